Source: an optimization exercise on an open RTL-to-GDS flow (aim: small area, a short achievable clock period and few clock cycles). Production flows keep margins and buffers that such runs may drop.
At most, simulation tests tie the RTL to the original design; equivalence was not proved.
Order is by start time. A run may have started before the one above it ended, and the first run may already hold edits.
Some runs may be left out. An edit can pass the tests and still lose a function that they never use.
For runs 2 to 5, 12, 14, 15 and 20, only the layout was checked, not whether the RTL still works.
Power and IR drop assume default switching activity. The flow treats the clock pin as an ideal source, which a real chip does not have.

==> design/flow/design.v <==
`timescale 1ns / 1ps
module EditDistance(
output reg [(32-1):0]addr_rom_0,
input wire [(2-1):0]data_o_0,
output reg [(32-1):0]addr_rom_1,
input wire [(2-1):0]data_o_1,
input wire clk,
input wire rst,
output reg result_en,
output reg [(32-1):0]result_addr,
output reg [(32-1):0]result
);
function [5:0]distance;
input [5:0] a;
input [5:0] b;
input [5:0] c;
input [(2-1):0] x;
input [(2-1):0] y;
reg [5:0] a1;
reg [5:0] b1;
reg [5:0] c1;
begin
    a1=a+1;
    b1=(x==y)?b:(b+2);
    c1=c+1;
    distance=
    (((a1<=b1)&&(a1<=c1))?(a1):(6'd0))|
    (((b1<=c1)&&(b1<=a1))?(b1):(6'd0))|
    (((c1<=a1)&&(c1<=b1))?(c1):(6'd0));
end
endfunction
genvar d,e;
reg [(32-1):0] state;
reg [(32-1):0] delay_addr_0,addr_rom_o_0; 
reg read_en_0,delay_en_0,read_en_o_0; 
always@(posedge clk)begin
    delay_en_0<=read_en_0;   delay_addr_0<=addr_rom_0;
    read_en_o_0<=delay_en_0; addr_rom_o_0<=delay_addr_0;
end
reg [(32-1):0] delay_addr_1,addr_rom_o_1; 
reg read_en_1,delay_en_1,read_en_o_1; 
always@(posedge clk)begin
    delay_en_1<=read_en_1;   delay_addr_1<=addr_rom_1;
    read_en_o_1<=delay_en_1; addr_rom_o_1<=delay_addr_1;
end
localparam [(32-1):0] size_0=32'h668,size_1=32'h3a8; 
reg delay2_en_0[0:(2*16+1)]; 
always@(posedge clk)begin : en_delay
integer a;
if ( rst ) begin
    delay2_en_0[0]<=0;
    for ( a=0 ; a<(2*16+1); a=a+1) delay2_en_0[a+1]<=0;
    result_en<=0;
end else begin
    delay2_en_0[0]<=read_en_0;
    for ( a=0 ; a<(2*16+1); a=a+1) delay2_en_0[a+1]<=delay2_en_0[a];
    result_en<=delay2_en_0[2*16+1]&&(delay2_addr_0[2*16+1]<=(size_0-16));
end
end
reg [(32-1):0] delay2_addr_0[0:(2*16+1)]; 
always@(posedge clk)begin : addr_delay
integer a;
if ( rst ) begin
    delay2_addr_0[0]<=0;
    for ( a=0 ; a<(2*16+1); a=a+1) delay2_addr_0[a+1]<=0;
    result_addr<=0;
end else begin
    delay2_addr_0[0]<=addr_rom_0;
    for ( a=0 ; a<(2*16+1); a=a+1) delay2_addr_0[a+1]<=delay2_addr_0[a];
    result_addr<=delay2_addr_0[2*16+1];
end
end
reg [(2-1):0] fixed_data[0:(16-1)];
always @(posedge clk) begin
if ( read_en_o_1 ) begin 
    fixed_data[addr_rom_o_1[3:0]]<=data_o_1;
end
end
reg [(2-1):0] pipe_data[1:16];
always @(posedge clk) begin : pipe
integer a;
    pipe_data[1]<=data_o_0;
    for ( a=1 ; a<16; a=a+1) begin
        pipe_data[a+1]<=pipe_data[a];
    end
end
wire [5:0] compute_matrix[0:16][0:16];
wire [5:0] diag_matrix[0:16][0:16]; 
assign compute_matrix[0][0]=0; 
assign diag_matrix[0][0]=0;
for ( d=0 ; d<(16); d=d+1) begin : boundary
    assign compute_matrix[d+1][0]=d+1;
    assign compute_matrix[0][d+1]=d+1;
    assign diag_matrix[d+1][0]=d+1;
    assign diag_matrix[0][d+1]=d+1;
end
for ( e=1 ; e<(16+1); e=e+1) begin : row
    for ( d=1 ; d<(16+1); d=d+1) begin : col
        reg [5:0] mcell;
        reg [5:0] dcell;
        always@(posedge clk)begin
            mcell<=distance(
                compute_matrix[e][d-1],diag_matrix[e-1][d-1],compute_matrix[e-1][d],
                pipe_data[d],fixed_data[d-1]
                );
            dcell<=mcell;
        end
        assign compute_matrix[e][d]=mcell;
        assign diag_matrix[e][d]=dcell;
    end
end
always@(posedge clk)begin
    result<=compute_matrix[16][16];
end
always @(posedge clk)begin
if (rst) begin
    state<=0;
    read_en_0<=0;
    addr_rom_0<=0;
    read_en_1<=0;
    addr_rom_1<=0;
end
else if (state==0) begin
	state<=state+1; 
    read_en_0<=0;
    addr_rom_0<=0;
    read_en_1<=0;
    addr_rom_1<=0;
end
else if (state==1) begin 
    state<=state+1; 
    read_en_0<=0;
    addr_rom_0<=0;
    read_en_1<=1; 
    addr_rom_1<=0;
end
else if (state==2) begin 
	if ( addr_rom_1<(16-1) ) begin
        state<=state;
        read_en_0<=0;
        addr_rom_0<=0;
        read_en_1<=1; 
        addr_rom_1<=addr_rom_1+1; 
    end else
    begin
    state<=state+1; 
    read_en_0<=0;
    addr_rom_0<=0;
    read_en_1<=0;
    addr_rom_1<=0;
    end
end
else if (state==3) begin 
    state<=state+1; 
    read_en_0<=1; 
    addr_rom_0<=0;
    read_en_1<=0;
    addr_rom_1<=0;
end
else if (state==4) begin 
	if ( addr_rom_0<(size_0-1) ) begin
        state<=state;
        read_en_0<=1;
        addr_rom_0<=addr_rom_0+1;
        read_en_1<=0; 
        addr_rom_1<=0; 
    end else
    begin
    state<=state+1; 
    read_en_0<=0;
    addr_rom_0<=0;
    read_en_1<=0;
    addr_rom_1<=0;
    end
end
end
endmodule
==> design/flow/run.sh <==
#!/bin/bash
# synth_recipe.tcl (not shown) runs the flow's synth.tcl, then flattens the netlist and writes it again
# the make line also repeats each setting of config.mk as NAME=value (left out here)
make -C /OpenROAD-flow-scripts/flow DESIGN_CONFIG=/design/flow/config.mk WORK_HOME=/design/flow/orfs CLKGATE_MAP_FILE= SYNTH_SCRIPT=/design/flow/synth_recipe.tcl finish
==> design/flow/config.mk <==
export PLATFORM = sky130hd
export DESIGN_NAME = EditDistance
export DESIGN_NICKNAME = EditDistance
export VERILOG_FILES = /design/flow/design.v
export SDC_FILE = /design/flow/constraint.sdc
export NUM_CORES = 4
export LEC_CHECK = 0
export CAP_MARGIN = 20
export CORE_MARGIN = 2
export CORE_UTILIZATION = 40
export SLEW_MARGIN = 20
==> design/flow/constraint.sdc <==
create_clock -name core_clock -period 5.0 [get_ports {clk}]
set_input_delay 1.0000 -clock core_clock [delete_from_list [all_inputs] [get_ports {clk}]]
set_output_delay 1.0000 -clock core_clock [all_outputs]
set_load 0.01 [all_outputs]
==> results of run 1 <==
## kinds of logic after synthesis
kind of cell / count (synthesis) / share of synthesized area [%]
multiplexers: 41 / 0.1654
other: 2 / 0.002894
buffers and inverters: 3429 / 5.020
adder cells (fa/ha/maj): 3535 / 16.89
AO/OA/AOI/OAI: 6567 / 17.73
AND/OR/NAND/NOR: 8612 / 16.48
XOR/XNOR: 3228 / 11.59
flip-flops: 4149 / 32.13
## how the worst min path moves through the flow
stage	from	endpoint	slack (ns)	cells after the start
2_1_floorplan	delay_addr_1[0]	addr_rom_o_1[0]	0.31	0
6_report	row[12].col[15].mcell[5]	row[12].col[15].dcell[5]	0.32	0
5_1_grt	row[12].col[15].mcell[5]	row[12].col[15].dcell[5]	0.32	0
3_3_place_gp	row[16].col[16].mcell[3]	result[3]	0.31	0
3_5_place_dp	row[16].col[16].mcell[1]	result[1]	0.31	0
4_1_cts	row[2].col[14].mcell[4]	row[2].col[14].dcell[4]	0.31	0
## worst max-delay path, cell delays in order, from the launching register on
cell and delay (ns):
edfxtp_1 0.45, xnor2_2 0.18, nand2_2 0.67, nand4_1 0.21, xnor2_1 0.31, ha_1 0.30
nand2_1 0.09, a21oi_1 0.05, o21a_1 0.18, o31ai_1 0.25, a21boi_0 0.20, o32ai_1 0.75
nor2_1 0.13, a221o_1 0.28
## final cells by class
type | count | share of cell area (%)
Inverter | 3036 | 3.950
Clock inverter | 231 | 1.197
Antenna cell | 9 | 0.007806
Clock buffer | 598 | 4.379
Timing Repair Buffer | 325 | 1.000
Tap cell | 8613 | 3.735
Multi-Input combinational cell | 22070 | 56.83
Sequential cell | 4149 | 28.90
## metal layers
metal	global-route usage (%)	wire (µm)
met1	27.38	323600
met2	37.61	352100
met3	2.320	36850
met4	9.618	36950
met5	0	13
## registers in the layout, summed over array words and instances (netlist names), 6 cells and up
signal,count
delay2_en_0,34
fixed_data,32
pipe_data,32
state,32
addr_rom_1,32
delay2_addr_0,1088
result_addr,32
row.col.mcell,1501
addr_rom_0,32
row.col.dcell,1315
result,6
## cells in the final DEF (no fill, tap or decap), drive strengths merged, types with 106 or more instances in the layout
master / netlist / layout
a2111oi: 224 / 224
a21boi: 148 / 148
a21o: 219 / 219
a21oi: 1388 / 1388
a221o: 189 / 189
a31o: 123 / 123
a31oi: 262 / 262
a32oi: 118 / 118
a41oi: 154 / 154
and2: 184 / 184
and3: 179 / 179
buf: 94 / 219
clkbuf: 299 / 598
clkdlybuf4s50: 0 / 106
clkinv: 11 / 123
dfxtp: 4117 / 4117
ha: 3369 / 3369
inv: 3025 / 3051
maj3: 165 / 165
nand2: 2841 / 2841
nand2b: 304 / 304
nand3: 1212 / 1212
nand4: 379 / 379
nor2: 965 / 965
nor2b: 1357 / 1357
nor3: 361 / 361
nor4: 447 / 447
o2111ai: 113 / 113
o21a: 280 / 280
o21ai: 1267 / 1267
o221ai: 1097 / 1097
o22ai: 179 / 179
o32ai: 137 / 137
or3: 156 / 156
xnor2: 2005 / 2005
xor2: 1153 / 1153
## stage by stage
stage	utilization [%]	instance area (µm²)
floorplan	-	259800
CTS	44.65	288400
finish	44.67	288500
global route	44.67	288500
global placement	42.16	272300
detailed placement	42.16	272300
==> run_results.csv, run 1 <==
group,metric,value,unit
placed_design,preCtsSetupSlack,1.019,ns
yosys,ys_ff_latch,4149,
yosys,async_flop_share,0,%
worst_setup_path,r2r-start,"fixed_data[1][0]",
route,dr.pass1.iters,7,
worst_setup_path,required,5.90,ns
route,drtAntennaViolNets,0,
clocking,ctsResizeCount,0,
yosys,yosys-top-cells-count,"dfxtp_1 (4117), ha_1 (3369), inv_1 (3018)",
timing,setup_ws,0.7639,ns
placed_design,portBuffers,108,
route,wl,749.4,mm
timing,hold_viol,0,
worst_setup_path,cp.arrival,5.13,ns
placed_design,dp_cells,38190,
clocking,clock-sinks,4149,
global_route,grt_max_degree,234,
global_route,grt_usage,21.77,%
layout,syn_to_final_growth,11.18,%
clocking,clk_pin_slew,0.06,ns
clocking,cts_root_buf,"clkbuf_16",
clocking,clockBufferDepth,4,
yosys,syn_inst,29560,
placed_design,gp_congestion,0.9265,
worst_setup_path,reg2reg_to,"row[10].col[2].mcell[5]",
worst_setup_path,crit_path_end,"row[10].col[2].mcell[5]",
floorplan,start_util,40.18,%
run_status,status,"no timing/DRC/antenna violations",
worst_setup_path,rr_worst_depth,13,
clocking,cts_max_level,5,
layout,drive_above_1_share,4.525,%
worst_setup_path,critPathMaxFanout,23,
layout,instances_no_fill,39030,
clocking,cts_setup_buffers,0,
timing,finalCritPeriodShare,84.72,%
clocking,cts_buffers,448,
yosys,netlist_area,259500,µm²
job,cap_violations,0,
clocking,insertion_delay,1.10,ns
timing,holdWs,0.3246,ns
placed_design,dp_hpwl,592.6,mm
layout,seq_area,83380,µm²
clocking,tritoncts,"built",
layout,fin_nets,33400,
clocking,holdBufCountCts,0,
route,drt-vias-per-instance,5.631,
timing,fmax,0.2361,GHz
global_route,grt_overflow,0,
yosys,synth_seq_area_share,32.13,%
worst_setup_path,startpoint,"fixed_data[1][0]",
yosys,yosys.area.top_type_share,31.76,%
worst_hold_path,hp-class,"flop to flop",
yosys,ys_types,107,
floorplan,ios,135,
route,route.detailed.drc,0,
floorplan,row_count,295,
yosys,synth_area_per_cell,8.778,µm²
worst_setup_path,path_class,"flop to flop",
worst_setup_path,critPathCaptureType,"flop",
timing,max_slew_margin,22.62,%
timing,worst_pin_slew,1.160,ns
yosys,synth_flop_cell,"dfxtp_1",
timing,finalSetupTns,0,ns
yosys,ys_warn_count,4,
yosys,yosysTopAreaCell,"dfxtp_1",
layout,fillers,62500,
global_route,grt_pass1_vias,214000,
route,dr.first_iter.drc_count,15970,
timing,rsz0062_at_grt,"false",
yosys,synth_edf_count,32,
worst_setup_path,reg2reg_slack,0.76,ns
yosys,yosys-top-cells-area,"dfxtp_1 (32%), ha_1 (16%), xnor2_1 (6.4%)",
floorplan,die_x,809.5,µm
floorplan,fp.dieArea,655200,µm²
timing,fin_crit,4.236,ns
global_route,grt_first_pass_wirelength,1180,mm
timing,drv_slew,0,
timing,finalSetupViolations,0,
global_route,antenna_found_initial,11,
worst_setup_path,crit_path_start_kind,"flop",
route,vias,219800,
route,wl_per_cell,19.20,µm
timing,skew,0.09513,ns
layout,multi_input_area,164000,µm²
yosys,synth.most_common_cell,"dfxtp_1",
floorplan,core_area,645900,µm²
floorplan,die_h,809.5,µm
Testbench counts, summed over its fixed seeds: cycles 53,760.
Power of run 1 is not shown: the default activity estimate is doubtful for this run.
==> run 2: changes to the inputs <==
==> design/flow/design.v (replaced) <==
`timescale 1ns / 1ps
module EditDistance(
output wire [31:0] addr_rom_0,
input  wire [1:0]  data_o_0,
output wire [31:0] addr_rom_1,
input  wire [1:0]  data_o_1,
input  wire clk,
input  wire rst,
output reg         result_en,
output wire [31:0] result_addr,
output wire [31:0] result
);
localparam P    = 16;         
localparam N    = 1640;       
localparam W    = N - P + 1;  
localparam NB   = 1;          
localparam CW   = P / NB;     
reg        ph;
reg [10:0] cnt;
reg        done;
reg [10:0] raddr;
reg        ld1, ld2;          
always @(posedge clk) begin
    if (rst) begin
        ph    <= 1'b0;
        cnt   <= 11'd0;
        done  <= 1'b0;
        result_en <= 1'b0;
        raddr <= 11'd0;
    end else begin
        if (!ph && cnt[3:0] == 4'd15) begin
            ph  <= 1'b1;
            cnt <= 11'd0;
        end else begin
            cnt <= cnt + 11'd1;
        end
        if (ph && cnt == (11'd19 + NB - 1) && !done)
            result_en <= 1'b1;
        if (result_en) begin
            raddr <= raddr + 11'd1;
            if (raddr == W - 1) begin
                result_en <= 1'b0;
                done <= 1'b1;
            end
        end
    end
end
always @(posedge clk) begin
    ld1 <= !ph;
    ld2 <= ld1;
end
assign addr_rom_0  = {21'd0, cnt};
assign addr_rom_1  = {28'd0, cnt[3:0]};
assign result_addr = {21'd0, raddr};
reg [1:0] pat [0:P-1];
always @(posedge clk) begin : pat_shift
    integer j;
    if (ld2) begin
        pat[P-1] <= data_o_1;
        for (j = 0; j < P-1; j = j + 1) pat[j] <= pat[j+1];
    end
end
wire [1:0] tsel [0:NB-1];
assign tsel[0] = data_o_0;
genvar g;
for (g = 1; g < NB; g = g + 1) begin : tdel
    reg [1:0] q;
    if (g == 1) begin : d1
        always @(posedge clk) q <= data_o_0;
    end else begin : dn
        always @(posedge clk) q <= tdel[g-1].q;
    end
    assign tsel[g] = q;
end
reg [P-1:0] m;
always @(posedge clk) begin : match
    integer j;
    for (j = 0; j < P; j = j + 1) m[j] <= (tsel[j / CW] == pat[j]);
end
wire [P-1:0] nbr [0:P];
assign nbr[0] = {P{1'b1}};
genvar r, k, c;
for (r = 1; r <= P; r = r + 1) begin : row
    reg [P-1:0] nbq;
    wire [NB:0] aout;              
    reg  [NB:0] aq;
    assign aout[0] = 1'b0;
    always @(posedge clk) aq <= aout;
    for (k = 0; k < NB; k = k + 1) begin : blk
        wire [CW:0] a;
        assign a[0] = (k == 0) ? 1'b0 : aq[k];
        for (c = 0; c < CW; c = c + 1) begin : cl
            assign a[c+1] = nbr[r-1][k*CW+c] & (m[k*CW+c] | a[c]);
            always @(posedge clk)
                nbq[k*CW+c] <= a[c] | (~m[k*CW+c] & nbr[r-1][k*CW+c]);
        end
        assign aout[k+1] = a[CW];
    end
    assign nbr[r] = nbq;
end
function [4:0] pop;
input [P-1:0] v;
integer j;
begin
    pop = 5'd0;
    for (j = 0; j < P; j = j + 1) pop = pop + v[j];
end
endfunction
reg [4:0] acc [0:NB-1];
for (k = 0; k < NB; k = k + 1) begin : sum
    wire [P-1:0] part = nbr[P] & ({{(P-CW){1'b0}}, {CW{1'b1}}} << (k*CW));
    always @(posedge clk)
        acc[k] <= (k == 0 ? 5'd0 : acc[k == 0 ? 0 : k-1]) + pop(part);
end
assign result = {26'd0, acc[NB-1], 1'b0};
endmodule
==> run 2 against run 1 <==
Utilization decreased by 0.12 points. Die area decreased by 94%. Critical path depth fell by 2. Routed wire length decreased by 96%. Global-route usage down 7.0 points. Hold slack gained 0.0015 ns. Still clean. Clock-buffer cell count down 539. First-iteration DRC count fell by 97%. Sequential share of layout area increased by 15 points.
==> run_results.csv, run 2 <==
group,metric,value,unit
run_status,status,"no timing/DRC/antenna violations",
worst_setup_path,path_class,"flop to flop",
timing,max_slew_margin,34.54,%
floorplan,start_util,40.43,%
pwr,power_density,603.4,nW/µm²
layout,fillers,3514,
yosys,ys_types,50,
layout,final_common_cell,"dfxtp_1",
yosys,yosys.area.top_type_share,41.31,%
floorplan,fp.dieArea,38380,µm²
yosys,synthMuxAreaShare,0.06795,%
clocking,cts_setup_buffers,0,
worst_setup_path,critPathMaxFanout,2,
layout,seq_area,7052,µm²
pwr,power,9.794,mW
global_route,grt_usage,14.81,%
yosys,netlist_area,14730,µm²
worst_hold_path,min_to,"ld2",
yosys,synthAdderAreaFrac,2.038,%
layout,fin_nets,1643,
route,wl,28.89,mm
layout,final_cell_mix,"dfxtp_1 (302), inv_1 (166), o21ai_0 (155), a21oi_1 (123), conb_1 (97)",
global_route,grt_first_pass_wirelength,47.83,mm
worst_setup_path,critPathCaptureType,"flop",
yosys,synth_compound_area_share,25.29,%
layout,largest_reg_flops,256,
timing,holdWs,0.3261,ns
timing,hold_viol,0,
global_route,antenna_found_initial,0,
timing,finalSetupTns,0,ns
pwr,power.leakage,7.052,nW
yosys,synth_seq_area_share,47.83,%
yosys,yosys-top-cells-area,"dfxtp_1 (41%), edfxtp_1 (6.5%), o21ai_0 (5.3%)",
yosys,synth_edf_count,32,
timing,worst_pin_slew,0.9572,ns
clocking,cts_buffers,37,
placed_design,dp_hpwl,20.52,mm
clocking,holdBufCountCts,0,
yosys,syn_inst,1617,
yosys,synth_xor_area_share,2.854,%
clocking,insertion_delay,0.53,ns
global_route,grt_overflow,0,
yosys,ys_warn_count,3,
timing,fin_crit,3.281,ns
layout,drive_above_1_share,6.011,%
clocking,cts_max_level,2,
worst_setup_path,reg2reg_slack,1.72,ns
timing,rsz0062_at_grt,"false",
route,dr.first_iter.drc_count,428,
worst_hold_path,hp-class,"flop to flop",
clocking,cts_root_buf,"clkbuf_16",
worst_setup_path,required,5.47,ns
route,wl_per_cell,13.66,µm
yosys,synth_top_family_by_area,"compound AO/OA/AOI/OAI gates",
layout,syn_to_final_growth,10.18,%
floorplan,row_count,70,
floorplan,core_area,36430,µm²
yosys,synth_flop_cell,"dfxtp_1",
worst_setup_path,r2r-start,"row[16].nbq[0]",
route,dr.pass1.iters,5,
route,drt-vias-per-instance,5.096,
worst_setup_path,rr_worst_depth,11,
global_route,grt_pass1_vias,10310,
layout,top_regs,"row.nbq: 256 flops, pat: 32 flops, m: 16 flops",
timing,skew,0.01186,ns
placed_design,gp_congestion,0.8304,
yosys,yosysTopAreaCell,"dfxtp_1",
floorplan,die_x,195.9,µm
clocking,clockBufferDepth,3,
clocking,clk_pin_slew,0.06,ns
worst_setup_path,cp.arrival,3.75,ns
clocking,clock-sinks,336,
worst_setup_path,reg2reg_to,"acc[0][4]",
worst_hold_path,hp-start,"ld1",
timing,drv_slew,0,
yosys,yosys-top-cells-count,"dfxtp_1 (304), inv_1 (166), o21ai_0 (155)",
pwr,vdd_drop_max,302.1,µV
layout,instances_no_fill,2115,
route,route.detailed.drc,0,
floorplan,ios,135,
global_route,grt_max_degree,64,
timing,finalCritPeriodShare,65.61,%
yosys,synth.most_common_cell,"dfxtp_1",
timing,fmax,0.3048,GHz
floorplan,die_h,195.9,µm
yosys,ys_ff_latch,336,
layout,num_antenna_cells,0,
timing,finalSetupViolations,0,
placed_design,portBuffers,37,
layout,largest-register,"row.nbq",
placed_design,dp_cells,2048,
job,cap_violations,0,
clocking,tritoncts,"built",
worst_hold_path,min_path_cells,0,
worst_setup_path,crit_path_start_kind,"flop",
yosys,async_flop_share,0,%
route,vias,10780,
yosys,synth-simple-area-share,10.12,%
route,drtAntennaViolNets,0,
layout,multi_input_area,6312,µm²
yosys,synth_area_per_cell,9.110,µm²
clocking,ctsResizeCount,0,
## run 2: changes by cell type in the layout (fill, tap and decap cells not counted), moves of 1033 or more
| cell | change |
|---|---|
| nand3_1 | -1174 |
| ha_1 | -3361 |
| inv_1 | -2849 |
| nand2_1 | -2751 |
| nor2b_1 | -1341 |
| o21ai_0 | -1033 |
| xor2_1 | -1061 |
| o221ai_1 | -1058 |
| xnor2_1 | -1877 |
| dfxtp_1 | -3815 |
| a21oi_1 | -1258 |
## run 2: area by class of cell
cell class              instances  share of cell area, %
inverters                     168                  3.885
well taps                     468                  3.607
clock buffers                  59                  6.907
flip-flops and latches        336                  43.44
clock inverters                 8                 0.4317
repair buffers                 49                  2.837
multi-input cells            1027                  38.89
## run 2: cell families after synthesis
kind of cell,count (synthesis)
xor+xnor,48
mux,1
fa+ha+maj,18
flops,336
simple gates,300
buf+inv,350
compound gates,563
other cells,1
## run 2: how the worst max path moves through the flow
stage	start	end	slack (ns)
CTS	row[16].nbq[0]	acc[0][4]	1.70
floorplan	row[16].nbq[0]	acc[0][4]	1.84
global placement	row[16].nbq[0]	acc[0][4]	1.74
global route	row[16].nbq[0]	acc[0][4]	1.57
finish	row[16].nbq[0]	acc[0][4]	1.72
detailed placement	row[16].nbq[0]	acc[0][4]	1.72
## run 2: routing by layer
layer  vias up  GRT usage (%)  wire length, µm
met1      5149          17.11            12690
met3        50          2.699             1028
met4         0          5.584              673
met5         -              0                0
li1       5433              -                -
met2       147          27.16            14500
## run 2: critical path, stage by stage (launching register included)
cell and delay (ns):
dfxtp_1 0.31, fa_1 0.53, inv_1 0.06, fa_1 0.48
fa_1 0.53, fa_1 0.41, inv_1 0.07, ha_1 0.16
inv_1 0.06, fa_1 0.40, nor2b_1 0.13, o21a_1 0.11
## run 2: report_power, final
group | internal, mW | switching, mW | leakage (nW) | total [mW]
registers | 3.56 | 0.506 | 2.87 | 4.06
clock network | 1.59 | 1.08 | 0.584 | 2.67
logic | 1.35 | 1.71 | 3.60 | 3.07
## run 2: stage by stage
stage	setup WS [ns]	util [%]	cell area (µm²)
finish	1.719	44.55	16230
global route	1.567	44.55	16230
CTS	1.700	44.54	16230
detailed placement	1.719	41.27	15040
global placement	1.736	41.27	15040
floorplan	1.838	-	15090
==> run 3: changes to the inputs <==
--- a/design/flow/design.v
+++ b/design/flow/design.v
@@ -14,5 +14,5 @@
 localparam N    = 1640;       
 localparam W    = N - P + 1;  
-localparam NB   = 1;          
+localparam NB   = 2;          
 localparam CW   = P / NB;     
 reg        ph;
@@ -35,5 +35,5 @@
             cnt <= cnt + 11'd1;
         end
-        if (ph && cnt == (11'd19 + NB - 1) && !done)
+        if (ph && cnt == (11'd19 + NB) && !done)
             result_en <= 1'b1;
         if (result_en) begin
@@ -99,18 +99,24 @@
     assign nbr[r] = nbq;
 end
-function [4:0] pop;
-input [P-1:0] v;
+function [3:0] pop8;
+input [7:0] v;
 integer j;
 begin
-    pop = 5'd0;
-    for (j = 0; j < P; j = j + 1) pop = pop + v[j];
+    pop8 = 4'd0;
+    for (j = 0; j < 8; j = j + 1) pop8 = pop8 + v[j];
 end
 endfunction
-reg [4:0] acc [0:NB-1];
-for (k = 0; k < NB; k = k + 1) begin : sum
-    wire [P-1:0] part = nbr[P] & ({{(P-CW){1'b0}}, {CW{1'b1}}} << (k*CW));
-    always @(posedge clk)
-        acc[k] <= (k == 0 ? 5'd0 : acc[k == 0 ? 0 : k-1]) + pop(part);
+wire [3:0] pal [0:1];
+for (k = 0; k < 2; k = k + 1) begin : half
+    localparam DL = NB - 1 - (k * 8) / CW;    
+    reg [3:0] pc [0:DL];
+    always @(posedge clk) pc[0] <= pop8(nbr[P][k*8 +: 8]);
+    for (c = 1; c <= DL; c = c + 1) begin : dly
+        always @(posedge clk) pc[c] <= pc[c-1];
+    end
+    assign pal[k] = pc[DL];
 end
-assign result = {26'd0, acc[NB-1], 1'b0};
+reg [4:0] zeros;
+always @(posedge clk) zeros <= pal[0] + pal[1];
+assign result = {26'd0, zeros, 1'b0};
 endmodule
==> run 3 against run 2 <==
Critical path type unchanged. Routed wire length is 8.9% lower. Register-to-register slack improved by 0.59 ns. Highest routed layer unchanged. Clock-buffer cell count decreased by 4.
==> run_results.csv, run 3 <==
group,metric,value,unit
pwr,seqPwrFrac,46.7,%
floorplan,start_util,40.35,%
route,wl,26.31,mm
route,route.detailed.drc,0,
pwr,internal_power,6.488,mW
layout,multi_input_area,5688,µm²
global_route,grt_max_degree,49,
floorplan,die_x,195.7,µm
yosys,synth.most_common_cell,"dfxtp_1",
pwr,power.leakage,7.052,nW
worst_hold_path,hp-class,"flop to flop",
layout,largest-register,"row.nbq",
worst_setup_path,critPathMaxFanout,2,
layout,top_regs,"row.nbq: 256 flops, pat: 32 flops",
worst_setup_path,required,5.39,ns
timing,drv_slew,0,
clocking,tritoncts,"built",
placed_design,dp_hpwl,17.71,mm
route,drt-vias-per-instance,4.778,
floorplan,fp.dieArea,38310,µm²
global_route,grt_usage,13.70,%
pwr,switching_share,30.80,%
yosys,ys_ff_latch,366,
clocking,cts_root_buf,"clkbuf_16",
timing,rsz0062_at_grt,"false",
yosys,yosysTopAreaCell,"dfxtp_1",
pwr,pwr-share-clk,27.7,%
timing,hold_viol,0,
floorplan,core_area,36430,µm²
job,cap_violations,0,
clocking,clk_pin_slew,0.06,ns
yosys,synth_area_per_cell,9.686,µm²
timing,worst_pin_slew,1.052,ns
timing,max_slew_margin,29.76,%
layout,fin_nets,1564,
pwr,power,9.376,mW
yosys,synth_flop_cell,"dfxtp_1",
layout,utilization,44.39,%
clocking,holdBufCountCts,0,
worst_hold_path,min_to,"ld2",
yosys,netlist_area,14700,µm²
floorplan,die_h,195.7,µm
layout,drive_above_1_share,6.992,%
timing,fmax,0.3710,GHz
placed_design,placed_area,15030,µm²
clocking,cts_buffers,37,
layout,num_antenna_cells,0,
yosys,synth_edf_count,32,
layout,final_common_cell,"dfxtp_1",
worst_setup_path,critPathCaptureType,"flop",
clocking,clock-sinks,366,
clocking,clockBufferDepth,3,
clocking,cts_max_level,2,
worst_hold_path,hp-start,"ld1",
pwr,total_switching_power,2.887,mW
worst_setup_path,reg2reg_to,"half[1].pc[0][2]",
global_route,antenna_found_initial,0,
timing,finalSetupViolations,0,
yosys,ys_types,52,
clocking,cts_setup_buffers,0,
yosys,yosys-top-cells-count,"dfxtp_1 (334), inv_1 (174), o21ai_0 (163)",
timing,skew,0.01627,ns
pwr,power_density,579.7,nW/µm²
route,drtAntennaViolNets,0,
pwr,combPwrFrac,25.6,%
timing,finalSetupTns,0,ns
timing,holdWs,0.3265,ns
yosys,yosys.area.top_type_share,45.48,%
run_status,status,"no timing/DRC/antenna violations",
layout,final_area,16170,µm²
clocking,ctsResizeCount,0,
yosys,yosys-top-cells-area,"dfxtp_1 (45%), edfxtp_1 (6.5%), o21ai_0 (5.5%)",
route,wl_per_cell,12.98,µm
worst_hold_path,min_path_cells,0,
placed_design,portBuffers,37,
worst_setup_path,startpoint,"row[16].nbq[8]",
route,vias,9686,
clocking,insertion_delay,0.51,ns
layout,largest_reg_flops,256,
pwr,vdd_drop_max,217.3,µV
yosys,synth_seq_area_share,52.01,%
worst_setup_path,rr_worst_depth,9,
worst_setup_path,cp.arrival,3.08,ns
route,dr.first_iter.drc_count,455,
layout,seq_area,7649,µm²
floorplan,row_count,70,
yosys,ys_warn_count,4,
global_route,grt_first_pass_wirelength,44.58,mm
worst_setup_path,reg2reg_slack,2.30,ns
global_route,grt_pass1_vias,9083,
timing,finalCritPeriodShare,53.91,%
worst_setup_path,crit_path_start_kind,"flop",
worst_setup_path,r2r-start,"row[16].nbq[8]",
layout,syn_to_final_growth,9.999,%
layout,final_cell_mix,"dfxtp_1 (333), inv_1 (174), o21ai_0 (163), conb_1 (97), a21o_1 (76)",
worst_setup_path,path_class,"flop to flop",
yosys,async_flop_share,0,%
yosys,syn_inst,1518,
placed_design,gp_congestion,0.7455,
global_route,grt_overflow,0,
timing,fin_crit,2.696,ns
floorplan,ios,135,
layout,fillers,3512,
route,dr.pass1.iters,5,
run 3: power groups by stage:
| stage | registers (mW) | logic (mW) | clock network, mW |
|---|---|---|---|
| after global placement | 4.42 | 2.37 | 0 |
| after global routing | 4.49 | 2.79 | 2.81 |
| after floorplan | 4.27 | 2.04 | 0 |
| after detailed placement | 4.43 | 2.41 | 0 |
| final | 4.38 | 2.40 | 2.60 |
| after CTS | 4.38 | 2.43 | 2.68 |
run 3: layer usage:
metal | GRT usage [%] | wire length [µm] | vias to the layer above
met1 | 19.75 | 13470 | 4541
met5 | 0 | 0 | -
met4 | 3.816 | 518 | 0
li1 | - | - | 4992
met3 | 2.286 | 845 | 41
met2 | 21.23 | 11480 | 112
run 3: through the flow:
stage / setup WS [ns] / instances
after floorplan: 2.404 / 1614
after global placement: 2.350 / 1964
after detailed placement: 2.291 / 1964
after CTS: 2.294 / 2027
after global routing: 2.147 / 2027
final: 2.304 / 2027
run 3: worst max-delay path by stage:
stage,to,slack (ns)
floorplan,half[0].pc[0][2],2.40
global placement,half[1].pc[0][1],2.35
detailed placement,half[0].pc[0][2],2.29
CTS,half[1].pc[0][2],2.29
global route,half[1].pc[0][2],2.15
finish,half[1].pc[0][2],2.30
run 3: cells by family after synthesis:
group                      after synthesis  share of synthesized area [%]
and+or+nand+nor                        239                          8.510
other                                    1                        0.02551
AOI/OAI and AO/OA                      494                          22.04
adders and majority gates               23                          2.417
xor gates and xnor gates                53                          3.157
buffers and inverters                  341                          11.77
muxes                                    1                        0.06808
DFF                                    366                          52.01
run 3: area by class of cell:
class                   instances  share of cell area (%)
clock buffers                  55                   6.638
clock inverters                 8                  0.4178
inverters                     175                   4.062
multi-input cells             907                   35.17
flip-flops and latches        366                   47.29
well taps                     468                   3.621
repair buffers                 48                   2.801
run 3: critical path, stage by stage (launching register included):
cell and delay (ns):
dfxtp_1 0.31, fa_1 0.53, inv_1 0.05, fa_1 0.49, fa_1 0.41, inv_1 0.07
ha_1 0.15, inv_1 0.06, fa_1 0.37, xnor2_1 0.14
==> run 4: changes to the inputs <==
--- a/design/flow/design.v
+++ b/design/flow/design.v
@@ -78,24 +78,37 @@
     for (j = 0; j < P; j = j + 1) m[j] <= (tsel[j / CW] == pat[j]);
 end
-wire [P-1:0] nbr [0:P];
-assign nbr[0] = {P{1'b1}};
+wire [P-1:0] vr [0:P];
 genvar r, k, c;
+for (k = 0; k < P; k = k + 1) begin : top
+    assign vr[0][k] = (k % 2 == 1);           
+end
 for (r = 1; r <= P; r = r + 1) begin : row
-    reg [P-1:0] nbq;
+    reg [P-1:0] vq;
     wire [NB:0] aout;              
     reg  [NB:0] aq;
+    always @(posedge clk) aq <= aout;
     assign aout[0] = 1'b0;
-    always @(posedge clk) aq <= aout;
     for (k = 0; k < NB; k = k + 1) begin : blk
-        wire [CW:0] a;
-        assign a[0] = (k == 0) ? 1'b0 : aq[k];
+        wire [CW:0] a;                 
+        assign a[0] = (k == 0) ? ((r % 2) == 1) : aq[k];
         for (c = 0; c < CW; c = c + 1) begin : cl
-            assign a[c+1] = nbr[r-1][k*CW+c] & (m[k*CW+c] | a[c]);
-            always @(posedge clk)
-                nbq[k*CW+c] <= a[c] | (~m[k*CW+c] & nbr[r-1][k*CW+c]);
+            localparam J = k*CW + c;
+            wire mm = m[J];
+            wire v  = vr[r-1][J];
+            if ((r + J) % 2 == 0) begin : ev
+                assign a[c+1] = ~((mm | a[c]) & v);
+                always @(posedge clk) vq[J] <= ~((~mm & v) | a[c]);
+            end else begin : od
+                assign a[c+1] = ~((a[c] & ~mm) | v);
+                always @(posedge clk) vq[J] <= ~((mm | v) & a[c]);
+            end
         end
         assign aout[k+1] = a[CW];
     end
-    assign nbr[r] = nbq;
+    assign vr[r] = vq;
+end
+wire [P-1:0] nbr16;
+for (k = 0; k < P; k = k + 1) begin : fix
+    assign nbr16[k] = (k % 2 == 0) ? ~vr[P][k] : vr[P][k];
 end
 function [3:0] pop8;
@@ -111,5 +124,5 @@
     localparam DL = NB - 1 - (k * 8) / CW;    
     reg [3:0] pc [0:DL];
-    always @(posedge clk) pc[0] <= pop8(nbr[P][k*8 +: 8]);
+    always @(posedge clk) pc[0] <= pop8(nbr16[k*8 +: 8]);
     for (c = 1; c <= DL; c = c + 1) begin : dly
         always @(posedge clk) pc[c] <= pc[c-1];
--- a/design/flow/config.mk
+++ b/design/flow/config.mk
@@ -9,3 +9,4 @@
 export CORE_MARGIN = 2
 export CORE_UTILIZATION = 40
+export SETUP_SLACK_MARGIN = 2.8
 export SLEW_MARGIN = 20
==> run 4 against run 3 <==
Still clean on timing, DRC and antenna. Die area is 2.8% lower. Sequential cell count stayed put. First-iteration DRC count fell by 2.0%. Clock power increased by 9.2%. Synthesized area decreased by 2.9%. Cell area fell by 1.2%. Non-clock buffer count is 4 higher. Clock-buffer cell count increased by 1. Clock skew is 0.0072 ns lower. Largest power group unchanged.
==> run_results.csv, run 4 <==
group,metric,value,unit
run_status,status,"no timing/DRC/antenna violations",
yosys,synth.most_common_cell,"dfxtp_1",
route,dr.pass1.iters,5,
placed_design,dp_hpwl,17.37,mm
clocking,cts_buffers,38,
layout,num_antenna_cells,0,
floorplan,ios,135,
global_route,grt_first_pass_wirelength,44.00,mm
layout,utilization,45.16,%
route,dr.first_iter.drc_count,446,
layout,top_regs,"row.vq: 256 flops, pat: 32 flops",
yosys,async_flop_share,0,%
timing,rsz0062_at_grt,"true",
timing,fin_crit,2.737,ns
global_route,grt_pass1_vias,9570,
layout,largest-register,"row.vq",
layout,instances_no_fill,1955,
clocking,clockBufferDepth,3,
clocking,clock-sinks,366,
timing,fmax,0.3654,GHz
floorplan,die_h,192.9,µm
global_route,antenna_found_initial,0,
layout,syn_to_final_growth,11.96,%
timing,finalSetupTns,0,ns
timing,finalSetupViolations,0,
placed_design,portBuffers,37,
global_route,grt_max_degree,35,
route,vias,9696,
floorplan,core_area,35400,µm²
yosys,synth_seq_area_share,53.56,%
floorplan,start_util,40.34,%
pwr,power_density,597.1,nW/µm²
clocking,clk_pin_slew,0.06,ns
timing,drv_slew,0,
yosys,yosys-top-cells-area,"dfxtp_1 (47%), edfxtp_1 (6.7%), buf_4 (5.5%)",
route,wl_per_cell,13.03,µm
route,wl,25.47,mm
yosys,yosys-top-cells-count,"dfxtp_1 (334), o21ai_0 (141), a21oi_1 (136)",
timing,max_slew_margin,35.20,%
timing,worst_pin_slew,0.9688,ns
global_route,grt_overflow,0,
yosys,synth_flop_cell,"dfxtp_1",
clocking,tritoncts,"built",
yosys,synthMuxAreaShare,0.07010,%
route,drt-vias-per-instance,4.960,
yosys,ys_types,60,
worst_setup_path,critPathCaptureType,"flop",
placed_design,gp_congestion,0.7560,
yosys,synth_compound_area_share,21.33,%
floorplan,row_count,69,
yosys,yosys.area.top_type_share,46.83,%
job,cap_violations,0,
timing,hold_viol,0,
clocking,insertion_delay,0.51,ns
route,route.detailed.drc,0,
yosys,synth-simple-area-share,9.157,%
layout,drive_above_1_share,10.84,%
layout,final_cell_mix,"dfxtp_1 (309), o21ai_0 (141), a21oi_1 (134), conb_1 (97), inv_1 (94)",
yosys,synth_xor_area_share,3.251,%
yosys,synth_edf_count,32,
yosys,synth_area_per_cell,9.909,µm²
yosys,ys_warn_count,4,
clocking,cts_root_buf,"clkbuf_16",
clocking,holdBufCountCts,0,
worst_hold_path,hp-class,"flop to flop",
layout,fin_nets,1494,
pwr,vdd_drop_max,452.3,µV
layout,largest_reg_flops,256,
pwr,power,9.545,mW
placed_design,dp_cells,1883,
pwr,power.leakage,6.633,nW
worst_setup_path,path_class,"flop to flop",
worst_setup_path,critPathMaxFanout,2,
yosys,netlist_area,14280,µm²
global_route,grt_usage,14.01,%
clocking,cts_max_level,2,
floorplan,fp.dieArea,37220,µm²
worst_setup_path,required,5.41,ns
yosys,synth_top_family_by_area,"compound AO/OA/AOI/OAI gates",
timing,holdWs,0.3269,ns
yosys,yosysTopAreaCell,"dfxtp_1",
timing,finalCritPeriodShare,54.73,%
yosys,synthAdderAreaFrac,2.489,%
layout,final_common_cell,"dfxtp_1",
route,drtAntennaViolNets,0,
worst_setup_path,crit_path_start_kind,"flop",
timing,skew,0.009097,ns
floorplan,die_x,192.9,µm
worst_setup_path,cp.arrival,3.15,ns
yosys,syn_inst,1441,
yosys,ys_ff_latch,366,
[run 4: changes by cell type in the layout (fill, tap and decap cells not counted), sizes merged, moves of 22 or more]
cell / before / now
a221oi: 0 / 22
inv: 175 / 103
clkdlybuf4s50: 37 / 5
nor2: 58 / 86
nand2: 29 / 64
a21oi: 66 / 136
a21o: 76 / 30
o21ai: 228 / 145
[run 4: path summary, 6_finish.rpt]
kind,slack [ns],start,cells past startpoint,to
worst min register to register,0.33,half[0].pc[0][0],0,half[0].pc[1][0]
worst min-delay path,0.33,half[0].pc[0][0],0,half[0].pc[1][0]
worst max register to register,2.26,row[16].vq[8],10,half[1].pc[0][1]
worst max-delay path,2.26,row[16].vq[8],10,half[1].pc[0][1]
[run 4: cell type report]
cell class / instances / area, µm²
clock buffer: 56 / 1140
clock inverter: 13 / 140.1
fill: 3366 / 19410
inverter: 104 / 390.4
multi-input combinational: 903 / 5590
sequential: 366 / 7694
tap: 461 / 576.8
timing repair buffer: 52 / 455.4
[run 4: critical path, cell delays in order, from the launching register on]
cell and delay, ns:
dfxtp_2 0.32, inv_2 0.03, fa_1 0.52, inv_1 0.05
fa_1 0.50, fa_1 0.43, inv_2 0.08, ha_4 0.13
inv_2 0.04, fa_2 0.51, inv_1 0.03
[run 4: per-stage QoR]
step                setup slack, ns  instance area (µm²)
global placement              2.307                14630
finish                        2.263                15990
CTS                           2.266                15980
detailed placement            2.237                14630
floorplan                     2.370                14640
global route                  2.202                15990
[run 4: what timing repair did]
| action | in CTS | in global routing |
|---|---|---|
| buffers inserted | 2 | 1 |
| setup endpoints to repair | 43 | 40 |
| resized for setup | 87 | 21 |
| pin swaps | 2 | 1 |
[run 4: logic make-up after synthesis]
group	count (synthesis)
buffers and inverters	268
xor gates and xnor gates	53
other	1
muxes	1
adders and majority gates	23
AOI/OAI and AO/OA	469
DFF	366
and+or+nand+nor	260
[run 4: report_power, final]
part / internal [mW] / switching (mW)
registers: 3.87 / 0.536
clock network: 1.73 / 1.11
logic: 1.10 / 1.20
[run 4: per-layer routing]
layer	GRT usage, %	vias to the layer above	share of wire (%)
met2	24.70	131	48
met1	17.54	4663	47
met5	0	-	0
met4	4.516	0	2.3
li1	-	4851	-
met3	2.208	51	3.0
==> run 5: changes to the inputs <==
--- a/design/flow/config.mk
+++ b/design/flow/config.mk
@@ -9,4 +9,3 @@
 export CORE_MARGIN = 2
 export CORE_UTILIZATION = 40
-export SETUP_SLACK_MARGIN = 2.8
 export SLEW_MARGIN = 20
==> run 5 against run 4 <==
Hold slack worse by 0.0017 ns. Synthesized cell count stayed put. Non-clock buffer count is 4 lower. Die area stayed put. Via count is 0.55% lower. Register-to-register slack hardly changed. Cell area is 0.77% lower. Largest cell class unchanged.
==> run_results.csv, run 5 <==
group,metric,value,unit
run_status,status,"no timing/DRC/antenna violations",
yosys,synth.most_common_cell,"dfxtp_1",
clocking,cts_buffers,37,
timing,skew,0.02097,ns
timing,finalSetupViolations,0,
timing,max_slew_margin,35.63,%
global_route,grt_overflow,0,
clocking,cts_root_buf,"clkbuf_16",
worst_setup_path,path_class,"flop to flop",
timing,fmax,0.3655,GHz
floorplan,fp.dieArea,37220,µm²
yosys,yosys-top-cells-area,"dfxtp_1 (47%), edfxtp_1 (6.7%), buf_4 (5.5%)",
global_route,grt_max_degree,35,
yosys,ys_types,60,
timing,fin_crit,2.736,ns
yosys,synth_edf_count,32,
worst_hold_path,hp-class,"flop to flop",
layout,final_common_cell,"dfxtp_1",
global_route,grt_pass1_vias,9521,
yosys,yosys-top-cells-count,"dfxtp_1 (334), o21ai_0 (141), a21oi_1 (136)",
route,wl,26.07,mm
worst_setup_path,cp_slowest_cell,"fa_1",
global_route,grt_first_pass_wirelength,44.83,mm
route,dr.first_iter.drc_count,425,
layout,drive_above_1_share,8.003,%
pwr,vdd_drop_max,319.3,µV
yosys,synth_flop_cell,"dfxtp_1",
floorplan,die_h,192.9,µm
global_route,antenna_found_initial,0,
clocking,cts_setup_buffers,0,
floorplan,core_area,35400,µm²
global_route,grt_usage,14.39,%
clocking,clock-sinks,366,
yosys,synth_seq_area_share,53.56,%
route,vias,9643,
timing,finalCritPeriodShare,54.72,%
layout,final_cell_mix,"dfxtp_1 (334), o21ai_0 (141), a21oi_1 (136), inv_1 (100), conb_1 (97)",
placed_design,portBuffers,37,
pwr,power_density,587.0,nW/µm²
clocking,cts_max_level,2,
clocking,clk_pin_slew,0.06,ns
route,drt-vias-per-instance,4.950,
yosys,async_flop_share,0,%
worst_setup_path,critPathCaptureType,"flop",
floorplan,die_x,192.9,µm
worst_setup_path,critical_path.max_stage_delay,0.53,ns
placed_design,dp_hpwl,17.76,mm
layout,syn_to_final_growth,11.10,%
timing,finalSetupTns,0,ns
layout,fillers,3386,
floorplan,row_count,69,
route,wl_per_cell,13.38,µm
layout,largest-register,"row.vq",
pwr,power.leakage,6.536,nW
worst_setup_path,cp_num_buf_inv,4,
layout,largest_reg_flops,256,
placed_design,placed_area,14620,µm²
timing,drv_slew,0,
route,drtAntennaViolNets,0,
worst_setup_path,reg2reg_slack,2.26,ns
yosys,syn_inst,1441,
placed_design,gp_congestion,0.7491,
job,cap_violations,0,
worst_setup_path,path_cells,"inv_1 > fa_1 > inv_1 > fa_1 > fa_1 > inv_1 > ha_1 > inv_1 > fa_1 > xnor2_1",
layout,final_area,15860,µm²
yosys,ys_ff_latch,366,
route,route.detailed.drc,0,
worst_setup_path,required,5.41,ns
yosys,yosysTopAreaCell,"dfxtp_1",
clocking,holdBufCountCts,0,
floorplan,ios,135,
floorplan,start_util,40.34,%
timing,holdWs,0.3252,ns
worst_setup_path,crit_path_start_kind,"flop",
yosys,ys_warn_count,4,
clocking,tritoncts,"built",
clocking,insertion_delay,0.52,ns
layout,fin_nets,1489,
worst_setup_path,critPathMaxFanout,2,
clocking,clockBufferDepth,3,
route,dr.pass1.iters,4,
yosys,netlist_area,14280,µm²
clocking,ctsResizeCount,0,
worst_setup_path,cp.arrival,3.15,ns
timing,hold_viol,0,
timing,worst_pin_slew,0.9567,ns
yosys,yosys.area.top_type_share,46.83,%
worst_setup_path,crit_family,"adder cells",
timing,rsz0062_at_grt,"false",
yosys,synth_area_per_cell,9.909,µm²
layout,top_regs,"row.vq: 256 flops, pat: 32 flops",
layout,num_antenna_cells,0,
[run 5: cell counts after synthesis]
No cell type changed its count.
[run 5: through the flow]
step	utilization [%]	worst slack [ns]	total power [mW]	std cells
2_1_floorplan	-	2.370	6.132	1537
3_3_place_gp	41.30	2.309	6.534	1882
3_5_place_dp	41.30	2.247	6.630	1882
4_1_cts	44.82	2.251	9.419	1948
5_1_grt	44.82	2.122	10.03	1948
6_report	44.82	2.264	9.313	1948
[run 5: final timing paths]
| check | startpoint | end | depth (start not counted) |
|---|---|---|---|
| max | row[16].vq[8] | half[1].pc[0][2] | 10 |
| min | half[0].pc[0][1] | half[0].pc[1][1] | 0 |
| max reg2reg | row[16].vq[8] | half[1].pc[0][2] | 10 |
| min reg2reg | half[0].pc[0][1] | half[0].pc[1][1] | 0 |
[run 5: layout make-up]
class	instances	area [µm²]	share of cell area [%]
sequential	366	7647	48.21
multi-input combinational	903	5553	35.00
clock buffer	54	1142	7.201
tap	461	576.8	3.636
timing repair buffer	48	452.9	2.855
inverter	104	390.4	2.461
clock inverter	12	101.3	0.6388
[run 5: power by group]
part	switching (mW)	internal [mW]	leakage [nW]	total [mW]
logic	1.13	1.00	2.81	2.13
clock network	1.12	1.64	0.617	2.76
registers	0.552	3.87	3.11	4.42
total	2.80	6.51	6.54	9.31
[run 5: logic make-up (layout without fill, tap and decap cells)]
family          count (synthesis)  after routing  share of synthesized area (%)
compound gates                469            469                          21.33
flops                         366            366                          53.56
buf+inv                       268            218                          10.12
simple gates                  260            260                          9.157
xor+xnor                       53             53                          3.251
fa+ha+maj                      23             23                          2.489
other cells                     1             97                        0.02626
mux                             1              1                        0.07010
[run 5: layer usage]
layer  GRT usage [%]  wire (µm)  up-vias  part of all wire (%)
li1                -          -     4834                     -
met1           18.32      12270     4622                    47
met2           24.51      12380      145                    47
met3           2.896        911       42                   3.5
met4           4.662        514        0                   2.0
met5               0          0        -                     0
==> run 6: changes to the inputs <==
--- a/design/flow/design.v
+++ b/design/flow/design.v
@@ -112,17 +112,42 @@
     assign nbr16[k] = (k % 2 == 0) ? ~vr[P][k] : vr[P][k];
 end
-function [3:0] pop8;
+localparam HALF = 8;
+localparam G    = P / HALF;
+function [3:0] popg;
 input [7:0] v;
-integer j;
+reg [7:0] s;
+reg x;
 begin
-    pop8 = 4'd0;
-    for (j = 0; j < 8; j = j + 1) pop8 = pop8 + v[j];
+    s = v;
+    x = s[0] & s[1]; s[1] = s[0] | s[1]; s[0] = x;
+    x = s[2] & s[3]; s[3] = s[2] | s[3]; s[2] = x;
+    x = s[0] & s[2]; s[2] = s[0] | s[2]; s[0] = x;
+    x = s[1] & s[3]; s[3] = s[1] | s[3]; s[1] = x;
+    x = s[1] & s[2]; s[2] = s[1] | s[2]; s[1] = x;
+    x = s[4] & s[5]; s[5] = s[4] | s[5]; s[4] = x;
+    x = s[6] & s[7]; s[7] = s[6] | s[7]; s[6] = x;
+    x = s[4] & s[6]; s[6] = s[4] | s[6]; s[4] = x;
+    x = s[5] & s[7]; s[7] = s[5] | s[7]; s[5] = x;
+    x = s[5] & s[6]; s[6] = s[5] | s[6]; s[5] = x;
+    x = s[0] & s[4]; s[4] = s[0] | s[4]; s[0] = x;
+    x = s[2] & s[6]; s[6] = s[2] | s[6]; s[2] = x;
+    x = s[2] & s[4]; s[4] = s[2] | s[4]; s[2] = x;
+    x = s[1] & s[5]; s[5] = s[1] | s[5]; s[1] = x;
+    x = s[3] & s[7]; s[7] = s[3] | s[7]; s[3] = x;
+    x = s[3] & s[5]; s[5] = s[3] | s[5]; s[3] = x;
+    x = s[1] & s[2]; s[2] = s[1] | s[2]; s[1] = x;
+    x = s[3] & s[4]; s[4] = s[3] | s[4]; s[3] = x;
+    x = s[5] & s[6]; s[6] = s[5] | s[6]; s[5] = x;
+    popg[0] = (s[7] & ~s[6]) | (s[5] & ~s[4]) | (s[3] & ~s[2]) | (s[1] & ~s[0]);
+    popg[1] = (s[6] & ~s[5]) | (s[5] & ~s[4]) | (s[2] & ~s[1]) | (s[1] & ~s[0]);
+    popg[2] = (s[4] & ~s[3]) | (s[3] & ~s[2]) | (s[2] & ~s[1]) | (s[1] & ~s[0]);
+    popg[3] = (s[0]);
 end
 endfunction
-wire [3:0] pal [0:1];
-for (k = 0; k < 2; k = k + 1) begin : half
-    localparam DL = NB - 1 - (k * 8) / CW;    
-    reg [3:0] pc [0:DL];
-    always @(posedge clk) pc[0] <= pop8(nbr16[k*8 +: 8]);
+wire [4-1:0] pal [0:G-1];
+for (k = 0; k < G; k = k + 1) begin : grp
+    localparam DL = NB - 1 - (k * HALF) / CW;    
+    reg [4-1:0] pc [0:DL];
+    always @(posedge clk) pc[0] <= popg(nbr16[k*HALF +: HALF]);
     for (c = 1; c <= DL; c = c + 1) begin : dly
         always @(posedge clk) pc[c] <= pc[c-1];
@@ -131,5 +156,11 @@
 end
 reg [4:0] zeros;
-always @(posedge clk) zeros <= pal[0] + pal[1];
+always @(posedge clk) begin : tot
+    integer j;
+    reg [4:0] z;
+    z = 5'd0;
+    for (j = 0; j < G; j = j + 1) z = z + pal[j];
+    zeros <= z;
+end
 assign result = {26'd0, zeros, 1'b0};
 endmodule
--- a/design/flow/config.mk
+++ b/design/flow/config.mk
@@ -9,3 +9,5 @@
 export CORE_MARGIN = 2
 export CORE_UTILIZATION = 40
+export CTS_BUF_LIST = sky130_fd_sc_hd__clkbuf_8
+export CTS_CLUSTER_SIZE = 30
 export SLEW_MARGIN = 20
==> run 6 against run 5 <==
Still clean on timing, DRC and antenna. Clock skew increased by 0.020 ns. Synthesized cell count increased by 0.49%. Sequential share of layout area increased by 1.5 points. First-iteration DRC count increased by 9.9%. Synthesized area decreased by 3.1%. Combinational power decreased by 8%.
==> run_results.csv, run 6 <==
group,metric,value,unit
worst_setup_path,crit_path_start_kind,"flop",
clocking,clk_pin_slew,0.06,ns
clocking,clockBufferDepth,3,
floorplan,core_area,34290,µm²
yosys,synth_seq_area_share,55.28,%
worst_setup_path,critPathCaptureType,"output pin",
pwr,vdd_drop_max,214.2,µV
worst_setup_path,path_cells,"clkdlybuf4s50_1",
layout,drive_above_1_share,6.649,%
timing,skew,0.04123,ns
global_route,grt_overflow,0,
route,wl,25.22,mm
layout,final_area,15380,µm²
layout,utilization,44.86,%
layout,largest_reg_flops,256,
global_route,antenna_found_initial,0,
yosys,syn_inst,1448,
clocking,clock-sinks,366,
route,vias,9661,
floorplan,ios,135,
worst_setup_path,critPathMaxFanout,8,
layout,fin_nets,1510,
floorplan,fp.dieArea,36090,µm²
layout,num_antenna_cells,0,
clocking,cts_buffers,57,
worst_setup_path,crit_family,"buffers and inverters",
timing,worst_pin_slew,0.8068,ns
placed_design,preCtsSetupSlack,2.440,ns
route,dr.first_iter.drc_count,467,
floorplan,die_h,190.0,µm
timing,setup_ws,2.292,ns
yosys,synth_flop_cell,"dfxtp_1",
layout,final_cell_mix,"dfxtp_1 (334), a21oi_1 (181), o21ai_0 (153), nor2_1 (116), conb_1 (97)",
timing,finalCritPeriodShare,54.16,%
timing,fin_crit,2.708,ns
route,route.detailed.drc,0,
yosys,synth.most_common_cell,"dfxtp_1",
yosys,yosysTopAreaCell,"dfxtp_1",
worst_hold_path,hp-class,"flop to flop",
global_route,grt_usage,13.86,%
timing,max_slew_margin,46.14,%
yosys,synth_area_per_cell,9.553,µm²
layout,largest-register,"row.vq",
route,drtAntennaViolNets,0,
placed_design,gp_congestion,0.7670,
route,drt-vias-per-instance,4.857,
global_route,grt_pass1_vias,8853,
run_status,status,"no timing/DRC/antenna violations",
worst_setup_path,critical_path.max_stage_delay,0.61,ns
timing,finalSetupViolations,0,
route,wl_per_cell,12.68,µm
layout,top_regs,"row.vq: 256 flops, pat: 32 flops",
clocking,cts_max_level,2,
clocking,insertion_delay,0.60,ns
clocking,cts_root_buf,"clkbuf_8",
yosys,yosys-top-cells-area,"dfxtp_1 (48%), edfxtp_1 (6.9%), a21oi_1 (6.5%)",
timing,hold_viol,0,
worst_setup_path,cp_num_buf_inv,1,
floorplan,row_count,68,
pwr,power_density,577.1,nW/µm²
global_route,grt_first_pass_wirelength,42.66,mm
timing,holdWs,0.3263,ns
worst_setup_path,required,4.00,ns
clocking,ctsResizeCount,0,
yosys,netlist_area,13830,µm²
yosys,yosys-top-cells-count,"dfxtp_1 (334), a21oi_1 (181), o21ai_0 (153)",
route,dr.pass1.iters,5,
yosys,ys_ff_latch,366,
timing,fmax,0.3693,GHz
placed_design,placed_area,14210,µm²
yosys,ys_warn_count,4,
placed_design,dp_hpwl,17.42,mm
clocking,cts_setup_buffers,0,
worst_setup_path,cp.arrival,1.71,ns
yosys,yosys.area.top_type_share,48.34,%
job,cap_violations,0,
clocking,tritoncts,"built",
floorplan,start_util,40.34,%
timing,finalSetupTns,0,ns
clocking,holdBufCountCts,0,
pwr,power.leakage,6.313,nW
floorplan,die_x,190.0,µm
worst_setup_path,path_class,"flop to output pin",
yosys,async_flop_share,0,%
timing,rsz0062_at_grt,"false",
placed_design,portBuffers,37,
layout,final_common_cell,"dfxtp_1",
yosys,ys_types,59,
global_route,grt_max_degree,33,
worst_setup_path,cp_slowest_cell,"clkdlybuf4s50_1",
timing,drv_slew,0,
layout,syn_to_final_growth,11.20,%
yosys,synth_edf_count,32,
==> run 6: cell count changes after synthesis, moves of 9 or more <==
cell / delta
inv_1: -47
a21oi_1: +45
nor2_1: +31
nand2_1: +24
a21o_1: -23
o21ba_2: -13
o21ai_0: +12
a2bb2oi_1: +9
buf_2: -9
==> run 6: report_power, final <==
part / internal (mW) / switching (mW) / leakage, nW / total, mW
sequential: 3.85 / 0.574 / 3.11 / 4.42
combinational: 0.909 / 1.05 / 2.52 / 1.96
clock: 1.37 / 1.13 / 0.681 / 2.50
total: 6.13 / 2.75 / 6.31 / 8.88
==> run 6: cell families after synthesis <==
kind of cell             count (synthesis)  synth area share [%]
AO/OA/AOI/OAI                          477                 20.40
flip-flops                             366                 55.28
AND/OR/NAND/NOR                        324                 11.11
buffers and inverters                  214                 8.575
XOR/XNOR                                50                 3.166
adder cells (fa/ha/maj)                 14                 1.302
multiplexers                             2                0.1447
other                                    1               0.02711
==> run 6: worst paths after layout <==
path / slack (ns) / end / depth (start not counted) / start
worst min register to register: 0.33 / ld2 / 0 / ld1
worst min-delay path: 0.33 / ld2 / 0 / ld1
worst max register to register: 2.48 / row[4].vq[14] / 6 / m[9]
worst max-delay path: 2.29 / result_en / 1 / result_en
==> run 6: layout make-up <==
cell class	count	area (µm²)
clock buffer	70	963.4
sequential	366	7647
timing repair buffer	42	407.9
fill	3323	18910
inverter	60	225.2
clock inverter	32	209.0
tap	455	569.3
multi-input combinational	964	5360
==> run 6: per-stage QoR <==
step | total power [mW] | cells
6_report | 8.877 | 1989
5_1_grt | 9.530 | 1989
4_1_cts | 8.980 | 1989
3_5_place_dp | 6.434 | 1887
3_3_place_gp | 6.391 | 1887
2_1_floorplan | 5.967 | 1544
==> run 6: routing by layer <==
metal / vias up / global-route usage (%) / part of all wire, %
li1: 4946 / - / -
met1: 4484 / 18.79 / 49
met2: 193 / 22.38 / 45
met3: 38 / 2.583 / 4.2
met4: 0 / 4.413 / 1.7
met5: - / 0 / 0
Testbench counts for the RTL of run 6, summed over its fixed seeds: cycles 53,248.
==> run 7: changes to the inputs <==
--- a/design/flow/config.mk
+++ b/design/flow/config.mk
@@ -6,8 +6,11 @@
 export NUM_CORES = 4
 export LEC_CHECK = 0
+export ABC_CLOCK_PERIOD_IN_PS = 1500
 export CAP_MARGIN = 20
 export CORE_MARGIN = 2
 export CORE_UTILIZATION = 40
-export CTS_BUF_LIST = sky130_fd_sc_hd__clkbuf_8
+export CTS_BUF_LIST = sky130_fd_sc_hd__clkbuf_16
+export CTS_CLUSTER_DIAMETER = 100
 export CTS_CLUSTER_SIZE = 30
+export SETUP_SLACK_MARGIN = 2.9
 export SLEW_MARGIN = 20
==> run 7 against run 6 <==
Clock-buffer cell count shrank 54. Sequential power is essentially flat. Synthesized cell count is the same. Die area is the same. Combinational power grew 5%. First-iteration DRC count shrank 1.9%. Clock skew shrank 0.015 ns. Register-to-register slack gained 0.43 ns. Non-clock buffer count grew 32. Cell count shrank 2.3%. Largest power group unchanged. Cell area shrank 2.4%. Largest cell class unchanged.
==> run_results.csv, run 7 <==
group,metric,value,unit
route,drtAntennaViolNets,0,
layout,final_common_cell,"dfxtp_1",
floorplan,row_count,68,
job,cap_violations,0,
global_route,met1_usage,18.92,%
timing,worst_pin_slew,0.7353,ns
yosys,ys_ff_latch,366,
route,wl,25.10,mm
global_route,grt_first_pass_wirelength,42.58,mm
pwr,power_density,532.3,nW/µm²
floorplan,die_h,190.0,µm
global_route,grt_max_degree,33,
layout,top_regs,"row.vq: 256 flops, pat: 32 flops",
clocking,cts_buffers,16,
layout,final_area,15020,µm²
global_route,gr-usage-met2,23.12,%
placed_design,placed_area,14220,µm²
yosys,synth_edf_count,32,
worst_setup_path,critPathCaptureType,"flop",
layout,drive_above_1_share,12.09,%
timing,fmax,0.4793,GHz
timing,fin_crit,2.086,ns
worst_setup_path,cp.arrival,2.49,ns
yosys,yosysTopAreaCell,"dfxtp_1",
yosys,synth_xor_area_share,3.166,%
worst_setup_path,crit_path_start_kind,"flop",
yosys,async_flop_share,0,%
yosys,ys_warn_count,4,
timing,drv_slew,0,
floorplan,start_util,40.34,%
timing,rsz0062_at_grt,"true",
layout,instances_no_fill,1944,
layout,syn_to_final_growth,8.548,%
clocking,cts_max_level,1,
worst_setup_path,path_cells,"nor3b_4 > nand2_2 > a21oi_2 > o21ai_1 > o21ai_1 > nand2_1 > ha_2 > nor3b_1 > or4_1",
route,vias,9478,
yosys,synth-simple-area-share,11.11,%
placed_design,gp_congestion,0.7692,
yosys,ys_types,59,
layout,num_antenna_cells,0,
route,dr.first_iter.drc_count,458,
layout,fillers,3316,
worst_setup_path,critical_path.max_stage_delay,0.48,ns
layout,final_cell_mix,"dfxtp_1 (288), a21oi_1 (179), o21ai_0 (150), nor2_1 (114), conb_1 (97)",
worst_setup_path,rr_worst_depth,9,
yosys,yosys-top-cells-count,"dfxtp_1 (334), a21oi_1 (181), o21ai_0 (153)",
run_status,status,"no timing/DRC/antenna violations",
worst_hold_path,min_path_cells,0,
clocking,tritoncts,"built",
layout,fin_nets,1502,
pwr,vdd_drop_max,226.6,µV
layout,largest_reg_flops,256,
route,dr.pass1.iters,5,
worst_setup_path,crit_top_cell,"o21ai_1",
global_route,grt_pass1_vias,8778,
timing,finalCritPeriodShare,41.73,%
yosys,synthMuxAreaShare,0.1447,%
clocking,clockBufferDepth,3,
yosys,synth.most_common_cell,"dfxtp_1",
pwr,power.leakage,6.161,nW
timing,finalSetupViolations,0,
timing,max_slew_margin,50.93,%
timing,skew,0.02603,ns
yosys,synth_area_per_cell,9.553,µm²
worst_setup_path,cp_slowest_cell,"or4_1",
clocking,cts_root_buf,"clkbuf_16",
yosys,yosys.area.top_type_share,48.34,%
layout,largest-register,"row.vq",
yosys,yosys-top-cells-area,"dfxtp_1 (48%), edfxtp_1 (6.9%), a21oi_1 (6.5%)",
yosys,synthAdderAreaFrac,1.302,%
worst_setup_path,required,5.41,ns
yosys,synth_top_family_by_area,"compound AO/OA/AOI/OAI gates",
floorplan,ios,135,
global_route,grt_usage,13.67,%
yosys,netlist_area,13830,µm²
placed_design,portBuffers,37,
placed_design,dp_hpwl,17.39,mm
yosys,synth_compound_area_share,20.40,%
clocking,holdBufCountCts,0,
floorplan,core_area,34290,µm²
worst_setup_path,critPathMaxFanout,5,
clocking,clk_pin_slew,0.11,ns
worst_setup_path,path_class,"flop to flop",
clocking,insertion_delay,0.52,ns
route,drt-vias-per-instance,4.876,
yosys,synth_seq_area_share,55.28,%
placed_design,dp_cells,1887,
worst_hold_path,hp-class,"flop to flop",
timing,holdWs,0.3383,ns
floorplan,die_x,190.0,µm
global_route,antenna_found_initial,0,
global_route,grt.busiest_layer,"met2",
floorplan,fp.dieArea,36090,µm²
yosys,synth_flop_cell,"dfxtp_1",
timing,hold_viol,0,
timing,finalSetupTns,0,ns
global_route,grt_overflow,0,
global_route,met3_usage,1.660,%
clocking,clock-sinks,366,
yosys,syn_inst,1448,
route,route.detailed.drc,0,
route,wl_per_cell,12.91,µm
## run 7: cell count changes in the layout (fill, tap and decap cells not counted), moves of 6 or more
| cell | delta |
|---|---|
| dfxtp_2 | +27 |
| a221oi_2 | +6 |
| clkdlybuf4s50_1 | -32 |
| inv_1 | -18 |
| clkbuf_16 | +16 |
| buf_2 | +26 |
| dfxtp_1 | -46 |
| clkbuf_8 | -70 |
| a221oi_1 | -6 |
| dfxtp_4 | +19 |
| buf_4 | +32 |
## run 7: metrics by stage
| stage | util [%] | power, mW | setup WS (ns) |
|---|---|---|---|
| 2_1_floorplan | - | 5.974 | 2.905 |
| 3_3_place_gp | 41.46 | 6.398 | 2.492 |
| 3_5_place_dp | 41.46 | 6.441 | 2.466 |
| 4_1_cts | 43.57 | 8.009 | 2.756 |
| 5_1_grt | 43.79 | 8.598 | 2.790 |
| 6_report | 43.79 | 7.993 | 2.914 |
## run 7: where the power goes
group          total, mW  internal (mW)  switching [mW]
combinational       2.05          0.961            1.09
clock               1.49          0.606           0.889
sequential          4.45           3.85           0.599
## run 7: timing repair
action,4_1_cts,5_1_grt
setup endpoints to repair,163,99
pin swaps,2,10
setup buffers,24,8
cloned,0,1
gates resized for setup,167,57
## run 7: worst max-delay path, delay by kind of cell (launching register included)
kind,cells,cell delay (ns)
simple gates,5,1.06
compound gates,3,0.35
flops,1,0.38
fa+ha+maj,1,0.19
## run 7: layer usage
metal / vias to the layer above / share of wire [%]
li1: 4894 / -
met1: 4409 / 50
met2: 145 / 45
met3: 30 / 3.1
met4: 0 / 1.3
met5: - / 0
## run 7: final cells by class
cell class | instances | area [µm²] | share of cell area (%)
clock inverters | 8 | 60.06 | 0.4000
repair buffers | 74 | 500.5 | 3.333
multi-input cells | 964 | 5485 | 36.53
well taps | 455 | 569.3 | 3.791
repair inverters | 1 | 5.005 | 0.03333
clock buffers | 16 | 400.4 | 2.666
flip-flops and latches | 366 | 7752 | 51.63
inverters | 60 | 242.7 | 1.617
## run 7: worst paths after layout
check	start	to	slack [ns]
setup / recovery	row[16].vq[8]	grp[1].pc[0][0]	2.91
hold / removal	grp[0].pc[0][1]	grp[0].pc[1][1]	0.34
setup reg to reg	row[16].vq[8]	grp[1].pc[0][0]	2.91
hold reg to reg	grp[0].pc[0][1]	grp[0].pc[1][1]	0.34
## run 7: kinds of logic (layout without fill, tap and decap cells)
| kind of cell | count (synthesis) | after routing |
|---|---|---|
| other | 1 | 97 |
| AND/OR/NAND/NOR | 324 | 324 |
| buffers and inverters | 214 | 159 |
| adder cells (fa/ha/maj) | 14 | 14 |
| AO/OA/AOI/OAI | 477 | 477 |
| XOR/XNOR | 50 | 50 |
| flip-flops | 366 | 366 |
| multiplexers | 2 | 2 |
==> run 8: changes to the inputs <==
--- a/design/flow/config.mk
+++ b/design/flow/config.mk
@@ -6,5 +6,4 @@
 export NUM_CORES = 4
 export LEC_CHECK = 0
-export ABC_CLOCK_PERIOD_IN_PS = 1500
 export CAP_MARGIN = 20
 export CORE_MARGIN = 2
==> run 8 against run 7 <==
Still clean on timing, DRC and antenna. Critical path depth unchanged. Sequential share of layout area unchanged. Synthesized area unchanged. Critical endpoint unchanged. Highest routed layer unchanged. Clock-buffer cell count unchanged.
==> run_results.csv, run 8 <==
group,metric,value,unit
clocking,clock-sinks,366,
yosys,synth_edf_count,32,
worst_hold_path,hp-class,"flop to flop",
global_route,grt_usage,13.67,%
worst_setup_path,required,5.41,ns
clocking,clockBufferDepth,3,
layout,largest-register,"row.vq",
route,vias,9478,
yosys,yosysTopAreaCell,"dfxtp_1",
worst_setup_path,path_class,"flop to flop",
pwr,power,7.993,mW
run_status,status,"no timing/DRC/antenna violations",
route,route.detailed.drc,0,
floorplan,start_util,40.34,%
global_route,grt_max_degree,33,
placed_design,gp_congestion,0.7692,
timing,finalSetupViolations,0,
yosys,syn_inst,1448,
layout,final_common_cell,"dfxtp_1",
worst_setup_path,critPathMaxFanout,5,
floorplan,ios,135,
layout,syn_to_final_growth,8.548,%
route,wl,25.10,mm
layout,largest_reg_flops,256,
global_route,antenna_found_initial,0,
layout,num_antenna_cells,0,
pwr,vdd_drop_max,226.6,µV
worst_setup_path,cp_slowest_cell,"or4_1",
layout,top_regs,"row.vq: 256 flops, pat: 32 flops",
yosys,async_flop_share,0,%
timing,fmax,0.4793,GHz
yosys,yosys-top-cells-count,"dfxtp_1 (334), a21oi_1 (181), o21ai_0 (153)",
clocking,cts_buffers,16,
global_route,grt_overflow,0,
route,wl_per_cell,12.91,µm
floorplan,row_count,68,
yosys,ys_ff_latch,366,
timing,skew,0.02603,ns
yosys,synth.most_common_cell,"dfxtp_1",
clocking,insertion_delay,0.52,ns
clocking,tritoncts,"built",
worst_setup_path,critPathCaptureType,"flop",
timing,hold_viol,0,
worst_setup_path,path_cells,"nor3b_4 > nand2_2 > a21oi_2 > o21ai_1 > o21ai_1 > nand2_1 > ha_2 > nor3b_1 > or4_1",
clocking,cts_max_level,1,
layout,fillers,3316,
route,drtAntennaViolNets,0,
timing,rsz0062_at_grt,"true",
worst_setup_path,crit_family,"simple AND/OR/NAND/NOR gates",
timing,finalSetupTns,0,ns
yosys,synth_area_per_cell,9.553,µm²
pwr,power.leakage,6.161,nW
global_route,grt_pass1_vias,8778,
worst_setup_path,cp.arrival,2.49,ns
yosys,yosys.area.top_type_share,48.34,%
global_route,grt_first_pass_wirelength,42.58,mm
layout,fin_nets,1502,
yosys,yosys-top-cells-area,"dfxtp_1 (48%), edfxtp_1 (6.9%), a21oi_1 (6.5%)",
timing,max_slew_margin,50.93,%
clocking,clk_pin_slew,0.11,ns
floorplan,die_x,190.0,µm
job,cap_violations,0,
clocking,cts_root_buf,"clkbuf_16",
route,dr.pass1.iters,5,
floorplan,die_h,190.0,µm
floorplan,core_area,34290,µm²
pwr,power_density,532.3,nW/µm²
worst_setup_path,crit_path_start_kind,"flop",
yosys,ys_warn_count,4,
route,dr.first_iter.drc_count,458,
layout,drive_above_1_share,12.09,%
yosys,synth_seq_area_share,55.28,%
timing,drv_slew,0,
floorplan,fp.dieArea,36090,µm²
worst_setup_path,crit_top_cell,"o21ai_1",
layout,final_cell_mix,"dfxtp_1 (288), a21oi_1 (179), o21ai_0 (150), nor2_1 (114), conb_1 (97)",
worst_setup_path,cp_num_buf_inv,0,
yosys,synth_flop_cell,"dfxtp_1",
yosys,ys_types,59,
placed_design,dp_hpwl,17.39,mm
timing,worst_pin_slew,0.7353,ns
route,drt-vias-per-instance,4.876,
clocking,holdBufCountCts,0,
placed_design,portBuffers,37,
worst_setup_path,critical_path.max_stage_delay,0.48,ns
yosys,netlist_area,13830,µm²
timing,finalCritPeriodShare,41.73,%
timing,fin_crit,2.086,ns
[run 8: worst register-to-register path, delay by kind of cell (launching register included)]
family / cells / cell delay [ns]
AOI/OAI and AO/OA: 3 / 0.35
and+or+nand+nor: 5 / 1.06
adders and majority gates: 1 / 0.19
DFF: 1 / 0.38
[run 8: metrics by stage]
| stage | hold slack (ns) | setup slack, ns | util [%] | area, µm² | instances |
|---|---|---|---|---|---|
| after floorplan | 0.3096 | 2.905 | - | 14200 | 1544 |
| after global placement | 0.3114 | 2.492 | 41.46 | 14220 | 1887 |
| after detailed placement | 0.3121 | 2.466 | 41.46 | 14220 | 1887 |
| after CTS | 0.3382 | 2.756 | 43.57 | 14940 | 1935 |
| after global routing | 0.3467 | 2.790 | 43.79 | 15020 | 1944 |
| final | 0.3383 | 2.914 | 43.79 | 15020 | 1944 |
[run 8: worst paths after layout]
| kind | startpoint | endpoint | slack, ns | cells past startpoint |
|---|---|---|---|---|
| worst max-delay path | row[16].vq[8] | grp[1].pc[0][0] | 2.91 | 9 |
| worst min-delay path | grp[0].pc[0][1] | grp[0].pc[1][1] | 0.34 | 0 |
| worst max register to register | row[16].vq[8] | grp[1].pc[0][0] | 2.91 | 9 |
| worst min register to register | grp[0].pc[0][1] | grp[0].pc[1][1] | 0.34 | 0 |
[run 8: layout make-up]
| type | instances | area (µm²) | area share (%) |
|---|---|---|---|
| Sequential cell | 366 | 7752 | 51.63 |
| Timing Repair Buffer | 74 | 500.5 | 3.333 |
| Clock inverter | 8 | 60.06 | 0.4000 |
| Timing Repair inverter | 1 | 5.005 | 0.03333 |
| Tap cell | 455 | 569.3 | 3.791 |
| Multi-Input combinational cell | 964 | 5485 | 36.53 |
| Clock buffer | 16 | 400.4 | 2.666 |
| Inverter | 60 | 242.7 | 1.617 |
[run 8: repair_timing]
item / CTS / global route
endpoints found under the setup margin: 163 / 99
buffers inserted: 24 / 8
pin swaps: 2 / 10
gates cloned: 0 / 1
gates resized for setup: 167 / 57
[run 8: power breakdown]
group	switching, mW	internal, mW	leakage [nW]	total (mW)
Sequential	0.599	3.85	3.13	4.45
Combinational	1.09	0.961	2.79	2.05
Clock	0.889	0.606	0.241	1.49
[run 8: routing by layer]
metal  up-vias  wire length [µm]  global-route usage [%]
li1       4894                 -                       -
met1      4409             12580                   18.92
met2       145             11420                   23.12
met3        30               769                   1.660
met4         0               334                   2.534
met5         -                 0                       0
[run 8: logic make-up after synthesis]
| group | count (synthesis) | share of synthesized area (%) |
|---|---|---|
| buffers and inverters | 214 | 8.575 |
| xor gates and xnor gates | 50 | 3.166 |
| and+or+nand+nor | 324 | 11.11 |
| muxes | 2 | 0.1447 |
| other | 1 | 0.02711 |
| DFF | 366 | 55.28 |
| AOI/OAI and AO/OA | 477 | 20.40 |
| adders and majority gates | 14 | 1.302 |
==> run 9: changes to the inputs <==
--- a/design/flow/config.mk
+++ b/design/flow/config.mk
@@ -12,4 +12,4 @@
 export CTS_CLUSTER_DIAMETER = 100
 export CTS_CLUSTER_SIZE = 30
-export SETUP_SLACK_MARGIN = 2.9
+export SETUP_SLACK_MARGIN = 3.1
 export SLEW_MARGIN = 20
==> run 9 against run 8 <==
Global-route usage is 0.30 points higher. Hold slack worse by 0.0018 ns. Sequential power hardly changed. Die area unchanged. Register-to-register slack improved by 0.03 ns. Worst setup slack improved by 0.028 ns. Power is 3.7% higher. Utilization up 1.5 points. Clock power is 4% higher. First-iteration DRC count grew 15%. Sequential share of layout area shrank 1.6 points. Largest cell class unchanged.
==> run_results.csv, run 9 <==
group,metric,value,unit
run_status,status,"no timing/DRC/antenna violations",
floorplan,ios,135,
pwr,power,8.288,mW
timing,fmax,0.4858,GHz
floorplan,fp.dieArea,36090,µm²
placed_design,preCtsSetupSlack,2.464,ns
route,drt-vias-per-instance,4.883,
timing,finalSetupViolations,0,
route,wl,25.72,mm
yosys,netlist_area,13830,µm²
timing,holdWs,0.3364,ns
yosys,ys_ff_latch,366,
worst_setup_path,critPathMaxFanout,4,
yosys,yosys-top-cells-count,"dfxtp_1 (334), a21oi_1 (181), o21ai_0 (153)",
placed_design,dp_hpwl,17.35,mm
layout,largest-register,"row.vq",
yosys,async_flop_share,0,%
timing,setup_ws,2.941,ns
layout,drive_above_1_share,14.67,%
timing,hold_viol,0,
yosys,syn_inst,1448,
placed_design,portBuffers,37,
global_route,antenna_found_initial,0,
layout,fin_nets,1519,
clocking,cts_max_level,1,
timing,drv_slew,0,
timing,finalCritPeriodShare,41.17,%
timing,skew,0.01376,ns
layout,num_antenna_cells,0,
layout,utilization,45.31,%
pwr,vdd_drop_max,279.9,µV
floorplan,die_x,190.0,µm
yosys,synth_area_per_cell,9.553,µm²
global_route,grt_first_pass_wirelength,43.20,mm
clocking,insertion_delay,0.51,ns
timing,max_slew_margin,52.95,%
placed_design,gp_congestion,0.7700,
layout,final_common_cell,"dfxtp_1",
pwr,power_density,533.4,nW/µm²
global_route,grt_overflow,0,
yosys,synth_flop_cell,"dfxtp_1",
route,dr.first_iter.drc_count,526,
clocking,tritoncts,"built",
worst_setup_path,critPathCaptureType,"flop",
job,cap_violations,0,
global_route,grt_pass1_vias,8919,
yosys,yosysTopAreaCell,"dfxtp_1",
layout,final_area,15540,µm²
layout,syn_to_final_growth,12.31,%
yosys,synth_seq_area_share,55.28,%
worst_setup_path,crit_path_start_kind,"flop",
clocking,clockBufferDepth,3,
pwr,power.leakage,6.300,nW
floorplan,row_count,68,
clocking,clk_pin_slew,0.11,ns
yosys,synth.most_common_cell,"dfxtp_1",
placed_design,placed_area,14270,µm²
worst_setup_path,required,5.39,ns
global_route,grt_usage,13.97,%
yosys,yosys.area.top_type_share,48.34,%
yosys,ys_warn_count,4,
clocking,cts_buffers,16,
timing,finalSetupTns,0,ns
worst_setup_path,cp.arrival,2.44,ns
layout,instances_no_fill,1961,
yosys,ys_types,59,
worst_hold_path,hp-class,"flop to flop",
yosys,yosys-top-cells-area,"dfxtp_1 (48%), edfxtp_1 (6.9%), a21oi_1 (6.5%)",
floorplan,core_area,34290,µm²
layout,final_cell_mix,"dfxtp_1 (286), a21oi_1 (175), o21ai_0 (146), nor2_1 (114), conb_1 (97)",
layout,largest_reg_flops,256,
floorplan,die_h,190.0,µm
worst_setup_path,path_class,"flop to flop",
clocking,cts_root_buf,"clkbuf_16",
route,route.detailed.drc,0,
route,drtAntennaViolNets,0,
route,dr.pass1.iters,4,
placed_design,dp_cells,1887,
clocking,clock-sinks,366,
yosys,synth_edf_count,32,
timing,worst_pin_slew,0.7043,ns
layout,top_regs,"row.vq: 256 flops, pat: 32 flops",
route,vias,9576,
timing,fin_crit,2.059,ns
route,wl_per_cell,13.12,µm
floorplan,start_util,40.34,%
timing,rsz0062_at_grt,"true",
global_route,grt_max_degree,33,
## run 9: cell types whose count changed in the layout (fill, tap and decap cells not counted), moves of 4 or more
| cell | before | now |
|---|---|---|
| a21oi_2 | 2 | 6 |
| nor2b_1 | 24 | 20 |
| buf_6 | 0 | 30 |
| dfxtp_2 | 27 | 22 |
| buf_2 | 26 | 5 |
| clkbuf_2 | 4 | 0 |
| o21ai_1 | 3 | 7 |
| inv_1 | 56 | 52 |
| o21ai_0 | 150 | 146 |
| buf_4 | 37 | 48 |
| dfxtp_4 | 19 | 26 |
| a21oi_1 | 179 | 175 |
## run 9: worst paths after layout
path,cells after the start,slack (ns),end,from
worst max register to register,7,2.94,grp[1].pc[0][0],row[16].vq[14]
worst min register to register,0,0.34,grp[0].pc[1][1],grp[0].pc[0][1]
worst max-delay path,7,2.94,grp[1].pc[0][0],row[16].vq[14]
worst min-delay path,0,0.34,grp[0].pc[1][1],grp[0].pc[0][1]
## run 9: report_power, final
group,switching [mW],internal (mW)
combinational,1.16,1.13
sequential,0.599,3.86
clock,0.886,0.661
total,2.64,5.65
## run 9: cell families (layout without fill, tap and decap cells)
kind of cell	after synthesis	after routing	share of synthesized area (%)
other cells	1	97	0.02711
flops	366	366	55.28
fa+ha+maj	14	14	1.302
xor+xnor	50	50	3.166
mux	2	2	0.1447
compound gates	477	477	20.40
buf+inv	214	176	8.575
simple gates	324	324	11.11
## run 9: cell type report
cell class	count	area, µm²
Multi-Input combinational cell	964	5632
Clock inverter	6	37.54
Fill cell	3253	18750
Sequential cell	366	7772
Timing Repair inverter	2	12.51
Timing Repair Buffer	90	805.8
Inverter	60	256.5
Clock buffer	18	450.4
Tap cell	455	569.3
## run 9: worst max-delay path: stages, from the launching register on
cell	delay, ns
dfxtp_2	0.35
nand2b_4	0.16
a21o_1	0.17
o22a_1	0.22
or2_4	0.28
ha_4	0.16
nor3b_1	0.13
or4_4	0.47
## run 9: per-layer routing
layer | up-vias | part of all wire (%) | wire length (µm) | global-route usage [%]
met5 | - | 0 | 0 | 0
met3 | 28 | 3.2 | 835 | 1.734
met1 | 4473 | 49 | 12630 | 19.57
li1 | 4933 | - | - | -
met2 | 142 | 46 | 11850 | 22.99
met4 | 0 | 1.6 | 401 | 3.280
## run 9: timing repair
action / in CTS / in global routing
cloned: 1 / 1
gates resized for setup: 252 / 44
pin swaps: 17 / 16
hold buffers: 0 / 0
endpoints found under the setup margin: 195 / 110
buffers inserted: 40 / 8
==> run 10: changes to the inputs <==
--- a/design/flow/config.mk
+++ b/design/flow/config.mk
@@ -8,8 +8,9 @@
 export CAP_MARGIN = 20
 export CORE_MARGIN = 2
-export CORE_UTILIZATION = 40
+export CORE_UTILIZATION = 70
 export CTS_BUF_LIST = sky130_fd_sc_hd__clkbuf_16
 export CTS_CLUSTER_DIAMETER = 100
 export CTS_CLUSTER_SIZE = 30
-export SETUP_SLACK_MARGIN = 3.1
+export PLACE_DENSITY = 0.8
+export SETUP_SLACK_MARGIN = 2.9
 export SLEW_MARGIN = 20
==> run 10 against run 9 <==
Cell area down 5.3%. Largest cell class unchanged. Sequential cell count did not move. Sequential share of layout area grew 2.6 points. Routed wire length increased by 1.9%. Worst setup slack better by 0.022 ns. Combinational power decreased by about 10%.
==> run_results.csv, run 10 <==
group,metric,value,unit
layout,largest_reg_flops,256,
yosys,synth_flop_cell,"dfxtp_1",
worst_setup_path,crit_path_start_kind,"flop",
placed_design,portBuffers,37,
floorplan,fp.dieArea,20900,µm²
layout,final_area,14720,µm²
floorplan,ios,135,
clocking,cts_root_buf,"clkbuf_16",
clocking,clk_pin_slew,0.11,ns
yosys,yosys-top-cells-area,"dfxtp_1 (48%), edfxtp_1 (6.9%), a21oi_1 (6.5%)",
yosys,ys_ff_latch,366,
global_route,grt_overflow,0,
clocking,insertion_delay,0.52,ns
layout,syn_to_final_growth,6.413,%
route,wl,26.21,mm
yosys,yosys-top-cells-count,"dfxtp_1 (334), a21oi_1 (181), o21ai_0 (153)",
global_route,antenna_found_initial,0,
timing,fmax,0.4909,GHz
route,drtAntennaViolNets,0,
clocking,tritoncts,"built",
placed_design,placed_area,13970,µm²
route,route.detailed.drc,0,
layout,final_common_cell,"dfxtp_1",
pwr,power,8.032,mW
route,vias,9857,
yosys,async_flop_share,0,%
route,drt-vias-per-instance,5.636,
placed_design,gp_congestion,0.8261,
layout,top_regs,"row.vq: 256 flops, pat: 32 flops",
worst_setup_path,cp_slowest_cell,"or3b_2",
yosys,ys_types,59,
global_route,grt_usage,24.45,%
clocking,cts_buffers,16,
layout,fin_nets,1499,
yosys,synth_edf_count,32,
yosys,synth_area_per_cell,9.553,µm²
job,cap_violations,0,
route,dr.pass1.iters,5,
timing,worst_pin_slew,0.7546,ns
route,wl_per_cell,14.98,µm
clocking,holdBufCountCts,0,
floorplan,start_util,71.31,%
timing,finalSetupViolations,0,
timing,max_slew_margin,49.64,%
worst_setup_path,crit_family,"simple AND/OR/NAND/NOR gates",
worst_setup_path,required,5.41,ns
pwr,vdd_drop_max,410.6,µV
floorplan,core_area,19400,µm²
yosys,netlist_area,13830,µm²
worst_setup_path,path_class,"flop to flop",
yosys,yosysTopAreaCell,"dfxtp_1",
clocking,clockBufferDepth,3,
timing,hold_viol,0,
route,dr.first_iter.drc_count,516,
pwr,power_density,545.6,nW/µm²
timing,fin_crit,2.037,ns
layout,final_cell_mix,"dfxtp_1 (287), a21oi_1 (179), o21ai_0 (151), nor2_1 (115), conb_1 (97)",
worst_setup_path,critPathMaxFanout,7,
global_route,grt_pass1_vias,9011,
worst_hold_path,hp-class,"flop to flop",
clocking,clock-sinks,366,
worst_setup_path,path_cells,"or3b_2 > o311a_1 > and2_1 > ha_1 > nor2b_1 > a2111o_1",
pwr,power.leakage,6.158,nW
worst_setup_path,cp.arrival,2.45,ns
timing,finalCritPeriodShare,40.74,%
yosys,syn_inst,1448,
layout,drive_above_1_share,11.59,%
floorplan,die_h,144.6,µm
floorplan,die_x,144.6,µm
global_route,grt_first_pass_wirelength,42.06,mm
yosys,yosys.area.top_type_share,48.34,%
layout,num_antenna_cells,0,
worst_setup_path,cp_num_buf_inv,0,
floorplan,row_count,51,
run_status,status,"no timing/DRC/antenna violations",
placed_design,dp_hpwl,17.52,mm
timing,finalSetupTns,0,ns
clocking,cts_max_level,1,
timing,rsz0062_at_grt,"false",
timing,drv_slew,0,
global_route,grt_max_degree,33,
layout,fillers,1398,
yosys,synth.most_common_cell,"dfxtp_1",
timing,skew,0.02850,ns
layout,largest-register,"row.vq",
worst_setup_path,critPathCaptureType,"flop",
yosys,synth_seq_area_share,55.28,%
timing,holdWs,0.3367,ns
yosys,ys_warn_count,4,
worst_setup_path,critical_path.max_stage_delay,0.50,ns
==> run 10: cell counts after synthesis <==
No cell type changed its count.
==> run 10: final timing paths <==
path                                         to  slack (ns)  cells after the start     startpoint
worst min-delay path                        ld2        0.34                      0            ld1
worst max-delay path            grp[0].pc[0][0]        2.96                      6  row[16].vq[1]
worst max register to register  grp[0].pc[0][0]        2.96                      6  row[16].vq[1]
worst min register to register              ld2        0.34                      0            ld1
==> run 10: cell type report <==
class                   count  area, µm²  share of cell area [%]
clock buffers              17      425.4                   2.890
clock inverters             5      45.04                  0.3060
inverters                  60      240.2                   1.632
multi-input cells         964       5459                   37.08
flip-flops and latches    366       7746                   52.62
well taps                 265      331.6                   2.252
repair buffers             71      467.9                   3.179
repair inverters            1      5.005                 0.03400
==> run 10: through the flow <==
| step | utilization, % | std cells | setup slack (ns) |
|---|---|---|---|
| floorplan | - | 1544 | 2.905 |
| detailed placement | 72.02 | 1696 | 2.443 |
| global placement | 72.02 | 1696 | 2.508 |
| CTS | 76.08 | 1742 | 2.901 |
| finish | 75.88 | 1749 | 2.963 |
| global route | 75.88 | 1749 | 2.878 |
==> run 10: power by group <==
group	internal, mW	switching (mW)
clock network	0.631	0.881
logic	0.951	1.09
registers	3.85	0.622
total	5.43	2.60
==> run 10: kinds of logic (layout without fill, tap and decap cells) <==
family	after synthesis	count (layout)	share of synthesized area, %
compound gates	477	477	20.40
fa+ha+maj	14	14	1.302
simple gates	324	324	11.11
flops	366	366	55.28
buf+inv	214	154	8.575
other cells	1	97	0.02711
mux	2	2	0.1447
xor+xnor	50	50	3.166
==> run 10: routing by layer <==
metal	share of wire [%]	global-route usage, %	up-vias
met2	50	43.20	172
met3	3.5	2.682	32
met5	0	0	-
met4	1.3	5.621	0
met1	45	32.45	4758
li1	-	-	4895
==> run 10: repair_timing <==
item / in CTS / in global routing
endpoints found under the setup margin: 141 / 103
pin swaps: 1 / 7
setup buffers: 24 / 6
resized for setup: 153 / 66
cloned: 0 / 1
==> run 10: worst reg2reg max path: cells and delay by family (launching register included) <==
kind | cells | cell delay, ns
AO/OA/AOI/OAI | 2 | 0.54
AND/OR/NAND/NOR | 3 | 0.82
flip-flops | 1 | 0.40
adder cells (fa/ha/maj) | 1 | 0.17
==> run 11: changes to the inputs <==
--- a/design/flow/config.mk
+++ b/design/flow/config.mk
@@ -8,9 +8,8 @@
 export CAP_MARGIN = 20
 export CORE_MARGIN = 2
-export CORE_UTILIZATION = 70
+export CORE_UTILIZATION = 60
 export CTS_BUF_LIST = sky130_fd_sc_hd__clkbuf_16
 export CTS_CLUSTER_DIAMETER = 100
 export CTS_CLUSTER_SIZE = 30
-export PLACE_DENSITY = 0.8
 export SETUP_SLACK_MARGIN = 2.9
 export SLEW_MARGIN = 20
==> run 11 against run 10 <==
Critical path depth down 5. Still clean on timing, DRC and antenna. Utilization shrank 11 points. Power fell by 0.15%. First-iteration DRC count down 7.4%. Sequential share of layout area is 0.19 points lower. Non-clock buffer count up 1.
==> run_results.csv, run 11 <==
group,metric,value,unit
job,cap_violations,0,
worst_setup_path,critPathCaptureType,"output pin",
route,dr.pass1.iters,5,
yosys,synth.most_common_cell,"dfxtp_1",
worst_setup_path,critPathMaxFanout,1,
layout,final_common_cell,"dfxtp_1",
clocking,tritoncts,"built",
timing,finalSetupViolations,0,
clocking,cts_buffers,16,
yosys,async_flop_share,0,%
worst_setup_path,critical_path.max_stage_delay,0.31,ns
worst_setup_path,cp_num_buf_inv,1,
yosys,yosys.area.top_type_share,48.34,%
worst_setup_path,r2r-start,"row[16].vq[8]",
pwr,vdd_drop_max,312.3,µV
route,wl_per_cell,14.74,µm
yosys,netlist_area,13830,µm²
placed_design,portBuffers,37,
worst_setup_path,crit_family,"flip-flops",
global_route,grt_overflow,0,
yosys,ys_types,59,
layout,fin_nets,1499,
placed_design,gp_congestion,0.7761,
pwr,total_switching_power,2.576,mW
route,route.detailed.drc,0,
yosys,yosys-top-cells-area,"dfxtp_1 (48%), edfxtp_1 (6.9%), a21oi_1 (6.5%)",
global_route,grt_first_pass_wirelength,43.00,mm
worst_setup_path,path_class,"flop to output pin",
timing,fin_crit,2.063,ns
yosys,ys_ff_latch,366,
yosys,ys_warn_count,4,
route,vias,9745,
worst_setup_path,cp_slowest_cell,"dfxtp_1",
layout,drive_above_1_share,11.25,%
timing,hold_viol,0,
layout,seq_area,7741,µm²
layout,final_cell_mix,"dfxtp_1 (291), a21oi_1 (178), o21ai_0 (151), nor2_1 (115), conb_1 (97)",
layout,top_regs,"row.vq: 256 flops, pat: 32 flops",
placed_design,preCtsSetupSlack,2.389,ns
yosys,syn_inst,1448,
timing,max_slew_margin,46.07,%
clocking,cts_max_level,1,
global_route,grt_usage,21.18,%
timing,worst_pin_slew,0.8073,ns
pwr,pwr-share-clk,18.9,%
yosys,yosysTopAreaCell,"dfxtp_1",
clocking,clockBufferDepth,3,
floorplan,row_count,55,
worst_setup_path,rr_worst_depth,8,
route,dr.first_iter.drc_count,478,
route,wl,26.09,mm
pwr,seqPwrFrac,55.5,%
clocking,insertion_delay,0.51,ns
route,drtAntennaViolNets,0,
floorplan,start_util,61.10,%
worst_hold_path,hp-class,"flop to flop",
clocking,clk_pin_slew,0.10,ns
timing,setup_ws,2.937,ns
global_route,antenna_found_initial,0,
yosys,synth_edf_count,32,
timing,holdWs,0.3362,ns
floorplan,die_x,155.8,µm
timing,fmax,0.4848,GHz
clocking,holdBufCountCts,0,
yosys,yosys-top-cells-count,"dfxtp_1 (334), a21oi_1 (181), o21ai_0 (153)",
floorplan,fp.dieArea,24290,µm²
layout,fillers,1928,
clocking,clock-sinks,366,
layout,largest-register,"row.vq",
floorplan,core_area,22640,µm²
layout,syn_to_final_growth,6.720,%
worst_setup_path,path_cells,"dlygate4sd2_1",
pwr,switching_share,32.11,%
timing,finalCritPeriodShare,41.25,%
layout,multi_input_area,5465,µm²
pwr,internal_power,5.445,mW
layout,largest_reg_flops,256,
route,drt-vias-per-instance,5.506,
layout,utilization,65.21,%
pwr,power.leakage,6.167,nW
worst_setup_path,startpoint,"zeros[0]",
worst_setup_path,crit_path_start_kind,"flop",
global_route,grt_max_degree,33,
global_route,grt_pass1_vias,9143,
yosys,synth_flop_cell,"dfxtp_1",
worst_hold_path,min_path_cells,0,
clocking,cts_root_buf,"clkbuf_16",
timing,rsz0062_at_grt,"true",
pwr,power_density,543.3,nW/µm²
yosys,synth_seq_area_share,55.28,%
timing,drv_slew,0,
worst_hold_path,hp-start,"grp[0].pc[0][0]",
worst_setup_path,required,4.00,ns
floorplan,die_h,155.8,µm
worst_setup_path,path_depth,1,
yosys,synth_area_per_cell,9.553,µm²
timing,skew,0.02425,ns
timing,finalSetupTns,0,ns
placed_design,dp_hpwl,17.71,mm
pwr,combPwrFrac,25.5,%
worst_setup_path,cp.arrival,1.06,ns
run_status,status,"no timing/DRC/antenna violations",
layout,num_antenna_cells,0,
floorplan,ios,135,
pwr,power,8.020,mW
[run 11: cell count changes in the layout (fill, tap and decap cells not counted), moves of 2 or more]
cell	previous run	this run
clkdlybuf4s15_1	0	2
dfxtp_1	287	291
dfxtp_2	31	27
buf_2	28	25
[run 11: repair_timing]
item | 4_1_cts | 5_1_grt
setup endpoints to repair | 152 | 105
buffers inserted | 25 | 4
resized for setup | 154 | 55
pin swaps | 1 | 5
[run 11: power by group through the flow]
stage | clock (mW) | combinational [mW] | sequential (mW)
finish | 1.52 | 2.05 | 4.45
global route | 1.66 | 2.33 | 4.56
CTS | 1.56 | 2.02 | 4.42
detailed placement | 0 | 1.98 | 4.49
global placement | 0 | 1.93 | 4.48
floorplan | 0 | 1.68 | 4.29
[run 11: final cells by class]
type / instances / share of cell area, %
repair buffers: 72 / 3.356
well taps: 285 / 2.415
flip-flops and latches: 366 / 52.44
clock inverters: 6 / 0.2882
clock buffers: 17 / 2.882
inverters: 60 / 1.602
multi-input cells: 964 / 37.02
[run 11: cell families (layout without fill, tap and decap cells)]
kind of cell / count (synthesis) / count (layout) / share of synthesized area, %
buffers and inverters: 214 / 155 / 8.575
adder cells (fa/ha/maj): 14 / 14 / 1.302
AND/OR/NAND/NOR: 324 / 324 / 11.11
XOR/XNOR: 50 / 50 / 3.166
multiplexers: 2 / 2 / 0.1447
AO/OA/AOI/OAI: 477 / 477 / 20.40
other: 1 / 97 / 0.02711
flip-flops: 366 / 366 / 55.28
[run 11: per-layer routing]
layer | share of wire (%) | GRT usage (%) | wire [µm] | vias to the layer above
met5 | 0 | 0 | 0 | -
met4 | 1.3 | 4.543 | 346 | 0
met3 | 2.7 | 2.056 | 714 | 28
met2 | 48 | 36.58 | 12510 | 145
met1 | 48 | 29.10 | 12520 | 4674
li1 | - | - | - | 4898
[run 11: path summary, 6_finish.rpt]
| check | to | slack (ns) |
|---|---|---|
| max reg2reg | grp[1].pc[0][0] | 2.97 |
| min reg2reg | grp[0].pc[1][0] | 0.34 |
| max | result[1] | 2.94 |
| min | grp[0].pc[1][0] | 0.34 |
[run 11: metrics by stage]
step	cells	cell area (µm²)
4_1_cts	1766	14740
5_1_grt	1770	14760
3_3_place_gp	1718	14010
6_report	1770	14760
3_5_place_dp	1718	14010
2_1_floorplan	1544	14200
==> run 12: changes to the inputs <==
--- a/design/flow/design.v
+++ b/design/flow/design.v
@@ -20,5 +20,6 @@
 reg        done;
 reg [10:0] raddr;
-reg        ld1, ld2;          
+localparam [10:0] FIRST = 11'd19 + NB;
+localparam [10:0] LAST  = W - 1;
 always @(posedge clk) begin
     if (rst) begin
@@ -35,9 +36,9 @@
             cnt <= cnt + 11'd1;
         end
-        if (ph && cnt == (11'd19 + NB) && !done)
+        if (ph && (cnt & FIRST) == FIRST && !done)
             result_en <= 1'b1;
         if (result_en) begin
             raddr <= raddr + 11'd1;
-            if (raddr == W - 1) begin
+            if ((raddr & LAST) == LAST) begin
                 result_en <= 1'b0;
                 done <= 1'b1;
@@ -46,8 +47,5 @@
     end
 end
-always @(posedge clk) begin
-    ld1 <= !ph;
-    ld2 <= ld1;
-end
+wire ld = !ph || cnt[10:1] == 10'd0;
 assign addr_rom_0  = {21'd0, cnt};
 assign addr_rom_1  = {28'd0, cnt[3:0]};
@@ -56,5 +54,5 @@
 always @(posedge clk) begin : pat_shift
     integer j;
-    if (ld2) begin
+    if (ld) begin
         pat[P-1] <= data_o_1;
         for (j = 0; j < P-1; j = j + 1) pat[j] <= pat[j+1];
--- a/design/flow/config.mk
+++ b/design/flow/config.mk
@@ -8,8 +8,9 @@
 export CAP_MARGIN = 20
 export CORE_MARGIN = 2
-export CORE_UTILIZATION = 60
+export CORE_UTILIZATION = 70
 export CTS_BUF_LIST = sky130_fd_sc_hd__clkbuf_16
 export CTS_CLUSTER_DIAMETER = 100
 export CTS_CLUSTER_SIZE = 30
+export PLACE_DENSITY = 0.8
 export SETUP_SLACK_MARGIN = 2.9
 export SLEW_MARGIN = 20
==> run 12 against run 11 <==
Still clean on timing, DRC and antenna. Maximum frequency fell by 0.67%. Utilization rose by 11 points. Non-clock buffer count rose by 2. Routed wire length fell by 2.3%. Cell area rose by 1.4%. Power rose by 1.3%. First-iteration DRC count rose by 31%. Synthesized cell count rose by 1.2%. Clock skew fell by 0.0074 ns. Critical endpoint is now result_addr[4]. Largest cell class unchanged. Largest power group unchanged.
==> run_results.csv, run 12 <==
group,metric,value,unit
run_status,status,"no timing/DRC/antenna violations",
yosys,netlist_area,14040,µm²
placed_design,dp_hpwl,17.41,mm
clocking,holdBufCountCts,0,
placed_design,portBuffers,37,
floorplan,row_count,51,
global_route,grt_pass1_vias,9041,
worst_setup_path,critical_path.max_stage_delay,0.35,ns
clocking,cts_max_level,1,
yosys,synth_flop_cell,"dfxtp_1",
clocking,tritoncts,"built",
pwr,power_density,542.6,nW/µm²
layout,fillers,1366,
clocking,cts_buffers,16,
timing,max_slew_margin,34.50,%
worst_setup_path,path_cells,"clkdlybuf4s15_2",
worst_setup_path,cp_slowest_cell,"dfxtp_2",
clocking,clk_pin_slew,0.11,ns
worst_setup_path,critPathCaptureType,"output pin",
layout,largest-register,"row.vq",
yosys,yosys-top-cells-area,"dfxtp_1 (47%), edfxtp_1 (6.8%), a21oi_1 (6.3%)",
global_route,grt_max_degree,33,
yosys,ys_types,71,
timing,setup_ws,2.924,ns
worst_setup_path,critPathMaxFanout,2,
clocking,clock-sinks,364,
yosys,synth_seq_area_share,54.19,%
yosys,synth_area_per_cell,9.576,µm²
worst_setup_path,cp.arrival,1.08,ns
yosys,yosys.area.top_type_share,47.34,%
route,route.detailed.drc,0,
worst_setup_path,crit_path_start_kind,"flop",
route,wl_per_cell,14.44,µm
placed_design,dp_cells,1718,
floorplan,fp.dieArea,21200,µm²
floorplan,core_area,19590,µm²
floorplan,ios,135,
placed_design,preCtsSetupSlack,2.466,ns
worst_setup_path,crit_family,"flip-flops",
timing,rsz0062_at_grt,"false",
timing,drv_slew,0,
route,dr.first_iter.drc_count,625,
worst_hold_path,hp-class,"flop to flop",
route,drtAntennaViolNets,0,
yosys,yosys-top-cells-count,"dfxtp_1 (332), a21oi_1 (177), nor2_1 (161)",
timing,hold_viol,0,
timing,fin_crit,2.076,ns
route,drt-vias-per-instance,5.630,
yosys,async_flop_share,0,%
layout,fin_nets,1515,
clocking,cts_root_buf,"clkbuf_16",
pwr,vdd_drop_max,347.2,µV
clocking,clockBufferDepth,3,
pwr,power.leakage,6.153,nW
timing,finalSetupTns,0,ns
layout,syn_to_final_growth,6.675,%
global_route,grt_first_pass_wirelength,42.41,mm
floorplan,die_h,145.6,µm
layout,largest_reg_flops,256,
job,cap_violations,0,
floorplan,die_x,145.6,µm
layout,final_common_cell,"dfxtp_1",
yosys,synth.most_common_cell,"dfxtp_1",
floorplan,start_util,71.66,%
layout,final_cell_mix,"dfxtp_1 (292), a21oi_1 (175), nor2_1 (160), o21ai_0 (142), conb_1 (97)",
yosys,syn_inst,1466,
global_route,antenna_found_initial,0,
clocking,insertion_delay,0.51,ns
timing,worst_pin_slew,0.9812,ns
layout,num_antenna_cells,0,
yosys,yosysTopAreaCell,"dfxtp_1",
timing,fmax,0.4816,GHz
placed_design,gp_congestion,0.8279,
worst_setup_path,cp_num_buf_inv,1,
yosys,ys_warn_count,4,
route,vias,9942,
global_route,grt_overflow,0,
yosys,synth_edf_count,32,
worst_setup_path,path_class,"flop to output pin",
yosys,ys_ff_latch,364,
route,wl,25.50,mm
layout,instances_no_fill,1766,
timing,finalCritPeriodShare,41.53,%
layout,utilization,76.45,%
layout,drive_above_1_share,11.53,%
global_route,grt_usage,23.28,%
layout,top_regs,"row.vq: 256 flops, pat: 32 flops",
worst_setup_path,required,4.00,ns
timing,skew,0.01682,ns
timing,finalSetupViolations,0,
route,dr.pass1.iters,5,
-- run 12: through the flow --
stage / area [µm²] / hold slack (ns) / total power, mW
finish: 14980 / 0.3357 / 8.125
global route: 14980 / 0.3432 / 8.659
CTS: 14900 / 0.3363 / 8.048
detailed placement: 14200 / 0.3121 / 6.552
global placement: 14200 / 0.3108 / 6.446
floorplan: 14420 / 0.3096 / 6.078
-- run 12: cell type report --
cell class                 instances  area, µm²  area share (%)
timing repair buffer              74      589.3           3.935
multi-input combinational        988       5685           37.96
tap                              265      331.6           2.214
clock inverter                     4      45.04          0.3008
inverter                          54      206.4           1.379
clock buffer                      17      425.4           2.841
sequential                       364       7692           51.37
-- run 12: repair_timing --
item                       in CTS  in global routing
gates cloned                    0                  0
pin swaps                       0                  2
buffers inserted               21                  6
resized for setup             138                 44
setup endpoints to repair     100                130
-- run 12: where the power goes --
group	leakage [nW]	total (mW)	internal, mW	switching [mW]
Sequential	3.11	4.44	3.83	0.603
Combinational	2.81	2.19	0.994	1.19
Clock	0.232	1.50	0.631	0.867
Total	6.15	8.13	5.46	2.67
-- run 12: path summary, 6_finish.rpt --
kind / from / to / slack (ns) / cells after the start
worst max register to register: cnt[1] / pat[11][1] / 2.95 / 4
worst max-delay path: raddr[4] / result_addr[4] / 2.92 / 1
worst min register to register: grp[0].pc[0][1] / grp[0].pc[1][1] / 0.34 / 0
worst min-delay path: grp[0].pc[0][1] / grp[0].pc[1][1] / 0.34 / 0
-- run 12: layer usage --
layer | global-route usage (%) | part of all wire, % | up-vias
met5 | 0 | 0 | -
met4 | 4.706 | 1.0 | 0
met3 | 2.382 | 3.6 | 23
met2 | 39.95 | 48 | 199
met1 | 32.39 | 47 | 4749
li1 | - | - | 4971
-- run 12: kinds of logic after synthesis --
kind of cell,share of synthesized area [%]
other cells,0.02671
compound gates,21.95
buf+inv,8.574
mux,0.07130
xor+xnor,3.057
flops,54.19
simple gates,11.10
fa+ha+maj,1.034
==> run 13: changes to the inputs <==
--- a/design/flow/design.v
+++ b/design/flow/design.v
@@ -20,6 +20,5 @@
 reg        done;
 reg [10:0] raddr;
-localparam [10:0] FIRST = 11'd19 + NB;
-localparam [10:0] LAST  = W - 1;
+reg        ld1, ld2;          
 always @(posedge clk) begin
     if (rst) begin
@@ -36,9 +35,9 @@
             cnt <= cnt + 11'd1;
         end
-        if (ph && (cnt & FIRST) == FIRST && !done)
+        if (ph && cnt == (11'd19 + NB) && !done)
             result_en <= 1'b1;
         if (result_en) begin
             raddr <= raddr + 11'd1;
-            if ((raddr & LAST) == LAST) begin
+            if (raddr == W - 1) begin
                 result_en <= 1'b0;
                 done <= 1'b1;
@@ -47,5 +46,8 @@
     end
 end
-wire ld = !ph || cnt[10:1] == 10'd0;
+always @(posedge clk) begin
+    ld1 <= !ph;
+    ld2 <= ld1;
+end
 assign addr_rom_0  = {21'd0, cnt};
 assign addr_rom_1  = {28'd0, cnt[3:0]};
@@ -54,5 +56,5 @@
 always @(posedge clk) begin : pat_shift
     integer j;
-    if (ld) begin
+    if (ld2) begin
         pat[P-1] <= data_o_1;
         for (j = 0; j < P-1; j = j + 1) pat[j] <= pat[j+1];
--- a/design/flow/config.mk
+++ b/design/flow/config.mk
@@ -8,9 +8,9 @@
 export CAP_MARGIN = 20
 export CORE_MARGIN = 2
-export CORE_UTILIZATION = 70
+export CORE_UTILIZATION = 80
 export CTS_BUF_LIST = sky130_fd_sc_hd__clkbuf_16
 export CTS_CLUSTER_DIAMETER = 100
 export CTS_CLUSTER_SIZE = 30
-export PLACE_DENSITY = 0.8
+export PLACE_DENSITY = 0.85
 export SETUP_SLACK_MARGIN = 2.9
 export SLEW_MARGIN = 20
==> run 13 against run 12 <==
Register-to-register slack lost 0.12 ns. Sequential cell count grew 2. Combinational power is essentially flat. Synthesized cell count shrank 1.2%. Maximum frequency shrank 4.3%. Highest routed layer unchanged.
==> run_results.csv, run 13 <==
group,metric,value,unit
worst_setup_path,crit_path_start_kind,"flop",
pwr,power_density,551.1,nW/µm²
timing,skew,0.02505,ns
layout,seq_area,7750,µm²
global_route,antenna_found_initial,0,
route,vias,10450,
clocking,insertion_delay,0.50,ns
worst_setup_path,critPathCaptureType,"flop",
floorplan,die_x,135.5,µm
worst_setup_path,cp_slowest_cell,"or4_1",
layout,top_regs,"row.vq: 256 flops, pat: 32 flops",
layout,num_antenna_cells,0,
clocking,cts_max_level,1,
layout,largest-register,"row.vq",
layout,final_cell_mix,"dfxtp_1 (290), a21oi_1 (179), o21ai_0 (151), nor2_1 (115), conb_1 (97)",
timing,finalCritPeriodShare,43.38,%
layout,fillers,938,
timing,fin_crit,2.169,ns
run_status,status,"no timing/DRC/antenna violations",
timing,worst_pin_slew,0.8606,ns
route,dr.first_iter.drc_count,798,
layout,largest_reg_flops,256,
yosys,synth_seq_area_share,55.28,%
yosys,yosys.area.top_type_share,48.34,%
worst_setup_path,crit_top_cell,"inv_1",
worst_setup_path,critical_path.max_stage_delay,0.43,ns
yosys,yosysTopAreaCell,"dfxtp_1",
route,wl,29.32,mm
worst_setup_path,cp.arrival,2.55,ns
clocking,holdBufCountCts,0,
timing,fmax,0.4610,GHz
layout,multi_input_area,5463,µm²
job,cap_violations,0,
pwr,vdd_drop_max,507.6,µV
global_route,grt_max_degree,33,
layout,final_common_cell,"dfxtp_1",
global_route,grt_first_pass_wirelength,45.28,mm
clocking,clockBufferDepth,3,
yosys,synth.most_common_cell,"dfxtp_1",
placed_design,preCtsSetupSlack,2.448,ns
worst_setup_path,required,5.38,ns
placed_design,gp_congestion,0.8636,
global_route,grt_usage,29.96,%
timing,hold_viol,0,
floorplan,die_h,135.5,µm
yosys,synth_edf_count,32,
global_route,grt_overflow,0,
yosys,ys_types,59,
floorplan,start_util,80.82,%
yosys,synth_area_per_cell,9.553,µm²
placed_design,dp_hpwl,18.01,mm
yosys,yosys-top-cells-count,"dfxtp_1 (334), a21oi_1 (181), o21ai_0 (153)",
route,route.detailed.drc,0,
yosys,ys_warn_count,4,
timing,finalSetupViolations,0,
worst_setup_path,path_class,"flop to flop",
layout,drive_above_1_share,11.97,%
route,wl_per_cell,17.03,µm
floorplan,core_area,17120,µm²
yosys,netlist_area,13830,µm²
placed_design,portBuffers,37,
floorplan,ios,135,
layout,syn_to_final_growth,7.001,%
route,drtAntennaViolNets,0,
clocking,cts_root_buf,"clkbuf_16",
worst_hold_path,hp-class,"flop to flop",
timing,setup_ws,2.831,ns
route,drt-vias-per-instance,6.070,
route,dr.pass1.iters,5,
worst_setup_path,path_cells,"inv_1 > maj3_1 > a21oi_2 > or2_4 > inv_1 > ha_1 > nor2b_1 > or4_1",
floorplan,row_count,48,
timing,max_slew_margin,42.42,%
floorplan,fp.dieArea,18360,µm²
yosys,syn_inst,1448,
layout,fin_nets,1511,
timing,finalSetupTns,0,ns
clocking,tritoncts,"built",
clocking,clk_pin_slew,0.11,ns
timing,drv_slew,0,
yosys,synth_flop_cell,"dfxtp_1",
yosys,async_flop_share,0,%
clocking,cts_buffers,16,
timing,rsz0062_at_grt,"true",
worst_setup_path,critPathMaxFanout,4,
clocking,clock-sinks,366,
pwr,power.leakage,6.217,nW
yosys,yosys-top-cells-area,"dfxtp_1 (48%), edfxtp_1 (6.9%), a21oi_1 (6.5%)",
global_route,grt_pass1_vias,9658,
yosys,ys_ff_latch,366,
run 13: changes by cell type after synthesis, moves of 10 or more:
cell / change
inv_1: +10
nor2_1: -45
o22ai_1: +14
o21ai_1: -15
nand2_1: +20
run 13: stage by stage:
| stage | hold slack [ns] | cell area (µm²) | total power, mW | utilization (%) | instances |
|---|---|---|---|---|---|
| after floorplan | 0.3096 | 14200 | 5.974 | - | 1544 |
| after global placement | 0.3106 | 13940 | 6.336 | 81.42 | 1658 |
| after detailed placement | 0.3128 | 13940 | 6.486 | 81.42 | 1658 |
| after CTS | 0.3466 | 14740 | 8.018 | 86.11 | 1709 |
| after global routing | 0.3481 | 14800 | 8.643 | 86.48 | 1721 |
| final | 0.3326 | 14800 | 8.157 | 86.48 | 1721 |
run 13: cell type report:
type	instances	area share, %
clock buffers	17	2.874
clock inverters	5	0.3043
inverters	60	1.623
multi-input cells	964	36.91
flip-flops and latches	366	52.36
well taps	225	1.902
repair buffers	83	3.998
repair inverters	1	0.03381
run 13: cell families (layout without fill, tap and decap cells):
kind of cell | after synthesis | in the layout | synth area share [%]
AO/OA/AOI/OAI | 477 | 477 | 20.40
flip-flops | 366 | 366 | 55.28
AND/OR/NAND/NOR | 324 | 324 | 11.11
buffers and inverters | 214 | 166 | 8.575
XOR/XNOR | 50 | 50 | 3.166
adder cells (fa/ha/maj) | 14 | 14 | 1.302
multiplexers | 2 | 2 | 0.1447
other | 1 | 97 | 0.02711
run 13: worst paths after layout:
| kind | endpoint | cells after the start | from | slack, ns |
|---|---|---|---|---|
| max | grp[1].pc[0][0] | 8 | row[16].vq[8] | 2.83 |
| min | grp[0].pc[1][3] | 0 | grp[0].pc[0][3] | 0.33 |
| min reg2reg | grp[0].pc[1][3] | 0 | grp[0].pc[0][3] | 0.33 |
| max reg2reg | grp[1].pc[0][0] | 8 | row[16].vq[8] | 2.83 |
run 13: critical path, delay by kind of cell, from the launching register on:
family	cells	cell delay (ns)
compound gates	1	0.21
fa+ha+maj	2	0.57
buf+inv	2	0.12
flops	1	0.40
simple gates	3	0.75
run 13: report_power, final:
group	switching (mW)	internal, mW
clock network	0.867	0.631
logic	1.20	0.970
registers	0.640	3.85
run 13: timing repair:
item	CTS	global route
pin swaps	1	9
gates resized for setup	145	67
buffers inserted	29	11
gates cloned	0	1
endpoints found under the setup margin	158	98
run 13: metal layers:
metal / share of wire (%) / vias to the layer above / global-route usage [%]
met5: 0 / - / 0
met4: 2.1 / 0 / 7.350
met3: 5.1 / 56 / 3.330
met2: 52 / 364 / 54.94
met1: 41 / 5098 / 38.04
li1: - / 4929 / -
Testbench counts for the RTL of run 13, summed over its fixed seeds: cycles 53,248.
==> run 14: changes to the inputs <==
--- a/design/flow/design.v
+++ b/design/flow/design.v
@@ -20,5 +20,6 @@
 reg        done;
 reg [10:0] raddr;
-reg        ld1, ld2;          
+localparam [10:0] FIRST = 11'd19 + NB;
+localparam [10:0] LAST  = W - 1;
 always @(posedge clk) begin
     if (rst) begin
@@ -35,9 +36,9 @@
             cnt <= cnt + 11'd1;
         end
-        if (ph && cnt == (11'd19 + NB) && !done)
+        if (ph && (cnt & FIRST) == FIRST && !done)
             result_en <= 1'b1;
         if (result_en) begin
             raddr <= raddr + 11'd1;
-            if (raddr == W - 1) begin
+            if ((raddr & LAST) == LAST) begin
                 result_en <= 1'b0;
                 done <= 1'b1;
@@ -46,8 +47,5 @@
     end
 end
-always @(posedge clk) begin
-    ld1 <= !ph;
-    ld2 <= ld1;
-end
+wire ld = !ph || cnt[10:1] == 10'd0;
 assign addr_rom_0  = {21'd0, cnt};
 assign addr_rom_1  = {28'd0, cnt[3:0]};
@@ -56,5 +54,5 @@
 always @(posedge clk) begin : pat_shift
     integer j;
-    if (ld2) begin
+    if (ld) begin
         pat[P-1] <= data_o_1;
         for (j = 0; j < P-1; j = j + 1) pat[j] <= pat[j+1];
@@ -74,4 +72,5 @@
 end
 reg [P-1:0] m;
+wire [P-1:0] mn = ~m;
 always @(posedge clk) begin : match
     integer j;
@@ -96,10 +95,20 @@
             wire mm = m[J];
             wire v  = vr[r-1][J];
-            if ((r + J) % 2 == 0) begin : ev
-                assign a[c+1] = ~((mm | a[c]) & v);
-                always @(posedge clk) vq[J] <= ~((~mm & v) | a[c]);
-            end else begin : od
-                assign a[c+1] = ~((a[c] & ~mm) | v);
-                always @(posedge clk) vq[J] <= ~((mm | v) & a[c]);
+            if (r == 1 || J == 0) begin : edge_cell
+                if ((r + J) % 2 == 0) begin : ev
+                    assign a[c+1] = ~((mm | a[c]) & v);
+                    always @(posedge clk) vq[J] <= ~((~mm & v) | a[c]);
+                end else begin : od
+                    assign a[c+1] = ~((a[c] & ~mm) | v);
+                    always @(posedge clk) vq[J] <= ~((mm | v) & a[c]);
+                end
+            end else begin : inner
+                wire vo;
+                if ((r + J) % 2 == 0) begin : ev
+                    EdCellE u (.a(a[c]), .v(v), .m(mm), .mn(mn[J]), .ao(a[c+1]), .vo(vo));
+                end else begin : od
+                    EdCellO u (.a(a[c]), .v(v), .m(mm), .mn(mn[J]), .ao(a[c+1]), .vo(vo));
+                end
+                always @(posedge clk) vq[J] <= vo;
             end
         end
@@ -165,2 +174,12 @@
 assign result = {26'd0, zeros, 1'b0};
 endmodule
+module EdCellE(input wire a, input wire v, input wire m, input wire mn,
+               output wire ao, output wire vo);
+    assign ao = ~((m | a) & v);
+    assign vo = ~((mn & v) | a);
+endmodule
+module EdCellO(input wire a, input wire v, input wire m, input wire mn,
+               output wire ao, output wire vo);
+    assign ao = ~((a & mn) | v);
+    assign vo = ~((m | v) & a);
+endmodule
--- a/design/flow/config.mk
+++ b/design/flow/config.mk
@@ -8,9 +8,10 @@
 export CAP_MARGIN = 20
 export CORE_MARGIN = 2
-export CORE_UTILIZATION = 80
+export CORE_UTILIZATION = 70
 export CTS_BUF_LIST = sky130_fd_sc_hd__clkbuf_16
 export CTS_CLUSTER_DIAMETER = 100
 export CTS_CLUSTER_SIZE = 30
-export PLACE_DENSITY = 0.85
+export PLACE_DENSITY = 0.8
 export SETUP_SLACK_MARGIN = 2.9
 export SLEW_MARGIN = 20
+export SYNTH_HIERARCHICAL = 1
==> run 14 against run 13 <==
Critical path type unchanged. Clock-buffer cell count did not move. Sequential power fell by 2%. Largest power group unchanged. Global-route usage fell by 9.3 points. Routed wire length fell by 27%. Clock power barely moved. Cell count fell by 8.0%.
==> run_results.csv, run 14 <==
group,metric,value,unit
yosys,synth_area_per_cell,10.45,µm²
clocking,cts_max_level,1,
run_status,status,"no timing/DRC/antenna violations",
floorplan,ios,135,
global_route,grt_pass1_vias,7768,
route,detailroute.wirelength.met2,10.60,mm
worst_setup_path,cp.arrival,2.49,ns
route,dr.first_iter.drc_count,488,
clocking,cts_root_buf,"clkbuf_16",
worst_setup_path,cp_num_buf_inv,2,
yosys,syn_inst,1246,
worst_setup_path,crit_family,"simple AND/OR/NAND/NOR gates",
timing,setup_ws,2.918,ns
yosys,ys_warn_count,10,
layout,final_cell_mix,"dfxtp_1 (296), o21ai_1 (218), a21oi_1 (127), a21oi_2 (106), conb_1 (97)",
route,routed.top_layer,"met4",
global_route,grt_max_degree,33,
route,wl_per_cell,13.55,µm
worst_setup_path,path_cells,"nor3b_4 > buf_4 > buf_6 > a221oi_2 > and2_4 > or2_4 > or3_1 > a211o_1",
worst_setup_path,critical_path.max_stage_delay,0.39,ns
clocking,insertion_delay,0.51,ns
route,drt-vias-per-instance,5.356,
layout,drive_above_1_share,20.90,%
floorplan,die_h,140.4,µm
timing,finalSetupTns,0,ns
global_route,grt_first_pass_wirelength,35.21,mm
layout,final_area,14220,µm²
job,cap_violations,0,
worst_setup_path,cp_slowest_cell,"or3_1",
floorplan,die_x,140.4,µm
layout,top_regs,"row.vq: 256 flops, pat: 32 flops",
timing,finalSetupViolations,0,
placed_design,dp_hpwl,14.26,mm
clocking,tritoncts,"built",
pwr,vdd_drop_max,358.7,µV
layout,num_antenna_cells,0,
placed_design,dp_cells,1503,
placed_design,placed_area,13310,µm²
worst_setup_path,crit_path_start_kind,"flop",
route,dr.pass1.iters,5,
route,routed-wl-met3,672,µm
clocking,clockBufferDepth,3,
pwr,power_density,545.0,nW/µm²
timing,hold_viol,0,
layout,largest-register,"row.vq",
yosys,netlist_area,13020,µm²
timing,skew,0.03597,ns
timing,finalCritPeriodShare,41.63,%
route,vias,8479,
layout,final_common_cell,"dfxtp_1",
layout,fin_nets,1365,
layout,syn_to_final_growth,9.145,%
layout,instances_no_fill,1583,
clocking,holdBufCountCts,0,
route,drtAntennaViolNets,0,
floorplan,start_util,72.02,%
layout,utilization,78.60,%
worst_hold_path,hp-class,"flop to flop",
layout,largest_reg_flops,256,
route,drt-met1-wl,9.848,mm
timing,holdWs,0.3367,ns
clocking,cts_buffers,16,
floorplan,fp.dieArea,19710,µm²
timing,fmax,0.4804,GHz
route,route.detailed.drc,0,
pwr,power.leakage,5.678,nW
worst_setup_path,required,5.41,ns
global_route,grt_overflow,0,
timing,drv_slew,0,
global_route,grt_usage,20.71,%
placed_design,preCtsSetupSlack,2.509,ns
floorplan,row_count,49,
floorplan,core_area,18090,µm²
worst_setup_path,path_class,"flop to flop",
global_route,antenna_found_initial,0,
timing,fin_crit,2.082,ns
placed_design,gp_congestion,0.7762,
clocking,clock-sinks,364,
timing,rsz0062_at_grt,"true",
timing,worst_pin_slew,0.6771,ns
pwr,power,7.748,mW
timing,max_slew_margin,54.77,%
worst_setup_path,critPathMaxFanout,5,
worst_setup_path,critPathCaptureType,"flop",
placed_design,portBuffers,37,
route,wl,21.44,mm
clocking,clk_pin_slew,0.11,ns
-- run 14: where the power goes --
group	internal, mW	switching (mW)
combinational	0.872	1.01
sequential	3.83	0.560
clock	0.632	0.849
-- run 14: metal layers --
metal / GRT usage, % / vias to the layer above
met5: 0 / -
met3: 3.009 / 26
met2: 36.38 / 135
met1: 27.47 / 3931
li1: - / 4387
met4: 4.306 / 0
-- run 14: cell type report --
cell class	count	area, µm²
Clock buffer	17	425.4
Sequential cell	364	7687
Multi-Input combinational cell	835	4912
Fill cell	1210	3870
Inverter	31	136.4
Tap cell	229	286.5
Clock inverter	7	52.55
Timing Repair Buffer	100	715.7
-- run 14: worst reg2reg max path, stage by stage, from the launching register on --
cell	delay [ns]
dfxtp_4	0.37
nor3b_4	0.24
buf_4	0.16
buf_6	0.11
a221oi_2	0.04
and2_4	0.17
or2_4	0.25
or3_1	0.39
a211o_1	0.26
-- run 14: worst paths after layout --
| kind | start | to | slack, ns | depth (start not counted) |
|---|---|---|---|---|
| max | row[16].vq[2] | grp[0].pc[0][2] | 2.92 | 8 |
| max reg2reg | row[16].vq[2] | grp[0].pc[0][2] | 2.92 | 8 |
| min | grp[0].pc[0][1] | grp[0].pc[1][1] | 0.34 | 0 |
| min reg2reg | grp[0].pc[0][1] | grp[0].pc[1][1] | 0.34 | 0 |
-- run 14: what timing repair did --
action                                  CTS  global route
resized for setup                       148            36
endpoints found under the setup margin  126            97
pin swaps                                 1             8
buffers inserted                         37            19
==> run 15: changes to the inputs <==
--- a/design/flow/config.mk
+++ b/design/flow/config.mk
@@ -6,4 +6,5 @@
 export NUM_CORES = 4
 export LEC_CHECK = 0
+export ABC_AREA = 1
 export CAP_MARGIN = 20
 export CORE_MARGIN = 2
==> run 15 against run 14 <==
Largest power group unchanged. Critical path type is now flop to output pin. Clock-buffer cell count unchanged. Register-to-register slack improved by 0.05 ns. Synthesized area decreased by 0.81%. Clock power about the same. Clock skew decreased by 0.0020 ns.
==> run_results.csv, run 15 <==
group,metric,value,unit
run_status,status,"no timing/DRC/antenna violations",
pwr,vdd_drop_max,408.2,µV
layout,largest_reg_flops,256,
timing,finalCritPeriodShare,41.73,%
clocking,clk_pin_slew,0.11,ns
worst_setup_path,rr_worst_depth,11,
layout,fillers,1222,
layout,syn_to_final_growth,9.026,%
clocking,clockBufferDepth,3,
pwr,power.leakage,5.795,nW
timing,fin_crit,2.086,ns
route,drtAntennaViolNets,0,
floorplan,core_area,18020,µm²
floorplan,die_x,139.9,µm
layout,fin_nets,1423,
timing,hold_viol,0,
route,wl_per_cell,12.76,µm
timing,rsz0062_at_grt,"true",
pwr,pwr-share-clk,19.5,%
placed_design,gp_congestion,0.8076,
clocking,cts_root_buf,"clkbuf_16",
global_route,grt_first_pass_wirelength,35.29,mm
global_route,grt_overflow,0,
pwr,internal_power,5.221,mW
layout,num_antenna_cells,0,
placed_design,portBuffers,37,
worst_setup_path,required,4.00,ns
yosys,syn_inst,1305,
yosys,synth_area_per_cell,9.900,µm²
route,route.detailed.drc,0,
layout,final_common_cell,"dfxtp_1",
global_route,grt_usage,20.69,%
floorplan,row_count,49,
timing,fmax,0.4793,GHz
worst_hold_path,min_path_cells,0,
layout,drive_above_1_share,18.50,%
clocking,clock-sinks,364,
global_route,grt_max_degree,33,
pwr,power_density,537.9,nW/µm²
worst_setup_path,crit_path_start_kind,"flop",
timing,finalSetupViolations,0,
timing,finalSetupTns,0,ns
route,dr.pass1.iters,5,
floorplan,ios,135,
placed_design,preCtsSetupSlack,2.463,ns
worst_setup_path,cp.arrival,1.09,ns
layout,final_cell_mix,"dfxtp_1 (305), o21ai_1 (215), a21oi_1 (126), a21oi_2 (106), conb_1 (97)",
placed_design,dp_hpwl,13.77,mm
timing,drv_slew,0,
timing,skew,0.03401,ns
floorplan,fp.dieArea,19560,µm²
route,drt-vias-per-instance,5.354,
clocking,insertion_delay,0.51,ns
pwr,total_switching_power,2.355,mW
worst_setup_path,path_class,"flop to output pin",
floorplan,start_util,71.68,%
clocking,holdBufCountCts,0,
timing,max_slew_margin,45.81,%
yosys,netlist_area,12920,µm²
route,wl,20.93,mm
layout,top_regs,"row.vq: 256 flops, pat: 32 flops",
layout,largest-register,"row.vq",
global_route,antenna_found_initial,0,
job,cap_violations,0,
worst_setup_path,critPathCaptureType,"output pin",
worst_hold_path,hp-class,"flop to flop",
pwr,combPwrFrac,23.8,%
timing,setup_ws,2.914,ns
clocking,cts_max_level,1,
clocking,cts_buffers,16,
route,dr.first_iter.drc_count,438,
timing,worst_pin_slew,0.8128,ns
route,vias,8781,
worst_setup_path,critPathMaxFanout,4,
global_route,grt_pass1_vias,8220,
pwr,seqPwrFrac,56.7,%
floorplan,die_h,139.9,µm
yosys,ys_warn_count,10,
pwr,switching_share,31.08,%
clocking,tritoncts,"built",
==> run 15: critical path, cell delays in order (launching register included) <==
cell,delay [ns]
dfxtp_2,0.36
buf_6,0.12
buf_6,0.11
==> run 15: path summary, 6_finish.rpt <==
path / slack (ns) / start / end
setup reg to reg: 2.97 / m[8] / row[7].vq[15]
setup / recovery: 2.91 / cnt[1] / addr_rom_1[1]
hold / removal: 0.33 / grp[0].pc[0][1] / grp[0].pc[1][1]
hold reg to reg: 0.33 / grp[0].pc[0][1] / grp[0].pc[1][1]
==> run 15: final cells by class <==
class                           instances  area (µm²)  area share (%)
Inverter                               80       334.1           2.372
Sequential cell                       364        7676           54.49
Multi-Input combinational cell        847        4587           32.56
Clock inverter                          6       48.80          0.3464
Clock buffer                           17       425.4           3.020
Timing Repair Buffer                   97       728.2           5.170
Tap cell                              229       286.5           2.034
==> run 15: power by group through the flow <==
| stage | registers (mW) | logic (mW) | clock network (mW) |
|---|---|---|---|
| 6_report | 4.29 | 1.81 | 1.48 |
| 3_5_place_dp | 4.37 | 1.74 | 0 |
| 4_1_cts | 4.30 | 1.77 | 1.52 |
| 3_3_place_gp | 4.32 | 1.67 | 0 |
| 5_1_grt | 4.41 | 2.08 | 1.62 |
| 2_1_floorplan | 4.29 | 1.46 | 0 |
==> run 15: repair_timing <==
item                                    4_1_cts  5_1_grt
buffers inserted                             34       18
endpoints found under the setup margin      107       81
cloned                                        0        0
gates resized for setup                     141       35
pin swaps                                     0        8
==> run 15: per-layer routing <==
layer	GRT usage, %	vias up	routed length, µm
met5	0	-	0
met4	4.579	0	291
met3	2.615	22	680
met2	38.41	153	10520
met1	25.78	4149	9434
li1	-	4457	-
==> run 15: metrics by stage <==
step / total power [mW] / cell area, µm² / std cells / utilization, % / hold slack, ns
finish: 7.576 / 14090 / 1640 / 78.15 / 0.3271
global route: 8.099 / 14090 / 1640 / 78.15 / 0.3355
CTS: 7.586 / 13980 / 1622 / 77.55 / 0.3262
detailed placement: 6.111 / 13200 / 1565 / 73.22 / 0.3138
global placement: 5.988 / 13200 / 1565 / 73.22 / 0.3122
floorplan: 5.751 / 13280 / 1401 / - / 0.3096
==> run 16: changes to the inputs <==
--- a/design/flow/design.v
+++ b/design/flow/design.v
@@ -181,5 +181,5 @@
 module EdCellO(input wire a, input wire v, input wire m, input wire mn,
                output wire ao, output wire vo);
-    assign ao = ~((a & mn) | v);
+    assign ao = ~((mn & a) | v);
     assign vo = ~((m | v) & a);
 endmodule
--- a/design/flow/config.mk
+++ b/design/flow/config.mk
@@ -6,5 +6,4 @@
 export NUM_CORES = 4
 export LEC_CHECK = 0
-export ABC_AREA = 1
 export CAP_MARGIN = 20
 export CORE_MARGIN = 2
==> run 16 against run 15 <==
Via count grew 1.2%. Clock power about the same. Utilization up 0.69 points. Synthesized cell count is 4.5% lower. Largest power group unchanged. Highest routed layer unchanged.
==> run_results.csv, run 16 <==
group,metric,value,unit
floorplan,die_x,138.3,µm
layout,largest_reg_flops,256,
worst_setup_path,cp.arrival,1.10,ns
floorplan,row_count,49,
clocking,cts_buffers,16,
global_route,grt_overflow,0,
route,drtAntennaViolNets,0,
clocking,clk_pin_slew,0.11,ns
timing,fmax,0.4757,GHz
timing,drv_slew,0,
pwr,vdd_drop_max,388.8,µV
route,wl,22.25,mm
layout,num_antenna_cells,0,
route,drt-vias-per-instance,5.562,
clocking,cts_max_level,1,
layout,largest-register,"row.vq",
global_route,grt_pass1_vias,8011,
layout,utilization,78.84,%
worst_hold_path,hp-class,"flop to flop",
clocking,holdBufCountCts,0,
timing,finalSetupTns,0,ns
yosys,syn_inst,1246,
timing,setup_ws,2.898,ns
layout,top_regs,"row.vq: 256 flops, pat: 32 flops",
clocking,tritoncts,"built",
floorplan,core_area,17840,µm²
layout,fin_nets,1381,
floorplan,die_h,138.3,µm
global_route,grt_usage,20.83,%
worst_setup_path,critPathCaptureType,"output pin",
yosys,ys_warn_count,10,
global_route,grt_first_pass_wirelength,34.74,mm
layout,final_cell_mix,"dfxtp_1 (297), o21ai_1 (216), a21oi_1 (215), conb_1 (97), buf_4 (70)",
timing,worst_pin_slew,0.6146,ns
route,dr.first_iter.drc_count,520,
run_status,status,"no timing/DRC/antenna violations",
timing,rsz0062_at_grt,"true",
pwr,power.leakage,5.736,nW
layout,drive_above_1_share,15.86,%
route,vias,8883,
pwr,power_density,541.7,nW/µm²
worst_setup_path,required,4.00,ns
timing,finalCritPeriodShare,42.05,%
yosys,netlist_area,12630,µm²
global_route,antenna_found_initial,0,
timing,max_slew_margin,58.97,%
timing,skew,0.03416,ns
placed_design,preCtsSetupSlack,2.455,ns
job,cap_violations,0,
route,route.detailed.drc,0,
timing,finalSetupViolations,0,
layout,syn_to_final_growth,11.36,%
placed_design,portBuffers,37,
placed_design,gp_congestion,0.7793,
worst_setup_path,crit_path_start_kind,"flop",
timing,hold_viol,0,
layout,fillers,1180,
floorplan,fp.dieArea,19140,µm²
worst_setup_path,path_class,"flop to output pin",
clocking,cts_root_buf,"clkbuf_16",
yosys,synth_area_per_cell,10.14,µm²
floorplan,ios,135,
worst_setup_path,critPathMaxFanout,2,
clocking,insertion_delay,0.51,ns
global_route,grt_max_degree,32,
placed_design,dp_hpwl,13.65,mm
floorplan,start_util,70.80,%
route,dr.pass1.iters,4,
timing,fin_crit,2.102,ns
clocking,clock-sinks,364,
clocking,clockBufferDepth,3,
route,wl_per_cell,13.93,µm
layout,final_common_cell,"dfxtp_1",
==> run 16: cell count changes in the layout (fill, tap and decap cells not counted), moves of 7 or more <==
| cell | before | now |
|---|---|---|
| a21oi_1 | 126 | 215 |
| a21oi_2 | 106 | 18 |
| buf_4 | 54 | 70 |
| dfxtp_1 | 305 | 297 |
| inv_1 | 76 | 29 |
| nand2_1 | 94 | 38 |
| nand3_1 | 27 | 15 |
| nor2_1 | 88 | 62 |
| xnor2_1 | 2 | 9 |
| xor2_1 | 35 | 42 |
==> run 16: critical path, cell delays in order (launching register included) <==
cell	delay, ns
dfxtp_4	0.37
buf_6	0.12
buf_6	0.11
==> run 16: repair_timing <==
action                     in CTS  in global routing
buffers inserted               35                 32
setup endpoints to repair     126                 91
gates resized for setup       153                 67
pin swaps                       6                 15
gates cloned                    1                  2
==> run 16: layout make-up <==
cell class | instances | area [µm²] | area share, %
timing repair buffer | 114 | 850.8 | 6.049
tap | 229 | 286.5 | 2.037
sequential | 364 | 7691 | 54.68
clock inverter | 5 | 45.04 | 0.3202
inverter | 31 | 140.1 | 0.9963
multi-input combinational | 835 | 4617 | 32.82
clock buffer | 17 | 425.4 | 3.024
timing repair inverter | 2 | 10.01 | 0.07116
==> run 16: path summary, 6_finish.rpt <==
kind                   startpoint         endpoint  slack, ns  cells after the start
setup reg to reg           cnt[7]       pat[13][1]       2.92                      4
setup / recovery           cnt[0]    addr_rom_1[0]       2.90                      2
hold reg to reg   grp[0].pc[0][0]  grp[0].pc[1][0]       0.33                      0
hold / removal    grp[0].pc[0][0]  grp[0].pc[1][0]       0.33                      0
==> run 16: routing by layer <==
metal / track usage, % / vias to the layer above / share of wire, %
li1: - / 4445 / -
met1: 25.24 / 4193 / 43
met2: 38.95 / 216 / 52
met3: 3.048 / 29 / 4.1
met4: 5.209 / 0 / 1.3
met5: 0 / - / 0
==> run 16: metrics by stage <==
stage	instances	power (mW)	hold slack [ns]	cell area [µm²]
6_report	1597	7.620	0.3303	14070
5_1_grt	1597	8.113	0.3436	14070
4_1_cts	1563	7.509	0.3342	13730
3_5_place_dp	1505	6.029	0.3132	12930
3_3_place_gp	1505	5.900	0.3133	12930
2_1_floorplan	1342	5.666	0.3096	13020
==> run 16: where the power goes <==
| group | leakage, nW | switching (mW) | internal (mW) |
|---|---|---|---|
| logic | 2.38 | 0.986 | 0.835 |
| registers | 3.11 | 0.498 | 3.82 |
| clock network | 0.242 | 0.849 | 0.630 |
Testbench counts for the RTL of run 16, summed over its fixed seeds: cycles 53,248.
==> run 17: changes to the inputs <==
--- a/design/flow/config.mk
+++ b/design/flow/config.mk
@@ -6,4 +6,5 @@
 export NUM_CORES = 4
 export LEC_CHECK = 0
+export ABC_AREA = 1
 export CAP_MARGIN = 20
 export CORE_MARGIN = 2
==> run 17 against run 16 <==
Non-clock buffer count fell by 13. Die area is 0.81% lower. Routed wire length shrank 1.1%. Largest power group unchanged. Highest routed layer unchanged.
==> run_results.csv, run 17 <==
group,metric,value,unit
placed_design,gp_congestion,0.7802,
clocking,cts_max_level,1,
pwr,pwr-share-clk,19.8,%
pwr,combPwrFrac,22.9,%
layout,fillers,1156,
floorplan,core_area,17420,µm²
layout,syn_to_final_growth,10.38,%
clocking,cts_root_buf,"clkbuf_16",
worst_setup_path,crit_path_start_kind,"flop",
worst_setup_path,required,4.00,ns
timing,hold_viol,0,
pwr,power.leakage,5.791,nW
run_status,status,"no timing/DRC/antenna violations",
worst_setup_path,critical_path.max_stage_delay,0.35,ns
job,cap_violations,0,
global_route,grt_pass1_vias,8030,
placed_design,dp_hpwl,14.01,mm
timing,max_slew_margin,47.67,%
layout,drive_above_1_share,13.47,%
floorplan,start_util,71.92,%
route,dr.first_iter.drc_count,588,
pwr,power_density,541.6,nW/µm²
route,wl,22.01,mm
timing,finalCritPeriodShare,41.27,%
clocking,insertion_delay,0.51,ns
floorplan,fp.dieArea,18980,µm²
timing,fmax,0.4846,GHz
clocking,clk_pin_slew,0.11,ns
route,dr.pass1.iters,5,
global_route,grt_usage,21.78,%
layout,final_cell_mix,"dfxtp_1 (302), o21ai_1 (213), a21oi_1 (208), conb_1 (97), nand2_1 (94)",
placed_design,placed_area,12780,µm²
route,drt-vias-per-instance,5.495,
timing,finalSetupViolations,0,
layout,top_regs,"row.vq: 256 flops, pat: 32 flops",
worst_setup_path,path_class,"flop to output pin",
layout,largest-register,"row.vq",
layout,final_area,13830,µm²
floorplan,row_count,48,
worst_setup_path,startpoint,"cnt[9]",
route,drtAntennaViolNets,0,
clocking,cts_buffers,16,
yosys,syn_inst,1305,
worst_setup_path,cp.arrival,1.06,ns
timing,fin_crit,2.063,ns
floorplan,die_x,137.8,µm
layout,seq_area,7682,µm²
clocking,clock-sinks,364,
pwr,switching_share,30.91,%
global_route,grt_max_degree,33,
worst_hold_path,hp-class,"flop to flop",
layout,largest_reg_flops,256,
yosys,ys_warn_count,10,
timing,drv_slew,0,
layout,multi_input_area,4299,µm²
yosys,synth_area_per_cell,9.598,µm²
route,route.detailed.drc,0,
timing,worst_pin_slew,0.7850,ns
worst_setup_path,cp_num_buf_inv,1,
layout,utilization,79.38,%
timing,rsz0062_at_grt,"false",
pwr,seqPwrFrac,57.2,%
clocking,holdBufCountCts,0,
worst_setup_path,r2r-start,"m[8]",
worst_setup_path,path_cells,"clkdlybuf4s15_2",
layout,final_common_cell,"dfxtp_1",
route,vias,9028,
pwr,vdd_drop_max,356.0,µV
clocking,tritoncts,"built",
worst_setup_path,cp_slowest_cell,"dfxtp_2",
floorplan,ios,135,
global_route,grt_first_pass_wirelength,34.27,mm
floorplan,die_h,137.8,µm
placed_design,portBuffers,37,
layout,num_antenna_cells,0,
worst_hold_path,hp-start,"grp[0].pc[0][0]",
timing,finalSetupTns,0,ns
layout,fin_nets,1430,
pwr,internal_power,5.173,mW
worst_setup_path,critPathCaptureType,"output pin",
yosys,netlist_area,12530,µm²
clocking,clockBufferDepth,3,
global_route,grt_overflow,0,
global_route,antenna_found_initial,0,
route,wl_per_cell,13.40,µm
pwr,total_switching_power,2.314,mW
timing,skew,0.03655,ns
worst_setup_path,critPathMaxFanout,2,
worst_setup_path,crit_family,"flip-flops",
## run 17: timing repair
| item | CTS | global route |
|---|---|---|
| endpoints found under the setup margin | 99 | 82 |
| gates resized for setup | 140 | 65 |
| setup buffers | 27 | 30 |
| cloned | 1 | 3 |
| pin swaps | 0 | 13 |
## run 17: layer usage
layer	up-vias	part of all wire (%)	GRT usage [%]
li1	4480	-	-
met1	4304	44	26.77
met2	213	50	40.91
met4	0	1.3	4.535
met5	-	0	0
met3	31	4.1	2.796
## run 17: layout make-up
class / count / share of cell area (%)
timing repair buffer: 101 / 5.376
inverter: 80 / 2.389
timing repair inverter: 3 / 0.1086
sequential: 364 / 55.57
clock buffer: 17 / 3.077
multi-input combinational: 847 / 31.09
clock inverter: 6 / 0.3529
tap: 225 / 2.036
## run 17: final timing paths
| path | endpoint | slack [ns] | cells past startpoint |
|---|---|---|---|
| worst max-delay path | addr_rom_0[9] | 2.94 | 1 |
| worst min-delay path | grp[0].pc[1][0] | 0.34 | 0 |
| worst max register to register | row[7].vq[15] | 2.98 | 11 |
| worst min register to register | grp[0].pc[1][0] | 0.34 | 0 |
## run 17: power groups by stage
stage | clock [mW] | sequential [mW] | combinational [mW]
CTS | 1.51 | 4.25 | 1.59
global placement | 0 | 4.26 | 1.49
floorplan | 0 | 4.23 | 1.30
finish | 1.48 | 4.29 | 1.72
global route | 1.61 | 4.39 | 1.98
detailed placement | 0 | 4.32 | 1.57
## run 17: per-stage QoR
step                      instances  total power [mW]  setup slack (ns)  hold slack (ns)
after floorplan                1401             5.529             3.017           0.3096
after global placement         1559             5.759             2.535           0.3112
after detailed placement       1559             5.897             2.487           0.3150
after CTS                      1610             7.356             2.780           0.3397
after global routing           1643             7.982             2.860           0.3495
final                          1643             7.488             2.937           0.3383
==> run 18: changes to the inputs <==
--- a/design/flow/config.mk
+++ b/design/flow/config.mk
@@ -14,5 +14,5 @@
 export CTS_CLUSTER_SIZE = 30
 export PLACE_DENSITY = 0.8
-export SETUP_SLACK_MARGIN = 2.9
+export SETUP_SLACK_MARGIN = 2.75
 export SLEW_MARGIN = 20
 export SYNTH_HIERARCHICAL = 1
==> run 18 against run 17 <==
Hold slack barely moved. Utilization shrank 2.1 points. Cell count is 2.6% lower. Synthesized area is the same. Power shrank 1.9%. Clock-buffer cell count stayed put. Critical path depth is the same. Critical path type unchanged. Largest cell class unchanged.
==> run_results.csv, run 18 <==
group,metric,value,unit
route,drtAntennaViolNets,0,
timing,fin_crit,2.206,ns
yosys,synth_area_per_cell,9.598,µm²
placed_design,placed_area,12780,µm²
worst_setup_path,cp_num_buf_inv,1,
floorplan,core_area,17420,µm²
global_route,grt_usage,20.94,%
layout,largest_reg_flops,256,
run_status,status,"no timing/DRC/antenna violations",
layout,final_area,13460,µm²
timing,finalCritPeriodShare,44.13,%
clocking,insertion_delay,0.50,ns
worst_setup_path,path_class,"flop to output pin",
layout,final_cell_mix,"dfxtp_1 (309), a21oi_1 (224), o21ai_1 (218), conb_1 (97), nand2_1 (94)",
floorplan,die_h,137.8,µm
placed_design,gp_congestion,0.7802,
global_route,grt_first_pass_wirelength,33.17,mm
route,dr.first_iter.drc_count,541,
worst_setup_path,critical_path.max_stage_delay,0.41,ns
route,route.detailed.drc,0,
route,drt-vias-per-instance,5.419,
route,wl_per_cell,12.87,µm
worst_setup_path,critPathMaxFanout,6,
yosys,netlist_area,12530,µm²
timing,rsz0062_at_grt,"true",
worst_setup_path,crit_family,"flip-flops",
clocking,tritoncts,"built",
timing,skew,0.02958,ns
floorplan,die_x,137.8,µm
route,wl,20.60,mm
clocking,clk_pin_slew,0.11,ns
clocking,clock-sinks,364,
global_route,grt_overflow,0,
clocking,cts_max_level,1,
placed_design,preCtsSetupSlack,2.487,ns
worst_setup_path,required,4.00,ns
layout,fillers,1236,
layout,seq_area,7651,µm²
timing,drv_slew,0,
worst_setup_path,path_cells,"dlygate4sd2_1",
pwr,power_density,545.9,nW/µm²
timing,finalSetupViolations,0,
global_route,antenna_found_initial,0,
floorplan,start_util,71.92,%
worst_setup_path,cp_slowest_cell,"dfxtp_2",
layout,utilization,77.26,%
layout,multi_input_area,4205,µm²
global_route,grt_max_degree,33,
placed_design,dp_hpwl,14.01,mm
worst_hold_path,hp-class,"flop to flop",
clocking,cts_buffers,16,
layout,largest-register,"row.vq",
global_route,met3_usage,2.686,%
layout,num_antenna_cells,0,
floorplan,row_count,48,
clocking,clockBufferDepth,3,
placed_design,portBuffers,37,
floorplan,ios,135,
worst_setup_path,critPathCaptureType,"output pin",
pwr,vdd_drop_max,355.6,µV
route,dr.pass1.iters,5,
floorplan,fp.dieArea,18980,µm²
global_route,grt_pass1_vias,7905,
layout,syn_to_final_growth,7.422,%
timing,setup_ws,2.794,ns
route,vias,8670,
layout,final_common_cell,"dfxtp_1",
layout,drive_above_1_share,6.182,%
timing,hold_viol,0,
timing,worst_pin_slew,0.7860,ns
global_route,grt.busiest_layer,"met2",
worst_setup_path,crit_path_start_kind,"flop",
pwr,power.leakage,5.657,nW
global_route,met1_usage,25.02,%
layout,fin_nets,1387,
clocking,cts_root_buf,"clkbuf_16",
yosys,ys_warn_count,10,
global_route,gr-usage-met2,40.22,%
timing,finalSetupTns,0,ns
worst_setup_path,cp.arrival,1.21,ns
job,cap_violations,0,
layout,top_regs,"row.vq: 256 flops, pat: 32 flops",
yosys,syn_inst,1305,
timing,fmax,0.4532,GHz
timing,max_slew_margin,47.60,%
clocking,holdBufCountCts,0,
-- run 18: layer usage --
layer,vias up,share of wire (%)
li1,4390,-
met1,4079,44
met2,171,51
met3,30,3.8
met4,0,1.2
met5,-,0
-- run 18: repair_timing --
item                       in CTS  in global routing
cloned                          0                  1
buffers inserted                4                 13
setup endpoints to repair      71                 50
hold endpoints to repair        0                  0
resized for setup              56                 17
-- run 18: worst paths after layout --
| path | start | to | slack, ns | depth (start not counted) |
|---|---|---|---|---|
| setup / recovery | raddr[7] | result_addr[7] | 2.79 | 1 |
| hold / removal | grp[0].pc[0][3] | grp[0].pc[1][3] | 0.34 | 0 |
| setup reg to reg | m[8] | row[3].vq[15] | 2.92 | 10 |
| hold reg to reg | grp[0].pc[0][3] | grp[0].pc[1][3] | 0.34 | 0 |
-- run 18: final cells by class --
| type | count | area share, % |
|---|---|---|
| repair inverters | 1 | 0.03720 |
| clock inverters | 6 | 0.3627 |
| repair buffers | 60 | 3.887 |
| multi-input cells | 847 | 31.25 |
| inverters | 80 | 2.343 |
| flip-flops and latches | 364 | 56.86 |
| well taps | 225 | 2.092 |
| clock buffers | 17 | 3.162 |
-- run 18: power breakdown --
group | leakage (nW) | switching (mW) | total [mW] | internal, mW
Clock | 0.248 | 0.846 | 1.48 | 0.631
Combinational | 2.30 | 0.942 | 1.60 | 0.663
Sequential | 3.11 | 0.444 | 4.26 | 3.82
-- run 18: metrics by stage --
step                hold WS, ns  std cells  power (mW)
floorplan                0.3096       1401       5.529
global placement         0.3112       1559       5.759
detailed placement       0.3150       1559       5.897
CTS                      0.3397       1586       7.345
global route             0.3502       1600       7.840
finish                   0.3383       1600       7.345
==> run 19: changes to the inputs <==
--- a/design/flow/config.mk
+++ b/design/flow/config.mk
@@ -14,5 +14,5 @@
 export CTS_CLUSTER_SIZE = 30
 export PLACE_DENSITY = 0.8
-export SETUP_SLACK_MARGIN = 2.75
+export SETUP_SLACK_MARGIN = 3.0
 export SLEW_MARGIN = 20
 export SYNTH_HIERARCHICAL = 1
==> run 19 against run 18 <==
Register-to-register slack improved by 0.06 ns. Hold slack got worse by 0.00058 ns. Cell count is 3.2% higher. Via count grew 4.8%. Die area stayed put. Synthesized area is the same. Utilization increased by 4.0 points.
==> run_results.csv, run 19 <==
group,metric,value,unit
run_status,status,"no timing/DRC/antenna violations",
worst_setup_path,critical_path.max_stage_delay,0.41,ns
clocking,holdBufCountCts,0,
layout,largest_reg_flops,256,
floorplan,ios,135,
yosys,synth_area_per_cell,9.598,µm²
job,cap_violations,0,
route,dr.first_iter.drc_count,644,
global_route,grt.busiest_layer,"met2",
placed_design,portBuffers,37,
route,wl,23.14,mm
pwr,power_density,537.8,nW/µm²
route,drtAntennaViolNets,0,
pwr,internal_power,5.227,mW
worst_setup_path,path_class,"flop to output pin",
worst_hold_path,hp-start,"grp[0].pc[0][0]",
route,vias,9085,
timing,worst_pin_slew,0.6134,ns
layout,final_area,14160,µm²
global_route,grt_pass1_vias,8126,
timing,finalSetupTns,0,ns
pwr,power.leakage,5.875,nW
worst_setup_path,crit_family,"flip-flops",
worst_setup_path,reg2reg_to,"row[7].vq[15]",
worst_setup_path,critPathCaptureType,"output pin",
layout,num_antenna_cells,0,
worst_setup_path,cp.arrival,1.04,ns
clocking,clk_pin_slew,0.12,ns
pwr,total_switching_power,2.387,mW
layout,largest-register,"row.vq",
worst_setup_path,cp_num_buf_inv,1,
global_route,antenna_found_initial,0,
worst_setup_path,required,4.00,ns
route,route.detailed.drc,0,
floorplan,die_x,137.8,µm
global_route,grt_overflow,0,
pwr,vdd_drop_max,359.1,µV
pwr,pwr-share-clk,19.7,%
clocking,clock-sinks,364,
timing,skew,0.03783,ns
floorplan,die_h,137.8,µm
layout,top_regs,"row.vq: 256 flops, pat: 32 flops",
clocking,tritoncts,"built",
clocking,cts_max_level,1,
clocking,cts_root_buf,"clkbuf_16",
global_route,grt_first_pass_wirelength,35.52,mm
placed_design,dp_hpwl,14.01,mm
global_route,met1_usage,28.32,%
clocking,insertion_delay,0.51,ns
timing,finalCritPeriodShare,40.73,%
worst_setup_path,cp_slowest_cell,"dfxtp_4",
layout,fin_nets,1438,
global_route,gr-usage-met2,42.21,%
floorplan,core_area,17420,µm²
timing,hold_viol,0,
layout,final_cell_mix,"dfxtp_1 (300), o21ai_1 (208), a21oi_1 (194), conb_1 (97), nand2_1 (94)",
floorplan,fp.dieArea,18980,µm²
worst_hold_path,hp-class,"flop to flop",
worst_setup_path,crit_path_start_kind,"flop",
worst_hold_path,min_to,"grp[0].pc[1][0]",
yosys,ys_warn_count,10,
layout,syn_to_final_growth,13.04,%
worst_setup_path,reg2reg_slack,2.98,ns
worst_setup_path,r2r-start,"m[8]",
layout,drive_above_1_share,15.50,%
route,drt-vias-per-instance,5.503,
placed_design,placed_area,12780,µm²
pwr,switching_share,31.35,%
route,dr.pass1.iters,7,
global_route,grt_max_degree,33,
timing,fmax,0.4910,GHz
worst_setup_path,rr_worst_depth,11,
worst_hold_path,min_path_cells,0,
clocking,clockBufferDepth,3,
floorplan,row_count,48,
yosys,syn_inst,1305,
timing,finalSetupViolations,0,
global_route,met3_usage,2.796,%
timing,max_slew_margin,59.05,%
pwr,seqPwrFrac,56.5,%
yosys,netlist_area,12530,µm²
clocking,cts_buffers,16,
timing,fin_crit,2.037,ns
worst_setup_path,path_cells,"buf_6",
floorplan,start_util,71.92,%
layout,utilization,81.29,%
placed_design,gp_congestion,0.7802,
timing,rsz0062_at_grt,"true",
timing,drv_slew,0,
worst_setup_path,critPathMaxFanout,6,
global_route,grt_usage,22.66,%
route,wl_per_cell,14.02,µm
layout,final_common_cell,"dfxtp_1",
layout,fillers,1073,
pwr,combPwrFrac,23.8,%
-- run 19: stage by stage --
step | total power [mW] | worst slack [ns] | hold WS, ns | instances
after CTS | 7.425 | 2.907 | 0.3397 | 1624
after floorplan | 5.529 | 3.017 | 0.3096 | 1401
after global routing | 8.091 | 2.871 | 0.3495 | 1651
after global placement | 5.759 | 2.535 | 0.3112 | 1559
after detailed placement | 5.897 | 2.487 | 0.3150 | 1559
final | 7.614 | 2.963 | 0.3377 | 1651
-- run 19: per-layer routing --
metal | share of wire (%) | up-vias | routed length [µm]
met2 | 51 | 226 | 11910
met3 | 4.3 | 29 | 998
li1 | - | 4498 | -
met1 | 43 | 4332 | 9955
met4 | 1.2 | 0 | 277
met5 | 0 | - | 0
-- run 19: power by group through the flow --
stage          Clock [mW]  Sequential (mW)  Combinational [mW]
2_1_floorplan           0             4.23                1.30
3_3_place_gp            0             4.26                1.49
3_5_place_dp            0             4.32                1.57
4_1_cts              1.51             4.26                1.65
5_1_grt              1.62             4.40                2.07
6_report             1.50             4.30                1.81
-- run 19: worst reg2reg max path: stages (launching register included) --
cell and delay [ns]:
dfxtp_4 0.39, buf_8 0.14, clkinvlp_4 0.10, buf_6 0.16, a21oi_4 0.15, o21ai_2 0.09, a21oi_2 0.20, o21ai_2 0.09
a21oi_2 0.20, o21ai_1 0.12, a21oi_1 0.18, a21oi_1 0.07
-- run 19: worst max-delay path by stage --
| stage | start | endpoint | slack (ns) | cells after the start |
|---|---|---|---|---|
| floorplan | m[8] | row[11].vq[15] | 3.02 | 9 |
| CTS | result_en | result_en | 2.91 | 1 |
| global placement | rst | cnt[7] | 2.54 | 5 |
| finish | cnt[3] | addr_rom_0[3] | 2.96 | 1 |
| detailed placement | rst | cnt[7] | 2.49 | 5 |
| global route | m[8] | row[15].vq[15] | 2.87 | 11 |
-- run 19: cell type report --
cell class | instances | area, µm² | area share [%]
repair inverters | 2 | 12.51 | 0.08837
well taps | 225 | 281.5 | 1.988
clock buffers | 17 | 425.4 | 3.005
clock inverters | 6 | 48.80 | 0.3446
flip-flops and latches | 364 | 7687 | 54.29
inverters | 80 | 330.3 | 2.333
multi-input cells | 847 | 4394 | 31.04
repair buffers | 110 | 978.4 | 6.911
-- run 19: repair_timing --
item,4_1_cts,5_1_grt
hold endpoints to repair,0,0
pin swaps,4,16
gates cloned,2,1
gates resized for setup,209,61
setup buffers,40,26
endpoints found under the setup margin,115,128
==> run 20: changes to the inputs <==
--- a/design/flow/design.v
+++ b/design/flow/design.v
@@ -22,10 +22,11 @@
 localparam [10:0] FIRST = 11'd19 + NB;
 localparam [10:0] LAST  = W - 1;
+reg rq;
+always @(posedge clk) rq <= rst;
 always @(posedge clk) begin
-    if (rst) begin
+    if (rq) begin
         ph    <= 1'b0;
         cnt   <= 11'd0;
         done  <= 1'b0;
-        result_en <= 1'b0;
         raddr <= 11'd0;
     end else begin
@@ -36,14 +37,18 @@
             cnt <= cnt + 11'd1;
         end
-        if (ph && (cnt & FIRST) == FIRST && !done)
-            result_en <= 1'b1;
         if (result_en) begin
             raddr <= raddr + 11'd1;
-            if ((raddr & LAST) == LAST) begin
-                result_en <= 1'b0;
+            if ((raddr & LAST) == LAST)
                 done <= 1'b1;
-            end
         end
     end
+end
+always @(posedge clk) begin
+    if (rst || rq)
+        result_en <= 1'b0;
+    else if (result_en && (raddr & LAST) == LAST)
+        result_en <= 1'b0;
+    else if (ph && (cnt & FIRST) == FIRST && !done)
+        result_en <= 1'b1;
 end
 wire ld = !ph || cnt[10:1] == 10'd0;
--- a/design/flow/config.mk
+++ b/design/flow/config.mk
@@ -14,5 +14,5 @@
 export CTS_CLUSTER_SIZE = 30
 export PLACE_DENSITY = 0.8
-export SETUP_SLACK_MARGIN = 3.0
+export SETUP_SLACK_MARGIN = 2.9
 export SLEW_MARGIN = 20
 export SYNTH_HIERARCHICAL = 1
==> run 20 against run 19 <==
Via count is 2.9% lower. Worst setup slack worse by 0.015 ns. Hold slack worse by 0.00071 ns. Utilization is 3.2 points lower. First-iteration DRC count is 27% lower. Largest power group unchanged. Maximum frequency is 0.75% lower. Synthesized area is 0.42% higher. Sequential share of layout area is 1.1 points higher. Critical path depth stayed put. Synthesized cell count is 0.15% lower. Global-route usage is 2.5 points lower.
==> run_results.csv, run 20 <==
group,metric,value,unit
yosys,netlist_area,12580,µm²
worst_setup_path,rr_worst_depth,11,
floorplan,fp.dieArea,19060,µm²
global_route,antenna_found_initial,0,
timing,worst_pin_slew,0.6192,ns
worst_hold_path,min_path_cells,0,
placed_design,dp_hpwl,13.91,mm
global_route,grt_pass1_vias,7739,
placed_design,portBuffers,37,
timing,max_slew_margin,58.66,%
worst_setup_path,r2r-start,"m[8]",
layout,fin_nets,1427,
clocking,clock-sinks,365,
layout,largest-register,"row.vq",
timing,fmax,0.4874,GHz
layout,largest_reg_flops,256,
route,route.detailed.drc,0,
placed_design,placed_area,12840,µm²
global_route,grt_overflow,0,
timing,rsz0062_at_grt,"true",
worst_setup_path,path_cells,"clkbuf_2",
layout,final_area,13880,µm²
placed_design,gp_congestion,0.7597,
clocking,cts_buffers,16,
run_status,status,"no timing/DRC/antenna violations",
pwr,power.leakage,5.839,nW
layout,syn_to_final_growth,10.35,%
floorplan,core_area,17780,µm²
worst_setup_path,path_depth,1,
worst_setup_path,cp.arrival,1.05,ns
timing,setup_ws,2.948,ns
floorplan,ios,135,
timing,drv_slew,0,
clocking,cts_root_buf,"clkbuf_16",
worst_setup_path,cp_num_buf_inv,1,
yosys,ys_warn_count,10,
worst_setup_path,crit_path_start_kind,"flop",
worst_setup_path,critical_path.max_stage_delay,0.41,ns
timing,skew,0.03023,ns
route,dr.first_iter.drc_count,473,
clocking,holdBufCountCts,0,
global_route,grt_usage,20.18,%
worst_setup_path,cp_slowest_cell,"dfxtp_4",
job,cap_violations,0,
timing,finalSetupViolations,0,
worst_setup_path,path_class,"flop to output pin",
global_route,grt_first_pass_wirelength,33.55,mm
route,dr.pass1.iters,5,
worst_hold_path,hp-class,"flop to flop",
floorplan,die_x,138.1,µm
timing,finalCritPeriodShare,41.04,%
timing,fin_crit,2.052,ns
worst_setup_path,critPathMaxFanout,6,
global_route,grt_max_degree,33,
route,vias,8821,
route,drt-vias-per-instance,5.366,
layout,final_cell_mix,"dfxtp_1 (303), a21oi_1 (216), o21ai_1 (206), conb_1 (97), nand2_1 (90)",
timing,hold_viol,0,
timing,holdWs,0.3370,ns
pwr,vdd_drop_max,515.9,µV
floorplan,start_util,70.75,%
clocking,insertion_delay,0.51,ns
clocking,cts_max_level,1,
yosys,synth_area_per_cell,9.653,µm²
pwr,power_density,540.3,nW/µm²
floorplan,row_count,49,
worst_setup_path,required,4.00,ns
clocking,clockBufferDepth,3,
worst_setup_path,crit_family,"flip-flops",
worst_hold_path,hp-start,"grp[0].pc[0][2]",
worst_setup_path,startpoint,"result_en",
clocking,tritoncts,"built",
layout,num_antenna_cells,0,
layout,top_regs,"row.vq: 256 flops, pat: 32 flops",
placed_design,preCtsSetupSlack,2.502,ns
layout,utilization,78.06,%
route,drtAntennaViolNets,0,
layout,drive_above_1_share,14.06,%
yosys,syn_inst,1303,
worst_setup_path,critPathCaptureType,"output pin",
timing,finalSetupTns,0,ns
floorplan,die_h,138.1,µm
route,wl_per_cell,13.01,µm
clocking,clk_pin_slew,0.11,ns
route,wl,21.38,mm
layout,final_common_cell,"dfxtp_1",
[run 20: layout make-up]
cell class	count	area (µm²)
clock buffers	17	425.4
repair inverters	2	12.51
flip-flops and latches	365	7695
inverters	83	339.1
fillers	1182	3900
clock inverters	6	48.80
multi-input cells	841	4342
well taps	229	286.5
repair buffers	101	730.7
[run 20: power breakdown]
part / total (mW) / switching (mW) / leakage (nW) / internal (mW)
Sequential: 4.28 / 0.456 / 3.12 / 3.83
Clock: 1.48 / 0.853 / 0.248 / 0.631
Combinational: 1.73 / 0.997 / 2.47 / 0.736
Total: 7.50 / 2.31 / 5.84 / 5.19
[run 20: worst paths after layout]
check                         end  slack [ns]
hold reg to reg   grp[0].pc[1][2]        0.34
setup reg to reg    row[9].vq[15]        2.95
hold / removal    grp[0].pc[1][2]        0.34
setup / recovery        result_en        2.95
[run 20: timing repair]
item,in CTS,in global routing
pin swaps,0,16
buffers inserted,23,34
resized for setup,134,68
setup endpoints to repair,114,88
cloned,1,1
[run 20: per-stage QoR]
stage	instances	total power, mW
after floorplan	1399	5.556
after global placement	1562	5.789
after detailed placement	1562	5.914
after CTS	1609	7.392
after global routing	1644	7.982
final	1644	7.499
[run 20: metal layers]
layer | global-route usage (%) | routed length [µm] | share of wire, %
met4 | 5.156 | 276 | 1.3
met2 | 36.61 | 10780 | 50
met3 | 2.702 | 741 | 3.5
met1 | 25.61 | 9584 | 45
met5 | 0 | 0 | 0
==> run 21: changes to the inputs <==
--- a/design/flow/design.v
+++ b/design/flow/design.v
@@ -22,11 +22,10 @@
 localparam [10:0] FIRST = 11'd19 + NB;
 localparam [10:0] LAST  = W - 1;
-reg rq;
-always @(posedge clk) rq <= rst;
 always @(posedge clk) begin
-    if (rq) begin
+    if (rst) begin
         ph    <= 1'b0;
         cnt   <= 11'd0;
         done  <= 1'b0;
+        result_en <= 1'b0;
         raddr <= 11'd0;
     end else begin
@@ -37,18 +36,14 @@
             cnt <= cnt + 11'd1;
         end
+        if (ph && (cnt & FIRST) == FIRST && !done)
+            result_en <= 1'b1;
         if (result_en) begin
             raddr <= raddr + 11'd1;
-            if ((raddr & LAST) == LAST)
+            if ((raddr & LAST) == LAST) begin
+                result_en <= 1'b0;
                 done <= 1'b1;
+            end
         end
     end
-end
-always @(posedge clk) begin
-    if (rst || rq)
-        result_en <= 1'b0;
-    else if (result_en && (raddr & LAST) == LAST)
-        result_en <= 1'b0;
-    else if (ph && (cnt & FIRST) == FIRST && !done)
-        result_en <= 1'b1;
 end
 wire ld = !ph || cnt[10:1] == 10'd0;
--- a/design/flow/config.mk
+++ b/design/flow/config.mk
@@ -11,6 +11,6 @@
 export CORE_UTILIZATION = 70
 export CTS_BUF_LIST = sky130_fd_sc_hd__clkbuf_16
-export CTS_CLUSTER_DIAMETER = 100
-export CTS_CLUSTER_SIZE = 30
+export CTS_CLUSTER_DIAMETER = 80
+export CTS_CLUSTER_SIZE = 24
 export PLACE_DENSITY = 0.8
 export SETUP_SLACK_MARGIN = 2.9
==> run 21 against run 20 <==
Global-route usage is 2.0 points higher. Via count is 1.9% higher. Sequential power hardly changed. Sequential cell count is 1 lower. Largest cell class unchanged. Non-clock buffer count is 4 lower.
==> run_results.csv, run 21 <==
group,metric,value,unit
run_status,status,"no timing/DRC/antenna violations",
timing,hold_viol,0,
global_route,grt_pass1_vias,8063,
worst_setup_path,r2r-start,"m[9]",
route,wl,22.26,mm
worst_setup_path,critical_path.max_stage_delay,0.35,ns
floorplan,row_count,48,
pwr,power.leakage,5.788,nW
pwr,power_density,546.1,nW/µm²
worst_setup_path,critPathCaptureType,"flop",
layout,top_regs,"row.vq: 256 flops, pat: 32 flops",
placed_design,dp_hpwl,14.01,mm
pwr,internal_power,5.234,mW
timing,setup_ws,2.875,ns
clocking,holdBufCountCts,0,
global_route,grt_first_pass_wirelength,34.70,mm
placed_design,preCtsSetupSlack,2.487,ns
route,vias,8987,
placed_design,dp_cells,1559,
clocking,clockBufferDepth,3,
pwr,vdd_drop_max,430.0,µV
timing,finalSetupViolations,0,
layout,fin_nets,1428,
yosys,synth_area_per_cell,9.598,µm²
floorplan,core_area,17420,µm²
clocking,cts_root_buf,"clkbuf_16",
worst_setup_path,cp.arrival,2.55,ns
floorplan,fp.dieArea,18980,µm²
placed_design,gp_congestion,0.7802,
clocking,insertion_delay,0.50,ns
clocking,tritoncts,"built",
worst_hold_path,hp-start,"grp[0].pc[0][0]",
route,drtAntennaViolNets,0,
pwr,combPwrFrac,22.6,%
timing,fmax,0.4705,GHz
timing,drv_slew,0,
floorplan,die_h,137.8,µm
route,wl_per_cell,13.56,µm
worst_setup_path,crit_family,"compound AO/OA/AOI/OAI gates",
floorplan,die_x,137.8,µm
timing,finalSetupTns,0,ns
timing,fin_crit,2.126,ns
layout,utilization,79.53,%
yosys,netlist_area,12530,µm²
worst_setup_path,rr_worst_depth,10,
layout,syn_to_final_growth,10.59,%
placed_design,placed_area,12780,µm²
timing,rsz0062_at_grt,"true",
timing,max_slew_margin,46.53,%
floorplan,ios,135,
clocking,cts_max_level,1,
worst_setup_path,path_class,"flop to flop",
yosys,syn_inst,1305,
worst_setup_path,crit_path_start_kind,"flop",
layout,final_cell_mix,"dfxtp_1 (302), o21ai_1 (216), a21oi_1 (205), conb_1 (97), nand2_1 (94)",
job,cap_violations,0,
layout,final_area,13850,µm²
global_route,grt_overflow,0,
layout,instances_no_fill,1642,
layout,num_antenna_cells,0,
worst_setup_path,reg2reg_to,"row[12].vq[15]",
pwr,seqPwrFrac,56.7,%
yosys,ys_warn_count,10,
worst_hold_path,hp-class,"flop to flop",
layout,drive_above_1_share,13.13,%
global_route,grt_max_degree,33,
layout,final_common_cell,"dfxtp_1",
pwr,power,7.565,mW
clocking,clk_pin_slew,0.09,ns
placed_design,portBuffers,37,
timing,worst_pin_slew,0.8020,ns
layout,largest-register,"row.vq",
clocking,clock-sinks,364,
route,drt-vias-per-instance,5.473,
floorplan,start_util,71.92,%
worst_setup_path,critPathMaxFanout,17,
worst_setup_path,path_cells,"buf_6 > clkinvlp_4 > buf_4 > a21oi_1 > o21ai_1 > a21oi_1 > o21ai_1 > a21oi_2 > o21ai_1 > o21ai_1",
pwr,switching_share,30.81,%
route,dr.pass1.iters,5,
timing,finalCritPeriodShare,42.51,%
worst_setup_path,cp_slowest_cell,"dfxtp_1",
route,route.detailed.drc,0,
timing,holdWs,0.3342,ns
worst_hold_path,min_path_cells,0,
clocking,cts_buffers,19,
pwr,total_switching_power,2.331,mW
worst_setup_path,reg2reg_slack,2.87,ns
global_route,grt_usage,22.18,%
timing,skew,0.02263,ns
worst_setup_path,crit_top_cell,"o21ai_1",
layout,largest_reg_flops,256,
worst_setup_path,cp_num_buf_inv,3,
pwr,pwr-share-clk,20.7,%
worst_setup_path,required,5.43,ns
global_route,antenna_found_initial,0,
route,dr.first_iter.drc_count,555,
layout,fillers,1143,
worst_hold_path,min_to,"grp[0].pc[1][0]",
[run 21: layout make-up]
class	count	area, µm²	area share [%]
Timing Repair Buffer	97	729.5	5.266
Multi-Input combinational cell	847	4299	31.04
Clock inverter	8	46.29	0.3342
Inverter	80	330.3	2.385
Clock buffer	19	475.5	3.432
Sequential cell	364	7680	55.44
Timing Repair inverter	2	10.01	0.07226
Tap cell	225	281.5	2.032
[run 21: worst max path at each step]
stage                    from              to  slack, ns  cells after the start
floorplan                m[8]  row[11].vq[15]       3.02                      9
detailed placement        rst          cnt[7]       2.49                      5
finish                   m[9]  row[12].vq[15]       2.87                     10
CTS                 result_en       result_en       2.79                      1
global placement          rst          cnt[7]       2.54                      5
global route             m[9]  row[12].vq[15]       2.75                     10
[run 21: repair_timing]
action / CTS / global route
gates cloned: 1 / 1
setup endpoints to repair: 100 / 85
pin swaps: 0 / 14
gates resized for setup: 135 / 63
setup buffers: 27 / 27
[run 21: routing by layer]
metal / GRT usage (%) / up-vias / part of all wire, %
li1: - / 4493 / -
met1: 27.05 / 4234 / 42
met2: 41.18 / 227 / 52
met3: 2.943 / 33 / 4.3
met4: 5.896 / 0 / 1.7
met5: 0 / - / 0
[run 21: power by group through the flow]
stage / Clock [mW] / Sequential (mW) / Combinational (mW)
finish: 1.57 / 4.29 / 1.71
global route: 1.70 / 4.39 / 1.97
CTS: 1.60 / 4.26 / 1.59
detailed placement: 0 / 4.32 / 1.57
global placement: 0 / 4.26 / 1.49
floorplan: 0 / 4.23 / 1.30
Testbench counts for the RTL of run 21, summed over its fixed seeds: cycles 53,248.
==> run 22: changes to the inputs <==
--- a/design/flow/config.mk
+++ b/design/flow/config.mk
@@ -10,7 +10,7 @@
 export CORE_MARGIN = 2
 export CORE_UTILIZATION = 70
-export CTS_BUF_LIST = sky130_fd_sc_hd__clkbuf_16
-export CTS_CLUSTER_DIAMETER = 80
-export CTS_CLUSTER_SIZE = 24
+export CTS_BUF_LIST = sky130_fd_sc_hd__clkbuf_8
+export CTS_CLUSTER_DIAMETER = 60
+export CTS_CLUSTER_SIZE = 20
 export PLACE_DENSITY = 0.8
 export SETUP_SLACK_MARGIN = 2.9
==> run 22 against run 21 <==
Still clean on timing, DRC and antenna. Register-to-register slack improved by 0.09 ns. Utilization decreased by 1.6 points. Clock power decreased by 19%. Largest cell class unchanged.
==> run_results.csv, run 22 <==
group,metric,value,unit
clocking,insertion_delay,0.55,ns
route,dr.first_iter.drc_count,552,
timing,max_slew_margin,47.05,%
route,route.detailed.drc,0,
clocking,clockBufferDepth,3,
global_route,grt_usage,21.55,%
pwr,power.leakage,5.700,nW
floorplan,die_x,137.8,µm
timing,finalSetupViolations,0,
route,wl,21.27,mm
timing,holdWs,0.3392,ns
global_route,met3_usage,2.796,%
worst_setup_path,cp.arrival,1.06,ns
layout,largest_reg_flops,256,
global_route,grt_pass1_vias,8026,
layout,final_common_cell,"dfxtp_1",
worst_setup_path,critPathCaptureType,"output pin",
clocking,cts_root_buf,"clkbuf_8",
clocking,cts_buffers,22,
pwr,vdd_drop_max,356.7,µV
pwr,combPwrFrac,23.1,%
placed_design,portBuffers,37,
floorplan,row_count,48,
worst_setup_path,required,4.00,ns
timing,finalCritPeriodShare,41.18,%
global_route,grt_max_degree,33,
pwr,switching_share,31.28,%
yosys,ys_warn_count,10,
pwr,internal_power,4.950,mW
global_route,grt.busiest_layer,"met2",
layout,drive_above_1_share,12.73,%
global_route,met1_usage,26.25,%
layout,largest-register,"row.vq",
timing,worst_pin_slew,0.7942,ns
floorplan,fp.dieArea,18980,µm²
worst_setup_path,cp_slowest_cell,"dfxtp_4",
route,drtAntennaViolNets,0,
timing,fin_crit,2.059,ns
pwr,total_switching_power,2.253,mW
timing,skew,0.02163,ns
timing,finalSetupTns,0,ns
timing,rsz0062_at_grt,"true",
layout,num_antenna_cells,0,
worst_setup_path,critPathMaxFanout,3,
timing,hold_viol,0,
worst_setup_path,path_class,"flop to output pin",
clocking,clk_pin_slew,0.12,ns
worst_setup_path,path_cells,"buf_2",
worst_setup_path,crit_path_start_kind,"flop",
route,drt-vias-per-instance,5.411,
layout,final_cell_mix,"dfxtp_1 (302), o21ai_1 (216), a21oi_1 (209), conb_1 (97), nand2_1 (94)",
placed_design,dp_hpwl,14.01,mm
job,cap_violations,0,
clocking,tritoncts,"built",
pwr,pwr-share-clk,17.6,%
layout,syn_to_final_growth,8.371,%
route,dr.pass1.iters,4,
pwr,seqPwrFrac,59.2,%
route,wl_per_cell,12.98,µm
clocking,clock-sinks,364,
floorplan,ios,135,
floorplan,core_area,17420,µm²
layout,fin_nets,1423,
placed_design,gp_congestion,0.7802,
route,vias,8868,
run_status,status,"no timing/DRC/antenna violations",
timing,drv_slew,0,
worst_hold_path,hp-class,"flop to flop",
yosys,netlist_area,12530,µm²
yosys,syn_inst,1305,
global_route,grt_overflow,0,
floorplan,start_util,71.92,%
worst_setup_path,crit_family,"flip-flops",
global_route,antenna_found_initial,0,
worst_setup_path,cp_num_buf_inv,1,
timing,fmax,0.4856,GHz
worst_setup_path,critical_path.max_stage_delay,0.37,ns
global_route,grt_first_pass_wirelength,34.07,mm
clocking,cts_max_level,1,
yosys,synth_area_per_cell,9.598,µm²
pwr,power_density,530.6,nW/µm²
global_route,gr-usage-met2,40.24,%
layout,top_regs,"row.vq: 256 flops, pat: 32 flops",
floorplan,die_h,137.8,µm
==> run 22: per-layer routing <==
layer / up-vias / wire [µm]
li1: 4464 / -
met3: 31 / 985
met4: 0 / 371
met2: 218 / 10660
met5: - / 0
met1: 4155 / 9251
==> run 22: final timing paths <==
check / endpoint / slack, ns / depth (start not counted) / from
worst max register to register: row[7].vq[15] / 2.96 / 10 / m[8]
worst max-delay path: addr_rom_1[0] / 2.94 / 1 / cnt[0]
worst min register to register: grp[0].pc[1][0] / 0.34 / 0 / grp[0].pc[0][0]
worst min-delay path: grp[0].pc[1][0] / 0.34 / 0 / grp[0].pc[0][0]
==> run 22: stage by stage <==
stage | area, µm² | utilization, % | power [mW] | setup slack [ns] | instances
after global routing | 13570 | 77.94 | 7.710 | 2.813 | 1639
after CTS | 13300 | 76.36 | 7.134 | 2.830 | 1620
after detailed placement | 12780 | 73.40 | 5.897 | 2.487 | 1559
after global placement | 12780 | 73.40 | 5.759 | 2.535 | 1559
after floorplan | 12890 | - | 5.529 | 3.017 | 1401
final | 13570 | 77.94 | 7.203 | 2.941 | 1639
==> run 22: timing repair <==
action,4_1_cts,5_1_grt
endpoints found under the setup margin,98,67
gates resized for setup,171,36
setup buffers,28,19
pin swaps,0,11
hold buffers,0,0
gates cloned,1,0
==> run 22: power groups by stage <==
stage	Combinational, mW	Sequential, mW	Clock, mW
3_3_place_gp	1.49	4.26	0
3_5_place_dp	1.57	4.32	0
5_1_grt	1.93	4.37	1.41
4_1_cts	1.58	4.25	1.31
6_report	1.67	4.27	1.27
2_1_floorplan	1.30	4.23	0
==> run 22: area by class of cell <==
type                            instances  area (µm²)
Clock inverter                          9       47.55
Inverter                               80       322.8
Sequential cell                       364        7680
Tap cell                              225       281.5
Timing Repair inverter                  1       5.005
Timing Repair Buffer                   90       644.4
Clock buffer                           23       316.6
Fill cell                            1215        3842
Multi-Input combinational cell        847        4277
==> run 23: changes to the inputs <==
==> design/flow/flow/run.sh (new file) <==
#!/bin/bash
set -euo pipefail
bash standard.sh \
  "CTS_ARGS=-sink_clustering_enable -repair_clock_nets -sink_clustering_size 30 -sink_clustering_max_diameter 100 -buf_list sky130_fd_sc_hd__clkbuf_16 -dont_use_dummy_load" \
  finish > flow.log 2>&1
==> design/flow/standard.sh (new file) <==
#!/bin/bash
# synth_recipe.tcl (not shown) runs the flow's synth.tcl, then flattens the netlist and writes it again
# the make line also repeats each setting of config.mk as NAME=value (left out here)
make -C /OpenROAD-flow-scripts/flow DESIGN_CONFIG=/design/flow/config.mk WORK_HOME=/design/flow/orfs CLKGATE_MAP_FILE= SYNTH_SCRIPT=/design/flow/synth_recipe.tcl "${@:-finish}"
--- a/design/flow/config.mk
+++ b/design/flow/config.mk
@@ -10,7 +10,7 @@
 export CORE_MARGIN = 2
 export CORE_UTILIZATION = 70
-export CTS_BUF_LIST = sky130_fd_sc_hd__clkbuf_8
-export CTS_CLUSTER_DIAMETER = 60
-export CTS_CLUSTER_SIZE = 20
+export CTS_BUF_LIST = sky130_fd_sc_hd__clkbuf_16
+export CTS_CLUSTER_DIAMETER = 100
+export CTS_CLUSTER_SIZE = 30
 export PLACE_DENSITY = 0.8
 export SETUP_SLACK_MARGIN = 2.9
removed: design/flow/run.sh
==> run 23 against run 22 <==
Still clean. Cell count fell by 0.49%. First-iteration DRC count rose by 6.0%. Hold slack got worse by 0.0042 ns. Clock-buffer cell count fell by 7. Critical path type unchanged. Largest cell class unchanged. Highest routed layer unchanged.
==> run_results.csv, run 23 <==
group,metric,value,unit
timing,finalSetupTns,0,ns
worst_setup_path,critical_path.max_stage_delay,0.35,ns
route,wl,21.58,mm
layout,drive_above_1_share,12.80,%
timing,fmax,0.4836,GHz
timing,max_slew_margin,47.87,%
clocking,clk_pin_slew,0.11,ns
layout,final_cell_mix,"dfxtp_1 (302), o21ai_1 (216), a21oi_1 (208), conb_1 (97), nand2_1 (94)",
layout,final_common_cell,"dfxtp_1",
global_route,grt_max_degree,33,
timing,finalSetupViolations,0,
layout,fin_nets,1425,
floorplan,row_count,48,
layout,top_regs,"row.vq: 256 flops, pat: 32 flops",
run_status,status,"no timing/DRC/antenna violations",
timing,worst_pin_slew,0.7819,ns
floorplan,core_area,17420,µm²
job,cap_violations,0,
floorplan,ios,135,
pwr,power.leakage,5.700,nW
pwr,power_density,536.4,nW/µm²
route,route.detailed.drc,0,
timing,fin_crit,2.068,ns
placed_design,gp_congestion,0.7802,
route,vias,8948,
global_route,grt_usage,21.78,%
clocking,clockBufferDepth,3,
route,drt-vias-per-instance,5.486,
global_route,grt_first_pass_wirelength,34.20,mm
floorplan,die_h,137.8,µm
worst_setup_path,required,4.00,ns
floorplan,start_util,71.92,%
worst_setup_path,critPathMaxFanout,2,
layout,syn_to_final_growth,9.230,%
worst_setup_path,path_cells,"clkdlybuf4s15_2",
yosys,syn_inst,1305,
layout,num_antenna_cells,0,
floorplan,die_x,137.8,µm
clocking,cts_root_buf,"clkbuf_16",
worst_setup_path,crit_path_start_kind,"flop",
global_route,antenna_found_initial,0,
timing,skew,0.06153,ns
timing,finalCritPeriodShare,41.36,%
route,wl_per_cell,13.23,µm
timing,hold_viol,0,
worst_setup_path,critPathCaptureType,"output pin",
floorplan,fp.dieArea,18980,µm²
worst_setup_path,cp_slowest_cell,"dfxtp_2",
clocking,holdBufCountCts,0,
worst_setup_path,cp_num_buf_inv,1,
clocking,tritoncts,"built",
global_route,grt_overflow,0,
global_route,grt_pass1_vias,8036,
worst_setup_path,cp.arrival,1.07,ns
route,dr.first_iter.drc_count,585,
route,dr.pass1.iters,9,
placed_design,portBuffers,37,
layout,utilization,78.56,%
clocking,clock-sinks,364,
layout,largest-register,"row.vq",
timing,drv_slew,0,
clocking,insertion_delay,0.51,ns
yosys,ys_warn_count,10,
layout,largest_reg_flops,256,
route,drtAntennaViolNets,0,
yosys,netlist_area,12530,µm²
worst_hold_path,hp-class,"flop to flop",
clocking,cts_max_level,1,
placed_design,dp_hpwl,14.01,mm
worst_setup_path,path_class,"flop to output pin",
yosys,synth_area_per_cell,9.598,µm²
worst_setup_path,crit_family,"flip-flops",
timing,rsz0062_at_grt,"true",
pwr,vdd_drop_max,355.7,µV
clocking,cts_buffers,16,
==> run 23: metrics by stage <==
stage / cells / setup slack [ns] / cell area [µm²] / power (mW) / hold slack, ns
6_report: 1631 / 2.932 / 13680 / 7.338 / 0.3350
4_1_cts: 1603 / 2.792 / 13460 / 7.261 / 0.3354
3_3_place_gp: 1559 / 2.535 / 12780 / 5.759 / 0.3112
3_5_place_dp: 1559 / 2.487 / 12780 / 5.897 / 0.3150
2_1_floorplan: 1401 / 3.017 / 12890 / 5.529 / 0.3096
5_1_grt: 1631 / 2.796 / 13680 / 7.828 / 0.3495
==> run 23: what timing repair did <==
item	in CTS	in global routing
pin swaps	0	12
setup endpoints to repair	98	90
gates resized for setup	132	63
cloned	1	1
setup buffers	27	27
==> run 23: worst register-to-register path, delay by kind of cell, from the launching register on <==
family | cells | cell delay (ns)
flops | 1 | 0.35
compound gates | 8 | 1.15
buf+inv | 2 | 0.39
==> run 23: report_power, final <==
group	switching (mW)	internal, mW
clock network	0.816	0.579
logic	0.970	0.703
registers	0.454	3.82
==> run 23: worst paths after layout <==
| kind | start | slack, ns | endpoint | cells after the start |
|---|---|---|---|---|
| worst max register to register | m[8] | 3.00 | row[15].vq[15] | 10 |
| worst min register to register | grp[0].pc[0][2] | 0.33 | grp[0].pc[1][2] | 0 |
| worst max-delay path | cnt[9] | 2.93 | addr_rom_0[9] | 1 |
| worst min-delay path | grp[0].pc[0][2] | 0.33 | grp[0].pc[1][2] | 0 |
==> run 23: metal layers <==
| metal | share of wire (%) | GRT usage, % |
|---|---|---|
| met5 | 0 | 0 |
| met4 | 1.4 | 4.819 |
| met3 | 4.1 | 2.723 |
| met2 | 51 | 40.85 |
| met1 | 44 | 26.75 |
==> run 23: area by class of cell <==
type,count,area [µm²]
clock buffer,16,400.4
fill,1182,3735
inverter,80,330.3
multi-input combinational,847,4273
sequential,364,7680
tap,225,281.5
timing repair buffer,97,706.9
timing repair inverter,2,10.01
==> run 24: changes to the inputs <==
--- a/design/flow/config.mk
+++ b/design/flow/config.mk
@@ -13,4 +13,5 @@
 export CTS_CLUSTER_DIAMETER = 100
 export CTS_CLUSTER_SIZE = 30
+export GPL_TIMING_DRIVEN = 0
 export PLACE_DENSITY = 0.8
 export SETUP_SLACK_MARGIN = 2.9
==> run 24 against run 23 <==
First-iteration DRC count increased by 9.7%. Clock power about the same. Cell area grew 6.0%. Via count increased by 2.8%. Critical path depth is 1 higher. Sequential power barely moved. Largest cell class unchanged. Largest power group unchanged. Highest routed layer unchanged.
==> run_results.csv, run 24 <==
group,metric,value,unit
run_status,status,"no timing/DRC/antenna violations",
layout,largest-register,"row.vq",
route,dr.pass1.iters,7,
placed_design,portBuffers,36,
layout,final_common_cell,"dfxtp_1",
worst_setup_path,path_cells,"buf_6 > buf_6",
worst_setup_path,crit_top_cell,"buf_6",
worst_hold_path,hp-class,"flop to flop",
layout,fin_nets,1526,
route,wl,22.92,mm
floorplan,ios,135,
clocking,cts_root_buf,"clkbuf_16",
timing,max_slew_margin,57.95,%
route,dr.first_iter.drc_count,642,
floorplan,die_x,137.8,µm
timing,holdWs,0.3377,ns
timing,rsz0062_at_grt,"true",
clocking,clk_pin_slew,0.10,ns
clocking,tritoncts,"built",
timing,worst_pin_slew,0.6299,ns
clocking,insertion_delay,0.50,ns
global_route,grt_first_pass_wirelength,35.27,mm
floorplan,core_area,17420,µm²
yosys,netlist_area,12530,µm²
global_route,grt_usage,22.43,%
route,drtAntennaViolNets,0,
clocking,clock-sinks,364,
timing,finalCritPeriodShare,41.71,%
global_route,antenna_found_initial,0,
route,vias,9203,
yosys,syn_inst,1305,
pwr,power.leakage,6.260,nW
floorplan,start_util,71.92,%
route,route.detailed.drc,0,
layout,top_regs,"row.vq: 256 flops, pat: 32 flops",
layout,final_cell_mix,"dfxtp_1 (301), o21ai_1 (214), a21oi_1 (204), buf_4 (150), conb_1 (97)",
placed_design,dp_hpwl,14.50,mm
timing,fmax,0.4794,GHz
layout,utilization,83.23,%
layout,num_antenna_cells,0,
pwr,power,7.406,mW
timing,finalSetupViolations,0,
pwr,vdd_drop_max,346.2,µV
yosys,synth_area_per_cell,9.598,µm²
layout,syn_to_final_growth,15.73,%
global_route,grt_overflow,0,
timing,drv_slew,0,
worst_setup_path,cp_slowest_cell,"dfxtp_4",
worst_setup_path,critPathMaxFanout,4,
job,cap_violations,0,
placed_design,gp_congestion,0.7147,
floorplan,fp.dieArea,18980,µm²
clocking,cts_max_level,1,
pwr,power_density,510.9,nW/µm²
timing,fin_crit,2.086,ns
timing,hold_viol,0,
clocking,cts_buffers,16,
worst_setup_path,critical_path.max_stage_delay,0.37,ns
layout,largest_reg_flops,256,
worst_setup_path,required,4.00,ns
route,drt-vias-per-instance,5.314,
timing,skew,0.06430,ns
yosys,ys_warn_count,10,
floorplan,die_h,137.8,µm
floorplan,row_count,48,
worst_setup_path,critPathCaptureType,"output pin",
worst_setup_path,cp.arrival,1.09,ns
global_route,grt_max_degree,33,
clocking,clockBufferDepth,3,
worst_setup_path,crit_path_start_kind,"flop",
global_route,grt_pass1_vias,8185,
layout,drive_above_1_share,19.11,%
route,wl_per_cell,13.23,µm
worst_setup_path,path_class,"flop to output pin",
clocking,holdBufCountCts,0,
timing,finalSetupTns,0,ns
-- run 24: path summary, 6_finish.rpt --
| check | cells past startpoint | slack [ns] | endpoint | from |
|---|---|---|---|---|
| hold / removal | 0 | 0.34 | grp[0].pc[1][2] | grp[0].pc[0][2] |
| setup reg to reg | 10 | 2.96 | row[13].vq[15] | m[8] |
| hold reg to reg | 0 | 0.34 | grp[0].pc[1][2] | grp[0].pc[0][2] |
| setup / recovery | 2 | 2.91 | addr_rom_1[1] | cnt[1] |
-- run 24: what timing repair did --
item                                    4_1_cts  5_1_grt
gates resized for setup                     151       65
gates cloned                                  0        0
endpoints found under the setup margin      124       94
pin swaps                                     1        8
setup buffers                                30       24
-- run 24: report_power, final --
group / internal [mW] / total (mW) / switching, mW
combinational: 0.749 / 1.73 / 0.979
sequential: 3.82 / 4.30 / 0.477
clock: 0.579 / 1.38 / 0.804
-- run 24: critical path: cells and delay by family (launching register included) --
kind,cells,cell delay [ns]
buffers and inverters,2,0.22
flip-flops,1,0.37
-- run 24: per-layer routing --
layer	up-vias	GRT usage, %	routed length, µm
met5	-	0	0
li1	4657	-	-
met2	241	42.10	11650
met1	4271	27.69	9695
met4	0	4.762	428
met3	34	2.723	1148
-- run 24: layout make-up --
cell class	instances	area (µm²)
inverter	80	330.3
multi-input combinational	847	4309
sequential	364	7681
timing repair buffer	90	661.9
fill	1073	2920
buffer	110	832.0
tap	225	281.5
clock buffer	16	400.4
-- run 24: stage by stage --
step | setup WS, ns | instances | area, µm²
finish | 2.914 | 1732 | 14500
global route | 2.823 | 1732 | 14500
CTS | 2.893 | 1708 | 14240
detailed placement | 2.421 | 1662 | 13530
global placement | 2.615 | 1662 | 13530
floorplan | 3.017 | 1401 | 12890
==> run 25: changes to the inputs <==
--- a/design/flow/config.mk
+++ b/design/flow/config.mk
@@ -9,10 +9,9 @@
 export CAP_MARGIN = 20
 export CORE_MARGIN = 2
-export CORE_UTILIZATION = 70
+export CORE_UTILIZATION = 65
 export CTS_BUF_LIST = sky130_fd_sc_hd__clkbuf_16
 export CTS_CLUSTER_DIAMETER = 100
 export CTS_CLUSTER_SIZE = 30
-export GPL_TIMING_DRIVEN = 0
-export PLACE_DENSITY = 0.8
+export PLACE_DENSITY = 0.75
 export SETUP_SLACK_MARGIN = 2.9
 export SLEW_MARGIN = 20
==> run 25 against run 24 <==
Still clean. Hold slack worse by 0.0020 ns. Register-to-register slack worse by 0.02 ns. Synthesized cell count unchanged. Cell count down 3.6%. Maximum frequency up 1.3%. Worst setup slack better by 0.028 ns. Via count down 4.7%. Non-clock buffer count down 100. Critical path type is now flop to flop.
==> run_results.csv, run 25 <==
group,metric,value,unit
route,route.detailed.drc,0,
clocking,cts_max_level,1,
route,vias,8769,
route,routed-wl-met3,684,µm
timing,finalSetupTns,0,ns
route,drt-met1-wl,9.415,mm
route,routed.top_layer,"met4",
run_status,status,"no timing/DRC/antenna violations",
worst_setup_path,required,5.38,ns
worst_setup_path,critPathMaxFanout,8,
timing,drv_slew,0,
global_route,grt_pass1_vias,8074,
worst_setup_path,cp.arrival,2.44,ns
pwr,seqPwrFrac,57.9,%
floorplan,ios,135,
yosys,ys_warn_count,10,
layout,top_regs,"row.vq: 256 flops, pat: 32 flops",
floorplan,die_x,142.8,µm
worst_setup_path,crit_top_cell,"o21ai_2",
global_route,grt_max_degree,33,
placed_design,dp_hpwl,13.81,mm
timing,fmax,0.4859,GHz
global_route,antenna_found_initial,0,
floorplan,die_h,142.8,µm
layout,syn_to_final_growth,10.08,%
global_route,grt_first_pass_wirelength,34.36,mm
route,wl_per_cell,12.42,µm
timing,setup_ws,2.942,ns
clocking,clockBufferDepth,3,
yosys,syn_inst,1305,
layout,fin_nets,1428,
global_route,grt_overflow,0,
worst_hold_path,hp-class,"flop to flop",
pwr,internal_power,5.133,mW
yosys,netlist_area,12530,µm²
floorplan,row_count,50,
layout,final_cell_mix,"dfxtp_1 (302), a21oi_1 (209), o21ai_1 (209), conb_1 (97), nand2_1 (94)",
clocking,clock-sinks,364,
pwr,power.leakage,5.741,nW
worst_setup_path,critPathCaptureType,"flop",
clocking,clk_pin_slew,0.10,ns
clocking,cts_root_buf,"clkbuf_16",
pwr,vdd_drop_max,329.7,µV
worst_setup_path,critical_path.max_stage_delay,0.36,ns
timing,max_slew_margin,56.38,%
layout,largest-register,"row.vq",
worst_setup_path,cp_slowest_cell,"dfxtp_2",
placed_design,preCtsSetupSlack,2.458,ns
clocking,tritoncts,"built",
layout,num_antenna_cells,0,
placed_design,portBuffers,37,
route,detailroute.wirelength.met2,10.37,mm
layout,final_common_cell,"dfxtp_1",
pwr,combPwrFrac,23.3,%
route,dr.pass1.iters,5,
worst_setup_path,path_cells,"buf_12 > clkinvlp_4 > buf_4 > buf_6 > a21oi_4 > o21ai_2 > a21oi_2 > o21ai_2 > a21oi_2 > o21ai_2 > a21oi_1 > a21oi_1",
floorplan,core_area,18830,µm²
timing,finalSetupViolations,0,
worst_setup_path,path_class,"flop to flop",
global_route,grt_usage,19.78,%
route,drtAntennaViolNets,0,
route,wl,20.72,mm
clocking,insertion_delay,0.51,ns
route,drt-vias-per-instance,5.254,
timing,rsz0062_at_grt,"true",
pwr,pwr-share-clk,18.7,%
job,cap_violations,0,
timing,worst_pin_slew,0.6535,ns
yosys,synth_area_per_cell,9.598,µm²
timing,finalCritPeriodShare,41.16,%
worst_setup_path,crit_path_start_kind,"flop",
route,dr.first_iter.drc_count,517,
placed_design,gp_congestion,0.7965,
clocking,cts_buffers,16,
floorplan,start_util,66.52,%
pwr,switching_share,30.42,%
pwr,total_switching_power,2.245,mW
floorplan,fp.dieArea,20400,µm²
pwr,power_density,535.1,nW/µm²
layout,drive_above_1_share,13.20,%
timing,fin_crit,2.058,ns
worst_setup_path,cp_num_buf_inv,4,
layout,largest_reg_flops,256,
timing,hold_viol,0,
timing,skew,0.06500,ns
worst_setup_path,crit_family,"compound AO/OA/AOI/OAI gates",
==> run 25: area by class of cell <==
type                       count  area [µm²]
sequential                   364        7680
tap                          260       325.3
timing repair buffer         100       716.9
clock buffer                  16       400.4
multi-input combinational    847        4327
fill                        1379        5042
inverter                      80       326.6
timing repair inverter         2       12.51
==> run 25: metal layers <==
| layer | global-route usage (%) | up-vias |
|---|---|---|
| li1 | - | 4456 |
| met1 | 24.88 | 4130 |
| met2 | 36.61 | 163 |
| met3 | 2.549 | 20 |
| met4 | 3.908 | 0 |
| met5 | 0 | - |
==> run 25: power by group through the flow <==
stage	clock network, mW	registers [mW]	logic, mW
6_report	1.38	4.27	1.72
5_1_grt	1.52	4.39	2.01
4_1_cts	1.42	4.25	1.59
3_5_place_dp	0	4.32	1.58
3_3_place_gp	0	4.27	1.50
2_1_floorplan	0	4.23	1.30
==> run 25: repair_timing <==
action | in CTS | in global routing
hold endpoints to repair | 0 | 0
setup endpoints to repair | 120 | 79
resized for setup | 137 | 69
hold buffers | 0 | 0
setup buffers | 25 | 32
pin swaps | 0 | 21
cloned | 1 | 1
==> run 25: path summary, 6_finish.rpt <==
check / from / end / slack [ns] / depth (start not counted)
hold reg to reg: grp[0].pc[0][0] / grp[0].pc[1][0] / 0.34 / 0
hold / removal: grp[0].pc[0][0] / grp[0].pc[1][0] / 0.34 / 0
setup / recovery: m[8] / row[5].vq[15] / 2.94 / 12
setup reg to reg: m[8] / row[5].vq[15] / 2.94 / 12
==> run 25: through the flow <==
step | hold slack [ns] | util (%) | total power, mW | instance area, µm² | instances
floorplan | 0.3096 | - | 5.529 | 12890 | 1401
global placement | 0.3126 | 68.12 | 5.769 | 12830 | 1594
detailed placement | 0.3121 | 68.12 | 5.900 | 12830 | 1594
CTS | 0.3366 | 71.53 | 7.259 | 13470 | 1636
global route | 0.3498 | 73.22 | 7.913 | 13790 | 1669
finish | 0.3357 | 73.22 | 7.378 | 13790 | 1669
==> run 26: changes to the inputs <==
==> design/flow/flow/run.sh (replaced) <==
#!/bin/bash
set -euo pipefail
bash standard.sh \
  "CTS_ARGS=-sink_clustering_enable -repair_clock_nets -sink_clustering_size 30 -sink_clustering_max_diameter 100 -buf_list sky130_fd_sc_hd__clkbuf_16 -dont_use_dummy_load" \
  SKIP_REPAIR_TIE_FANOUT=1 \
  finish > flow.log 2>&1
--- a/design/flow/config.mk
+++ b/design/flow/config.mk
@@ -9,9 +9,9 @@
 export CAP_MARGIN = 20
 export CORE_MARGIN = 2
-export CORE_UTILIZATION = 65
+export CORE_UTILIZATION = 70
 export CTS_BUF_LIST = sky130_fd_sc_hd__clkbuf_16
 export CTS_CLUSTER_DIAMETER = 100
 export CTS_CLUSTER_SIZE = 30
-export PLACE_DENSITY = 0.75
+export PLACE_DENSITY = 0.8
 export SETUP_SLACK_MARGIN = 2.9
 export SLEW_MARGIN = 20
==> run 26 against run 25 <==
Via count shrank 2.3%. Largest power group unchanged. Still clean on timing, DRC and antenna. Worst setup slack got worse by 0.038 ns. First-iteration DRC count is 0.97% higher. Utilization increased by 3.1 points. Largest cell class unchanged. Critical path depth is 10 lower. Highest routed layer unchanged.
==> run_results.csv, run 26 <==
group,metric,value,unit
worst_setup_path,crit_top_cell,"buf_6",
worst_hold_path,min_path_cells,0,
placed_design,portBuffers,37,
timing,finalSetupViolations,0,
worst_setup_path,critPathCaptureType,"output pin",
timing,skew,0.06093,ns
layout,largest_reg_flops,256,
worst_setup_path,cp_slowest_cell,"dfxtp_4",
worst_setup_path,required,4.00,ns
placed_design,placed_area,12420,µm²
clocking,clockBufferDepth,3,
layout,fillers,1197,
yosys,synth_area_per_cell,9.598,µm²
route,drt-vias-per-instance,5.612,
layout,final_common_cell,"dfxtp_1",
worst_hold_path,min_to,"grp[0].pc[1][3]",
route,wl,21.04,mm
layout,drive_above_1_share,12.22,%
worst_setup_path,path_cells,"buf_6 > buf_6",
global_route,grt_first_pass_wirelength,34.42,mm
placed_design,gp_congestion,0.7375,
clocking,holdBufCountCts,0,
floorplan,die_x,137.8,µm
pwr,power.leakage,5.355,nW
worst_setup_path,cp_num_buf_inv,2,
global_route,grt_usage,21.82,%
floorplan,start_util,71.92,%
clocking,cts_buffers,16,
timing,finalSetupTns,0,ns
global_route,antenna_found_initial,0,
timing,fmax,0.4771,GHz
timing,setup_ws,2.904,ns
clocking,cts_root_buf,"clkbuf_16",
timing,fin_crit,2.096,ns
yosys,netlist_area,12530,µm²
timing,hold_viol,0,
route,vias,8564,
timing,holdWs,0.3431,ns
pwr,vdd_drop_max,420.8,µV
floorplan,fp.dieArea,18980,µm²
route,dr.first_iter.drc_count,522,
worst_setup_path,rr_worst_depth,11,
pwr,power_density,550.7,nW/µm²
yosys,syn_inst,1305,
worst_setup_path,crit_path_start_kind,"flop",
timing,drv_slew,0,
worst_hold_path,hp-class,"flop to flop",
worst_setup_path,r2r-start,"m[8]",
layout,num_antenna_cells,0,
worst_setup_path,reg2reg_slack,3.03,ns
placed_design,preCtsSetupSlack,2.497,ns
timing,rsz0062_at_grt,"true",
route,drtAntennaViolNets,0,
global_route,grt_overflow,0,
worst_setup_path,crit_family,"flip-flops",
yosys,ys_warn_count,10,
worst_setup_path,cp.arrival,1.10,ns
floorplan,die_h,137.8,µm
floorplan,core_area,17420,µm²
floorplan,row_count,48,
route,dr.pass1.iters,5,
worst_setup_path,critical_path.max_stage_delay,0.38,ns
route,route.detailed.drc,0,
floorplan,ios,135,
global_route,grt_pass1_vias,8026,
clocking,clk_pin_slew,0.11,ns
layout,final_cell_mix,"dfxtp_1 (303), o21ai_1 (218), a21oi_1 (215), nand2_1 (94), nor2_1 (89)",
placed_design,dp_hpwl,13.82,mm
clocking,cts_max_level,1,
timing,max_slew_margin,58.02,%
worst_setup_path,critPathMaxFanout,4,
worst_setup_path,reg2reg_to,"row[11].vq[15]",
clocking,insertion_delay,0.50,ns
layout,syn_to_final_growth,6.083,%
route,wl_per_cell,13.79,µm
timing,worst_pin_slew,0.6288,ns
job,cap_violations,0,
run_status,status,"no timing/DRC/antenna violations",
layout,final_area,13290,µm²
layout,fin_nets,1320,
clocking,tritoncts,"built",
worst_hold_path,hp-start,"grp[0].pc[0][3]",
timing,finalCritPeriodShare,41.92,%
layout,largest-register,"row.vq",
layout,top_regs,"row.vq: 256 flops, pat: 32 flops",
clocking,clock-sinks,364,
global_route,grt_max_degree,98,
worst_setup_path,path_class,"flop to output pin",
## run 26: cell types whose count changed in the layout (fill, tap and decap cells not counted), moves of 6 or more
cell / change
clkdlybuf4s15_2: +6
buf_2: -7
a21oi_1: +6
o21ai_1: +9
o21ai_2: -9
buf_4: -11
conb_1: -96
## run 26: power by group
part	total, mW	switching, mW	internal, mW
clock network	1.39	0.808	0.579
registers	4.27	0.458	3.82
logic	1.66	0.967	0.690
## run 26: final cells by class
cell class	count	area [µm²]	share of cell area, %
multi-input cells	751	3902	29.37
clock buffers	16	400.4	3.013
repair buffers	89	688.2	5.179
repair inverters	1	5.005	0.03766
flip-flops and latches	364	7684	57.83
well taps	225	281.5	2.119
inverters	80	326.6	2.458
## run 26: worst max-delay path by stage
stage                     startpoint              to  depth (start not counted)
final                         cnt[2]   addr_rom_0[2]                          2
after detailed placement        m[0]    row[3].aq[1]                          9
after global placement           rst          cnt[7]                          5
after CTS                  result_en       result_en                          1
after global routing          cnt[2]   addr_rom_0[2]                          2
after floorplan                 m[8]  row[11].vq[15]                          9
## run 26: metal layers
metal  global-route usage, %  routed length [µm]  vias to the layer above
met2                   41.04               10530                      183
met3                   2.723                 818                       37
met5                       0                   0                        -
li1                        -                   -                     4360
met1                   26.14                9260                     3984
met4                   6.122                 434                        0
## run 26: metrics by stage
stage | util, % | total power, mW | instances
finish | 76.29 | 7.318 | 1526
CTS | 75.45 | 7.284 | 1509
floorplan | - | 5.529 | 1305
global route | 76.29 | 7.789 | 1526
global placement | 71.33 | 5.753 | 1463
detailed placement | 71.33 | 5.905 | 1463
## run 26: repair_timing
item,4_1_cts,5_1_grt
resized for setup,136,52
gates cloned,1,0
pin swaps,0,5
setup buffers,29,17
setup endpoints to repair,113,122
==> run 27: changes to the inputs <==
--- a/design/flow/config.mk
+++ b/design/flow/config.mk
@@ -10,9 +10,6 @@
 export CORE_MARGIN = 2
 export CORE_UTILIZATION = 70
-export CTS_BUF_LIST = sky130_fd_sc_hd__clkbuf_16
-export CTS_CLUSTER_DIAMETER = 100
-export CTS_CLUSTER_SIZE = 30
 export PLACE_DENSITY = 0.8
-export SETUP_SLACK_MARGIN = 2.9
+export SETUP_SLACK_MARGIN = 2.85
 export SLEW_MARGIN = 20
 export SYNTH_HIERARCHICAL = 1
==> run 27 against run 26 <==
Utilization fell by 0.45 points. Routed wire length fell by 0.97%. Die area did not move. Cell area fell by 0.58%. Hold slack barely moved. Critical path depth fell by 1. Sequential share of layout area rose by 0.35 points. Sequential cell count did not move. Critical endpoint is now addr_rom_0[10]. Largest power group unchanged.
==> run_results.csv, run 27 <==
group,metric,value,unit
route,wl,20.84,mm
worst_setup_path,critPathMaxFanout,3,
layout,fin_nets,1309,
timing,finalSetupViolations,0,
route,dr.first_iter.drc_count,451,
route,drt-vias-per-instance,5.632,
placed_design,portBuffers,37,
floorplan,core_area,17420,µm²
floorplan,die_x,137.8,µm
global_route,grt_usage,21.35,%
timing,finalSetupTns,0,ns
worst_setup_path,crit_family,"flip-flops",
clocking,tritoncts,"built",
timing,max_slew_margin,46.24,%
placed_design,gp_congestion,0.7375,
pwr,power,7.300,mW
timing,hold_viol,0,
timing,fin_crit,2.111,ns
worst_hold_path,hp-class,"flop to flop",
global_route,grt_max_degree,98,
yosys,synth_area_per_cell,9.598,µm²
worst_setup_path,cp_num_buf_inv,1,
layout,num_antenna_cells,0,
route,wl_per_cell,13.76,µm
layout,largest_reg_flops,256,
layout,final_common_cell,"dfxtp_1",
pwr,vdd_drop_max,420.1,µV
layout,drive_above_1_share,10.31,%
route,vias,8532,
placed_design,preCtsSetupSlack,2.497,ns
timing,worst_pin_slew,0.8064,ns
layout,top_regs,"row.vq: 256 flops, pat: 32 flops",
floorplan,fp.dieArea,18980,µm²
worst_setup_path,critPathCaptureType,"output pin",
global_route,grt_overflow,0,
floorplan,ios,135,
worst_setup_path,r2r-start,"m[8]",
clocking,cts_buffers,16,
layout,final_cell_mix,"dfxtp_1 (304), o21ai_1 (218), a21oi_1 (213), nand2_1 (94), nor2_1 (89)",
timing,fmax,0.4737,GHz
worst_setup_path,required,4.00,ns
worst_setup_path,critical_path.max_stage_delay,0.34,ns
clocking,clk_pin_slew,0.11,ns
worst_setup_path,cp_slowest_cell,"dfxtp_2",
clocking,cts_max_level,1,
clocking,clockBufferDepth,3,
timing,rsz0062_at_grt,"true",
worst_setup_path,startpoint,"cnt[10]",
floorplan,die_h,137.8,µm
global_route,antenna_found_initial,0,
job,cap_violations,0,
worst_hold_path,hp-start,"grp[0].pc[0][3]",
worst_setup_path,path_class,"flop to output pin",
pwr,power.leakage,5.291,nW
floorplan,start_util,71.92,%
worst_setup_path,path_cells,"dlygate4sd2_1",
global_route,grt_pass1_vias,7916,
timing,skew,0.06252,ns
clocking,holdBufCountCts,0,
clocking,cts_root_buf,"clkbuf_16",
layout,largest-register,"row.vq",
route,route.detailed.drc,0,
timing,drv_slew,0,
timing,finalCritPeriodShare,42.22,%
route,dr.pass1.iters,5,
route,drtAntennaViolNets,0,
layout,syn_to_final_growth,5.464,%
timing,setup_ws,2.889,ns
pwr,power_density,552.6,nW/µm²
placed_design,dp_hpwl,13.82,mm
worst_setup_path,cp.arrival,1.11,ns
clocking,insertion_delay,0.50,ns
clocking,clock-sinks,364,
floorplan,row_count,48,
run_status,status,"no timing/DRC/antenna violations",
global_route,grt_first_pass_wirelength,33.77,mm
worst_setup_path,crit_path_start_kind,"flop",
yosys,ys_warn_count,10,
yosys,syn_inst,1305,
yosys,netlist_area,12530,µm²
run 27: cell types whose count changed in the layout (fill, tap and decap cells not counted), moves of 2 or more:
cell	previous run	this run
clkbuf_2	4	9
dfxtp_2	13	11
a21oi_4	2	0
buf_6	2	0
dlygate4sd2_1	0	6
a21oi_2	15	19
clkinvlp_4	7	5
buf_2	18	2
a21oi_1	215	213
clkdlybuf4s15_1	3	11
clkdlybuf4s15_2	6	4
buf_4	49	40
run 27: per-stage QoR:
| step | util, % | hold slack, ns | area [µm²] | instances |
|---|---|---|---|---|
| 2_1_floorplan | - | 0.3096 | 12530 | 1305 |
| 3_3_place_gp | 71.33 | 0.3148 | 12420 | 1463 |
| 3_5_place_dp | 71.33 | 0.3132 | 12420 | 1463 |
| 4_1_cts | 74.48 | 0.3440 | 12970 | 1491 |
| 5_1_grt | 75.85 | 0.3463 | 13210 | 1515 |
| 6_report | 75.85 | 0.3432 | 13210 | 1515 |
run 27: power breakdown:
group | leakage [nW] | switching, mW | internal, mW | total (mW)
combinational | 1.98 | 0.962 | 0.678 | 1.64
sequential | 3.11 | 0.454 | 3.82 | 4.27
clock | 0.197 | 0.812 | 0.579 | 1.39
total | 5.29 | 2.23 | 5.07 | 7.30
run 27: what timing repair did:
action	CTS	global route
endpoints found under the setup margin	108	86
gates resized for setup	99	47
pin swaps	0	2
gates cloned	1	0
buffers inserted	11	24
run 27: metal layers:
layer,up-vias,global-route usage (%),share of wire (%)
met5,-,0,0
met4,0,5.669,1.8
met3,31,2.649,3.7
met2,158,40.57,50
met1,4014,25.37,44
li1,4329,-,-
run 27: layout make-up:
class | count | area, µm²
multi-input combinational | 751 | 3886
timing repair buffer | 78 | 633.1
sequential | 364 | 7685
tap | 225 | 281.5
inverter | 80 | 319.1
fill | 1220 | 4207
clock buffer | 16 | 400.4
timing repair inverter | 1 | 5.005
run 27: worst paths after layout:
check / end / slack [ns] / cells after the start
max: addr_rom_0[10] / 2.89 / 1
min: grp[0].pc[1][3] / 0.34 / 0
max reg2reg: row[5].vq[15] / 2.99 / 11
min reg2reg: grp[0].pc[1][3] / 0.34 / 0
==> run 28: changes to the inputs <==
--- a/design/flow/config.mk
+++ b/design/flow/config.mk
@@ -11,5 +11,5 @@
 export CORE_UTILIZATION = 70
 export PLACE_DENSITY = 0.8
-export SETUP_SLACK_MARGIN = 2.85
+export SETUP_SLACK_MARGIN = 2.95
 export SLEW_MARGIN = 20
 export SYNTH_HIERARCHICAL = 1
==> run 28 against run 27 <==
Non-clock buffer count grew 14. Worst setup slack gained 0.10 ns. Clock-buffer cell count is the same. Clock power is essentially flat. Utilization grew 0.50 points. Register-to-register slack is essentially flat. Global-route usage grew 0.43 points. Via count is essentially flat. Clock skew grew 0.0013 ns. Sequential share of layout area shrank 0.35 points. Highest routed layer unchanged.
==> run_results.csv, run 28 <==
group,metric,value,unit
timing,fin_crit,2.006,ns
timing,holdWs,0.3414,ns
route,drtAntennaViolNets,0,
floorplan,core_area,17420,µm²
worst_hold_path,min_path_cells,0,
layout,fillers,1197,
layout,final_area,13300,µm²
yosys,syn_inst,1305,
layout,largest-register,"row.vq",
global_route,antenna_found_initial,0,
floorplan,row_count,48,
floorplan,start_util,71.92,%
worst_setup_path,critPathMaxFanout,4,
route,vias,8535,
pwr,power,7.345,mW
layout,final_common_cell,"dfxtp_1",
layout,syn_to_final_growth,6.153,%
worst_hold_path,min_to,"grp[0].pc[1][3]",
timing,skew,0.06385,ns
clocking,cts_buffers,16,
clocking,holdBufCountCts,0,
timing,fmax,0.4984,GHz
route,dr.pass1.iters,4,
global_route,grt_pass1_vias,8032,
clocking,insertion_delay,0.50,ns
route,route.detailed.drc,0,
worst_setup_path,path_class,"flop to output pin",
floorplan,die_x,137.8,µm
placed_design,portBuffers,37,
timing,worst_pin_slew,0.6207,ns
floorplan,die_h,137.8,µm
worst_setup_path,reg2reg_to,"row[5].vq[15]",
worst_setup_path,reg2reg_slack,3.00,ns
layout,top_regs,"row.vq: 256 flops, pat: 32 flops",
job,cap_violations,0,
layout,final_cell_mix,"dfxtp_1 (299), o21ai_1 (216), a21oi_1 (208), nand2_1 (94), nor2_1 (89)",
worst_setup_path,cp_num_buf_inv,1,
floorplan,fp.dieArea,18980,µm²
worst_setup_path,critPathCaptureType,"output pin",
clocking,clock-sinks,364,
yosys,ys_warn_count,10,
worst_setup_path,path_depth,1,
pwr,power.leakage,5.391,nW
worst_hold_path,hp-start,"grp[0].pc[0][3]",
layout,drive_above_1_share,13.73,%
placed_design,gp_congestion,0.7375,
pwr,power_density,552.4,nW/µm²
clocking,cts_root_buf,"clkbuf_16",
timing,finalCritPeriodShare,40.13,%
worst_setup_path,cp_slowest_cell,"dfxtp_2",
pwr,vdd_drop_max,421.9,µV
clocking,tritoncts,"built",
worst_setup_path,rr_worst_depth,9,
route,dr.first_iter.drc_count,455,
global_route,grt_first_pass_wirelength,34.40,mm
timing,drv_slew,0,
worst_setup_path,r2r-start,"m[10]",
run_status,status,"no timing/DRC/antenna violations",
layout,num_antenna_cells,0,
layout,largest_reg_flops,256,
timing,finalSetupViolations,0,
floorplan,ios,135,
worst_setup_path,cp.arrival,1.01,ns
layout,seq_area,7689,µm²
yosys,netlist_area,12530,µm²
placed_design,placed_area,12420,µm²
layout,instances_no_fill,1529,
route,drt-vias-per-instance,5.582,
route,wl,20.98,mm
timing,rsz0062_at_grt,"true",
worst_setup_path,path_cells,"buf_2",
clocking,clk_pin_slew,0.11,ns
timing,finalSetupTns,0,ns
timing,hold_viol,0,
clocking,clockBufferDepth,3,
yosys,synth_area_per_cell,9.598,µm²
worst_setup_path,crit_family,"flip-flops",
route,wl_per_cell,13.72,µm
worst_setup_path,critical_path.max_stage_delay,0.38,ns
placed_design,dp_hpwl,13.82,mm
global_route,grt_usage,21.78,%
layout,fin_nets,1323,
placed_design,dp_cells,1463,
global_route,grt_overflow,0,
timing,max_slew_margin,58.56,%
worst_hold_path,hp-class,"flop to flop",
worst_setup_path,crit_path_start_kind,"flop",
clocking,cts_max_level,1,
layout,multi_input_area,3936,µm²
global_route,grt_max_degree,98,
worst_setup_path,required,4.00,ns
==> run 28: final cells by class <==
cell class,instances,area share (%)
Inverter,80,2.484
Clock buffer,16,3.011
Tap cell,225,2.117
Timing Repair Buffer,92,4.921
Multi-Input combinational cell,751,29.60
Sequential cell,364,57.82
Timing Repair inverter,1,0.03764
==> run 28: metrics by stage <==
step                worst slack [ns]  util, %
finish                         2.994    76.34
global route                   2.858    76.34
CTS                            2.836    74.90
detailed placement             2.497    71.33
global placement               2.521    71.33
floorplan                      3.017        -
==> run 28: worst max-delay path by stage <==
stage,from,end,slack (ns)
after global routing,m[10],row[5].vq[15],2.86
after CTS,result_en,result_en,2.84
final,raddr[6],result_addr[6],2.99
after floorplan,m[8],row[11].vq[15],3.02
after global placement,rst,cnt[7],2.52
after detailed placement,m[0],row[3].aq[1],2.50
==> run 28: power breakdown <==
group | internal, mW | switching [mW]
clock | 0.579 | 0.811
combinational | 0.700 | 0.977
sequential | 3.82 | 0.460
total | 5.10 | 2.25
==> run 28: repair_timing <==
item,4_1_cts,5_1_grt
buffers inserted,33,16
pin swaps,0,6
resized for setup,175,42
endpoints found under the setup margin,120,98
gates cloned,1,0
==> run 28: layer usage <==
| layer | global-route usage (%) | routed length, µm |
|---|---|---|
| met4 | 6.009 | 401 |
| met5 | 0 | 0 |
| met2 | 41.10 | 10530 |
| met1 | 26.09 | 9297 |
| met3 | 2.612 | 750 |
==> run 29: changes to the inputs <==
--- a/design/flow/config.mk
+++ b/design/flow/config.mk
@@ -11,5 +11,5 @@
 export CORE_UTILIZATION = 70
 export PLACE_DENSITY = 0.8
-export SETUP_SLACK_MARGIN = 2.95
+export SETUP_SLACK_MARGIN = 3.0
 export SLEW_MARGIN = 20
 export SYNTH_HIERARCHICAL = 1
==> run 29 against run 28 <==
Critical path type unchanged. Die area is the same. Still clean. Worst setup slack barely moved. Sequential share of layout area is 1.2 points lower. Hold slack hardly changed. Routed wire length rose by 5.0%. Via count rose by 2.1%. Sequential cell count is the same. Highest routed layer unchanged.
==> run_results.csv, run 29 <==
group,metric,value,unit
run_status,status,"no timing/DRC/antenna violations",
worst_setup_path,critical_path.max_stage_delay,0.40,ns
clocking,cts_root_buf,"clkbuf_16",
timing,skew,0.06463,ns
clocking,cts_max_level,1,
timing,finalCritPeriodShare,40.14,%
global_route,grt_pass1_vias,8017,
worst_setup_path,crit_family,"flip-flops",
layout,largest_reg_flops,256,
pwr,power_density,546.0,nW/µm²
placed_design,dp_hpwl,13.82,mm
timing,max_slew_margin,57.97,%
floorplan,row_count,48,
clocking,clk_pin_slew,0.10,ns
clocking,cts_buffers,16,
worst_hold_path,hp-class,"flop to flop",
pwr,vdd_drop_max,423.2,µV
worst_setup_path,rr_worst_depth,11,
route,route.detailed.drc,0,
clocking,clock-sinks,364,
route,drtAntennaViolNets,0,
layout,num_antenna_cells,0,
worst_hold_path,min_to,"grp[0].pc[1][3]",
layout,drive_above_1_share,15.53,%
worst_setup_path,required,4.00,ns
layout,fillers,1116,
worst_setup_path,critPathCaptureType,"output pin",
floorplan,die_h,137.8,µm
worst_setup_path,crit_path_start_kind,"flop",
worst_setup_path,cp_slowest_cell,"dfxtp_4",
floorplan,core_area,17420,µm²
global_route,grt_max_degree,98,
global_route,grt_first_pass_wirelength,34.53,mm
global_route,antenna_found_initial,0,
layout,final_cell_mix,"dfxtp_1 (301), o21ai_1 (212), a21oi_1 (201), nand2_1 (94), nor2_1 (89)",
timing,finalSetupViolations,0,
placed_design,gp_congestion,0.7375,
yosys,syn_inst,1305,
timing,drv_slew,0,
route,drt-vias-per-instance,5.641,
global_route,grt_usage,21.93,%
floorplan,ios,135,
worst_setup_path,reg2reg_to,"row[11].vq[15]",
timing,worst_pin_slew,0.6246,ns
floorplan,fp.dieArea,18980,µm²
timing,rsz0062_at_grt,"true",
yosys,netlist_area,12530,µm²
route,vias,8716,
route,dr.pass1.iters,5,
worst_setup_path,path_cells,"buf_6",
clocking,tritoncts,"built",
layout,top_regs,"row.vq: 256 flops, pat: 32 flops",
job,cap_violations,0,
worst_setup_path,cp.arrival,1.01,ns
yosys,synth_area_per_cell,9.598,µm²
layout,largest-register,"row.vq",
timing,holdWs,0.3410,ns
worst_setup_path,cp_num_buf_inv,1,
floorplan,start_util,71.92,%
worst_setup_path,r2r-start,"m[8]",
clocking,clockBufferDepth,3,
worst_hold_path,hp-start,"grp[0].pc[0][3]",
timing,fmax,0.4983,GHz
route,wl_per_cell,14.25,µm
route,wl,22.02,mm
worst_setup_path,path_class,"flop to output pin",
timing,finalSetupTns,0,ns
layout,final_common_cell,"dfxtp_1",
layout,fin_nets,1339,
yosys,ys_warn_count,10,
timing,hold_viol,0,
placed_design,portBuffers,37,
worst_hold_path,min_path_cells,0,
clocking,insertion_delay,0.50,ns
timing,fin_crit,2.007,ns
worst_setup_path,critPathMaxFanout,5,
floorplan,die_x,137.8,µm
global_route,grt_overflow,0,
worst_setup_path,reg2reg_slack,3.05,ns
route,dr.first_iter.drc_count,517,
layout,syn_to_final_growth,8.440,%
pwr,power.leakage,5.487,nW
-- run 29: area by class of cell --
| class | instances | area, µm² | area share (%) |
|---|---|---|---|
| clock buffers | 16 | 400.4 | 2.948 |
| inverters | 80 | 330.3 | 2.432 |
| multi-input cells | 752 | 3978 | 29.28 |
| flip-flops and latches | 364 | 7691 | 56.62 |
| well taps | 225 | 281.5 | 2.073 |
| repair buffers | 106 | 892.1 | 6.568 |
| repair inverters | 2 | 10.01 | 0.07369 |
-- run 29: where the power goes --
part	internal (mW)	total, mW	switching [mW]
clock	0.579	1.40	0.816
combinational	0.733	1.74	1.00
sequential	3.82	4.28	0.467
total	5.13	7.42	2.29
-- run 29: how the worst max path moves through the flow --
stage	start	slack [ns]	to	cells past startpoint
2_1_floorplan	m[8]	3.02	row[11].vq[15]	9
3_3_place_gp	rst	2.52	cnt[7]	5
3_5_place_dp	m[0]	2.50	row[3].aq[1]	9
4_1_cts	m[9]	2.94	row[2].vq[15]	8
5_1_grt	m[8]	2.91	row[10].vq[15]	10
6_report	cnt[2]	2.99	addr_rom_0[2]	1
-- run 29: what timing repair did --
action,CTS,global route
pin swaps,2,18
setup buffers,39,24
gates resized for setup,194,53
gates cloned,1,2
hold buffers,0,0
setup endpoints to repair,125,123
-- run 29: metrics by stage --
step / cells / power (mW) / cell area (µm²) / setup slack [ns] / util (%)
3_3_place_gp: 1463 / 5.753 / 12420 / 2.521 / 71.33
2_1_floorplan: 1305 / 5.529 / 12530 / 3.017 / -
5_1_grt: 1545 / 7.873 / 13580 / 2.907 / 77.99
3_5_place_dp: 1463 / 5.905 / 12420 / 2.497 / 71.33
6_report: 1545 / 7.417 / 13580 / 2.993 / 77.99
4_1_cts: 1519 / 7.301 / 13150 / 2.943 / 75.51
-- run 29: per-layer routing --
layer  share of wire (%)  GRT usage, %  vias to the layer above
li1                    -             -                     4402
met3                 3.8         2.649                       31
met2                  51         41.16                      157
met5                   0             0                        -
met1                  44         26.67                     4126
met4                 1.7         5.556                        0
==> run 30: changes to the inputs <==
--- a/design/flow/config.mk
+++ b/design/flow/config.mk
@@ -11,5 +11,5 @@
 export CORE_UTILIZATION = 70
 export PLACE_DENSITY = 0.8
-export SETUP_SLACK_MARGIN = 3.0
+export SETUP_SLACK_MARGIN = 3.12
 export SLEW_MARGIN = 20
 export SYNTH_HIERARCHICAL = 1
==> run 30 against run 29 <==
Power increased by 0.60%. Cell count decreased by 0.26%. Synthesized area stayed put. Still clean on timing, DRC and antenna. Critical path type unchanged.
==> run_results.csv, run 30 <==
group,metric,value,unit
worst_setup_path,path_cells,"buf_6",
route,wl,21.87,mm
worst_setup_path,critical_path.max_stage_delay,0.38,ns
global_route,grt_pass1_vias,7850,
worst_setup_path,path_depth,1,
clocking,holdBufCountCts,0,
timing,finalSetupViolations,0,
timing,fin_crit,1.986,ns
yosys,syn_inst,1305,
placed_design,portBuffers,37,
worst_setup_path,cp_num_buf_inv,1,
layout,final_cell_mix,"dfxtp_1 (300), o21ai_1 (193), a21oi_1 (179), nand2_1 (94), nor2_1 (83)",
global_route,grt_max_degree,98,
layout,largest-register,"row.vq",
worst_hold_path,hp-class,"flop to flop",
route,vias,8676,
clocking,tritoncts,"built",
job,cap_violations,0,
route,dr.first_iter.drc_count,424,
pwr,vdd_drop_max,404.2,µV
timing,finalSetupTns,0,ns
layout,top_regs,"row.vq: 256 flops, pat: 32 flops",
yosys,synth_area_per_cell,9.598,µm²
clocking,cts_root_buf,"clkbuf_16",
floorplan,fp.dieArea,18980,µm²
worst_setup_path,rr_worst_depth,4,
floorplan,row_count,48,
floorplan,die_x,137.8,µm
route,route.detailed.drc,0,
route,drt-vias-per-instance,5.630,
global_route,grt_usage,21.30,%
floorplan,ios,135,
layout,num_antenna_cells,0,
placed_design,dp_hpwl,13.36,mm
route,drtAntennaViolNets,0,
route,wl_per_cell,14.19,µm
pwr,power_density,542.4,nW/µm²
clocking,clockBufferDepth,3,
layout,fin_nets,1335,
worst_setup_path,critPathCaptureType,"output pin",
timing,max_slew_margin,54.55,%
placed_design,gp_congestion,0.7532,
clocking,clk_pin_slew,0.11,ns
layout,largest_reg_flops,256,
pwr,power,7.461,mW
run_status,status,"no timing/DRC/antenna violations",
layout,syn_to_final_growth,9.829,%
layout,final_common_cell,"dfxtp_1",
clocking,clock-sinks,364,
worst_setup_path,cp.arrival,0.99,ns
pwr,power.leakage,5.495,nW
floorplan,core_area,17420,µm²
layout,utilization,78.99,%
layout,drive_above_1_share,19.00,%
yosys,netlist_area,12530,µm²
worst_setup_path,critPathMaxFanout,3,
timing,worst_pin_slew,0.6810,ns
worst_setup_path,crit_family,"flip-flops",
worst_setup_path,crit_path_start_kind,"flop",
timing,fmax,0.5036,GHz
clocking,cts_max_level,1,
route,dr.pass1.iters,4,
worst_setup_path,required,4.00,ns
worst_setup_path,path_class,"flop to output pin",
yosys,ys_warn_count,10,
floorplan,start_util,71.92,%
floorplan,die_h,137.8,µm
timing,skew,0.05453,ns
timing,hold_viol,0,
timing,drv_slew,0,
global_route,grt_overflow,0,
timing,finalCritPeriodShare,39.72,%
clocking,insertion_delay,0.50,ns
worst_hold_path,min_path_cells,0,
global_route,antenna_found_initial,0,
timing,rsz0062_at_grt,"true",
clocking,cts_buffers,16,
worst_setup_path,cp_slowest_cell,"dfxtp_4",
global_route,grt_first_pass_wirelength,33.67,mm
## run 30: power breakdown
part           total, mW  switching [mW]  internal (mW)
sequential          4.31           0.487           3.82
combinational       1.77            1.02          0.756
clock               1.38           0.803          0.579
total               7.46            2.31           5.15
## run 30: final timing paths
path	slack, ns	endpoint	startpoint
setup / recovery	3.01	addr_rom_1[2]	cnt[2]
hold / removal	0.34	grp[0].pc[1][0]	grp[0].pc[0][0]
setup reg to reg	3.09	pat[8][1]	cnt[1]
hold reg to reg	0.34	grp[0].pc[1][0]	grp[0].pc[0][0]
## run 30: layout make-up
| cell class | count | area [µm²] |
|---|---|---|
| Sequential cell | 364 | 7685 |
| Multi-Input combinational cell | 752 | 4153 |
| Fill cell | 1105 | 3660 |
| Timing Repair Buffer | 103 | 903.4 |
| Clock buffer | 16 | 400.4 |
| Inverter | 80 | 329.1 |
| Tap cell | 225 | 281.5 |
| Timing Repair inverter | 1 | 5.005 |
## run 30: layer usage
metal,share of wire (%),wire [µm],track usage (%),vias up
met5,0,0,0,-
met4,1.7,367,4.875,0
met3,3.7,811,2.465,35
met2,50,10950,39.52,148
met1,45,9742,26.60,4106
li1,-,-,-,4387
## run 30: timing repair
action                                  4_1_cts  5_1_grt
buffers inserted                             41       20
resized for setup                           206       95
endpoints found under the setup margin      156       96
cloned                                        0        2
pin swaps                                     0       21
## run 30: through the flow
stage,hold WS (ns),std cells,setup slack [ns],cell area (µm²)
floorplan,0.3096,1305,3.120,12530
global placement,0.3130,1462,2.544,12420
detailed placement,0.3150,1462,2.503,12420
CTS,0.3390,1519,3.010,13240
global route,0.3489,1541,2.976,13760
finish,0.3373,1541,3.014,13760
==> run 31: changes to the inputs <==
--- a/design/flow/config.mk
+++ b/design/flow/config.mk
@@ -11,5 +11,5 @@
 export CORE_UTILIZATION = 70
 export PLACE_DENSITY = 0.8
-export SETUP_SLACK_MARGIN = 3.12
+export SETUP_SLACK_MARGIN = 3.2
 export SLEW_MARGIN = 20
 export SYNTH_HIERARCHICAL = 1
==> run 31 against run 30 <==
Still clean on timing, DRC and antenna. Sequential cell count unchanged. Synthesized cell count unchanged. Sequential share of layout area down 1.5 points. Routed wire length up 12%. Critical endpoint is now addr_rom_1[0].
==> run_results.csv, run 31 <==
group,metric,value,unit
clocking,holdBufCountCts,0,
worst_setup_path,crit_path_start_kind,"flop",
layout,num_antenna_cells,0,
clocking,insertion_delay,0.50,ns
yosys,synth_area_per_cell,9.598,µm²
layout,final_common_cell,"dfxtp_1",
timing,finalSetupTns,0,ns
worst_hold_path,hp-class,"flop to flop",
route,drt-vias-per-instance,5.791,
job,cap_violations,0,
timing,hold_viol,0,
worst_setup_path,path_cells,"buf_2",
layout,largest-register,"row.vq",
route,wl_per_cell,15.76,µm
layout,multi_input_area,4344,µm²
clocking,cts_root_buf,"clkbuf_16",
worst_setup_path,path_class,"flop to output pin",
placed_design,portBuffers,37,
worst_hold_path,hp-start,"grp[0].pc[0][2]",
layout,fin_nets,1349,
clocking,cts_max_level,1,
layout,fillers,1035,
timing,rsz0062_at_grt,"true",
global_route,grt_max_degree,98,
route,drtAntennaViolNets,0,
floorplan,row_count,48,
worst_setup_path,critPathCaptureType,"output pin",
layout,seq_area,7699,µm²
global_route,antenna_found_initial,0,
timing,max_slew_margin,54.90,%
layout,largest_reg_flops,256,
route,dr.first_iter.drc_count,606,
yosys,netlist_area,12530,µm²
global_route,grt_pass1_vias,8148,
yosys,syn_inst,1305,
yosys,ys_warn_count,10,
placed_design,gp_congestion,0.7574,
floorplan,ios,135,
timing,finalCritPeriodShare,40.06,%
floorplan,core_area,17420,µm²
worst_setup_path,r2r-start,"m[8]",
pwr,vdd_drop_max,320.3,µV
run_status,status,"no timing/DRC/antenna violations",
worst_setup_path,critical_path.max_stage_delay,0.37,ns
floorplan,die_h,137.8,µm
worst_setup_path,cp_num_buf_inv,1,
clocking,clk_pin_slew,0.11,ns
worst_hold_path,min_path_cells,0,
placed_design,dp_cells,1462,
layout,syn_to_final_growth,13.15,%
clocking,clockBufferDepth,3,
timing,skew,0.05597,ns
placed_design,preCtsSetupSlack,2.598,ns
timing,finalSetupViolations,0,
floorplan,die_x,137.8,µm
layout,drive_above_1_share,22.78,%
placed_design,dp_hpwl,13.57,mm
route,wl,24.51,mm
timing,fmax,0.4992,GHz
worst_setup_path,critPathMaxFanout,3,
worst_hold_path,min_to,"grp[0].pc[1][2]",
route,vias,9005,
pwr,power.leakage,5.634,nW
layout,final_cell_mix,"dfxtp_1 (297), o21ai_1 (175), a21oi_1 (164), nand2_1 (93), nor2_1 (85)",
pwr,power_density,541.9,nW/µm²
global_route,grt_usage,23.21,%
floorplan,start_util,71.92,%
floorplan,fp.dieArea,18980,µm²
global_route,grt_overflow,0,
route,route.detailed.drc,0,
clocking,tritoncts,"built",
timing,drv_slew,0,
timing,fin_crit,2.003,ns
clocking,cts_buffers,16,
timing,worst_pin_slew,0.6755,ns
route,dr.pass1.iters,7,
worst_setup_path,crit_family,"flip-flops",
worst_setup_path,reg2reg_to,"row[9].vq[15]",
clocking,clock-sinks,364,
worst_setup_path,cp_slowest_cell,"dfxtp_4",
timing,setup_ws,2.997,ns
worst_setup_path,required,4.00,ns
worst_setup_path,cp.arrival,1.00,ns
global_route,grt_first_pass_wirelength,35.85,mm
layout,instances_no_fill,1555,
layout,top_regs,"row.vq: 256 flops, pat: 32 flops",
worst_setup_path,rr_worst_depth,10,
timing,holdWs,0.3413,ns
worst_setup_path,reg2reg_slack,3.16,ns
-- run 31: cell types whose count changed in the layout (fill, tap and decap cells not counted), sizes merged --
cell / before / now
buf: 97 / 112
inv: 73 / 71
clkinvlp: 7 / 8
-- run 31: through the flow --
stage               util (%)  cell area, µm²  total power, mW
floorplan                  -           12540            5.533
global placement       71.31           12420            5.748
detailed placement     71.31           12420            5.892
CTS                    76.94           13400            7.329
global route           81.37           14170            8.142
finish                 81.37           14170            7.681
-- run 31: worst max path at each step --
| stage | startpoint | endpoint | slack, ns | depth (start not counted) |
|---|---|---|---|---|
| after CTS | raddr[4] | result_addr[4] | 3.00 | 1 |
| after global routing | cnt[0] | addr_rom_1[0] | 2.98 | 1 |
| after detailed placement | rst | cnt[7] | 2.60 | 5 |
| after floorplan | m[9] | row[10].vq[15] | 3.21 | 8 |
| after global placement | rst | cnt[7] | 2.61 | 5 |
| final | cnt[0] | addr_rom_1[0] | 3.00 | 1 |
-- run 31: repair_timing --
action / CTS / global route
endpoints found under the setup margin: 174 / 97
setup buffers: 53 / 23
gates resized for setup: 216 / 146
pin swaps: 9 / 46
cloned: 1 / 0
-- run 31: where the power goes --
group / leakage [nW] / internal, mW / switching, mW
sequential: 3.12 / 3.82 / 0.529
combinational: 2.32 / 0.845 / 1.09
clock: 0.197 / 0.579 / 0.814
total: 5.63 / 5.24 / 2.44
-- run 31: routing by layer --
layer / track usage, % / wire length [µm] / share of wire (%)
met1: 28.26 / 10420 / 43
met2: 43.37 / 12520 / 51
met3: 2.907 / 1066 / 4.3
met4: 6.066 / 499 / 2.0
met5: 0 / 0 / 0
-- run 31: cell type report --
type                    instances  share of cell area [%]
clock buffers                  16                   2.825
inverters                      80                   2.428
multi-input cells             752                   30.65
flip-flops and latches        364                   54.32
well taps                     225                   1.986
repair buffers                118                   7.787
==> run 32: changes to the inputs <==
--- a/design/flow/config.mk
+++ b/design/flow/config.mk
@@ -11,5 +11,5 @@
 export CORE_UTILIZATION = 70
 export PLACE_DENSITY = 0.8
-export SETUP_SLACK_MARGIN = 3.2
+export SETUP_SLACK_MARGIN = 3.05
 export SLEW_MARGIN = 20
 export SYNTH_HIERARCHICAL = 1
==> run 32 against run 31 <==
Critical path type unchanged. Clock skew increased by 0.0041 ns. Highest routed layer unchanged. Cell area decreased by 4.3%. First-iteration DRC count decreased by 20%. Register-to-register slack got worse by 0.06 ns. Non-clock buffer count decreased by 21. Routed wire length decreased by 15%. Sequential cell count unchanged. Worst setup slack improved by 0.026 ns. Still clean on timing, DRC and antenna.
==> run_results.csv, run 32 <==
group,metric,value,unit
timing,max_slew_margin,56.96,%
timing,fmax,0.5059,GHz
clocking,cts_max_level,1,
floorplan,start_util,71.92,%
route,route.detailed.drc,0,
pwr,total_switching_power,2.234,mW
timing,skew,0.06003,ns
placed_design,gp_congestion,0.7349,
worst_setup_path,crit_family,"flip-flops",
layout,instances_no_fill,1533,
route,wl_per_cell,13.54,µm
yosys,netlist_area,12530,µm²
layout,largest_reg_flops,256,
layout,top_regs,"row.vq: 256 flops, pat: 32 flops",
worst_setup_path,cp_num_buf_inv,1,
floorplan,core_area,17420,µm²
placed_design,dp_cells,1464,
worst_setup_path,required,4.00,ns
pwr,power.leakage,5.445,nW
global_route,grt_overflow,0,
floorplan,die_h,137.8,µm
timing,finalSetupTns,0,ns
worst_setup_path,critPathCaptureType,"output pin",
route,dr.first_iter.drc_count,484,
timing,finalCritPeriodShare,39.53,%
timing,rsz0062_at_grt,"true",
route,vias,8564,
yosys,synth_area_per_cell,9.598,µm²
layout,fin_nets,1327,
worst_setup_path,r2r-start,"m[8]",
worst_setup_path,reg2reg_to,"row[9].vq[15]",
clocking,clock-sinks,364,
clocking,tritoncts,"built",
yosys,ys_warn_count,10,
layout,syn_to_final_growth,8.271,%
worst_setup_path,path_class,"flop to output pin",
clocking,cts_buffers,16,
worst_setup_path,crit_path_start_kind,"flop",
global_route,grt_pass1_vias,7920,
clocking,insertion_delay,0.49,ns
clocking,clockBufferDepth,3,
layout,utilization,77.87,%
layout,final_cell_mix,"dfxtp_1 (302), o21ai_1 (208), a21oi_1 (198), nand2_1 (94), nor2_1 (87)",
worst_setup_path,critical_path.max_stage_delay,0.37,ns
pwr,seqPwrFrac,58.2,%
pwr,combPwrFrac,23.0,%
timing,drv_slew,0,
job,cap_violations,0,
timing,finalSetupViolations,0,
timing,worst_pin_slew,0.6450,ns
worst_setup_path,startpoint,"cnt[0]",
placed_design,dp_hpwl,13.54,mm
worst_setup_path,critPathMaxFanout,3,
pwr,internal_power,5.102,mW
layout,multi_input_area,3994,µm²
worst_setup_path,path_depth,1,
timing,fin_crit,1.977,ns
layout,drive_above_1_share,15.37,%
floorplan,ios,135,
timing,holdWs,0.3399,ns
run_status,status,"no timing/DRC/antenna violations",
worst_setup_path,path_cells,"buf_6",
global_route,grt_max_degree,98,
route,dr.pass1.iters,5,
clocking,cts_root_buf,"clkbuf_16",
route,drt-vias-per-instance,5.586,
pwr,pwr-share-clk,18.8,%
layout,largest-register,"row.vq",
pwr,power_density,540.9,nW/µm²
global_route,grt_first_pass_wirelength,33.68,mm
global_route,antenna_found_initial,0,
floorplan,fp.dieArea,18980,µm²
layout,num_antenna_cells,0,
yosys,syn_inst,1305,
placed_design,portBuffers,37,
floorplan,row_count,48,
pwr,vdd_drop_max,399.3,µV
worst_hold_path,hp-class,"flop to flop",
worst_setup_path,cp_slowest_cell,"dfxtp_4",
worst_setup_path,reg2reg_slack,3.10,ns
global_route,grt_usage,21.22,%
worst_setup_path,crit_path_end,"addr_rom_0[0]",
layout,final_common_cell,"dfxtp_1",
floorplan,die_x,137.8,µm
timing,hold_viol,0,
worst_setup_path,cp.arrival,0.98,ns
route,drtAntennaViolNets,0,
route,wl,20.76,mm
layout,seq_area,7685,µm²
pwr,switching_share,30.46,%
layout,fillers,1147,
worst_setup_path,rr_worst_depth,10,
clocking,clk_pin_slew,0.11,ns
==> run 32: worst min-delay path by stage <==
stage,start,to,slack [ns],cells past startpoint
5_1_grt,grp[0].pc[0][3],grp[0].pc[1][3],0.34,0
4_1_cts,grp[0].pc[0][3],grp[0].pc[1][3],0.34,0
6_report,grp[0].pc[0][2],grp[0].pc[1][2],0.34,0
3_5_place_dp,grp[0].pc[0][2],grp[0].pc[1][2],0.31,0
3_3_place_gp,grp[0].pc[0][0],grp[0].pc[1][0],0.31,0
2_1_floorplan,grp[0].pc[0][0],grp[0].pc[1][0],0.31,0
==> run 32: cell type report <==
class / count / area share (%)
Inverter: 80 / 2.454
Sequential cell: 364 / 56.67
Timing Repair Buffer: 97 / 6.403
Clock buffer: 16 / 2.952
Multi-Input combinational cell: 751 / 29.45
Tap cell: 225 / 2.076
==> run 32: timing repair <==
| action | 4_1_cts | 5_1_grt |
|---|---|---|
| setup buffers | 33 | 20 |
| gates resized for setup | 205 | 58 |
| pin swaps | 0 | 5 |
| endpoints found under the setup margin | 129 | 127 |
| hold buffers | 0 | 0 |
==> run 32: power by group through the flow <==
stage	clock network [mW]	logic (mW)	registers, mW
6_report	1.38	1.69	4.27
5_1_grt	1.51	1.96	4.37
4_1_cts	1.42	1.60	4.24
3_5_place_dp	0	1.58	4.31
3_3_place_gp	0	1.50	4.26
2_1_floorplan	0	1.30	4.23
==> run 32: through the flow <==
step	power [mW]	cell area [µm²]	setup WS [ns]
2_1_floorplan	5.529	12530	3.085
3_3_place_gp	5.757	12430	2.525
3_5_place_dp	5.893	12430	2.479
4_1_cts	7.260	13180	3.002
5_1_grt	7.842	13560	2.925
6_report	7.336	13560	3.023
==> run 32: routing by layer <==
layer  up-vias  GRT usage [%]  share of wire [%]
met2       109          39.97                 51
met4         0          3.968                1.0
met5         -              0                  0
met3        18          2.502                3.5
met1      4070          26.30                 45
li1       4367              -                  -
==> run 33: changes to the inputs <==
==> design/flow/flow/run.sh (replaced) <==
#!/bin/bash
set -euo pipefail
bash standard.sh \
  "CTS_ARGS=-sink_clustering_enable -repair_clock_nets -sink_clustering_size 36 -sink_clustering_max_diameter 120 -buf_list sky130_fd_sc_hd__clkbuf_16 -dont_use_dummy_load" \
  SKIP_REPAIR_TIE_FANOUT=1 \
  finish > flow.log 2>&1
==> run 33 against run 32 <==
Critical path depth unchanged. Sequential cell count unchanged. Die area unchanged. Sequential share of layout area increased by 0.21 points. Via count about the same. First-iteration DRC count increased by 28%. Power decreased by 0.71%. Cell count decreased by 0.46%. Clock-buffer cell count decreased by 2. Critical endpoint is now addr_rom_0[6].
==> run_results.csv, run 33 <==
group,metric,value,unit
run_status,status,"no timing/DRC/antenna violations",
timing,rsz0062_at_grt,"true",
clocking,cts_buffers,14,
pwr,power.leakage,5.399,nW
pwr,power,7.284,mW
floorplan,die_x,137.8,µm
worst_setup_path,cp_slowest_cell,"dfxtp_2",
worst_setup_path,rr_worst_depth,3,
worst_setup_path,path_depth,1,
timing,fmax,0.4998,GHz
worst_setup_path,cp.arrival,1.00,ns
floorplan,core_area,17420,µm²
route,route.detailed.drc,0,
timing,skew,0.07405,ns
job,cap_violations,0,
layout,final_common_cell,"dfxtp_1",
yosys,netlist_area,12530,µm²
placed_design,portBuffers,37,
layout,largest-register,"row.vq",
global_route,grt_overflow,0,
placed_design,gp_congestion,0.7349,
worst_setup_path,path_class,"flop to output pin",
timing,drv_slew,0,
global_route,grt_max_degree,98,
layout,final_area,13510,µm²
global_route,grt_usage,21.14,%
placed_design,placed_area,12430,µm²
floorplan,start_util,71.92,%
placed_design,dp_hpwl,13.54,mm
clocking,insertion_delay,0.50,ns
layout,num_antenna_cells,0,
clocking,clk_pin_slew,0.12,ns
route,wl,20.97,mm
timing,holdWs,0.3442,ns
yosys,synth_area_per_cell,9.598,µm²
route,vias,8556,
timing,finalSetupViolations,0,
pwr,power_density,539.0,nW/µm²
pwr,vdd_drop_max,460.6,µV
worst_setup_path,cp_num_buf_inv,1,
timing,finalSetupTns,0,ns
worst_setup_path,critPathMaxFanout,4,
route,wl_per_cell,13.74,µm
layout,fin_nets,1320,
worst_hold_path,min_path_cells,0,
layout,top_regs,"row.vq: 256 flops, pat: 32 flops",
worst_setup_path,crit_path_start_kind,"flop",
timing,fin_crit,2.001,ns
clocking,tritoncts,"built",
timing,worst_pin_slew,0.6273,ns
layout,largest_reg_flops,256,
route,drt-vias-per-instance,5.607,
timing,hold_viol,0,
clocking,clockBufferDepth,3,
global_route,grt_pass1_vias,7893,
floorplan,die_h,137.8,µm
route,dr.first_iter.drc_count,620,
route,dr.pass1.iters,5,
layout,drive_above_1_share,16.06,%
worst_setup_path,path_cells,"buf_6",
timing,finalCritPeriodShare,40.01,%
floorplan,row_count,48,
timing,max_slew_margin,58.14,%
clocking,cts_max_level,1,
yosys,syn_inst,1305,
layout,utilization,77.59,%
global_route,antenna_found_initial,0,
worst_setup_path,crit_family,"flip-flops",
floorplan,ios,135,
clocking,clock-sinks,364,
yosys,ys_warn_count,10,
worst_setup_path,critPathCaptureType,"output pin",
worst_setup_path,critical_path.max_stage_delay,0.39,ns
worst_hold_path,hp-class,"flop to flop",
floorplan,fp.dieArea,18980,µm²
global_route,grt_first_pass_wirelength,33.57,mm
route,drtAntennaViolNets,0,
clocking,cts_root_buf,"clkbuf_16",
worst_setup_path,required,4.00,ns
layout,syn_to_final_growth,7.891,%
layout,final_cell_mix,"dfxtp_1 (301), o21ai_1 (206), a21oi_1 (187), nand2_1 (94), nor2_1 (86)",
layout,fillers,1164,
-- run 33: cell count changes in the layout (fill, tap and decap cells not counted), moves of 2 or more --
cell	before	now
a21oi_1	198	187
a21oi_2	34	45
buf_2	3	5
buf_4	56	50
buf_6	30	32
clkbuf_16	16	14
o21ai_1	208	206
o21ai_2	11	13
-- run 33: through the flow --
| stage | worst slack [ns] | cells |
|---|---|---|
| finish | 2.999 | 1526 |
| global route | 2.959 | 1526 |
| CTS | 2.990 | 1511 |
| detailed placement | 2.479 | 1464 |
| global placement | 2.525 | 1464 |
| floorplan | 3.085 | 1305 |
-- run 33: area by class of cell --
type | count | area, µm² | share of cell area, %
timing repair buffer | 92 | 813.3 | 6.018
clock buffer | 14 | 350.3 | 2.592
multi-input combinational | 751 | 4050 | 29.97
sequential | 364 | 7686 | 56.87
tap | 225 | 281.5 | 2.083
inverter | 80 | 332.8 | 2.463
-- run 33: what timing repair did --
item                                    4_1_cts  5_1_grt
gates cloned                                  0        1
pin swaps                                     0       10
endpoints found under the setup margin      135      115
buffers inserted                             33       14
gates resized for setup                     207       72
hold buffers                                  0        0
-- run 33: layer usage --
metal / vias to the layer above / wire length [µm] / global-route usage, % / share of wire [%]
met4: 0 / 159 / 3.855 / 0.76
met2: 113 / 10730 / 40.46 / 51
met3: 16 / 715 / 2.465 / 3.4
li1: 4342 / - / - / -
met5: - / 0 / 0 / 0
met1: 4085 / 9365 / 25.70 / 45
-- run 33: path summary, 6_finish.rpt --
check / start / to / slack, ns
hold reg to reg: grp[0].pc[0][2] / grp[0].pc[1][2] / 0.34
setup reg to reg: cnt[5] / pat[3][1] / 3.12
hold / removal: grp[0].pc[0][2] / grp[0].pc[1][2] / 0.34
setup / recovery: cnt[6] / addr_rom_0[6] / 3.00
-- run 33: where the power goes --
part,leakage (nW),switching (mW),total [mW],internal [mW]
sequential,3.11,0.464,4.28,3.82
combinational,2.11,0.997,1.71,0.712
clock,0.173,0.785,1.30,0.511
==> run 34: changes to the inputs <==
==> design/flow/flow/run.sh (replaced) <==
#!/bin/bash
set -euo pipefail
bash standard.sh \
  "CTS_ARGS=-sink_clustering_enable -repair_clock_nets -sink_clustering_size 24 -sink_clustering_max_diameter 80 -buf_list sky130_fd_sc_hd__clkbuf_16 -dont_use_dummy_load" \
  SKIP_REPAIR_TIE_FANOUT=1 \
  finish > flow.log 2>&1
==> run 34 against run 33 <==
Still clean on timing, DRC and antenna. Sequential share of layout area is 0.48 points lower. Die area stayed put. Worst setup slack better by 0.018 ns. Sequential cell count stayed put. Hold slack worse by 0.015 ns. Cell area is 0.86% higher. Largest cell class unchanged.
==> run_results.csv, run 34 <==
group,metric,value,unit
worst_hold_path,hp-start,"grp[0].pc[0][1]",
clocking,holdBufCountCts,0,
worst_setup_path,cp_num_buf_inv,1,
timing,fmax,0.5044,GHz
clocking,clockBufferDepth,3,
route,wl,20.68,mm
clocking,cts_root_buf,"clkbuf_16",
worst_hold_path,min_to,"grp[0].pc[1][1]",
route,route.detailed.drc,0,
placed_design,placed_area,12430,µm²
route,vias,8566,
timing,skew,0.02783,ns
yosys,ys_warn_count,10,
placed_design,gp_congestion,0.7349,
timing,max_slew_margin,57.63,%
clocking,tritoncts,"built",
global_route,grt_first_pass_wirelength,33.80,mm
layout,largest_reg_flops,256,
route,dr.first_iter.drc_count,593,
pwr,vdd_drop_max,324.4,µV
layout,drive_above_1_share,15.56,%
timing,fin_crit,1.982,ns
worst_setup_path,crit_family,"flip-flops",
floorplan,die_h,137.8,µm
worst_setup_path,cp.arrival,0.98,ns
layout,seq_area,7687,µm²
timing,rsz0062_at_grt,"true",
worst_setup_path,reg2reg_to,"row[7].vq[15]",
layout,fillers,1140,
layout,final_cell_mix,"dfxtp_1 (302), o21ai_1 (214), a21oi_1 (187), nand2_1 (94), nor2_1 (87)",
worst_setup_path,cp_slowest_cell,"dfxtp_2",
worst_setup_path,crit_path_start_kind,"flop",
route,wl_per_cell,13.52,µm
yosys,syn_inst,1305,
clocking,cts_buffers,19,
layout,fin_nets,1324,
timing,worst_pin_slew,0.6348,ns
worst_setup_path,startpoint,"cnt[6]",
worst_setup_path,critPathMaxFanout,4,
timing,finalSetupViolations,0,
global_route,antenna_found_initial,0,
worst_hold_path,hp-class,"flop to flop",
pwr,power.leakage,5.460,nW
route,dr.pass1.iters,5,
timing,finalCritPeriodShare,39.65,%
timing,finalSetupTns,0,ns
worst_setup_path,critical_path.max_stage_delay,0.37,ns
route,drt-vias-per-instance,5.599,
layout,multi_input_area,4018,µm²
floorplan,die_x,137.8,µm
placed_design,dp_hpwl,13.54,mm
layout,top_regs,"row.vq: 256 flops, pat: 32 flops",
timing,hold_viol,0,
worst_setup_path,reg2reg_slack,3.11,ns
global_route,grt_overflow,0,
layout,final_area,13630,µm²
run_status,status,"no timing/DRC/antenna violations",
worst_setup_path,rr_worst_depth,10,
clocking,insertion_delay,0.50,ns
yosys,netlist_area,12530,µm²
floorplan,ios,135,
global_route,grt_max_degree,98,
clocking,clock-sinks,364,
clocking,cts_max_level,1,
placed_design,portBuffers,37,
clocking,clk_pin_slew,0.09,ns
layout,final_common_cell,"dfxtp_1",
floorplan,core_area,17420,µm²
pwr,power_density,548.4,nW/µm²
timing,drv_slew,0,
floorplan,fp.dieArea,18980,µm²
worst_hold_path,min_path_cells,0,
worst_setup_path,path_class,"flop to output pin",
global_route,grt_pass1_vias,8008,
layout,largest-register,"row.vq",
global_route,grt_usage,21.30,%
worst_setup_path,path_cells,"buf_6",
worst_setup_path,critPathCaptureType,"output pin",
yosys,synth_area_per_cell,9.598,µm²
job,cap_violations,0,
worst_setup_path,required,4.00,ns
floorplan,start_util,71.92,%
route,drtAntennaViolNets,0,
layout,num_antenna_cells,0,
worst_setup_path,r2r-start,"m[8]",
layout,syn_to_final_growth,8.821,%
floorplan,row_count,48,
-- run 34: worst max path at each step --
stage,slack (ns),endpoint,cells after the start
global placement,2.53,cnt[7],5
global route,2.94,row[2].vq[15],9
floorplan,3.09,cnt[7],5
CTS,3.01,result_en,1
finish,3.02,addr_rom_0[6],1
detailed placement,2.48,cnt[7],5
-- run 34: layout make-up --
class | count | share of cell area (%)
Multi-Input combinational cell | 751 | 29.47
Inverter | 80 | 2.442
Clock buffer | 19 | 3.488
Timing Repair Buffer | 91 | 6.132
Tap cell | 225 | 2.065
Sequential cell | 364 | 56.40
-- run 34: through the flow --
step	total power [mW]	util (%)	setup WS, ns	hold slack, ns	instances
final	7.475	78.26	3.018	0.3293	1530
after global routing	7.982	78.26	2.940	0.3397	1530
after CTS	7.383	75.93	3.006	0.3299	1512
after detailed placement	5.893	71.37	2.479	0.3143	1464
after global placement	5.757	71.37	2.525	0.3149	1464
after floorplan	5.529	-	3.085	0.3096	1305
-- run 34: power breakdown --
part / total [mW] / switching, mW / internal (mW)
Clock: 1.50 / 0.816 / 0.680
Sequential: 4.27 / 0.455 / 3.82
Combinational: 1.71 / 0.995 / 0.711
-- run 34: layer usage --
layer	part of all wire [%]	GRT usage, %	vias up	routed length, µm
met5	0	0	-	0
met4	1.2	4.195	0	253
li1	-	-	4373	-
met3	3.8	2.539	22	795
met2	51	40.96	134	10520
met1	44	25.58	4037	9111
-- run 34: repair_timing --
| action | CTS | global route |
|---|---|---|
| resized for setup | 205 | 65 |
| endpoints found under the setup margin | 134 | 129 |
| pin swaps | 0 | 3 |
| buffers inserted | 29 | 18 |
==> run 35: changes to the inputs <==
==> design/flow/flow/run.sh (replaced) <==
#!/bin/bash
set -euo pipefail
bash standard.sh \
  "CTS_ARGS=-sink_clustering_enable -repair_clock_nets -sink_clustering_size 30 -sink_clustering_max_diameter 100 -buf_list sky130_fd_sc_hd__clkbuf_16 -dont_use_dummy_load" \
  SKIP_REPAIR_TIE_FANOUT=1 \
  finish > flow.log 2>&1
--- a/design/flow/config.mk
+++ b/design/flow/config.mk
@@ -7,9 +7,9 @@
 export LEC_CHECK = 0
 export ABC_AREA = 1
-export CAP_MARGIN = 20
+export CAP_MARGIN = 5
 export CORE_MARGIN = 2
 export CORE_UTILIZATION = 70
 export PLACE_DENSITY = 0.8
 export SETUP_SLACK_MARGIN = 3.05
-export SLEW_MARGIN = 20
+export SLEW_MARGIN = 5
 export SYNTH_HIERARCHICAL = 1
==> run 35 against run 34 <==
Still clean on timing, DRC and antenna. Routed wire length up 0.39%. Cell area down 0.50%. Sequential power about the same. Combinational power about the same. Clock skew up 0.032 ns. Worst setup slack better by 0.0059 ns. Clock-buffer cell count down 3. Power down 1.9%. Largest power group unchanged.
==> run_results.csv, run 35 <==
group,metric,value,unit
run_status,status,"no timing/DRC/antenna violations",
worst_setup_path,cp_num_buf_inv,1,
timing,drv_slew,0,
floorplan,core_area,17420,µm²
pwr,combPwrFrac,23.0,%
pwr,seqPwrFrac,58.2,%
layout,syn_to_final_growth,8.271,%
route,drtAntennaViolNets,0,
layout,top_regs,"row.vq: 256 flops, pat: 32 flops",
route,wl,20.76,mm
worst_setup_path,cp_slowest_cell,"dfxtp_4",
timing,fmax,0.5059,GHz
global_route,grt_first_pass_wirelength,33.68,mm
clocking,clock-sinks,364,
timing,fin_crit,1.977,ns
timing,holdWs,0.3399,ns
worst_hold_path,hp-start,"grp[0].pc[0][2]",
layout,final_area,13560,µm²
worst_setup_path,path_cells,"buf_6",
yosys,synth_area_per_cell,9.598,µm²
timing,max_slew_margin,56.96,%
timing,finalSetupViolations,0,
placed_design,portBuffers,37,
clocking,cts_max_level,1,
route,dr.first_iter.drc_count,484,
placed_design,gp_congestion,0.7349,
job,cap_violations,0,
global_route,antenna_found_initial,0,
layout,fin_nets,1327,
clocking,cts_buffers,16,
worst_hold_path,hp-class,"flop to flop",
pwr,power_density,540.9,nW/µm²
layout,largest-register,"row.vq",
timing,hold_viol,0,
worst_setup_path,critPathCaptureType,"output pin",
layout,drive_above_1_share,15.37,%
pwr,switching_share,30.46,%
route,dr.pass1.iters,5,
placed_design,dp_hpwl,13.54,mm
worst_setup_path,reg2reg_slack,3.10,ns
placed_design,placed_area,12430,µm²
worst_setup_path,reg2reg_to,"row[9].vq[15]",
worst_hold_path,min_path_cells,0,
floorplan,row_count,48,
yosys,netlist_area,12530,µm²
floorplan,ios,135,
route,wl_per_cell,13.54,µm
worst_setup_path,crit_path_start_kind,"flop",
layout,largest_reg_flops,256,
worst_setup_path,crit_family,"flip-flops",
global_route,grt_overflow,0,
global_route,grt_usage,21.22,%
worst_hold_path,min_to,"grp[0].pc[1][2]",
pwr,power,7.336,mW
pwr,pwr-share-clk,18.8,%
clocking,cts_root_buf,"clkbuf_16",
route,route.detailed.drc,0,
pwr,vdd_drop_max,399.3,µV
timing,worst_pin_slew,0.6450,ns
pwr,power.leakage,5.445,nW
worst_setup_path,critical_path.max_stage_delay,0.37,ns
clocking,clk_pin_slew,0.11,ns
worst_setup_path,cp.arrival,0.98,ns
floorplan,fp.dieArea,18980,µm²
floorplan,die_h,137.8,µm
clocking,tritoncts,"built",
worst_setup_path,rr_worst_depth,10,
clocking,insertion_delay,0.49,ns
timing,finalCritPeriodShare,39.53,%
route,drt-vias-per-instance,5.586,
worst_setup_path,path_class,"flop to output pin",
pwr,internal_power,5.102,mW
global_route,grt_pass1_vias,7920,
worst_setup_path,required,4.00,ns
timing,finalSetupTns,0,ns
timing,skew,0.06003,ns
layout,final_common_cell,"dfxtp_1",
pwr,total_switching_power,2.234,mW
route,vias,8564,
layout,num_antenna_cells,0,
global_route,grt_max_degree,98,
layout,final_cell_mix,"dfxtp_1 (302), o21ai_1 (208), a21oi_1 (198), nand2_1 (94), nor2_1 (87)",
worst_setup_path,critPathMaxFanout,3,
yosys,ys_warn_count,10,
worst_setup_path,r2r-start,"m[8]",
yosys,syn_inst,1305,
floorplan,start_util,71.92,%
timing,rsz0062_at_grt,"true",
floorplan,die_x,137.8,µm
layout,fillers,1147,
clocking,clockBufferDepth,3,
==> run 35: timing repair <==
| item | CTS | global route |
|---|---|---|
| endpoints found under the setup margin | 129 | 127 |
| setup buffers | 33 | 20 |
| resized for setup | 205 | 58 |
| hold buffers | 0 | 0 |
| pin swaps | 0 | 5 |
==> run 35: area by class of cell <==
class | count | area [µm²] | area share [%]
inverter | 80 | 332.8 | 2.454
sequential | 364 | 7685 | 56.67
tap | 225 | 281.5 | 2.076
timing repair buffer | 97 | 868.3 | 6.403
clock buffer | 16 | 400.4 | 2.952
multi-input combinational | 751 | 3994 | 29.45
==> run 35: stage by stage <==
step	setup slack, ns	instances	utilization, %
after CTS	3.002	1513	75.68
after global placement	2.525	1464	71.37
after detailed placement	2.479	1464	71.37
after floorplan	3.085	1305	-
final	3.023	1533	77.87
after global routing	2.925	1533	77.87
==> run 35: how the worst max path moves through the flow <==
stage | startpoint | to | slack (ns) | cells after the start
4_1_cts | cnt[6] | addr_rom_0[6] | 3.00 | 1
2_1_floorplan | rst | cnt[7] | 3.09 | 5
5_1_grt | m[8] | row[4].vq[15] | 2.93 | 10
6_report | cnt[0] | addr_rom_0[0] | 3.02 | 1
3_3_place_gp | rst | cnt[7] | 2.53 | 5
3_5_place_dp | rst | cnt[7] | 2.48 | 5
==> run 35: metal layers <==
| metal | track usage [%] | part of all wire [%] |
|---|---|---|
| met5 | 0 | 0 |
| met4 | 3.968 | 1.0 |
| met3 | 2.502 | 3.5 |
| met2 | 39.97 | 51 |
| met1 | 26.30 | 45 |
==> run 35: power groups by stage <==
| stage | Combinational, mW | Clock (mW) | Sequential (mW) |
|---|---|---|---|
| after floorplan | 1.30 | 0 | 4.23 |
| after global placement | 1.50 | 0 | 4.26 |
| after detailed placement | 1.58 | 0 | 4.31 |
| after CTS | 1.60 | 1.42 | 4.24 |
| after global routing | 1.96 | 1.51 | 4.37 |
| final | 1.69 | 1.38 | 4.27 |
==> run 36: changes to the inputs <==
--- a/design/flow/config.mk
+++ b/design/flow/config.mk
@@ -7,9 +7,9 @@
 export LEC_CHECK = 0
 export ABC_AREA = 1
-export CAP_MARGIN = 5
+export CAP_MARGIN = 10
 export CORE_MARGIN = 2
 export CORE_UTILIZATION = 70
 export PLACE_DENSITY = 0.8
 export SETUP_SLACK_MARGIN = 3.05
-export SLEW_MARGIN = 5
+export SLEW_MARGIN = 10
 export SYNTH_HIERARCHICAL = 1
==> run 36 against run 35 <==
Utilization unchanged. Maximum frequency unchanged. Synthesized cell count unchanged. Global-route usage unchanged. Sequential share of layout area unchanged. Hold slack unchanged. First-iteration DRC count unchanged. Sequential power about the same. Non-clock buffer count unchanged. Critical endpoint unchanged.
==> run_results.csv, run 36 <==
group,metric,value,unit
floorplan,core_area,17420,µm²
route,drt-vias-per-instance,5.586,
worst_setup_path,cp_num_buf_inv,1,
layout,fillers,1147,
yosys,synth_area_per_cell,9.598,µm²
worst_setup_path,cp.arrival,0.98,ns
clocking,holdBufCountCts,0,
timing,fmax,0.5059,GHz
route,drtAntennaViolNets,0,
timing,finalCritPeriodShare,39.53,%
job,cap_violations,0,
floorplan,die_h,137.8,µm
clocking,cts_max_level,1,
worst_hold_path,hp-start,"grp[0].pc[0][2]",
floorplan,fp.dieArea,18980,µm²
route,wl_per_cell,13.54,µm
route,vias,8564,
global_route,grt_pass1_vias,7920,
timing,fin_crit,1.977,ns
floorplan,start_util,71.92,%
route,wl,20.76,mm
layout,largest_reg_flops,256,
route,dr.pass1.iters,5,
global_route,grt_first_pass_wirelength,33.68,mm
layout,syn_to_final_growth,8.271,%
clocking,insertion_delay,0.49,ns
timing,holdWs,0.3399,ns
floorplan,ios,135,
pwr,power_density,540.9,nW/µm²
worst_setup_path,critPathCaptureType,"output pin",
global_route,grt_max_degree,98,
worst_hold_path,hp-class,"flop to flop",
layout,top_regs,"row.vq: 256 flops, pat: 32 flops",
worst_setup_path,path_cells,"buf_6",
layout,fin_nets,1327,
worst_setup_path,startpoint,"cnt[0]",
route,dr.first_iter.drc_count,484,
timing,worst_pin_slew,0.6450,ns
worst_setup_path,critPathMaxFanout,3,
timing,skew,0.06003,ns
clocking,clockBufferDepth,3,
worst_hold_path,min_to,"grp[0].pc[1][2]",
placed_design,dp_hpwl,13.54,mm
yosys,syn_inst,1305,
layout,drive_above_1_share,15.37,%
global_route,antenna_found_initial,0,
placed_design,placed_area,12430,µm²
worst_hold_path,min_path_cells,0,
timing,finalSetupViolations,0,
timing,finalSetupTns,0,ns
worst_setup_path,required,4.00,ns
clocking,cts_buffers,16,
layout,seq_area,7685,µm²
global_route,grt_overflow,0,
worst_setup_path,rr_worst_depth,10,
timing,rsz0062_at_grt,"true",
worst_setup_path,crit_family,"flip-flops",
floorplan,die_x,137.8,µm
layout,largest-register,"row.vq",
placed_design,portBuffers,37,
clocking,clk_pin_slew,0.11,ns
clocking,cts_root_buf,"clkbuf_16",
yosys,ys_warn_count,10,
clocking,clock-sinks,364,
worst_setup_path,cp_slowest_cell,"dfxtp_4",
worst_setup_path,r2r-start,"m[8]",
floorplan,row_count,48,
layout,num_antenna_cells,0,
placed_design,gp_congestion,0.7349,
timing,hold_viol,0,
global_route,grt_usage,21.22,%
layout,final_area,13560,µm²
worst_setup_path,crit_path_start_kind,"flop",
run_status,status,"no timing/DRC/antenna violations",
layout,multi_input_area,3994,µm²
pwr,power.leakage,5.445,nW
layout,utilization,77.87,%
layout,final_cell_mix,"dfxtp_1 (302), o21ai_1 (208), a21oi_1 (198), nand2_1 (94), nor2_1 (87)",
worst_setup_path,critical_path.max_stage_delay,0.37,ns
yosys,netlist_area,12530,µm²
clocking,tritoncts,"built",
timing,max_slew_margin,56.96,%
layout,final_common_cell,"dfxtp_1",
worst_setup_path,reg2reg_slack,3.10,ns
pwr,vdd_drop_max,399.3,µV
route,route.detailed.drc,0,
worst_setup_path,reg2reg_to,"row[9].vq[15]",
timing,drv_slew,0,
worst_setup_path,path_class,"flop to output pin",
run 36: worst max path at each step:
stage	cells past startpoint	end	slack [ns]
5_1_grt	10	row[4].vq[15]	2.93
4_1_cts	1	addr_rom_0[6]	3.00
2_1_floorplan	5	cnt[7]	3.09
6_report	1	addr_rom_0[0]	3.02
3_3_place_gp	5	cnt[7]	2.53
3_5_place_dp	5	cnt[7]	2.48
run 36: layer usage:
| layer | GRT usage [%] | wire (µm) | vias up | share of wire, % |
|---|---|---|---|---|
| met5 | 0 | 0 | - | 0 |
| met4 | 3.968 | 212 | 0 | 1.0 |
| met3 | 2.502 | 734 | 18 | 3.5 |
| met2 | 39.97 | 10500 | 109 | 51 |
| met1 | 26.30 | 9316 | 4070 | 45 |
| li1 | - | - | 4367 | - |
run 36: metrics by stage:
step                cells  total power [mW]  setup slack (ns)
floorplan            1305             5.529             3.085
global placement     1464             5.757             2.525
detailed placement   1464             5.893             2.479
CTS                  1513             7.260             3.002
global route         1533             7.842             2.925
finish               1533             7.336             3.023
run 36: where the power goes:
| group | total [mW] | internal (mW) | switching (mW) |
|---|---|---|---|
| Sequential | 4.27 | 3.82 | 0.454 |
| Clock | 1.38 | 0.579 | 0.799 |
| Combinational | 1.69 | 0.706 | 0.981 |
| Total | 7.34 | 5.10 | 2.23 |
run 36: layout make-up:
class	instances	area share, %
clock buffer	16	2.952
multi-input combinational	751	29.45
inverter	80	2.454
tap	225	2.076
timing repair buffer	97	6.403
sequential	364	56.67
run 36: what timing repair did:
item | in CTS | in global routing
endpoints found under the setup margin | 129 | 127
resized for setup | 205 | 58
pin swaps | 0 | 5
setup buffers | 33 | 20
==> run 37: changes to the inputs <==
--- a/design/flow/config.mk
+++ b/design/flow/config.mk
@@ -7,9 +7,10 @@
 export LEC_CHECK = 0
 export ABC_AREA = 1
-export CAP_MARGIN = 10
+export CAP_MARGIN = 20
 export CORE_MARGIN = 2
 export CORE_UTILIZATION = 70
 export PLACE_DENSITY = 0.8
 export SETUP_SLACK_MARGIN = 3.05
-export SLEW_MARGIN = 10
+export SLEW_MARGIN = 20
 export SYNTH_HIERARCHICAL = 1
+export TNS_END_PERCENT = 20
==> run 37 against run 36 <==
Routed wire length increased by 0.75%. Combinational power is essentially flat. Critical endpoint is now cnt[7]. Via count barely moved. Sequential cell count unchanged. Sequential share of layout area rose by 0.35 points. Utilization decreased by 0.52 points. Largest power group unchanged. Cell count fell by 0.39%.
==> run_results.csv, run 37 <==
group,metric,value,unit
worst_setup_path,reg2reg_slack,3.07,ns
worst_setup_path,required,5.39,ns
layout,num_antenna_cells,0,
route,vias,8562,
worst_setup_path,cp_slowest_cell,"clkdlybuf4s50_1",
global_route,grt_first_pass_wirelength,33.59,mm
global_route,grt_pass1_vias,7903,
route,drtAntennaViolNets,0,
timing,holdWs,0.3388,ns
timing,max_slew_margin,57.23,%
worst_setup_path,path_cells,"clkdlybuf4s50_1 > clkinv_1 > o21ai_2 > a21oi_1 > o21a_1",
floorplan,die_h,137.8,µm
layout,fin_nets,1321,
timing,fin_crit,2.037,ns
yosys,ys_warn_count,10,
worst_setup_path,critPathCaptureType,"flop",
placed_design,gp_congestion,0.7349,
timing,finalSetupViolations,0,
floorplan,ios,135,
layout,top_regs,"row.vq: 256 flops, pat: 32 flops",
timing,drv_slew,0,
worst_setup_path,cp_num_buf_inv,2,
clocking,clockBufferDepth,3,
clocking,cts_buffers,16,
pwr,vdd_drop_max,396.5,µV
global_route,antenna_found_initial,0,
worst_hold_path,hp-class,"flop to flop",
clocking,cts_root_buf,"clkbuf_16",
clocking,clock-sinks,364,
clocking,insertion_delay,0.49,ns
timing,finalSetupTns,0,ns
placed_design,dp_hpwl,13.54,mm
worst_setup_path,crit_family,"buffers and inverters",
layout,utilization,77.34,%
route,wl_per_cell,13.70,µm
timing,fmax,0.4910,GHz
floorplan,fp.dieArea,18980,µm²
timing,hold_viol,0,
worst_setup_path,cp.arrival,2.43,ns
clocking,cts_max_level,1,
layout,fillers,1168,
layout,largest-register,"row.vq",
timing,skew,0.06028,ns
floorplan,core_area,17420,µm²
layout,final_cell_mix,"dfxtp_1 (304), o21ai_1 (209), a21oi_1 (191), nand2_1 (94), nor2_1 (87)",
worst_setup_path,critical_path.max_stage_delay,0.65,ns
clocking,tritoncts,"built",
layout,drive_above_1_share,14.98,%
placed_design,portBuffers,37,
run_status,status,"no timing/DRC/antenna violations",
floorplan,start_util,71.92,%
floorplan,die_x,137.8,µm
yosys,netlist_area,12530,µm²
route,dr.first_iter.drc_count,477,
global_route,grt_overflow,0,
timing,rsz0062_at_grt,"true",
layout,final_common_cell,"dfxtp_1",
global_route,grt_usage,21.15,%
pwr,power.leakage,5.395,nW
floorplan,row_count,48,
layout,largest_reg_flops,256,
worst_setup_path,crit_path_start_kind,"primary input",
layout,syn_to_final_growth,7.542,%
yosys,synth_area_per_cell,9.598,µm²
route,route.detailed.drc,0,
timing,worst_pin_slew,0.6407,ns
yosys,syn_inst,1305,
global_route,grt_max_degree,98,
route,dr.pass1.iters,5,
route,drt-vias-per-instance,5.607,
worst_setup_path,path_class,"primary input to flop",
job,cap_violations,0,
timing,finalCritPeriodShare,40.73,%
clocking,clk_pin_slew,0.10,ns
worst_setup_path,critPathMaxFanout,10,
pwr,power_density,547.3,nW/µm²
route,wl,20.92,mm
[run 37: cell types whose count changed in the layout (fill, tap and decap cells not counted), moves of 3 or more]
cell             previous run  this run
buf_6                      30        16
clkdlybuf4s15_1             0         3
buf_2                       3        12
buf_4                      56        50
a21oi_1                   198       191
a21oi_2                    34        41
[run 37: worst reg2reg max path: cells and delay by family (launching register included)]
kind,cells,cell delay (ns)
buf+inv,2,0.29
flops,1,0.37
compound gates,8,1.16
[run 37: worst paths after layout]
path	from	endpoint	cells past startpoint
worst min register to register	grp[0].pc[0][3]	grp[0].pc[1][3]	0
worst max register to register	m[8]	row[9].vq[15]	10
worst max-delay path	rst	cnt[7]	5
worst min-delay path	grp[0].pc[0][3]	grp[0].pc[1][3]	0
[run 37: final cells by class]
class	count	area, µm²	area share [%]
Sequential cell	364	7680	57.01
Tap cell	225	281.5	2.090
Clock buffer	16	400.4	2.972
Multi-Input combinational cell	751	4016	29.82
Inverter	80	331.6	2.461
Timing Repair Buffer	91	760.7	5.647
[run 37: routing by layer]
metal	wire [µm]	track usage, %	part of all wire (%)	up-vias
met5	0	0	0	-
met4	192	3.345	0.92	0
met3	782	2.539	3.7	16
met2	10550	40.08	50	114
met1	9395	26.24	45	4080
li1	-	-	-	4352
[run 37: stage by stage]
stage	instance area, µm²	setup WS, ns	instances	power [mW]
after detailed placement	12430	2.479	1464	5.893
after global placement	12430	2.525	1464	5.757
after floorplan	12530	3.085	1305	5.529
final	13470	2.963	1527	7.373
after global routing	13470	2.887	1527	7.872
after CTS	13120	2.949	1513	7.263
[run 37: repair_timing]
action,in CTS,in global routing
resized for setup,179,64
endpoints found under the setup margin,129,142
buffers inserted,33,14
pin swaps,0,2
hold buffers,0,0
[run 37: report_power, final]
part / switching [mW] / internal, mW
clock: 0.804 / 0.579
combinational: 0.990 / 0.722
sequential: 0.461 / 3.82
total: 2.26 / 5.12
==> run 38: changes to the inputs <==
--- a/design/flow/config.mk
+++ b/design/flow/config.mk
@@ -11,6 +11,6 @@
 export CORE_UTILIZATION = 70
 export PLACE_DENSITY = 0.8
-export SETUP_SLACK_MARGIN = 3.05
+export SETUP_SLACK_MARGIN = 3.1
 export SLEW_MARGIN = 20
 export SYNTH_HIERARCHICAL = 1
-export TNS_END_PERCENT = 20
+export TNS_END_PERCENT = 2
==> run 38 against run 37 <==
Critical path depth down 4. Cell area is 2.2% lower. Worst setup slack improved by 0.052 ns. Largest power group unchanged. Still clean. Largest cell class unchanged. Cell count is 0.52% lower. Clock skew grew 0.0026 ns. Die area stayed put.
==> run_results.csv, run 38 <==
group,metric,value,unit
layout,fillers,1221,
yosys,ys_warn_count,10,
worst_setup_path,cp_slowest_cell,"dfxtp_4",
layout,final_cell_mix,"dfxtp_1 (304), a21oi_1 (217), o21ai_1 (213), nand2_1 (94), nor2_1 (88)",
worst_setup_path,cp.arrival,0.98,ns
global_route,grt_usage,21.10,%
global_route,antenna_found_initial,0,
pwr,power,7.257,mW
route,wl,20.13,mm
worst_setup_path,critPathMaxFanout,3,
global_route,grt_first_pass_wirelength,33.50,mm
pwr,vdd_drop_max,356.5,µV
layout,num_antenna_cells,0,
global_route,grt_overflow,0,
layout,utilization,75.62,%
pwr,power.leakage,5.335,nW
timing,rsz0062_at_grt,"true",
timing,finalCritPeriodShare,39.69,%
worst_setup_path,required,4.00,ns
job,cap_violations,0,
worst_setup_path,critPathCaptureType,"output pin",
layout,seq_area,7680,µm²
floorplan,row_count,48,
clocking,clockBufferDepth,3,
timing,hold_viol,0,
timing,setup_ws,3.015,ns
yosys,synth_area_per_cell,9.598,µm²
worst_setup_path,path_class,"flop to output pin",
pwr,power_density,551.0,nW/µm²
worst_setup_path,cp_num_buf_inv,1,
route,dr.first_iter.drc_count,471,
route,dr.pass1.iters,5,
route,wl_per_cell,13.25,µm
placed_design,preCtsSetupSlack,2.479,ns
layout,multi_input_area,3901,µm²
route,drtAntennaViolNets,0,
clocking,tritoncts,"built",
route,vias,8450,
timing,fin_crit,1.985,ns
timing,finalSetupViolations,0,
floorplan,die_x,137.8,µm
clocking,cts_max_level,1,
clocking,holdBufCountCts,0,
worst_setup_path,path_cells,"buf_2",
worst_setup_path,critical_path.max_stage_delay,0.37,ns
worst_hold_path,hp-class,"flop to flop",
floorplan,die_h,137.8,µm
placed_design,portBuffers,37,
layout,final_common_cell,"dfxtp_1",
worst_setup_path,crit_path_start_kind,"flop",
global_route,grt_pass1_vias,7888,
clocking,insertion_delay,0.49,ns
timing,skew,0.06292,ns
layout,drive_above_1_share,12.29,%
route,route.detailed.drc,0,
clocking,cts_buffers,16,
placed_design,dp_hpwl,13.54,mm
layout,syn_to_final_growth,5.144,%
layout,largest-register,"row.vq",
clocking,cts_root_buf,"clkbuf_16",
placed_design,gp_congestion,0.7349,
floorplan,ios,135,
floorplan,core_area,17420,µm²
timing,drv_slew,0,
global_route,grt_max_degree,98,
floorplan,fp.dieArea,18980,µm²
layout,fin_nets,1313,
floorplan,start_util,71.92,%
timing,holdWs,0.3387,ns
timing,max_slew_margin,58.49,%
layout,largest_reg_flops,256,
clocking,clock-sinks,364,
run_status,status,"no timing/DRC/antenna violations",
yosys,netlist_area,12530,µm²
worst_setup_path,crit_family,"flip-flops",
route,drt-vias-per-instance,5.563,
clocking,clk_pin_slew,0.11,ns
timing,finalSetupTns,0,ns
yosys,syn_inst,1305,
layout,top_regs,"row.vq: 256 flops, pat: 32 flops",
timing,worst_pin_slew,0.6218,ns
timing,fmax,0.5039,GHz
run 38: through the flow:
step                      instance area (µm²)  instances
after floorplan                         12530       1305
after global placement                  12430       1464
after CTS                               12990       1509
final                                   13170       1519
after global routing                    13170       1519
after detailed placement                12430       1464
run 38: final cells by class:
type                            instances  area share, %
Tap cell                              225          2.138
Multi-Input combinational cell        751          29.62
Sequential cell                       364          58.31
Inverter                               80          2.470
Timing Repair Buffer                   83          4.418
Clock buffer                           16          3.040
run 38: final timing paths:
path | start | end | slack (ns) | cells after the start
max reg2reg | m[8] | row[3].vq[15] | 3.04 | 10
max | cnt[0] | addr_rom_1[0] | 3.02 | 1
min | grp[0].pc[0][3] | grp[0].pc[1][3] | 0.34 | 0
min reg2reg | grp[0].pc[0][3] | grp[0].pc[1][3] | 0.34 | 0
run 38: where the power goes:
part | switching, mW | total, mW | internal, mW
clock network | 0.802 | 1.38 | 0.579
logic | 0.956 | 1.62 | 0.668
registers | 0.436 | 4.25 | 3.82
total | 2.19 | 7.26 | 5.06
run 38: timing repair:
item / 4_1_cts / 5_1_grt
setup buffers: 29 / 10
pin swaps: 0 / 3
gates resized for setup: 177 / 28
setup endpoints to repair: 150 / 150
hold endpoints to repair: 0 / 0
run 38: metal layers:
layer  GRT usage, %  wire length, µm  vias to the layer above  share of wire [%]
met1          26.08             9119                     3987                 45
li1               -                -                     4335                  -
met2          40.02            10100                      113                 50
met5              0                0                        -                  0
met4          3.515              191                        0               0.95
met3          2.539              727                       15                3.6
==> run 39: changes to the inputs <==
--- a/design/flow/config.mk
+++ b/design/flow/config.mk
@@ -11,6 +11,6 @@
 export CORE_UTILIZATION = 70
 export PLACE_DENSITY = 0.8
-export SETUP_SLACK_MARGIN = 3.1
+export SETUP_SLACK_MARGIN = 3.2
 export SLEW_MARGIN = 20
 export SYNTH_HIERARCHICAL = 1
-export TNS_END_PERCENT = 2
+export TNS_END_PERCENT = 5
==> run 39 against run 38 <==
First-iteration DRC count shrank 20%. Combinational power grew 5%. Power grew 1.2%. Worst setup slack gained 0.0068 ns. Maximum frequency grew 0.35%. Cell count grew 1.4%. Clock power is essentially flat. Hold slack lost 0.0021 ns. Synthesized cell count is the same. Clock skew shrank 0.0091 ns. Register-to-register slack gained 0.09 ns. Non-clock buffer count grew 21. Highest routed layer unchanged.
==> run_results.csv, run 39 <==
group,metric,value,unit
worst_setup_path,cp.arrival,0.98,ns
global_route,grt_overflow,0,
pwr,power_density,544.6,nW/µm²
timing,hold_viol,0,
clocking,cts_max_level,1,
layout,drive_above_1_share,15.58,%
floorplan,ios,135,
clocking,cts_buffers,16,
floorplan,core_area,17420,µm²
clocking,insertion_delay,0.49,ns
floorplan,die_x,137.8,µm
floorplan,die_h,137.8,µm
job,cap_violations,0,
timing,max_slew_margin,58.60,%
worst_setup_path,critical_path.max_stage_delay,0.38,ns
placed_design,gp_congestion,0.7532,
layout,num_antenna_cells,0,
global_route,grt_usage,20.78,%
clocking,clockBufferDepth,3,
pwr,power.leakage,5.451,nW
pwr,total_switching_power,2.234,mW
yosys,ys_warn_count,10,
timing,drv_slew,0,
timing,finalSetupViolations,0,
timing,finalCritPeriodShare,39.55,%
yosys,syn_inst,1305,
worst_setup_path,critPathMaxFanout,3,
route,dr.pass1.iters,5,
route,wl,20.72,mm
route,vias,8537,
route,wl_per_cell,13.45,µm
clocking,clk_pin_slew,0.11,ns
pwr,switching_share,30.43,%
worst_setup_path,path_cells,"buf_6",
worst_setup_path,path_class,"flop to output pin",
layout,final_common_cell,"dfxtp_1",
pwr,internal_power,5.109,mW
layout,top_regs,"row.vq: 256 flops, pat: 32 flops",
timing,fmax,0.5056,GHz
timing,skew,0.05377,ns
layout,multi_input_area,3989,µm²
route,drtAntennaViolNets,0,
route,drt-vias-per-instance,5.540,
worst_hold_path,hp-class,"flop to flop",
timing,rsz0062_at_grt,"true",
layout,largest_reg_flops,256,
worst_setup_path,critPathCaptureType,"output pin",
layout,utilization,77.42,%
timing,finalSetupTns,0,ns
route,route.detailed.drc,0,
layout,fillers,1171,
run_status,status,"no timing/DRC/antenna violations",
pwr,pwr-share-clk,18.7,%
layout,seq_area,7685,µm²
placed_design,dp_cells,1462,
worst_setup_path,crit_family,"flip-flops",
clocking,holdBufCountCts,0,
clocking,cts_root_buf,"clkbuf_16",
global_route,antenna_found_initial,0,
layout,fin_nets,1335,
yosys,netlist_area,12530,µm²
clocking,clock-sinks,364,
pwr,vdd_drop_max,444.8,µV
global_route,grt_first_pass_wirelength,33.09,mm
worst_setup_path,required,4.00,ns
layout,instances_no_fill,1541,
pwr,combPwrFrac,23.1,%
yosys,synth_area_per_cell,9.598,µm²
layout,largest-register,"row.vq",
worst_setup_path,crit_path_start_kind,"flop",
pwr,seqPwrFrac,58.2,%
floorplan,start_util,71.92,%
floorplan,row_count,48,
timing,worst_pin_slew,0.6202,ns
placed_design,dp_hpwl,13.36,mm
layout,syn_to_final_growth,7.652,%
layout,final_cell_mix,"dfxtp_1 (302), o21ai_1 (213), a21oi_1 (199), nand2_1 (94), nor2_1 (86)",
global_route,grt_max_degree,98,
global_route,grt_pass1_vias,7797,
floorplan,fp.dieArea,18980,µm²
placed_design,portBuffers,37,
clocking,tritoncts,"built",
placed_design,preCtsSetupSlack,2.503,ns
worst_setup_path,cp_num_buf_inv,1,
timing,setup_ws,3.022,ns
route,dr.first_iter.drc_count,376,
worst_setup_path,cp_slowest_cell,"dfxtp_4",
timing,fin_crit,1.978,ns
[run 39: timing repair]
item                       in CTS  in global routing
buffers inserted               39                 23
pin swaps                       9                  3
setup endpoints to repair     212                156
cloned                          0                  1
hold endpoints to repair        0                  0
gates resized for setup       188                 56
[run 39: area by class of cell]
cell class	count	area share (%)
clock buffers	16	2.969
inverters	80	2.515
multi-input cells	751	29.58
flip-flops and latches	364	56.99
well taps	225	2.088
repair buffers	104	5.799
repair inverters	1	0.05567
[run 39: power by group through the flow]
stage	combinational (mW)	clock, mW	sequential, mW
floorplan	1.30	0	4.23
global placement	1.49	0	4.27
detailed placement	1.57	0	4.32
CTS	1.60	1.41	4.25
global route	1.95	1.51	4.38
finish	1.70	1.37	4.27
[run 39: metal layers]
layer / vias up / GRT usage [%] / wire [µm]
li1: 4383 / - / -
met1: 4015 / 25.83 / 9457
met2: 112 / 38.50 / 10260
met3: 27 / 2.502 / 730
met4: 0 / 4.989 / 269
met5: - / 0 / 0
[run 39: path summary, 6_finish.rpt]
check,startpoint,endpoint,slack (ns),depth (start not counted)
worst max-delay path,cnt[2],addr_rom_1[2],3.02,1
worst min-delay path,grp[0].pc[0][0],grp[0].pc[1][0],0.34,0
worst min register to register,grp[0].pc[0][0],grp[0].pc[1][0],0.34,0
worst max register to register,m[8],row[6].vq[15],3.13,10
[run 39: through the flow]
| stage | power [mW] | area (µm²) | hold slack, ns |
|---|---|---|---|
| after global routing | 7.841 | 13480 | 0.3489 |
| after global placement | 5.755 | 12420 | 0.3130 |
| after detailed placement | 5.890 | 12420 | 0.3150 |
| final | 7.343 | 13480 | 0.3366 |
| after CTS | 7.266 | 13100 | 0.3390 |
| after floorplan | 5.529 | 12530 | 0.3096 |
==> run 40: changes to the inputs <==
--- a/design/flow/config.mk
+++ b/design/flow/config.mk
@@ -11,5 +11,5 @@
 export CORE_UTILIZATION = 70
 export PLACE_DENSITY = 0.8
-export SETUP_SLACK_MARGIN = 3.2
+export SETUP_SLACK_MARGIN = 3.1
 export SLEW_MARGIN = 20
 export SYNTH_HIERARCHICAL = 1
==> run 40 against run 39 <==
Maximum frequency is 0.59% lower. Register-to-register slack worse by 0.06 ns. Still clean. Combinational power is 3% lower. Global-route usage is 0.40 points higher. Cell count is 0.84% lower. Worst setup slack worse by 0.012 ns. Via count is 0.34% lower. First-iteration DRC count is 18% higher. Hold slack better by 0.0022 ns. Routed wire length is 0.28% higher.
==> run_results.csv, run 40 <==
group,metric,value,unit
run_status,status,"no timing/DRC/antenna violations",
floorplan,row_count,48,
route,wl,20.78,mm
global_route,grt_pass1_vias,7912,
worst_setup_path,cp_num_buf_inv,1,
timing,fin_crit,1.989,ns
worst_setup_path,critPathMaxFanout,3,
route,vias,8508,
timing,rsz0062_at_grt,"true",
placed_design,dp_hpwl,13.54,mm
worst_setup_path,path_depth,1,
clocking,cts_root_buf,"clkbuf_16",
worst_setup_path,crit_path_start_kind,"flop",
yosys,ys_warn_count,10,
layout,fin_nets,1322,
worst_setup_path,critPathCaptureType,"output pin",
worst_hold_path,min_path_cells,0,
timing,max_slew_margin,57.51,%
floorplan,core_area,17420,µm²
placed_design,dp_cells,1464,
layout,final_cell_mix,"dfxtp_1 (303), a21oi_1 (218), o21ai_1 (214), nand2_1 (94), nor2_1 (89)",
clocking,cts_buffers,16,
yosys,netlist_area,12530,µm²
worst_hold_path,min_to,"grp[0].pc[1][3]",
global_route,grt_usage,21.17,%
pwr,power_density,549.4,nW/µm²
layout,seq_area,7681,µm²
clocking,clock-sinks,364,
global_route,grt_max_degree,98,
job,cap_violations,0,
timing,finalSetupTns,0,ns
clocking,tritoncts,"built",
timing,hold_viol,0,
layout,num_antenna_cells,0,
route,drtAntennaViolNets,0,
layout,top_regs,"row.vq: 256 flops, pat: 32 flops",
floorplan,fp.dieArea,18980,µm²
yosys,syn_inst,1305,
pwr,power.leakage,5.381,nW
clocking,clk_pin_slew,0.11,ns
worst_setup_path,critical_path.max_stage_delay,0.37,ns
route,dr.pass1.iters,5,
timing,drv_slew,0,
clocking,insertion_delay,0.49,ns
worst_hold_path,hp-class,"flop to flop",
clocking,holdBufCountCts,0,
layout,utilization,76.22,%
layout,instances_no_fill,1528,
worst_setup_path,rr_worst_depth,10,
floorplan,die_h,137.8,µm
pwr,vdd_drop_max,394.9,µV
global_route,grt_first_pass_wirelength,33.62,mm
layout,syn_to_final_growth,5.983,%
worst_setup_path,cp_slowest_cell,"dfxtp_4",
clocking,cts_max_level,1,
floorplan,ios,135,
worst_setup_path,crit_family,"flip-flops",
worst_setup_path,cp.arrival,0.99,ns
timing,skew,0.05957,ns
global_route,grt_overflow,0,
worst_setup_path,reg2reg_to,"row[3].vq[15]",
timing,setup_ws,3.011,ns
worst_setup_path,required,4.00,ns
placed_design,preCtsSetupSlack,2.479,ns
worst_setup_path,path_class,"flop to output pin",
placed_design,portBuffers,37,
layout,multi_input_area,3920,µm²
timing,finalCritPeriodShare,39.79,%
layout,final_common_cell,"dfxtp_1",
global_route,antenna_found_initial,0,
worst_setup_path,path_cells,"buf_2",
worst_setup_path,r2r-start,"m[8]",
yosys,synth_area_per_cell,9.598,µm²
timing,finalSetupViolations,0,
worst_hold_path,hp-start,"grp[0].pc[0][3]",
route,wl_per_cell,13.60,µm
route,dr.first_iter.drc_count,442,
route,drt-vias-per-instance,5.568,
timing,worst_pin_slew,0.6365,ns
floorplan,start_util,71.92,%
floorplan,die_x,137.8,µm
placed_design,gp_congestion,0.7349,
clocking,clockBufferDepth,3,
layout,largest-register,"row.vq",
layout,fillers,1207,
layout,largest_reg_flops,256,
route,route.detailed.drc,0,
layout,drive_above_1_share,12.97,%
worst_setup_path,reg2reg_slack,3.07,ns
timing,fmax,0.5027,GHz
## run 40: repair_timing
item	4_1_cts	5_1_grt
gates resized for setup	182	29
pin swaps	0	3
buffers inserted	33	14
setup endpoints to repair	150	144
cloned	0	1
## run 40: report_power, final
group / switching (mW) / internal (mW) / total, mW / leakage, nW
combinational: 0.968 / 0.686 / 1.65 / 2.07
sequential: 0.439 / 3.82 / 4.26 / 3.11
clock: 0.804 / 0.579 / 1.38 / 0.197
## run 40: cell type report
| class | instances | area share (%) |
|---|---|---|
| timing repair buffer | 91 | 4.976 |
| multi-input combinational | 752 | 29.53 |
| tap | 225 | 2.121 |
| clock buffer | 16 | 3.016 |
| sequential | 364 | 57.86 |
| inverter | 80 | 2.498 |
## run 40: worst max path at each step
stage | startpoint | to | slack (ns)
after global placement | rst | cnt[7] | 2.53
after global routing | m[0] | row[8].aq[1] | 2.91
after detailed placement | rst | cnt[7] | 2.48
final | cnt[0] | addr_rom_0[0] | 3.01
after floorplan | rst | cnt[7] | 3.09
after CTS | cnt[6] | addr_rom_0[6] | 3.00
## run 40: metal layers
metal  vias up  part of all wire, %  GRT usage [%]  wire, µm
li1       4358                    -              -         -
met1      4006                   44          26.18      9223
met2       128                   51          40.16     10530
met3        16                  4.1          2.539       859
met4         0                 0.82          3.515       170
met5         -                    0              0         0
## run 40: stage by stage
step | power, mW | instance area [µm²] | hold slack, ns
final | 7.293 | 13280 | 0.3387
after global routing | 7.798 | 13280 | 0.3446
after detailed placement | 5.893 | 12430 | 0.3143
after global placement | 5.757 | 12430 | 0.3149
after CTS | 7.255 | 13050 | 0.3426
after floorplan | 5.529 | 12530 | 0.3096

## re-timing with driven ports
How much do the figures lean on ideal ports? The routed layouts below were timed once more, with nothing changed but the port constraints.
Step 1 assumes that a clkbuf_16 drives the clock port and a buf_2 every other input.
Step 2 also shifts input and output timing later by t, the mid clock arrival at the registers, as if the neighbouring blocks saw the same clock.
Three values: ideal ports, drivers, drivers and shift; two values: the first two.
| run | t, ns | setup slack, ns | cell pins on the clock port's net |
|---|---|---|---|
| run 1 | 1.166 | 0.764 / 0.764 / 0.764 | 1 |
| run 2 | 0.571 | 1.719 / 1.719 / 1.719 | 1 |
| run 3 | 0.552 | 2.304 / 2.280 / 2.304 | 1 |
| run 4 | 0.558 | 2.263 / 2.263 / 2.263 | 1 |
| run 5 | 0.564 | 2.264 / 2.264 / 2.264 | 1 |
| run 6 | 0.629 | 2.292 / 2.244 / 2.466 | 1 |
| run 7 | 0.561 | 2.914 / 2.886 / 2.471 | 1 |
| run 8 | 0.561 | 2.914 / 2.886 / 2.471 | 1 |
| run 9 | 0.554 | 2.941 / 2.939 / 2.754 | 1 |
| run 10 | 0.552 | 2.963 / 2.946 / 2.707 | 1 |
| run 11 | 0.543 | 2.937 / 2.890 / 2.777 | 1 |
| run 12 | 0.548 | 2.924 / 2.876 / 2.816 | 1 |
| run 13 | 0.541 | 2.831 / 2.831 / 2.744 | 1 |
| run 14 | 0.535 | 2.918 / 2.893 / 2.745 | 1 |
| run 15 | 0.533 | 2.914 / 2.870 / 2.484 | 1 |
| run 16 | 0.536 | 2.898 / 2.855 / 2.507 | 1 |
| run 17 | 0.532 | 2.937 / 2.894 / 2.483 | 1 |
| run 18 | 0.530 | 2.794 / 2.751 / 2.492 | 1 |
| run 19 | 0.537 | 2.963 / 2.920 / 2.613 | 1 |
| run 20 | 0.537 | 2.948 / 2.904 / 2.748 | 1 |
| run 21 | 0.539 | 2.875 / 2.875 / 2.468 | 1 |
| run 22 | 0.582 | 2.941 / 2.901 / 2.499 | 1 |
| run 23 | 0.517 | 2.932 / 2.890 / 2.493 | 1 |
| run 24 | 0.514 | 2.914 / 2.867 / 2.711 | 1 |
| run 25 | 0.516 | 2.942 / 2.901 / 2.529 | 1 |
| run 26 | 0.510 | 2.904 / 2.860 / 2.527 | 1 |
| run 27 | 0.509 | 2.889 / 2.845 / 2.499 | 1 |
| run 28 | 0.511 | 2.994 / 2.949 / 2.766 | 1 |
| run 29 | 0.512 | 2.993 / 2.949 / 2.775 | 1 |
| run 30 | 0.516 | 3.014 / 2.968 / 2.726 | 1 |
| run 31 | 0.512 | 2.997 / 2.952 / 2.791 | 1 |
| run 32 | 0.499 | 3.023 / 2.981 / 2.788 | 1 |
| run 33 | 0.506 | 2.999 / 2.957 / 2.746 | 1 |
| run 34 | 0.531 | 3.018 / 2.975 / 2.769 | 1 |
| run 35 | 0.499 | 3.023 / 2.981 / 2.788 | 1 |
| run 36 | 0.499 | 3.023 / 2.981 / 2.788 | 1 |
| run 37 | 0.499 | 2.963 / 2.930 / 2.482 | 1 |
| run 38 | 0.500 | 3.015 / 2.972 / 2.681 | 1 |
| run 39 | 0.513 | 3.022 / 2.976 / 2.748 | 1 |
| run 40 | 0.500 | 3.011 / 2.968 / 2.674 | 1 |
After both steps every run listed still meets setup and hold. For run 37, which loses most, drivers alone change the setup slack by -0.033 ns; drivers and shift together by -0.481 ns.
